From an optimization exercise on the open Yosys and OpenROAD flow, aimed at small area; shortcuts taken in it are not production practice.
RTL that was checked went through simulation tests only; none was proved equivalent to the original.
Runs are listed by start time; runs that overlapped did not see each other's results, and the first one shown may already differ from the original design.
Some runs may be left out. An edit can pass the tests and still lose a function that they never use.
Only the layout flow was run in runs 2, 3, 6 to 8, 14, 17, 18, 21, 22, 26, 28, 30 and 32; the RTL was not checked for function there.
No activity file was given, so power comes from the tool's default toggle rates.

===== design/flow/run.sh =====
#!/bin/bash
# synth_recipe.tcl (not shown) runs the flow's synth.tcl, then flattens the netlist and writes it again
# the make line also repeats each setting of config.mk as NAME=value (left out here)
make -C /OpenROAD-flow-scripts/flow DESIGN_CONFIG=/design/flow/config.mk WORK_HOME=/design/flow/orfs CLKGATE_MAP_FILE= SYNTH_SCRIPT=/design/flow/synth_recipe.tcl finish

===== design/flow/config.mk =====
export PLATFORM = sky130hd
export DESIGN_NAME = MBF
export DESIGN_NICKNAME = MBF
export VERILOG_FILES = /design/flow/design.v
export SDC_FILE = /design/flow/constraint.sdc
export NUM_CORES = 4
export LEC_CHECK = 0
export CAP_MARGIN = 20
export CORE_MARGIN = 2
export CORE_UTILIZATION = 40
export SLEW_MARGIN = 20

===== design/flow/constraint.sdc =====
create_clock -name core_clock -period 7.0 [get_ports {CLK}]
set_input_delay 1.4000 -clock core_clock [delete_from_list [all_inputs] [get_ports {CLK}]]
set_output_delay 1.4000 -clock core_clock [all_outputs]
set_load 0.01 [all_outputs]

===== design/flow/design.v =====
`timescale 1ns/10ps
module MBF(CLK, RESET, IN_VALID, IN_DATA, X_DATA, Y_DATA, OUT_VALID);
input   CLK;
input   RESET;
input   IN_VALID;
input       [12:0]  IN_DATA;
output  reg [12:0]  X_DATA;
output  reg [12:0]  Y_DATA;
output  reg         OUT_VALID;
reg [5:0] data_cnt;
reg [12:0] s[0:10];
reg [12:0] in_data;
reg [33:0] y_h[0:11];
reg [33:0] y_l[0:11];
wire [17:0] H0, H1, H2, H3, H4, H5, H6, H7, H8, H9, H10, H11;
wire [17:0] L0, L1, L2, L3, L4, L5, L6, L7, L8, L9, L10, L11;
assign H0 = 18'd110592;
assign H1 = 18'd77824;
assign H2 = 18'd20480;
assign H3 = 18'd36864;
assign H4 = 18'd86016;
assign H5 = 18'd69632;
assign H6 = 18'd65536;
assign H7 = 18'd77824;
assign H8 = 18'd45056;
assign H9 = 18'd49152;
assign H10 = 18'd65536;
assign H11 = 18'd126976;
assign L0 = 18'd57344;
assign L1 = 18'd16384;
assign L2 = 18'd12288;
assign L3 = 18'd4096;
assign L4 = 18'd65536;
assign L5 = 18'd57344;
assign L6 = 18'd114688;
assign L7 = 18'd65536;
assign L8 = 18'd126976;
assign L9 = 18'd114688;
assign L10 = 18'd126976;
assign L11 = 18'd69632;
always@(posedge RESET or posedge CLK)
begin
    if (RESET) begin
        in_data <= 13'b0;
        s[0] <= 13'b0;
		s[1] <= 13'b0;
		s[2] <= 13'b0;
		s[3] <= 13'b0;
		s[4] <= 13'b0;
		s[5] <= 13'b0;	
		s[6] <= 13'b0;
		s[7] <= 13'b0;
		s[8] <= 13'b0;
		s[9] <= 13'b0;
		s[10] <= 13'b0;
 		y_h[0] <= 34'b0;
		y_h[1] <= 34'b0;
		y_h[2] <= 34'b0;
		y_h[3] <= 34'b0;
		y_h[4] <= 34'b0;
		y_h[5] <= 34'b0;	
		y_h[6] <= 34'b0;
		y_h[7] <= 34'b0;
		y_h[8] <= 34'b0;
		y_h[9] <= 34'b0;
		y_h[10] <= 34'b0;
		y_h[11] <= 34'b0;
		y_l[0] <= 34'b0;
		y_l[1] <= 34'b0;
		y_l[2] <= 34'b0;
		y_l[3] <= 34'b0;
		y_l[4] <= 34'b0;
		y_l[5] <= 34'b0;	
		y_l[6] <= 34'b0;
		y_l[7] <= 34'b0;
		y_l[8] <= 34'b0;
		y_l[9] <= 34'b0;
		y_l[10] <= 34'b0;
		y_l[11] <= 34'b0;
    end else begin
        in_data <= (IN_VALID) ? IN_DATA : 13'b0;
		s[0] <= in_data;
		s[1] <= s[0];
		s[2] <= s[1];
		s[3] <= s[2];
		s[4] <= s[3];
		s[5] <= s[4];
		s[6] <= s[5];
		s[7] <= s[6];
		s[8] <= s[7];
		s[9] <= s[8];
		s[10] <= s[9];
		y_h[0] <= H0 * in_data;
		y_h[1] <= H1 * s[0];
        y_h[2] <= H2 * s[1];
        y_h[3] <= H3 * s[2];
        y_h[4] <= H4 * s[3];
        y_h[5] <= H5 * s[4];
        y_h[6] <= H6 * s[5];
        y_h[7] <= H7 * s[6];
        y_h[8] <= H8 * s[7];
        y_h[9] <= H9 * s[8];
        y_h[10] <= H10 * s[9];
        y_h[11] <= H11 * s[10];
		y_l[0] <= L0 * in_data;
		y_l[1] <= L1 * s[0];
        y_l[2] <= L2 * s[1];
        y_l[3] <= L3 * s[2];
        y_l[4] <= L4 * s[3];
        y_l[5] <= L5 * s[4];
        y_l[6] <= L6 * s[5];
        y_l[7] <= L7 * s[6];
        y_l[8] <= L8 * s[7];
        y_l[9] <= L9 * s[8];
        y_l[10] <= L10 * s[9];
        y_l[11] <= L11 * s[10];
    end
end
reg [12:0] fk_x;
reg [12:0] fk_y;
always @ (posedge RESET or posedge CLK)
begin
	if (RESET) begin
		X_DATA <= 13'b0;
		Y_DATA <= 13'b0;
		fk_x <= 13'b0;
		fk_y <= 13'b0;
		OUT_VALID <= 1'b0;
	end else begin
		fk_y <= (((y_h[0] + y_h[1] + y_h[2] + y_h[3] + y_h[4] + y_h[5] + y_h[6] + y_h[7] + y_h[8] + y_h[9] + y_h[10] + y_h[11]) >> 20) & 14'd1) ? 
				(((y_h[0] + y_h[1] + y_h[2] + y_h[3] + y_h[4] + y_h[5] + y_h[6] + y_h[7] + y_h[8] + y_h[9] + y_h[10] + y_h[11]) >> 20) + 1'b1) >> 1 :
				((y_h[0] + y_h[1] + y_h[2] + y_h[3] + y_h[4] + y_h[5] + y_h[6] + y_h[7] + y_h[8] + y_h[9] + y_h[10] + y_h[11]) >> 21);
		fk_x <= (((y_l[0] + y_l[1] + y_l[2] + y_l[3] + y_l[4] + y_l[5] + y_l[6] + y_l[7] + y_l[8] + y_l[9] + y_l[10] + y_l[11]) >> 20) & 14'd1) ? 
				(((y_l[0] + y_l[1] + y_l[2] + y_l[3] + y_l[4] + y_l[5] + y_l[6] + y_l[7] + y_l[8] + y_l[9] + y_l[10] + y_l[11]) >> 20) + 1'b1) >> 1 :
				((y_l[0] + y_l[1] + y_l[2] + y_l[3] + y_l[4] + y_l[5] + y_l[6] + y_l[7] + y_l[8] + y_l[9] + y_l[10] + y_l[11]) >> 21);
		X_DATA <= fk_x;
		Y_DATA <= fk_y;
		OUT_VALID <= (fk_x) ? 1'b1 : 1'b0;
	end
end
endmodule

==> impl_metrics.ini, run 1 <==
[timing]
drv_slew = 0
final.period_utilization_pct = 94.6
setup_viol = 0
finalHoldViolations = 0
fin_tns_setup_ps = 0
tightestPinTransition_ps = 993
rsz0062_at_grt = false
finalClockSkew_ps = 12.8
max_freq_mhz = 151
fin_crit_ps = 6620
layout_setup_ws_ps = 380
slew_headroom_pct = 33.8

[die]
dieHeight_microns = 312
die_x_microns = 312
initial_core_util_pct = 40.5
dieArea_sq_um = 97300
io_pins = 43
coreArea_sq_um = 93600
row_count = 112

[global_routing]
grt_max_degree = 156
grt_pass1_vias = 23600
grt_usage_pct = 18.3
antenna_found_initial = 0
grt_pass1_wl_microns = 137000
grt-ovfl-total = 0

[setup_path]
cp_num_cells = 21
path_cells = fa_1, inv_1, fa_1, inv_1, fa_1, fa_1, fa_1, ha_1, a2111o_1, a21oi_4, nor2_4, a21oi_1, xnor2_1, ha_1, nand3_1, nand4b_1, nor4_4, nand3b_1, nor4b_2, a211oi_2, xnor2_1
crit_top_cell = fa_1
path_class = flop to flop
crit_buf_inv = 2
arrival_ps = 7120
ff2ff_path_depth = 21
cp_top_family = adder cells
worst_setup_path_start_kind = flop
max_stage_delay_ps = 570
rrSetupSlack_ps = 380
crit_fanout = 6
worstPathRequired_ps = 7500
cp-end-kind = flop
slowest_stage = fa_1

[clocking]
clock-sinks = 488
path_clk_slew_ps = 60
clockRootBuffer = clkbuf_16
cts_made_buffers = 55
cts_htree_levels = 2
cts.path.max_buffers = 3
clk_latency_ps = 620
cts_tree = built
cts_setup_buffers = 0

[place]
dp_hpwl_microns = 68100
port_buffers = 42
gp_congestion = 0.833
dp_slack_ps = 319

[finish]
fin_util_pct = 45.0
layout-drive-gt1-share_pct = 4.66
syn_to_final_growth_pct = 11.1
final_nets = 4410
final_cell_mix = inv_1, fa_1, dfrtp_1
antenna_cells = 0
final_common_cell = inv_1

[run_status]
status = no timing/DRC/antenna violations

[detailed_routing]
wl_microns = 83600
wire_per_inst_microns = 17.7
drtAntennaViolNets = 0
drt_pass1_iterations = 5
via_per_inst = 4.59
dr_total_vias = 21600
drc = 0
drt_iter0_drc = 1146

[logic_synthesis]
synth_cell_type_count = 75
avgSynthCellArea_sq_um = 11.6
yosys_register_bits = 488
synth_area_sq_um = 37900
synthCells = 3281
ys_seq_area_share_pct = 32.2
synth_warnings = 4
synth_edf_count = 0
synthArstFlopShare_pct = 100
ys.flop_type = dfrtp_1

[run]
drv_cap = 0

[min_path]
holdCritPathClass = flop to flop
whs_path_depth = 0
[worst register-to-register path: stages, from the launching register on]
cell	delay [ps]
dfrtp_1	470
fa_1	570
inv_1	50
fa_1	500
inv_1	50
fa_1	460
fa_1	520
fa_1	490
ha_1	320
a2111o_1	450
a21oi_4	310
nor2_4	110
a21oi_1	220
xnor2_1	140
ha_1	210
nand3_1	140
nand4b_1	430
nor4_4	330
nand3b_1	210
nor4b_2	320
a211oi_2	80
xnor2_1	140
[path summary, 6_finish.rpt]
path / start / endpoint
hold / removal: fk_y[5]$_DFF_PP0_ / Y_DATA[5]$_DFF_PP0_
setup / recovery: s[6][1]$_DFF_PP0_ / fk_y[11]$_DFF_PP0_
setup reg to reg: s[6][1]$_DFF_PP0_ / fk_y[11]$_DFF_PP0_
min in group asynchronous: RESET / y_h[0][15]$_DFF_PP0_
hold reg to reg: fk_y[5]$_DFF_PP0_ / Y_DATA[5]$_DFF_PP0_
max in group asynchronous: RESET / s[5][11]$_DFF_PP0_
[layer usage]
layer	track usage, %	part of all wire (%)	up-vias	routed length [microns]
li1	-	-	10500	-
met1	26.0	47	10800	39100
met2	29.5	47	283	39200
met3	2.22	2.9	109	2410
met4	5.95	3.4	0	2880
met5	0	0	-	0
[state kept, by name, summed over array words and instances (netlist names)]
name,flops
OUT_VALID,1
X_DATA,13
Y_DATA,13
fk_x,13
fk_y,13
in_data,13
s,137
y_h,157
y_l,128
[logic make-up after synthesis]
family	count (synthesis)	synth area share, %
flops	488	32.2
compound gates	404	6.78
mux	1	0.0297
buf+inv	799	7.93
xor+xnor	245	5.68
simple gates	364	4.85
fa+ha+maj	980	42.5
[final cells by class]
type / count / area, sq um
fillers: 8714 / 51500
multi-input cells: 1994 / 22700
flip-flops and latches: 488 / 12200
inverters: 794 / 2980
clock buffers: 77 / 1610
well taps: 1254 / 1570
repair buffers: 82 / 758
clock inverters: 22 / 270
[through the flow]
step           instance area (sq um)  hold WS [ps]  instances
6_report                       42100           345       4711
5_1_grt                        42100           353       4711
4_1_cts                        42100           347       4711
3_5_place_dp                   40200           338       4612
3_3_place_gp                   40200           334       4612
2_1_floorplan                  37900           331       3281
[synthesized netlist by cell type, types with 7 or more instances]
cell / count / share of area [%]
and2_1: 18 / 0.30
or3_1: 7 / 0.12
nor3_1: 31 / 0.41
a21boi_0: 15 / 0.30
xor2_1: 56 / 1.3
nand2b_1: 20 / 0.33
nand3_1: 17 / 0.22
fa_1: 515 / 27
ha_1: 464 / 15
inv_1: 794 / 7.9
dfrtp_1: 488 / 32
o21bai_1: 48 / 0.95
a21oi_1: 134 / 1.8
xnor2_1: 188 / 4.3
o21a_1: 16 / 0.32
nand2_1: 73 / 0.72
nor4_1: 8 / 0.13
nor2_1: 119 / 1.2
and3_1: 7 / 0.12
o21ai_0: 91 / 1.2
nor2b_1: 32 / 0.53
o41ai_1: 11 / 0.25
a21o_1: 44 / 0.87
[what timing repair did]
action	CTS	global route
resized for setup	0	2
hold buffers	0	0
setup endpoints to repair	0	2
hold endpoints to repair	0	0
Power of run 1 is not shown: default switching activity piles up to over one toggle a cycle in this logic, so the estimate is an artifact.
==> inputs of run 2 (changes only) <==
==> design/flow/design.v (replaced) <==
module MBF(CLK, RESET, IN_VALID, IN_DATA, X_DATA, Y_DATA, OUT_VALID);
  input CLK;
  input RESET;
  input IN_VALID;
  input [12:0] IN_DATA;
  output reg [12:0] X_DATA;
  output reg [12:0] Y_DATA;
  output OUT_VALID;
  reg [12:0] r0;
  reg [12:0] r1;
  reg [12:0] r2;
  reg [12:0] r3;
  reg [12:0] r4;
  reg [12:0] r5;
  reg [12:0] r6;
  reg [12:0] r7;
  reg [12:0] r8;
  reg [12:0] r9;
  reg [12:0] r10;
  reg [12:0] r11;
  reg [12:0] r12;
  reg [12:0] r13;
  always @(posedge CLK or posedge RESET) begin
    if (RESET) begin
      r0 <= 13'd0;
      r1 <= 13'd0;
      r2 <= 13'd0;
      r3 <= 13'd0;
      r4 <= 13'd0;
      r5 <= 13'd0;
      r6 <= 13'd0;
      r7 <= 13'd0;
      r8 <= 13'd0;
      r9 <= 13'd0;
      r10 <= 13'd0;
      r11 <= 13'd0;
      r12 <= 13'd0;
      r13 <= 13'd0;
      X_DATA <= 13'd0;
      Y_DATA <= 13'd0;
    end else begin
      r0 <= IN_VALID ? IN_DATA : 13'd0;
      r1 <= r0;
      r2 <= r1;
      r3 <= r2;
      r4 <= r3;
      r5 <= r4;
      r6 <= r5;
      r7 <= r6;
      r8 <= r7;
      r9 <= r8;
      r10 <= r9;
      r11 <= r10;
      r12 <= r11;
      r13 <= r12;
      X_DATA <= {1'b0, sx[20:9]};
      Y_DATA <= {1'b0, sy[20:9]};
    end
  end
  wire s1, c2;
  MBF_ha us1 (.a(r2[0]), .b(r13[0]), .s(s1), .co(c2));
  wire s3, c4;
  MBF_fa us3 (.a(r2[1]), .b(r13[1]), .c(c2), .s(s3), .co(c4));
  wire s5, c6;
  MBF_fa us5 (.a(r2[2]), .b(r13[2]), .c(c4), .s(s5), .co(c6));
  wire s7, c8;
  MBF_fa us7 (.a(r2[3]), .b(r13[3]), .c(c6), .s(s7), .co(c8));
  wire s9, c10;
  MBF_fa us9 (.a(r2[4]), .b(r13[4]), .c(c8), .s(s9), .co(c10));
  wire s11, c12;
  MBF_fa us11 (.a(r2[5]), .b(r13[5]), .c(c10), .s(s11), .co(c12));
  wire s13, c14;
  MBF_fa us13 (.a(r2[6]), .b(r13[6]), .c(c12), .s(s13), .co(c14));
  wire s15, c16;
  MBF_fa us15 (.a(r2[7]), .b(r13[7]), .c(c14), .s(s15), .co(c16));
  wire s17, c18;
  MBF_fa us17 (.a(r2[8]), .b(r13[8]), .c(c16), .s(s17), .co(c18));
  wire s19, c20;
  MBF_fa us19 (.a(r2[9]), .b(r13[9]), .c(c18), .s(s19), .co(c20));
  wire s21, c22;
  MBF_fa us21 (.a(r2[10]), .b(r13[10]), .c(c20), .s(s21), .co(c22));
  wire s23, c24;
  MBF_fa us23 (.a(r2[11]), .b(r13[11]), .c(c22), .s(s23), .co(c24));
  wire s25, c26;
  MBF_fa us25 (.a(r2[12]), .b(r13[12]), .c(c24), .s(s25), .co(c26));
  wire s27, c28;
  MBF_ha us27 (.a(r8[0]), .b(r11[0]), .s(s27), .co(c28));
  wire s29, c30;
  MBF_fa us29 (.a(r8[1]), .b(r11[1]), .c(c28), .s(s29), .co(c30));
  wire s31, c32;
  MBF_fa us31 (.a(r8[2]), .b(r11[2]), .c(c30), .s(s31), .co(c32));
  wire s33, c34;
  MBF_fa us33 (.a(r8[3]), .b(r11[3]), .c(c32), .s(s33), .co(c34));
  wire s35, c36;
  MBF_fa us35 (.a(r8[4]), .b(r11[4]), .c(c34), .s(s35), .co(c36));
  wire s37, c38;
  MBF_fa us37 (.a(r8[5]), .b(r11[5]), .c(c36), .s(s37), .co(c38));
  wire s39, c40;
  MBF_fa us39 (.a(r8[6]), .b(r11[6]), .c(c38), .s(s39), .co(c40));
  wire s41, c42;
  MBF_fa us41 (.a(r8[7]), .b(r11[7]), .c(c40), .s(s41), .co(c42));
  wire s43, c44;
  MBF_fa us43 (.a(r8[8]), .b(r11[8]), .c(c42), .s(s43), .co(c44));
  wire s45, c46;
  MBF_fa us45 (.a(r8[9]), .b(r11[9]), .c(c44), .s(s45), .co(c46));
  wire s47, c48;
  MBF_fa us47 (.a(r8[10]), .b(r11[10]), .c(c46), .s(s47), .co(c48));
  wire s49, c50;
  MBF_fa us49 (.a(r8[11]), .b(r11[11]), .c(c48), .s(s49), .co(c50));
  wire s51, c52;
  MBF_fa us51 (.a(r8[12]), .b(r11[12]), .c(c50), .s(s51), .co(c52));
  wire s53, c54;
  MBF_ha us53 (.a(r12[0]), .b(r10[0]), .s(s53), .co(c54));
  wire s55, c56;
  MBF_fa us55 (.a(r12[1]), .b(r10[1]), .c(c54), .s(s55), .co(c56));
  wire s57, c58;
  MBF_fa us57 (.a(r12[2]), .b(r10[2]), .c(c56), .s(s57), .co(c58));
  wire s59, c60;
  MBF_fa us59 (.a(r12[3]), .b(r10[3]), .c(c58), .s(s59), .co(c60));
  wire s61, c62;
  MBF_fa us61 (.a(r12[4]), .b(r10[4]), .c(c60), .s(s61), .co(c62));
  wire s63, c64;
  MBF_fa us63 (.a(r12[5]), .b(r10[5]), .c(c62), .s(s63), .co(c64));
  wire s65, c66;
  MBF_fa us65 (.a(r12[6]), .b(r10[6]), .c(c64), .s(s65), .co(c66));
  wire s67, c68;
  MBF_fa us67 (.a(r12[7]), .b(r10[7]), .c(c66), .s(s67), .co(c68));
  wire s69, c70;
  MBF_fa us69 (.a(r12[8]), .b(r10[8]), .c(c68), .s(s69), .co(c70));
  wire s71, c72;
  MBF_fa us71 (.a(r12[9]), .b(r10[9]), .c(c70), .s(s71), .co(c72));
  wire s73, c74;
  MBF_fa us73 (.a(r12[10]), .b(r10[10]), .c(c72), .s(s73), .co(c74));
  wire s75, c76;
  MBF_fa us75 (.a(r12[11]), .b(r10[11]), .c(c74), .s(s75), .co(c76));
  wire s77, c78;
  MBF_fa us77 (.a(r12[12]), .b(r10[12]), .c(c76), .s(s77), .co(c78));
  wire s79, c80;
  MBF_ha us79 (.a(r6[0]), .b(r7[0]), .s(s79), .co(c80));
  wire s81, c82;
  MBF_fa us81 (.a(r6[1]), .b(r7[1]), .c(c80), .s(s81), .co(c82));
  wire s83, c84;
  MBF_fa us83 (.a(r6[2]), .b(r7[2]), .c(c82), .s(s83), .co(c84));
  wire s85, c86;
  MBF_fa us85 (.a(r6[3]), .b(r7[3]), .c(c84), .s(s85), .co(c86));
  wire s87, c88;
  MBF_fa us87 (.a(r6[4]), .b(r7[4]), .c(c86), .s(s87), .co(c88));
  wire s89, c90;
  MBF_fa us89 (.a(r6[5]), .b(r7[5]), .c(c88), .s(s89), .co(c90));
  wire s91, c92;
  MBF_fa us91 (.a(r6[6]), .b(r7[6]), .c(c90), .s(s91), .co(c92));
  wire s93, c94;
  MBF_fa us93 (.a(r6[7]), .b(r7[7]), .c(c92), .s(s93), .co(c94));
  wire s95, c96;
  MBF_fa us95 (.a(r6[8]), .b(r7[8]), .c(c94), .s(s95), .co(c96));
  wire s97, c98;
  MBF_fa us97 (.a(r6[9]), .b(r7[9]), .c(c96), .s(s97), .co(c98));
  wire s99, c100;
  MBF_fa us99 (.a(r6[10]), .b(r7[10]), .c(c98), .s(s99), .co(c100));
  wire s101, c102;
  MBF_fa us101 (.a(r6[11]), .b(r7[11]), .c(c100), .s(s101), .co(c102));
  wire s103, c104;
  MBF_fa us103 (.a(r6[12]), .b(r7[12]), .c(c102), .s(s103), .co(c104));
  wire s105, c106;
  MBF_ha us105 (.a(r3[0]), .b(r9[0]), .s(s105), .co(c106));
  wire s107, c108;
  MBF_fa us107 (.a(r3[1]), .b(r9[1]), .c(c106), .s(s107), .co(c108));
  wire s109, c110;
  MBF_fa us109 (.a(r3[2]), .b(r9[2]), .c(c108), .s(s109), .co(c110));
  wire s111, c112;
  MBF_fa us111 (.a(r3[3]), .b(r9[3]), .c(c110), .s(s111), .co(c112));
  wire s113, c114;
  MBF_fa us113 (.a(r3[4]), .b(r9[4]), .c(c112), .s(s113), .co(c114));
  wire s115, c116;
  MBF_fa us115 (.a(r3[5]), .b(r9[5]), .c(c114), .s(s115), .co(c116));
  wire s117, c118;
  MBF_fa us117 (.a(r3[6]), .b(r9[6]), .c(c116), .s(s117), .co(c118));
  wire s119, c120;
  MBF_fa us119 (.a(r3[7]), .b(r9[7]), .c(c118), .s(s119), .co(c120));
  wire s121, c122;
  MBF_fa us121 (.a(r3[8]), .b(r9[8]), .c(c120), .s(s121), .co(c122));
  wire s123, c124;
  MBF_fa us123 (.a(r3[9]), .b(r9[9]), .c(c122), .s(s123), .co(c124));
  wire s125, c126;
  MBF_fa us125 (.a(r3[10]), .b(r9[10]), .c(c124), .s(s125), .co(c126));
  wire s127, c128;
  MBF_fa us127 (.a(r3[11]), .b(r9[11]), .c(c126), .s(s127), .co(c128));
  wire s129, c130;
  MBF_fa us129 (.a(r3[12]), .b(r9[12]), .c(c128), .s(s129), .co(c130));
  wire i131 = ~r10[0];
  wire i132 = ~r10[1];
  wire i133 = ~r10[2];
  wire i134 = ~r10[3];
  wire i135 = ~r10[4];
  wire i136 = ~r10[5];
  wire i137 = ~r10[6];
  wire i138 = ~r10[7];
  wire i139 = ~r10[8];
  wire i140 = ~r10[9];
  wire i141 = ~r10[10];
  wire i142 = ~r10[11];
  wire i143 = ~r10[12];
  wire i144 = ~r4[0];
  wire s145, c146;
  MBF_ha us145 (.a(i131), .b(i144), .s(s145), .co(c146));
  wire s147, c148;
  MBF_fa us147 (.a(r4[1]), .b(r4[0]), .c(i132), .s(s147), .co(c148));
  wire s149, c150;
  MBF_ha us149 (.a(c146), .b(s147), .s(s149), .co(c150));
  wire s151, c152;
  MBF_fa us151 (.a(r4[2]), .b(i133), .c(c148), .s(s151), .co(c152));
  wire s153, c154;
  MBF_ha us153 (.a(c150), .b(s151), .s(s153), .co(c154));
  wire s155, c156;
  MBF_fa us155 (.a(r4[3]), .b(i134), .c(c152), .s(s155), .co(c156));
  wire s157, c158;
  MBF_ha us157 (.a(c154), .b(s155), .s(s157), .co(c158));
  wire s159, c160;
  MBF_fa us159 (.a(r4[4]), .b(i135), .c(c156), .s(s159), .co(c160));
  wire s161, c162;
  MBF_ha us161 (.a(c158), .b(s159), .s(s161), .co(c162));
  wire s163, c164;
  MBF_fa us163 (.a(r4[5]), .b(i136), .c(c160), .s(s163), .co(c164));
  wire s165, c166;
  MBF_ha us165 (.a(c162), .b(s163), .s(s165), .co(c166));
  wire s167, c168;
  MBF_fa us167 (.a(r4[6]), .b(i137), .c(c164), .s(s167), .co(c168));
  wire s169, c170;
  MBF_ha us169 (.a(c166), .b(s167), .s(s169), .co(c170));
  wire s171, c172;
  MBF_fa us171 (.a(r4[7]), .b(i138), .c(c168), .s(s171), .co(c172));
  wire s173, c174;
  MBF_ha us173 (.a(c170), .b(s171), .s(s173), .co(c174));
  wire s175, c176;
  MBF_fa us175 (.a(r4[8]), .b(i139), .c(c172), .s(s175), .co(c176));
  wire s177, c178;
  MBF_ha us177 (.a(c174), .b(s175), .s(s177), .co(c178));
  wire s179, c180;
  MBF_fa us179 (.a(r4[9]), .b(i140), .c(c176), .s(s179), .co(c180));
  wire s181, c182;
  MBF_ha us181 (.a(c178), .b(s179), .s(s181), .co(c182));
  wire s183, c184;
  MBF_fa us183 (.a(r4[10]), .b(i141), .c(c180), .s(s183), .co(c184));
  wire s185, c186;
  MBF_ha us185 (.a(c182), .b(s183), .s(s185), .co(c186));
  wire s187, c188;
  MBF_fa us187 (.a(r4[11]), .b(i142), .c(c184), .s(s187), .co(c188));
  wire s189, c190;
  MBF_ha us189 (.a(c186), .b(s187), .s(s189), .co(c190));
  wire s191, c192;
  MBF_fa us191 (.a(r4[12]), .b(i143), .c(c188), .s(s191), .co(c192));
  wire s193, c194;
  MBF_ha us193 (.a(c190), .b(s191), .s(s193), .co(c194));
  wire i195 = ~c192;
  wire s196, c197;
  MBF_ha us196 (.a(i195), .b(c194), .s(s196), .co(c197));
  wire s198, c199;
  MBF_ha us198 (.a(s27), .b(s53), .s(s198), .co(c199));
  wire s200, c201;
  MBF_fa us200 (.a(c199), .b(s29), .c(s55), .s(s200), .co(c201));
  wire s202, c203;
  MBF_fa us202 (.a(c201), .b(s31), .c(s57), .s(s202), .co(c203));
  wire s204, c205;
  MBF_fa us204 (.a(s33), .b(s59), .c(c203), .s(s204), .co(c205));
  wire s206, c207;
  MBF_fa us206 (.a(s35), .b(s61), .c(c205), .s(s206), .co(c207));
  wire s208, c209;
  MBF_fa us208 (.a(s37), .b(s63), .c(c207), .s(s208), .co(c209));
  wire s210, c211;
  MBF_fa us210 (.a(s39), .b(s65), .c(c209), .s(s210), .co(c211));
  wire s212, c213;
  MBF_fa us212 (.a(s41), .b(s67), .c(c211), .s(s212), .co(c213));
  wire s214, c215;
  MBF_fa us214 (.a(s43), .b(s69), .c(c213), .s(s214), .co(c215));
  wire s216, c217;
  MBF_fa us216 (.a(s45), .b(s71), .c(c215), .s(s216), .co(c217));
  wire s218, c219;
  MBF_fa us218 (.a(s47), .b(s73), .c(c217), .s(s218), .co(c219));
  wire s220, c221;
  MBF_fa us220 (.a(s49), .b(s75), .c(c219), .s(s220), .co(c221));
  wire s222, c223;
  MBF_fa us222 (.a(s51), .b(s77), .c(c221), .s(s222), .co(c223));
  wire s224, c225;
  MBF_fa us224 (.a(c52), .b(c78), .c(c223), .s(s224), .co(c225));
  wire i226 = ~s196;
  wire s227, c228;
  MBF_ha us227 (.a(s105), .b(s153), .s(s227), .co(c228));
  wire s229, c230;
  MBF_fa us229 (.a(s107), .b(c228), .c(s157), .s(s229), .co(c230));
  wire s231, c232;
  MBF_fa us231 (.a(s109), .b(s161), .c(c230), .s(s231), .co(c232));
  wire s233, c234;
  MBF_fa us233 (.a(s111), .b(s165), .c(c232), .s(s233), .co(c234));
  wire s235, c236;
  MBF_fa us235 (.a(s113), .b(s169), .c(c234), .s(s235), .co(c236));
  wire s237, c238;
  MBF_fa us237 (.a(s115), .b(s173), .c(c236), .s(s237), .co(c238));
  wire s239, c240;
  MBF_fa us239 (.a(s117), .b(s177), .c(c238), .s(s239), .co(c240));
  wire s241, c242;
  MBF_fa us241 (.a(s119), .b(s181), .c(c240), .s(s241), .co(c242));
  wire s243, c244;
  MBF_fa us243 (.a(s121), .b(s185), .c(c242), .s(s243), .co(c244));
  wire s245, c246;
  MBF_fa us245 (.a(s123), .b(s189), .c(c244), .s(s245), .co(c246));
  wire s247, c248;
  MBF_fa us247 (.a(s125), .b(s193), .c(c246), .s(s247), .co(c248));
  wire i249 = ~s127;
  wire s250, c251;
  MBF_fa us250 (.a(i249), .b(i226), .c(c248), .s(s250), .co(c251));
  wire i252 = ~s127;
  wire s253, c254;
  MBF_fa us253 (.a(i252), .b(s129), .c(c251), .s(s253), .co(c254));
  wire i255 = ~s127;
  wire s256, c257;
  MBF_fa us256 (.a(i255), .b(c130), .c(c254), .s(s256), .co(c257));
  wire i258 = ~s127;
  wire s259, c260;
  MBF_ha us259 (.a(i258), .b(c257), .s(s259), .co(c260));
  wire i261 = ~s127;
  wire s262, c263;
  MBF_ha us262 (.a(i261), .b(c260), .s(s262), .co(c263));
  wire s264, c265;
  MBF_ha us264 (.a(r5[4]), .b(s79), .s(s264), .co(c265));
  wire s266, c267;
  MBF_fa us266 (.a(r5[5]), .b(c265), .c(s81), .s(s266), .co(c267));
  wire s268, c269;
  MBF_fa us268 (.a(r5[6]), .b(c267), .c(s83), .s(s268), .co(c269));
  wire s270, c271;
  MBF_fa us270 (.a(r5[7]), .b(s85), .c(c269), .s(s270), .co(c271));
  wire s272, c273;
  MBF_fa us272 (.a(r5[8]), .b(s87), .c(c271), .s(s272), .co(c273));
  wire s274, c275;
  MBF_fa us274 (.a(r5[9]), .b(s89), .c(c273), .s(s274), .co(c275));
  wire s276, c277;
  MBF_fa us276 (.a(r5[10]), .b(s91), .c(c275), .s(s276), .co(c277));
  wire s278, c279;
  MBF_fa us278 (.a(r5[11]), .b(s93), .c(c277), .s(s278), .co(c279));
  wire s280, c281;
  MBF_fa us280 (.a(r5[12]), .b(s95), .c(c279), .s(s280), .co(c281));
  wire s282, c283;
  MBF_ha us282 (.a(s97), .b(c281), .s(s282), .co(c283));
  wire s284, c285;
  MBF_ha us284 (.a(c283), .b(s99), .s(s284), .co(c285));
  wire s286, c287;
  MBF_ha us286 (.a(c285), .b(s101), .s(s286), .co(c287));
  wire s288, c289;
  MBF_ha us288 (.a(c287), .b(s103), .s(s288), .co(c289));
  wire s290, c291;
  MBF_ha us290 (.a(c104), .b(c289), .s(s290), .co(c291));
  wire i292 = ~s1;
  wire i293 = ~s3;
  wire i294 = ~s5;
  wire i295 = ~s7;
  wire i296 = ~s9;
  wire i297 = ~s11;
  wire i298 = ~s13;
  wire i299 = ~s15;
  wire i300 = ~s17;
  wire i301 = ~s19;
  wire i302 = ~s21;
  wire i303 = ~s23;
  wire i304 = ~s25;
  wire i305 = ~c26;
  wire i306 = ~r2[3];
  wire s307, c308;
  MBF_ha us307 (.a(i306), .b(i292), .s(s307), .co(c308));
  wire s309, c310;
  MBF_fa us309 (.a(r2[4]), .b(r2[3]), .c(c308), .s(s309), .co(c310));
  wire s311, c312;
  MBF_ha us311 (.a(i293), .b(s309), .s(s311), .co(c312));
  wire s313, c314;
  MBF_fa us313 (.a(r2[5]), .b(c310), .c(i294), .s(s313), .co(c314));
  wire s315, c316;
  MBF_ha us315 (.a(c312), .b(s313), .s(s315), .co(c316));
  wire s317, c318;
  MBF_fa us317 (.a(r2[6]), .b(i295), .c(c314), .s(s317), .co(c318));
  wire s319, c320;
  MBF_ha us319 (.a(c316), .b(s317), .s(s319), .co(c320));
  wire s321, c322;
  MBF_fa us321 (.a(r2[7]), .b(i296), .c(c318), .s(s321), .co(c322));
  wire s323, c324;
  MBF_ha us323 (.a(c320), .b(s321), .s(s323), .co(c324));
  wire s325, c326;
  MBF_fa us325 (.a(r2[8]), .b(i297), .c(c322), .s(s325), .co(c326));
  wire s327, c328;
  MBF_ha us327 (.a(c324), .b(s325), .s(s327), .co(c328));
  wire s329, c330;
  MBF_fa us329 (.a(r2[9]), .b(i298), .c(c326), .s(s329), .co(c330));
  wire s331, c332;
  MBF_ha us331 (.a(c328), .b(s329), .s(s331), .co(c332));
  wire s333, c334;
  MBF_fa us333 (.a(r2[10]), .b(i299), .c(c330), .s(s333), .co(c334));
  wire s335, c336;
  MBF_ha us335 (.a(c332), .b(s333), .s(s335), .co(c336));
  wire s337, c338;
  MBF_fa us337 (.a(r2[11]), .b(i300), .c(c334), .s(s337), .co(c338));
  wire s339, c340;
  MBF_ha us339 (.a(c336), .b(s337), .s(s339), .co(c340));
  wire s341, c342;
  MBF_fa us341 (.a(r2[12]), .b(i301), .c(c338), .s(s341), .co(c342));
  wire s343, c344;
  MBF_ha us343 (.a(c340), .b(s341), .s(s343), .co(c344));
  wire s345, c346;
  MBF_fa us345 (.a(i302), .b(c342), .c(c344), .s(s345), .co(c346));
  wire s347, c348;
  MBF_ha us347 (.a(i303), .b(c346), .s(s347), .co(c348));
  wire s349, c350;
  MBF_ha us349 (.a(i304), .b(c348), .s(s349), .co(c350));
  wire s351, c352;
  MBF_ha us351 (.a(i305), .b(c350), .s(s351), .co(c352));
  wire i353 = ~c352;
  wire i354 = ~r11[0];
  wire i355 = ~r11[1];
  wire i356 = ~r11[2];
  wire i357 = ~r11[3];
  wire i358 = ~r11[4];
  wire i359 = ~r11[5];
  wire i360 = ~r11[6];
  wire i361 = ~r11[7];
  wire i362 = ~r11[8];
  wire i363 = ~r11[9];
  wire i364 = ~r11[10];
  wire i365 = ~r11[11];
  wire i366 = ~r11[12];
  wire i367 = ~s1;
  wire i368 = ~s3;
  wire i369 = ~s5;
  wire i370 = ~s7;
  wire i371 = ~s9;
  wire i372 = ~s11;
  wire i373 = ~s13;
  wire i374 = ~s15;
  wire i375 = ~s17;
  wire i376 = ~s19;
  wire i377 = ~s21;
  wire i378 = ~s23;
  wire i379 = ~s25;
  wire i380 = ~c26;
  wire i381 = ~s105;
  wire i382 = ~s107;
  wire i383 = ~s109;
  wire i384 = ~s111;
  wire i385 = ~s113;
  wire i386 = ~s115;
  wire i387 = ~s117;
  wire i388 = ~s119;
  wire i389 = ~s121;
  wire i390 = ~s123;
  wire i391 = ~s125;
  wire i392 = ~s127;
  wire i393 = ~s129;
  wire i394 = ~c130;
  wire i395 = ~s262;
  wire i396 = ~s262;
  wire i397 = ~r2[0];
  wire i398 = ~r2[1];
  wire i399 = ~r2[2];
  wire i400 = ~s307;
  wire i401 = ~s311;
  wire i402 = ~s315;
  wire i403 = ~s319;
  wire i404 = ~s323;
  wire i405 = ~s327;
  wire i406 = ~s331;
  wire i407 = ~s335;
  wire i408 = ~s339;
  wire i409 = ~s343;
  wire i410 = ~s345;
  wire i411 = ~s347;
  wire i412 = ~s349;
  wire i413 = ~s351;
  wire s414, c415;
  MBF_fa us414 (.a(r5[0]), .b(s79), .c(i367), .s(s414), .co(c415));
  wire s416, c417;
  MBF_fa us416 (.a(i381), .b(s145), .c(s414), .s(s416), .co(c417));
  wire i418 = ~r5[1];
  wire s419, c420;
  MBF_fa us419 (.a(i418), .b(s81), .c(i368), .s(s419), .co(c420));
  wire s421, c422;
  MBF_fa us421 (.a(i382), .b(c415), .c(s149), .s(s421), .co(c422));
  wire s423, c424;
  MBF_fa us423 (.a(c417), .b(s419), .c(s421), .s(s423), .co(c424));
  wire s425, c426;
  MBF_fa us425 (.a(r6[0]), .b(r5[2]), .c(r5[1]), .s(s425), .co(c426));
  wire s427, c428;
  MBF_fa us427 (.a(i354), .b(i397), .c(s145), .s(s427), .co(c428));
  wire s429, c430;
  MBF_fa us429 (.a(s425), .b(s427), .c(s83), .s(s429), .co(c430));
  wire s431, c432;
  MBF_fa us431 (.a(c420), .b(i369), .c(i383), .s(s431), .co(c432));
  wire s433, c434;
  MBF_fa us433 (.a(c422), .b(s227), .c(s429), .s(s433), .co(c434));
  wire s435, c436;
  MBF_fa us435 (.a(s431), .b(c424), .c(s433), .s(s435), .co(c436));
  wire i437 = ~r5[0];
  wire s438, c439;
  MBF_fa us438 (.a(r6[1]), .b(r5[3]), .c(i355), .s(s438), .co(c439));
  wire s440, c441;
  MBF_fa us440 (.a(i398), .b(i437), .c(c426), .s(s440), .co(c441));
  wire s442, c443;
  MBF_fa us442 (.a(s438), .b(c428), .c(s149), .s(s442), .co(c443));
  wire s444, c445;
  MBF_fa us444 (.a(s440), .b(s442), .c(s85), .s(s444), .co(c445));
  wire s446, c447;
  MBF_fa us446 (.a(c430), .b(i370), .c(i384), .s(s446), .co(c447));
  wire s448, c449;
  MBF_fa us448 (.a(c432), .b(c434), .c(s444), .s(s448), .co(c449));
  wire s450, c451;
  MBF_fa us450 (.a(s446), .b(s229), .c(c436), .s(s450), .co(c451));
  wire s452, c453;
  MBF_ha us452 (.a(s448), .b(s450), .s(s452), .co(c453));
  wire s454, c455;
  MBF_fa us454 (.a(r5[1]), .b(r6[2]), .c(r5[0]), .s(s454), .co(c455));
  wire s456, c457;
  MBF_fa us456 (.a(i356), .b(i399), .c(s454), .s(s456), .co(c457));
  wire s458, c459;
  MBF_fa us458 (.a(c439), .b(s198), .c(s264), .s(s458), .co(c459));
  wire s460, c461;
  MBF_fa us460 (.a(c441), .b(s456), .c(s458), .s(s460), .co(c461));
  wire s462, c463;
  MBF_fa us462 (.a(c443), .b(s460), .c(s227), .s(s462), .co(c463));
  wire s464, c465;
  MBF_fa us464 (.a(s87), .b(c445), .c(s462), .s(s464), .co(c465));
  wire s466, c467;
  MBF_fa us466 (.a(i371), .b(i385), .c(c447), .s(s466), .co(c467));
  wire s468, c469;
  MBF_fa us468 (.a(c449), .b(s464), .c(s466), .s(s468), .co(c469));
  wire s470, c471;
  MBF_fa us470 (.a(s231), .b(c451), .c(s468), .s(s470), .co(c471));
  wire s472, c473;
  MBF_ha us472 (.a(c453), .b(s470), .s(s472), .co(c473));
  wire s474, c475;
  MBF_fa us474 (.a(r5[2]), .b(r6[3]), .c(i357), .s(s474), .co(c475));
  wire s476, c477;
  MBF_fa us476 (.a(c455), .b(s474), .c(i400), .s(s476), .co(c477));
  wire s478, c479;
  MBF_fa us478 (.a(c457), .b(c459), .c(s200), .s(s478), .co(c479));
  wire s480, c481;
  MBF_fa us480 (.a(s266), .b(s476), .c(c461), .s(s480), .co(c481));
  wire s482, c483;
  MBF_fa us482 (.a(s478), .b(s480), .c(c463), .s(s482), .co(c483));
  wire s484, c485;
  MBF_fa us484 (.a(s229), .b(s89), .c(c465), .s(s484), .co(c485));
  wire s486, c487;
  MBF_fa us486 (.a(s482), .b(i372), .c(i386), .s(s486), .co(c487));
  wire s488, c489;
  MBF_fa us488 (.a(c467), .b(s484), .c(c469), .s(s488), .co(c489));
  wire s490, c491;
  MBF_fa us490 (.a(s486), .b(s233), .c(c471), .s(s490), .co(c491));
  wire s492, c493;
  MBF_fa us492 (.a(s488), .b(c473), .c(s490), .s(s492), .co(c493));
  wire s494, c495;
  MBF_fa us494 (.a(r5[3]), .b(r6[4]), .c(i358), .s(s494), .co(c495));
  wire s496, c497;
  MBF_fa us496 (.a(c475), .b(s494), .c(c477), .s(s496), .co(c497));
  wire s498, c499;
  MBF_fa us498 (.a(i401), .b(s202), .c(s268), .s(s498), .co(c499));
  wire s500, c501;
  MBF_fa us500 (.a(c479), .b(s496), .c(c481), .s(s500), .co(c501));
  wire s502, c503;
  MBF_fa us502 (.a(s498), .b(s500), .c(c483), .s(s502), .co(c503));
  wire s504, c505;
  MBF_fa us504 (.a(s231), .b(s91), .c(c485), .s(s504), .co(c505));
  wire s506, c507;
  MBF_fa us506 (.a(s502), .b(i373), .c(i387), .s(s506), .co(c507));
  wire s508, c509;
  MBF_fa us508 (.a(c487), .b(s504), .c(c489), .s(s508), .co(c509));
  wire s510, c511;
  MBF_fa us510 (.a(s506), .b(s235), .c(c491), .s(s510), .co(c511));
  wire s512, c513;
  MBF_fa us512 (.a(s508), .b(c493), .c(s510), .s(s512), .co(c513));
  wire s514, c515;
  MBF_fa us514 (.a(r5[4]), .b(r6[5]), .c(i359), .s(s514), .co(c515));
  wire s516, c517;
  MBF_fa us516 (.a(c495), .b(s514), .c(c497), .s(s516), .co(c517));
  wire s518, c519;
  MBF_fa us518 (.a(c499), .b(s204), .c(s270), .s(s518), .co(c519));
  wire s520, c521;
  MBF_fa us520 (.a(i402), .b(s516), .c(c501), .s(s520), .co(c521));
  wire s522, c523;
  MBF_fa us522 (.a(s518), .b(s520), .c(c503), .s(s522), .co(c523));
  wire s524, c525;
  MBF_fa us524 (.a(s233), .b(s93), .c(c505), .s(s524), .co(c525));
  wire s526, c527;
  MBF_fa us526 (.a(s522), .b(i374), .c(i388), .s(s526), .co(c527));
  wire s528, c529;
  MBF_fa us528 (.a(c507), .b(s524), .c(c509), .s(s528), .co(c529));
  wire s530, c531;
  MBF_fa us530 (.a(s526), .b(s237), .c(s528), .s(s530), .co(c531));
  wire s532, c533;
  MBF_fa us532 (.a(c511), .b(s530), .c(c513), .s(s532), .co(c533));
  wire i534 = ~r5[5];
  wire s535, c536;
  MBF_fa us535 (.a(r6[6]), .b(i360), .c(i534), .s(s535), .co(c536));
  wire s537, c538;
  MBF_fa us537 (.a(c515), .b(s535), .c(c517), .s(s537), .co(c538));
  wire s539, c540;
  MBF_fa us539 (.a(s206), .b(s272), .c(c519), .s(s539), .co(c540));
  wire s541, c542;
  MBF_fa us541 (.a(s537), .b(i403), .c(c521), .s(s541), .co(c542));
  wire s543, c544;
  MBF_fa us543 (.a(s539), .b(s541), .c(c523), .s(s543), .co(c544));
  wire s545, c546;
  MBF_fa us545 (.a(s235), .b(s95), .c(c525), .s(s545), .co(c546));
  wire s547, c548;
  MBF_fa us547 (.a(s543), .b(i375), .c(i389), .s(s547), .co(c548));
  wire s549, c550;
  MBF_fa us549 (.a(c527), .b(s545), .c(c529), .s(s549), .co(c550));
  wire s551, c552;
  MBF_fa us551 (.a(s547), .b(s239), .c(c531), .s(s551), .co(c552));
  wire s553, c554;
  MBF_fa us553 (.a(s549), .b(s551), .c(c533), .s(s553), .co(c554));
  wire s555, c556;
  MBF_fa us555 (.a(r5[6]), .b(r6[7]), .c(r5[5]), .s(s555), .co(c556));
  wire s557, c558;
  MBF_fa us557 (.a(i361), .b(s555), .c(c536), .s(s557), .co(c558));
  wire s559, c560;
  MBF_fa us559 (.a(s557), .b(c538), .c(s208), .s(s559), .co(c560));
  wire s561, c562;
  MBF_fa us561 (.a(s274), .b(c540), .c(i404), .s(s561), .co(c562));
  wire s563, c564;
  MBF_fa us563 (.a(c542), .b(s559), .c(s561), .s(s563), .co(c564));
  wire s565, c566;
  MBF_fa us565 (.a(c544), .b(s563), .c(s237), .s(s565), .co(c566));
  wire s567, c568;
  MBF_fa us567 (.a(s97), .b(c546), .c(i376), .s(s567), .co(c568));
  wire s569, c570;
  MBF_fa us569 (.a(i390), .b(c548), .c(s565), .s(s569), .co(c570));
  wire s571, c572;
  MBF_fa us571 (.a(s567), .b(c550), .c(s241), .s(s571), .co(c572));
  wire s573, c574;
  MBF_fa us573 (.a(s569), .b(c552), .c(s571), .s(s573), .co(c574));
  wire s575, c576;
  MBF_ha us575 (.a(c554), .b(s573), .s(s575), .co(c576));
  wire s577, c578;
  MBF_fa us577 (.a(r5[7]), .b(r6[8]), .c(i362), .s(s577), .co(c578));
  wire s579, c580;
  MBF_fa us579 (.a(c556), .b(s577), .c(c558), .s(s579), .co(c580));
  wire s581, c582;
  MBF_fa us581 (.a(s579), .b(s210), .c(s276), .s(s581), .co(c582));
  wire s583, c584;
  MBF_fa us583 (.a(c560), .b(i405), .c(c562), .s(s583), .co(c584));
  wire s585, c586;
  MBF_fa us585 (.a(s581), .b(c564), .c(s583), .s(s585), .co(c586));
  wire s587, c588;
  MBF_fa us587 (.a(s585), .b(s239), .c(c566), .s(s587), .co(c588));
  wire s589, c590;
  MBF_fa us589 (.a(s99), .b(i377), .c(i391), .s(s589), .co(c590));
  wire s591, c592;
  MBF_fa us591 (.a(c568), .b(c570), .c(s587), .s(s591), .co(c592));
  wire s593, c594;
  MBF_fa us593 (.a(s589), .b(s243), .c(c572), .s(s593), .co(c594));
  wire s595, c596;
  MBF_fa us595 (.a(s591), .b(c574), .c(s593), .s(s595), .co(c596));
  wire s597, c598;
  MBF_ha us597 (.a(c576), .b(s595), .s(s597), .co(c598));
  wire s599, c600;
  MBF_fa us599 (.a(r5[8]), .b(r6[9]), .c(i363), .s(s599), .co(c600));
  wire s601, c602;
  MBF_fa us601 (.a(c578), .b(s599), .c(c580), .s(s601), .co(c602));
  wire s603, c604;
  MBF_fa us603 (.a(s601), .b(s212), .c(s278), .s(s603), .co(c604));
  wire s605, c606;
  MBF_fa us605 (.a(c582), .b(i406), .c(c584), .s(s605), .co(c606));
  wire s607, c608;
  MBF_fa us607 (.a(s603), .b(c586), .c(s605), .s(s607), .co(c608));
  wire s609, c610;
  MBF_fa us609 (.a(s607), .b(s241), .c(c588), .s(s609), .co(c610));
  wire s611, c612;
  MBF_fa us611 (.a(s101), .b(i378), .c(i392), .s(s611), .co(c612));
  wire s613, c614;
  MBF_fa us613 (.a(c590), .b(c592), .c(s609), .s(s613), .co(c614));
  wire s615, c616;
  MBF_fa us615 (.a(s611), .b(s245), .c(c594), .s(s615), .co(c616));
  wire s617, c618;
  MBF_fa us617 (.a(s613), .b(c596), .c(s615), .s(s617), .co(c618));
  wire s619, c620;
  MBF_ha us619 (.a(c598), .b(s617), .s(s619), .co(c620));
  wire s621, c622;
  MBF_fa us621 (.a(r5[9]), .b(r6[10]), .c(i364), .s(s621), .co(c622));
  wire s623, c624;
  MBF_fa us623 (.a(c600), .b(s621), .c(c602), .s(s623), .co(c624));
  wire s625, c626;
  MBF_fa us625 (.a(s623), .b(s214), .c(s280), .s(s625), .co(c626));
  wire s627, c628;
  MBF_fa us627 (.a(c604), .b(i407), .c(c606), .s(s627), .co(c628));
  wire s629, c630;
  MBF_fa us629 (.a(s625), .b(c608), .c(s627), .s(s629), .co(c630));
  wire s631, c632;
  MBF_fa us631 (.a(s629), .b(s243), .c(c610), .s(s631), .co(c632));
  wire s633, c634;
  MBF_fa us633 (.a(s103), .b(i379), .c(i393), .s(s633), .co(c634));
  wire s635, c636;
  MBF_fa us635 (.a(c612), .b(c614), .c(s631), .s(s635), .co(c636));
  wire s637, c638;
  MBF_fa us637 (.a(s633), .b(s247), .c(c616), .s(s637), .co(c638));
  wire s639, c640;
  MBF_fa us639 (.a(s635), .b(c618), .c(s637), .s(s639), .co(c640));
  wire s641, c642;
  MBF_ha us641 (.a(c620), .b(s639), .s(s641), .co(c642));
  wire s643, c644;
  MBF_fa us643 (.a(r5[10]), .b(r6[11]), .c(i365), .s(s643), .co(c644));
  wire s645, c646;
  MBF_fa us645 (.a(c622), .b(s643), .c(c624), .s(s645), .co(c646));
  wire s647, c648;
  MBF_fa us647 (.a(s645), .b(s282), .c(s216), .s(s647), .co(c648));
  wire s649, c650;
  MBF_fa us649 (.a(c626), .b(i408), .c(c628), .s(s649), .co(c650));
  wire s651, c652;
  MBF_fa us651 (.a(s647), .b(c630), .c(s649), .s(s651), .co(c652));
  wire s653, c654;
  MBF_fa us653 (.a(c104), .b(i380), .c(i394), .s(s653), .co(c654));
  wire s655, c656;
  MBF_fa us655 (.a(s651), .b(s245), .c(c632), .s(s655), .co(c656));
  wire s657, c658;
  MBF_fa us657 (.a(c634), .b(s653), .c(c636), .s(s657), .co(c658));
  wire s659, c660;
  MBF_fa us659 (.a(s655), .b(s250), .c(c638), .s(s659), .co(c660));
  wire s661, c662;
  MBF_fa us661 (.a(s657), .b(c640), .c(s659), .s(s661), .co(c662));
  wire s663, c664;
  MBF_ha us663 (.a(c642), .b(s661), .s(s663), .co(c664));
  wire s665, c666;
  MBF_fa us665 (.a(r5[11]), .b(r6[12]), .c(i366), .s(s665), .co(c666));
  wire s667, c668;
  MBF_fa us667 (.a(c644), .b(s665), .c(c646), .s(s667), .co(c668));
  wire s669, c670;
  MBF_fa us669 (.a(s667), .b(s284), .c(s218), .s(s669), .co(c670));
  wire s671, c672;
  MBF_fa us671 (.a(c648), .b(i409), .c(c650), .s(s671), .co(c672));
  wire s673, c674;
  MBF_fa us673 (.a(s669), .b(c652), .c(s671), .s(s673), .co(c674));
  wire s675, c676;
  MBF_fa us675 (.a(c654), .b(s673), .c(s247), .s(s675), .co(c676));
  wire s677, c678;
  MBF_fa us677 (.a(c656), .b(c658), .c(s675), .s(s677), .co(c678));
  wire s679, c680;
  MBF_fa us679 (.a(s253), .b(c660), .c(s677), .s(s679), .co(c680));
  wire s681, c682;
  MBF_fa us681 (.a(c662), .b(s679), .c(c664), .s(s681), .co(c682));
  wire s683, c684;
  MBF_fa us683 (.a(r5[12]), .b(c666), .c(c668), .s(s683), .co(c684));
  wire s685, c686;
  MBF_fa us685 (.a(s683), .b(s286), .c(s220), .s(s685), .co(c686));
  wire s687, c688;
  MBF_fa us687 (.a(c670), .b(i410), .c(c672), .s(s687), .co(c688));
  wire s689, c690;
  MBF_fa us689 (.a(s685), .b(c674), .c(s687), .s(s689), .co(c690));
  wire s691, c692;
  MBF_fa us691 (.a(s689), .b(s250), .c(c676), .s(s691), .co(c692));
  wire s693, c694;
  MBF_fa us693 (.a(c678), .b(s691), .c(s256), .s(s693), .co(c694));
  wire s695, c696;
  MBF_fa us695 (.a(c680), .b(s693), .c(c682), .s(s695), .co(c696));
  wire i697 = ~c684;
  wire s698, c699;
  MBF_fa us698 (.a(i697), .b(s288), .c(i411), .s(s698), .co(c699));
  wire s700, c701;
  MBF_fa us700 (.a(s222), .b(c686), .c(c688), .s(s700), .co(c701));
  wire s702, c703;
  MBF_fa us702 (.a(s698), .b(c690), .c(s700), .s(s702), .co(c703));
  wire s704, c705;
  MBF_fa us704 (.a(s702), .b(s253), .c(c692), .s(s704), .co(c705));
  wire s706, c707;
  MBF_fa us706 (.a(s704), .b(s259), .c(c694), .s(s706), .co(c707));
  wire s708, c709;
  MBF_ha us708 (.a(s706), .b(c696), .s(s708), .co(c709));
  wire s710, c711;
  MBF_fa us710 (.a(c684), .b(s290), .c(i412), .s(s710), .co(c711));
  wire s712, c713;
  MBF_fa us712 (.a(c699), .b(s224), .c(c701), .s(s712), .co(c713));
  wire s714, c715;
  MBF_fa us714 (.a(s710), .b(c703), .c(s712), .s(s714), .co(c715));
  wire s716, c717;
  MBF_fa us716 (.a(s714), .b(s256), .c(c705), .s(s716), .co(c717));
  wire s718, c719;
  MBF_fa us718 (.a(s716), .b(i395), .c(c707), .s(s718), .co(c719));
  wire s720, c721;
  MBF_ha us720 (.a(s718), .b(c709), .s(s720), .co(c721));
  wire i722 = ~c291;
  wire s723, c724;
  MBF_fa us723 (.a(i722), .b(i413), .c(c225), .s(s723), .co(c724));
  wire s725, c726;
  MBF_fa us725 (.a(c711), .b(s723), .c(c713), .s(s725), .co(c726));
  wire s727, c728;
  MBF_fa us727 (.a(c715), .b(s725), .c(s259), .s(s727), .co(c728));
  wire s729, c730;
  MBF_fa us729 (.a(c717), .b(s727), .c(c719), .s(s729), .co(c730));
  wire s731, c732;
  MBF_ha us731 (.a(c721), .b(s729), .s(s731), .co(c732));
  wire i733 = ~c291;
  wire s734, c735;
  MBF_fa us734 (.a(i733), .b(i353), .c(c724), .s(s734), .co(c735));
  wire s736, c737;
  MBF_fa us736 (.a(s734), .b(c726), .c(i396), .s(s736), .co(c737));
  wire s738, c739;
  MBF_fa us738 (.a(c728), .b(s736), .c(c730), .s(s738), .co(c739));
  wire s740, c741;
  MBF_ha us740 (.a(c732), .b(s738), .s(s740), .co(c741));
  wire s742, c743;
  MBF_fa us742 (.a(c291), .b(c735), .c(c737), .s(s742), .co(c743));
  wire s744, c745;
  MBF_fa us744 (.a(s742), .b(c739), .c(c741), .s(s744), .co(c745));
  wire i746 = ~r4[0];
  wire i747 = ~r4[1];
  wire i748 = ~r4[2];
  wire i749 = ~r4[3];
  wire i750 = ~r4[4];
  wire i751 = ~r4[5];
  wire i752 = ~r4[6];
  wire i753 = ~r4[7];
  wire i754 = ~r4[8];
  wire i755 = ~r4[9];
  wire i756 = ~r4[10];
  wire i757 = ~r4[11];
  wire i758 = ~r4[12];
  wire i759 = ~r7[0];
  wire i760 = ~r7[1];
  wire i761 = ~r7[2];
  wire i762 = ~r7[3];
  wire i763 = ~r7[4];
  wire i764 = ~r7[5];
  wire i765 = ~r7[6];
  wire i766 = ~r7[7];
  wire i767 = ~r7[8];
  wire i768 = ~r7[9];
  wire i769 = ~r7[10];
  wire i770 = ~r7[11];
  wire i771 = ~r7[12];
  wire i772 = ~s27;
  wire i773 = ~s29;
  wire i774 = ~s31;
  wire i775 = ~s33;
  wire i776 = ~s35;
  wire i777 = ~s37;
  wire i778 = ~s39;
  wire i779 = ~s41;
  wire i780 = ~s43;
  wire i781 = ~s45;
  wire i782 = ~s47;
  wire i783 = ~s49;
  wire i784 = ~s51;
  wire i785 = ~c52;
  wire i786 = ~s53;
  wire i787 = ~s55;
  wire i788 = ~s57;
  wire i789 = ~s59;
  wire i790 = ~s61;
  wire i791 = ~s63;
  wire i792 = ~s65;
  wire i793 = ~s67;
  wire i794 = ~s69;
  wire i795 = ~s71;
  wire i796 = ~s73;
  wire i797 = ~s75;
  wire i798 = ~s77;
  wire i799 = ~c78;
  wire i800 = ~r2[0];
  wire i801 = ~r2[1];
  wire i802 = ~r2[2];
  wire i803 = ~s307;
  wire i804 = ~s311;
  wire i805 = ~s315;
  wire i806 = ~s319;
  wire i807 = ~s323;
  wire i808 = ~s327;
  wire i809 = ~s331;
  wire i810 = ~s335;
  wire i811 = ~s339;
  wire i812 = ~s343;
  wire i813 = ~s345;
  wire i814 = ~s347;
  wire i815 = ~s349;
  wire i816 = ~s351;
  wire s817, c818;
  MBF_fa us817 (.a(r13[0]), .b(r5[0]), .c(i746), .s(s817), .co(c818));
  wire s819, c820;
  MBF_ha us819 (.a(i786), .b(s817), .s(s819), .co(c820));
  wire i821 = ~r13[1];
  wire s822, c823;
  MBF_fa us822 (.a(r5[1]), .b(i747), .c(i759), .s(s822), .co(c823));
  wire s824, c825;
  MBF_fa us824 (.a(i800), .b(i821), .c(c818), .s(s824), .co(c825));
  wire s826, c827;
  MBF_fa us826 (.a(s822), .b(i787), .c(c820), .s(s826), .co(c827));
  wire s828, c829;
  MBF_ha us828 (.a(s824), .b(s826), .s(s828), .co(c829));
  wire s830, c831;
  MBF_fa us830 (.a(r3[0]), .b(r4[0]), .c(r13[2]), .s(s830), .co(c831));
  wire s832, c833;
  MBF_fa us832 (.a(r5[2]), .b(r13[1]), .c(i748), .s(s832), .co(c833));
  wire s834, c835;
  MBF_fa us834 (.a(i760), .b(i801), .c(i772), .s(s834), .co(c835));
  wire s836, c837;
  MBF_fa us836 (.a(s830), .b(c823), .c(s832), .s(s836), .co(c837));
  wire s838, c839;
  MBF_fa us838 (.a(s834), .b(c825), .c(s836), .s(s838), .co(c839));
  wire s840, c841;
  MBF_fa us840 (.a(c827), .b(i788), .c(c829), .s(s840), .co(c841));
  wire s842, c843;
  MBF_ha us842 (.a(s838), .b(s840), .s(s842), .co(c843));
  wire i844 = ~r3[1];
  wire s845, c846;
  MBF_fa us845 (.a(r4[1]), .b(r13[3]), .c(r5[3]), .s(s845), .co(c846));
  wire s847, c848;
  MBF_fa us847 (.a(i749), .b(i761), .c(i802), .s(s847), .co(c848));
  wire s849, c850;
  MBF_fa us849 (.a(i844), .b(c831), .c(s845), .s(s849), .co(c850));
  wire s851, c852;
  MBF_fa us851 (.a(c833), .b(s847), .c(i773), .s(s851), .co(c852));
  wire s853, c854;
  MBF_fa us853 (.a(c835), .b(s849), .c(c837), .s(s853), .co(c854));
  wire s855, c856;
  MBF_fa us855 (.a(s851), .b(c839), .c(s853), .s(s855), .co(c856));
  wire s857, c858;
  MBF_fa us857 (.a(i789), .b(c841), .c(s855), .s(s857), .co(c858));
  wire s859, c860;
  MBF_ha us859 (.a(c843), .b(s857), .s(s859), .co(c860));
  wire s861, c862;
  MBF_fa us861 (.a(r3[2]), .b(r4[2]), .c(r9[0]), .s(s861), .co(c862));
  wire s863, c864;
  MBF_fa us863 (.a(r13[4]), .b(r3[1]), .c(i750), .s(s863), .co(c864));
  wire s865, c866;
  MBF_fa us865 (.a(i762), .b(c846), .c(s861), .s(s865), .co(c866));
  wire s867, c868;
  MBF_fa us867 (.a(c848), .b(s264), .c(s863), .s(s867), .co(c868));
  wire s869, c870;
  MBF_fa us869 (.a(i803), .b(c850), .c(s865), .s(s869), .co(c870));
  wire s871, c872;
  MBF_fa us871 (.a(s867), .b(c852), .c(i774), .s(s871), .co(c872));
  wire s873, c874;
  MBF_fa us873 (.a(c854), .b(s869), .c(s871), .s(s873), .co(c874));
  wire s875, c876;
  MBF_fa us875 (.a(c856), .b(i790), .c(s873), .s(s875), .co(c876));
  wire s877, c878;
  MBF_fa us877 (.a(c858), .b(c860), .c(s875), .s(s877), .co(c878));
  wire s879, c880;
  MBF_fa us879 (.a(r3[3]), .b(r4[3]), .c(r9[1]), .s(s879), .co(c880));
  wire s881, c882;
  MBF_fa us881 (.a(r13[5]), .b(i751), .c(i763), .s(s881), .co(c882));
  wire s883, c884;
  MBF_fa us883 (.a(c862), .b(s879), .c(c864), .s(s883), .co(c884));
  wire s885, c886;
  MBF_fa us885 (.a(s198), .b(s881), .c(c866), .s(s885), .co(c886));
  wire s887, c888;
  MBF_fa us887 (.a(c868), .b(s883), .c(s266), .s(s887), .co(c888));
  wire s889, c890;
  MBF_fa us889 (.a(c870), .b(s885), .c(i804), .s(s889), .co(c890));
  wire s891, c892;
  MBF_fa us891 (.a(i775), .b(c872), .c(s887), .s(s891), .co(c892));
  wire s893, c894;
  MBF_fa us893 (.a(s889), .b(c874), .c(s891), .s(s893), .co(c894));
  wire s895, c896;
  MBF_fa us895 (.a(i791), .b(c876), .c(s893), .s(s895), .co(c896));
  wire s897, c898;
  MBF_ha us897 (.a(c878), .b(s895), .s(s897), .co(c898));
  wire s899, c900;
  MBF_fa us899 (.a(r3[4]), .b(r4[4]), .c(r9[2]), .s(s899), .co(c900));
  wire s901, c902;
  MBF_fa us901 (.a(r13[6]), .b(i752), .c(i764), .s(s901), .co(c902));
  wire s903, c904;
  MBF_fa us903 (.a(c880), .b(s899), .c(c882), .s(s903), .co(c904));
  wire s905, c906;
  MBF_fa us905 (.a(s901), .b(c884), .c(s903), .s(s905), .co(c906));
  wire s907, c908;
  MBF_fa us907 (.a(s200), .b(c886), .c(s905), .s(s907), .co(c908));
  wire s909, c910;
  MBF_fa us909 (.a(s268), .b(c888), .c(c890), .s(s909), .co(c910));
  wire s911, c912;
  MBF_fa us911 (.a(s907), .b(i805), .c(i776), .s(s911), .co(c912));
  wire s913, c914;
  MBF_fa us913 (.a(c892), .b(s909), .c(s911), .s(s913), .co(c914));
  wire s915, c916;
  MBF_fa us915 (.a(c894), .b(i792), .c(s913), .s(s915), .co(c916));
  wire s917, c918;
  MBF_fa us917 (.a(c896), .b(c898), .c(s915), .s(s917), .co(c918));
  wire s919, c920;
  MBF_fa us919 (.a(r3[5]), .b(r4[5]), .c(r9[3]), .s(s919), .co(c920));
  wire s921, c922;
  MBF_fa us921 (.a(r13[7]), .b(i753), .c(i765), .s(s921), .co(c922));
  wire s923, c924;
  MBF_fa us923 (.a(c900), .b(s919), .c(c902), .s(s923), .co(c924));
  wire s925, c926;
  MBF_fa us925 (.a(s921), .b(c904), .c(s923), .s(s925), .co(c926));
  wire s927, c928;
  MBF_fa us927 (.a(c906), .b(s925), .c(s202), .s(s927), .co(c928));
  wire s929, c930;
  MBF_fa us929 (.a(c908), .b(s270), .c(s927), .s(s929), .co(c930));
  wire s931, c932;
  MBF_fa us931 (.a(c910), .b(i806), .c(i777), .s(s931), .co(c932));
  wire s933, c934;
  MBF_fa us933 (.a(c912), .b(s929), .c(c914), .s(s933), .co(c934));
  wire s935, c936;
  MBF_fa us935 (.a(s931), .b(i793), .c(c916), .s(s935), .co(c936));
  wire s937, c938;
  MBF_fa us937 (.a(s933), .b(s935), .c(c918), .s(s937), .co(c938));
  wire i939 = ~r3[6];
  wire s940, c941;
  MBF_fa us940 (.a(r4[6]), .b(r9[4]), .c(r13[8]), .s(s940), .co(c941));
  wire s942, c943;
  MBF_fa us942 (.a(i754), .b(i766), .c(i939), .s(s942), .co(c943));
  wire s944, c945;
  MBF_fa us944 (.a(c920), .b(s940), .c(c922), .s(s944), .co(c945));
  wire s946, c947;
  MBF_fa us946 (.a(s942), .b(c924), .c(s944), .s(s946), .co(c947));
  wire s948, c949;
  MBF_fa us948 (.a(c926), .b(s946), .c(c928), .s(s948), .co(c949));
  wire s950, c951;
  MBF_fa us950 (.a(s204), .b(s272), .c(c930), .s(s950), .co(c951));
  wire s952, c953;
  MBF_fa us952 (.a(s948), .b(i807), .c(i778), .s(s952), .co(c953));
  wire s954, c955;
  MBF_fa us954 (.a(c932), .b(s950), .c(c934), .s(s954), .co(c955));
  wire s956, c957;
  MBF_fa us956 (.a(s952), .b(i794), .c(c936), .s(s956), .co(c957));
  wire s958, c959;
  MBF_fa us958 (.a(s954), .b(s956), .c(c938), .s(s958), .co(c959));
  wire s960, c961;
  MBF_fa us960 (.a(r3[7]), .b(r4[7]), .c(r9[5]), .s(s960), .co(c961));
  wire s962, c963;
  MBF_fa us962 (.a(r13[9]), .b(r3[6]), .c(i755), .s(s962), .co(c963));
  wire s964, c965;
  MBF_fa us964 (.a(i767), .b(c941), .c(s960), .s(s964), .co(c965));
  wire s966, c967;
  MBF_fa us966 (.a(c943), .b(s962), .c(c945), .s(s966), .co(c967));
  wire s968, c969;
  MBF_fa us968 (.a(s964), .b(s966), .c(c947), .s(s968), .co(c969));
  wire s970, c971;
  MBF_fa us970 (.a(s968), .b(c949), .c(s206), .s(s970), .co(c971));
  wire s972, c973;
  MBF_fa us972 (.a(s274), .b(c951), .c(s970), .s(s972), .co(c973));
  wire s974, c975;
  MBF_fa us974 (.a(i808), .b(i779), .c(c953), .s(s974), .co(c975));
  wire s976, c977;
  MBF_fa us976 (.a(s972), .b(c955), .c(s974), .s(s976), .co(c977));
  wire s978, c979;
  MBF_fa us978 (.a(i795), .b(s976), .c(c957), .s(s978), .co(c979));
  wire s980, c981;
  MBF_ha us980 (.a(s978), .b(c959), .s(s980), .co(c981));
  wire s982, c983;
  MBF_fa us982 (.a(r3[8]), .b(r4[8]), .c(r9[6]), .s(s982), .co(c983));
  wire s984, c985;
  MBF_fa us984 (.a(r13[10]), .b(i756), .c(i768), .s(s984), .co(c985));
  wire s986, c987;
  MBF_fa us986 (.a(c961), .b(s982), .c(c963), .s(s986), .co(c987));
  wire s988, c989;
  MBF_fa us988 (.a(s984), .b(c965), .c(s986), .s(s988), .co(c989));
  wire s990, c991;
  MBF_fa us990 (.a(c967), .b(s988), .c(c969), .s(s990), .co(c991));
  wire s992, c993;
  MBF_fa us992 (.a(s990), .b(s208), .c(c971), .s(s992), .co(c993));
  wire s994, c995;
  MBF_fa us994 (.a(s276), .b(c973), .c(s992), .s(s994), .co(c995));
  wire s996, c997;
  MBF_fa us996 (.a(i809), .b(i780), .c(c975), .s(s996), .co(c997));
  wire s998, c999;
  MBF_fa us998 (.a(s994), .b(c977), .c(s996), .s(s998), .co(c999));
  wire s1000, c1001;
  MBF_fa us1000 (.a(i796), .b(s998), .c(c979), .s(s1000), .co(c1001));
  wire s1002, c1003;
  MBF_ha us1002 (.a(c981), .b(s1000), .s(s1002), .co(c1003));
  wire s1004, c1005;
  MBF_fa us1004 (.a(r3[9]), .b(r4[9]), .c(r9[7]), .s(s1004), .co(c1005));
  wire s1006, c1007;
  MBF_fa us1006 (.a(r13[11]), .b(i757), .c(i769), .s(s1006), .co(c1007));
  wire s1008, c1009;
  MBF_fa us1008 (.a(c983), .b(s1004), .c(c985), .s(s1008), .co(c1009));
  wire s1010, c1011;
  MBF_fa us1010 (.a(s1006), .b(c987), .c(s1008), .s(s1010), .co(c1011));
  wire s1012, c1013;
  MBF_fa us1012 (.a(c989), .b(s1010), .c(c991), .s(s1012), .co(c1013));
  wire s1014, c1015;
  MBF_fa us1014 (.a(s1012), .b(s210), .c(c993), .s(s1014), .co(c1015));
  wire s1016, c1017;
  MBF_fa us1016 (.a(s278), .b(c995), .c(s1014), .s(s1016), .co(c1017));
  wire s1018, c1019;
  MBF_fa us1018 (.a(i810), .b(i781), .c(c997), .s(s1018), .co(c1019));
  wire s1020, c1021;
  MBF_fa us1020 (.a(s1016), .b(c999), .c(s1018), .s(s1020), .co(c1021));
  wire s1022, c1023;
  MBF_fa us1022 (.a(i797), .b(s1020), .c(c1001), .s(s1022), .co(c1023));
  wire s1024, c1025;
  MBF_ha us1024 (.a(c1003), .b(s1022), .s(s1024), .co(c1025));
  wire s1026, c1027;
  MBF_fa us1026 (.a(r3[10]), .b(r4[10]), .c(r9[8]), .s(s1026), .co(c1027));
  wire s1028, c1029;
  MBF_fa us1028 (.a(r13[12]), .b(i758), .c(i770), .s(s1028), .co(c1029));
  wire s1030, c1031;
  MBF_fa us1030 (.a(c1005), .b(s1026), .c(c1007), .s(s1030), .co(c1031));
  wire s1032, c1033;
  MBF_fa us1032 (.a(s1028), .b(c1009), .c(s1030), .s(s1032), .co(c1033));
  wire s1034, c1035;
  MBF_fa us1034 (.a(c1011), .b(s1032), .c(c1013), .s(s1034), .co(c1035));
  wire s1036, c1037;
  MBF_fa us1036 (.a(s1034), .b(s212), .c(c1015), .s(s1036), .co(c1037));
  wire s1038, c1039;
  MBF_fa us1038 (.a(s280), .b(s1036), .c(c1017), .s(s1038), .co(c1039));
  wire s1040, c1041;
  MBF_fa us1040 (.a(i811), .b(i782), .c(c1019), .s(s1040), .co(c1041));
  wire s1042, c1043;
  MBF_fa us1042 (.a(s1038), .b(c1021), .c(s1040), .s(s1042), .co(c1043));
  wire s1044, c1045;
  MBF_fa us1044 (.a(i798), .b(s1042), .c(c1023), .s(s1044), .co(c1045));
  wire s1046, c1047;
  MBF_ha us1046 (.a(c1025), .b(s1044), .s(s1046), .co(c1047));
  wire i1048 = ~r3[11];
  wire s1049, c1050;
  MBF_fa us1049 (.a(r4[11]), .b(r9[9]), .c(i771), .s(s1049), .co(c1050));
  wire s1051, c1052;
  MBF_fa us1051 (.a(i1048), .b(c1027), .c(c1029), .s(s1051), .co(c1052));
  wire s1053, c1054;
  MBF_fa us1053 (.a(s1049), .b(c1031), .c(s1051), .s(s1053), .co(c1054));
  wire s1055, c1056;
  MBF_fa us1055 (.a(c1033), .b(s1053), .c(c1035), .s(s1055), .co(c1056));
  wire s1057, c1058;
  MBF_fa us1057 (.a(s1055), .b(s214), .c(c1037), .s(s1057), .co(c1058));
  wire s1059, c1060;
  MBF_fa us1059 (.a(s282), .b(s1057), .c(c1039), .s(s1059), .co(c1060));
  wire s1061, c1062;
  MBF_fa us1061 (.a(i812), .b(i783), .c(c1041), .s(s1061), .co(c1062));
  wire s1063, c1064;
  MBF_fa us1063 (.a(s1059), .b(i799), .c(c1043), .s(s1063), .co(c1064));
  wire s1065, c1066;
  MBF_fa us1065 (.a(s1061), .b(s1063), .c(c1045), .s(s1065), .co(c1066));
  wire s1067, c1068;
  MBF_ha us1067 (.a(c1047), .b(s1065), .s(s1067), .co(c1068));
  wire i1069 = ~r3[12];
  wire s1070, c1071;
  MBF_fa us1070 (.a(r4[12]), .b(r9[10]), .c(r3[11]), .s(s1070), .co(c1071));
  wire s1072, c1073;
  MBF_fa us1072 (.a(i1069), .b(s1070), .c(c1050), .s(s1072), .co(c1073));
  wire s1074, c1075;
  MBF_fa us1074 (.a(c1052), .b(s1072), .c(c1054), .s(s1074), .co(c1075));
  wire s1076, c1077;
  MBF_fa us1076 (.a(s1074), .b(c1056), .c(s216), .s(s1076), .co(c1077));
  wire s1078, c1079;
  MBF_fa us1078 (.a(c1058), .b(s284), .c(s1076), .s(s1078), .co(c1079));
  wire s1080, c1081;
  MBF_fa us1080 (.a(c1060), .b(i813), .c(i784), .s(s1080), .co(c1081));
  wire s1082, c1083;
  MBF_fa us1082 (.a(c1062), .b(s1078), .c(s1080), .s(s1082), .co(c1083));
  wire s1084, c1085;
  MBF_fa us1084 (.a(c1064), .b(s1082), .c(c1066), .s(s1084), .co(c1085));
  wire s1086, c1087;
  MBF_ha us1086 (.a(c1068), .b(s1084), .s(s1086), .co(c1087));
  wire s1088, c1089;
  MBF_fa us1088 (.a(r9[11]), .b(r3[12]), .c(c1071), .s(s1088), .co(c1089));
  wire s1090, c1091;
  MBF_fa us1090 (.a(s1088), .b(c1073), .c(c1075), .s(s1090), .co(c1091));
  wire s1092, c1093;
  MBF_fa us1092 (.a(s1090), .b(s218), .c(c1077), .s(s1092), .co(c1093));
  wire s1094, c1095;
  MBF_fa us1094 (.a(s286), .b(i785), .c(c1079), .s(s1094), .co(c1095));
  wire s1096, c1097;
  MBF_fa us1096 (.a(s1092), .b(i814), .c(c1081), .s(s1096), .co(c1097));
  wire s1098, c1099;
  MBF_fa us1098 (.a(s1094), .b(c1083), .c(s1096), .s(s1098), .co(c1099));
  wire s1100, c1101;
  MBF_fa us1100 (.a(s1098), .b(c1085), .c(c1087), .s(s1100), .co(c1101));
  wire s1102, c1103;
  MBF_fa us1102 (.a(r9[12]), .b(c1089), .c(c1091), .s(s1102), .co(c1103));
  wire s1104, c1105;
  MBF_fa us1104 (.a(s1102), .b(s220), .c(c1093), .s(s1104), .co(c1105));
  wire s1106, c1107;
  MBF_fa us1106 (.a(s288), .b(i815), .c(c1095), .s(s1106), .co(c1107));
  wire s1108, c1109;
  MBF_fa us1108 (.a(s1104), .b(c1097), .c(s1106), .s(s1108), .co(c1109));
  wire s1110, c1111;
  MBF_fa us1110 (.a(c1099), .b(s1108), .c(c1101), .s(s1110), .co(c1111));
  wire i1112 = ~c1103;
  wire s1113, c1114;
  MBF_fa us1113 (.a(i1112), .b(s290), .c(s222), .s(s1113), .co(c1114));
  wire s1115, c1116;
  MBF_fa us1115 (.a(c1105), .b(i816), .c(c1107), .s(s1115), .co(c1116));
  wire s1117, c1118;
  MBF_fa us1117 (.a(s1113), .b(c1109), .c(s1115), .s(s1117), .co(c1118));
  wire s1119, c1120;
  MBF_ha us1119 (.a(s1117), .b(c1111), .s(s1119), .co(c1120));
  wire s1121, c1122;
  MBF_fa us1121 (.a(c1103), .b(c291), .c(i353), .s(s1121), .co(c1122));
  wire s1123, c1124;
  MBF_fa us1123 (.a(s224), .b(c1114), .c(s1121), .s(s1123), .co(c1124));
  wire s1125, c1126;
  MBF_fa us1125 (.a(c1116), .b(s1123), .c(c1118), .s(s1125), .co(c1126));
  wire s1127, c1128;
  MBF_ha us1127 (.a(s1125), .b(c1120), .s(s1127), .co(c1128));
  wire i1129 = ~c225;
  wire s1130, c1131;
  MBF_fa us1130 (.a(i1129), .b(c1122), .c(c1124), .s(s1130), .co(c1131));
  wire s1132, c1133;
  MBF_fa us1132 (.a(s1130), .b(c1126), .c(c1128), .s(s1132), .co(c1133));
  wire i1134 = ~c225;
  wire s1135, c1136;
  MBF_fa us1135 (.a(i1134), .b(c1131), .c(c1133), .s(s1135), .co(c1136));
  wire [20:0] sy = {s744, s740, s731, s720, s708, s695, s681, s663, s641, s619, s597, s575, s553, s532, s512, s492, s472, s452, s435, s423, s416};
  wire [20:0] sx = {s1135, s1132, s1127, s1119, s1110, s1100, s1086, s1067, s1046, s1024, s1002, s980, s958, s937, s917, s897, s877, s859, s842, s828, s819};
  assign OUT_VALID = |X_DATA;
endmodule
module MBF_fa(input a, input b, input c, output s, output co);
  assign {co, s} = a + b + c;
endmodule
module MBF_ha(input a, input b, output s, output co);
  assign {co, s} = a + b;
endmodule
--- a/design/flow/config.mk
+++ b/design/flow/config.mk
@@ -10,2 +10,3 @@
 export CORE_UTILIZATION = 40
 export SLEW_MARGIN = 20
+export SYNTH_HIERARCHICAL = 1
==> impl_metrics.ini, run 2 <==
[timing]
drv_slew = 0
finalClockSkew_ps = 48.1
finalHoldViolations = 0
max_freq_mhz = 103
finalHoldWorstSlack_ps = 345
tightestPinTransition_ps = 854
slew_headroom_pct = 43.1
setup_viol = 16
fin_crit_ps = 9670
final.period_utilization_pct = 138
rsz0062_at_grt = true
layout_setup_ws_ps = -2670

[logic_synthesis]
synth_edf_count = 0
yosys_register_bits = 206
synth.most_common_cell = fa_1
ys_seq_area_share_pct = 34.7
yosys-top-cells-count = fa_1, dfrtp_1, inv_1, ha_1, and2_1
synth_warnings = 7
synth_area_leaders = fa_1, dfrtp_1, ha_1, inv_1, and2_1
yosys.area.top_type = fa_1
synthArstFlopShare_pct = 100
ys.flop_type = dfrtp_1
synthCells = 847
synth_cell_type_count = 10
synth_top_cell_area_share_pct = 55.3
synth_area_sq_um = 14900
avgSynthCellArea_sq_um = 17.6

[finish]
final_area_sq_um = 19300
final_common_cell = buf_4
layout-drive-gt1-share_pct = 42.1
antenna_cells = 0
final_nets = 1651
final_cell_mix = buf_4, fa_1, dfrtp_1
syn_to_final_growth_pct = 29.5
fin_cells = 1645

[detailed_routing]
wl_microns = 35200
dr_total_vias = 7465
drt_pass1_iterations = 4
drt_iter0_drc = 378
via_per_inst = 4.54
drc = 0
wire_per_inst_microns = 21.4
drtAntennaViolNets = 0

[die]
initial_core_util_pct = 40.6
dieHeight_microns = 197
row_count = 70
io_pins = 43
coreArea_sq_um = 36600
dieArea_sq_um = 38700
die_x_microns = 197

[min_path]
holdCritPathClass = flop to flop

[place]
port_buffers = 40
dp_hpwl_microns = 31000
dp_slack_ps = -2960
dpl_cell_area_sq_um = 18000
gp_congestion = 0.856
dp_cells = 1586

[global_routing]
grtUsageMet3_pct = 2.70
grt_pass1_vias = 9031
grt-ovfl-total = 0
antenna_found_initial = 0
grt_max_degree = 140
grtUsageMet1_pct = 31.9
grt_pass1_wl_microns = 54200
grt-busiest-layer = met1
use_met2_pct = 28.2
grt_usage_pct = 19.6

[setup_path]
worstPathRequired_ps = 7430
path_class = flop to flop
path_cells = ha_4, fa_2, fa_2, fa_2, fa_2, fa_2, fa_2, fa_2, fa_2, fa_2, fa_2, fa_2, fa_2, fa_2, fa_2, fa_2, fa_2, fa_2, fa_2, fa_2, fa_1, ha_4, fa_1
cp-end-kind = flop
cp_top_family = adder cells
slowest_stage = fa_2
crit_buf_inv = 0
worst_setup_path_start_kind = flop
crit_fanout = 2
crit_top_cell = fa_2
max_stage_delay_ps = 610
arrival_ps = 10100
rrSetupSlack_ps = -2670

[clocking]
cts_htree_levels = 1
clk_latency_ps = 560
clock-sinks = 206
cts_tree = built
path_clk_slew_ps = 60
cts.path.max_buffers = 3
clockRootBuffer = clkbuf_16
cts_made_buffers = 25

[run]
drv_cap = 0

[run_status]
status = complete, but fails checks
failed_checks = negative setup slack
-- run 2: cell type report --
cell class              count  area [sq um]
fillers                  3009         17400
multi-input cells         496          9820
flip-flops and latches    206          5160
repair buffers            286          2300
clock buffers              37           741
well taps                 468           586
inverters                 143           544
clock inverters             9           113
-- run 2: path summary, 6_finish.rpt --
check                                       endpoint  cells after the start              from
worst max register to register  Y_DATA[11]$_DFF_PP0_                     23   r8[0]$_DFF_PP0_
worst max-delay path            Y_DATA[11]$_DFF_PP0_                     23   r8[0]$_DFF_PP0_
max in group asynchronous           r13[8]$_DFF_PP0_                      4             RESET
worst min register to register      r1[12]$_DFF_PP0_                      0  r0[12]$_DFF_PP0_
min in group asynchronous        Y_DATA[5]$_DFF_PP0_                      3             RESET
worst min-delay path                r1[12]$_DFF_PP0_                      0  r0[12]$_DFF_PP0_
-- run 2: kinds of logic after synthesis --
family	synth area share, %
buf+inv	3.74
simple gates	0.707
fa+ha+maj	60.9
flops	34.7
other cells	0.0252
-- run 2: layer usage --
layer	vias to the layer above	part of all wire [%]
met2	144	44
li1	3116	-
met1	4171	48
met4	0	1.6
met3	34	6.0
met5	-	0
-- run 2: per-stage QoR --
step | utilization, % | TNS, ps
after floorplan | - | -19490
after CTS | 52.3 | -22730
after global routing | 52.6 | -24710
after global placement | 49.2 | -26730
after detailed placement | 49.2 | -27160
final | 52.6 | -22030
-- run 2: Yosys stat by module (local to each module, per instance) --
module  cells inside  area, sq um
MBF              370         5820
MBF_fa             1         20.0
MBF_ha             1         12.5
-- run 2: repair_timing --
action / 4_1_cts / 5_1_grt
hold endpoints to repair: 0 / 0
buffers inserted: 9 / 4
hold buffers: 0 / 0
gates resized for setup: 67 / 19
pin swaps: 37 / 16
endpoints found under the setup margin: 18 / 18
Power of run 2 is left out for the same reason.
==> inputs of run 3 (changes only) <==
==> design/flow/design.v (replaced) <==
module MBF(CLK, RESET, IN_VALID, IN_DATA, X_DATA, Y_DATA, OUT_VALID);
  input CLK;
  input RESET;
  input IN_VALID;
  input [12:0] IN_DATA;
  output [12:0] X_DATA;
  output [12:0] Y_DATA;
  output OUT_VALID;
  reg [12:0] r0;
  reg [12:0] r1;
  reg [12:0] r2;
  reg [12:0] r3;
  reg [12:0] r4;
  reg [12:0] r5;
  reg [12:0] r6;
  reg [12:0] r7;
  reg [12:0] r8;
  reg [12:0] r9;
  reg [12:0] r10;
  reg [12:0] r11;
  reg [12:0] r12;
  reg [12:0] r13;
  reg [12:0] r14;
  wire [11:0] sy, sx;
  always @(posedge CLK or posedge RESET) begin
    if (RESET) begin
      r0 <= 13'd0;
      r1 <= 13'd0;
      r2 <= 13'd0;
      r3 <= 13'd0;
      r4 <= 13'd0;
      r5 <= 13'd0;
      r6 <= 13'd0;
      r7 <= 13'd0;
      r8 <= 13'd0;
      r9 <= 13'd0;
      r10 <= 13'd0;
      r11 <= 13'd0;
      r12 <= 13'd0;
      r13 <= 13'd0;
      r14 <= 13'd0;
    end else begin
      r0 <= IN_VALID ? IN_DATA : 13'd0;
      r1 <= r0;
      r2 <= r1;
      r3 <= r2;
      r4 <= r3;
      r5 <= r4;
      r6 <= r5;
      r7 <= r6;
      r8 <= r7;
      r9 <= r8;
      r10 <= r9;
      r11 <= r10;
      r12 <= r11;
      r13 <= r12;
      r14 <= r13;
    end
  end
  reg q328;
  reg q331;
  reg q334;
  reg q339;
  reg q342;
  reg q343;
  reg q346;
  reg q347;
  reg q353;
  reg q354;
  reg q357;
  reg q358;
  reg q359;
  reg q367;
  reg q381;
  reg q386;
  reg q389;
  reg q390;
  reg q405;
  reg q414;
  reg q417;
  reg q425;
  reg q428;
  reg q429;
  reg q432;
  reg q433;
  reg q434;
  reg q460;
  reg q467;
  reg q472;
  reg q482;
  reg q485;
  reg q514;
  reg q525;
  reg q535;
  reg q538;
  reg q571;
  reg q574;
  reg q587;
  reg q619;
  reg q657;
  reg q660;
  reg q663;
  reg q664;
  reg q667;
  reg q668;
  reg q669;
  reg q673;
  reg q674;
  reg q675;
  reg q681;
  reg q692;
  reg q698;
  reg q701;
  reg q702;
  reg q712;
  reg q715;
  reg q720;
  reg q721;
  reg q724;
  reg q725;
  reg q739;
  reg q740;
  reg q746;
  reg q749;
  reg q764;
  reg q963;
  reg q977;
  reg q983;
  reg q986;
  reg q987;
  reg q1001;
  reg q1023;
  reg q1046;
  reg q1072;
  reg q1097;
  reg q1119;
  reg q1120;
  reg q1133;
  reg q1138;
  reg q1141;
  reg q1142;
  always @(posedge CLK) begin
    if (RESET) begin
      q328 <= 1'b0;
      q331 <= 1'b0;
      q334 <= 1'b0;
      q339 <= 1'b0;
      q342 <= 1'b0;
      q343 <= 1'b0;
      q346 <= 1'b0;
      q347 <= 1'b1;
      q353 <= 1'b0;
      q354 <= 1'b0;
      q357 <= 1'b0;
      q358 <= 1'b0;
      q359 <= 1'b0;
      q367 <= 1'b0;
      q381 <= 1'b0;
      q386 <= 1'b0;
      q389 <= 1'b1;
      q390 <= 1'b0;
      q405 <= 1'b0;
      q414 <= 1'b0;
      q417 <= 1'b0;
      q425 <= 1'b0;
      q428 <= 1'b0;
      q429 <= 1'b0;
      q432 <= 1'b0;
      q433 <= 1'b0;
      q434 <= 1'b1;
      q460 <= 1'b0;
      q467 <= 1'b0;
      q472 <= 1'b0;
      q482 <= 1'b0;
      q485 <= 1'b0;
      q514 <= 1'b0;
      q525 <= 1'b0;
      q535 <= 1'b0;
      q538 <= 1'b0;
      q571 <= 1'b0;
      q574 <= 1'b0;
      q587 <= 1'b0;
      q619 <= 1'b0;
      q657 <= 1'b0;
      q660 <= 1'b0;
      q663 <= 1'b0;
      q664 <= 1'b0;
      q667 <= 1'b0;
      q668 <= 1'b0;
      q669 <= 1'b0;
      q673 <= 1'b1;
      q674 <= 1'b0;
      q675 <= 1'b0;
      q681 <= 1'b0;
      q692 <= 1'b1;
      q698 <= 1'b1;
      q701 <= 1'b0;
      q702 <= 1'b0;
      q712 <= 1'b0;
      q715 <= 1'b0;
      q720 <= 1'b1;
      q721 <= 1'b0;
      q724 <= 1'b0;
      q725 <= 1'b1;
      q739 <= 1'b0;
      q740 <= 1'b0;
      q746 <= 1'b0;
      q749 <= 1'b0;
      q764 <= 1'b0;
      q963 <= 1'b0;
      q977 <= 1'b1;
      q983 <= 1'b0;
      q986 <= 1'b1;
      q987 <= 1'b0;
      q1001 <= 1'b0;
      q1023 <= 1'b0;
      q1046 <= 1'b0;
      q1072 <= 1'b0;
      q1097 <= 1'b0;
      q1119 <= 1'b0;
      q1120 <= 1'b0;
      q1133 <= 1'b0;
      q1138 <= 1'b0;
      q1141 <= 1'b1;
      q1142 <= 1'b0;
    end else begin
      q328 <= c280;
      q331 <= c282;
      q334 <= c284;
      q339 <= s337;
      q342 <= s340;
      q343 <= c290;
      q346 <= c293;
      q347 <= c295;
      q353 <= s235;
      q354 <= c297;
      q357 <= s248;
      q358 <= s139;
      q359 <= c299;
      q367 <= s365;
      q381 <= s379;
      q386 <= s384;
      q389 <= s387;
      q390 <= c388;
      q405 <= s403;
      q414 <= s412;
      q417 <= s415;
      q425 <= s283;
      q428 <= s296;
      q429 <= s185;
      q432 <= s137;
      q433 <= c364;
      q434 <= c366;
      q460 <= s458;
      q467 <= c413;
      q472 <= s470;
      q482 <= s233;
      q485 <= s183;
      q514 <= s512;
      q525 <= s523;
      q535 <= s281;
      q538 <= s231;
      q571 <= s569;
      q574 <= c524;
      q587 <= s279;
      q619 <= s617;
      q657 <= s655;
      q660 <= s658;
      q663 <= s661;
      q664 <= c625;
      q667 <= c520;
      q668 <= s465;
      q669 <= c628;
      q673 <= s583;
      q674 <= s463;
      q675 <= c630;
      q681 <= s679;
      q692 <= s690;
      q698 <= s696;
      q701 <= s699;
      q702 <= c700;
      q712 <= s710;
      q715 <= s713;
      q720 <= s627;
      q721 <= s517;
      q724 <= s461;
      q725 <= c680;
      q739 <= c711;
      q740 <= c714;
      q746 <= c518;
      q749 <= s515;
      q764 <= c516;
      q963 <= s289;
      q977 <= s975;
      q983 <= s981;
      q986 <= s984;
      q987 <= c985;
      q1001 <= s999;
      q1023 <= s1021;
      q1046 <= s1044;
      q1072 <= s1070;
      q1097 <= s1095;
      q1119 <= s1117;
      q1120 <= s624;
      q1133 <= s1131;
      q1138 <= s1136;
      q1141 <= s1139;
      q1142 <= c1140;
    end
  end
  wire s1, c2;
  MBF_ha us1 (.a(r1[0]), .b(r12[0]), .s(s1), .co(c2));
  wire s3, c4;
  MBF_ha us3 (.a(r5[0]), .b(r6[0]), .s(s3), .co(c4));
  wire s5, c6;
  MBF_ha us5 (.a(r2[0]), .b(r8[0]), .s(s5), .co(c6));
  wire s7, c8;
  MBF_hn us7 (.a(r9[0]), .b(r3[0]), .s(s7), .co(c8));
  wire s9, c10;
  MBF_fa us9 (.a(r4[0]), .b(s7), .c(s3), .s(s9), .co(c10));
  wire i11 = ~s9;
  wire s12, c13;
  MBF_fa us12 (.a(s1), .b(s5), .c(i11), .s(s12), .co(c13));
  wire s14, c15;
  MBF_fa us14 (.a(r1[1]), .b(r12[1]), .c(c2), .s(s14), .co(c15));
  wire s16, c17;
  MBF_fa us16 (.a(r5[1]), .b(r6[1]), .c(c4), .s(s16), .co(c17));
  wire s18, c19;
  MBF_fa us18 (.a(r2[1]), .b(r8[1]), .c(c6), .s(s18), .co(c19));
  wire s20, c21;
  MBF_fa us20 (.a(r3[1]), .b(r3[0]), .c(c8), .s(s20), .co(c21));
  wire i22 = ~s20;
  wire s23, c24;
  MBF_hn us23 (.a(r9[1]), .b(i22), .s(s23), .co(c24));
  wire s25, c26;
  MBF_fa us25 (.a(c10), .b(s16), .c(s23), .s(s25), .co(c26));
  wire s27, c28;
  MBF_fa us27 (.a(r4[1]), .b(s14), .c(s18), .s(s27), .co(c28));
  wire i29 = ~s25;
  wire s30, c31;
  MBF_fa us30 (.a(s27), .b(c13), .c(i29), .s(s30), .co(c31));
  wire s32, c33;
  MBF_fa us32 (.a(r1[2]), .b(r12[2]), .c(c15), .s(s32), .co(c33));
  wire s34, c35;
  MBF_fa us34 (.a(r5[2]), .b(r6[2]), .c(c17), .s(s34), .co(c35));
  wire s36, c37;
  MBF_fa us36 (.a(r2[2]), .b(r8[2]), .c(c19), .s(s36), .co(c37));
  wire i38 = ~r9[2];
  wire s39, c40;
  MBF_fa us39 (.a(r3[2]), .b(i38), .c(c21), .s(s39), .co(c40));
  wire s41, c42;
  MBF_ha us41 (.a(c24), .b(s39), .s(s41), .co(c42));
  wire s43, c44;
  MBF_ha us43 (.a(s5), .b(s41), .s(s43), .co(c44));
  wire s45, c46;
  MBF_fa us45 (.a(r5[0]), .b(r4[2]), .c(r4[1]), .s(s45), .co(c46));
  wire i47 = ~s7;
  wire s48, c49;
  MBF_fa us48 (.a(r10[0]), .b(r1[0]), .c(i47), .s(s48), .co(c49));
  wire s50, c51;
  MBF_fa us50 (.a(s45), .b(s34), .c(c26), .s(s50), .co(c51));
  wire s52, c53;
  MBF_fa us52 (.a(s48), .b(c28), .c(s32), .s(s52), .co(c53));
  wire i54 = ~s43;
  wire s55, c56;
  MBF_fa us55 (.a(s36), .b(i54), .c(s52), .s(s55), .co(c56));
  wire i57 = ~s50;
  wire s58, c59;
  MBF_fa us58 (.a(i57), .b(c31), .c(s55), .s(s58), .co(c59));
  wire s60, c61;
  MBF_fa us60 (.a(r1[3]), .b(r12[3]), .c(c33), .s(s60), .co(c61));
  wire s62, c63;
  MBF_fa us62 (.a(r5[3]), .b(r6[3]), .c(c35), .s(s62), .co(c63));
  wire s64, c65;
  MBF_fa us64 (.a(r2[3]), .b(r8[3]), .c(c37), .s(s64), .co(c65));
  wire i66 = ~r9[3];
  wire s67, c68;
  MBF_fa us67 (.a(r3[3]), .b(i66), .c(c40), .s(s67), .co(c68));
  wire s69, c70;
  MBF_ha us69 (.a(c42), .b(s67), .s(s69), .co(c70));
  wire s71, c72;
  MBF_fa us71 (.a(s18), .b(c44), .c(s69), .s(s71), .co(c72));
  wire s73, c74;
  MBF_fa us73 (.a(r10[1]), .b(r1[1]), .c(r4[0]), .s(s73), .co(c74));
  wire s75, c76;
  MBF_fa us75 (.a(r5[1]), .b(r4[3]), .c(c46), .s(s75), .co(c76));
  wire i77 = ~s75;
  wire s78, c79;
  MBF_fa us78 (.a(s73), .b(c49), .c(i77), .s(s78), .co(c79));
  wire s80, c81;
  MBF_fa us80 (.a(s23), .b(s62), .c(c51), .s(s80), .co(c81));
  wire s82, c83;
  MBF_fa us82 (.a(s78), .b(s60), .c(s64), .s(s82), .co(c83));
  wire s84, c85;
  MBF_fa us84 (.a(c53), .b(s82), .c(c56), .s(s84), .co(c85));
  wire i86 = ~c59;
  wire s87, c88;
  MBF_fa us87 (.a(s71), .b(s80), .c(i86), .s(s87), .co(c88));
  wire i89 = ~s87;
  wire s90, c91;
  MBF_hn us90 (.a(s84), .b(i89), .s(s90), .co(c91));
  wire s92, c93;
  MBF_fa us92 (.a(r1[4]), .b(r12[4]), .c(c61), .s(s92), .co(c93));
  wire s94, c95;
  MBF_fa us94 (.a(r5[4]), .b(r6[4]), .c(c63), .s(s94), .co(c95));
  wire s96, c97;
  MBF_fa us96 (.a(r2[4]), .b(r8[4]), .c(c65), .s(s96), .co(c97));
  wire s98, c99;
  MBF_ha us98 (.a(r7[0]), .b(r10[0]), .s(s98), .co(c99));
  wire s100, c101;
  MBF_ha us100 (.a(r11[0]), .b(r9[0]), .s(s100), .co(c101));
  wire s102, c103;
  MBF_ha us102 (.a(s98), .b(s100), .s(s102), .co(c103));
  wire i104 = ~r9[4];
  wire s105, c106;
  MBF_fa us105 (.a(r3[4]), .b(i104), .c(c68), .s(s105), .co(c106));
  wire s107, c108;
  MBF_ha us107 (.a(c70), .b(s105), .s(s107), .co(c108));
  wire s109, c110;
  MBF_fa us109 (.a(s36), .b(s107), .c(c72), .s(s109), .co(c110));
  wire s111, c112;
  MBF_ha us111 (.a(r4[4]), .b(s3), .s(s111), .co(c112));
  wire s113, c114;
  MBF_fa us113 (.a(r4[1]), .b(r5[2]), .c(r4[0]), .s(s113), .co(c114));
  wire s115, c116;
  MBF_fa us115 (.a(r10[2]), .b(r1[2]), .c(c74), .s(s115), .co(c116));
  wire s117, c118;
  MBF_fa us117 (.a(s113), .b(s102), .c(s111), .s(s117), .co(c118));
  wire i119 = ~s115;
  wire s120, c121;
  MBF_fa us120 (.a(c76), .b(i119), .c(s117), .s(s120), .co(c121));
  wire i122 = ~c79;
  wire s123, c124;
  MBF_fa us123 (.a(i122), .b(s120), .c(s43), .s(s123), .co(c124));
  wire s125, c126;
  MBF_fa us125 (.a(s94), .b(s123), .c(c81), .s(s125), .co(c126));
  wire s127, c128;
  MBF_fa us127 (.a(s92), .b(s96), .c(c83), .s(s127), .co(c128));
  wire i129 = ~s109;
  wire s130, c131;
  MBF_fa us130 (.a(s127), .b(c85), .c(i129), .s(s130), .co(c131));
  wire s132, c133;
  MBF_fa us132 (.a(s125), .b(c88), .c(c91), .s(s132), .co(c133));
  wire i134 = ~s132;
  wire s135, c136;
  MBF_hn us135 (.a(s130), .b(i134), .s(s135), .co(c136));
  wire s137, c138;
  MBF_fa us137 (.a(r1[5]), .b(r12[5]), .c(c93), .s(s137), .co(c138));
  wire s139, c140;
  MBF_fa us139 (.a(r5[5]), .b(r6[5]), .c(c95), .s(s139), .co(c140));
  wire s141, c142;
  MBF_fa us141 (.a(r2[5]), .b(r8[5]), .c(c97), .s(s141), .co(c142));
  wire s143, c144;
  MBF_fa us143 (.a(r7[1]), .b(r10[1]), .c(c99), .s(s143), .co(c144));
  wire s145, c146;
  MBF_fa us145 (.a(r11[1]), .b(r9[1]), .c(c101), .s(s145), .co(c146));
  wire s147, c148;
  MBF_fa us147 (.a(c103), .b(s143), .c(s145), .s(s147), .co(c148));
  wire i149 = ~r9[5];
  wire s150, c151;
  MBF_fa us150 (.a(r3[5]), .b(i149), .c(c106), .s(s150), .co(c151));
  wire s152, c153;
  MBF_ha us152 (.a(c108), .b(s150), .s(s152), .co(c153));
  wire s154, c155;
  MBF_fa us154 (.a(s64), .b(c110), .c(s152), .s(s154), .co(c155));
  wire s156, c157;
  MBF_fa us156 (.a(r4[5]), .b(c112), .c(s16), .s(s156), .co(c157));
  wire s158, c159;
  MBF_hn us158 (.a(r1[3]), .b(s1), .s(s158), .co(c159));
  wire i160 = ~r10[3];
  wire s161, c162;
  MBF_fa us161 (.a(r4[2]), .b(r5[3]), .c(i160), .s(s161), .co(c162));
  wire i163 = ~s158;
  wire s164, c165;
  MBF_fa us164 (.a(c114), .b(i163), .c(s161), .s(s164), .co(c165));
  wire s166, c167;
  MBF_fa us166 (.a(c118), .b(s164), .c(s147), .s(s166), .co(c167));
  wire s168, c169;
  MBF_fa us168 (.a(s156), .b(c121), .c(s166), .s(s168), .co(c169));
  wire s170, c171;
  MBF_fa us170 (.a(c124), .b(s71), .c(s168), .s(s170), .co(c171));
  wire s172, c173;
  MBF_fa us172 (.a(c116), .b(s137), .c(s141), .s(s172), .co(c173));
  wire s174, c175;
  MBF_fa us174 (.a(s139), .b(c126), .c(s170), .s(s174), .co(c175));
  wire s176, c177;
  MBF_fa us176 (.a(c128), .b(s172), .c(c131), .s(s176), .co(c177));
  wire s178, c179;
  MBF_fa us178 (.a(s154), .b(s174), .c(c133), .s(s178), .co(c179));
  wire i180 = ~s176;
  wire s181, c182;
  MBF_fa us181 (.a(i180), .b(c136), .c(s178), .s(s181), .co(c182));
  wire s183, c184;
  MBF_fa us183 (.a(r1[6]), .b(r12[6]), .c(c138), .s(s183), .co(c184));
  wire s185, c186;
  MBF_fa us185 (.a(r5[6]), .b(r6[6]), .c(c140), .s(s185), .co(c186));
  wire s187, c188;
  MBF_fa us187 (.a(r2[6]), .b(r8[6]), .c(c142), .s(s187), .co(c188));
  wire s189, c190;
  MBF_fa us189 (.a(r7[2]), .b(r10[2]), .c(c144), .s(s189), .co(c190));
  wire s191, c192;
  MBF_fa us191 (.a(r11[2]), .b(r9[2]), .c(c146), .s(s191), .co(c192));
  wire s193, c194;
  MBF_fa us193 (.a(c148), .b(s189), .c(s191), .s(s193), .co(c194));
  wire i195 = ~r9[6];
  wire s196, c197;
  MBF_fa us196 (.a(r3[6]), .b(i195), .c(c151), .s(s196), .co(c197));
  wire s198, c199;
  MBF_ha us198 (.a(c153), .b(s196), .s(s198), .co(c199));
  wire s200, c201;
  MBF_fa us200 (.a(s96), .b(s198), .c(c155), .s(s200), .co(c201));
  wire s202, c203;
  MBF_fa us202 (.a(r4[6]), .b(c157), .c(s34), .s(s202), .co(c203));
  wire s204, c205;
  MBF_fa us204 (.a(r1[4]), .b(r1[3]), .c(c159), .s(s204), .co(c205));
  wire i206 = ~s204;
  wire s207, c208;
  MBF_hn us207 (.a(s14), .b(i206), .s(s207), .co(c208));
  wire i209 = ~r10[4];
  wire s210, c211;
  MBF_fa us210 (.a(r4[3]), .b(r5[4]), .c(i209), .s(s210), .co(c211));
  wire s212, c213;
  MBF_fa us212 (.a(c162), .b(s210), .c(c165), .s(s212), .co(c213));
  wire s214, c215;
  MBF_fa us214 (.a(s212), .b(s193), .c(s202), .s(s214), .co(c215));
  wire s216, c217;
  MBF_fa us216 (.a(c167), .b(c169), .c(s214), .s(s216), .co(c217));
  wire s218, c219;
  MBF_fa us218 (.a(s109), .b(c171), .c(s216), .s(s218), .co(c219));
  wire s220, c221;
  MBF_fa us220 (.a(s207), .b(s183), .c(s187), .s(s220), .co(c221));
  wire s222, c223;
  MBF_fa us222 (.a(s185), .b(c175), .c(s218), .s(s222), .co(c223));
  wire s224, c225;
  MBF_fa us224 (.a(c173), .b(s220), .c(c177), .s(s224), .co(c225));
  wire s226, c227;
  MBF_fa us226 (.a(s200), .b(s222), .c(c179), .s(s226), .co(c227));
  wire i228 = ~s224;
  wire s229, c230;
  MBF_fa us229 (.a(i228), .b(c182), .c(s226), .s(s229), .co(c230));
  wire s231, c232;
  MBF_fa us231 (.a(r1[7]), .b(r12[7]), .c(c184), .s(s231), .co(c232));
  wire s233, c234;
  MBF_fa us233 (.a(r5[7]), .b(r6[7]), .c(c186), .s(s233), .co(c234));
  wire s235, c236;
  MBF_fa us235 (.a(r2[7]), .b(r8[7]), .c(c188), .s(s235), .co(c236));
  wire s237, c238;
  MBF_fa us237 (.a(r7[3]), .b(r10[3]), .c(c190), .s(s237), .co(c238));
  wire s239, c240;
  MBF_fa us239 (.a(r11[3]), .b(r9[3]), .c(c192), .s(s239), .co(c240));
  wire s241, c242;
  MBF_fa us241 (.a(s237), .b(s239), .c(c194), .s(s241), .co(c242));
  wire i243 = ~r9[7];
  wire s244, c245;
  MBF_fa us244 (.a(r3[7]), .b(i243), .c(c197), .s(s244), .co(c245));
  wire s246, c247;
  MBF_ha us246 (.a(c199), .b(s244), .s(s246), .co(c247));
  wire s248, c249;
  MBF_fa us248 (.a(s141), .b(s246), .c(c201), .s(s248), .co(c249));
  wire s250, c251;
  MBF_fa us250 (.a(r4[7]), .b(s62), .c(c203), .s(s250), .co(c251));
  wire s252, c253;
  MBF_fa us252 (.a(r1[5]), .b(c205), .c(c208), .s(s252), .co(c253));
  wire i254 = ~s252;
  wire s255, c256;
  MBF_hn us255 (.a(s32), .b(i254), .s(s255), .co(c256));
  wire i257 = ~r10[5];
  wire s258, c259;
  MBF_fa us258 (.a(r4[4]), .b(r5[5]), .c(i257), .s(s258), .co(c259));
  wire s260, c261;
  MBF_fa us260 (.a(c211), .b(s258), .c(c213), .s(s260), .co(c261));
  wire s262, c263;
  MBF_fa us262 (.a(s260), .b(c215), .c(s241), .s(s262), .co(c263));
  wire s264, c265;
  MBF_fa us264 (.a(s250), .b(c217), .c(s262), .s(s264), .co(c265));
  wire s266, c267;
  MBF_fa us266 (.a(s154), .b(c219), .c(s264), .s(s266), .co(c267));
  wire s268, c269;
  MBF_fa us268 (.a(s255), .b(s231), .c(s235), .s(s268), .co(c269));
  wire s270, c271;
  MBF_fa us270 (.a(s233), .b(c223), .c(s266), .s(s270), .co(c271));
  wire s272, c273;
  MBF_fa us272 (.a(c221), .b(s268), .c(c225), .s(s272), .co(c273));
  wire s274, c275;
  MBF_fa us274 (.a(s248), .b(s270), .c(c227), .s(s274), .co(c275));
  wire i276 = ~s272;
  wire s277, c278;
  MBF_fa us277 (.a(i276), .b(c230), .c(s274), .s(s277), .co(c278));
  wire s279, c280;
  MBF_fa us279 (.a(r1[8]), .b(r12[8]), .c(c232), .s(s279), .co(c280));
  wire s281, c282;
  MBF_fa us281 (.a(r5[8]), .b(r6[8]), .c(c234), .s(s281), .co(c282));
  wire s283, c284;
  MBF_fa us283 (.a(r2[8]), .b(r8[8]), .c(c236), .s(s283), .co(c284));
  wire s285, c286;
  MBF_fa us285 (.a(r7[4]), .b(r10[4]), .c(c238), .s(s285), .co(c286));
  wire s287, c288;
  MBF_fa us287 (.a(r11[4]), .b(r9[4]), .c(c240), .s(s287), .co(c288));
  wire s289, c290;
  MBF_fa us289 (.a(s285), .b(s287), .c(c242), .s(s289), .co(c290));
  wire i291 = ~r9[8];
  wire s292, c293;
  MBF_fa us292 (.a(r3[8]), .b(i291), .c(c245), .s(s292), .co(c293));
  wire s294, c295;
  MBF_ha us294 (.a(c247), .b(s292), .s(s294), .co(c295));
  wire s296, c297;
  MBF_fa us296 (.a(s187), .b(s294), .c(c249), .s(s296), .co(c297));
  wire s298, c299;
  MBF_fa us298 (.a(r4[8]), .b(s94), .c(c251), .s(s298), .co(c299));
  wire i300 = ~s60;
  wire s301, c302;
  MBF_fa us301 (.a(r1[6]), .b(i300), .c(c253), .s(s301), .co(c302));
  wire s303, c304;
  MBF_ha us303 (.a(c256), .b(s301), .s(s303), .co(c304));
  wire i305 = ~r5[6];
  wire s306, c307;
  MBF_fa us306 (.a(i305), .b(r10[6]), .c(r4[5]), .s(s306), .co(c307));
  wire i308 = ~s306;
  wire s309, c310;
  MBF_fa us309 (.a(c259), .b(i308), .c(c261), .s(s309), .co(c310));
  wire s311, c312;
  MBF_fa us311 (.a(s309), .b(s289), .c(s298), .s(s311), .co(c312));
  wire s313, c314;
  MBF_fa us313 (.a(c263), .b(c265), .c(s311), .s(s313), .co(c314));
  wire s315, c316;
  MBF_fa us315 (.a(s200), .b(c267), .c(s313), .s(s315), .co(c316));
  wire s317, c318;
  MBF_fa us317 (.a(s303), .b(s279), .c(s283), .s(s317), .co(c318));
  wire s319, c320;
  MBF_fa us319 (.a(s281), .b(c271), .c(s315), .s(s319), .co(c320));
  wire s321, c322;
  MBF_fa us321 (.a(c269), .b(s317), .c(c273), .s(s321), .co(c322));
  wire s323, c324;
  MBF_fa us323 (.a(s296), .b(s319), .c(c275), .s(s323), .co(c324));
  wire i325 = ~s321;
  wire s326, c327;
  MBF_fa us326 (.a(i325), .b(c278), .c(s323), .s(s326), .co(c327));
  wire s329, c330;
  MBF_fa us329 (.a(r2[9]), .b(r13[9]), .c(q328), .s(s329), .co(c330));
  wire s332, c333;
  MBF_fa us332 (.a(r6[9]), .b(r7[9]), .c(q331), .s(s332), .co(c333));
  wire s335, c336;
  MBF_fa us335 (.a(r3[9]), .b(r9[9]), .c(q334), .s(s335), .co(c336));
  wire s337, c338;
  MBF_fa us337 (.a(r7[5]), .b(r10[5]), .c(c286), .s(s337), .co(c338));
  wire s340, c341;
  MBF_fa us340 (.a(r11[5]), .b(r9[5]), .c(c288), .s(s340), .co(c341));
  wire s344, c345;
  MBF_fa us344 (.a(q339), .b(q342), .c(q343), .s(s344), .co(c345));
  wire s348, c349;
  MBF_fa us348 (.a(r4[9]), .b(q346), .c(q347), .s(s348), .co(c349));
  wire i350 = ~s348;
  wire s351, c352;
  MBF_hn us351 (.a(r10[9]), .b(i350), .s(s351), .co(c352));
  wire s355, c356;
  MBF_fa us355 (.a(q353), .b(q354), .c(s351), .s(s355), .co(c356));
  wire s360, c361;
  MBF_fa us360 (.a(r5[9]), .b(q358), .c(q359), .s(s360), .co(c361));
  wire i362 = ~s92;
  wire s363, c364;
  MBF_fa us363 (.a(r1[7]), .b(i362), .c(c302), .s(s363), .co(c364));
  wire s365, c366;
  MBF_ha us365 (.a(c304), .b(s363), .s(s365), .co(c366));
  wire i368 = ~c307;
  wire s369, c370;
  MBF_fa us369 (.a(r4[5]), .b(i368), .c(c310), .s(s369), .co(c370));
  wire s371, c372;
  MBF_fa us371 (.a(s369), .b(c312), .c(c314), .s(s371), .co(c372));
  wire i373 = ~c318;
  wire s374, c375;
  MBF_fa us374 (.a(c316), .b(s371), .c(i373), .s(s374), .co(c375));
  wire i376 = ~c322;
  wire s377, c378;
  MBF_fa us377 (.a(c320), .b(s374), .c(i376), .s(s377), .co(c378));
  wire s379, c380;
  MBF_fa us379 (.a(s377), .b(c324), .c(c327), .s(s379), .co(c380));
  wire s382, c383;
  MBF_fa us382 (.a(c370), .b(c372), .c(c375), .s(s382), .co(c383));
  wire s384, c385;
  MBF_fa us384 (.a(s382), .b(c378), .c(c380), .s(s384), .co(c385));
  wire s387, c388;
  MBF_ha us387 (.a(c383), .b(c385), .s(s387), .co(c388));
  wire s391, c392;
  MBF_fa us391 (.a(r5[6]), .b(r6[7]), .c(q357), .s(s391), .co(c392));
  wire i393 = ~q381;
  wire s394, c395;
  MBF_fa us394 (.a(r11[7]), .b(q367), .c(i393), .s(s394), .co(c395));
  wire s396, c397;
  MBF_fa us396 (.a(s332), .b(s344), .c(s360), .s(s396), .co(c397));
  wire s398, c399;
  MBF_fa us398 (.a(s329), .b(s335), .c(s394), .s(s398), .co(c399));
  wire s400, c401;
  MBF_fa us400 (.a(s391), .b(s396), .c(s355), .s(s400), .co(c401));
  wire i402 = ~s400;
  wire s403, c404;
  MBF_hn us403 (.a(s398), .b(i402), .s(s403), .co(c404));
  wire s406, c407;
  MBF_fa us406 (.a(r2[10]), .b(r13[10]), .c(c330), .s(s406), .co(c407));
  wire s408, c409;
  MBF_fa us408 (.a(r6[10]), .b(r7[10]), .c(c333), .s(s408), .co(c409));
  wire s410, c411;
  MBF_fa us410 (.a(r3[10]), .b(r9[10]), .c(c336), .s(s410), .co(c411));
  wire s412, c413;
  MBF_fa us412 (.a(r7[6]), .b(r10[6]), .c(c338), .s(s412), .co(c413));
  wire s415, c416;
  MBF_fa us415 (.a(r11[6]), .b(r9[6]), .c(c341), .s(s415), .co(c416));
  wire s418, c419;
  MBF_fa us418 (.a(q414), .b(q417), .c(c345), .s(s418), .co(c419));
  wire i420 = ~r10[10];
  wire s421, c422;
  MBF_fa us421 (.a(r4[10]), .b(i420), .c(c349), .s(s421), .co(c422));
  wire s423, c424;
  MBF_ha us423 (.a(c352), .b(s421), .s(s423), .co(c424));
  wire s426, c427;
  MBF_fa us426 (.a(q425), .b(s423), .c(c356), .s(s426), .co(c427));
  wire s430, c431;
  MBF_fa us430 (.a(r5[10]), .b(q429), .c(c361), .s(s430), .co(c431));
  wire s435, c436;
  MBF_fa us435 (.a(r2[8]), .b(q433), .c(q434), .s(s435), .co(c436));
  wire i437 = ~s435;
  wire s438, c439;
  MBF_hn us438 (.a(q432), .b(i437), .s(s438), .co(c439));
  wire s440, c441;
  MBF_fa us440 (.a(r5[7]), .b(r6[8]), .c(q428), .s(s440), .co(c441));
  wire s442, c443;
  MBF_fa us442 (.a(q386), .b(c392), .c(s440), .s(s442), .co(c443));
  wire s444, c445;
  MBF_fa us444 (.a(r11[8]), .b(c395), .c(s438), .s(s444), .co(c445));
  wire s446, c447;
  MBF_fa us446 (.a(s408), .b(s418), .c(s430), .s(s446), .co(c447));
  wire s448, c449;
  MBF_fa us448 (.a(s406), .b(s410), .c(c399), .s(s448), .co(c449));
  wire s450, c451;
  MBF_fa us450 (.a(c397), .b(s442), .c(s446), .s(s450), .co(c451));
  wire s452, c453;
  MBF_fa us452 (.a(s426), .b(c401), .c(s450), .s(s452), .co(c453));
  wire i454 = ~c404;
  wire s455, c456;
  MBF_fa us455 (.a(s444), .b(s448), .c(i454), .s(s455), .co(c456));
  wire i457 = ~s455;
  wire s458, c459;
  MBF_ha us458 (.a(s452), .b(i457), .s(s458), .co(c459));
  wire s461, c462;
  MBF_fa us461 (.a(r2[11]), .b(r13[11]), .c(c407), .s(s461), .co(c462));
  wire s463, c464;
  MBF_fa us463 (.a(r6[11]), .b(r7[11]), .c(c409), .s(s463), .co(c464));
  wire s465, c466;
  MBF_fa us465 (.a(r3[11]), .b(r9[11]), .c(c411), .s(s465), .co(c466));
  wire s468, c469;
  MBF_fa us468 (.a(r8[7]), .b(r11[7]), .c(q467), .s(s468), .co(c469));
  wire s470, c471;
  MBF_fa us470 (.a(r11[7]), .b(r9[7]), .c(c416), .s(s470), .co(c471));
  wire s473, c474;
  MBF_fa us473 (.a(q472), .b(s468), .c(c419), .s(s473), .co(c474));
  wire i475 = ~r10[11];
  wire s476, c477;
  MBF_fa us476 (.a(r4[11]), .b(i475), .c(c422), .s(s476), .co(c477));
  wire s478, c479;
  MBF_ha us478 (.a(c424), .b(s476), .s(s478), .co(c479));
  wire s480, c481;
  MBF_fa us480 (.a(s335), .b(s478), .c(c427), .s(s480), .co(c481));
  wire s483, c484;
  MBF_fa us483 (.a(r5[11]), .b(q482), .c(c431), .s(s483), .co(c484));
  wire i486 = ~q485;
  wire s487, c488;
  MBF_fa us487 (.a(r2[9]), .b(i486), .c(c436), .s(s487), .co(c488));
  wire s489, c490;
  MBF_ha us489 (.a(c439), .b(s487), .s(s489), .co(c490));
  wire s491, c492;
  MBF_fa us491 (.a(r5[8]), .b(r6[9]), .c(q389), .s(s491), .co(c492));
  wire i493 = ~r11[9];
  wire s494, c495;
  MBF_fa us494 (.a(i493), .b(c441), .c(s491), .s(s494), .co(c495));
  wire s496, c497;
  MBF_fa us496 (.a(c443), .b(s494), .c(s463), .s(s496), .co(c497));
  wire s498, c499;
  MBF_fa us498 (.a(s489), .b(c445), .c(s461), .s(s498), .co(c499));
  wire s500, c501;
  MBF_fa us500 (.a(s473), .b(s483), .c(c447), .s(s500), .co(c501));
  wire i502 = ~s355;
  wire s503, c504;
  MBF_fa us503 (.a(s465), .b(i502), .c(c449), .s(s503), .co(c504));
  wire s505, c506;
  MBF_fa us505 (.a(s496), .b(s500), .c(c451), .s(s505), .co(c506));
  wire s507, c508;
  MBF_fa us507 (.a(s480), .b(c453), .c(s505), .s(s507), .co(c508));
  wire s509, c510;
  MBF_fa us509 (.a(s498), .b(s503), .c(c456), .s(s509), .co(c510));
  wire i511 = ~s509;
  wire s512, c513;
  MBF_fa us512 (.a(s507), .b(c459), .c(i511), .s(s512), .co(c513));
  wire s515, c516;
  MBF_fa us515 (.a(r2[12]), .b(r13[12]), .c(c462), .s(s515), .co(c516));
  wire s517, c518;
  MBF_fa us517 (.a(r6[12]), .b(r7[12]), .c(c464), .s(s517), .co(c518));
  wire s519, c520;
  MBF_fa us519 (.a(r3[12]), .b(r9[12]), .c(c466), .s(s519), .co(c520));
  wire s521, c522;
  MBF_fa us521 (.a(r8[8]), .b(r11[8]), .c(c469), .s(s521), .co(c522));
  wire s523, c524;
  MBF_fa us523 (.a(r11[8]), .b(r9[8]), .c(c471), .s(s523), .co(c524));
  wire s526, c527;
  MBF_fa us526 (.a(q525), .b(s521), .c(c474), .s(s526), .co(c527));
  wire i528 = ~r10[12];
  wire s529, c530;
  MBF_fa us529 (.a(r4[12]), .b(i528), .c(c477), .s(s529), .co(c530));
  wire s531, c532;
  MBF_ha us531 (.a(c479), .b(s529), .s(s531), .co(c532));
  wire s533, c534;
  MBF_fa us533 (.a(s410), .b(s531), .c(c481), .s(s533), .co(c534));
  wire s536, c537;
  MBF_fa us536 (.a(r5[12]), .b(q535), .c(c484), .s(s536), .co(c537));
  wire i539 = ~q538;
  wire s540, c541;
  MBF_fa us540 (.a(r2[10]), .b(i539), .c(c488), .s(s540), .co(c541));
  wire s542, c543;
  MBF_ha us542 (.a(c490), .b(s540), .s(s542), .co(c543));
  wire s544, c545;
  MBF_fa us544 (.a(r5[9]), .b(r6[10]), .c(q390), .s(s544), .co(c545));
  wire i546 = ~r11[10];
  wire s547, c548;
  MBF_fa us547 (.a(i546), .b(c492), .c(s544), .s(s547), .co(c548));
  wire s549, c550;
  MBF_fa us549 (.a(c495), .b(s547), .c(s517), .s(s549), .co(c550));
  wire s551, c552;
  MBF_fa us551 (.a(s542), .b(s515), .c(s519), .s(s551), .co(c552));
  wire s553, c554;
  MBF_fa us553 (.a(s526), .b(s536), .c(c497), .s(s553), .co(c554));
  wire i555 = ~c499;
  wire s556, c557;
  MBF_fa us556 (.a(i555), .b(c501), .c(s426), .s(s556), .co(c557));
  wire s558, c559;
  MBF_fa us558 (.a(s549), .b(s553), .c(c506), .s(s558), .co(c559));
  wire i560 = ~s556;
  wire s561, c562;
  MBF_fa us561 (.a(c504), .b(s551), .c(i560), .s(s561), .co(c562));
  wire s563, c564;
  MBF_fa us563 (.a(s533), .b(c508), .c(s558), .s(s563), .co(c564));
  wire i565 = ~s563;
  wire s566, c567;
  MBF_fa us566 (.a(s561), .b(c510), .c(i565), .s(s566), .co(c567));
  wire i568 = ~s566;
  wire s569, c570;
  MBF_ha us569 (.a(c513), .b(i568), .s(s569), .co(c570));
  wire s572, c573;
  MBF_fa us572 (.a(r8[9]), .b(r11[9]), .c(c522), .s(s572), .co(c573));
  wire s575, c576;
  MBF_fa us575 (.a(r12[9]), .b(r10[9]), .c(q574), .s(s575), .co(c576));
  wire s577, c578;
  MBF_fa us577 (.a(s575), .b(s572), .c(c527), .s(s577), .co(c578));
  wire i579 = ~c532;
  wire s580, c581;
  MBF_hn us580 (.a(c530), .b(i579), .s(s580), .co(c581));
  wire i582 = ~c534;
  wire s583, c584;
  MBF_fa us583 (.a(s465), .b(s580), .c(i582), .s(s583), .co(c584));
  wire s585, c586;
  MBF_ha us585 (.a(s332), .b(c537), .s(s585), .co(c586));
  wire i588 = ~q587;
  wire s589, c590;
  MBF_fa us589 (.a(r2[11]), .b(i588), .c(c541), .s(s589), .co(c590));
  wire s591, c592;
  MBF_ha us591 (.a(c543), .b(s589), .s(s591), .co(c592));
  wire i593 = ~r11[11];
  wire s594, c595;
  MBF_fa us594 (.a(r5[10]), .b(r6[11]), .c(i593), .s(s594), .co(c595));
  wire s596, c597;
  MBF_fa us596 (.a(c545), .b(s594), .c(c548), .s(s596), .co(c597));
  wire s598, c599;
  MBF_fa us598 (.a(s596), .b(c518), .c(s585), .s(s598), .co(c599));
  wire s600, c601;
  MBF_fa us600 (.a(c516), .b(c520), .c(s591), .s(s600), .co(c601));
  wire s602, c603;
  MBF_fa us602 (.a(s577), .b(c550), .c(c554), .s(s602), .co(c603));
  wire s604, c605;
  MBF_fa us604 (.a(s480), .b(c557), .c(s598), .s(s604), .co(c605));
  wire s606, c607;
  MBF_fa us606 (.a(s602), .b(c559), .c(s604), .s(s606), .co(c607));
  wire s608, c609;
  MBF_fa us608 (.a(c552), .b(s600), .c(c562), .s(s608), .co(c609));
  wire i610 = ~c564;
  wire s611, c612;
  MBF_fa us611 (.a(s583), .b(i610), .c(s608), .s(s611), .co(c612));
  wire i613 = ~s606;
  wire s614, c615;
  MBF_fa us614 (.a(i613), .b(c567), .c(s611), .s(s614), .co(c615));
  wire i616 = ~s614;
  wire s617, c618;
  MBF_ha us617 (.a(c570), .b(i616), .s(s617), .co(c618));
  wire s620, c621;
  MBF_fa us620 (.a(r8[10]), .b(r11[10]), .c(c573), .s(s620), .co(c621));
  wire s622, c623;
  MBF_fa us622 (.a(r12[10]), .b(r10[10]), .c(c576), .s(s622), .co(c623));
  wire s624, c625;
  MBF_fa us624 (.a(s622), .b(s620), .c(c578), .s(s624), .co(c625));
  wire i626 = ~s519;
  wire s627, c628;
  MBF_fa us627 (.a(s465), .b(i626), .c(c584), .s(s627), .co(c628));
  wire s629, c630;
  MBF_ha us629 (.a(s408), .b(c586), .s(s629), .co(c630));
  wire i631 = ~s329;
  wire s632, c633;
  MBF_fa us632 (.a(r2[12]), .b(i631), .c(c590), .s(s632), .co(c633));
  wire s634, c635;
  MBF_ha us634 (.a(c592), .b(s632), .s(s634), .co(c635));
  wire i636 = ~r11[12];
  wire s637, c638;
  MBF_fa us637 (.a(r5[11]), .b(r6[12]), .c(i636), .s(s637), .co(c638));
  wire s639, c640;
  MBF_fa us639 (.a(c595), .b(s637), .c(c597), .s(s639), .co(c640));
  wire s641, c642;
  MBF_fa us641 (.a(s639), .b(s629), .c(c599), .s(s641), .co(c642));
  wire s643, c644;
  MBF_fa us643 (.a(s624), .b(c603), .c(s533), .s(s643), .co(c644));
  wire s645, c646;
  MBF_fa us645 (.a(c605), .b(s641), .c(s643), .s(s645), .co(c646));
  wire s647, c648;
  MBF_fa us647 (.a(s634), .b(c601), .c(c609), .s(s647), .co(c648));
  wire s649, c650;
  MBF_fa us649 (.a(s627), .b(c612), .c(s647), .s(s649), .co(c650));
  wire i651 = ~c615;
  wire s652, c653;
  MBF_fa us652 (.a(c607), .b(s645), .c(i651), .s(s652), .co(c653));
  wire i654 = ~s649;
  wire s655, c656;
  MBF_fa us655 (.a(i654), .b(c618), .c(s652), .s(s655), .co(c656));
  wire s658, c659;
  MBF_fa us658 (.a(r8[11]), .b(r11[11]), .c(c621), .s(s658), .co(c659));
  wire s661, c662;
  MBF_fa us661 (.a(r12[11]), .b(r10[11]), .c(c623), .s(s661), .co(c662));
  wire s665, c666;
  MBF_fa us665 (.a(q660), .b(q663), .c(q664), .s(s665), .co(c666));
  wire i670 = ~q668;
  wire s671, c672;
  MBF_fa us671 (.a(i670), .b(q669), .c(q667), .s(s671), .co(c672));
  wire s676, c677;
  MBF_ha us676 (.a(q674), .b(q675), .s(s676), .co(c677));
  wire i678 = ~s406;
  wire s679, c680;
  MBF_fa us679 (.a(i678), .b(c633), .c(c635), .s(s679), .co(c680));
  wire s682, c683;
  MBF_fa us682 (.a(c638), .b(c640), .c(c642), .s(s682), .co(c683));
  wire s684, c685;
  MBF_fa us684 (.a(c644), .b(s682), .c(c646), .s(s684), .co(c685));
  wire i686 = ~s684;
  wire s687, c688;
  MBF_fa us687 (.a(c648), .b(i686), .c(c650), .s(s687), .co(c688));
  wire i689 = ~s687;
  wire s690, c691;
  MBF_fa us690 (.a(i689), .b(c653), .c(c656), .s(s690), .co(c691));
  wire i693 = ~c688;
  wire s694, c695;
  MBF_fa us694 (.a(c683), .b(c685), .c(i693), .s(s694), .co(c695));
  wire s696, c697;
  MBF_ha us696 (.a(s694), .b(c691), .s(s696), .co(c697));
  wire s699, c700;
  MBF_ha us699 (.a(c695), .b(c697), .s(s699), .co(c700));
  wire s703, c704;
  MBF_fa us703 (.a(r6[12]), .b(q692), .c(s676), .s(s703), .co(c704));
  wire s705, c706;
  MBF_fa us705 (.a(q673), .b(q681), .c(s671), .s(s705), .co(c706));
  wire i707 = ~s705;
  wire s708, c709;
  MBF_fa us708 (.a(s665), .b(s703), .c(i707), .s(s708), .co(c709));
  wire s710, c711;
  MBF_fa us710 (.a(r8[12]), .b(r11[12]), .c(c659), .s(s710), .co(c711));
  wire s713, c714;
  MBF_fa us713 (.a(r12[12]), .b(r10[12]), .c(c662), .s(s713), .co(c714));
  wire s716, c717;
  MBF_fa us716 (.a(q712), .b(q715), .c(c666), .s(s716), .co(c717));
  wire s718, c719;
  MBF_hn us718 (.a(q667), .b(c672), .s(s718), .co(c719));
  wire s722, c723;
  MBF_ha us722 (.a(q721), .b(c677), .s(s722), .co(c723));
  wire i726 = ~q725;
  wire s727, c728;
  MBF_hn us727 (.a(q724), .b(i726), .s(s727), .co(c728));
  wire s729, c730;
  MBF_fa us729 (.a(q698), .b(q720), .c(s722), .s(s729), .co(c730));
  wire s731, c732;
  MBF_fa us731 (.a(c704), .b(s718), .c(s716), .s(s731), .co(c732));
  wire i733 = ~s729;
  wire s734, c735;
  MBF_fa us734 (.a(s727), .b(c706), .c(i733), .s(s734), .co(c735));
  wire i736 = ~s734;
  wire s737, c738;
  MBF_fa us737 (.a(s731), .b(c709), .c(i736), .s(s737), .co(c738));
  wire s741, c742;
  MBF_fa us741 (.a(q739), .b(q740), .c(c717), .s(s741), .co(c742));
  wire i743 = ~c719;
  wire s744, c745;
  MBF_hn us744 (.a(q667), .b(i743), .s(s744), .co(c745));
  wire s747, c748;
  MBF_ha us747 (.a(q746), .b(c723), .s(s747), .co(c748));
  wire i750 = ~c728;
  wire s751, c752;
  MBF_hn us751 (.a(q749), .b(i750), .s(s751), .co(c752));
  wire s753, c754;
  MBF_fa us753 (.a(q720), .b(s751), .c(s671), .s(s753), .co(c754));
  wire s755, c756;
  MBF_fa us755 (.a(q701), .b(s747), .c(c730), .s(s755), .co(c756));
  wire s757, c758;
  MBF_fa us757 (.a(s741), .b(c732), .c(s755), .s(s757), .co(c758));
  wire s759, c760;
  MBF_fa us759 (.a(s744), .b(s753), .c(c735), .s(s759), .co(c760));
  wire i761 = ~s759;
  wire s762, c763;
  MBF_fa us762 (.a(s757), .b(i761), .c(c738), .s(s762), .co(c763));
  wire i765 = ~c752;
  wire s766, c767;
  MBF_hn us766 (.a(q764), .b(i765), .s(s766), .co(c767));
  wire s768, c769;
  MBF_fa us768 (.a(q702), .b(s766), .c(c754), .s(s768), .co(c769));
  wire s770, c771;
  MBF_fa us770 (.a(c748), .b(s718), .c(c742), .s(s770), .co(c771));
  wire s772, c773;
  MBF_fa us772 (.a(c756), .b(s770), .c(c758), .s(s772), .co(c773));
  wire i774 = ~s772;
  wire s775, c776;
  MBF_fa us775 (.a(s768), .b(c760), .c(i774), .s(s775), .co(c776));
  wire i777 = ~s775;
  wire s778, c779;
  MBF_ha us778 (.a(c763), .b(i777), .s(s778), .co(c779));
  wire s780, c781;
  MBF_fa us780 (.a(q702), .b(c767), .c(s744), .s(s780), .co(c781));
  wire i782 = ~c771;
  wire s783, c784;
  MBF_fa us783 (.a(c769), .b(s780), .c(i782), .s(s783), .co(c784));
  wire i785 = ~c773;
  wire s786, c787;
  MBF_fa us786 (.a(s783), .b(i785), .c(c776), .s(s786), .co(c787));
  wire i788 = ~s786;
  wire s789, c790;
  MBF_ha us789 (.a(c779), .b(i788), .s(s789), .co(c790));
  wire i791 = ~q702;
  wire s792, c793;
  MBF_fa us792 (.a(i791), .b(c781), .c(c784), .s(s792), .co(c793));
  wire i794 = ~c790;
  wire s795, c796;
  MBF_fa us795 (.a(s792), .b(c787), .c(i794), .s(s795), .co(c796));
  wire i797 = ~s795;
  wire i798 = ~r3[0];
  wire s799, c800;
  MBF_fa us799 (.a(i798), .b(r12[0]), .c(r4[0]), .s(s799), .co(c800));
  wire i801 = ~s799;
  wire s802, c803;
  MBF_hn us802 (.a(s100), .b(i801), .s(s802), .co(c803));
  wire s804, c805;
  MBF_fa us804 (.a(r12[1]), .b(r4[1]), .c(r3[1]), .s(s804), .co(c805));
  wire s806, c807;
  MBF_fa us806 (.a(r6[0]), .b(r1[0]), .c(s145), .s(s806), .co(c807));
  wire s808, c809;
  MBF_fa us808 (.a(c800), .b(s804), .c(c803), .s(s808), .co(c809));
  wire i810 = ~s808;
  wire s811, c812;
  MBF_hn us811 (.a(s806), .b(i810), .s(s811), .co(c812));
  wire s813, c814;
  MBF_fa us813 (.a(r2[0]), .b(r3[0]), .c(r12[2]), .s(s813), .co(c814));
  wire s815, c816;
  MBF_fa us815 (.a(r3[2]), .b(r6[1]), .c(r1[1]), .s(s815), .co(c816));
  wire s817, c818;
  MBF_fa us817 (.a(r4[2]), .b(c805), .c(s813), .s(s817), .co(c818));
  wire s819, c820;
  MBF_fa us819 (.a(r3[1]), .b(s98), .c(s815), .s(s819), .co(c820));
  wire s821, c822;
  MBF_fa us821 (.a(s819), .b(c807), .c(s191), .s(s821), .co(c822));
  wire s823, c824;
  MBF_fa us823 (.a(s817), .b(c809), .c(c812), .s(s823), .co(c824));
  wire i825 = ~s823;
  wire s826, c827;
  MBF_hn us826 (.a(s821), .b(i825), .s(s826), .co(c827));
  wire s828, c829;
  MBF_fa us828 (.a(r3[1]), .b(r12[3]), .c(r4[3]), .s(s828), .co(c829));
  wire s830, c831;
  MBF_fa us830 (.a(r3[3]), .b(r6[2]), .c(r1[2]), .s(s830), .co(c831));
  wire s832, c833;
  MBF_fa us832 (.a(r2[1]), .b(c816), .c(s830), .s(s832), .co(c833));
  wire s834, c835;
  MBF_fa us834 (.a(c814), .b(s828), .c(c818), .s(s834), .co(c835));
  wire s836, c837;
  MBF_fa us836 (.a(s143), .b(c820), .c(s832), .s(s836), .co(c837));
  wire s838, c839;
  MBF_fa us838 (.a(s239), .b(c822), .c(s836), .s(s838), .co(c839));
  wire s840, c841;
  MBF_fa us840 (.a(s834), .b(c824), .c(c827), .s(s840), .co(c841));
  wire i842 = ~s840;
  wire s843, c844;
  MBF_hn us843 (.a(s838), .b(i842), .s(s843), .co(c844));
  wire s845, c846;
  MBF_fa us845 (.a(r2[2]), .b(r3[2]), .c(r8[0]), .s(s845), .co(c846));
  wire i847 = ~r12[4];
  wire s848, c849;
  MBF_fa us848 (.a(r3[4]), .b(r6[3]), .c(i847), .s(s848), .co(c849));
  wire s850, c851;
  MBF_fa us850 (.a(r2[1]), .b(c829), .c(s845), .s(s850), .co(c851));
  wire s852, c853;
  MBF_fa us852 (.a(c831), .b(s158), .c(s848), .s(s852), .co(c853));
  wire s854, c855;
  MBF_fa us854 (.a(s111), .b(s850), .c(c835), .s(s854), .co(c855));
  wire s856, c857;
  MBF_fa us856 (.a(c833), .b(s852), .c(s189), .s(s856), .co(c857));
  wire s858, c859;
  MBF_fa us858 (.a(c837), .b(s856), .c(s287), .s(s858), .co(c859));
  wire i860 = ~s854;
  wire s861, c862;
  MBF_fa us861 (.a(i860), .b(c839), .c(s858), .s(s861), .co(c862));
  wire i863 = ~s861;
  wire s864, c865;
  MBF_fa us864 (.a(c841), .b(i863), .c(c844), .s(s864), .co(c865));
  wire s866, c867;
  MBF_fa us866 (.a(r2[3]), .b(r3[3]), .c(r8[1]), .s(s866), .co(c867));
  wire i868 = ~r12[5];
  wire s869, c870;
  MBF_fa us869 (.a(r3[5]), .b(r6[4]), .c(i868), .s(s869), .co(c870));
  wire s871, c872;
  MBF_fa us871 (.a(c846), .b(s866), .c(s102), .s(s871), .co(c872));
  wire s873, c874;
  MBF_fa us873 (.a(c849), .b(s869), .c(c853), .s(s873), .co(c874));
  wire s875, c876;
  MBF_fa us875 (.a(c851), .b(s871), .c(s156), .s(s875), .co(c876));
  wire s877, c878;
  MBF_fa us877 (.a(s207), .b(s873), .c(s237), .s(s877), .co(c878));
  wire i879 = ~c857;
  wire s880, c881;
  MBF_fa us880 (.a(i879), .b(c855), .c(s875), .s(s880), .co(c881));
  wire s882, c883;
  MBF_fa us882 (.a(s877), .b(s340), .c(c859), .s(s882), .co(c883));
  wire i884 = ~s880;
  wire s885, c886;
  MBF_fa us885 (.a(i884), .b(c862), .c(s882), .s(s885), .co(c886));
  wire i887 = ~c865;
  wire s888, c889;
  MBF_hn us888 (.a(s885), .b(i887), .s(s888), .co(c889));
  wire s890, c891;
  MBF_fa us890 (.a(r2[4]), .b(r3[4]), .c(r8[2]), .s(s890), .co(c891));
  wire i892 = ~r12[6];
  wire s893, c894;
  MBF_fa us893 (.a(r3[6]), .b(r6[5]), .c(i892), .s(s893), .co(c894));
  wire i895 = ~c870;
  wire s896, c897;
  MBF_fa us896 (.a(c867), .b(i895), .c(s890), .s(s896), .co(c897));
  wire s898, c899;
  MBF_fa us898 (.a(c872), .b(s896), .c(s147), .s(s898), .co(c899));
  wire s900, c901;
  MBF_fa us900 (.a(s202), .b(c876), .c(s898), .s(s900), .co(c901));
  wire s902, c903;
  MBF_fa us902 (.a(s893), .b(c874), .c(s285), .s(s902), .co(c903));
  wire s904, c905;
  MBF_fa us904 (.a(c878), .b(s255), .c(s902), .s(s904), .co(c905));
  wire s906, c907;
  MBF_fa us906 (.a(s415), .b(c883), .c(s904), .s(s906), .co(c907));
  wire i908 = ~c886;
  wire s909, c910;
  MBF_fa us909 (.a(c881), .b(s900), .c(i908), .s(s909), .co(c910));
  wire i911 = ~s906;
  wire s912, c913;
  MBF_fa us912 (.a(i911), .b(c889), .c(s909), .s(s912), .co(c913));
  wire s914, c915;
  MBF_fa us914 (.a(r2[5]), .b(r3[5]), .c(r8[3]), .s(s914), .co(c915));
  wire i916 = ~r12[7];
  wire s917, c918;
  MBF_fa us917 (.a(r3[7]), .b(r6[6]), .c(i916), .s(s917), .co(c918));
  wire i919 = ~c894;
  wire s920, c921;
  MBF_fa us920 (.a(c891), .b(i919), .c(s914), .s(s920), .co(c921));
  wire i922 = ~s917;
  wire s923, c924;
  MBF_fa us923 (.a(i922), .b(c897), .c(s920), .s(s923), .co(c924));
  wire s925, c926;
  MBF_fa us925 (.a(s923), .b(s193), .c(c899), .s(s925), .co(c926));
  wire s927, c928;
  MBF_fa us927 (.a(s250), .b(c901), .c(s925), .s(s927), .co(c928));
  wire s929, c930;
  MBF_fa us929 (.a(s337), .b(c903), .c(s303), .s(s929), .co(c930));
  wire s931, c932;
  MBF_fa us931 (.a(c905), .b(s929), .c(s470), .s(s931), .co(c932));
  wire i933 = ~s927;
  wire s934, c935;
  MBF_fa us934 (.a(i933), .b(c907), .c(s931), .s(s934), .co(c935));
  wire i936 = ~s934;
  wire s937, c938;
  MBF_fa us937 (.a(c910), .b(i936), .c(c913), .s(s937), .co(c938));
  wire s939, c940;
  MBF_fa us939 (.a(r3[6]), .b(r8[4]), .c(r12[8]), .s(s939), .co(c940));
  wire s941, c942;
  MBF_fa us941 (.a(r3[8]), .b(r6[7]), .c(r2[6]), .s(s941), .co(c942));
  wire i943 = ~c918;
  wire s944, c945;
  MBF_fa us944 (.a(c915), .b(i943), .c(s939), .s(s944), .co(c945));
  wire i946 = ~s941;
  wire s947, c948;
  MBF_fa us947 (.a(i946), .b(c921), .c(s944), .s(s947), .co(c948));
  wire s949, c950;
  MBF_fa us949 (.a(c924), .b(s947), .c(c926), .s(s949), .co(c950));
  wire s951, c952;
  MBF_fa us951 (.a(s241), .b(s298), .c(c928), .s(s951), .co(c952));
  wire s953, c954;
  MBF_fa us953 (.a(s412), .b(s365), .c(c930), .s(s953), .co(c954));
  wire s955, c956;
  MBF_fa us955 (.a(s953), .b(s523), .c(c932), .s(s955), .co(c956));
  wire i957 = ~c935;
  wire s958, c959;
  MBF_fa us958 (.a(s949), .b(s951), .c(i957), .s(s958), .co(c959));
  wire i960 = ~s955;
  wire s961, c962;
  MBF_fa us961 (.a(i960), .b(c938), .c(s958), .s(s961), .co(c962));
  wire i964 = ~c942;
  wire s965, c966;
  MBF_fa us965 (.a(r2[6]), .b(c940), .c(i964), .s(s965), .co(c966));
  wire s967, c968;
  MBF_fa us967 (.a(c945), .b(s965), .c(c948), .s(s967), .co(c968));
  wire s969, c970;
  MBF_fa us969 (.a(s967), .b(c950), .c(c952), .s(s969), .co(c970));
  wire i971 = ~s969;
  wire s972, c973;
  MBF_fa us972 (.a(c954), .b(i971), .c(c956), .s(s972), .co(c973));
  wire i974 = ~s972;
  wire s975, c976;
  MBF_fa us975 (.a(i974), .b(c959), .c(c962), .s(s975), .co(c976));
  wire s978, c979;
  MBF_fa us978 (.a(c966), .b(c968), .c(c970), .s(s978), .co(c979));
  wire i980 = ~c973;
  wire s981, c982;
  MBF_fa us981 (.a(s978), .b(i980), .c(c976), .s(s981), .co(c982));
  wire s984, c985;
  MBF_ha us984 (.a(c979), .b(c982), .s(s984), .co(c985));
  wire s988, c989;
  MBF_fa us988 (.a(r3[7]), .b(r4[7]), .c(r9[5]), .s(s988), .co(c989));
  wire s990, c991;
  MBF_fa us990 (.a(r13[9]), .b(q963), .c(q977), .s(s990), .co(c991));
  wire s992, c993;
  MBF_fa us992 (.a(r4[9]), .b(r7[8]), .c(s468), .s(s992), .co(c993));
  wire s994, c995;
  MBF_fa us994 (.a(s360), .b(s988), .c(s990), .s(s994), .co(c995));
  wire s996, c997;
  MBF_fa us996 (.a(s575), .b(s438), .c(s992), .s(s996), .co(c997));
  wire i998 = ~s996;
  wire s999, c1000;
  MBF_ha us999 (.a(s994), .b(i998), .s(s999), .co(c1000));
  wire s1002, c1003;
  MBF_fa us1002 (.a(r3[8]), .b(r4[8]), .c(r9[6]), .s(s1002), .co(c1003));
  wire i1004 = ~r13[10];
  wire s1005, c1006;
  MBF_fa us1005 (.a(r4[10]), .b(r7[9]), .c(i1004), .s(s1005), .co(c1006));
  wire s1007, c1008;
  MBF_fa us1007 (.a(q983), .b(c989), .c(c991), .s(s1007), .co(c1008));
  wire i1009 = ~s1005;
  wire s1010, c1011;
  MBF_fa us1010 (.a(s344), .b(s1002), .c(i1009), .s(s1010), .co(c1011));
  wire s1012, c1013;
  MBF_fa us1012 (.a(s430), .b(c995), .c(s1007), .s(s1012), .co(c1013));
  wire s1014, c1015;
  MBF_fa us1014 (.a(s521), .b(s622), .c(c993), .s(s1014), .co(c1015));
  wire s1016, c1017;
  MBF_fa us1016 (.a(s489), .b(c997), .c(s1014), .s(s1016), .co(c1017));
  wire s1018, c1019;
  MBF_fa us1018 (.a(s1010), .b(s1012), .c(c1000), .s(s1018), .co(c1019));
  wire i1020 = ~s1018;
  wire s1021, c1022;
  MBF_hn us1021 (.a(s1016), .b(i1020), .s(s1021), .co(c1022));
  wire s1024, c1025;
  MBF_fa us1024 (.a(r3[9]), .b(r4[9]), .c(r9[7]), .s(s1024), .co(c1025));
  wire i1026 = ~r13[11];
  wire s1027, c1028;
  MBF_fa us1027 (.a(r4[11]), .b(r7[10]), .c(i1026), .s(s1027), .co(c1028));
  wire s1029, c1030;
  MBF_fa us1029 (.a(q986), .b(c1003), .c(s1024), .s(s1029), .co(c1030));
  wire s1031, c1032;
  MBF_fa us1031 (.a(c1008), .b(s418), .c(s1029), .s(s1031), .co(c1032));
  wire s1033, c1034;
  MBF_fa us1033 (.a(c1011), .b(s483), .c(c1013), .s(s1033), .co(c1034));
  wire s1035, c1036;
  MBF_fa us1035 (.a(c1006), .b(s1027), .c(s572), .s(s1035), .co(c1036));
  wire s1037, c1038;
  MBF_fa us1037 (.a(s661), .b(c1015), .c(s542), .s(s1037), .co(c1038));
  wire s1039, c1040;
  MBF_fa us1039 (.a(s1035), .b(c1017), .c(s1037), .s(s1039), .co(c1040));
  wire s1041, c1042;
  MBF_fa us1041 (.a(s1031), .b(s1033), .c(c1019), .s(s1041), .co(c1042));
  wire i1043 = ~s1039;
  wire s1044, c1045;
  MBF_fa us1044 (.a(c1022), .b(i1043), .c(s1041), .s(s1044), .co(c1045));
  wire s1047, c1048;
  MBF_fa us1047 (.a(r3[10]), .b(r4[10]), .c(r9[8]), .s(s1047), .co(c1048));
  wire i1049 = ~r13[12];
  wire s1050, c1051;
  MBF_fa us1050 (.a(r4[12]), .b(r7[11]), .c(i1049), .s(s1050), .co(c1051));
  wire s1052, c1053;
  MBF_fa us1052 (.a(q987), .b(c1025), .c(s1047), .s(s1052), .co(c1053));
  wire i1054 = ~c1030;
  wire s1055, c1056;
  MBF_fa us1055 (.a(c1028), .b(s1050), .c(i1054), .s(s1055), .co(c1056));
  wire s1057, c1058;
  MBF_fa us1057 (.a(s1052), .b(s473), .c(c1032), .s(s1057), .co(c1058));
  wire s1059, c1060;
  MBF_fa us1059 (.a(s1055), .b(s620), .c(s713), .s(s1059), .co(c1060));
  wire s1061, c1062;
  MBF_fa us1061 (.a(s536), .b(c1034), .c(s1057), .s(s1061), .co(c1062));
  wire s1063, c1064;
  MBF_fa us1063 (.a(c1036), .b(s591), .c(c1038), .s(s1063), .co(c1064));
  wire s1065, c1066;
  MBF_fa us1065 (.a(s1059), .b(c1040), .c(s1063), .s(s1065), .co(c1066));
  wire s1067, c1068;
  MBF_fa us1067 (.a(s1061), .b(c1042), .c(c1045), .s(s1067), .co(c1068));
  wire i1069 = ~s1067;
  wire s1070, c1071;
  MBF_hn us1070 (.a(s1065), .b(i1069), .s(s1070), .co(c1071));
  wire i1073 = ~r7[12];
  wire s1074, c1075;
  MBF_fa us1074 (.a(r4[11]), .b(i1073), .c(r9[9]), .s(s1074), .co(c1075));
  wire i1076 = ~c1048;
  wire s1077, c1078;
  MBF_fa us1077 (.a(r3[11]), .b(i1076), .c(c1051), .s(s1077), .co(c1078));
  wire i1079 = ~s1077;
  wire s1080, c1081;
  MBF_fa us1080 (.a(s1074), .b(c1053), .c(i1079), .s(s1080), .co(c1081));
  wire s1082, c1083;
  MBF_fa us1082 (.a(s1080), .b(s526), .c(c1058), .s(s1082), .co(c1083));
  wire s1084, c1085;
  MBF_fa us1084 (.a(c1056), .b(c714), .c(s658), .s(s1084), .co(c1085));
  wire s1086, c1087;
  MBF_fa us1086 (.a(s585), .b(c1062), .c(s1082), .s(s1086), .co(c1087));
  wire s1088, c1089;
  MBF_fa us1088 (.a(c1060), .b(s634), .c(c1064), .s(s1088), .co(c1089));
  wire s1090, c1091;
  MBF_fa us1090 (.a(s1084), .b(c1066), .c(s1088), .s(s1090), .co(c1091));
  wire i1092 = ~s1090;
  wire s1093, c1094;
  MBF_fa us1093 (.a(s1086), .b(i1092), .c(c1068), .s(s1093), .co(c1094));
  wire s1095, c1096;
  MBF_ha us1095 (.a(c1071), .b(s1093), .s(s1095), .co(c1096));
  wire s1098, c1099;
  MBF_fa us1098 (.a(r4[12]), .b(r9[10]), .c(r3[11]), .s(s1098), .co(c1099));
  wire i1100 = ~r3[12];
  wire s1101, c1102;
  MBF_fa us1101 (.a(i1100), .b(c1075), .c(s1098), .s(s1101), .co(c1102));
  wire i1103 = ~c1078;
  wire s1104, c1105;
  MBF_fa us1104 (.a(i1103), .b(s1101), .c(c1081), .s(s1104), .co(c1105));
  wire s1106, c1107;
  MBF_fa us1106 (.a(s1104), .b(s629), .c(s577), .s(s1106), .co(c1107));
  wire s1108, c1109;
  MBF_fa us1108 (.a(c1083), .b(s1106), .c(c1087), .s(s1108), .co(c1109));
  wire s1110, c1111;
  MBF_fa us1110 (.a(s710), .b(c1085), .c(c1089), .s(s1110), .co(c1111));
  wire s1112, c1113;
  MBF_fa us1112 (.a(s679), .b(c1091), .c(s1110), .s(s1112), .co(c1113));
  wire i1114 = ~s1112;
  wire s1115, c1116;
  MBF_fa us1115 (.a(s1108), .b(i1114), .c(c1094), .s(s1115), .co(c1116));
  wire s1117, c1118;
  MBF_ha us1117 (.a(c1096), .b(s1115), .s(s1117), .co(c1118));
  wire s1121, c1122;
  MBF_fa us1121 (.a(r3[12]), .b(c1099), .c(c1102), .s(s1121), .co(c1122));
  wire s1123, c1124;
  MBF_fa us1123 (.a(s1121), .b(c1105), .c(c1107), .s(s1123), .co(c1124));
  wire i1125 = ~c1111;
  wire s1126, c1127;
  MBF_fa us1126 (.a(s1123), .b(c1109), .c(i1125), .s(s1126), .co(c1127));
  wire i1128 = ~c1113;
  wire s1129, c1130;
  MBF_fa us1129 (.a(i1128), .b(s1126), .c(c1116), .s(s1129), .co(c1130));
  wire s1131, c1132;
  MBF_ha us1131 (.a(c1118), .b(s1129), .s(s1131), .co(c1132));
  wire s1134, c1135;
  MBF_fa us1134 (.a(c1122), .b(c1124), .c(c1127), .s(s1134), .co(c1135));
  wire s1136, c1137;
  MBF_fa us1136 (.a(s1134), .b(c1130), .c(c1132), .s(s1136), .co(c1137));
  wire s1139, c1140;
  MBF_ha us1139 (.a(c1135), .b(c1137), .s(s1139), .co(c1140));
  wire s1143, c1144;
  MBF_fa us1143 (.a(r10[11]), .b(q1120), .c(q1133), .s(s1143), .co(c1144));
  wire i1145 = ~s676;
  wire s1146, c1147;
  MBF_fa us1146 (.a(q739), .b(i1145), .c(s727), .s(s1146), .co(c1147));
  wire i1148 = ~s1146;
  wire s1149, c1150;
  MBF_ha us1149 (.a(s1143), .b(i1148), .s(s1149), .co(c1150));
  wire s1151, c1152;
  MBF_fa us1151 (.a(r10[12]), .b(q1138), .c(c1144), .s(s1151), .co(c1152));
  wire i1153 = ~s751;
  wire s1154, c1155;
  MBF_fa us1154 (.a(s722), .b(s665), .c(i1153), .s(s1154), .co(c1155));
  wire s1156, c1157;
  MBF_fa us1156 (.a(s1151), .b(s1154), .c(c1150), .s(s1156), .co(c1157));
  wire i1158 = ~s1156;
  wire s1159, c1160;
  MBF_hn us1159 (.a(c1147), .b(i1158), .s(s1159), .co(c1160));
  wire s1161, c1162;
  MBF_fa us1161 (.a(s747), .b(c1152), .c(s716), .s(s1161), .co(c1162));
  wire i1163 = ~c1155;
  wire s1164, c1165;
  MBF_fa us1164 (.a(q1141), .b(s766), .c(i1163), .s(s1164), .co(c1165));
  wire i1166 = ~s1164;
  wire s1167, c1168;
  MBF_fa us1167 (.a(s1161), .b(c1157), .c(i1166), .s(s1167), .co(c1168));
  wire s1169, c1170;
  MBF_ha us1169 (.a(c1160), .b(s1167), .s(s1169), .co(c1170));
  wire s1171, c1172;
  MBF_fa us1171 (.a(q1141), .b(q1142), .c(c748), .s(s1171), .co(c1172));
  wire s1173, c1174;
  MBF_fa us1173 (.a(s1171), .b(s741), .c(c1162), .s(s1173), .co(c1174));
  wire i1175 = ~s1173;
  wire s1176, c1177;
  MBF_fa us1176 (.a(c767), .b(c1165), .c(i1175), .s(s1176), .co(c1177));
  wire i1178 = ~s1176;
  wire s1179, c1180;
  MBF_fa us1179 (.a(c1168), .b(c1170), .c(i1178), .s(s1179), .co(c1180));
  wire i1181 = ~c1172;
  wire s1182, c1183;
  MBF_fa us1182 (.a(i1181), .b(c742), .c(c1174), .s(s1182), .co(c1183));
  wire i1184 = ~c1177;
  wire s1185, c1186;
  MBF_fa us1185 (.a(s1182), .b(i1184), .c(c1180), .s(s1185), .co(c1186));
  wire i1187 = ~c1172;
  wire s1188, c1189;
  MBF_fa us1188 (.a(i1187), .b(c1183), .c(c1186), .s(s1188), .co(c1189));
  assign sy = {i797, s789, s778, s762, s737, s708, q657, q619, q571, q514, q460, q405};
  assign sx = {s1188, s1185, s1179, s1169, s1159, s1149, q1119, q1097, q1072, q1046, q1023, q1001};
  assign X_DATA = {1'b0, sx};
  assign Y_DATA = {1'b0, sy};
  assign OUT_VALID = |sx;
endmodule
module MBF_fa(input a, input b, input c, output s, output co);
  assign {co, s} = a + b + c;
endmodule
module MBF_ha(input a, input b, output s, output co);
  assign {co, s} = a + b;
endmodule
module MBF_hn(input a, input b, output s, output co);
  assign s = a ^ b;
  assign co = ~(a | b);
endmodule
==> impl_metrics.ini, run 3 <==
[place]
dp_slack_ps = -253
port_buffers = 40
dp_hpwl_microns = 30900
dp_cells = 1654
gp_congestion = 0.850

[setup_path]
ff2ff_path_depth = 21
worstPathRequired_ps = 7470
path_cells = ha_2, fa_1, fa_2, fa_1, fa_1, fa_2, inv_2, fa_1, inv_1, inv_1, ha_2, fa_2, fa_2, fa_2, fa_2, fa_2, fa_2, fa_2, fa_2, ha_4, or2_1
slowest_stage = fa_1
cp-end-kind = flop
arrival_ps = 7510
max_stage_delay_ps = 550
crit_fanout = 2
worst_setup_path_start_kind = flop
crit_top_cell = fa_2
path_class = flop to flop

[logic_synthesis]
avgSynthCellArea_sq_um = 15.6
yosys_register_bits = 255
synth_top_cell_area_share_pct = 49.4
synthArstFlopShare_pct = 67.8
synth_area_sq_um = 16700
ys_seq_area_share_pct = 35.8
yosys.area.top_type = fa_1
yosys-top-cells-count = fa_1, inv_1, dfrtp_1, dfxtp_1, nor2b_1
synthCells = 1066
ys.flop_type = dfrtp_1
synth_cell_type_count = 15
synth.most_common_cell = fa_1
synth_edf_count = 0
synth_warnings = 7
synth_area_leaders = fa_1, dfrtp_1, dfxtp_1, ha_1, inv_1

[detailed_routing]
drtAntennaViolNets = 0
dr_total_vias = 7715
wire_per_inst_microns = 20.8
drt_iter0_drc = 348
via_per_inst = 4.51
drc = 0
wl_microns = 35500
drt_pass1_iterations = 5

[finish]
fillerInstances = 3556
fin_cells = 1709
syn_to_final_growth_pct = 14.2
final_nets = 1652
final_common_cell = fa_1
fin_util_pct = 46.4
multi_input_area_sq_um = 9840
regArea_sq_um = 5970
antenna_cells = 0
final_cell_mix = fa_1, inv_1, dfrtp_1
layout-drive-gt1-share_pct = 11.9

[clocking]
cts_tree = built
clockRootBuffer = clkbuf_16
clk_latency_ps = 580
cts_made_buffers = 29
cts_hold_buf = 0
cts.path.max_buffers = 3
path_clk_slew_ps = 60
clock-sinks = 255
cts_htree_levels = 1

[timing]
tightestPinTransition_ps = 887
layout_setup_ws_ps = -38.9
setup_viol = 1
fin_crit_ps = 7040
rsz0062_at_grt = true
slew_headroom_pct = 40.9
finalHoldViolations = 0
fin_tns_setup_ps = -38.9
final.period_utilization_pct = 101
drv_slew = 0
max_freq_mhz = 142
finalClockSkew_ps = 31.8

[global_routing]
grt_pass1_vias = 9533
grt_max_degree = 112
antenna_found_initial = 3
grt_pass1_wl_microns = 57900
grt-ovfl-total = 0
grt_usage_pct = 18.2

[die]
die_x_microns = 208
initial_core_util_pct = 40.6
row_count = 74
io_pins = 43
coreArea_sq_um = 41000
dieArea_sq_um = 43300
dieHeight_microns = 208

[min_path]
whs_path_depth = 0
holdCritPathClass = flop to flop

[run_status]
failed_checks = negative setup slack
status = complete, but fails checks

[run]
drv_cap = 0
-- run 3: cell types whose count changed after synthesis, moves of 6 or more --
cell | before | now
buf_4 | 2 | 26
dfrtp_1 | 206 | 173
dfxtp_1 | 0 | 82
buf_2 | 0 | 6
inv_1 | 143 | 195
nor2b_1 | 0 | 71
or2_1 | 0 | 11
-- run 3: path summary, 6_finish.rpt --
kind | start | to | slack [ps]
max | r1[0]$_DFF_PP0_ | q389$_SDFF_PP1_ | -40
min | r1[12]$_DFF_PP0_ | r2[12]$_DFF_PP0_ | 350
max reg2reg | r1[0]$_DFF_PP0_ | q389$_SDFF_PP1_ | -40
min reg2reg | r1[12]$_DFF_PP0_ | r2[12]$_DFF_PP0_ | 350
max in group asynchronous | RESET | r3[8]$_DFF_PP0_ | 4760
min in group asynchronous | RESET | r6[11]$_DFF_PP0_ | 910
-- run 3: kinds of logic after synthesis --
group / after synthesis / share of synthesized area (%)
flops: 255 / 35.8
other cells: 1 / 0.0225
fa+ha+maj: 480 / 54.5
simple gates: 99 / 3.71
buf+inv: 231 / 5.92
-- run 3: cell type report --
cell class                 count  share of cell area, %
multi-input combinational    581                   51.6
sequential                   255                   31.4
timing repair buffer          94                   4.20
clock buffer                  35                   4.19
inverter                     195                   3.88
tap                          532                   3.50
clock inverter                17                   1.22
-- run 3: Yosys stat by module, one instance, submodules excluded --
module,flip-flops and latches,cells
MBF_fa,0,1
MBF_ha,0,1
MBF,255,538
MBF_hn,0,3
-- run 3: what timing repair did --
item,CTS,global route
setup buffers,1,2
pin swaps,5,2
endpoints found under the setup margin,3,7
gates cloned,0,0
gates resized for setup,13,11
-- run 3: routing by layer --
metal | share of wire (%) | GRT usage (%)
met1 | 45 | 26.9
met2 | 48 | 29.1
met3 | 5.7 | 2.78
met4 | 1.5 | 3.42
met5 | 0 | 0
-- run 3: critical path: cells and delay by family (launching register included) --
kind | cells | cell delay, ps
buf+inv | 3 | 160
simple gates | 1 | 190
fa+ha+maj | 17 | 6210
flops | 1 | 390
-- run 3: stage by stage --
stage	instance area, sq um	hold slack [ps]
CTS	19000	349
finish	19000	346
floorplan	16700	331
global placement	17900	332
detailed placement	17900	335
global route	19000	352
Power of run 3 is left out for the same reason.
==> run 4: too many edits to list; what changed since run 3 <==
design/flow/design.v: 1433 -> 1493 lines; modules unchanged: 3
  MBF: edited, 1423 -> 1483 lines, shown in part
==> module MBF, changes in run 4, first 71 of 2577 lines <==
@@ -58,1364 +58,1424 @@
     end
   end
-  reg q328;
-  reg q331;
-  reg q334;
-  reg q339;
-  reg q342;
-  reg q343;
-  reg q346;
-  reg q347;
-  reg q353;
-  reg q354;
-  reg q357;
-  reg q358;
-  reg q359;
-  reg q367;
-  reg q381;
-  reg q386;
-  reg q389;
-  reg q390;
-  reg q405;
-  reg q414;
-  reg q417;
-  reg q425;
-  reg q428;
-  reg q429;
-  reg q432;
-  reg q433;
-  reg q434;
-  reg q460;
-  reg q467;
-  reg q472;
-  reg q482;
-  reg q485;
-  reg q514;
-  reg q525;
-  reg q535;
-  reg q538;
-  reg q571;
-  reg q574;
-  reg q587;
-  reg q619;
-  reg q657;
-  reg q660;
+  reg q362;
+  reg q379;
+  reg q387;
+  reg q391;
+  reg q392;
+  reg q422;
+  reg q466;
+  reg q517;
+  reg q573;
+  reg q620;
   reg q663;
-  reg q664;
-  reg q667;
-  reg q668;
-  reg q669;
-  reg q673;
-  reg q674;
-  reg q675;
-  reg q681;
-  reg q692;
-  reg q698;
+  reg q689;
   reg q701;
-  reg q702;
-  reg q712;
-  reg q715;
==> impl_metrics.ini, run 4 <==
[run_status]
status = no timing/DRC/antenna violations

[logic_synthesis]
yosys.area.top_type = fa_1
synth_top_cell_area_share_pct = 64.6
synthCells = 1019
synth_warnings = 7
ys_seq_area_share_pct = 28.4
yosys_register_bits = 212
yosys-top-cells-count = fa_1, dfrtp_1, inv_1, dfxtp_1, buf_4
synth_edf_count = 0
avgSynthCellArea_sq_um = 17.8
synth.most_common_cell = fa_1
synth_cell_type_count = 15
synth_area_sq_um = 18100
ys.flop_type = dfrtp_1
synthArstFlopShare_pct = 85.4
synth_area_leaders = fa_1, dfrtp_1, dfxtp_1, inv_1, ha_1

[timing]
final.period_utilization_pct = 97.0
rsz0062_at_grt = false
fin_crit_ps = 6790
finalClockSkew_ps = 27.3
max_freq_mhz = 147
finalHoldViolations = 0
setup_viol = 0
drv_slew = 0
fin_tns_setup_ps = 0
slew_headroom_pct = 33.3
tightestPinTransition_ps = 1000

[setup_path]
cp_top_family = adder cells
path_class = flop to output pin
crit_fanout = 5
path_cells = buf_4, fa_1, fa_1, fa_1, fa_1, fa_1, ha_1, fa_1, fa_1, nor4_1, nand3_1, clkdlybuf4s50_1
crit_top_cell = fa_1
max_stage_delay_ps = 530
slowest_stage = fa_1
crit_buf_inv = 2
worst_setup_path_start_kind = flop
arrival_ps = 5390
worstPathRequired_ps = 5600
cp-end-kind = output pin

[global_routing]
grt-ovfl-total = 0
grt_max_degree = 135
grt_pass1_vias = 10500
antenna_found_initial = 0
grt_pass1_wl_microns = 67300
grt_usage_pct = 20.0

[finish]
syn_to_final_growth_pct = 12.1
final_nets = 1714
final_cell_mix = fa_1, dfrtp_1, inv_1
fillerInstances = 3872
antenna_cells = 0
layout-drive-gt1-share_pct = 7.56
final_common_cell = fa_1

[detailed_routing]
via_per_inst = 4.71
drc = 0
drt_pass1_iterations = 4
drtAntennaViolNets = 0
dr_total_vias = 8025
wire_per_inst_microns = 24.3
wl_microns = 41400
drt_iter0_drc = 415

[die]
initial_core_util_pct = 40.7
io_pins = 43
die_x_microns = 217
dieHeight_microns = 217
row_count = 77
coreArea_sq_um = 44500
dieArea_sq_um = 47000

[clocking]
path_clk_slew_ps = 60
cts_tree = built
clock-sinks = 212
cts_hold_buf = 0
cts_made_buffers = 27
clk_latency_ps = 560
cts.path.max_buffers = 3
cts_htree_levels = 1
clockRootBuffer = clkbuf_16

[run]
drv_cap = 0

[min_path]
holdCritPathClass = flop to flop

[place]
port_buffers = 40
dp_hpwl_microns = 35600
gp_congestion = 0.861
## run 4: changes by cell type after synthesis
cell	change
buf_2	-4
buf_6	-1
clkbuf_1	-2
clkbuf_2	+1
dfrtp_1	+8
dfxtp_1	-51
fa_1	+174
ha_1	-46
inv_1	-75
nor2b_1	-49
or2_1	-2
## run 4: per-stage QoR
| stage | cells | utilization (%) | instance area [sq um] | worst slack, ps | hold WS, ps |
|---|---|---|---|---|---|
| final | 1703 | 45.7 | 20300 | 210 | 347 |
| after global routing | 1703 | 45.7 | 20300 | 3.92 | 350 |
| after CTS | 1703 | 45.6 | 20300 | 143 | 348 |
| after detailed placement | 1653 | 43.3 | 19300 | 167 | 335 |
| after global placement | 1653 | 43.3 | 19300 | 283 | 333 |
| after floorplan | 1020 | - | 18100 | 577 | 331 |
## run 4: worst paths after layout
check | start | to | slack [ps] | cells after the start
max | r3[11]$_DFF_PP0_ | OUT_VALID | 210 | 12
min | r0[3]$_DFF_PP0_ | r1[3]$_DFF_PP0_ | 350 | 0
max reg2reg | r2[0]$_DFF_PP0_ | q391$_SDFF_PP1_ | 350 | 24
min reg2reg | r0[3]$_DFF_PP0_ | r1[3]$_DFF_PP0_ | 350 | 0
max in group asynchronous | RESET | r6[11]$_DFF_PP0_ | 4140 | 4
min in group asynchronous | RESET | r12[7]$_DFF_PP0_ | 1660 | 3
## run 4: layer usage
layer  GRT usage, %  share of wire (%)  up-vias
met4           3.93                1.8        0
met3           3.47                4.1       49
met5              0                  0        -
li1               -                  -     3114
met1           28.5                 44     4709
met2           32.7                 50      153
## run 4: Yosys stat by module, one instance, submodules excluded
module,flip-flops and latches,cells
MBF,212,391
MBF_fa,0,1
MBF_ha,0,1
MBF_hn,0,3
## run 4: logic make-up (layout without fill, tap and decap cells)
logic type / Yosys count / after routing / share of synthesized area (%)
adders and majority gates: 608 / 608 / 66.2
other: 1 / 2 / 0.0207
buffers and inverters: 150 / 241 / 3.71
and+or+nand+nor: 48 / 48 / 1.65
DFF: 212 / 212 / 28.4
## run 4: what timing repair did
item,CTS,global route
buffers inserted,0,0
resized for setup,0,2
endpoints found under the hold margin,0,0
endpoints found under the setup margin,0,1
## run 4: final cells by class
| class | instances | area (sq um) | area share (%) |
|---|---|---|---|
| tap | 592 | 741 | 3.65 |
| multi-input combinational | 658 | 12300 | 60.6 |
| sequential | 212 | 5150 | 25.4 |
| clock buffer | 28 | 689 | 3.39 |
| inverter | 120 | 458 | 2.25 |
| timing repair buffer | 71 | 633 | 3.12 |
| clock inverter | 22 | 342 | 1.68 |
## run 4: worst reg2reg max path, delay by kind of cell, from the launching register on
family / cells / cell delay [ps]
buffers and inverters: 7 / 350
adder cells (fa/ha/maj): 16 / 5500
AND/OR/NAND/NOR: 1 / 210
flip-flops: 1 / 480
Power of run 4 is not shown: the default activity estimate is doubtful for this run.
==> inputs of run 5 (changes only) <==
--- a/design/flow/config.mk
+++ b/design/flow/config.mk
@@ -8,5 +8,7 @@
 export CAP_MARGIN = 20
 export CORE_MARGIN = 2
-export CORE_UTILIZATION = 40
+export CORE_UTILIZATION = 60
+export CTS_BUF_LIST = sky130_fd_sc_hd__clkbuf_2 sky130_fd_sc_hd__clkbuf_4
+export CTS_CLUSTER_SIZE = 20
 export SLEW_MARGIN = 20
 export SYNTH_HIERARCHICAL = 1
==> impl_metrics.ini, run 5 <==
[logic_synthesis]
avgSynthCellArea_sq_um = 17.8
synthArstFlopShare_pct = 85.4
yosys.area.top_type = fa_1
synth_area_sq_um = 18100
ys.flop_type = dfrtp_1
synth.most_common_cell = fa_1
yosys_register_bits = 212
synth_warnings = 7
yosys-top-cells-count = fa_1, dfrtp_1, inv_1, dfxtp_1, buf_4
synth_top_cell_area_share_pct = 64.6
synth_edf_count = 0
synthCells = 1019
ys_seq_area_share_pct = 28.4
synth_cell_type_count = 15
synth_area_leaders = fa_1, dfrtp_1, dfxtp_1, inv_1, ha_1

[timing]
rsz0062_at_grt = false
setup_viol = 0
final.period_utilization_pct = 97.6
slew_headroom_pct = 51.3
fin_tns_setup_ps = 0
drv_slew = 0
finalClockSkew_ps = 70.6
max_freq_mhz = 146
tightestPinTransition_ps = 731
finalHoldViolations = 0
fin_crit_ps = 6840

[clocking]
clock-sinks = 212
cts_htree_levels = 2
cts.path.max_buffers = 3
path_clk_slew_ps = 70
cts_made_buffers = 58
clockRootBuffer = clkbuf_4
cts_tree = built
clk_latency_ps = 760

[detailed_routing]
drt_iter0_drc = 667
wl_microns = 43200
drc = 0
drt_pass1_iterations = 4
wire_per_inst_microns = 27.4
dr_total_vias = 8585
via_per_inst = 5.44
drtAntennaViolNets = 0

[global_routing]
grt_usage_pct = 31.5
grt_pass1_wl_microns = 67300
antenna_found_initial = 1
grt-ovfl-total = 0
grt_pass1_vias = 10700
grt_max_degree = 94

[die]
row_count = 63
coreArea_sq_um = 29700
dieHeight_microns = 178
initial_core_util_pct = 61.0
io_pins = 43
die_x_microns = 178
dieArea_sq_um = 31600

[finish]
final_nets = 1764
final_cell_mix = fa_1, dfrtp_1, inv_1
regArea_sq_um = 5160
fin_util_pct = 67.3
layout-drive-gt1-share_pct = 13.4
fillerInstances = 2060
multi_input_area_sq_um = 12300
syn_to_final_growth_pct = 10.3
final_common_cell = fa_1

[setup_path]
worst_setup_path_start_kind = flop
arrival_ps = 5440
crit_fanout = 5
path_class = flop to output pin
cp-end-kind = output pin
worstPathRequired_ps = 5600

[place]
dp_hpwl_microns = 37000
port_buffers = 40
gp_congestion = 0.891

[run]
drv_cap = 0

[run_status]
status = no timing/DRC/antenna violations

[min_path]
holdCritPathClass = flop to flop
run 5: stage by stage:
step                      cell area (sq um)  std cells  hold slack (ps)  setup WS [ps]
after CTS                             19900       1571              343          0.661
after floorplan                       18100       1020              331            577
after global placement                19100       1464              333            389
after detailed placement              19100       1464              336            273
after global routing                  20000       1579              356          0.469
final                                 20000       1579              341            165
run 5: final timing paths:
kind                                  startpoint               end  slack (ps)  cells past startpoint
worst max-delay path            r3[10]$_DFF_PP0_        Y_DATA[11]         160                     11
worst min-delay path            r1[12]$_DFF_PP0_  r2[12]$_DFF_PP0_         340                      0
worst max register to register   r1[1]$_DFF_PP0_   q391$_SDFF_PP1_         330                     18
worst min register to register  r1[12]$_DFF_PP0_  r2[12]$_DFF_PP0_         340                      0
max in group asynchronous                  RESET   r3[1]$_DFF_PP0_        4510                      4
min in group asynchronous                  RESET  r9[12]$_DFF_PP0_        1320                      3
run 5: what timing repair did:
action	in CTS	in global routing
buffers inserted	0	6
gates resized for setup	8	5
endpoints found under the setup margin	2	2
hold buffers	0	0
run 5: final cells by class:
type	count	area share (%)
diodes	2	0.0250
clock buffers	93	3.49
clock inverters	14	0.426
inverters	120	2.29
multi-input cells	658	61.6
flip-flops and latches	212	25.8
well taps	390	2.44
repair buffers	90	3.91
run 5: logic make-up after synthesis:
family	synth area share (%)
flip-flops	28.4
buffers and inverters	3.71
other	0.0207
adder cells (fa/ha/maj)	66.2
AND/OR/NAND/NOR	1.65
run 5: modules after synthesis, one instance, submodules excluded:
module  flops+latches  cell area (sq um)  cells inside
MBF_ha              0               12.5             1
MBF_fa              0               20.0             1
MBF               212               6050           391
MBF_hn              0               20.0             3
run 5: layer usage:
layer	up-vias	wire length, microns	GRT usage (%)
met5	-	0	0
met4	0	830	7.58
met3	59	5260	13.6
met2	430	18300	41.9
met1	4842	18800	48.7
li1	3254	-	-
run 5: worst max-delay path, cell delays in order, from the launching register on:
cell and delay [ps]:
dfrtp_2 450, buf_6 150, inv_1 50, fa_1 390
fa_1 450, fa_1 530, fa_1 430, fa_1 440
fa_1 390, fa_1 390, fa_1 490, clkdlybuf4s50_1 530
Power of run 5 is not shown: the default activity estimate is doubtful for this run.
==> inputs of run 6 (changes only) <==
==> design/flow/design.v (replaced) <==
module MBF(CLK, RESET, IN_VALID, IN_DATA, X_DATA, Y_DATA, OUT_VALID);
  input CLK;
  input RESET;
  input IN_VALID;
  input [12:0] IN_DATA;
  output [12:0] X_DATA;
  output [12:0] Y_DATA;
  output OUT_VALID;
  reg [12:0] r0;
  reg [12:0] r1;
  reg [12:0] r2;
  reg [12:0] r3;
  reg [12:0] r4;
  reg [12:0] r5;
  reg [12:0] r6;
  reg [12:0] r7;
  reg [12:0] r8;
  reg [12:0] r9;
  reg [12:0] r10;
  reg [12:0] r11;
  reg [12:0] r12;
  reg [12:0] r13;
  reg [12:0] r14;
  wire [11:0] sy, sx;
  wire en = IN_VALID & ~RESET;
  always @(posedge CLK) begin
    r0 <= ~(IN_DATA & {13{en}});   
    r1 <= ~(r0 | {13{RESET}});
    r2 <= ~(r1 & {13{~RESET}});   
    r3 <= ~(r2 | {13{RESET}});
    r4 <= ~(r3 & {13{~RESET}});   
    r5 <= ~(r4 | {13{RESET}});
    r6 <= ~(r5 & {13{~RESET}});   
    r7 <= ~(r6 | {13{RESET}});
    r8 <= ~(r7 & {13{~RESET}});   
    r9 <= ~(r8 | {13{RESET}});
    r10 <= ~(r9 & {13{~RESET}});   
    r11 <= ~(r10 | {13{RESET}});
    r12 <= ~(r11 & {13{~RESET}});   
    r13 <= ~(r12 | {13{RESET}});
    r14 <= ~(r13 & {13{~RESET}});   
  end
  reg q280;
  reg q284;
  reg q285;
  reg q286;
  reg q290;
  reg q293;
  reg q297;
  reg q298;
  reg q301;
  reg q305;
  reg q329;
  reg q340;
  reg q346;
  reg q350;
  reg q351;
  reg q374;
  reg q375;
  reg q379;
  reg q382;
  reg q386;
  reg q391;
  reg q424;
  reg q430;
  reg q433;
  reg q434;
  reg q476;
  reg q482;
  reg q485;
  reg q530;
  reg q536;
  reg q537;
  reg q585;
  reg q628;
  reg q670;
  reg q671;
  reg q672;
  reg q673;
  reg q676;
  reg q680;
  reg q681;
  reg q685;
  reg q686;
  reg q706;
  reg q714;
  reg q717;
  reg q718;
  reg q728;
  reg q729;
  reg q732;
  reg q736;
  reg q740;
  reg q752;
  reg q753;
  reg q754;
  reg q769;
  reg q934;
  reg q950;
  reg q959;
  reg q963;
  reg q964;
  reg q1008;
  reg q1035;
  reg q1063;
  reg q1091;
  reg q1116;
  reg q1136;
  reg q1137;
  reg q1148;
  reg q1153;
  reg q1156;
  reg q1157;
  always @(posedge CLK) begin
    if (RESET) begin
      q280 <= 1'b1;
      q284 <= 1'b1;
      q285 <= 1'b1;
      q286 <= 1'b0;
      q290 <= 1'b0;
      q293 <= 1'b0;
      q297 <= 1'b0;
      q298 <= 1'b0;
      q301 <= 1'b0;
      q305 <= 1'b0;
      q329 <= 1'b0;
      q340 <= 1'b1;
      q346 <= 1'b1;
      q350 <= 1'b0;
      q351 <= 1'b0;
      q374 <= 1'b1;
      q375 <= 1'b1;
      q379 <= 1'b0;
      q382 <= 1'b0;
      q386 <= 1'b0;
      q391 <= 1'b0;
      q424 <= 1'b0;
      q430 <= 1'b0;
      q433 <= 1'b0;
      q434 <= 1'b0;
      q476 <= 1'b0;
      q482 <= 1'b0;
      q485 <= 1'b0;
      q530 <= 1'b0;
      q536 <= 1'b0;
      q537 <= 1'b0;
      q585 <= 1'b0;
      q628 <= 1'b0;
      q670 <= 1'b0;
      q671 <= 1'b0;
      q672 <= 1'b0;
      q673 <= 1'b0;
      q676 <= 1'b1;
      q680 <= 1'b0;
      q681 <= 1'b0;
      q685 <= 1'b0;
      q686 <= 1'b0;
      q706 <= 1'b1;
      q714 <= 1'b0;
      q717 <= 1'b1;
      q718 <= 1'b0;
      q728 <= 1'b0;
      q729 <= 1'b0;
      q732 <= 1'b1;
      q736 <= 1'b0;
      q740 <= 1'b0;
      q752 <= 1'b0;
      q753 <= 1'b1;
      q754 <= 1'b0;
      q769 <= 1'b0;
      q934 <= 1'b0;
      q950 <= 1'b1;
      q959 <= 1'b0;
      q963 <= 1'b1;
      q964 <= 1'b0;
      q1008 <= 1'b0;
      q1035 <= 1'b0;
      q1063 <= 1'b0;
      q1091 <= 1'b0;
      q1116 <= 1'b0;
      q1136 <= 1'b0;
      q1137 <= 1'b0;
      q1148 <= 1'b1;
      q1153 <= 1'b1;
      q1156 <= 1'b0;
      q1157 <= 1'b0;
    end else begin
      q280 <= c231;
      q284 <= s181;
      q285 <= s89;
      q286 <= c234;
      q290 <= s59;
      q293 <= s291;
      q297 <= s295;
      q298 <= c241;
      q301 <= c243;
      q305 <= s193;
      q329 <= s327;
      q340 <= s338;
      q346 <= s344;
      q350 <= s348;
      q351 <= c349;
      q374 <= s230;
      q375 <= s134;
      q379 <= s92;
      q382 <= s380;
      q386 <= s384;
      q391 <= s242;
      q424 <= s422;
      q430 <= s137;
      q433 <= s431;
      q434 <= c385;
      q476 <= s474;
      q482 <= s184;
      q485 <= s483;
      q530 <= s528;
      q536 <= s233;
      q537 <= c484;
      q585 <= s583;
      q628 <= s626;
      q670 <= s668;
      q671 <= c532;
      q672 <= s477;
      q673 <= s428;
      q676 <= s674;
      q680 <= s678;
      q681 <= c636;
      q685 <= c639;
      q686 <= s594;
      q706 <= s704;
      q714 <= s712;
      q717 <= s715;
      q718 <= c716;
      q728 <= s531;
      q729 <= s480;
      q732 <= s730;
      q736 <= s734;
      q740 <= s638;
      q752 <= s534;
      q753 <= c731;
      q754 <= c735;
      q769 <= c535;
      q934 <= s240;
      q950 <= s948;
      q959 <= s957;
      q963 <= s961;
      q964 <= c962;
      q1008 <= s1006;
      q1035 <= s1033;
      q1063 <= s1061;
      q1091 <= s1089;
      q1116 <= s1114;
      q1136 <= s1134;
      q1137 <= s635;
      q1148 <= s1146;
      q1153 <= s1151;
      q1156 <= s1154;
      q1157 <= c1155;
    end
  end
  wire s1, c2;
  MBF_hn us1 (.a(r2[0]), .b(r8[0]), .s(s1), .co(c2));
  wire i3 = ~r12[0];
  wire s4, c5;
  MBF_ha us4 (.a(r1[0]), .b(i3), .s(s4), .co(c5));
  wire s6, c7;
  MBF_fa us6 (.a(r5[0]), .b(r3[0]), .c(r4[0]), .s(s6), .co(c7));
  wire s8, c9;
  MBF_fa us8 (.a(r6[0]), .b(r9[0]), .c(s1), .s(s8), .co(c9));
  wire i10 = ~s6;
  wire s11, c12;
  MBF_fa us11 (.a(s4), .b(i10), .c(s8), .s(s11), .co(c12));
  wire i13 = ~c2;
  wire s14, c15;
  MBF_fa us14 (.a(r2[1]), .b(r8[1]), .c(i13), .s(s14), .co(c15));
  wire i16 = ~r12[1];
  wire s17, c18;
  MBF_fa us17 (.a(r1[1]), .b(i16), .c(c5), .s(s17), .co(c18));
  wire s19, c20;
  MBF_fa us19 (.a(r5[1]), .b(r3[1]), .c(r4[1]), .s(s19), .co(c20));
  wire s21, c22;
  MBF_fa us21 (.a(r6[1]), .b(r9[1]), .c(r4[0]), .s(s21), .co(c22));
  wire s23, c24;
  MBF_fa us23 (.a(c7), .b(s19), .c(s14), .s(s23), .co(c24));
  wire s25, c26;
  MBF_fa us25 (.a(s21), .b(c9), .c(s17), .s(s25), .co(c26));
  wire i27 = ~s23;
  wire s28, c29;
  MBF_fa us28 (.a(c12), .b(i27), .c(s25), .s(s28), .co(c29));
  wire s30, c31;
  MBF_fa us30 (.a(r2[2]), .b(r8[2]), .c(c15), .s(s30), .co(c31));
  wire i32 = ~r12[2];
  wire s33, c34;
  MBF_fa us33 (.a(r1[2]), .b(i32), .c(c18), .s(s33), .co(c34));
  wire s35, c36;
  MBF_ha us35 (.a(r3[2]), .b(r5[0]), .s(s35), .co(c36));
  wire s37, c38;
  MBF_fa us37 (.a(r5[2]), .b(r10[0]), .c(r3[0]), .s(s37), .co(c38));
  wire s39, c40;
  MBF_fa us39 (.a(r4[2]), .b(r6[2]), .c(r9[2]), .s(s39), .co(c40));
  wire s41, c42;
  MBF_fa us41 (.a(r1[0]), .b(s1), .c(s35), .s(s41), .co(c42));
  wire s43, c44;
  MBF_fa us43 (.a(r9[0]), .b(r4[1]), .c(c22), .s(s43), .co(c44));
  wire s45, c46;
  MBF_fa us45 (.a(c20), .b(s37), .c(s41), .s(s45), .co(c46));
  wire s47, c48;
  MBF_fa us47 (.a(s30), .b(c24), .c(s45), .s(s47), .co(c48));
  wire s49, c50;
  MBF_fa us49 (.a(s39), .b(s43), .c(c26), .s(s49), .co(c50));
  wire s51, c52;
  MBF_fa us51 (.a(s33), .b(s49), .c(c29), .s(s51), .co(c52));
  wire i53 = ~s51;
  wire s54, c55;
  MBF_ha us54 (.a(s47), .b(i53), .s(s54), .co(c55));
  wire s56, c57;
  MBF_fa us56 (.a(r2[3]), .b(r8[3]), .c(c31), .s(s56), .co(c57));
  wire i58 = ~r12[3];
  wire s59, c60;
  MBF_fa us59 (.a(r1[3]), .b(i58), .c(c34), .s(s59), .co(c60));
  wire s61, c62;
  MBF_fa us61 (.a(r3[3]), .b(r5[1]), .c(c36), .s(s61), .co(c62));
  wire s63, c64;
  MBF_fa us63 (.a(r5[3]), .b(r10[1]), .c(r3[1]), .s(s63), .co(c64));
  wire s65, c66;
  MBF_fa us65 (.a(r4[3]), .b(r4[0]), .c(r6[3]), .s(s65), .co(c66));
  wire s67, c68;
  MBF_fa us67 (.a(r9[3]), .b(r9[1]), .c(r1[0]), .s(s67), .co(c68));
  wire s69, c70;
  MBF_fa us69 (.a(r1[1]), .b(c38), .c(s63), .s(s69), .co(c70));
  wire s71, c72;
  MBF_fa us71 (.a(c40), .b(s65), .c(s67), .s(s71), .co(c72));
  wire i73 = ~s14;
  wire s74, c75;
  MBF_fa us74 (.a(c42), .b(s61), .c(i73), .s(s74), .co(c75));
  wire i76 = ~s69;
  wire s77, c78;
  MBF_fa us77 (.a(c44), .b(i76), .c(s71), .s(s77), .co(c78));
  wire s79, c80;
  MBF_fa us79 (.a(c46), .b(s74), .c(s56), .s(s79), .co(c80));
  wire s81, c82;
  MBF_fa us81 (.a(s59), .b(c50), .c(s77), .s(s81), .co(c82));
  wire i83 = ~c52;
  wire s84, c85;
  MBF_fa us84 (.a(c48), .b(s79), .c(i83), .s(s84), .co(c85));
  wire i86 = ~s81;
  wire s87, c88;
  MBF_fa us87 (.a(i86), .b(c55), .c(s84), .s(s87), .co(c88));
  wire s89, c90;
  MBF_fa us89 (.a(r2[4]), .b(r8[4]), .c(c57), .s(s89), .co(c90));
  wire i91 = ~r12[4];
  wire s92, c93;
  MBF_fa us92 (.a(r1[4]), .b(i91), .c(c60), .s(s92), .co(c93));
  wire s94, c95;
  MBF_ha us94 (.a(r11[0]), .b(r9[0]), .s(s94), .co(c95));
  wire i96 = ~r10[0];
  wire s97, c98;
  MBF_ha us97 (.a(r7[0]), .b(i96), .s(s97), .co(c98));
  wire s99, c100;
  MBF_ha us99 (.a(s94), .b(s97), .s(s99), .co(c100));
  wire s101, c102;
  MBF_fa us101 (.a(r3[4]), .b(r5[2]), .c(c62), .s(s101), .co(c102));
  wire s103, c104;
  MBF_fa us103 (.a(r1[2]), .b(r4[4]), .c(r4[1]), .s(s103), .co(c104));
  wire s105, c106;
  MBF_fa us105 (.a(r5[4]), .b(r10[2]), .c(s1), .s(s105), .co(c106));
  wire s107, c108;
  MBF_fa us107 (.a(r6[4]), .b(r6[0]), .c(r9[4]), .s(s107), .co(c108));
  wire s109, c110;
  MBF_fa us109 (.a(r9[2]), .b(r1[1]), .c(c66), .s(s109), .co(c110));
  wire s111, c112;
  MBF_fa us111 (.a(s35), .b(c64), .c(s99), .s(s111), .co(c112));
  wire s113, c114;
  MBF_fa us113 (.a(c68), .b(s103), .c(s107), .s(s113), .co(c114));
  wire s115, c116;
  MBF_fa us115 (.a(s105), .b(c70), .c(s101), .s(s115), .co(c116));
  wire s117, c118;
  MBF_fa us117 (.a(c72), .b(s109), .c(s113), .s(s117), .co(c118));
  wire i119 = ~s30;
  wire s120, c121;
  MBF_fa us120 (.a(i119), .b(s111), .c(c75), .s(s120), .co(c121));
  wire s122, c123;
  MBF_fa us122 (.a(s115), .b(s120), .c(s89), .s(s122), .co(c123));
  wire s124, c125;
  MBF_fa us124 (.a(c78), .b(s117), .c(s92), .s(s124), .co(c125));
  wire s126, c127;
  MBF_fa us126 (.a(c80), .b(s122), .c(c85), .s(s126), .co(c127));
  wire i128 = ~c88;
  wire s129, c130;
  MBF_fa us129 (.a(c82), .b(s124), .c(i128), .s(s129), .co(c130));
  wire i131 = ~s129;
  wire s132, c133;
  MBF_ha us132 (.a(s126), .b(i131), .s(s132), .co(c133));
  wire s134, c135;
  MBF_fa us134 (.a(r2[5]), .b(r8[5]), .c(c90), .s(s134), .co(c135));
  wire i136 = ~r12[5];
  wire s137, c138;
  MBF_fa us137 (.a(r1[5]), .b(i136), .c(c93), .s(s137), .co(c138));
  wire s139, c140;
  MBF_fa us139 (.a(r11[1]), .b(r9[1]), .c(c95), .s(s139), .co(c140));
  wire i141 = ~r10[1];
  wire s142, c143;
  MBF_fa us142 (.a(r7[1]), .b(i141), .c(c98), .s(s142), .co(c143));
  wire s144, c145;
  MBF_fa us144 (.a(c100), .b(s139), .c(s142), .s(s144), .co(c145));
  wire s146, c147;
  MBF_fa us146 (.a(r3[5]), .b(r5[3]), .c(c102), .s(s146), .co(c147));
  wire s148, c149;
  MBF_fa us148 (.a(r1[3]), .b(r4[5]), .c(r4[2]), .s(s148), .co(c149));
  wire s150, c151;
  MBF_fa us150 (.a(r6[5]), .b(r6[1]), .c(r9[5]), .s(s150), .co(c151));
  wire i152 = ~r9[3];
  wire s153, c154;
  MBF_fa us153 (.a(r5[5]), .b(i152), .c(r10[3]), .s(s153), .co(c154));
  wire s155, c156;
  MBF_fa us155 (.a(s4), .b(s153), .c(c106), .s(s155), .co(c156));
  wire s157, c158;
  MBF_fa us157 (.a(c104), .b(c108), .c(s148), .s(s157), .co(c158));
  wire s159, c160;
  MBF_fa us159 (.a(s150), .b(s14), .c(c110), .s(s159), .co(c160));
  wire s161, c162;
  MBF_fa us161 (.a(s61), .b(c112), .c(s155), .s(s161), .co(c162));
  wire s163, c164;
  MBF_fa us163 (.a(c114), .b(s157), .c(s159), .s(s163), .co(c164));
  wire s165, c166;
  MBF_fa us165 (.a(s144), .b(s146), .c(c116), .s(s165), .co(c166));
  wire s167, c168;
  MBF_fa us167 (.a(c118), .b(s56), .c(s163), .s(s167), .co(c168));
  wire s169, c170;
  MBF_fa us169 (.a(c121), .b(s161), .c(s165), .s(s169), .co(c170));
  wire s171, c172;
  MBF_fa us171 (.a(c123), .b(s134), .c(s169), .s(s171), .co(c172));
  wire s173, c174;
  MBF_fa us173 (.a(s167), .b(s137), .c(c125), .s(s173), .co(c174));
  wire i175 = ~s173;
  wire s176, c177;
  MBF_fa us176 (.a(i175), .b(c127), .c(s171), .s(s176), .co(c177));
  wire i178 = ~c130;
  wire s179, c180;
  MBF_fa us179 (.a(i178), .b(s176), .c(c133), .s(s179), .co(c180));
  wire s181, c182;
  MBF_fa us181 (.a(r2[6]), .b(r8[6]), .c(c135), .s(s181), .co(c182));
  wire i183 = ~r12[6];
  wire s184, c185;
  MBF_fa us184 (.a(r1[6]), .b(i183), .c(c138), .s(s184), .co(c185));
  wire s186, c187;
  MBF_fa us186 (.a(r11[2]), .b(r9[2]), .c(c140), .s(s186), .co(c187));
  wire i188 = ~r10[2];
  wire s189, c190;
  MBF_fa us189 (.a(r7[2]), .b(i188), .c(c143), .s(s189), .co(c190));
  wire s191, c192;
  MBF_fa us191 (.a(s186), .b(c145), .c(s189), .s(s191), .co(c192));
  wire s193, c194;
  MBF_fa us193 (.a(r3[6]), .b(r5[4]), .c(c147), .s(s193), .co(c194));
  wire s195, c196;
  MBF_fa us195 (.a(r1[4]), .b(r4[6]), .c(r4[3]), .s(s195), .co(c196));
  wire s197, c198;
  MBF_fa us197 (.a(r6[6]), .b(r6[2]), .c(r9[6]), .s(s197), .co(c198));
  wire i199 = ~r9[4];
  wire s200, c201;
  MBF_fa us200 (.a(r5[6]), .b(i199), .c(r10[4]), .s(s200), .co(c201));
  wire s202, c203;
  MBF_fa us202 (.a(c149), .b(c151), .c(s195), .s(s202), .co(c203));
  wire s204, c205;
  MBF_fa us204 (.a(c154), .b(s200), .c(s17), .s(s204), .co(c205));
  wire s206, c207;
  MBF_fa us206 (.a(s197), .b(c158), .c(s202), .s(s206), .co(c207));
  wire s208, c209;
  MBF_fa us208 (.a(c156), .b(s101), .c(s204), .s(s208), .co(c209));
  wire s210, c211;
  MBF_fa us210 (.a(s30), .b(c160), .c(s206), .s(s210), .co(c211));
  wire s212, c213;
  MBF_fa us212 (.a(c162), .b(s191), .c(s208), .s(s212), .co(c213));
  wire s214, c215;
  MBF_fa us214 (.a(c164), .b(s89), .c(s210), .s(s214), .co(c215));
  wire s216, c217;
  MBF_fa us216 (.a(s193), .b(c166), .c(s212), .s(s216), .co(c217));
  wire s218, c219;
  MBF_fa us218 (.a(c168), .b(s214), .c(s184), .s(s218), .co(c219));
  wire s220, c221;
  MBF_fa us220 (.a(c170), .b(s181), .c(s216), .s(s220), .co(c221));
  wire s222, c223;
  MBF_fa us222 (.a(c172), .b(s220), .c(c177), .s(s222), .co(c223));
  wire i224 = ~s222;
  wire s225, c226;
  MBF_fa us225 (.a(c174), .b(s218), .c(i224), .s(s225), .co(c226));
  wire i227 = ~s225;
  wire s228, c229;
  MBF_ha us228 (.a(c180), .b(i227), .s(s228), .co(c229));
  wire s230, c231;
  MBF_fa us230 (.a(r2[7]), .b(r8[7]), .c(c182), .s(s230), .co(c231));
  wire i232 = ~r12[7];
  wire s233, c234;
  MBF_fa us233 (.a(r1[7]), .b(i232), .c(c185), .s(s233), .co(c234));
  wire s235, c236;
  MBF_fa us235 (.a(r11[3]), .b(r9[3]), .c(c187), .s(s235), .co(c236));
  wire i237 = ~r10[3];
  wire s238, c239;
  MBF_fa us238 (.a(r7[3]), .b(i237), .c(c190), .s(s238), .co(c239));
  wire s240, c241;
  MBF_fa us240 (.a(s235), .b(s238), .c(c192), .s(s240), .co(c241));
  wire s242, c243;
  MBF_fa us242 (.a(r3[7]), .b(r5[5]), .c(c194), .s(s242), .co(c243));
  wire s244, c245;
  MBF_fa us244 (.a(r1[5]), .b(r4[7]), .c(r4[4]), .s(s244), .co(c245));
  wire s246, c247;
  MBF_fa us246 (.a(r6[7]), .b(r6[3]), .c(r9[7]), .s(s246), .co(c247));
  wire i248 = ~r9[5];
  wire s249, c250;
  MBF_fa us249 (.a(r5[7]), .b(i248), .c(r10[5]), .s(s249), .co(c250));
  wire s251, c252;
  MBF_fa us251 (.a(c196), .b(c198), .c(s244), .s(s251), .co(c252));
  wire i253 = ~s246;
  wire s254, c255;
  MBF_fa us254 (.a(c201), .b(i253), .c(s249), .s(s254), .co(c255));
  wire s256, c257;
  MBF_fa us256 (.a(s254), .b(c205), .c(s33), .s(s256), .co(c257));
  wire s258, c259;
  MBF_fa us258 (.a(c203), .b(s251), .c(c207), .s(s258), .co(c259));
  wire s260, c261;
  MBF_fa us260 (.a(s146), .b(c209), .c(s256), .s(s260), .co(c261));
  wire s262, c263;
  MBF_fa us262 (.a(s56), .b(c211), .c(s258), .s(s262), .co(c263));
  wire s264, c265;
  MBF_fa us264 (.a(s240), .b(c213), .c(s260), .s(s264), .co(c265));
  wire s266, c267;
  MBF_fa us266 (.a(s134), .b(c215), .c(s262), .s(s266), .co(c267));
  wire s268, c269;
  MBF_fa us268 (.a(s242), .b(c217), .c(s264), .s(s268), .co(c269));
  wire s270, c271;
  MBF_fa us270 (.a(s230), .b(c221), .c(s268), .s(s270), .co(c271));
  wire s272, c273;
  MBF_fa us272 (.a(s266), .b(s233), .c(c219), .s(s272), .co(c273));
  wire i274 = ~s272;
  wire s275, c276;
  MBF_fa us275 (.a(i274), .b(s270), .c(c223), .s(s275), .co(c276));
  wire i277 = ~c226;
  wire s278, c279;
  MBF_fa us278 (.a(s275), .b(i277), .c(c229), .s(s278), .co(c279));
  wire i281 = ~q280;
  wire s282, c283;
  MBF_fa us282 (.a(r3[8]), .b(r9[8]), .c(i281), .s(s282), .co(c283));
  wire i287 = ~r2[8];
  wire s288, c289;
  MBF_fa us288 (.a(i287), .b(r13[8]), .c(q286), .s(s288), .co(c289));
  wire s291, c292;
  MBF_fa us291 (.a(r11[4]), .b(r9[4]), .c(c236), .s(s291), .co(c292));
  wire i294 = ~r10[4];
  wire s295, c296;
  MBF_fa us295 (.a(r7[4]), .b(i294), .c(c239), .s(s295), .co(c296));
  wire s299, c300;
  MBF_fa us299 (.a(q293), .b(q297), .c(q298), .s(s299), .co(c300));
  wire i302 = ~q301;
  wire s303, c304;
  MBF_fa us303 (.a(r4[8]), .b(r6[6]), .c(i302), .s(s303), .co(c304));
  wire i306 = ~c250;
  wire s307, c308;
  MBF_fa us307 (.a(c245), .b(c247), .c(i306), .s(s307), .co(c308));
  wire i309 = ~c255;
  wire s310, c311;
  MBF_fa us310 (.a(c252), .b(i309), .c(s307), .s(s310), .co(c311));
  wire i312 = ~c257;
  wire s313, c314;
  MBF_fa us313 (.a(s310), .b(i312), .c(c259), .s(s313), .co(c314));
  wire i315 = ~c261;
  wire s316, c317;
  MBF_fa us316 (.a(i315), .b(c263), .c(s313), .s(s316), .co(c317));
  wire i318 = ~c265;
  wire s319, c320;
  MBF_fa us319 (.a(i318), .b(c267), .c(s316), .s(s319), .co(c320));
  wire i321 = ~c269;
  wire s322, c323;
  MBF_fa us322 (.a(i321), .b(s319), .c(c273), .s(s322), .co(c323));
  wire i324 = ~s322;
  wire s325, c326;
  MBF_fa us325 (.a(c271), .b(i324), .c(c276), .s(s325), .co(c326));
  wire s327, c328;
  MBF_ha us327 (.a(s325), .b(c279), .s(s327), .co(c328));
  wire s330, c331;
  MBF_fa us330 (.a(c308), .b(c311), .c(c314), .s(s330), .co(c331));
  wire s332, c333;
  MBF_fa us332 (.a(c317), .b(s330), .c(c320), .s(s332), .co(c333));
  wire i334 = ~c326;
  wire s335, c336;
  MBF_fa us335 (.a(s332), .b(c323), .c(i334), .s(s335), .co(c336));
  wire i337 = ~c328;
  wire s338, c339;
  MBF_hn us338 (.a(s335), .b(i337), .s(s338), .co(c339));
  wire s341, c342;
  MBF_fa us341 (.a(c331), .b(c333), .c(c336), .s(s341), .co(c342));
  wire i343 = ~c339;
  wire s344, c345;
  MBF_hn us344 (.a(s341), .b(i343), .s(s344), .co(c345));
  wire i347 = ~c345;
  wire s348, c349;
  MBF_hn us348 (.a(c342), .b(i347), .s(s348), .co(c349));
  wire s352, c353;
  MBF_fa us352 (.a(r5[8]), .b(r5[5]), .c(r7[8]), .s(s352), .co(c353));
  wire s354, c355;
  MBF_fa us354 (.a(r7[4]), .b(r10[8]), .c(r10[6]), .s(s354), .co(c355));
  wire s356, c357;
  MBF_fa us356 (.a(r6[8]), .b(r11[6]), .c(q284), .s(s356), .co(c357));
  wire s358, c359;
  MBF_fa us358 (.a(q290), .b(q305), .c(q329), .s(s358), .co(c359));
  wire s360, c361;
  MBF_fa us360 (.a(s299), .b(s352), .c(s354), .s(s360), .co(c361));
  wire s362, c363;
  MBF_fa us362 (.a(q285), .b(r2[6]), .c(s356), .s(s362), .co(c363));
  wire s364, c365;
  MBF_fa us364 (.a(s282), .b(s288), .c(s303), .s(s364), .co(c365));
  wire i366 = ~s362;
  wire s367, c368;
  MBF_fa us367 (.a(s358), .b(s360), .c(i366), .s(s367), .co(c368));
  wire i369 = ~s367;
  wire s370, c371;
  MBF_hn us370 (.a(s364), .b(i369), .s(s370), .co(c371));
  wire s372, c373;
  MBF_fa us372 (.a(r3[9]), .b(r9[9]), .c(c283), .s(s372), .co(c373));
  wire i376 = ~r2[9];
  wire s377, c378;
  MBF_fa us377 (.a(i376), .b(r13[9]), .c(c289), .s(s377), .co(c378));
  wire s380, c381;
  MBF_fa us380 (.a(r11[5]), .b(r9[5]), .c(c292), .s(s380), .co(c381));
  wire i383 = ~r10[5];
  wire s384, c385;
  MBF_fa us384 (.a(r7[5]), .b(i383), .c(c296), .s(s384), .co(c385));
  wire s387, c388;
  MBF_fa us387 (.a(q382), .b(q386), .c(c300), .s(s387), .co(c388));
  wire s389, c390;
  MBF_fa us389 (.a(r4[9]), .b(r6[7]), .c(c304), .s(s389), .co(c390));
  wire s392, c393;
  MBF_fa us392 (.a(r2[7]), .b(r5[9]), .c(r5[6]), .s(s392), .co(c393));
  wire s394, c395;
  MBF_fa us394 (.a(r7[9]), .b(r7[5]), .c(r10[9]), .s(s394), .co(c395));
  wire s396, c397;
  MBF_fa us396 (.a(r10[7]), .b(q379), .c(q391), .s(s396), .co(c397));
  wire s398, c399;
  MBF_fa us398 (.a(r6[9]), .b(r11[7]), .c(q374), .s(s398), .co(c399));
  wire i400 = ~q375;
  wire s401, c402;
  MBF_fa us401 (.a(i400), .b(r2[6]), .c(q340), .s(s401), .co(c402));
  wire s403, c404;
  MBF_fa us403 (.a(c353), .b(c355), .c(c359), .s(s403), .co(c404));
  wire s405, c406;
  MBF_fa us405 (.a(s392), .b(s394), .c(s396), .s(s405), .co(c406));
  wire i407 = ~s401;
  wire s408, c409;
  MBF_fa us408 (.a(c357), .b(s398), .c(i407), .s(s408), .co(c409));
  wire s410, c411;
  MBF_fa us410 (.a(s387), .b(c361), .c(s403), .s(s410), .co(c411));
  wire s412, c413;
  MBF_fa us412 (.a(c363), .b(c365), .c(s372), .s(s412), .co(c413));
  wire s414, c415;
  MBF_fa us414 (.a(s377), .b(s389), .c(s408), .s(s414), .co(c415));
  wire s416, c417;
  MBF_fa us416 (.a(s405), .b(s410), .c(c368), .s(s416), .co(c417));
  wire i418 = ~c371;
  wire s419, c420;
  MBF_fa us419 (.a(s412), .b(s414), .c(i418), .s(s419), .co(c420));
  wire i421 = ~s419;
  wire s422, c423;
  MBF_ha us422 (.a(s416), .b(i421), .s(s422), .co(c423));
  wire s425, c426;
  MBF_fa us425 (.a(r3[10]), .b(r9[10]), .c(c373), .s(s425), .co(c426));
  wire i427 = ~r2[10];
  wire s428, c429;
  MBF_fa us428 (.a(i427), .b(r13[10]), .c(c378), .s(s428), .co(c429));
  wire s431, c432;
  MBF_fa us431 (.a(r11[6]), .b(r9[6]), .c(c381), .s(s431), .co(c432));
  wire i435 = ~r8[6];
  wire s436, c437;
  MBF_fa us436 (.a(i435), .b(r11[6]), .c(q434), .s(s436), .co(c437));
  wire s438, c439;
  MBF_fa us438 (.a(q433), .b(s436), .c(c388), .s(s438), .co(c439));
  wire s440, c441;
  MBF_fa us440 (.a(r4[10]), .b(r6[8]), .c(c390), .s(s440), .co(c441));
  wire s442, c443;
  MBF_fa us442 (.a(r2[8]), .b(r5[10]), .c(r5[7]), .s(s442), .co(c443));
  wire s444, c445;
  MBF_fa us444 (.a(r7[10]), .b(r7[6]), .c(r10[10]), .s(s444), .co(c445));
  wire s446, c447;
  MBF_fa us446 (.a(r10[8]), .b(q430), .c(q346), .s(s446), .co(c447));
  wire s448, c449;
  MBF_fa us448 (.a(r6[10]), .b(r11[8]), .c(q284), .s(s448), .co(c449));
  wire s450, c451;
  MBF_fa us450 (.a(c393), .b(c395), .c(c397), .s(s450), .co(c451));
  wire s452, c453;
  MBF_fa us452 (.a(c402), .b(s442), .c(s444), .s(s452), .co(c453));
  wire s454, c455;
  MBF_fa us454 (.a(s446), .b(s282), .c(c404), .s(s454), .co(c455));
  wire s456, c457;
  MBF_fa us456 (.a(c399), .b(s448), .c(s303), .s(s456), .co(c457));
  wire s458, c459;
  MBF_fa us458 (.a(c406), .b(s450), .c(s452), .s(s458), .co(c459));
  wire s460, c461;
  MBF_fa us460 (.a(s438), .b(c411), .c(s454), .s(s460), .co(c461));
  wire s462, c463;
  MBF_fa us462 (.a(c409), .b(s456), .c(s425), .s(s462), .co(c463));
  wire s464, c465;
  MBF_fa us464 (.a(s428), .b(s440), .c(c413), .s(s464), .co(c465));
  wire s466, c467;
  MBF_fa us466 (.a(s458), .b(s460), .c(c417), .s(s466), .co(c467));
  wire s468, c469;
  MBF_fa us468 (.a(c415), .b(s462), .c(s464), .s(s468), .co(c469));
  wire i470 = ~s466;
  wire s471, c472;
  MBF_fa us471 (.a(c420), .b(i470), .c(s468), .s(s471), .co(c472));
  wire i473 = ~s471;
  wire s474, c475;
  MBF_ha us474 (.a(c423), .b(i473), .s(s474), .co(c475));
  wire s477, c478;
  MBF_fa us477 (.a(r3[11]), .b(r9[11]), .c(c426), .s(s477), .co(c478));
  wire i479 = ~r2[11];
  wire s480, c481;
  MBF_fa us480 (.a(i479), .b(r13[11]), .c(c429), .s(s480), .co(c481));
  wire s483, c484;
  MBF_fa us483 (.a(r11[7]), .b(r9[7]), .c(c432), .s(s483), .co(c484));
  wire i486 = ~r8[7];
  wire s487, c488;
  MBF_fa us487 (.a(i486), .b(r11[7]), .c(c437), .s(s487), .co(c488));
  wire s489, c490;
  MBF_fa us489 (.a(q485), .b(s487), .c(c439), .s(s489), .co(c490));
  wire s491, c492;
  MBF_fa us491 (.a(r4[11]), .b(r6[9]), .c(c441), .s(s491), .co(c492));
  wire s493, c494;
  MBF_fa us493 (.a(r2[9]), .b(r5[11]), .c(r5[8]), .s(s493), .co(c494));
  wire s495, c496;
  MBF_fa us495 (.a(r7[11]), .b(r7[7]), .c(r10[11]), .s(s495), .co(c496));
  wire s497, c498;
  MBF_fa us497 (.a(r10[9]), .b(q482), .c(q350), .s(s497), .co(c498));
  wire s499, c500;
  MBF_fa us499 (.a(r6[11]), .b(r11[9]), .c(q374), .s(s499), .co(c500));
  wire s501, c502;
  MBF_fa us501 (.a(c443), .b(c445), .c(c447), .s(s501), .co(c502));
  wire s503, c504;
  MBF_fa us503 (.a(s493), .b(s495), .c(s497), .s(s503), .co(c504));
  wire s505, c506;
  MBF_fa us505 (.a(c451), .b(c453), .c(s501), .s(s505), .co(c506));
  wire s507, c508;
  MBF_fa us507 (.a(c449), .b(s499), .c(c457), .s(s507), .co(c508));
  wire s509, c510;
  MBF_fa us509 (.a(s372), .b(s503), .c(c455), .s(s509), .co(c510));
  wire s511, c512;
  MBF_fa us511 (.a(c459), .b(s505), .c(s489), .s(s511), .co(c512));
  wire s513, c514;
  MBF_fa us513 (.a(s389), .b(s507), .c(s477), .s(s513), .co(c514));
  wire s515, c516;
  MBF_fa us515 (.a(s480), .b(s491), .c(c463), .s(s515), .co(c516));
  wire i517 = ~c465;
  wire s518, c519;
  MBF_fa us518 (.a(c461), .b(s509), .c(i517), .s(s518), .co(c519));
  wire s520, c521;
  MBF_fa us520 (.a(s511), .b(c467), .c(s518), .s(s520), .co(c521));
  wire s522, c523;
  MBF_fa us522 (.a(c469), .b(s513), .c(s515), .s(s522), .co(c523));
  wire i524 = ~s520;
  wire s525, c526;
  MBF_fa us525 (.a(s522), .b(c472), .c(i524), .s(s525), .co(c526));
  wire i527 = ~s525;
  wire s528, c529;
  MBF_ha us528 (.a(c475), .b(i527), .s(s528), .co(c529));
  wire s531, c532;
  MBF_fa us531 (.a(r3[12]), .b(r9[12]), .c(c478), .s(s531), .co(c532));
  wire i533 = ~r2[12];
  wire s534, c535;
  MBF_fa us534 (.a(i533), .b(r13[12]), .c(c481), .s(s534), .co(c535));
  wire i538 = ~q537;
  wire s539, c540;
  MBF_fa us539 (.a(r12[8]), .b(r10[8]), .c(i538), .s(s539), .co(c540));
  wire i541 = ~r8[8];
  wire s542, c543;
  MBF_fa us542 (.a(i541), .b(r11[8]), .c(c488), .s(s542), .co(c543));
  wire i544 = ~s539;
  wire s545, c546;
  MBF_fa us545 (.a(i544), .b(s542), .c(c490), .s(s545), .co(c546));
  wire s547, c548;
  MBF_fa us547 (.a(r4[12]), .b(r6[10]), .c(c492), .s(s547), .co(c548));
  wire s549, c550;
  MBF_fa us549 (.a(r2[10]), .b(r5[12]), .c(r5[9]), .s(s549), .co(c550));
  wire s551, c552;
  MBF_fa us551 (.a(r7[12]), .b(r7[8]), .c(r10[12]), .s(s551), .co(c552));
  wire s553, c554;
  MBF_fa us553 (.a(r10[10]), .b(q536), .c(q351), .s(s553), .co(c554));
  wire s555, c556;
  MBF_fa us555 (.a(c494), .b(c496), .c(c498), .s(s555), .co(c556));
  wire s557, c558;
  MBF_fa us557 (.a(r6[12]), .b(r11[10]), .c(c500), .s(s557), .co(c558));
  wire s559, c560;
  MBF_fa us559 (.a(s549), .b(s551), .c(s553), .s(s559), .co(c560));
  wire s561, c562;
  MBF_fa us561 (.a(s282), .b(c502), .c(c504), .s(s561), .co(c562));
  wire s563, c564;
  MBF_fa us563 (.a(s555), .b(s559), .c(c506), .s(s563), .co(c564));
  wire s565, c566;
  MBF_fa us565 (.a(s425), .b(s561), .c(c510), .s(s565), .co(c566));
  wire s567, c568;
  MBF_fa us567 (.a(s557), .b(c508), .c(s440), .s(s567), .co(c568));
  wire s569, c570;
  MBF_fa us569 (.a(s563), .b(s545), .c(c512), .s(s569), .co(c570));
  wire s571, c572;
  MBF_fa us571 (.a(s567), .b(s531), .c(s534), .s(s571), .co(c572));
  wire s573, c574;
  MBF_fa us573 (.a(s547), .b(c514), .c(c516), .s(s573), .co(c574));
  wire s575, c576;
  MBF_fa us575 (.a(s565), .b(c519), .c(s569), .s(s575), .co(c576));
  wire s577, c578;
  MBF_fa us577 (.a(c523), .b(s571), .c(s573), .s(s577), .co(c578));
  wire i579 = ~s577;
  wire s580, c581;
  MBF_fa us580 (.a(c521), .b(s575), .c(i579), .s(s580), .co(c581));
  wire i582 = ~c526;
  wire s583, c584;
  MBF_fa us583 (.a(i582), .b(c529), .c(s580), .s(s583), .co(c584));
  wire s586, c587;
  MBF_fa us586 (.a(r12[9]), .b(r10[9]), .c(c540), .s(s586), .co(c587));
  wire i588 = ~r8[9];
  wire s589, c590;
  MBF_fa us589 (.a(i588), .b(r11[9]), .c(c543), .s(s589), .co(c590));
  wire i591 = ~s586;
  wire s592, c593;
  MBF_fa us592 (.a(i591), .b(s589), .c(c546), .s(s592), .co(c593));
  wire s594, c595;
  MBF_hn us594 (.a(r6[11]), .b(c548), .s(s594), .co(c595));
  wire s596, c597;
  MBF_fa us596 (.a(r5[10]), .b(r7[9]), .c(r10[11]), .s(s596), .co(c597));
  wire s598, c599;
  MBF_fa us598 (.a(c550), .b(c552), .c(c554), .s(s598), .co(c599));
  wire s600, c601;
  MBF_fa us600 (.a(s596), .b(s288), .c(c556), .s(s600), .co(c601));
  wire s602, c603;
  MBF_fa us602 (.a(r11[11]), .b(r2[11]), .c(c558), .s(s602), .co(c603));
  wire s604, c605;
  MBF_fa us604 (.a(c560), .b(s598), .c(s372), .s(s604), .co(c605));
  wire s606, c607;
  MBF_fa us606 (.a(c562), .b(s600), .c(s604), .s(s606), .co(c607));
  wire s608, c609;
  MBF_fa us608 (.a(c564), .b(s477), .c(c566), .s(s608), .co(c609));
  wire s610, c611;
  MBF_fa us610 (.a(s602), .b(s491), .c(c568), .s(s610), .co(c611));
  wire s612, c613;
  MBF_fa us612 (.a(c532), .b(c535), .c(s610), .s(s612), .co(c613));
  wire s614, c615;
  MBF_fa us614 (.a(s606), .b(s594), .c(s592), .s(s614), .co(c615));
  wire s616, c617;
  MBF_fa us616 (.a(c572), .b(c574), .c(s612), .s(s616), .co(c617));
  wire s618, c619;
  MBF_fa us618 (.a(c570), .b(s608), .c(c576), .s(s618), .co(c619));
  wire i620 = ~s614;
  wire s621, c622;
  MBF_fa us621 (.a(i620), .b(c578), .c(s616), .s(s621), .co(c622));
  wire i623 = ~s621;
  wire s624, c625;
  MBF_fa us624 (.a(s618), .b(c581), .c(i623), .s(s624), .co(c625));
  wire s626, c627;
  MBF_ha us626 (.a(c584), .b(s624), .s(s626), .co(c627));
  wire s629, c630;
  MBF_fa us629 (.a(r12[10]), .b(r10[10]), .c(c587), .s(s629), .co(c630));
  wire i631 = ~r8[10];
  wire s632, c633;
  MBF_fa us632 (.a(i631), .b(r11[10]), .c(c590), .s(s632), .co(c633));
  wire i634 = ~s629;
  wire s635, c636;
  MBF_fa us635 (.a(i634), .b(s632), .c(c593), .s(s635), .co(c636));
  wire i637 = ~c595;
  wire s638, c639;
  MBF_hn us638 (.a(r6[12]), .b(i637), .s(s638), .co(c639));
  wire s640, c641;
  MBF_fa us640 (.a(r5[11]), .b(r7[10]), .c(r10[12]), .s(s640), .co(c641));
  wire i642 = ~r2[11];
  wire s643, c644;
  MBF_fa us643 (.a(r11[12]), .b(i642), .c(r2[12]), .s(s643), .co(c644));
  wire s645, c646;
  MBF_fa us645 (.a(c597), .b(s640), .c(c599), .s(s645), .co(c646));
  wire s647, c648;
  MBF_fa us647 (.a(s377), .b(c601), .c(s645), .s(s647), .co(c648));
  wire i649 = ~s425;
  wire s650, c651;
  MBF_fa us650 (.a(s643), .b(c603), .c(i649), .s(s650), .co(c651));
  wire s652, c653;
  MBF_fa us652 (.a(c605), .b(s647), .c(c607), .s(s652), .co(c653));
  wire s654, c655;
  MBF_fa us654 (.a(s531), .b(c609), .c(s652), .s(s654), .co(c655));
  wire s656, c657;
  MBF_fa us656 (.a(s650), .b(s547), .c(c611), .s(s656), .co(c657));
  wire s658, c659;
  MBF_fa us658 (.a(s638), .b(s635), .c(c615), .s(s658), .co(c659));
  wire s660, c661;
  MBF_fa us660 (.a(c613), .b(s656), .c(c617), .s(s660), .co(c661));
  wire s662, c663;
  MBF_fa us662 (.a(s654), .b(c619), .c(s658), .s(s662), .co(c663));
  wire i664 = ~s662;
  wire s665, c666;
  MBF_fa us665 (.a(c622), .b(s660), .c(i664), .s(s665), .co(c666));
  wire i667 = ~s665;
  wire s668, c669;
  MBF_fa us668 (.a(c625), .b(i667), .c(c627), .s(s668), .co(c669));
  wire s674, c675;
  MBF_fa us674 (.a(r12[11]), .b(r10[11]), .c(c630), .s(s674), .co(c675));
  wire i677 = ~r8[11];
  wire s678, c679;
  MBF_fa us678 (.a(i677), .b(r11[11]), .c(c633), .s(s678), .co(c679));
  wire i682 = ~q676;
  wire s683, c684;
  MBF_fa us683 (.a(i682), .b(q680), .c(q681), .s(s683), .co(c684));
  wire i687 = ~c644;
  wire s688, c689;
  MBF_fa us688 (.a(r2[12]), .b(c641), .c(i687), .s(s688), .co(c689));
  wire s690, c691;
  MBF_fa us690 (.a(s688), .b(c646), .c(c648), .s(s690), .co(c691));
  wire i692 = ~c651;
  wire s693, c694;
  MBF_fa us693 (.a(i692), .b(s690), .c(c653), .s(s693), .co(c694));
  wire i695 = ~c657;
  wire s696, c697;
  MBF_fa us696 (.a(i695), .b(c655), .c(s693), .s(s696), .co(c697));
  wire s698, c699;
  MBF_fa us698 (.a(c659), .b(s696), .c(c663), .s(s698), .co(c699));
  wire i700 = ~s698;
  wire s701, c702;
  MBF_fa us701 (.a(c661), .b(i700), .c(c666), .s(s701), .co(c702));
  wire i703 = ~c669;
  wire s704, c705;
  MBF_hn us704 (.a(s701), .b(i703), .s(s704), .co(c705));
  wire s707, c708;
  MBF_fa us707 (.a(c689), .b(c691), .c(c694), .s(s707), .co(c708));
  wire s709, c710;
  MBF_fa us709 (.a(c697), .b(s707), .c(c699), .s(s709), .co(c710));
  wire i711 = ~c702;
  wire s712, c713;
  MBF_fa us712 (.a(s709), .b(i711), .c(c705), .s(s712), .co(c713));
  wire s715, c716;
  MBF_fa us715 (.a(c708), .b(c710), .c(c713), .s(s715), .co(c716));
  wire s719, c720;
  MBF_fa us719 (.a(q671), .b(q672), .c(q673), .s(s719), .co(c720));
  wire s721, c722;
  MBF_fa us721 (.a(q685), .b(q686), .c(q706), .s(s721), .co(c722));
  wire s723, c724;
  MBF_fa us723 (.a(r6[12]), .b(s719), .c(s721), .s(s723), .co(c724));
  wire i725 = ~r8[11];
  wire s726, c727;
  MBF_fa us726 (.a(i725), .b(s683), .c(s723), .s(s726), .co(c727));
  wire s730, c731;
  MBF_fa us730 (.a(r12[12]), .b(r10[12]), .c(c675), .s(s730), .co(c731));
  wire i733 = ~r8[12];
  wire s734, c735;
  MBF_fa us734 (.a(i733), .b(r11[12]), .c(c679), .s(s734), .co(c735));
  wire i737 = ~q732;
  wire s738, c739;
  MBF_fa us738 (.a(i737), .b(q736), .c(c684), .s(s738), .co(c739));
  wire s741, c742;
  MBF_fa us741 (.a(q728), .b(q729), .c(q740), .s(s741), .co(c742));
  wire i743 = ~r6[12];
  wire s744, c745;
  MBF_fa us744 (.a(i743), .b(q714), .c(r8[12]), .s(s744), .co(c745));
  wire s746, c747;
  MBF_fa us746 (.a(c720), .b(c722), .c(s741), .s(s746), .co(c747));
  wire s748, c749;
  MBF_fa us748 (.a(s744), .b(c724), .c(s738), .s(s748), .co(c749));
  wire s750, c751;
  MBF_fa us750 (.a(s746), .b(c727), .c(s748), .s(s750), .co(c751));
  wire i755 = ~q753;
  wire s756, c757;
  MBF_fa us756 (.a(i755), .b(q754), .c(c739), .s(s756), .co(c757));
  wire s758, c759;
  MBF_fa us758 (.a(q671), .b(q752), .c(q685), .s(s758), .co(c759));
  wire s760, c761;
  MBF_fa us760 (.a(q717), .b(c742), .c(c745), .s(s760), .co(c761));
  wire s762, c763;
  MBF_fa us762 (.a(s758), .b(c747), .c(s760), .s(s762), .co(c763));
  wire s764, c765;
  MBF_fa us764 (.a(s756), .b(c749), .c(s762), .s(s764), .co(c765));
  wire i766 = ~r8[12];
  wire s767, c768;
  MBF_fa us767 (.a(i766), .b(c751), .c(s764), .s(s767), .co(c768));
  wire i770 = ~q769;
  wire s771, c772;
  MBF_fa us771 (.a(q718), .b(i770), .c(c759), .s(s771), .co(c772));
  wire s773, c774;
  MBF_fa us773 (.a(c761), .b(s771), .c(c757), .s(s773), .co(c774));
  wire s775, c776;
  MBF_fa us775 (.a(c763), .b(s773), .c(c765), .s(s775), .co(c776));
  wire s777, c778;
  MBF_ha us777 (.a(c768), .b(s775), .s(s777), .co(c778));
  wire i779 = ~q769;
  wire s780, c781;
  MBF_fa us780 (.a(i779), .b(c772), .c(c774), .s(s780), .co(c781));
  wire s782, c783;
  MBF_fa us782 (.a(s780), .b(c776), .c(c778), .s(s782), .co(c783));
  wire i784 = ~q769;
  wire s785, c786;
  MBF_fa us785 (.a(i784), .b(c781), .c(c783), .s(s785), .co(c786));
  wire s787, c788;
  MBF_fa us787 (.a(r3[0]), .b(r4[0]), .c(r12[0]), .s(s787), .co(c788));
  wire s789, c790;
  MBF_hn us789 (.a(s94), .b(s787), .s(s789), .co(c790));
  wire s791, c792;
  MBF_fa us791 (.a(r3[1]), .b(r4[1]), .c(r12[1]), .s(s791), .co(c792));
  wire s793, c794;
  MBF_fa us793 (.a(r6[0]), .b(r1[0]), .c(c790), .s(s793), .co(c794));
  wire s795, c796;
  MBF_fa us795 (.a(c788), .b(s791), .c(s139), .s(s795), .co(c796));
  wire i797 = ~s795;
  wire s798, c799;
  MBF_ha us798 (.a(s793), .b(i797), .s(s798), .co(c799));
  wire s800, c801;
  MBF_fa us800 (.a(r1[1]), .b(r2[0]), .c(r3[2]), .s(s800), .co(c801));
  wire s802, c803;
  MBF_fa us802 (.a(r4[2]), .b(r12[2]), .c(r1[0]), .s(s802), .co(c803));
  wire s804, c805;
  MBF_fa us804 (.a(s97), .b(c792), .c(s800), .s(s804), .co(c805));
  wire i806 = ~s802;
  wire s807, c808;
  MBF_fa us807 (.a(r6[1]), .b(r3[0]), .c(i806), .s(s807), .co(c808));
  wire s809, c810;
  MBF_fa us809 (.a(s804), .b(c796), .c(s186), .s(s809), .co(c810));
  wire s811, c812;
  MBF_fa us811 (.a(c794), .b(s807), .c(c799), .s(s811), .co(c812));
  wire i813 = ~s811;
  wire s814, c815;
  MBF_hn us814 (.a(s809), .b(i813), .s(s814), .co(c815));
  wire s816, c817;
  MBF_fa us816 (.a(r2[1]), .b(r3[3]), .c(r4[3]), .s(s816), .co(c817));
  wire s818, c819;
  MBF_fa us818 (.a(r6[2]), .b(r3[1]), .c(r1[2]), .s(s818), .co(c819));
  wire s820, c821;
  MBF_fa us820 (.a(r12[3]), .b(c801), .c(c803), .s(s820), .co(c821));
  wire s822, c823;
  MBF_fa us822 (.a(s816), .b(s142), .c(c805), .s(s822), .co(c823));
  wire i824 = ~s820;
  wire s825, c826;
  MBF_fa us825 (.a(s818), .b(i824), .c(c808), .s(s825), .co(c826));
  wire s827, c828;
  MBF_fa us827 (.a(s822), .b(s235), .c(c810), .s(s827), .co(c828));
  wire s829, c830;
  MBF_fa us829 (.a(s825), .b(c812), .c(c815), .s(s829), .co(c830));
  wire i831 = ~s829;
  wire s832, c833;
  MBF_hn us832 (.a(s827), .b(i831), .s(s832), .co(c833));
  wire s834, c835;
  MBF_fa us834 (.a(r1[3]), .b(r2[2]), .c(r3[4]), .s(s834), .co(c835));
  wire s836, c837;
  MBF_fa us836 (.a(r4[4]), .b(r6[0]), .c(r8[0]), .s(s836), .co(c837));
  wire i838 = ~r6[3];
  wire s839, c840;
  MBF_fa us839 (.a(i838), .b(r12[4]), .c(r1[2]), .s(s839), .co(c840));
  wire s841, c842;
  MBF_fa us841 (.a(s35), .b(s4), .c(c819), .s(s841), .co(c842));
  wire s843, c844;
  MBF_fa us843 (.a(c817), .b(s834), .c(s836), .s(s843), .co(c844));
  wire s845, c846;
  MBF_fa us845 (.a(s839), .b(c821), .c(s843), .s(s845), .co(c846));
  wire s847, c848;
  MBF_fa us847 (.a(s189), .b(c823), .c(s845), .s(s847), .co(c848));
  wire s849, c850;
  MBF_fa us849 (.a(s291), .b(c828), .c(s847), .s(s849), .co(c850));
  wire s851, c852;
  MBF_fa us851 (.a(s841), .b(c826), .c(c830), .s(s851), .co(c852));
  wire i853 = ~s849;
  wire s854, c855;
  MBF_fa us854 (.a(i853), .b(c833), .c(s851), .s(s854), .co(c855));
  wire s856, c857;
  MBF_fa us856 (.a(r1[4]), .b(r2[3]), .c(r3[5]), .s(s856), .co(c857));
  wire s858, c859;
  MBF_fa us858 (.a(r4[5]), .b(r6[1]), .c(r8[1]), .s(s858), .co(c859));
  wire s860, c861;
  MBF_fa us860 (.a(r12[5]), .b(c835), .c(c837), .s(s860), .co(c861));
  wire s862, c863;
  MBF_fa us862 (.a(r6[4]), .b(s99), .c(s61), .s(s862), .co(c863));
  wire s864, c865;
  MBF_fa us864 (.a(c840), .b(s856), .c(s858), .s(s864), .co(c865));
  wire s866, c867;
  MBF_fa us866 (.a(c844), .b(s860), .c(s864), .s(s866), .co(c867));
  wire s868, c869;
  MBF_fa us868 (.a(c842), .b(s17), .c(s862), .s(s868), .co(c869));
  wire s870, c871;
  MBF_fa us870 (.a(c846), .b(s866), .c(s238), .s(s870), .co(c871));
  wire s872, c873;
  MBF_fa us872 (.a(c848), .b(s870), .c(s380), .s(s872), .co(c873));
  wire i874 = ~s868;
  wire s875, c876;
  MBF_fa us875 (.a(i874), .b(c850), .c(s872), .s(s875), .co(c876));
  wire i877 = ~s875;
  wire s878, c879;
  MBF_fa us878 (.a(c852), .b(i877), .c(c855), .s(s878), .co(c879));
  wire s880, c881;
  MBF_fa us880 (.a(r1[5]), .b(r2[4]), .c(r3[6]), .s(s880), .co(c881));
  wire s882, c883;
  MBF_fa us882 (.a(r4[6]), .b(r6[2]), .c(r8[2]), .s(s882), .co(c883));
  wire s884, c885;
  MBF_fa us884 (.a(r12[6]), .b(c857), .c(c859), .s(s884), .co(c885));
  wire s886, c887;
  MBF_fa us886 (.a(s880), .b(s882), .c(c861), .s(s886), .co(c887));
  wire s888, c889;
  MBF_fa us888 (.a(r6[5]), .b(c863), .c(s101), .s(s888), .co(c889));
  wire s890, c891;
  MBF_fa us890 (.a(c865), .b(s884), .c(s886), .s(s890), .co(c891));
  wire s892, c893;
  MBF_fa us892 (.a(s33), .b(s144), .c(c869), .s(s892), .co(c893));
  wire s894, c895;
  MBF_fa us894 (.a(c867), .b(s890), .c(s295), .s(s894), .co(c895));
  wire i896 = ~c871;
  wire s897, c898;
  MBF_fa us897 (.a(s888), .b(i896), .c(s892), .s(s897), .co(c898));
  wire s899, c900;
  MBF_fa us899 (.a(s894), .b(s431), .c(c873), .s(s899), .co(c900));
  wire i901 = ~s897;
  wire s902, c903;
  MBF_fa us902 (.a(i901), .b(c876), .c(s899), .s(s902), .co(c903));
  wire i904 = ~c879;
  wire s905, c906;
  MBF_hn us905 (.a(s902), .b(i904), .s(s905), .co(c906));
  wire s907, c908;
  MBF_fa us907 (.a(r1[6]), .b(r2[5]), .c(r3[7]), .s(s907), .co(c908));
  wire s909, c910;
  MBF_fa us909 (.a(r4[7]), .b(r6[3]), .c(r8[3]), .s(s909), .co(c910));
  wire s911, c912;
  MBF_fa us911 (.a(r12[7]), .b(c881), .c(c883), .s(s911), .co(c912));
  wire s913, c914;
  MBF_fa us913 (.a(s907), .b(s909), .c(c885), .s(s913), .co(c914));
  wire s915, c916;
  MBF_fa us915 (.a(s911), .b(c887), .c(s913), .s(s915), .co(c916));
  wire s917, c918;
  MBF_fa us917 (.a(r6[6]), .b(s146), .c(c889), .s(s917), .co(c918));
  wire i919 = ~c891;
  wire s920, c921;
  MBF_fa us920 (.a(s59), .b(i919), .c(s191), .s(s920), .co(c921));
  wire s922, c923;
  MBF_fa us922 (.a(c893), .b(s917), .c(s920), .s(s922), .co(c923));
  wire s924, c925;
  MBF_fa us924 (.a(s915), .b(s384), .c(c895), .s(s924), .co(c925));
  wire s926, c927;
  MBF_fa us926 (.a(s924), .b(s483), .c(c900), .s(s926), .co(c927));
  wire i928 = ~c903;
  wire s929, c930;
  MBF_fa us929 (.a(c898), .b(s922), .c(i928), .s(s929), .co(c930));
  wire i931 = ~s926;
  wire s932, c933;
  MBF_fa us932 (.a(i931), .b(c906), .c(s929), .s(s932), .co(c933));
  wire s935, c936;
  MBF_fa us935 (.a(c908), .b(c910), .c(c912), .s(s935), .co(c936));
  wire s937, c938;
  MBF_fa us937 (.a(c914), .b(s935), .c(c916), .s(s937), .co(c938));
  wire i939 = ~s937;
  wire s940, c941;
  MBF_fa us940 (.a(c918), .b(c921), .c(i939), .s(s940), .co(c941));
  wire i942 = ~c925;
  wire s943, c944;
  MBF_fa us943 (.a(c923), .b(i942), .c(s940), .s(s943), .co(c944));
  wire i945 = ~c927;
  wire s946, c947;
  MBF_fa us946 (.a(s943), .b(i945), .c(c930), .s(s946), .co(c947));
  wire s948, c949;
  MBF_ha us948 (.a(c933), .b(s946), .s(s948), .co(c949));
  wire i951 = ~c941;
  wire s952, c953;
  MBF_fa us952 (.a(c936), .b(c938), .c(i951), .s(s952), .co(c953));
  wire i954 = ~s952;
  wire s955, c956;
  MBF_fa us955 (.a(c944), .b(i954), .c(c947), .s(s955), .co(c956));
  wire s957, c958;
  MBF_ha us957 (.a(c949), .b(s955), .s(s957), .co(c958));
  wire i960 = ~c953;
  wire s961, c962;
  MBF_fa us961 (.a(i960), .b(c956), .c(c958), .s(s961), .co(c962));
  wire s965, c966;
  MBF_fa us965 (.a(r3[6]), .b(r4[8]), .c(r5[8]), .s(s965), .co(c966));
  wire s967, c968;
  MBF_fa us967 (.a(r7[4]), .b(r9[4]), .c(r13[8]), .s(s967), .co(c968));
  wire s969, c970;
  MBF_fa us969 (.a(q379), .b(q934), .c(q305), .s(s969), .co(c970));
  wire i971 = ~q950;
  wire s972, c973;
  MBF_fa us972 (.a(r7[7]), .b(i971), .c(r2[7]), .s(s972), .co(c973));
  wire s974, c975;
  MBF_fa us974 (.a(s965), .b(s967), .c(s969), .s(s974), .co(c975));
  wire i976 = ~s539;
  wire s977, c978;
  MBF_fa us977 (.a(i976), .b(s436), .c(s972), .s(s977), .co(c978));
  wire i979 = ~s977;
  wire s980, c981;
  MBF_ha us980 (.a(s974), .b(i979), .s(s980), .co(c981));
  wire s982, c983;
  MBF_fa us982 (.a(r2[8]), .b(r3[7]), .c(r4[9]), .s(s982), .co(c983));
  wire s984, c985;
  MBF_fa us984 (.a(r5[9]), .b(r7[5]), .c(r9[5]), .s(s984), .co(c985));
  wire s986, c987;
  MBF_fa us986 (.a(r13[9]), .b(q430), .c(q391), .s(s986), .co(c987));
  wire i988 = ~r7[8];
  wire s989, c990;
  MBF_fa us989 (.a(i988), .b(r2[7]), .c(q959), .s(s989), .co(c990));
  wire s991, c992;
  MBF_fa us991 (.a(c966), .b(c968), .c(c970), .s(s991), .co(c992));
  wire s993, c994;
  MBF_fa us993 (.a(s299), .b(s982), .c(s984), .s(s993), .co(c994));
  wire i995 = ~c973;
  wire s996, c997;
  MBF_fa us996 (.a(i995), .b(s986), .c(s989), .s(s996), .co(c997));
  wire s998, c999;
  MBF_fa us998 (.a(c975), .b(s991), .c(s586), .s(s998), .co(c999));
  wire i1000 = ~s993;
  wire s1001, c1002;
  MBF_fa us1001 (.a(s487), .b(i1000), .c(c978), .s(s1001), .co(c1002));
  wire s1003, c1004;
  MBF_fa us1003 (.a(s996), .b(c981), .c(s998), .s(s1003), .co(c1004));
  wire i1005 = ~s1003;
  wire s1006, c1007;
  MBF_hn us1006 (.a(s1001), .b(i1005), .s(s1006), .co(c1007));
  wire s1009, c1010;
  MBF_fa us1009 (.a(r2[9]), .b(r3[8]), .c(r4[10]), .s(s1009), .co(c1010));
  wire s1011, c1012;
  MBF_fa us1011 (.a(r5[10]), .b(r7[6]), .c(r9[6]), .s(s1011), .co(c1012));
  wire s1013, c1014;
  MBF_fa us1013 (.a(r13[10]), .b(q482), .c(q963), .s(s1013), .co(c1014));
  wire s1015, c1016;
  MBF_fa us1015 (.a(c983), .b(c985), .c(c987), .s(s1015), .co(c1016));
  wire s1017, c1018;
  MBF_fa us1017 (.a(c990), .b(s1009), .c(s1011), .s(s1017), .co(c1018));
  wire i1019 = ~s1013;
  wire s1020, c1021;
  MBF_fa us1020 (.a(r7[9]), .b(i1019), .c(s303), .s(s1020), .co(c1021));
  wire s1022, c1023;
  MBF_fa us1022 (.a(c992), .b(s387), .c(c994), .s(s1022), .co(c1023));
  wire s1024, c1025;
  MBF_fa us1024 (.a(s1015), .b(c997), .c(s1017), .s(s1024), .co(c1025));
  wire s1026, c1027;
  MBF_fa us1026 (.a(s629), .b(c999), .c(s1022), .s(s1026), .co(c1027));
  wire s1028, c1029;
  MBF_fa us1028 (.a(s1020), .b(s542), .c(c1002), .s(s1028), .co(c1029));
  wire s1030, c1031;
  MBF_fa us1030 (.a(s1024), .b(c1004), .c(s1026), .s(s1030), .co(c1031));
  wire i1032 = ~s1028;
  wire s1033, c1034;
  MBF_fa us1033 (.a(i1032), .b(c1007), .c(s1030), .s(s1033), .co(c1034));
  wire s1036, c1037;
  MBF_fa us1036 (.a(r2[10]), .b(r3[9]), .c(r4[11]), .s(s1036), .co(c1037));
  wire s1038, c1039;
  MBF_fa us1038 (.a(r5[11]), .b(r7[7]), .c(r9[7]), .s(s1038), .co(c1039));
  wire s1040, c1041;
  MBF_fa us1040 (.a(r13[11]), .b(q536), .c(q964), .s(s1040), .co(c1041));
  wire s1042, c1043;
  MBF_fa us1042 (.a(c1010), .b(c1012), .c(c1014), .s(s1042), .co(c1043));
  wire s1044, c1045;
  MBF_fa us1044 (.a(s1036), .b(s1038), .c(s1040), .s(s1044), .co(c1045));
  wire s1046, c1047;
  MBF_fa us1046 (.a(c1016), .b(c1018), .c(s1042), .s(s1046), .co(c1047));
  wire s1048, c1049;
  MBF_fa us1048 (.a(r7[10]), .b(c1021), .c(s389), .s(s1048), .co(c1049));
  wire s1050, c1051;
  MBF_fa us1050 (.a(s1044), .b(s438), .c(c1023), .s(s1050), .co(c1051));
  wire s1052, c1053;
  MBF_fa us1052 (.a(c1025), .b(s1046), .c(s674), .s(s1052), .co(c1053));
  wire s1054, c1055;
  MBF_fa us1054 (.a(s1048), .b(s589), .c(c1029), .s(s1054), .co(c1055));
  wire s1056, c1057;
  MBF_fa us1056 (.a(s1050), .b(c1027), .c(s1052), .s(s1056), .co(c1057));
  wire s1058, c1059;
  MBF_fa us1058 (.a(c1031), .b(s1056), .c(c1034), .s(s1058), .co(c1059));
  wire i1060 = ~s1058;
  wire s1061, c1062;
  MBF_hn us1061 (.a(s1054), .b(i1060), .s(s1061), .co(c1062));
  wire s1064, c1065;
  MBF_fa us1064 (.a(r2[11]), .b(r3[10]), .c(r4[12]), .s(s1064), .co(c1065));
  wire s1066, c1067;
  MBF_fa us1066 (.a(r5[12]), .b(r7[8]), .c(r9[8]), .s(s1066), .co(c1067));
  wire s1068, c1069;
  MBF_fa us1068 (.a(r13[12]), .b(c1037), .c(c1039), .s(s1068), .co(c1069));
  wire s1070, c1071;
  MBF_fa us1070 (.a(c1041), .b(s1064), .c(s1066), .s(s1070), .co(c1071));
  wire s1072, c1073;
  MBF_fa us1072 (.a(s288), .b(c1043), .c(c1045), .s(s1072), .co(c1073));
  wire s1074, c1075;
  MBF_fa us1074 (.a(s1068), .b(s1070), .c(c1047), .s(s1074), .co(c1075));
  wire s1076, c1077;
  MBF_fa us1076 (.a(r7[11]), .b(s440), .c(c1049), .s(s1076), .co(c1077));
  wire s1078, c1079;
  MBF_fa us1078 (.a(s1072), .b(s489), .c(c1051), .s(s1078), .co(c1079));
  wire s1080, c1081;
  MBF_fa us1080 (.a(s1074), .b(s730), .c(c1053), .s(s1080), .co(c1081));
  wire s1082, c1083;
  MBF_fa us1082 (.a(s1076), .b(s632), .c(c1055), .s(s1082), .co(c1083));
  wire s1084, c1085;
  MBF_fa us1084 (.a(s1078), .b(c1057), .c(s1080), .s(s1084), .co(c1085));
  wire i1086 = ~s1082;
  wire s1087, c1088;
  MBF_fa us1087 (.a(i1086), .b(s1084), .c(c1059), .s(s1087), .co(c1088));
  wire s1089, c1090;
  MBF_ha us1089 (.a(c1062), .b(s1087), .s(s1089), .co(c1090));
  wire s1092, c1093;
  MBF_fa us1092 (.a(r3[11]), .b(r7[9]), .c(r9[9]), .s(s1092), .co(c1093));
  wire s1094, c1095;
  MBF_fa us1094 (.a(c1065), .b(c1067), .c(s1092), .s(s1094), .co(c1095));
  wire s1096, c1097;
  MBF_fa us1096 (.a(c1069), .b(c1071), .c(s377), .s(s1096), .co(c1097));
  wire i1098 = ~s1094;
  wire s1099, c1100;
  MBF_fa us1099 (.a(r7[12]), .b(r2[12]), .c(i1098), .s(s1099), .co(c1100));
  wire s1101, c1102;
  MBF_fa us1101 (.a(c1073), .b(s1096), .c(c1075), .s(s1101), .co(c1102));
  wire s1103, c1104;
  MBF_fa us1103 (.a(s1099), .b(s491), .c(c1077), .s(s1103), .co(c1104));
  wire s1105, c1106;
  MBF_fa us1105 (.a(c731), .b(s545), .c(c1079), .s(s1105), .co(c1106));
  wire s1107, c1108;
  MBF_fa us1107 (.a(s1101), .b(c1081), .c(s1105), .s(s1107), .co(c1108));
  wire s1109, c1110;
  MBF_fa us1109 (.a(s1103), .b(s678), .c(c1083), .s(s1109), .co(c1110));
  wire i1111 = ~s1109;
  wire s1112, c1113;
  MBF_fa us1112 (.a(c1085), .b(s1107), .c(i1111), .s(s1112), .co(c1113));
  wire s1114, c1115;
  MBF_fa us1114 (.a(c1088), .b(s1112), .c(c1090), .s(s1114), .co(c1115));
  wire s1117, c1118;
  MBF_fa us1117 (.a(r3[12]), .b(r7[10]), .c(r9[10]), .s(s1117), .co(c1118));
  wire s1119, c1120;
  MBF_fa us1119 (.a(r2[12]), .b(c1093), .c(s1117), .s(s1119), .co(c1120));
  wire s1121, c1122;
  MBF_fa us1121 (.a(c1095), .b(s1119), .c(s428), .s(s1121), .co(c1122));
  wire s1123, c1124;
  MBF_fa us1123 (.a(c1097), .b(s1121), .c(c1102), .s(s1123), .co(c1124));
  wire s1125, c1126;
  MBF_fa us1125 (.a(c1100), .b(s547), .c(c1104), .s(s1125), .co(c1126));
  wire s1127, c1128;
  MBF_fa us1127 (.a(s592), .b(c1106), .c(s1123), .s(s1127), .co(c1128));
  wire s1129, c1130;
  MBF_fa us1129 (.a(s1125), .b(s734), .c(c1110), .s(s1129), .co(c1130));
  wire s1131, c1132;
  MBF_fa us1131 (.a(c1108), .b(s1127), .c(c1113), .s(s1131), .co(c1132));
  wire i1133 = ~s1129;
  wire s1134, c1135;
  MBF_fa us1134 (.a(i1133), .b(s1131), .c(c1115), .s(s1134), .co(c1135));
  wire s1138, c1139;
  MBF_fa us1138 (.a(c1118), .b(c1120), .c(c1122), .s(s1138), .co(c1139));
  wire i1140 = ~c1126;
  wire s1141, c1142;
  MBF_fa us1141 (.a(s1138), .b(c1124), .c(i1140), .s(s1141), .co(c1142));
  wire i1143 = ~c1130;
  wire s1144, c1145;
  MBF_fa us1144 (.a(c1128), .b(s1141), .c(i1143), .s(s1144), .co(c1145));
  wire s1146, c1147;
  MBF_fa us1146 (.a(c1132), .b(s1144), .c(c1135), .s(s1146), .co(c1147));
  wire s1149, c1150;
  MBF_fa us1149 (.a(c1139), .b(c1142), .c(c1145), .s(s1149), .co(c1150));
  wire s1151, c1152;
  MBF_ha us1151 (.a(s1149), .b(c1147), .s(s1151), .co(c1152));
  wire s1154, c1155;
  MBF_ha us1154 (.a(c1150), .b(c1152), .s(s1154), .co(c1155));
  wire s1158, c1159;
  MBF_fa us1158 (.a(q729), .b(q1137), .c(q686), .s(s1158), .co(c1159));
  wire s1160, c1161;
  MBF_fa us1160 (.a(r8[11]), .b(r10[11]), .c(q754), .s(s1160), .co(c1161));
  wire i1162 = ~s1160;
  wire s1163, c1164;
  MBF_fa us1163 (.a(q1148), .b(s1158), .c(i1162), .s(s1163), .co(c1164));
  wire s1165, c1166;
  MBF_fa us1165 (.a(q752), .b(q740), .c(q1153), .s(s1165), .co(c1166));
  wire s1167, c1168;
  MBF_fa us1167 (.a(c1159), .b(s1165), .c(s683), .s(s1167), .co(c1168));
  wire s1169, c1170;
  MBF_fa us1169 (.a(r8[12]), .b(r10[12]), .c(c1161), .s(s1169), .co(c1170));
  wire i1171 = ~s1169;
  wire s1172, c1173;
  MBF_fa us1172 (.a(i1171), .b(c1164), .c(s1167), .s(s1172), .co(c1173));
  wire i1174 = ~q769;
  wire s1175, c1176;
  MBF_fa us1175 (.a(q685), .b(q1156), .c(i1174), .s(s1175), .co(c1176));
  wire s1177, c1178;
  MBF_fa us1177 (.a(c1166), .b(s1175), .c(c1168), .s(s1177), .co(c1178));
  wire s1179, c1180;
  MBF_fa us1179 (.a(s738), .b(c1173), .c(s1177), .s(s1179), .co(c1180));
  wire i1181 = ~s1179;
  wire s1182, c1183;
  MBF_hn us1182 (.a(c1170), .b(i1181), .s(s1182), .co(c1183));
  wire i1184 = ~q769;
  wire s1185, c1186;
  MBF_fa us1185 (.a(q1157), .b(i1184), .c(c1176), .s(s1185), .co(c1186));
  wire s1187, c1188;
  MBF_fa us1187 (.a(s1185), .b(c1178), .c(s756), .s(s1187), .co(c1188));
  wire s1189, c1190;
  MBF_fa us1189 (.a(c1180), .b(s1187), .c(c1183), .s(s1189), .co(c1190));
  wire i1191 = ~q769;
  wire s1192, c1193;
  MBF_fa us1192 (.a(i1191), .b(c1186), .c(c757), .s(s1192), .co(c1193));
  wire s1194, c1195;
  MBF_fa us1194 (.a(c1188), .b(s1192), .c(c1190), .s(s1194), .co(c1195));
  wire i1196 = ~q769;
  wire s1197, c1198;
  MBF_fa us1197 (.a(i1196), .b(c1193), .c(c1195), .s(s1197), .co(c1198));
  assign sy = {s785, s782, s777, s767, s750, s726, q670, q628, q585, q530, q476, q424};
  assign sx = {s1197, s1194, s1189, s1182, s1172, s1163, q1136, q1116, q1091, q1063, q1035, q1008};
  assign X_DATA = {1'b0, sx};
  assign Y_DATA = {1'b0, sy};
  assign OUT_VALID = |sx;
endmodule
module MBF_fa(input a, input b, input c, output s, output co);
  assign {co, s} = a + b + c;
endmodule
module MBF_ha(input a, input b, output s, output co);
  assign {co, s} = a + b;
endmodule
module MBF_hn(input a, input b, output s, output co);
  assign s = a ^ b;
  assign co = ~(a | b);
endmodule
==> design/flow/config.mk (replaced) <==
export PLATFORM = sky130hd
export DESIGN_NAME = MBF
export DESIGN_NICKNAME = MBF
export VERILOG_FILES = /design/flow/design.v
export SDC_FILE = /design/flow/constraint.sdc
export NUM_CORES = 4
export LEC_CHECK = 0
export CAP_MARGIN = 20
export CORE_MARGIN = 2
export CORE_UTILIZATION = 40
export CTS_BUF_LIST = sky130_fd_sc_hd__clkbuf_4
export CTS_CLUSTER_SIZE = 12
export SLEW_MARGIN = 20
export SYNTH_HIERARCHICAL = 1
==> impl_metrics.ini, run 6 <==
[clocking]
clock-sinks = 245
cts.path.max_buffers = 3
cts_hold_buf = 0
path_clk_slew_ps = 70
cts_tree = built
cts_htree_levels = 3
clockRootBuffer = clkbuf_4
clk_latency_ps = 760
cts_made_buffers = 72

[timing]
finalHoldWorstSlack_ps = 324
final.period_utilization_pct = 97.0
setup_viol = 0
max_freq_mhz = 147
finalHoldViolations = 0
fin_crit_ps = 6790
finalClockSkew_ps = 65.9
tightestPinTransition_ps = 958
rsz0062_at_grt = true
drv_slew = 0
slew_headroom_pct = 36.1
fin_tns_setup_ps = 0

[setup_path]
ff2ff_path_depth = 25
path_class = flop to flop
crit_top_cell = fa_1
rrSetupSlack_ps = 210
max_stage_delay_ps = 620
worst_setup_path_start_kind = flop
r2r_end = q350$_SDFF_PP0_
worstPathRequired_ps = 7560
arrival_ps = 7340
r2r-start = r5[0]$_DFF_P_
worstSetupEndpoint = q350$_SDFF_PP0_
startpoint = r5[0]$_DFF_P_
cp-end-kind = flop
slowest_stage = fa_2
crit_fanout = 3

[place]
dp_cells = 1772
gp_congestion = 0.879
dp_hpwl_microns = 33800
dpl_cell_area_sq_um = 17800
port_buffers = 40

[finish]
fillerInstances = 3706
final_cell_mix = fa_1, dfxtp_1, inv_1
fin_util_pct = 44.9
final_common_cell = fa_1
final_nets = 1816
syn_to_final_growth_pct = 11.5
regArea_sq_um = 4910
multi_input_area_sq_um = 10900
layout-drive-gt1-share_pct = 13.2
fin_cells = 1903
final_area_sq_um = 18800

[logic_synthesis]
synth_area_sq_um = 16800
ys.flop_type = dfxtp_1
synth_cell_type_count = 17
synth_warnings = 7
avgSynthCellArea_sq_um = 14.0
yosys-top-cells-count = fa_1, dfxtp_1, inv_1, nor2_1, nand2b_1
yosys.area.top_type = fa_1
synth_edf_count = 0
synth_top_cell_area_share_pct = 54.3
synthCells = 1204
ys_seq_area_share_pct = 29.2
synthArstFlopShare_pct = 0
synth.most_common_cell = fa_1
synth_area_leaders = fa_1, dfxtp_1, inv_1, nand2b_1, ha_1
yosys_register_bits = 245

[min_path]
holdCritPathClass = flop to flop

[pwr]
p_leak_nw = 8.42
ir_drop_uv = 141
power.density_nw_per_um2 = 250

[global_routing]
grt_pass1_vias = 10600
grt-ovfl-total = 0
grt_usage_pct = 19.9
antenna_found_initial = 2
grt_pass1_wl_microns = 62800
grt_max_degree = 133

[detailed_routing]
wire_per_inst_microns = 20.7
drt_iter0_drc = 493
dr_total_vias = 8666
drtAntennaViolNets = 0
drt_pass1_iterations = 4
drc = 0
wl_microns = 39400
via_per_inst = 4.55

[die]
row_count = 75
die_x_microns = 209
dieHeight_microns = 209
coreArea_sq_um = 41800
dieArea_sq_um = 43700
initial_core_util_pct = 40.3
io_pins = 43

[run]
drv_cap = 0

[run_status]
status = no timing/DRC/antenna violations
[run 6: changes by cell type after synthesis, moves of 12 or more]
cell	previous run	this run
and2_1	13	0
buf_6	1	13
clkbuf_1	0	13
dfrtp_1	181	0
dfxtp_1	31	245
fa_1	585	456
ha_1	23	36
inv_1	120	163
nand2_1	0	13
nand2b_1	0	78
nor2_1	0	83
nor2b_1	22	56
or2_2	0	14
[run 6: critical path: cells and delay by family (launching register included)]
kind	cells	cell delay, ps
adders and majority gates	16	5750
buffers and inverters	8	370
DFF	1	360
and+or+nand+nor	1	120
[run 6: per-layer routing]
metal  track usage (%)  wire, microns  vias to the layer above
met5                 0              0                        -
met4              5.42            671                        0
met3              4.60           2310                       54
met2              31.2          18500                      233
met1              28.0          17900                     4653
li1                  -              -                     3726
[run 6: how the worst min path moves through the flow]
stage / cells past startpoint / from / endpoint / slack [ps]
floorplan: 1 / r1[10]$_DFF_P_ / r2[10]$_DFF_P_ / 360
global placement: 1 / r1[10]$_DFF_P_ / r2[10]$_DFF_P_ / 360
detailed placement: 1 / r1[11]$_DFF_P_ / r2[11]$_DFF_P_ / 360
CTS: 1 / r0[9]$_DFF_P_ / r1[9]$_DFF_P_ / 300
global route: 1 / r0[9]$_DFF_P_ / r1[9]$_DFF_P_ / 350
finish: 1 / r0[9]$_DFF_P_ / r1[9]$_DFF_P_ / 320
[run 6: Yosys stat by module (local to each module, per instance)]
module,area [sq um],flip-flops and latches
MBF_ha,12.5,0
MBF,7130,245
MBF_hn,20.0,0
MBF_fa,20.0,0
[run 6: cell type report]
cell class | instances | area share [%]
multi-input cells | 744 | 58.3
flip-flops and latches | 245 | 26.2
clock buffers | 103 | 4.12
repair buffers | 82 | 3.84
well taps | 539 | 3.60
inverters | 163 | 3.26
clock inverters | 24 | 0.707
diodes | 3 | 0.0400
[run 6: logic make-up after synthesis]
family	Yosys count	synth area share, %
flops	245	29.2
other cells	1	0.0223
fa+ha+maj	492	57.0
simple gates	250	7.86
buf+inv	216	5.99
[run 6: report_power, final]
| part | leakage, nW | total, mW | switching [mW] | internal, mW |
|---|---|---|---|---|
| Clock | 0.543 | 1.36 | 0.645 | 0.717 |
| Sequential | 1.99 | 1.51 | 0.0390 | 1.47 |
| Combinational | 5.89 | 1.81 | 0.906 | 0.902 |
| Total | 8.42 | 4.68 | 1.59 | 3.09 |
[run 6: through the flow]
step | power, mW | setup WS (ps)
finish | 4.68 | 212
global route | 5.09 | -38.5
CTS | 4.79 | 31.4
detailed placement | 3.38 | 147
global placement | 3.39 | 125
floorplan | 2.80 | 409
[run 6: timing repair]
| item | CTS | global route |
|---|---|---|
| endpoints found under the setup margin | 1 | 5 |
| hold endpoints to repair | 0 | 0 |
| resized for setup | 1 | 8 |
| pin swaps | 0 | 1 |
| buffers inserted | 0 | 1 |
==> inputs of run 7 (changes only) <==
--- a/design/flow/config.mk
+++ b/design/flow/config.mk
@@ -9,6 +9,4 @@
 export CORE_MARGIN = 2
 export CORE_UTILIZATION = 40
-export CTS_BUF_LIST = sky130_fd_sc_hd__clkbuf_4
-export CTS_CLUSTER_SIZE = 12
 export SLEW_MARGIN = 20
 export SYNTH_HIERARCHICAL = 1
==> impl_metrics.ini, run 7 <==
[global_routing]
grt_max_degree = 133
antenna_found_initial = 0
grt_pass1_vias = 10200
grt_pass1_wl_microns = 62000
grt-ovfl-total = 0
grt_usage_pct = 19.5

[finish]
regArea_sq_um = 4910
multi_input_area_sq_um = 10900
antenna_cells = 0
final_area_sq_um = 18900
layout-drive-gt1-share_pct = 9.24
final_common_cell = fa_1
final_nets = 1773
fillerInstances = 3666
final_cell_mix = fa_1, dfxtp_1, inv_1
syn_to_final_growth_pct = 12.3
fin_util_pct = 45.2

[die]
initial_core_util_pct = 40.3
dieHeight_microns = 209
coreArea_sq_um = 41800
row_count = 75
io_pins = 43
dieArea_sq_um = 43700
die_x_microns = 209

[logic_synthesis]
yosys_register_bits = 245
synth.most_common_cell = fa_1
synth_area_sq_um = 16800
synth_area_leaders = fa_1, dfxtp_1, inv_1, nand2b_1, ha_1
yosys-top-cells-count = fa_1, dfxtp_1, inv_1, nor2_1, nand2b_1
ys.flop_type = dfxtp_1
synthArstFlopShare_pct = 0
synthCells = 1204
synth_top_cell_area_share_pct = 54.3
avgSynthCellArea_sq_um = 14.0
synth_edf_count = 0
synth_warnings = 7
synth_cell_type_count = 17
yosys.area.top_type = fa_1
ys_seq_area_share_pct = 29.2

[setup_path]
crit_top_cell = fa_1
cp-end-kind = output pin
path_class = flop to output pin
path_cells = buf_4, fa_1, fa_1, inv_1, fa_1, fa_1, inv_1, inv_1, ha_1, fa_1, fa_1, fa_1, nor4_2, nand3_1, clkdlybuf4s50_1
crit_fanout = 4
arrival_ps = 5350
worst_setup_path_start_kind = flop
max_stage_delay_ps = 520
slowest_stage = fa_1
worstPathRequired_ps = 5600

[clocking]
cts_hold_buf = 0
clock-sinks = 245
clk_latency_ps = 580
cts_htree_levels = 1
clockRootBuffer = clkbuf_16
cts_tree = built
cts.path.max_buffers = 3
cts_made_buffers = 29
path_clk_slew_ps = 60

[detailed_routing]
wl_microns = 39000
via_per_inst = 4.57
drtAntennaViolNets = 0
dr_total_vias = 8344
drt_pass1_iterations = 4
drt_iter0_drc = 450
drc = 0
wire_per_inst_microns = 21.3

[timing]
drv_slew = 0
finalClockSkew_ps = 11.8
finalHoldViolations = 0
max_freq_mhz = 148
final.period_utilization_pct = 96.4
fin_crit_ps = 6750
tightestPinTransition_ps = 975
setup_viol = 0
slew_headroom_pct = 35.0
rsz0062_at_grt = true

[run_status]
status = no timing/DRC/antenna violations

[run]
drv_cap = 0

[pwr]
p_leak_nw = 8.36
ir_drop_uv = 195
finalPower_mw = 4.94
power.density_nw_per_um2 = 262

[place]
dp_hpwl_microns = 33800
gp_congestion = 0.879
port_buffers = 40
dpl_cell_area_sq_um = 17800

[min_path]
holdCritPathClass = flop to flop
## run 7: per-module statistics from Yosys, one instance, submodules excluded
| module | cells | area, sq um | copies in the design |
|---|---|---|---|
| MBF | 682 | 7130 | 1 |
| MBF_hn | 3 | 20.0 | 15 |
| MBF_fa | 1 | 20.0 | 456 |
| MBF_ha | 1 | 12.5 | 21 |
## run 7: per-stage QoR
| stage | setup slack, ps | setup TNS (ps) | cells | hold WS (ps) |
|---|---|---|---|---|
| finish | 251 | 0 | 1827 | 373 |
| global route | -0.314 | -0.314 | 1827 | 386 |
| detailed placement | 147 | 0 | 1772 | 363 |
| floorplan | 409 | 0 | 1205 | 356 |
| CTS | 112 | 0 | 1826 | 374 |
| global placement | 125 | 0 | 1772 | 360 |
## run 7: path summary, 6_finish.rpt
path	start	end	slack (ps)	depth (start not counted)
worst max-delay path	r10[11]$_DFF_P_	OUT_VALID	250	15
worst min-delay path	r0[10]$_DFF_P_	r1[10]$_DFF_P_	370	1
worst max register to register	r13[8]$_DFF_P_	q717$_SDFF_PP1_	250	18
worst min register to register	r0[10]$_DFF_P_	r1[10]$_DFF_P_	370	1
## run 7: repair_timing
item	in CTS	in global routing
setup endpoints to repair	0	5
buffers inserted	0	1
gates resized for setup	0	11
hold endpoints to repair	0	0
## run 7: worst max-delay path, delay by kind of cell, from the launching register on
kind | cells | cell delay (ps)
fa+ha+maj | 8 | 3270
buf+inv | 5 | 850
flops | 1 | 360
simple gates | 2 | 300
## run 7: cells by family after synthesis
logic type	share of synthesized area, %
buf+inv	5.99
fa+ha+maj	57.0
flops	29.2
simple gates	7.86
other cells	0.0223
## run 7: layer usage
| metal | wire length (microns) | GRT usage (%) | share of wire (%) | vias to the layer above |
|---|---|---|---|---|
| met3 | 2330 | 3.52 | 6.0 | 45 |
| met4 | 714 | 4.33 | 1.8 | 0 |
| met1 | 17700 | 27.9 | 45 | 4518 |
| met5 | 0 | 0 | 0 | - |
| met2 | 18200 | 31.3 | 47 | 195 |
| li1 | - | - | - | 3586 |
## run 7: layout make-up
cell class              count  area share (%)
flip-flops and latches    245            26.0
well taps                 539            3.57
repair buffers             82            3.80
inverters                 163            3.24
clock buffers              37            4.27
multi-input cells         744            57.9
clock inverters            17            1.22
## run 7: power breakdown
part | internal, mW | leakage [nW] | switching (mW)
clock | 0.972 | 0.495 | 0.645
combinational | 0.904 | 5.88 | 0.910
sequential | 1.47 | 1.99 | 0.0397
==> inputs of run 8 (changes only) <==
--- a/design/flow/config.mk
+++ b/design/flow/config.mk
@@ -6,7 +6,10 @@
 export NUM_CORES = 4
 export LEC_CHECK = 0
+export ABC_AREA = 1
 export CAP_MARGIN = 20
 export CORE_MARGIN = 2
 export CORE_UTILIZATION = 40
+export CTS_BUF_LIST = sky130_fd_sc_hd__clkbuf_4
+export CTS_CLUSTER_SIZE = 12
 export SLEW_MARGIN = 20
 export SYNTH_HIERARCHICAL = 1
==> impl_metrics.ini, run 8 <==
[run_status]
status = no timing/DRC/antenna violations

[logic_synthesis]
yosys.area.top_type = fa_1
synth_cell_type_count = 15
yosys-top-cells-count = fa_1, dfxtp_1, inv_1, nor2_1, nand2_1
synth_area_leaders = fa_1, dfxtp_1, inv_1, nor2_1, ha_1
synthCells = 1267
ys.flop_type = dfxtp_1
synth_edf_count = 0
synthArstFlopShare_pct = 0
synth_top_cell_area_share_pct = 54.7
synth.most_common_cell = fa_1
synth_area_sq_um = 16700
yosys_register_bits = 245
synth_warnings = 7
ys_seq_area_share_pct = 29.4
avgSynthCellArea_sq_um = 13.2

[min_path]
holdCritPathClass = flop to flop

[finish]
layout-drive-gt1-share_pct = 10.8
syn_to_final_growth_pct = 11.0
final_common_cell = fa_1
multi_input_area_sq_um = 10600
regArea_sq_um = 4910
final_nets = 1879
final_cell_mix = fa_1, dfxtp_1, inv_1
fin_cells = 1944
fillerInstances = 3751

[setup_path]
max_stage_delay_ps = 540
crit_buf_inv = 3
worst_setup_path_start_kind = flop
arrival_ps = 7320
path_class = flop to flop
path_cells = fa_2, fa_1, fa_1, fa_1, fa_1, fa_1, fa_1, fa_1, inv_1, fa_1, ha_1, fa_1, inv_1, inv_1, ha_1, fa_1, fa_1, or2_1
crit_top_cell = fa_1
crit_fanout = 3
worstPathRequired_ps = 7610
slowest_stage = fa_2
cp_top_family = adder cells
cp-end-kind = flop

[die]
coreArea_sq_um = 41000
initial_core_util_pct = 40.7
row_count = 74
dieArea_sq_um = 43300
io_pins = 43
dieHeight_microns = 208
die_x_microns = 208

[clocking]
clockRootBuffer = clkbuf_4
cts_made_buffers = 69
cts.path.max_buffers = 3
clk_latency_ps = 740
cts_setup_buffers = 0
cts_htree_levels = 3
cts_tree = built
clock-sinks = 245
cts_hold_buf = 0
path_clk_slew_ps = 70

[timing]
finalClockSkew_ps = 66.7
final.period_utilization_pct = 95.8
finalHoldViolations = 0
slew_headroom_pct = 30.6
max_freq_mhz = 149
tightestPinTransition_ps = 1040
fin_crit_ps = 6710
drv_slew = 0
layout_setup_ws_ps = 293
setup_viol = 0
fin_tns_setup_ps = 0
rsz0062_at_grt = false

[global_routing]
grt-ovfl-total = 0
grt_pass1_wl_microns = 63500
grt_max_degree = 94
grt_usage_pct = 20.1
grt_pass1_vias = 10800
antenna_found_initial = 1

[detailed_routing]
wire_per_inst_microns = 20.3
drtAntennaViolNets = 0
wl_microns = 39500
dr_total_vias = 8903
drt_iter0_drc = 401
via_per_inst = 4.58
drt_pass1_iterations = 9
drc = 0

[run]
drv_cap = 0

[place]
dp_cells = 1832
dp_slack_ps = 207
dp_hpwl_microns = 34100
gp_congestion = 0.943
port_buffers = 40

[pwr]
p_leak_nw = 8.42
power.density_nw_per_um2 = 246
ir_drop_uv = 141
## run 8: changes by cell type after synthesis, sizes merged, moves of 3 or more
cell / change
nand2b: -78
clkbuf: -13
nor2b: -56
nor4: -3
inv: +57
nor2: +63
buf: +12
nand2: +81
## run 8: per-stage QoR
step / utilization [%] / power (mW) / hold WS (ps) / area (sq um)
3_3_place_gp: 43.2 / 3.38 / 355 / 17700
3_5_place_dp: 43.2 / 3.41 / 357 / 17700
5_1_grt: 45.2 / 5.02 / 371 / 18500
2_1_floorplan: - / 2.85 / 351 / 16700
6_report: 45.2 / 4.56 / 357 / 18500
4_1_cts: 45.1 / 4.67 / 362 / 18500
## run 8: repair_timing
action | CTS | global route
gates cloned | 0 | 0
endpoints found under the setup margin | 1 | 2
hold endpoints to repair | 0 | 0
gates resized for setup | 1 | 4
## run 8: layer usage
| layer | part of all wire [%] | global-route usage, % |
|---|---|---|
| met1 | 44 | 27.5 |
| met4 | 1.8 | 5.90 |
| met3 | 6.9 | 5.07 |
| met2 | 47 | 31.9 |
| met5 | 0 | 0 |
## run 8: kinds of logic (layout without fill, tap and decap cells)
| logic type | after synthesis | after routing | share of synthesized area [%] |
|---|---|---|---|
| and+or+nand+nor | 257 | 257 | 6.08 |
| adders and majority gates | 492 | 492 | 57.4 |
| other | 1 | 3 | 0.0225 |
| DFF | 245 | 245 | 29.4 |
| buffers and inverters | 272 | 415 | 7.06 |
## run 8: final timing paths
check                 startpoint         endpoint  slack [ps]  depth (start not counted)
setup reg to reg  r13[8]$_DFF_P_  q717$_SDFF_PP1_         290                         18
hold / removal     r0[5]$_DFF_P_    r1[5]$_DFF_P_         360                          1
setup / recovery  r13[8]$_DFF_P_  q717$_SDFF_PP1_         290                         18
hold reg to reg    r0[5]$_DFF_P_    r1[5]$_DFF_P_         360                          1
## run 8: power by group
part | switching [mW] | internal (mW)
Clock | 0.608 | 0.631
Sequential | 0.0359 | 1.47
Combinational | 0.958 | 0.854
## run 8: per-module statistics from Yosys, one instance, submodules excluded
module | cell area, sq um | flip-flops and latches
MBF | 6990 | 245
MBF_ha | 12.5 | 0
MBF_fa | 20.0 | 0
MBF_hn | 20.0 | 0
## run 8: cell type report
type,instances,area share [%]
Clock buffer,90,3.65
Clock inverter,21,0.594
Sequential cell,245,26.5
Multi-Input combinational cell,751,57.3
Inverter,220,4.46
Timing Repair Buffer,84,3.92
Antenna cell,1,0.0135
Tap cell,532,3.59
## run 8: worst register-to-register path, delay by kind of cell (launching register included)
| kind | cells | cell delay (ps) |
|---|---|---|
| adder cells (fa/ha/maj) | 14 | 5790 |
| buffers and inverters | 3 | 150 |
| flip-flops | 1 | 420 |
| AND/OR/NAND/NOR | 1 | 210 |
==> run 9: too many edits to list; what changed since run 8 <==
design/flow/design.v: 1403 -> 1641 lines; modules unchanged: 3
  MBF: edited, 1393 -> 1622 lines, not shown
  MBF_xor2: new, 3 lines
  MBF_nand2: new, 3 lines
  MBF_nor2: new, 3 lines
==> module MBF_xor2 as of run 9 <==
module MBF_xor2(input a, input b, output y);
  assign y = a ^ b;
endmodule
==> module MBF_nand2 as of run 9 <==
module MBF_nand2(input a, input b, output y);
  assign y = ~(a & b);
endmodule
==> module MBF_nor2 as of run 9 <==
module MBF_nor2(input a, input b, output y);
  assign y = ~(a | b);
endmodule
--- a/design/flow/config.mk
+++ b/design/flow/config.mk
@@ -6,5 +6,4 @@
 export NUM_CORES = 4
 export LEC_CHECK = 0
-export ABC_AREA = 1
 export CAP_MARGIN = 20
 export CORE_MARGIN = 2
==> impl_metrics.ini, run 9 <==
[finish]
syn_to_final_growth_pct = 11.9
final_area_sq_um = 18100
fillerInstances = 3643
final_nets = 1787
final_common_cell = fa_1
final_cell_mix = fa_1, dfxtp_1, inv_1
layout-drive-gt1-share_pct = 9.98

[global_routing]
use_met2_pct = 30.9
grt_max_degree = 78
grtUsageMet3_pct = 4.97
grt-busiest-layer = met2
grt_pass1_vias = 9800
grt-ovfl-total = 0
grtUsageMet1_pct = 27.4
antenna_found_initial = 1
grt_pass1_wl_microns = 59600
grt_usage_pct = 19.9

[logic_synthesis]
synth_cell_type_count = 13
ys_seq_area_share_pct = 30.2
yosys-top-cells-count = fa_1, dfxtp_1, inv_1, nand2_1, nor2_1
ys.flop_type = dfxtp_1
synth.most_common_cell = fa_1
synth_top_cell_area_share_pct = 56.3
yosys_register_bits = 245
synth_edf_count = 0
synthCells = 1191
synthArstFlopShare_pct = 0
synth_warnings = 7
synth_area_leaders = fa_1, dfxtp_1, inv_1, nand2_1, nor2_1
synth_area_sq_um = 16200
yosys.area.top_type = fa_1
avgSynthCellArea_sq_um = 13.6

[clocking]
cts.path.max_buffers = 3
cts_made_buffers = 72
cts_setup_buffers = 0
cts_tree = built
cts_htree_levels = 3
clk_latency_ps = 730
path_clk_slew_ps = 60
clock-sinks = 245
clockRootBuffer = clkbuf_4

[timing]
setup_viol = 0
drv_slew = 0
final.period_utilization_pct = 94.7
rsz0062_at_grt = false
finalClockSkew_ps = 45.9
fin_tns_setup_ps = 0
tightestPinTransition_ps = 862
fin_crit_ps = 6630
max_freq_mhz = 151
finalHoldViolations = 0
slew_headroom_pct = 42.5

[die]
dieHeight_microns = 205
io_pins = 43
coreArea_sq_um = 39900
initial_core_util_pct = 40.6
dieArea_sq_um = 42200
row_count = 73
die_x_microns = 205

[place]
dpl_cell_area_sq_um = 17200
dp_hpwl_microns = 32800
port_buffers = 40
gp_congestion = 0.901

[pwr]
intPower_mw = 3.16
pwr-share-seq_pct = 30.8
power.density_nw_per_um2 = 272
p_leak_nw = 7.59
p_comb_share_pct = 41.4
finalPower_mw = 4.94
sw_frac_of_total_pct = 36.0
clkPwrFrac_pct = 27.7
ir_drop_uv = 159
power.switching_mw = 1.78

[setup_path]
cp-end-kind = output pin
arrival_ps = 5230
crit_fanout = 6
worstPathRequired_ps = 5600
worst_setup_path_start_kind = flop
path_class = flop to output pin

[min_path]
holdCritPathClass = flop to flop

[run]
drv_cap = 0

[detailed_routing]
wire_per_inst_microns = 20.4
via_per_inst = 4.63
wl_microns = 38400
dr_total_vias = 8703
drt_iter0_drc = 563
drc = 0
drtAntennaViolNets = 0
drt_pass1_iterations = 5

[run_status]
status = no timing/DRC/antenna violations
## run 9: final timing paths
path	cells after the start	slack, ps	end	start
worst max-delay path	12	370	Y_DATA[11]	r6[12]$_DFF_P_
worst min-delay path	1	360	r2[9]$_DFF_P_	r1[9]$_DFF_P_
worst max register to register	16	420	q717$_DFF_P_	r3[8]$_DFF_P_
worst min register to register	1	360	r2[9]$_DFF_P_	r1[9]$_DFF_P_
## run 9: critical path: stages (launching register included)
cell,delay (ps)
dfxtp_1,620
fa_1,520
fa_1,360
inv_1,70
fa_1,450
fa_1,390
fa_1,440
ha_1,230
fa_1,360
inv_1,70
fa_1,400
inv_1,60
clkdlybuf4s50_1,530
## run 9: cells by family after synthesis
kind of cell / Yosys count / synth area share [%]
flops: 245 / 30.2
fa+ha+maj: 475 / 57.8
buf+inv: 191 / 5.02
other cells: 1 / 0.0231
xor+xnor: 12 / 0.648
simple gates: 267 / 6.29
## run 9: Yosys stat by module, one instance, submodules excluded
module | cell area [sq um] | cells
MBF | 5760 | 442
MBF_fa | 20.0 | 1
MBF_ha | 12.5 | 1
MBF_nand2 | 3.75 | 1
MBF_nor2 | 3.75 | 1
MBF_xor2 | 8.76 | 1
## run 9: cell type report
type                       count  area, sq um  area share, %
sequential                   245         4910           27.1
tap                          525          657           3.62
timing repair buffer          56          520           2.87
inverter                     165          622           3.43
clock buffer                  97          728           4.01
multi-input combinational    756        10500           57.9
clock inverter                34          196           1.08
antenna                        1         2.50         0.0138
## run 9: metal layers
metal  vias up  share of wire (%)
met2       263                 48
li1       3699                  -
met4         0                2.5
met3        55                6.8
met5         -                  0
met1      4686                 43
## run 9: what timing repair did
| item | CTS | global route |
|---|---|---|
| setup endpoints to repair | 1 | 1 |
| hold buffers | 0 | 0 |
| resized for setup | 2 | 5 |
| pin swaps | 0 | 1 |
## run 9: through the flow
step / hold WS, ps / util, % / setup slack, ps / cells
3_5_place_dp: 357 / 43.1 / 388 / 1747
3_3_place_gp: 353 / 43.1 / 397 / 1747
4_1_cts: 364 / 45.4 / 26.8 / 1878
6_report: 360 / 45.5 / 371 / 1879
5_1_grt: 357 / 45.5 / 163 / 1879
2_1_floorplan: 352 / - / 712 / 1192
## run 9: power by group through the flow
stage	clock (mW)	combinational [mW]	sequential (mW)
6_report	1.37	2.05	1.52
5_1_grt	1.51	2.38	1.53
4_1_cts	1.44	2.11	1.53
3_5_place_dp	0	2.10	1.56
3_3_place_gp	0	2.09	1.56
2_1_floorplan	0	1.51	1.54
==> inputs of run 10 (changes only) <==
--- a/design/flow/config.mk
+++ b/design/flow/config.mk
@@ -6,9 +6,9 @@
 export NUM_CORES = 4
 export LEC_CHECK = 0
-export CAP_MARGIN = 20
+export CAP_MARGIN = 0
 export CORE_MARGIN = 2
 export CORE_UTILIZATION = 40
 export CTS_BUF_LIST = sky130_fd_sc_hd__clkbuf_4
 export CTS_CLUSTER_SIZE = 12
-export SLEW_MARGIN = 20
+export SLEW_MARGIN = 0
 export SYNTH_HIERARCHICAL = 1
==> impl_metrics.ini, run 10 <==
[run_status]
status = no timing/DRC/antenna violations

[logic_synthesis]
ys.flop_type = dfxtp_1
synth.most_common_cell = fa_1
synthCells = 1191
yosys_register_bits = 245
synth_edf_count = 0
synth_top_cell_area_share_pct = 56.3
yosys.area.top_type = fa_1
yosys-top-cells-count = fa_1, dfxtp_1, inv_1, nand2_1, nor2_1
ys_seq_area_share_pct = 30.2
synth_cell_type_count = 13
synthArstFlopShare_pct = 0
synth_area_leaders = fa_1, dfxtp_1, inv_1, nand2_1, nor2_1
synth_warnings = 7
synth_area_sq_um = 16200
avgSynthCellArea_sq_um = 13.6

[min_path]
min_from = r1[9]$_DFF_P_
whs_path_depth = 1
min_delay_worst_endpoint = r2[9]$_DFF_P_
holdCritPathClass = flop to flop

[setup_path]
slowest_stage = dfxtp_1
max_stage_delay_ps = 620
path_class = flop to output pin
worstPathRequired_ps = 5600
rrSetupSlack_ps = 420
path_cells = fa_1, fa_1, inv_1, fa_1, fa_1, fa_1, ha_1, fa_1, inv_1, fa_1, inv_1, clkdlybuf4s50_1
crit_fanout = 6
cp-end-kind = output pin
r2r-start = r3[8]$_DFF_P_
arrival_ps = 5220
worst_setup_path_start_kind = flop
r2r_end = q717$_DFF_P_
crit_top_cell = fa_1
ff2ff_path_depth = 16

[clocking]
clk_latency_ps = 730
cts_htree_levels = 3
cts_setup_buffers = 0
cts_made_buffers = 72
path_clk_slew_ps = 60
cts_tree = built
cts_hold_buf = 0
clock-sinks = 245
cts.path.max_buffers = 3
clockRootBuffer = clkbuf_4

[die]
die_x_microns = 205
row_count = 73
coreArea_sq_um = 39900
dieHeight_microns = 205
dieArea_sq_um = 42200
io_pins = 43
initial_core_util_pct = 40.6

[timing]
drv_slew = 0
layout_setup_ws_ps = 375
slew_headroom_pct = 34.3
final.period_utilization_pct = 94.6
max_freq_mhz = 151
setup_viol = 0
finalHoldViolations = 0
finalClockSkew_ps = 43.9
fin_tns_setup_ps = 0
fin_crit_ps = 6620
tightestPinTransition_ps = 983
rsz0062_at_grt = false

[global_routing]
antenna_found_initial = 1
grt-ovfl-total = 0
grt_pass1_wl_microns = 59600
grt_usage_pct = 19.9
grt_max_degree = 78
grt_pass1_vias = 9800

[detailed_routing]
wl_microns = 38400
drtAntennaViolNets = 0
drt_iter0_drc = 539
dr_total_vias = 8682
wire_per_inst_microns = 20.4
drt_pass1_iterations = 5
via_per_inst = 4.62
drc = 0

[pwr]
power.density_nw_per_um2 = 272
ir_drop_uv = 159
p_leak_nw = 7.59

[finish]
fin_util_pct = 45.4
final_cell_mix = fa_1, dfxtp_1, inv_1
final_nets = 1787
syn_to_final_growth_pct = 11.9
layout-drive-gt1-share_pct = 9.90
final_common_cell = fa_1

[place]
dp_slack_ps = 388
port_buffers = 40
dp_hpwl_microns = 32800
gp_congestion = 0.901

[run]
drv_cap = 0
-- run 10: cells by family (layout without fill, tap and decap cells) --
group	after synthesis	in the layout	share of synthesized area, %
adders and majority gates	475	475	57.8
and+or+nand+nor	267	267	6.29
DFF	245	245	30.2
buffers and inverters	191	352	5.02
xor gates and xnor gates	12	12	0.648
other	1	3	0.0231
-- run 10: how the worst max path moves through the flow --
stage	from	endpoint	slack, ps
floorplan	r3[8]$_DFF_P_	q717$_DFF_P_	710
global placement	r3[8]$_DFF_P_	q717$_DFF_P_	400
detailed placement	r3[8]$_DFF_P_	q717$_DFF_P_	390
CTS	r10[11]$_DFF_P_	OUT_VALID	30
global route	r6[12]$_DFF_P_	Y_DATA[11]	160
finish	r6[12]$_DFF_P_	Y_DATA[11]	380
-- run 10: final cells by class --
class / instances / area, sq um
Tap cell: 525 / 657
Clock inverter: 34 / 196
Multi-Input combinational cell: 756 / 10500
Inverter: 165 / 622
Sequential cell: 245 / 4910
Timing Repair Buffer: 56 / 520
Clock buffer: 97 / 728
Fill cell: 3644 / 21800
Antenna cell: 1 / 2.50
-- run 10: what timing repair did --
action                                  in CTS  in global routing
endpoints found under the setup margin       1                  1
resized for setup                            2                  5
pin swaps                                    0                  1
gates cloned                                 0                  0
-- run 10: critical path: cells and delay by family (launching register included) --
family | cells | cell delay (ps)
adder cells (fa/ha/maj) | 8 | 3150
buffers and inverters | 4 | 730
flip-flops | 1 | 620
-- run 10: metrics by stage --
stage / power [mW] / hold slack [ps] / cells / cell area, sq um
after floorplan: 3.04 / 352 / 1192 / 16200
after global placement: 3.64 / 353 / 1747 / 17200
after detailed placement: 3.66 / 357 / 1747 / 17200
after CTS: 5.07 / 364 / 1878 / 18100
after global routing: 5.42 / 357 / 1879 / 18100
final: 4.94 / 360 / 1879 / 18100
-- run 10: power by group --
part / leakage, nW / switching, mW / internal [mW]
logic: 5.05 / 1.09 / 0.954
clock network: 0.546 / 0.644 / 0.726
registers: 1.99 / 0.0423 / 1.48
total: 7.59 / 1.78 / 3.16
-- run 10: routing by layer --
metal / vias up / global-route usage, % / share of wire, %
li1: 3701 / - / -
met1: 4655 / 27.4 / 43
met2: 269 / 30.9 / 48
met3: 57 / 4.97 / 6.8
met4: 0 / 6.71 / 2.5
met5: - / 0 / 0
-- run 10: per-module statistics from Yosys (local to each module, per instance) --
module | flops+latches | area [sq um]
MBF | 245 | 5760
MBF_fa | 0 | 20.0
MBF_ha | 0 | 12.5
MBF_nand2 | 0 | 3.75
MBF_nor2 | 0 | 3.75
MBF_xor2 | 0 | 8.76
==> inputs of run 11 (changes only) <==
==> design/flow/config.mk (replaced) <==
export PLATFORM = sky130hd
export DESIGN_NAME = MBF
export DESIGN_NICKNAME = MBF
export VERILOG_FILES = /design/flow/design.v
export SDC_FILE = /design/flow/constraint.sdc
export NUM_CORES = 4
export LEC_CHECK = 0
export CAP_MARGIN = 20
export CORE_MARGIN = 2
export CORE_UTILIZATION = 40
export CTS_BUF_LIST = sky130_fd_sc_hd__clkbuf_8
export CTS_CLUSTER_DIAMETER = 60
export CTS_CLUSTER_SIZE = 24
export SLEW_MARGIN = 20
export SYNTH_HIERARCHICAL = 1
==> impl_metrics.ini, run 11 <==
[die]
dieHeight_microns = 205
die_x_microns = 205
initial_core_util_pct = 40.6
dieArea_sq_um = 42200
coreArea_sq_um = 39900
io_pins = 43
row_count = 73

[logic_synthesis]
ys_seq_area_share_pct = 30.2
yosys_register_bits = 245
synth_area_sq_um = 16200
synth_area_leaders = fa_1, dfxtp_1, inv_1, nand2_1, nor2_1
yosys-top-cells-count = fa_1, dfxtp_1, inv_1, nand2_1, nor2_1
synthCells = 1191
synth_cell_type_count = 13
ys.flop_type = dfxtp_1
synth.most_common_cell = fa_1
synth_edf_count = 0
synth_top_cell_area_share_pct = 56.3
synth_warnings = 7
yosys.area.top_type = fa_1
avgSynthCellArea_sq_um = 13.6
synthArstFlopShare_pct = 0

[global_routing]
grt_usage_pct = 19.3
grt-ovfl-total = 0
grt_pass1_wl_microns = 58300
antenna_found_initial = 0
grt_max_degree = 78
grt_pass1_vias = 9294

[detailed_routing]
wire_per_inst_microns = 21.1
via_per_inst = 4.68
wl_microns = 37900
drt_iter0_drc = 519
dr_total_vias = 8393
drc = 0
drtAntennaViolNets = 0
drt_pass1_iterations = 4

[finish]
fin_util_pct = 44.6
final_common_cell = fa_1
syn_to_final_growth_pct = 9.72
layout-drive-gt1-share_pct = 5.28
final_cell_mix = fa_1, dfxtp_1, inv_1
fillerInstances = 3620
final_nets = 1741
antenna_cells = 0

[pwr]
finalPower_mw = 4.62
intPower_mw = 2.85
ir_drop_uv = 157
p_comb_share_pct = 44.5
power.density_nw_per_um2 = 260
power.switching_mw = 1.77
p_leak_nw = 7.35
sw_frac_of_total_pct = 38.3
pwr-share-seq_pct = 33.0
clkPwrFrac_pct = 22.5

[timing]
finalHoldWorstSlack_ps = 374
finalHoldViolations = 0
rsz0062_at_grt = false
max_freq_mhz = 148
finalClockSkew_ps = 24.1
fin_tns_setup_ps = 0
setup_viol = 0
drv_slew = 0
tightestPinTransition_ps = 873
final.period_utilization_pct = 96.8
fin_crit_ps = 6780
slew_headroom_pct = 41.8

[setup_path]
arrival_ps = 5380
cp-end-kind = output pin
crit_fanout = 5
path_class = flop to output pin
worstPathRequired_ps = 5600
worst_setup_path_start_kind = flop

[place]
port_buffers = 40
gp_congestion = 0.901
dp_hpwl_microns = 32800

[run]
drv_cap = 0

[run_status]
status = no timing/DRC/antenna violations

[clocking]
clock-sinks = 245
cts_tree = built
clk_latency_ps = 620
clockRootBuffer = clkbuf_8
cts.path.max_buffers = 3
path_clk_slew_ps = 100
cts_hold_buf = 0
cts_htree_levels = 1
cts_made_buffers = 26

[min_path]
holdCritPathClass = flop to flop
==> run 11: path summary, 6_finish.rpt <==
| check | start | endpoint | slack (ps) | cells after the start |
|---|---|---|---|---|
| max reg2reg | r3[8]$_DFF_P_ | q717$_DFF_P_ | 380 | 16 |
| min | r1[9]$_DFF_P_ | r2[9]$_DFF_P_ | 370 | 1 |
| min reg2reg | r1[9]$_DFF_P_ | r2[9]$_DFF_P_ | 370 | 1 |
| max | r10[12]$_DFF_P_ | OUT_VALID | 220 | 14 |
==> run 11: cells by family after synthesis <==
logic type               Yosys count  synth area share [%]
adder cells (fa/ha/maj)          475                  57.8
flip-flops                       245                  30.2
buffers and inverters            191                  5.02
AND/OR/NAND/NOR                  267                  6.29
XOR/XNOR                          12                 0.648
other                              1                0.0231
==> run 11: layer usage <==
layer	GRT usage, %	wire length (microns)	up-vias
met1	27.9	17100	4606
met3	3.88	2030	45
met2	30.2	18000	195
li1	-	-	3547
met4	4.47	780	0
met5	0	0	-
==> run 11: cell type report <==
cell class / count / area, sq um / share of cell area, %
Clock buffer: 27 / 372 / 2.09
Clock inverter: 21 / 210 / 1.18
Inverter: 165 / 622 / 3.50
Multi-Input combinational cell: 756 / 10500 / 59.0
Sequential cell: 245 / 4910 / 27.6
Tap cell: 525 / 657 / 3.69
Timing Repair Buffer: 56 / 518 / 2.91
==> run 11: modules after synthesis, one instance, submodules excluded <==
module	cells inside	area, sq um
MBF_nand2	1	3.75
MBF_xor2	1	8.76
MBF_ha	1	12.5
MBF_fa	1	20.0
MBF	442	5760
MBF_nor2	1	3.75
==> run 11: power by group through the flow <==
stage               clock network (mW)  logic [mW]  registers (mW)
floorplan                            0        1.51            1.54
global placement                     0        2.09            1.56
detailed placement                   0        2.10            1.56
CTS                               1.08        2.11            1.53
global route                      1.13        2.37            1.53
finish                            1.04        2.06            1.52
==> run 11: worst max-delay path: stages, from the launching register on <==
cell             delay (ps)
dfxtp_2                 460
fa_1                    470
fa_1                    390
fa_1                    550
inv_1                    70
fa_1                    470
inv_1                    50
nor2_1                  130
fa_1                    190
inv_1                    80
fa_1                    400
fa_2                    610
nand4bb_1               110
or3_1                   310
clkdlybuf4s50_1         480
==> run 11: through the flow <==
step / setup slack [ps] / cell area, sq um / cells
after floorplan: 712 / 16200 / 1192
after global placement: 397 / 17200 / 1747
after detailed placement: 388 / 17200 / 1747
after CTS: 8.00 / 17800 / 1795
after global routing: 12.1 / 17800 / 1795
final: 222 / 17800 / 1795
==> run 11: what timing repair did <==
action / CTS / global route
gates resized for setup: 0 / 4
setup buffers: 0 / 0
endpoints found under the setup margin: 0 / 1
==> inputs of run 12 (changes only) <==
--- a/design/flow/config.mk
+++ b/design/flow/config.mk
@@ -10,6 +10,6 @@
 export CORE_UTILIZATION = 40
 export CTS_BUF_LIST = sky130_fd_sc_hd__clkbuf_8
-export CTS_CLUSTER_DIAMETER = 60
-export CTS_CLUSTER_SIZE = 24
+export CTS_CLUSTER_DIAMETER = 45
+export CTS_CLUSTER_SIZE = 30
 export SLEW_MARGIN = 20
 export SYNTH_HIERARCHICAL = 1
==> impl_metrics.ini, run 12 <==
[clocking]
cts_hold_buf = 0
path_clk_slew_ps = 90
cts_htree_levels = 2
clock-sinks = 245
clk_latency_ps = 620
cts_made_buffers = 37
cts.path.max_buffers = 3
cts_setup_buffers = 0
ctsResizeCount = 0
clockRootBuffer = clkbuf_8
cts_tree = built

[global_routing]
grt_pass1_vias = 9445
use_met2_pct = 30.3
grt_pass1_wl_microns = 58600
grtUsageMet1_pct = 27.3
grt-busiest-layer = met2
grtUsageMet3_pct = 4.69
antenna_found_initial = 0
grt-ovfl-total = 0
grt_max_degree = 78
grt_usage_pct = 19.5

[logic_synthesis]
synthArstFlopShare_pct = 0
ys_seq_area_share_pct = 30.2
ys.flop_type = dfxtp_1
avgSynthCellArea_sq_um = 13.6
synth_warnings = 7
synth_cell_type_count = 13
synth_top_cell_area_share_pct = 56.3
synth_area_leaders = fa_1, dfxtp_1, inv_1, nand2_1, nor2_1
synthCells = 1191
synth_area_sq_um = 16200
synth_edf_count = 0
yosys_register_bits = 245
yosys.area.top_type = fa_1
yosys-top-cells-count = fa_1, dfxtp_1, inv_1, nand2_1, nor2_1
synth.most_common_cell = fa_1

[setup_path]
cp-end-kind = output pin
arrival_ps = 5390
worst_setup_path_start_kind = flop
path_class = flop to output pin
crit_fanout = 5
worstPathRequired_ps = 5600

[timing]
slew_headroom_pct = 42.6
final.period_utilization_pct = 97.0
drv_slew = 0
finalClockSkew_ps = 59.4
finalHoldViolations = 0
setup_viol = 0
fin_crit_ps = 6790
tightestPinTransition_ps = 862
rsz0062_at_grt = false
fin_tns_setup_ps = 0
max_freq_mhz = 147

[die]
initial_core_util_pct = 40.6
row_count = 73
dieArea_sq_um = 42200
io_pins = 43
die_x_microns = 205
coreArea_sq_um = 39900
dieHeight_microns = 205

[detailed_routing]
drt_iter0_drc = 500
drc = 0
drt_pass1_iterations = 5
wl_microns = 37900
dr_total_vias = 8403
via_per_inst = 4.63
wire_per_inst_microns = 20.9
drtAntennaViolNets = 0

[run_status]
status = no timing/DRC/antenna violations

[pwr]
power.density_nw_per_um2 = 271
ir_drop_uv = 158
p_leak_nw = 7.47
finalPower_mw = 4.89

[min_path]
holdCritPathClass = flop to flop

[place]
gp_congestion = 0.901
dpl_cell_area_sq_um = 17200
port_buffers = 40
dp_hpwl_microns = 32800

[finish]
final_area_sq_um = 18000
final_nets = 1752
antenna_cells = 0
layout-drive-gt1-share_pct = 6.75
syn_to_final_growth_pct = 11.3
fin_util_pct = 45.2
final_cell_mix = fa_1, dfxtp_1, inv_1
fillerInstances = 3606
final_common_cell = fa_1

[run]
drv_cap = 0
## run 12: cell counts after synthesis
No cell type changed its count.
## run 12: per-module statistics from Yosys (local to each module, per instance)
| module | cell area, sq um | times used | flip-flops and latches |
|---|---|---|---|
| MBF_ha | 12.5 | 19 | 0 |
| MBF_fa | 20.0 | 456 | 0 |
| MBF | 5760 | 1 | 245 |
| MBF_nor2 | 3.75 | 125 | 0 |
| MBF_nand2 | 3.75 | 137 | 0 |
| MBF_xor2 | 8.76 | 12 | 0 |
## run 12: routing by layer
layer / vias up / wire (microns)
met5: - / 0
met4: 0 / 950
met3: 58 / 2500
met2: 225 / 18100
met1: 4542 / 16400
li1: 3578 / -
## run 12: worst paths after layout
path | startpoint | to | slack (ps) | cells after the start
worst max-delay path | r10[12]$_DFF_P_ | OUT_VALID | 210 | 14
worst min-delay path | r1[9]$_DFF_P_ | r2[9]$_DFF_P_ | 350 | 1
worst max register to register | r3[8]$_DFF_P_ | q717$_DFF_P_ | 410 | 16
worst min register to register | r1[9]$_DFF_P_ | r2[9]$_DFF_P_ | 350 | 1
## run 12: worst max-delay path: stages (launching register included)
cell and delay [ps]:
dfxtp_2 460, fa_1 470, fa_1 390, fa_1 550
inv_1 70, fa_1 470, inv_1 50, nor2_1 130
fa_1 190, inv_1 80, fa_1 390, fa_1 610
nand4bb_1 120, or3_1 310, clkdlybuf4s50_1 480
## run 12: power breakdown
part           switching (mW)  total, mW  internal (mW)
logic                    1.09       2.04          0.953
registers              0.0422       1.52           1.48
clock network           0.682       1.32          0.640
## run 12: cells by family after synthesis
logic type | share of synthesized area (%)
xor+xnor | 0.648
other cells | 0.0231
fa+ha+maj | 57.8
simple gates | 6.29
flops | 30.2
buf+inv | 5.02
## run 12: area by class of cell
class | count | area, sq um | area share (%)
multi-input combinational | 756 | 10500 | 58.2
sequential | 245 | 4910 | 27.2
tap | 525 | 657 | 3.64
inverter | 165 | 622 | 3.45
clock buffer | 42 | 578 | 3.20
timing repair buffer | 56 | 518 | 2.87
clock inverter | 25 | 259 | 1.44
## run 12: per-stage QoR
step / setup slack, ps / hold WS, ps / std cells
after floorplan: 712 / 352 / 1192
after global placement: 397 / 353 / 1747
after detailed placement: 388 / 357 / 1747
after CTS: 16.7 / 362 / 1814
after global routing: 19.1 / 368 / 1814
final: 211 / 353 / 1814
==> inputs of run 13 (changes only) <==
--- a/design/flow/config.mk
+++ b/design/flow/config.mk
@@ -9,7 +9,7 @@
 export CORE_MARGIN = 2
 export CORE_UTILIZATION = 40
-export CTS_BUF_LIST = sky130_fd_sc_hd__clkbuf_8
-export CTS_CLUSTER_DIAMETER = 45
-export CTS_CLUSTER_SIZE = 30
+export CTS_BUF_LIST = sky130_fd_sc_hd__clkbuf_16
+export CTS_CLUSTER_DIAMETER = 80
+export CTS_CLUSTER_SIZE = 40
 export SLEW_MARGIN = 20
 export SYNTH_HIERARCHICAL = 1
==> impl_metrics.ini, run 13 <==
[detailed_routing]
wire_per_inst_microns = 21.2
drt_pass1_iterations = 5
drc = 0
drt_iter0_drc = 557
wl_microns = 37800
dr_total_vias = 8298
via_per_inst = 4.66
drtAntennaViolNets = 0

[place]
dp_slack_ps = 388
gp_congestion = 0.901
dp_hpwl_microns = 32800
dp_cells = 1747
port_buffers = 40
dpl_cell_area_sq_um = 17200

[setup_path]
arrival_ps = 5410
cp-end-kind = output pin
path_cells = fa_1, fa_1, fa_1, inv_1, fa_1, inv_1, nor2_1, fa_1, inv_1, fa_1, fa_1, nand4bb_1, or3_1, clkdlybuf4s50_1
path_class = flop to output pin
worst_setup_path_start_kind = flop
crit_top_cell = fa_1
slowest_stage = fa_1
crit_buf_inv = 4
worstPathRequired_ps = 5600
crit_fanout = 5
max_stage_delay_ps = 610
cp_top_family = adder cells

[run]
drv_cap = 0

[logic_synthesis]
synth-simple-area-share_pct = 6.29
synth_mux_area_share_pct = 0
synth.most_common_cell = fa_1
synth_top_family_by_area = adder cells
yosys_register_bits = 245
synthCells = 1191
ys.flop_type = dfxtp_1
ys_seq_area_share_pct = 30.2
yosys-top-cells-count = fa_1, dfxtp_1, inv_1, nand2_1, nor2_1
synth_area_sq_um = 16200
synthArstFlopShare_pct = 0
yosys.area_share.adder_pct = 57.8
synth_compound_area_share_pct = 0
yosys.area.top_type = fa_1
synth_xor_area_share_pct = 0.648
synth_cell_type_count = 13
avgSynthCellArea_sq_um = 13.6
synth_top_cell_area_share_pct = 56.3
synth_area_leaders = fa_1, dfxtp_1, inv_1, nand2_1, nor2_1
synth_edf_count = 0
synth_warnings = 7

[timing]
finalClockSkew_ps = 25.1
drv_slew = 0
setup_viol = 0
layout_setup_ws_ps = 192
tightestPinTransition_ps = 861
max_freq_mhz = 147
rsz0062_at_grt = false
final.period_utilization_pct = 97.3
slew_headroom_pct = 42.6
finalHoldWorstSlack_ps = 348
fin_tns_setup_ps = 0
finalHoldViolations = 0
fin_crit_ps = 6810

[clocking]
cts_tree = built
clockRootBuffer = clkbuf_16
clock-sinks = 245
cts_setup_buffers = 0
clk_latency_ps = 550
path_clk_slew_ps = 100
cts_htree_levels = 1
cts_made_buffers = 19
cts.path.max_buffers = 3
cts_hold_buf = 0

[global_routing]
grt_pass1_vias = 9280
grt_usage_pct = 19.2
grt_pass1_wl_microns = 58100
grt_max_degree = 78
grt-ovfl-total = 0
antenna_found_initial = 0

[finish]
fin_cells = 1781
fin_util_pct = 45.0
layout-drive-gt1-share_pct = 4.30
fillerInstances = 3595
syn_to_final_growth_pct = 10.8
final_nets = 1734
final_common_cell = fa_1
final_area_sq_um = 18000
antenna_cells = 0
final_cell_mix = fa_1, dfxtp_1, inv_1

[pwr]
p_leak_nw = 7.40
finalPower_mw = 4.84
ir_drop_uv = 162
power.density_nw_per_um2 = 269

[die]
coreArea_sq_um = 39900
row_count = 73
dieHeight_microns = 205
die_x_microns = 205
initial_core_util_pct = 40.6
io_pins = 43
dieArea_sq_um = 42200

[min_path]
holdCritPathClass = flop to flop

[run_status]
status = no timing/DRC/antenna violations
run 13: area by class of cell:
type,count,area [sq um],area share (%)
Clock buffer,19,475,2.65
Clock inverter,15,287,1.59
Inverter,165,622,3.46
Multi-Input combinational cell,756,10500,58.5
Sequential cell,245,4910,27.3
Tap cell,525,657,3.66
Timing Repair Buffer,56,518,2.88
run 13: per-module statistics from Yosys (local to each module, per instance):
module	times used	area [sq um]	cells inside
MBF	1	5760	442
MBF_fa	456	20.0	1
MBF_ha	19	12.5	1
MBF_nand2	137	3.75	1
MBF_nor2	125	3.75	1
MBF_xor2	12	8.76	1
run 13: per-layer routing:
metal	up-vias	global-route usage, %	routed length [microns]
li1	3528	-	-
met1	4486	27.7	16500
met2	233	30.4	18100
met3	51	3.75	2220
met4	0	4.24	895
met5	-	0	0
run 13: report_power, final:
| part | switching (mW) | internal, mW | total (mW) | leakage [nW] |
|---|---|---|---|---|
| registers | 0.0427 | 1.48 | 1.52 | 1.99 |
| logic | 1.10 | 0.956 | 2.06 | 5.06 |
| clock network | 0.679 | 0.577 | 1.26 | 0.354 |
| total | 1.82 | 3.01 | 4.84 | 7.40 |
run 13: cell families after synthesis:
family,Yosys count
buffers and inverters,191
adders and majority gates,475
DFF,245
xor gates and xnor gates,12
and+or+nand+nor,267
other,1
run 13: final timing paths:
check                 startpoint       endpoint  slack [ps]  cells after the start
setup reg to reg   r3[8]$_DFF_P_   q717$_DFF_P_         400                     16
setup / recovery  r8[12]$_DFF_P_      OUT_VALID         190                     14
hold / removal     r1[9]$_DFF_P_  r2[9]$_DFF_P_         350                      1
hold reg to reg    r1[9]$_DFF_P_  r2[9]$_DFF_P_         350                      1
run 13: timing repair:
action,in CTS,in global routing
setup endpoints to repair,0,1
hold endpoints to repair,0,0
gates resized for setup,0,1
--- run 14: outline of the changes from run 13 ---
design/flow/design.v: 1641 -> 1609 lines; modules unchanged: 6
  MBF: edited, 1622 -> 1590 lines, shown in part
==> module MBF, changes in run 14, first 14 of 2519 lines <==
@@ -234,1387 +234,1355 @@
     r13[12] <= r13_d[12];
   end
-  reg q280;
-  wire q280_d; MBF_nor2 uq280_d (.a(c231), .b(RESET), .y(q280_d));
-  reg q283;
-  wire q283_d; MBF_nor2 uq283_d (.a(s181), .b(RESET), .y(q283_d));
-  reg q284;
-  wire q284_d; MBF_nor2 uq284_d (.a(s89), .b(RESET), .y(q284_d));
-  reg q285;
-  wire q285_d; MBF_nand2 uq285_d (.a(c234), .b(rst_n), .y(q285_d));
-  reg q289;
-  wire q289_d; MBF_nand2 uq289_d (.a(s59), .b(rst_n), .y(q289_d));
-  reg q292;
--- a/design/flow/config.mk
+++ b/design/flow/config.mk
@@ -9,7 +9,7 @@
 export CORE_MARGIN = 2
 export CORE_UTILIZATION = 40
-export CTS_BUF_LIST = sky130_fd_sc_hd__clkbuf_16
-export CTS_CLUSTER_DIAMETER = 80
-export CTS_CLUSTER_SIZE = 40
+export CTS_BUF_LIST = sky130_fd_sc_hd__clkbuf_8
+export CTS_CLUSTER_DIAMETER = 60
+export CTS_CLUSTER_SIZE = 24
 export SLEW_MARGIN = 20
 export SYNTH_HIERARCHICAL = 1
==> impl_metrics.ini, run 14 <==
[run_status]
status = no timing/DRC/antenna violations

[setup_path]
rrSetupSlack_ps = 390
crit_top_cell = fa_1
cp-end-kind = output pin
cp_top_family = adder cells
worstSetupEndpoint = OUT_VALID
path_cells = fa_1, fa_2, fa_1, inv_1, fa_1, inv_1, fa_1, fa_1, fa_1, or4_1, or3_1, clkdlybuf4s50_1
worst_setup_path_start_kind = flop
arrival_ps = 5340
ff2ff_path_depth = 21
path_class = flop to output pin
r2r-start = r13[8]$_DFF_P_
worstPathRequired_ps = 5600
startpoint = q707$_DFF_P_
crit_buf_inv = 3
slowest_stage = fa_1
crit_fanout = 2
max_stage_delay_ps = 520
r2r_end = q758$_DFF_P_
cp_num_cells = 12

[finish]
fin_cells = 1767
antenna_cells = 0
final_cell_mix = fa_1, dfxtp_1, inv_1
final_common_cell = fa_1
fin_util_pct = 44.8
final_nets = 1701
syn_to_final_growth_pct = 10.4
layout-drive-gt1-share_pct = 5.36

[clocking]
path_clk_slew_ps = 120
cts_made_buffers = 25
cts_htree_levels = 1
clockRootBuffer = clkbuf_8
clk_latency_ps = 600
cts.path.max_buffers = 3
cts_hold_buf = 0
cts_tree = built
clock-sinks = 241

[timing]
slew_headroom_pct = 35.3
final.period_utilization_pct = 96.2
max_freq_mhz = 148
finalHoldViolations = 0
drv_slew = 0
rsz0062_at_grt = false
tightestPinTransition_ps = 971
finalClockSkew_ps = 27.1
fin_tns_setup_ps = 0
layout_setup_ws_ps = 265
fin_crit_ps = 6740
setup_viol = 0

[logic_synthesis]
yosys-top-cells-count = fa_1, dfxtp_1, inv_1, nand2_1, nor2_1
synthArstFlopShare_pct = 0
synth_top_cell_area_share_pct = 54.7
synth_cell_type_count = 14
avgSynthCellArea_sq_um = 13.4
synth_warnings = 7
yosys_register_bits = 241
synth_edf_count = 0
synth_area_sq_um = 15700
synth.most_common_cell = fa_1
ys_seq_area_share_pct = 30.7
synthCells = 1174
yosys.area.top_type = fa_1
ys.flop_type = dfxtp_1
synth_area_leaders = fa_1, dfxtp_1, inv_1, nand2_1, nor2_1

[detailed_routing]
via_per_inst = 4.56
wire_per_inst_microns = 19.9
drt_iter0_drc = 463
wl_microns = 35200
dr_total_vias = 8062
drtAntennaViolNets = 0
drt_pass1_iterations = 5
drc = 0

[die]
die_x_microns = 202
dieArea_sq_um = 40900
initial_core_util_pct = 40.6
io_pins = 43
coreArea_sq_um = 38700
row_count = 72
dieHeight_microns = 202

[place]
port_buffers = 40
dp_cells = 1721
gp_congestion = 0.905
dp_slack_ps = 386
dp_hpwl_microns = 30600

[global_routing]
antenna_found_initial = 0
grt_usage_pct = 18.3
grt_pass1_wl_microns = 55300
grt_max_degree = 92
grt-ovfl-total = 0
grt_pass1_vias = 9249

[pwr]
power.density_nw_per_um2 = 274
ir_drop_uv = 182
p_leak_nw = 7.10

[run]
drv_cap = 0

[min_path]
holdCritPathClass = flop to flop
run 14: through the flow:
| stage | hold WS, ps | instance area [sq um] | power (mW) |
|---|---|---|---|
| 6_report | 365 | 17400 | 4.76 |
| 5_1_grt | 386 | 17400 | 5.22 |
| 4_1_cts | 367 | 17300 | 4.87 |
| 3_5_place_dp | 355 | 16700 | 3.74 |
| 3_3_place_gp | 353 | 16700 | 3.74 |
| 2_1_floorplan | 352 | 15700 | 3.14 |
run 14: layer usage:
metal	vias up	wire length [microns]	global-route usage, %
li1	3494	-	-
met1	4385	16000	26.3
met2	145	17000	29.4
met3	38	1630	3.39
met4	0	604	3.49
met5	-	0	0
run 14: modules after synthesis, one instance, submodules excluded:
module	times used	flops+latches
MBF	1	241
MBF_nand2	136	0
MBF_xor2	16	0
MBF_ha	25	0
MBF_nor2	127	0
MBF_fa	430	0
run 14: worst min-delay path by stage:
| stage | startpoint | end | slack (ps) | depth (start not counted) |
|---|---|---|---|---|
| 2_1_floorplan | r1[10]$_DFF_P_ | r2[10]$_DFF_P_ | 350 | 1 |
| 3_3_place_gp | r1[10]$_DFF_P_ | r2[10]$_DFF_P_ | 350 | 1 |
| 3_5_place_dp | r1[10]$_DFF_P_ | r2[10]$_DFF_P_ | 360 | 1 |
| 4_1_cts | r1[9]$_DFF_P_ | r2[9]$_DFF_P_ | 370 | 1 |
| 5_1_grt | r1[9]$_DFF_P_ | r2[9]$_DFF_P_ | 390 | 1 |
| 6_report | r1[9]$_DFF_P_ | r2[9]$_DFF_P_ | 360 | 1 |
run 14: kinds of logic after synthesis:
| group | count (synthesis) | synth area share [%] |
|---|---|---|
| xor gates and xnor gates | 16 | 0.891 |
| adders and majority gates | 455 | 56.7 |
| buffers and inverters | 193 | 5.22 |
| DFF | 241 | 30.7 |
| other | 1 | 0.0238 |
| and+or+nand+nor | 268 | 6.50 |
run 14: what timing repair did:
item | in CTS | in global routing
resized for setup | 0 | 4
setup endpoints to repair | 0 | 2
buffers inserted | 0 | 0
run 14: worst reg2reg max path: cells and delay by family (launching register included):
kind | cells | cell delay [ps]
simple gates | 3 | 360
flops | 1 | 400
buf+inv | 5 | 310
fa+ha+maj | 13 | 5480
run 14: layout make-up:
type | instances | area, sq um
well taps | 518 | 648
multi-input cells | 741 | 10100
flip-flops and latches | 241 | 4830
inverters | 167 | 629
repair buffers | 54 | 503
clock buffers | 25 | 344
clock inverters | 21 | 308
fillers | 3576 | 21400
run 14: where the power goes:
part	total, mW	switching, mW	internal [mW]
combinational	2.16	1.14	1.02
clock	1.10	0.653	0.451
sequential	1.50	0.0420	1.46
total	4.76	1.83	2.93
--- run 15: outline of the changes from run 14 ---
design/flow/design.v: 1609 -> 1568 lines; modules unchanged: 6
  MBF: edited, 1590 -> 1549 lines, not shown
==> impl_metrics.ini, run 15 <==
[logic_synthesis]
synth_warnings = 7
synth_top_cell_area_share_pct = 56.5
synth_edf_count = 0
avgSynthCellArea_sq_um = 13.5
synthArstFlopShare_pct = 0
ys.flop_type = dfxtp_1
synth.most_common_cell = fa_1
synth_area_leaders = fa_1, dfxtp_1, inv_1, nand2_1, nor2_1
synth_area_sq_um = 15500
synth_cell_type_count = 13
synthCells = 1147
ys_seq_area_share_pct = 29.5
yosys_register_bits = 229
yosys.area.top_type = fa_1
yosys-top-cells-count = fa_1, dfxtp_1, inv_1, nand2_1, nor2_1

[finish]
antenna_cells = 0
fin_util_pct = 44.9
final_cell_mix = fa_1, dfxtp_1, inv_1
final_nets = 1700
layout-drive-gt1-share_pct = 7.57
syn_to_final_growth_pct = 11.3
final_common_cell = fa_1
fin_cells = 1759

[pwr]
finalPower_mw = 4.20
p_leak_nw = 7.22
sw_frac_of_total_pct = 37.4
power.density_nw_per_um2 = 243
power.switching_mw = 1.57
clkPwrFrac_pct = 25.2
ir_drop_uv = 169
p_comb_share_pct = 40.1
pwr-share-seq_pct = 34.7
intPower_mw = 2.63

[global_routing]
grt-ovfl-total = 0
grt_max_degree = 89
grt_usage_pct = 18.9
grt_pass1_wl_microns = 56400
antenna_found_initial = 1
grt_pass1_vias = 9393

[die]
dieArea_sq_um = 40400
row_count = 72
die_x_microns = 201
initial_core_util_pct = 40.3
dieHeight_microns = 201
coreArea_sq_um = 38500
io_pins = 43

[setup_path]
arrival_ps = 7290
r2r_end = q1030$_DFF_P_
r2r-start = r12[0]$_DFF_P_
slowest_stage = fa_2
cp-end-kind = flop
worst_setup_path_start_kind = flop
crit_buf_inv = 3
ff2ff_path_depth = 19
path_class = flop to flop
crit_top_cell = fa_1
cp_top_family = adder cells
crit_fanout = 3
worstPathRequired_ps = 7470
max_stage_delay_ps = 620
rrSetupSlack_ps = 180
cp_num_cells = 19
path_cells = inv_1, ha_1, fa_1, fa_1, fa_1, fa_2, fa_1, fa_1, fa_1, inv_1, fa_1, fa_1, inv_1, fa_1, fa_1, ha_1, fa_1, ha_1, nor2_1

[detailed_routing]
wire_per_inst_microns = 20.4
drtAntennaViolNets = 0
wl_microns = 35900
drt_pass1_iterations = 4
dr_total_vias = 7890
via_per_inst = 4.49
drc = 0
drt_iter0_drc = 442

[min_path]
whs_path_depth = 1
min_from = r0[7]$_DFF_P_
min_delay_worst_endpoint = r1[7]$_DFF_P_
holdCritPathClass = flop to flop

[timing]
drv_slew = 0
finalClockSkew_ps = 26.8
fin_tns_setup_ps = 0
max_freq_mhz = 147
layout_setup_ws_ps = 178
slew_headroom_pct = 32.1
finalHoldViolations = 0
fin_crit_ps = 6820
setup_viol = 0
final.period_utilization_pct = 97.5
tightestPinTransition_ps = 1020

[clocking]
cts.path.max_buffers = 3
path_clk_slew_ps = 110
clk_latency_ps = 610
cts_htree_levels = 1
cts_made_buffers = 25
clockRootBuffer = clkbuf_8
cts_hold_buf = 0
cts_tree = built
clock-sinks = 229

[place]
port_buffers = 40
dp_cells = 1713
dp_hpwl_microns = 30800
dp_slack_ps = -1.42
gp_congestion = 0.877

[run]
drv_cap = 0

[run_status]
status = no timing/DRC/antenna violations
run 15: changes by cell type after synthesis, sizes merged, moves of 7 or more:
| cell | change |
|---|---|
| nand2 | -7 |
| fa | +8 |
| nor2 | -14 |
| inv | +8 |
| xor2 | -8 |
| dfxtp | -12 |
run 15: metal layers:
layer / vias up / global-route usage [%] / part of all wire, %
li1: 3441 / - / -
met1: 4233 / 25.9 / 42
met2: 157 / 31.2 / 49
met3: 57 / 3.56 / 5.8
met4: 2 / 4.97 / 2.4
met5: - / 0 / 0.036
run 15: power groups by stage:
stage,registers (mW),logic [mW],clock network [mW]
2_1_floorplan,1.47,1.28,0
6_report,1.45,1.68,1.06
5_1_grt,1.46,1.96,1.14
3_5_place_dp,1.49,1.73,0
4_1_cts,1.46,1.73,1.09
3_3_place_gp,1.49,1.70,0
run 15: area by class of cell:
| class | count | area, sq um |
|---|---|---|
| Clock buffer | 27 | 372 |
| Clock inverter | 18 | 246 |
| Fill cell | 3519 | 21200 |
| Inverter | 175 | 658 |
| Multi-Input combinational cell | 718 | 10100 |
| Sequential cell | 229 | 4590 |
| Tap cell | 518 | 648 |
| Timing Repair Buffer | 74 | 653 |
run 15: worst max-delay path by stage:
stage              startpoint       endpoint  slack, ps
2_1_floorplan   r3[8]$_DFF_P_  q1183$_DFF_P_        340
3_3_place_gp    r9[0]$_DFF_P_  q1030$_DFF_P_        130
3_5_place_dp    r9[0]$_DFF_P_  q1030$_DFF_P_         -1
4_1_cts         r7[6]$_DFF_P_  q1183$_DFF_P_         50
5_1_grt        r10[0]$_DFF_P_   q488$_DFF_P_         -8
6_report       r12[0]$_DFF_P_  q1030$_DFF_P_        180
run 15: through the flow:
stage	hold WS, ps	area (sq um)
3_5_place_dp	359	16600
3_3_place_gp	356	16600
6_report	355	17300
4_1_cts	363	17200
5_1_grt	381	17300
2_1_floorplan	352	15500
run 15: cell families (layout without fill, tap and decap cells):
group                      count (synthesis)  in the layout  synth area share, %
other                                      1              2               0.0242
xor gates and xnor gates                   8              8                0.451
DFF                                      229            229                 29.5
buffers and inverters                    201            294                 5.49
adders and majority gates                461            461                 58.3
and+or+nand+nor                          247            247                 6.15
run 15: timing repair:
item / in CTS / in global routing
pin swaps: 0 / 3
setup buffers: 0 / 1
gates resized for setup: 1 / 12
endpoints found under the setup margin: 1 / 7
run 15: per-module statistics from Yosys, one instance, submodules excluded:
module     cells  area, sq um  flops+latches
MBF          436         5490            229
MBF_fa         1         20.0              0
MBF_ha         1         12.5              0
MBF_xor2       1         8.76              0
MBF_nand2      1         3.75              0
MBF_nor2       1         3.75              0
==> inputs of run 16 (changes only) <==
--- a/design/flow/config.mk
+++ b/design/flow/config.mk
@@ -8,8 +8,8 @@
 export CAP_MARGIN = 20
 export CORE_MARGIN = 2
-export CORE_UTILIZATION = 40
+export CORE_UTILIZATION = 55
 export CTS_BUF_LIST = sky130_fd_sc_hd__clkbuf_8
-export CTS_CLUSTER_DIAMETER = 60
-export CTS_CLUSTER_SIZE = 24
+export CTS_CLUSTER_DIAMETER = 50
+export CTS_CLUSTER_SIZE = 20
 export SLEW_MARGIN = 20
 export SYNTH_HIERARCHICAL = 1
==> impl_metrics.ini, run 16 <==
[run_status]
status = no timing/DRC/antenna violations

[run]
drv_cap = 0

[setup_path]
worst_setup_path_start_kind = flop
max_stage_delay_ps = 560
arrival_ps = 7280
slowest_stage = fa_1
crit_top_cell = fa_1
cp-end-kind = flop
path_cells = ha_1, fa_1, fa_1, fa_1, fa_1, fa_1, fa_1, fa_1, fa_1, fa_1, fa_1, inv_1, fa_1, fa_1, ha_1, fa_1, ha_1, nor2_1
crit_fanout = 4
cp_top_family = adder cells
worstPathRequired_ps = 7450
path_class = flop to flop
crit_buf_inv = 1

[die]
die_x_microns = 172
initial_core_util_pct = 55.9
dieHeight_microns = 172
dieArea_sq_um = 29600
coreArea_sq_um = 27800
io_pins = 43
row_count = 61

[pwr]
intPower_mw = 2.69
power.density_nw_per_um2 = 248
p_comb_share_pct = 40.4
power.switching_mw = 1.55
p_leak_nw = 7.24
pwr-share-seq_pct = 34.1
ir_drop_uv = 143
clkPwrFrac_pct = 25.6
sw_frac_of_total_pct = 36.5

[timing]
setup_viol = 0
max_freq_mhz = 147
rsz0062_at_grt = false
slew_headroom_pct = 33.7
tightestPinTransition_ps = 995
drv_slew = 0
finalHoldViolations = 0
fin_tns_setup_ps = 0
final.period_utilization_pct = 97.5
fin_crit_ps = 6830
finalClockSkew_ps = 24.5

[global_routing]
use_met2_pct = 39.9
grt_usage_pct = 26.3
grt-busiest-layer = met1
grt-ovfl-total = 0
grt_max_degree = 88
grt_pass1_wl_microns = 54700
grtUsageMet1_pct = 40.3
antenna_found_initial = 0
grt_pass1_vias = 8987
grtUsageMet3_pct = 5.79

[logic_synthesis]
synthCells = 1147
synth_xor_area_share_pct = 0.451
synthArstFlopShare_pct = 0
synth_top_family_by_area = adder cells
synth_area_sq_um = 15500
avgSynthCellArea_sq_um = 13.5
ys.flop_type = dfxtp_1
synth.most_common_cell = fa_1
synth_top_cell_area_share_pct = 56.5
synth_warnings = 7
yosys.area.top_type = fa_1
yosys.area_share.adder_pct = 58.3
ys_seq_area_share_pct = 29.5
synth_area_leaders = fa_1, dfxtp_1, inv_1, nand2_1, nor2_1
synth_edf_count = 0
synth-simple-area-share_pct = 6.15
yosys-top-cells-count = fa_1, dfxtp_1, inv_1, nand2_1, nor2_1
synth_mux_area_share_pct = 0
synth_compound_area_share_pct = 0
synth_cell_type_count = 13
yosys_register_bits = 229

[finish]
fillerInstances = 2276
regArea_sq_um = 4590
multi_input_area_sq_um = 10100
fin_util_pct = 61.7
syn_to_final_growth_pct = 10.4
layout-drive-gt1-share_pct = 8.43
final_nets = 1701
final_common_cell = fa_1
antenna_cells = 0
final_cell_mix = fa_1, dfxtp_1, inv_1

[detailed_routing]
wl_microns = 35600
dr_total_vias = 7998
wire_per_inst_microns = 21.9
drt_iter0_drc = 572
drtAntennaViolNets = 0
drc = 0
drt_pass1_iterations = 5
via_per_inst = 4.92

[clocking]
path_clk_slew_ps = 100
clock-sinks = 229
cts_htree_levels = 1
clk_latency_ps = 590
clockRootBuffer = clkbuf_8
cts.path.max_buffers = 3
cts_tree = built
cts_made_buffers = 28

[place]
gp_congestion = 0.924
dp_hpwl_microns = 30500
port_buffers = 40

[min_path]
holdCritPathClass = flop to flop
run 16: cell counts after synthesis:
Identical to the previous run, type by type.
run 16: layout make-up:
type / instances / share of cell area, %
Clock buffer: 30 / 2.41
Clock inverter: 22 / 1.42
Inverter: 175 / 3.84
Multi-Input combinational cell: 718 / 59.0
Sequential cell: 229 / 26.8
Tap cell: 378 / 2.76
Timing Repair Buffer: 72 / 3.72
run 16: cells by family (layout without fill, tap and decap cells):
family,count (synthesis),count (layout)
buffers and inverters,201,299
other,1,2
flip-flops,229,229
XOR/XNOR,8,8
AND/OR/NAND/NOR,247,247
adder cells (fa/ha/maj),461,461
run 16: per-module statistics from Yosys (local to each module, per instance):
module,area [sq um],times used,flops+latches
MBF,5490,1,229
MBF_fa,20.0,438,0
MBF_ha,12.5,23,0
MBF_nand2,3.75,129,0
MBF_nor2,3.75,113,0
MBF_xor2,8.76,8,0
run 16: repair_timing:
action / CTS / global route
setup endpoints to repair: 0 / 5
setup buffers: 0 / 0
hold buffers: 0 / 0
endpoints found under the hold margin: 0 / 0
resized for setup: 0 / 18
run 16: final timing paths:
path	startpoint	endpoint	slack, ps	cells past startpoint
min	r1[10]$_DFF_P_	r2[10]$_DFF_P_	360	1
max	r9[0]$_DFF_P_	q1030$_DFF_P_	170	18
min reg2reg	r1[10]$_DFF_P_	r2[10]$_DFF_P_	360	1
max reg2reg	r9[0]$_DFF_P_	q1030$_DFF_P_	170	18
run 16: through the flow:
step	hold slack (ps)	worst slack, ps	cells	area, sq um	power, mW
global route	389	0.655	1624	17100	4.60
global placement	353	109	1572	16400	3.19
finish	365	174	1624	17100	4.24
floorplan	352	341	1148	15500	2.75
detailed placement	359	24.9	1572	16400	3.21
CTS	371	21.6	1624	17100	4.30
run 16: metal layers:
metal | routed length, microns | part of all wire (%)
met1 | 16400 | 46
met3 | 2750 | 7.7
met5 | 0 | 0
met2 | 16100 | 45
met4 | 416 | 1.2
run 16: worst reg2reg max path: cells and delay by family, from the launching register on:
family / cells / cell delay (ps)
buffers and inverters: 1 / 50
DFF: 1 / 370
adders and majority gates: 16 / 6240
and+or+nand+nor: 1 / 30
run 16: power groups by stage:
stage	registers [mW]	logic (mW)	clock network, mW
after floorplan	1.47	1.28	0
after global placement	1.48	1.71	0
after detailed placement	1.48	1.73	0
after CTS	1.45	1.74	1.12
after global routing	1.45	1.98	1.17
final	1.44	1.71	1.09
--- run 17: outline of the changes from run 16 ---
design/flow/design.v: 1568 -> 1569 lines; modules unchanged: 6
  MBF: edited, 1549 -> 1544 lines, not shown
  MBF_maj3: new, 3 lines
  MBF_and2: new, 3 lines
==> module MBF_maj3 as of run 17 <==
module MBF_maj3(input a, input b, input c, output y);
  assign y = (a & b) | (c & (a | b));
endmodule
==> module MBF_and2 as of run 17 <==
module MBF_and2(input a, input b, output y);
  assign y = a & b;
endmodule
--- a/design/flow/config.mk
+++ b/design/flow/config.mk
@@ -8,5 +8,5 @@
 export CAP_MARGIN = 20
 export CORE_MARGIN = 2
-export CORE_UTILIZATION = 55
+export CORE_UTILIZATION = 50
 export CTS_BUF_LIST = sky130_fd_sc_hd__clkbuf_8
 export CTS_CLUSTER_DIAMETER = 50
==> impl_metrics.ini, run 17 <==
[setup_path]
worst_setup_path_start_kind = flop
r2r_end = q479$_DFF_P_
startpoint = r10[0]$_DFF_P_
ff2ff_path_depth = 19
worstSetupEndpoint = q479$_DFF_P_
r2r-start = r10[0]$_DFF_P_
arrival_ps = 7250
path_class = flop to flop
rrSetupSlack_ps = 210
crit_fanout = 3
worstPathRequired_ps = 7460
cp-end-kind = flop

[run_status]
status = no timing/DRC/antenna violations

[run]
drv_cap = 0

[logic_synthesis]
synth_top_cell_area_share_pct = 55.5
synth_edf_count = 0
synth_warnings = 7
synth.most_common_cell = fa_1
synthCells = 1147
yosys-top-cells-count = fa_1, dfxtp_1, inv_1, nand2_1, nor2_1
yosys_register_bits = 229
ys_seq_area_share_pct = 29.7
ys.flop_type = dfxtp_1
synth_area_leaders = fa_1, dfxtp_1, inv_1, nand2_1, nor2_1
yosys.area.top_type = fa_1
synth_cell_type_count = 15
synthArstFlopShare_pct = 0
avgSynthCellArea_sq_um = 13.4
synth_area_sq_um = 15400

[die]
initial_core_util_pct = 50.5
die_x_microns = 180
row_count = 64
io_pins = 43
dieHeight_microns = 180
dieArea_sq_um = 32200
coreArea_sq_um = 30500

[timing]
finalHoldViolations = 0
max_freq_mhz = 147
final.period_utilization_pct = 97.1
rsz0062_at_grt = false
finalClockSkew_ps = 20.2
setup_viol = 0
drv_slew = 0
tightestPinTransition_ps = 748
fin_tns_setup_ps = 0
slew_headroom_pct = 50.0
finalHoldWorstSlack_ps = 363
fin_crit_ps = 6790

[finish]
syn_to_final_growth_pct = 10.9
antenna_cells = 0
final_common_cell = fa_1
final_cell_mix = fa_1, dfxtp_1, inv_1
layout-drive-gt1-share_pct = 8.78
fillerInstances = 2528
final_nets = 1695

[pwr]
power.density_nw_per_um2 = 251
ir_drop_uv = 165
p_leak_nw = 7.23

[clocking]
cts.path.max_buffers = 3
path_clk_slew_ps = 100
cts_hold_buf = 0
cts_tree = built
cts_setup_buffers = 0
clockRootBuffer = clkbuf_8
cts_htree_levels = 1
cts_made_buffers = 29
clock-sinks = 229
ctsResizeCount = 0
clk_latency_ps = 610

[place]
dp_hpwl_microns = 30900
port_buffers = 40
gp_congestion = 0.891

[detailed_routing]
via_per_inst = 4.84
dr_total_vias = 7974
wl_microns = 36000
drt_pass1_iterations = 5
drc = 0
wire_per_inst_microns = 21.8
drt_iter0_drc = 534
drtAntennaViolNets = 0

[min_path]
whs_path_depth = 1
holdCritPathClass = flop to flop

[global_routing]
grt_max_degree = 55
grt_usage_pct = 23.6
antenna_found_initial = 1
grt_pass1_wl_microns = 55800
grt_pass1_vias = 9137
grt-ovfl-total = 0
==> run 17: how the worst min path moves through the flow <==
stage	startpoint	end	slack [ps]
global placement	r1[12]$_DFF_P_	r2[12]$_DFF_P_	360
finish	r0[9]$_DFF_P_	r1[9]$_DFF_P_	360
CTS	r0[9]$_DFF_P_	r1[9]$_DFF_P_	360
floorplan	r1[10]$_DFF_P_	r2[10]$_DFF_P_	350
global route	r0[1]$_DFF_P_	r1[1]$_DFF_P_	380
detailed placement	r1[11]$_DFF_P_	r2[11]$_DFF_P_	360
==> run 17: power breakdown <==
| part | total (mW) | switching [mW] | internal [mW] |
|---|---|---|---|
| Combinational | 1.73 | 0.913 | 0.819 |
| Sequential | 1.45 | 0.0470 | 1.40 |
| Clock | 1.11 | 0.637 | 0.473 |
| Total | 4.29 | 1.60 | 2.70 |
==> run 17: per-module statistics from Yosys, one instance, submodules excluded <==
module     copies in the design  cell area [sq um]  cells
MBF_nor2                    113               3.75      1
MBF_fa                      427               20.0      1
MBF_nand2                   129               3.75      1
MBF_maj3                     11               11.3      1
MBF_ha                       21               12.5      1
MBF_and2                      2               6.26      1
MBF_xor2                      8               8.76      1
MBF                           1               5490    436
==> run 17: cells by family after synthesis <==
| group | count (synthesis) | synth area share (%) |
|---|---|---|
| XOR/XNOR | 8 | 0.455 |
| adder cells (fa/ha/maj) | 459 | 58.0 |
| buffers and inverters | 201 | 5.53 |
| flip-flops | 229 | 29.7 |
| other | 1 | 0.0243 |
| AND/OR/NAND/NOR | 249 | 6.28 |
==> run 17: layout make-up <==
type / instances / area (sq um) / share of cell area (%)
clock buffer: 31 / 427 / 2.50
timing repair buffer: 78 / 683 / 4.00
tap: 396 / 495 / 2.90
clock inverter: 22 / 246 / 1.44
inverter: 175 / 658 / 3.85
sequential: 229 / 4590 / 26.8
multi-input combinational: 718 / 9990 / 58.5
==> run 17: metrics by stage <==
stage | util [%] | power [mW] | std cells | setup slack, ps | instance area, sq um
2_1_floorplan | - | 2.75 | 1148 | 341 | 15400
3_3_place_gp | 53.8 | 3.21 | 1596 | 195 | 16400
3_5_place_dp | 53.8 | 3.24 | 1596 | 159 | 16400
4_1_cts | 56.0 | 4.36 | 1649 | 138 | 17100
5_1_grt | 56.0 | 4.67 | 1649 | 6.48 | 17100
6_report | 56.0 | 4.29 | 1649 | 206 | 17100
==> run 17: critical path: stages, from the launching register on <==
cell	delay [ps]
dfxtp_1	420
inv_1	70
ha_1	190
fa_1	490
fa_1	440
fa_1	420
fa_1	540
fa_1	430
fa_1	510
fa_1	420
fa_1	420
fa_1	520
inv_1	60
fa_1	570
nor2_1	60
fa_1	380
ha_1	210
ha_1	180
ha_1	270
nand2_1	50
==> run 17: metal layers <==
metal  part of all wire (%)  vias up  track usage, %
met3                    6.8       53            5.47
met4                    2.0        2            5.24
li1                       -     3486               -
met1                     45     4231            35.0
met5                  0.036        -               0
met2                     46      202            36.1
==> inputs of run 18 (changes only) <==
==> design/flow/flow/run.sh (new file) <==
#!/bin/bash
# The standard layout, with the port buffers that global placement inserts made from the
# smallest buffer cell. The make output goes to flow_make.log; ORFS keeps each step's own
# log under orfs/logs/.
set -euo pipefail
export BUFFER_PORTS_ARGS="-buffer_cell sky130_fd_sc_hd__buf_1"
bash standard.sh finish > flow_make.log 2>&1
==> design/flow/standard.sh (new file) <==
#!/bin/bash
# synth_recipe.tcl (not shown) runs the flow's synth.tcl, then flattens the netlist and writes it again
# the make line also repeats each setting of config.mk as NAME=value (left out here)
make -C /OpenROAD-flow-scripts/flow DESIGN_CONFIG=/design/flow/config.mk WORK_HOME=/design/flow/orfs CLKGATE_MAP_FILE= SYNTH_SCRIPT=/design/flow/synth_recipe.tcl "${@:-finish}"
removed: design/flow/run.sh
==> impl_metrics.ini, run 18 <==
[clocking]
cts_htree_levels = 1
cts.path.max_buffers = 3
path_clk_slew_ps = 100
clockRootBuffer = clkbuf_8
cts_tree = built
clock-sinks = 229
clk_latency_ps = 610
cts_hold_buf = 0
cts_made_buffers = 28

[logic_synthesis]
synth_warnings = 7
synth_area_leaders = fa_1, dfxtp_1, inv_1, nand2_1, nor2_1
synth_cell_type_count = 15
synth.most_common_cell = fa_1
synth_mux_area_share_pct = 0
ys_seq_area_share_pct = 29.7
synth_compound_area_share_pct = 0
synth_area_sq_um = 15400
synth-simple-area-share_pct = 6.28
synth_edf_count = 0
synth_top_family_by_area = adder cells
synth_top_cell_area_share_pct = 55.5
yosys.area_share.adder_pct = 58.0
yosys-top-cells-count = fa_1, dfxtp_1, inv_1, nand2_1, nor2_1
synthArstFlopShare_pct = 0
yosys_register_bits = 229
avgSynthCellArea_sq_um = 13.4
yosys.area.top_type = fa_1
ys.flop_type = dfxtp_1
synth_xor_area_share_pct = 0.455
synthCells = 1147

[setup_path]
crit_fanout = 2
cp-end-kind = flop
worst_setup_path_start_kind = flop
arrival_ps = 7330
path_class = flop to flop
worstPathRequired_ps = 7480

[timing]
slew_headroom_pct = 40.7
drv_slew = 0
fin_tns_setup_ps = 0
finalClockSkew_ps = 28.9
finalHoldViolations = 0
max_freq_mhz = 146
setup_viol = 0
tightestPinTransition_ps = 889
rsz0062_at_grt = false
final.period_utilization_pct = 97.8
fin_crit_ps = 6850

[global_routing]
grt_pass1_vias = 9210
grt_max_degree = 76
antenna_found_initial = 0
grt_usage_pct = 23.6
grt-ovfl-total = 0
grt_pass1_wl_microns = 56000

[detailed_routing]
drc = 0
wire_per_inst_microns = 21.8
drt_iter0_drc = 549
wl_microns = 35900
drtAntennaViolNets = 0
drt_pass1_iterations = 5
dr_total_vias = 8023
via_per_inst = 4.87

[finish]
antenna_cells = 0
fillerInstances = 2554
final_common_cell = fa_1
layout-drive-gt1-share_pct = 9.28
syn_to_final_growth_pct = 9.33
final_cell_mix = fa_1, dfxtp_1, inv_1
final_nets = 1693

[place]
dp_hpwl_microns = 30800
gp_congestion = 0.882
port_buffers = 40

[min_path]
holdCritPathClass = flop to flop

[run]
drv_cap = 0

[die]
die_x_microns = 180
dieArea_sq_um = 32200
row_count = 64
initial_core_util_pct = 50.5
coreArea_sq_um = 30500
dieHeight_microns = 180
io_pins = 43

[pwr]
power.density_nw_per_um2 = 254
p_leak_nw = 7.11
ir_drop_uv = 160
finalPower_mw = 4.28

[run_status]
status = no timing/DRC/antenna violations
==> run 18: cell counts after synthesis <==
Identical to the previous run, type by type.
==> run 18: cell families after synthesis <==
logic type                 after synthesis
buffers and inverters                  201
other                                    1
and+or+nand+nor                        249
xor gates and xnor gates                 8
DFF                                    229
adders and majority gates              459
==> run 18: per-stage QoR <==
stage	std cells	utilization (%)	hold slack (ps)	setup WS, ps	area, sq um
2_1_floorplan	1148	-	352	341	15400
3_3_place_gp	1594	52.9	356	180	16100
3_5_place_dp	1594	52.9	358	100	16100
4_1_cts	1645	55.1	372	48.3	16800
5_1_grt	1646	55.2	385	4.02	16800
6_report	1646	55.2	374	153	16800
==> run 18: cell type report <==
| cell class | instances | area, sq um | area share, % |
|---|---|---|---|
| multi-input cells | 718 | 10000 | 59.3 |
| flip-flops and latches | 229 | 4590 | 27.3 |
| inverters | 175 | 658 | 3.91 |
| well taps | 396 | 495 | 2.94 |
| repair buffers | 77 | 432 | 2.56 |
| clock buffers | 31 | 427 | 2.53 |
| clock inverters | 20 | 246 | 1.46 |
==> run 18: worst paths after layout <==
kind | slack, ps | endpoint | cells past startpoint | from
setup / recovery | 150 | q823$_DFF_P_ | 18 | r3[8]$_DFF_P_
hold / removal | 370 | r1[6]$_DFF_P_ | 1 | r0[6]$_DFF_P_
hold reg to reg | 370 | r1[6]$_DFF_P_ | 1 | r0[6]$_DFF_P_
setup reg to reg | 150 | q823$_DFF_P_ | 18 | r3[8]$_DFF_P_
==> run 18: per-module statistics from Yosys (local to each module, per instance) <==
module	copies in the design	flops+latches	cell area, sq um
MBF_nand2	129	0	3.75
MBF_xor2	8	0	8.76
MBF	1	229	5490
MBF_ha	21	0	12.5
MBF_nor2	113	0	3.75
MBF_fa	427	0	20.0
MBF_maj3	11	0	11.3
MBF_and2	2	0	6.26
==> run 18: layer usage <==
layer  vias to the layer above  global-route usage (%)  part of all wire [%]
met5                         -                       0                     0
met2                       212                    35.8                    46
met1                      4278                    34.8                    45
met4                         0                    5.20                   2.1
li1                       3484                       -                     -
met3                        49                    6.16                   7.3
==> run 18: worst max-delay path, stage by stage, from the launching register on <==
cell and delay (ps):
dfxtp_1 340, fa_1 440, fa_1 460, fa_1 530, inv_1 70, fa_1 420, fa_2 360, fa_2 360
fa_1 400, fa_1 400, fa_1 400, fa_1 510, buf_4 160, fa_1 390, fa_1 530, nor2_1 60
fa_1 380, fa_1 480, nand2_1 50
==> run 18: power breakdown <==
group	switching [mW]	total, mW	internal [mW]
Clock	0.619	1.12	0.499
Sequential	0.0492	1.45	1.40
Combinational	0.940	1.71	0.769
Total	1.61	4.28	2.67
==> run 18: timing repair <==
item,CTS,global route
gates resized for setup,0,14
buffers inserted,0,1
setup endpoints to repair,0,4
--- run 19: outline of the changes from run 18 ---
design/flow/design.v: 1569 -> 1559 lines; modules unchanged: 8
  MBF: edited, 1544 -> 1531 lines, not shown
  MBF_or2: new, 3 lines
==> module MBF_or2 as of run 19 <==
module MBF_or2(input a, input b, output y);
  assign y = a | b;
endmodule
==> impl_metrics.ini, run 19 <==
[setup_path]
ff2ff_path_depth = 17
path_cells = fa_1, fa_2, inv_1, fa_2, fa_1, fa_1, fa_1, fa_1, fa_1, fa_1, fa_1, nor2_1, fa_1, ha_1, fa_1, fa_1, nand2_1
path_class = flop to flop
crit_top_cell = fa_1
arrival_ps = 7240
r2r-start = r7[6]$_DFF_P_
startpoint = r7[6]$_DFF_P_
crit_fanout = 3
worstPathRequired_ps = 7450
slowest_stage = fa_1
worst_setup_path_start_kind = flop
max_stage_delay_ps = 630
r2r_end = q816$_DFF_P_
rrSetupSlack_ps = 210
cp-end-kind = flop

[finish]
final_common_cell = fa_1
multi_input_area_sq_um = 9990
final_nets = 1678
fillerInstances = 2568
final_cell_mix = fa_1, dfxtp_1, inv_1
layout-drive-gt1-share_pct = 9.14
syn_to_final_growth_pct = 9.52
regArea_sq_um = 4590
antenna_cells = 0

[global_routing]
grt_pass1_vias = 9194
antenna_found_initial = 0
grt_pass1_wl_microns = 56300
grt_max_degree = 70
grt-ovfl-total = 0
grt_usage_pct = 25.0

[logic_synthesis]
ys_seq_area_share_pct = 29.9
ys.flop_type = dfxtp_1
synthArstFlopShare_pct = 0
synth_edf_count = 0
synth_warnings = 7
synthCells = 1135
yosys.area.top_type = fa_1
yosys_register_bits = 229
synth_area_sq_um = 15300
synth_area_leaders = fa_1, dfxtp_1, inv_1, nand2_1, nor2_1
synth_top_cell_area_share_pct = 55.7
synth_cell_type_count = 16
avgSynthCellArea_sq_um = 13.5
yosys-top-cells-count = fa_1, dfxtp_1, inv_1, nand2_1, nor2_1
synth.most_common_cell = fa_1

[detailed_routing]
dr_total_vias = 8029
via_per_inst = 4.92
drt_iter0_drc = 498
drc = 0
drt_pass1_iterations = 4
wire_per_inst_microns = 22.8
wl_microns = 37200
drtAntennaViolNets = 0

[die]
dieArea_sq_um = 32100
initial_core_util_pct = 50.4
io_pins = 43
row_count = 64
dieHeight_microns = 179
die_x_microns = 179
coreArea_sq_um = 30400

[timing]
finalHoldViolations = 0
final.period_utilization_pct = 97.0
rsz0062_at_grt = false
drv_slew = 0
fin_tns_setup_ps = 0
setup_viol = 0
finalHoldWorstSlack_ps = 385
finalClockSkew_ps = 38.4
slew_headroom_pct = 45.1
max_freq_mhz = 147
fin_crit_ps = 6790
tightestPinTransition_ps = 824

[clocking]
clk_latency_ps = 600
cts_tree = built
path_clk_slew_ps = 110
cts.path.max_buffers = 3
cts_made_buffers = 25
clockRootBuffer = clkbuf_8
clock-sinks = 229
cts_setup_buffers = 0
cts_htree_levels = 1

[min_path]
min_from = r0[1]$_DFF_P_
min_delay_worst_endpoint = r1[1]$_DFF_P_
whs_path_depth = 1
holdCritPathClass = flop to flop

[pwr]
ir_drop_uv = 162
finalPower_mw = 4.11
p_leak_nw = 7.26
power.density_nw_per_um2 = 245

[place]
port_buffers = 40
dp_hpwl_microns = 31900
gp_congestion = 0.898

[run_status]
status = no timing/DRC/antenna violations

[run]
drv_cap = 0
run 19: what timing repair did:
item                                    in CTS  in global routing
resized for setup                            0                 14
endpoints found under the setup margin       0                  5
hold buffers                                 0                  0
run 19: through the flow:
| step | area [sq um] | setup WS (ps) | cells | utilization (%) |
|---|---|---|---|---|
| after floorplan | 15400 | 391 | 1136 | - |
| after global placement | 16100 | 152 | 1587 | 53.0 |
| after detailed placement | 16100 | 130 | 1587 | 53.0 |
| after CTS | 16800 | 108 | 1632 | 55.1 |
| after global routing | 16800 | 7.19 | 1632 | 55.2 |
| final | 16800 | 208 | 1632 | 55.2 |
run 19: area by class of cell:
class | count | share of cell area, %
multi-input cells | 718 | 59.4
flip-flops and latches | 229 | 27.3
well taps | 396 | 2.95
inverters | 163 | 3.65
clock inverters | 20 | 1.90
repair buffers | 81 | 2.75
clock buffers | 25 | 2.05
run 19: per-module statistics from Yosys (local to each module, per instance):
module / area, sq um / cells / copies in the design
MBF_ha: 12.5 / 1 / 17
MBF_nand2: 3.75 / 1 / 131
MBF: 5440 / 424 / 1
MBF_and2: 6.26 / 1 / 2
MBF_maj3: 11.3 / 1 / 11
MBF_xor2: 8.76 / 1 / 10
MBF_nor2: 3.75 / 1 / 110
MBF_fa: 20.0 / 1 / 427
MBF_or2: 6.26 / 1 / 3
run 19: metal layers:
metal  vias up  track usage (%)  part of all wire (%)  routed length [microns]
met3        52             7.12                   8.0                     2980
met5         -                0                     0                        0
met2       223             35.8                    43                    15900
li1       3458                -                     -                        -
met4         0             6.01                   2.3                      846
met1      4296             37.9                    47                    17400
run 19: cells by family (layout without fill, tap and decap cells):
| kind of cell | after synthesis | count (layout) | share of synthesized area (%) |
|---|---|---|---|
| other cells | 1 | 2 | 0.0244 |
| flops | 229 | 229 | 29.9 |
| fa+ha+maj | 455 | 455 | 57.9 |
| simple gates | 251 | 251 | 6.40 |
| xor+xnor | 10 | 10 | 0.571 |
| buf+inv | 189 | 289 | 5.26 |
run 19: worst max path at each step:
stage / endpoint / slack, ps / depth (start not counted)
floorplan: q816$_DFF_P_ / 390 / 17
global placement: q816$_DFF_P_ / 150 / 17
detailed placement: q816$_DFF_P_ / 130 / 17
CTS: q816$_DFF_P_ / 110 / 17
global route: q816$_DFF_P_ / 7 / 17
finish: q816$_DFF_P_ / 210 / 17
run 19: report_power, final:
| part | switching [mW] | internal (mW) | total [mW] |
|---|---|---|---|
| clock | 0.588 | 0.536 | 1.12 |
| sequential | 0.0504 | 1.40 | 1.45 |
| combinational | 0.833 | 0.704 | 1.54 |
run 19: critical path, delay by kind of cell (launching register included):
family        cells  cell delay [ps]
fa+ha+maj        14             6060
buf+inv           1               60
simple gates      2              130
flops             1              380
==> inputs of run 20 (changes only) <==
==> design/flow/flow/run.sh (replaced) <==
#!/bin/bash
# The standard layout, with the port buffers that global placement inserts made from the
# smallest buffer cell, and clock tree synthesis without dummy loads. The make output goes to
# flow_make.log; ORFS keeps each step's own log under orfs/logs/.
set -euo pipefail
export BUFFER_PORTS_ARGS="-buffer_cell sky130_fd_sc_hd__buf_1"
export CTS_ARGS="-sink_clustering_enable -repair_clock_nets -dont_use_dummy_load -buf_list sky130_fd_sc_hd__clkbuf_8 -sink_clustering_size 20 -sink_clustering_max_diameter 50"
bash standard.sh finish > flow_make.log 2>&1
--- a/design/flow/config.mk
+++ b/design/flow/config.mk
@@ -12,4 +12,5 @@
 export CTS_CLUSTER_DIAMETER = 50
 export CTS_CLUSTER_SIZE = 20
+export GPL_TIMING_DRIVEN = 0
 export SLEW_MARGIN = 20
 export SYNTH_HIERARCHICAL = 1
==> impl_metrics.ini, run 20 <==
[global_routing]
grt_pass1_wl_microns = 53200
antenna_found_initial = 0
grt_max_degree = 72
grt_usage_pct = 23.4
grt-ovfl-total = 0
grt_pass1_vias = 8960

[finish]
final_common_cell = fa_1
final_area_sq_um = 16600
final_nets = 1671
fillerInstances = 2586
layout-drive-gt1-share_pct = 9.18
final_cell_mix = fa_1, dfxtp_1, inv_1
antenna_cells = 0
syn_to_final_growth_pct = 7.95
fin_cells = 1605

[setup_path]
path_class = flop to flop
rrSetupSlack_ps = 190
max_stage_delay_ps = 700
worstPathRequired_ps = 7460
crit_fanout = 4
worst_setup_path_start_kind = flop
crit_top_cell = fa_1
slowest_stage = fa_2
arrival_ps = 7270
cp-end-kind = flop
path_cells = ha_1, fa_1, fa_1, fa_1, fa_1, fa_1, fa_2, fa_1, fa_1, fa_1, fa_1, ha_1, fa_1, ha_2, inv_1, nor2_1, inv_1, xor2_1, nand2_1

[detailed_routing]
dr_total_vias = 7921
drt_pass1_iterations = 4
via_per_inst = 4.94
wl_microns = 34600
drtAntennaViolNets = 0
drc = 0
wire_per_inst_microns = 21.6
drt_iter0_drc = 439

[timing]
tightestPinTransition_ps = 730
layout_setup_ws_ps = 186
slew_headroom_pct = 51.2
final.period_utilization_pct = 97.3
finalClockSkew_ps = 88.4
drv_slew = 0
finalHoldViolations = 0
fin_crit_ps = 6810
fin_tns_setup_ps = 0
setup_viol = 0
rsz0062_at_grt = false
max_freq_mhz = 147

[die]
dieHeight_microns = 179
io_pins = 43
die_x_microns = 179
row_count = 64
dieArea_sq_um = 32100
initial_core_util_pct = 50.4
coreArea_sq_um = 30400

[clocking]
cts.path.max_buffers = 3
cts_hold_buf = 0
path_clk_slew_ps = 100
clk_latency_ps = 590
cts_tree = built
clock-sinks = 229
cts_htree_levels = 1
cts_made_buffers = 25
clockRootBuffer = clkbuf_8

[logic_synthesis]
synthCells = 1135
synth_area_leaders = fa_1, dfxtp_1, inv_1, nand2_1, nor2_1
synth_edf_count = 0
synth_cell_type_count = 16
ys_seq_area_share_pct = 29.9
ys.flop_type = dfxtp_1
yosys-top-cells-count = fa_1, dfxtp_1, inv_1, nand2_1, nor2_1
synth_top_cell_area_share_pct = 55.7
synthArstFlopShare_pct = 0
synth_warnings = 7
yosys_register_bits = 229
avgSynthCellArea_sq_um = 13.5
synth.most_common_cell = fa_1
synth_area_sq_um = 15300
yosys.area.top_type = fa_1

[place]
dpl_cell_area_sq_um = 16100
dp_cells = 1576
dp_hpwl_microns = 30000
gp_congestion = 0.888
port_buffers = 40
dp_slack_ps = -218

[pwr]
clkPwrFrac_pct = 19.7
intPower_mw = 2.49
sw_frac_of_total_pct = 34.7
ir_drop_uv = 167
power.switching_mw = 1.32
p_leak_nw = 7.11
pwr-share-seq_pct = 38.1
power.density_nw_per_um2 = 230
p_comb_share_pct = 42.2

[run]
drv_cap = 0

[run_status]
status = no timing/DRC/antenna violations

[min_path]
holdCritPathClass = flop to flop
## run 20: changes by cell type in the layout (fill, tap and decap cells not counted), sizes merged
cell      before  now
buf           80   74
bufinv         4    0
clkbuf        26   25
clkinv         6    0
clkinvlp       3    0
inv          170  163
## run 20: path summary, 6_finish.rpt
| kind | startpoint | endpoint | cells after the start |
|---|---|---|---|
| hold reg to reg | r11[7]$_DFF_P_ | r12[7]$_DFF_P_ | 1 |
| setup reg to reg | r9[0]$_DFF_P_ | q478$_DFF_P_ | 19 |
| hold / removal | r11[7]$_DFF_P_ | r12[7]$_DFF_P_ | 1 |
| setup / recovery | r9[0]$_DFF_P_ | q478$_DFF_P_ | 19 |
## run 20: layout make-up
type / instances / area, sq um / area share, %
Timing Repair Buffer: 48 / 284 / 1.71
Inverter: 163 / 617 / 3.72
Sequential cell: 229 / 4610 / 27.8
Clock buffer: 25 / 344 / 2.08
Multi-Input combinational cell: 718 / 10000 / 60.5
Buffer: 26 / 195 / 1.18
Tap cell: 396 / 495 / 2.99
## run 20: repair_timing
action | 4_1_cts | 5_1_grt
endpoints found under the setup margin | 3 | 7
buffers inserted | 1 | 3
resized for setup | 11 | 31
pin swaps | 0 | 7
## run 20: per-module statistics from Yosys (local to each module, per instance)
module / times used / flops+latches
MBF: 1 / 229
MBF_fa: 427 / 0
MBF_ha: 17 / 0
MBF_maj3: 11 / 0
MBF_xor2: 10 / 0
MBF_and2: 2 / 0
MBF_or2: 3 / 0
MBF_nand2: 131 / 0
MBF_nor2: 110 / 0
## run 20: layer usage
layer	up-vias	wire length, microns	GRT usage (%)
li1	3419	-	-
met1	4255	16000	35.6
met2	204	15300	34.5
met3	43	2750	6.28
met4	0	591	4.17
met5	-	0	0
## run 20: logic make-up (layout without fill, tap and decap cells)
kind of cell,after synthesis,in the layout,share of synthesized area (%)
XOR/XNOR,10,10,0.571
adder cells (fa/ha/maj),455,455,57.9
buffers and inverters,189,262,5.26
flip-flops,229,229,29.9
other,1,2,0.0244
AND/OR/NAND/NOR,251,251,6.40
## run 20: worst max-delay path, delay by kind of cell (launching register included)
kind                       cells  cell delay [ps]
buffers and inverters          2              180
adders and majority gates     14             5940
and+or+nand+nor                2              110
xor gates and xnor gates       1              130
DFF                            1              360
## run 20: power by group through the flow
stage | logic (mW) | registers, mW | clock network (mW)
after floorplan | 1.20 | 1.46 | 0
after global placement | 1.61 | 1.48 | 0
after detailed placement | 1.62 | 1.48 | 0
after CTS | 1.64 | 1.45 | 0.781
after global routing | 1.86 | 1.46 | 0.826
final | 1.61 | 1.45 | 0.752
## run 20: per-stage QoR
stage,hold slack [ps],power [mW],util (%)
final,364,3.81,54.5
after global routing,375,4.15,54.5
after CTS,360,3.87,54.2
after detailed placement,359,3.10,52.9
after global placement,358,3.09,52.6
after floorplan,352,2.66,-
## Run 21: large edit since run 20, in outline
design/flow/design.v: 1559 -> 1549 lines; modules unchanged: 9
  MBF: edited, 1531 -> 1521 lines, shown in part
==> module MBF, changes in run 21, first 18 of 2314 lines <==
@@ -230,176 +230,173 @@
     r13[12] <= r13_d[12];
   end
+  reg q390;
+  wire q390_d; MBF_nand2 uq390_d (.a(s388), .b(rst_n), .y(q390_d));
+  reg q391;
+  wire q391_d; MBF_nor2 uq391_d (.a(q390), .b(RESET), .y(q391_d));
+  reg q392;
+  wire q392_d; MBF_nand2 uq392_d (.a(c337), .b(rst_n), .y(q392_d));
+  reg q396;
+  wire q396_d; MBF_nand2 uq396_d (.a(c339), .b(rst_n), .y(q396_d));
+  reg q399;
+  wire q399_d; MBF_nand2 uq399_d (.a(s287), .b(rst_n), .y(q399_d));
+  reg q400;
+  wire q400_d; MBF_nand2 uq400_d (.a(c342), .b(rst_n), .y(q400_d));
   reg q406;
   wire q406_d; MBF_nand2 uq406_d (.a(s404), .b(rst_n), .y(q406_d));
-  reg q407;
--- a/design/flow/config.mk
+++ b/design/flow/config.mk
@@ -12,5 +12,4 @@
 export CTS_CLUSTER_DIAMETER = 50
 export CTS_CLUSTER_SIZE = 20
-export GPL_TIMING_DRIVEN = 0
 export SLEW_MARGIN = 20
 export SYNTH_HIERARCHICAL = 1
==> impl_metrics.ini, run 21 <==
[pwr]
power.density_nw_per_um2 = 237
clkPwrFrac_pct = 21.1
p_leak_nw = 7.23
sw_frac_of_total_pct = 35.7
p_comb_share_pct = 42.3
intPower_mw = 2.54
pwr-share-seq_pct = 36.6
ir_drop_uv = 121
power.switching_mw = 1.41

[finish]
syn_to_final_growth_pct = 8.80
layout-drive-gt1-share_pct = 10.1
fin_cells = 1629
final_common_cell = fa_1
final_nets = 1694
final_cell_mix = fa_1, dfxtp_1, inv_1
antenna_cells = 0

[detailed_routing]
via_per_inst = 4.89
wl_microns = 35600
drt_iter0_drc = 452
drtAntennaViolNets = 0
dr_total_vias = 7958
wire_per_inst_microns = 21.8
drt_pass1_iterations = 5
drc = 0

[global_routing]
grt-ovfl-total = 0
grtUsageMet3_pct = 4.90
antenna_found_initial = 0
grt-busiest-layer = met2
grt_max_degree = 66
grt_pass1_wl_microns = 56600
grt_pass1_vias = 9473
grt_usage_pct = 24.8
use_met2_pct = 38.6
grtUsageMet1_pct = 36.7

[clocking]
clock-sinks = 228
cts_tree = built
clockRootBuffer = clkbuf_8
cts_made_buffers = 30
cts_hold_buf = 0
path_clk_slew_ps = 100
clk_latency_ps = 610
cts_htree_levels = 1
cts.path.max_buffers = 3

[die]
die_x_microns = 179
io_pins = 43
coreArea_sq_um = 30300
row_count = 64
dieHeight_microns = 179
initial_core_util_pct = 50.5
dieArea_sq_um = 32100

[place]
dp_hpwl_microns = 30600
port_buffers = 40
dp_cells = 1597
gp_congestion = 0.930

[timing]
finalHoldWorstSlack_ps = 315
slew_headroom_pct = 40.7
rsz0062_at_grt = false
tightestPinTransition_ps = 889
finalHoldViolations = 0
fin_crit_ps = 6820
max_freq_mhz = 147
final.period_utilization_pct = 97.4
finalClockSkew_ps = 52.0
setup_viol = 0
drv_slew = 0

[logic_synthesis]
synth.most_common_cell = fa_1
synth_warnings = 7
yosys.area.top_type = fa_1
yosys_register_bits = 228
avgSynthCellArea_sq_um = 13.5
synthCells = 1132
synthArstFlopShare_pct = 0
ys_seq_area_share_pct = 29.8
synth_area_sq_um = 15300
synth_area_leaders = fa_1, dfxtp_1, inv_1, nand2_1, nor2_1
ys.flop_type = dfxtp_1
synth_cell_type_count = 16
synth_edf_count = 0
yosys-top-cells-count = fa_1, dfxtp_1, inv_1, nand2_1, nor2_1
synth_top_cell_area_share_pct = 56.0

[setup_path]
worstPathRequired_ps = 7410
crit_fanout = 2
cp-end-kind = flop
startpoint = r9[8]$_DFF_P_
worst_setup_path_start_kind = flop
ff2ff_path_depth = 18
arrival_ps = 7230
path_class = flop to flop
r2r-start = r9[8]$_DFF_P_

[run_status]
status = no timing/DRC/antenna violations

[min_path]
min_from = r1[10]$_DFF_P_
holdCritPathClass = flop to flop
whs_path_depth = 1

[run]
drv_cap = 0
run 21: cell count changes after synthesis, sizes merged:
cell,change
nor4b,+1
nor2,-3
dfxtp,-1
and4b,-1
maj3,-1
nand2,+3
ha,-3
fa,+2
run 21: worst paths after layout:
check                        end  slack [ps]
hold / removal    r2[10]$_DFF_P_         310
setup / recovery    q790$_DFF_P_         180
setup reg to reg    q790$_DFF_P_         180
hold reg to reg   r2[10]$_DFF_P_         310
run 21: cell families after synthesis:
logic type	Yosys count	share of synthesized area, %
xor gates and xnor gates	10	0.571
other	1	0.0245
DFF	228	29.8
buffers and inverters	189	5.27
and+or+nand+nor	251	6.44
adders and majority gates	453	57.9
run 21: timing repair:
item | 4_1_cts | 5_1_grt
endpoints found under the hold margin | 0 | 0
endpoints found under the setup margin | 1 | 4
pin swaps | 3 | 5
buffers inserted | 1 | 1
gates resized for setup | 4 | 21
run 21: per-stage QoR:
stage                     setup TNS [ps]  total power [mW]  setup WS, ps  area [sq um]  utilization, %
after global routing                   0              4.32         0.130         16700            54.9
after detailed placement           -67.1              3.13         -67.1         16200            53.3
after floorplan                        0              2.72          90.6         15300               -
after CTS                              0              3.98          7.00         16600            54.8
final                                  0              3.95           182         16700            54.9
after global placement                 0              3.11          50.0         16200            53.3
run 21: worst max-delay path, stage by stage, from the launching register on:
cell	delay, ps
dfxtp_1	330
inv_1	60
fa_1	410
fa_2	360
fa_1	490
fa_2	600
fa_1	460
fa_2	530
inv_1	50
fa_2	340
fa_2	380
fa_2	380
fa_2	370
fa_1	410
fa_1	390
ha_1	210
fa_2	340
fa_1	480
nand2_1	50
run 21: Yosys stat by module (local to each module, per instance):
module     copies in the design  area, sq um  flops+latches  cells inside
MBF                           1         5430            228           423
MBF_and2                      2         6.26              0             1
MBF_fa                      429         20.0              0             1
MBF_ha                       14         12.5              0             1
MBF_maj3                     10         11.3              0             1
MBF_nand2                   134         3.75              0             1
MBF_nor2                    107         3.75              0             1
MBF_or2                       3         6.26              0             1
MBF_xor2                     10         8.76              0             1
run 21: cell type report:
class	instances	area, sq um
Timing Repair Buffer	96	574
Fill cell	2567	13700
Tap cell	396	495
Sequential cell	228	4570
Clock buffer	30	413
Inverter	163	613
Multi-Input combinational cell	716	10000
run 21: layer usage:
layer / share of wire, % / vias up
met4: 2.0 / 0
met5: 0 / -
met3: 6.7 / 48
met1: 45 / 4267
met2: 46 / 200
li1: - / 3443
run 21: power by group through the flow:
stage / Sequential (mW) / Combinational, mW / Clock [mW]
after floorplan: 1.46 / 1.26 / 0
after global placement: 1.48 / 1.63 / 0
after detailed placement: 1.48 / 1.66 / 0
after CTS: 1.45 / 1.67 / 0.861
after global routing: 1.45 / 1.95 / 0.917
final: 1.45 / 1.67 / 0.832
==> inputs of run 22 (changes only) <==
--- a/design/flow/config.mk
+++ b/design/flow/config.mk
@@ -8,5 +8,5 @@
 export CAP_MARGIN = 20
 export CORE_MARGIN = 2
-export CORE_UTILIZATION = 50
+export CORE_UTILIZATION = 65
 export CTS_BUF_LIST = sky130_fd_sc_hd__clkbuf_8
 export CTS_CLUSTER_DIAMETER = 50
==> impl_metrics.ini, run 22 <==
[detailed_routing]
drc = 0
drtAntennaViolNets = 0
via_per_inst = 5.19
wire_per_inst_microns = 22.7
wl_microns = 35000
dr_total_vias = 8008
drt_pass1_iterations = 4
drt_iter0_drc = 535

[setup_path]
arrival_ps = 7190
worst_setup_path_start_kind = flop
r2r-start = r9[8]$_DFF_P_
max_stage_delay_ps = 540
path_class = flop to flop
crit_fanout = 2
startpoint = r9[8]$_DFF_P_
cp-end-kind = flop
worstPathRequired_ps = 7400
slowest_stage = fa_1
path_cells = inv_1, fa_2, fa_2, fa_1, fa_2, fa_1, fa_2, inv_1, fa_2, fa_2, fa_2, fa_2, fa_2, fa_1, ha_1, fa_1, fa_1, nand2_1
crit_top_cell = fa_2

[logic_synthesis]
ys.flop_type = dfxtp_1
synth_edf_count = 0
synth_area_leaders = fa_1, dfxtp_1, inv_1, nand2_1, nor2_1
yosys_register_bits = 228
synth_area_sq_um = 15300
avgSynthCellArea_sq_um = 13.5
yosys-top-cells-count = fa_1, dfxtp_1, inv_1, nand2_1, nor2_1
synth_warnings = 7
synthArstFlopShare_pct = 0
synth_top_cell_area_share_pct = 56.0
ys_seq_area_share_pct = 29.8
synth_cell_type_count = 16
yosys.area.top_type = fa_1
synthCells = 1132
synth.most_common_cell = fa_1

[timing]
finalClockSkew_ps = 116
slew_headroom_pct = 32.9
finalHoldViolations = 0
setup_viol = 0
tightestPinTransition_ps = 1010
final.period_utilization_pct = 97.0
fin_crit_ps = 6790
drv_slew = 0
max_freq_mhz = 147
fin_tns_setup_ps = 0
rsz0062_at_grt = false

[global_routing]
antenna_found_initial = 0
grt_max_degree = 92
grt_usage_pct = 31.4
grt_pass1_vias = 9325
grt_pass1_wl_microns = 54600
grt-ovfl-total = 0

[clocking]
cts.path.max_buffers = 3
cts_made_buffers = 24
clock-sinks = 228
cts_hold_buf = 0
clockRootBuffer = clkbuf_8
clk_latency_ps = 620
path_clk_slew_ps = 110
cts_tree = built
cts_htree_levels = 1

[pwr]
p_comb_share_pct = 43.5
clkPwrFrac_pct = 19.0
sw_frac_of_total_pct = 35.9
power.switching_mw = 1.38
intPower_mw = 2.46
p_leak_nw = 7.17
pwr-share-seq_pct = 37.5
power.density_nw_per_um2 = 233
ir_drop_uv = 215

[finish]
final_nets = 1684
antenna_cells = 0
syn_to_final_growth_pct = 7.56
final_common_cell = fa_1
final_area_sq_um = 16500
layout-drive-gt1-share_pct = 9.98
fin_util_pct = 70.7
final_cell_mix = fa_1, dfxtp_1, inv_1
fin_cells = 1542

[die]
io_pins = 43
row_count = 56
dieArea_sq_um = 24800
initial_core_util_pct = 65.7
die_x_microns = 158
coreArea_sq_um = 23300
dieHeight_microns = 158

[place]
gp_congestion = 0.917
dp_cells = 1513
dp_hpwl_microns = 30600
dpl_cell_area_sq_um = 16000
port_buffers = 40

[min_path]
holdCritPathClass = flop to flop
min_from = r9[10]$_DFF_P_

[run]
drv_cap = 0

[run_status]
status = no timing/DRC/antenna violations
[run 22: cell counts after synthesis]
No cell type changed its count.
[run 22: repair_timing]
action                     4_1_cts  5_1_grt
setup endpoints to repair        2        3
pin swaps                        2       11
gates resized for setup          5       28
buffers inserted                 0        5
[run 22: critical path: cells and delay by family, from the launching register on]
kind	cells	cell delay, ps
flip-flops	1	350
buffers and inverters	2	110
AND/OR/NAND/NOR	1	50
adder cells (fa/ha/maj)	15	6050
[run 22: per-stage QoR]
stage | hold slack, ps | total power, mW | setup WS [ps]
final | 366 | 3.84 | 210
after global routing | 388 | 4.20 | 16.7
after CTS | 374 | 3.85 | 45.6
after detailed placement | 356 | 3.13 | 43.4
after global placement | 354 | 3.11 | 93.7
after floorplan | 352 | 2.72 | 90.6
[run 22: area by class of cell]
| class | instances | area (sq um) |
|---|---|---|
| Inverter | 163 | 613 |
| Multi-Input combinational cell | 716 | 10000 |
| Fill cell | 1739 | 6850 |
| Timing Repair Buffer | 92 | 544 |
| Tap cell | 319 | 399 |
| Clock buffer | 24 | 330 |
| Sequential cell | 228 | 4570 |
[run 22: power by group through the flow]
stage / combinational (mW) / sequential, mW / clock (mW)
2_1_floorplan: 1.26 / 1.46 / 0
4_1_cts: 1.67 / 1.44 / 0.745
3_3_place_gp: 1.64 / 1.47 / 0
6_report: 1.67 / 1.44 / 0.729
3_5_place_dp: 1.65 / 1.47 / 0
5_1_grt: 1.96 / 1.45 / 0.794
[run 22: final timing paths]
| kind | end | slack [ps] | cells after the start |
|---|---|---|---|
| setup reg to reg | q790$_DFF_P_ | 210 | 18 |
| hold reg to reg | r10[10]$_DFF_P_ | 370 | 1 |
| hold / removal | r10[10]$_DFF_P_ | 370 | 1 |
| setup / recovery | q790$_DFF_P_ | 210 | 18 |
[run 22: per-module statistics from Yosys (local to each module, per instance)]
| module | flip-flops and latches | copies in the design | cells inside | cell area [sq um] |
|---|---|---|---|---|
| MBF_maj3 | 0 | 10 | 1 | 11.3 |
| MBF_fa | 0 | 429 | 1 | 20.0 |
| MBF_ha | 0 | 14 | 1 | 12.5 |
| MBF | 228 | 1 | 423 | 5430 |
| MBF_nor2 | 0 | 107 | 1 | 3.75 |
| MBF_or2 | 0 | 3 | 1 | 6.26 |
| MBF_xor2 | 0 | 10 | 1 | 8.76 |
| MBF_nand2 | 0 | 134 | 1 | 3.75 |
| MBF_and2 | 0 | 2 | 1 | 6.26 |
[run 22: kinds of logic after synthesis]
family / after synthesis / share of synthesized area [%]
XOR/XNOR: 10 / 0.571
flip-flops: 228 / 29.8
buffers and inverters: 189 / 5.27
AND/OR/NAND/NOR: 251 / 6.44
adder cells (fa/ha/maj): 453 / 57.9
other: 1 / 0.0245
[run 22: layer usage]
| metal | routed length (microns) | GRT usage, % | up-vias |
|---|---|---|---|
| li1 | - | - | 3433 |
| met3 | 2760 | 7.85 | 61 |
| met4 | 875 | 7.36 | 0 |
| met5 | 0 | 0 | - |
| met1 | 15800 | 47.9 | 4225 |
| met2 | 15600 | 46.7 | 289 |
==> inputs of run 23 (changes only) <==
==> design/flow/design.v: back to that of run 19 <==
--- a/design/flow/config.mk
+++ b/design/flow/config.mk
@@ -8,5 +8,5 @@
 export CAP_MARGIN = 20
 export CORE_MARGIN = 2
-export CORE_UTILIZATION = 65
+export CORE_UTILIZATION = 50
 export CTS_BUF_LIST = sky130_fd_sc_hd__clkbuf_8
 export CTS_CLUSTER_DIAMETER = 50
==> impl_metrics.ini, run 23 <==
[setup_path]
path_class = flop to flop
ff2ff_path_depth = 17
r2r_end = q816$_DFF_P_
rrSetupSlack_ps = 220
worst_setup_path_start_kind = flop
worstPathRequired_ps = 7410
crit_fanout = 3
cp-end-kind = flop
arrival_ps = 7190
r2r-start = r7[6]$_DFF_P_

[finish]
syn_to_final_growth_pct = 7.52
antenna_cells = 0
final_nets = 1678
final_area_sq_um = 16500
fin_util_pct = 54.2
final_cell_mix = fa_1, dfxtp_1, inv_1
layout-drive-gt1-share_pct = 8.14
final_common_cell = fa_1
fin_cells = 1612

[detailed_routing]
met3_length_microns = 3240
top_layer_used = met4
drc = 0
drt_iter0_drc = 509
wl_met2_microns = 15800
drtAntennaViolNets = 0
wl_microns = 36900
via_per_inst = 5.00
dr_total_vias = 8065
wire_per_inst_microns = 22.9
drt_pass1_iterations = 4
wl_met1_microns = 17100

[run]
drv_cap = 0

[timing]
setup_viol = 0
fin_crit_ps = 6780
final.period_utilization_pct = 96.9
slew_headroom_pct = 45.1
drv_slew = 0
finalClockSkew_ps = 88.3
finalHoldViolations = 0
max_freq_mhz = 147
tightestPinTransition_ps = 824

[logic_synthesis]
yosys-top-cells-count = fa_1, dfxtp_1, inv_1, nand2_1, nor2_1
synth_edf_count = 0
synthCells = 1135
yosys.area.top_type = fa_1
synth_compound_area_share_pct = 0
yosys.area_share.adder_pct = 57.9
synth_top_family_by_area = adder cells
ys_seq_area_share_pct = 29.9
synth_top_cell_area_share_pct = 55.7
synth_xor_area_share_pct = 0.571
synth-simple-area-share_pct = 6.40
avgSynthCellArea_sq_um = 13.5
synthArstFlopShare_pct = 0
synth_warnings = 7
synth_cell_type_count = 16
yosys_register_bits = 229
synth_mux_area_share_pct = 0
synth.most_common_cell = fa_1
synth_area_leaders = fa_1, dfxtp_1, inv_1, nand2_1, nor2_1
synth_area_sq_um = 15300
ys.flop_type = dfxtp_1

[clocking]
cts_hold_buf = 0
cts_htree_levels = 1
path_clk_slew_ps = 110
cts_made_buffers = 25
cts_setup_buffers = 0
cts.path.max_buffers = 3
ctsResizeCount = 0
clockRootBuffer = clkbuf_8
clock-sinks = 229
clk_latency_ps = 600
cts_tree = built

[place]
dpl_cell_area_sq_um = 16100
gp_congestion = 0.898
dp_hpwl_microns = 31900
port_buffers = 40
dp_cells = 1587

[pwr]
clkPwrFrac_pct = 20.0
intPower_mw = 2.42
power.density_nw_per_um2 = 226
ir_drop_uv = 143
p_comb_share_pct = 41.1
sw_frac_of_total_pct = 35.2
pwr-share-seq_pct = 38.8
power.switching_mw = 1.32
p_leak_nw = 7.12

[die]
initial_core_util_pct = 50.4
row_count = 64
coreArea_sq_um = 30400
dieArea_sq_um = 32100
dieHeight_microns = 179
die_x_microns = 179
io_pins = 43

[global_routing]
grt_usage_pct = 24.9
grt_max_degree = 70
antenna_found_initial = 0
grt-ovfl-total = 0
grt_pass1_vias = 9099
grt_pass1_wl_microns = 56000

[min_path]
holdCritPathClass = flop to flop
min_from = r0[1]$_DFF_P_
min_delay_worst_endpoint = r1[1]$_DFF_P_
whs_path_depth = 1

[run_status]
status = no timing/DRC/antenna violations
## run 23: changes by cell type in the layout (fill, tap and decap cells not counted), sizes merged, moves of 2 or more
| cell | delta |
|---|---|
| nand2 | -3 |
| nor2 | +3 |
| buf | -11 |
| ha | +3 |
| fa | -2 |
## run 23: cells by family after synthesis
logic type / after synthesis
xor gates and xnor gates: 10
adders and majority gates: 455
buffers and inverters: 189
DFF: 229
other: 1
and+or+nand+nor: 251
## run 23: through the flow
stage                     hold slack, ps  TNS, ps  power, mW  worst slack [ps]
after global routing                 398    -9.29       4.06             -9.29
final                                376        0       3.74               219
after global placement               357        0       3.00               152
after detailed placement             357        0       3.03               130
after CTS                            385        0       3.78              81.7
after floorplan                      352        0       2.66               391
## run 23: power groups by stage
stage,logic [mW],registers [mW],clock network [mW]
after floorplan,1.20,1.46,0
after global placement,1.52,1.48,0
after detailed placement,1.55,1.48,0
after CTS,1.56,1.45,0.771
after global routing,1.78,1.46,0.813
final,1.54,1.45,0.749
## run 23: modules after synthesis (local to each module, per instance)
module,area (sq um),flip-flops and latches
MBF,5440,229
MBF_and2,6.26,0
MBF_fa,20.0,0
MBF_ha,12.5,0
MBF_maj3,11.3,0
MBF_nand2,3.75,0
MBF_nor2,3.75,0
MBF_or2,6.26,0
MBF_xor2,8.76,0
## run 23: cell type report
cell class	instances	area (sq um)
Clock buffer	25	344
Fill cell	2600	13900
Inverter	163	613
Multi-Input combinational cell	718	10000
Sequential cell	229	4590
Tap cell	396	495
Timing Repair Buffer	81	462
## run 23: worst max-delay path by stage
stage / startpoint / endpoint / slack (ps)
final: r7[6]$_DFF_P_ / q816$_DFF_P_ / 220
after global routing: r3[2]$_DFF_P_ / q478$_DFF_P_ / -9
after global placement: r2[10]$_DFF_P_ / q816$_DFF_P_ / 150
after floorplan: r3[8]$_DFF_P_ / q816$_DFF_P_ / 390
after CTS: r2[10]$_DFF_P_ / q816$_DFF_P_ / 80
after detailed placement: r2[10]$_DFF_P_ / q816$_DFF_P_ / 130
## run 23: worst max-delay path, cell delays in order (launching register included)
cell,delay [ps]
dfxtp_4,380
fa_1,430
fa_2,530
inv_1,60
fa_2,390
fa_1,390
fa_2,610
fa_1,440
fa_1,400
fa_1,420
fa_1,400
fa_1,550
nor2_1,70
fa_1,370
ha_1,200
fa_1,380
fa_1,500
nand2_1,60
## run 23: layer usage
metal	up-vias	global-route usage (%)
li1	3431	-
met3	48	6.87
met2	253	35.6
met1	4333	38.1
met4	0	5.68
met5	-	0
==> inputs of run 24 (changes only) <==
--- a/design/flow/flow/run.sh
+++ b/design/flow/flow/run.sh
@@ -5,4 +5,4 @@
 set -euo pipefail
 export BUFFER_PORTS_ARGS="-buffer_cell sky130_fd_sc_hd__buf_1"
-export CTS_ARGS="-sink_clustering_enable -repair_clock_nets -dont_use_dummy_load -buf_list sky130_fd_sc_hd__clkbuf_8 -sink_clustering_size 20 -sink_clustering_max_diameter 50"
+export CTS_ARGS="-sink_clustering_enable -repair_clock_nets -dont_use_dummy_load -buf_list sky130_fd_sc_hd__clkbuf_16 -sink_clustering_size 30 -sink_clustering_max_diameter 60"
 bash standard.sh finish > flow_make.log 2>&1
==> impl_metrics.ini, run 24 <==
[finish]
regArea_sq_um = 4590
antenna_cells = 0
fin_cells = 1608
syn_to_final_growth_pct = 8.60
final_common_cell = fa_1
final_cell_mix = fa_1, dfxtp_1, inv_1
final_nets = 1674
multi_input_area_sq_um = 9980
fillerInstances = 2565
layout-drive-gt1-share_pct = 7.34

[global_routing]
antenna_found_initial = 0
grt_pass1_wl_microns = 56000
grt-ovfl-total = 0
grt_usage_pct = 24.9
grt_pass1_vias = 9117
grt_max_degree = 70

[setup_path]
ff2ff_path_depth = 17
r2r_end = q816$_DFF_P_
worstPathRequired_ps = 7350
path_class = flop to flop
slowest_stage = fa_1
crit_top_cell = fa_1
cp-end-kind = flop
worst_setup_path_start_kind = flop
arrival_ps = 7130
path_cells = fa_1, fa_2, inv_1, fa_2, fa_1, fa_1, fa_1, fa_1, fa_1, fa_1, fa_1, nor2_1, fa_1, ha_1, fa_1, fa_1, nand2_1
r2r-start = r7[6]$_DFF_P_
rrSetupSlack_ps = 220
crit_fanout = 3
max_stage_delay_ps = 630

[logic_synthesis]
synthCells = 1135
yosys.area.top_type = fa_1
yosys_register_bits = 229
yosys.area_share.adder_pct = 57.9
synth_compound_area_share_pct = 0
yosys-top-cells-count = fa_1, dfxtp_1, inv_1, nand2_1, nor2_1
ys_seq_area_share_pct = 29.9
synth_cell_type_count = 16
synth_warnings = 7
synth_top_cell_area_share_pct = 55.7
ys.flop_type = dfxtp_1
synth_mux_area_share_pct = 0
synth-simple-area-share_pct = 6.40
synth_top_family_by_area = adder cells
synth_edf_count = 0
synth.most_common_cell = fa_1
synth_area_sq_um = 15300
synthArstFlopShare_pct = 0
synth_area_leaders = fa_1, dfxtp_1, inv_1, nand2_1, nor2_1
avgSynthCellArea_sq_um = 13.5
synth_xor_area_share_pct = 0.571

[min_path]
whs_path_depth = 1
holdCritPathClass = flop to flop
min_from = r1[12]$_DFF_P_
min_delay_worst_endpoint = r2[12]$_DFF_P_

[detailed_routing]
wire_per_inst_microns = 23.0
via_per_inst = 5.01
wl_microns = 36900
dr_total_vias = 8049
drt_pass1_iterations = 5
drc = 0
drt_iter0_drc = 467
drtAntennaViolNets = 0

[clocking]
clock-sinks = 229
cts_hold_buf = 0
cts_setup_buffers = 0
cts_htree_levels = 1
path_clk_slew_ps = 70
cts.path.max_buffers = 3
clockRootBuffer = clkbuf_16
cts_made_buffers = 21
clk_latency_ps = 520
cts_tree = built

[pwr]
p_leak_nw = 7.21
ir_drop_uv = 166
power.density_nw_per_um2 = 238
finalPower_mw = 3.96

[run]
drv_cap = 0

[timing]
final.period_utilization_pct = 96.9
finalClockSkew_ps = 48.9
fin_tns_setup_ps = 0
max_freq_mhz = 147
fin_crit_ps = 6780
drv_slew = 0
rsz0062_at_grt = false
slew_headroom_pct = 45.3
setup_viol = 0
tightestPinTransition_ps = 821
finalHoldViolations = 0

[die]
initial_core_util_pct = 50.4
io_pins = 43
dieArea_sq_um = 32100
dieHeight_microns = 179
coreArea_sq_um = 30400
row_count = 64
die_x_microns = 179

[run_status]
status = no timing/DRC/antenna violations

[place]
dp_hpwl_microns = 31900
port_buffers = 40
gp_congestion = 0.898
dp_cells = 1587
-- run 24: cell counts after synthesis --
Identical to the previous run, type by type.
-- run 24: worst max path at each step --
| stage | start | cells past startpoint | endpoint | slack, ps |
|---|---|---|---|---|
| floorplan | r3[8]$_DFF_P_ | 17 | q816$_DFF_P_ | 390 |
| global placement | r2[10]$_DFF_P_ | 17 | q816$_DFF_P_ | 150 |
| detailed placement | r2[10]$_DFF_P_ | 17 | q816$_DFF_P_ | 130 |
| CTS | r2[10]$_DFF_P_ | 17 | q816$_DFF_P_ | 110 |
| global route | r3[2]$_DFF_P_ | 20 | q478$_DFF_P_ | 4 |
| finish | r7[6]$_DFF_P_ | 17 | q816$_DFF_P_ | 220 |
-- run 24: cells by family after synthesis --
group | count (synthesis)
xor gates and xnor gates | 10
DFF | 229
other | 1
and+or+nand+nor | 251
adders and majority gates | 455
buffers and inverters | 189
-- run 24: per-layer routing --
layer	GRT usage (%)	vias up	routed length, microns
met5	0	-	0
met4	4.23	0	530
met3	7.25	35	3300
met2	35.8	263	15900
met1	38.2	4331	17200
li1	-	3420	-
-- run 24: where the power goes --
part	internal (mW)	switching (mW)
sequential	1.40	0.0500
combinational	0.701	0.828
clock	0.526	0.455
total	2.63	1.33
-- run 24: repair_timing --
item,in CTS,in global routing
endpoints found under the setup margin,0,5
resized for setup,0,13
hold endpoints to repair,0,0
-- run 24: final cells by class --
| type | instances | share of cell area (%) |
|---|---|---|
| inverter | 163 | 3.68 |
| multi-input combinational | 718 | 59.9 |
| clock buffer | 21 | 3.15 |
| tap | 396 | 2.97 |
| timing repair buffer | 81 | 2.77 |
| sequential | 229 | 27.5 |
-- run 24: stage by stage --
step,hold WS [ps],area (sq um),setup slack (ps),util (%)
finish,374,16700,219,54.8
global route,398,16700,4.20,54.8
CTS,379,16600,114,54.7
detailed placement,357,16100,130,53.0
global placement,357,16100,152,53.0
floorplan,352,15400,391,-
-- run 24: modules after synthesis, one instance, submodules excluded --
module | cell area, sq um | flops+latches
MBF_maj3 | 11.3 | 0
MBF | 5440 | 229
MBF_or2 | 6.26 | 0
MBF_ha | 12.5 | 0
MBF_and2 | 6.26 | 0
MBF_xor2 | 8.76 | 0
MBF_nor2 | 3.75 | 0
MBF_fa | 20.0 | 0
MBF_nand2 | 3.75 | 0
-- run 24: worst max-delay path: cells and delay by family, from the launching register on --
| kind | cells | cell delay (ps) |
|---|---|---|
| flops | 1 | 360 |
| buf+inv | 1 | 60 |
| fa+ha+maj | 14 | 6080 |
| simple gates | 2 | 130 |
==> inputs of run 25 (changes only) <==
--- a/design/flow/flow/run.sh
+++ b/design/flow/flow/run.sh
@@ -5,4 +5,4 @@
 set -euo pipefail
 export BUFFER_PORTS_ARGS="-buffer_cell sky130_fd_sc_hd__buf_1"
-export CTS_ARGS="-sink_clustering_enable -repair_clock_nets -dont_use_dummy_load -buf_list sky130_fd_sc_hd__clkbuf_16 -sink_clustering_size 30 -sink_clustering_max_diameter 60"
+export CTS_ARGS="-sink_clustering_enable -repair_clock_nets -dont_use_dummy_load -buf_list sky130_fd_sc_hd__clkbuf_8 -sink_clustering_size 28 -sink_clustering_max_diameter 60"
 bash standard.sh finish > flow_make.log 2>&1
==> impl_metrics.ini, run 25 <==
[logic_synthesis]
synthCells = 1135
ys_seq_area_share_pct = 29.9
yosys_register_bits = 229
yosys-top-cells-count = fa_1, dfxtp_1, inv_1, nand2_1, nor2_1
synth_cell_type_count = 16
yosys.area.top_type = fa_1
synth_warnings = 7
avgSynthCellArea_sq_um = 13.5
synth_area_leaders = fa_1, dfxtp_1, inv_1, nand2_1, nor2_1
synth_top_cell_area_share_pct = 55.7
synth_area_sq_um = 15300
synthArstFlopShare_pct = 0
synth_edf_count = 0
synth.most_common_cell = fa_1
ys.flop_type = dfxtp_1

[clocking]
cts_made_buffers = 21
cts_hold_buf = 0
clk_latency_ps = 560
cts_setup_buffers = 0
clockRootBuffer = clkbuf_8
cts_tree = built
path_clk_slew_ps = 100
clock-sinks = 229
cts.path.max_buffers = 3
cts_htree_levels = 1

[die]
row_count = 64
coreArea_sq_um = 30400
dieArea_sq_um = 32100
dieHeight_microns = 179
io_pins = 43
initial_core_util_pct = 50.4
die_x_microns = 179

[finish]
layout-drive-gt1-share_pct = 7.34
syn_to_final_growth_pct = 7.06
final_area_sq_um = 16400
final_cell_mix = fa_1, dfxtp_1, inv_1
final_common_cell = fa_1
final_nets = 1674
antenna_cells = 0

[detailed_routing]
wl_microns = 36900
wire_per_inst_microns = 22.9
via_per_inst = 4.99
drc = 0
drt_iter0_drc = 517
dr_total_vias = 8027
drt_pass1_iterations = 4
drtAntennaViolNets = 0

[global_routing]
grt_usage_pct = 24.8
grt_pass1_vias = 9101
grt_pass1_wl_microns = 55900
antenna_found_initial = 0
grt-ovfl-total = 0
grt_max_degree = 70

[timing]
max_freq_mhz = 148
slew_headroom_pct = 44.3
drv_slew = 0
fin_tns_setup_ps = 0
tightestPinTransition_ps = 836
rsz0062_at_grt = false
finalHoldViolations = 0
fin_crit_ps = 6760
final.period_utilization_pct = 96.6
setup_viol = 0
finalClockSkew_ps = 62.7

[setup_path]
ff2ff_path_depth = 17
crit_fanout = 3
worst_setup_path_start_kind = flop
cp-end-kind = flop
worstPathRequired_ps = 7390
arrival_ps = 7150
path_class = flop to flop
rrSetupSlack_ps = 240

[pwr]
ir_drop_uv = 132
power.density_nw_per_um2 = 223
p_leak_nw = 7.09
finalPower_mw = 3.67

[min_path]
holdCritPathClass = flop to flop
whs_path_depth = 1

[place]
dpl_cell_area_sq_um = 16100
gp_congestion = 0.898
dp_hpwl_microns = 31900
port_buffers = 40

[run_status]
status = no timing/DRC/antenna violations

[run]
drv_cap = 0
## run 25: cell types whose count changed in the layout (fill, tap and decap cells not counted)
cell / previous run / this run
clkbuf_16: 21 / 0
clkbuf_8: 0 / 21
## run 25: area by class of cell
class                           instances  area, sq um
Multi-Input combinational cell        718         9980
Fill cell                            2598        14000
Sequential cell                       229         4590
Inverter                              163          613
Timing Repair Buffer                   81          462
Tap cell                              396          495
Clock buffer                           21          289
## run 25: final timing paths
check	endpoint	start
worst max-delay path	q816$_DFF_P_	r7[6]$_DFF_P_
worst min-delay path	r1[9]$_DFF_P_	r0[9]$_DFF_P_
worst max register to register	q816$_DFF_P_	r7[6]$_DFF_P_
worst min register to register	r1[9]$_DFF_P_	r0[9]$_DFF_P_
## run 25: metrics by stage
stage	std cells	worst slack [ps]	utilization [%]	hold WS, ps
global route	1608	5.73	54.0	390
finish	1608	237	54.0	364
global placement	1587	152	53.0	357
detailed placement	1587	130	53.0	357
CTS	1608	111	53.9	370
floorplan	1136	391	-	352
## run 25: metal layers
| layer | track usage (%) | vias to the layer above | part of all wire, % |
|---|---|---|---|
| met5 | 0 | - | 0 |
| met4 | 5.11 | 0 | 1.9 |
| met3 | 7.06 | 47 | 8.4 |
| met2 | 35.4 | 241 | 43 |
| met1 | 38.2 | 4321 | 47 |
| li1 | - | 3418 | - |
## run 25: worst max-delay path: stages (launching register included)
cell,delay [ps]
dfxtp_2,360
fa_1,430
fa_2,530
inv_1,60
fa_2,380
fa_1,390
fa_1,620
fa_1,470
fa_1,400
fa_1,420
fa_1,400
fa_1,550
nor2_1,70
fa_1,370
ha_1,200
fa_1,380
fa_1,490
nand2_1,60
## run 25: where the power goes
part	leakage, nW	internal [mW]	switching, mW
Sequential	1.86	1.40	0.0500
Combinational	5.08	0.701	0.828
Clock	0.151	0.268	0.420
## run 25: cell families (layout without fill, tap and decap cells)
group	after synthesis	after routing	share of synthesized area, %
adder cells (fa/ha/maj)	455	455	57.9
AND/OR/NAND/NOR	251	251	6.40
flip-flops	229	229	29.9
buffers and inverters	189	265	5.26
XOR/XNOR	10	10	0.571
other	1	2	0.0244
## run 25: modules after synthesis (local to each module, per instance), a selection
module     area, sq um  cells inside  flops+latches
MBF_nor2          3.75             1              0
MBF_ha            12.5             1              0
MBF_or2           6.26             1              0
MBF_nand2         3.75             1              0
MBF_maj3          11.3             1              0
MBF_and2          6.26             1              0
## run 25: repair_timing
item | 4_1_cts | 5_1_grt
resized for setup | 0 | 13
setup endpoints to repair | 0 | 5
endpoints found under the hold margin | 0 | 0
--- run 26: outline of the changes from run 25 ---
design/flow/design.v: 1559 -> 1589 lines; modules unchanged: 9
  MBF: edited, 1531 -> 1561 lines, not shown
==> impl_metrics.ini, run 26 <==
[run_status]
status = no timing/DRC/antenna violations

[timing]
rsz0062_at_grt = false
finalHoldWorstSlack_ps = 336
setup_viol = 0
tightestPinTransition_ps = 679
slew_headroom_pct = 54.7
fin_tns_setup_ps = 0
finalClockSkew_ps = 82.9
layout_setup_ws_ps = 320
max_freq_mhz = 150
finalHoldViolations = 0
drv_slew = 0
fin_crit_ps = 6680
final.period_utilization_pct = 95.4

[finish]
final_nets = 1660
fin_cells = 1612
layout-drive-gt1-share_pct = 4.11
antenna_cells = 0
final_cell_mix = fa_1, dfxtp_1, inv_1
fillerInstances = 2608
fin_util_pct = 53.4
multi_input_area_sq_um = 9690
final_area_sq_um = 16300
syn_to_final_growth_pct = 5.71
regArea_sq_um = 4910
final_common_cell = fa_1

[clocking]
clock-sinks = 245
clk_latency_ps = 580
cts_tree = built
cts_setup_buffers = 0
clockRootBuffer = clkbuf_8
cts_htree_levels = 1
cts.path.max_buffers = 3
path_clk_slew_ps = 100
cts_made_buffers = 24

[setup_path]
path_class = flop to flop
worstPathRequired_ps = 7480
arrival_ps = 7160
worst_setup_path_start_kind = flop
slowest_stage = fa_1
crit_fanout = 3
crit_top_cell = fa_1
path_cells = fa_1, fa_1, fa_1, fa_1, fa_1, fa_1, fa_1, fa_1, fa_1, fa_1, inv_1, fa_1, ha_1, fa_1, inv_1, fa_1, nor2_1
worstSetupEndpoint = q765$_DFF_P_
r2r_end = q765$_DFF_P_
rrSetupSlack_ps = 320
ff2ff_path_depth = 17
max_stage_delay_ps = 570
r2r-start = r2[8]$_DFF_P_
cp-end-kind = flop
startpoint = r2[8]$_DFF_P_

[die]
die_x_microns = 180
row_count = 64
dieArea_sq_um = 32200
initial_core_util_pct = 50.5
dieHeight_microns = 180
coreArea_sq_um = 30500
io_pins = 43

[logic_synthesis]
yosys-top-cells-count = fa_1, dfxtp_1, inv_1, nand2_1, nor2_1
synth_warnings = 7
synth_top_cell_area_share_pct = 51.2
synth_edf_count = 0
ys_seq_area_share_pct = 31.8
avgSynthCellArea_sq_um = 13.2
synth_area_leaders = fa_1, dfxtp_1, inv_1, nand2_1, nor2_1
yosys.area.top_type = fa_1
synth_area_sq_um = 15400
synthCells = 1167
ys.flop_type = dfxtp_1
synth_cell_type_count = 17
synth.most_common_cell = fa_1
synthArstFlopShare_pct = 0
yosys_register_bits = 245

[global_routing]
grt_usage_pct = 23.0
grt_pass1_vias = 9049
antenna_found_initial = 0
grt_max_degree = 93
grt_pass1_wl_microns = 54600
grt-ovfl-total = 0

[min_path]
min_from = r2[6]$_DFF_P_
holdCritPathClass = flop to flop

[detailed_routing]
drt_iter0_drc = 564
wire_per_inst_microns = 21.6
dr_total_vias = 7897
drtAntennaViolNets = 0
drt_pass1_iterations = 5
drc = 0
via_per_inst = 4.90
wl_microns = 34800

[pwr]
ir_drop_uv = 235
finalPower_mw = 5.00
p_leak_nw = 6.92
power.density_nw_per_um2 = 307

[place]
dp_slack_ps = 240
dpl_cell_area_sq_um = 16000
dp_hpwl_microns = 29600
dp_cells = 1588
port_buffers = 40
gp_congestion = 0.885

[run]
drv_cap = 0
run 26: cell count changes after synthesis, sizes merged, moves of 2 or more:
| cell | before | now |
|---|---|---|
| and4b | 2 | 0 |
| xor2 | 10 | 17 |
| nor2 | 110 | 116 |
| inv | 163 | 167 |
| or2 | 3 | 13 |
| dfxtp | 229 | 245 |
| nand2 | 131 | 125 |
| fa | 427 | 394 |
| and2 | 2 | 16 |
| ha | 17 | 32 |
run 26: Yosys stat by module (local to each module, per instance), a selection:
| module | flip-flops and latches | times used | area, sq um |
|---|---|---|---|
| MBF | 245 | 1 | 5780 |
| MBF_maj3 | 0 | 10 | 11.3 |
| MBF_nor2 | 0 | 116 | 3.75 |
| MBF_xor2 | 0 | 17 | 8.76 |
| MBF_fa | 0 | 394 | 20.0 |
| MBF_and2 | 0 | 16 | 6.26 |
| MBF_nand2 | 0 | 125 | 3.75 |
run 26: worst max-delay path, delay by kind of cell (launching register included):
kind | cells | cell delay (ps)
DFF | 1 | 370
adders and majority gates | 14 | 6030
and+or+nand+nor | 1 | 90
buffers and inverters | 2 | 120
run 26: timing repair:
item | CTS | global route
setup endpoints to repair | 0 | 3
gates resized for setup | 0 | 2
hold buffers | 0 | 0
run 26: logic make-up (layout without fill, tap and decap cells):
family / Yosys count / in the layout / synth area share, %
fa+ha+maj: 436 / 436 / 54.5
simple gates: 275 / 275 / 7.34
other cells: 1 / 2 / 0.0243
buf+inv: 193 / 241 / 5.33
xor+xnor: 17 / 17 / 0.966
flops: 245 / 245 / 31.8
run 26: area by class of cell:
class,count,area share (%)
clock buffer,24,2.03
inverter,167,3.86
multi-input combinational,730,59.5
sequential,245,30.1
tap,396,3.04
timing repair buffer,50,1.48
run 26: worst min path at each step:
stage | end | slack (ps) | cells past startpoint
2_1_floorplan | r1[0]$_DFF_P_ | 360 | 1
3_3_place_gp | r1[8]$_DFF_P_ | 360 | 1
3_5_place_dp | r1[11]$_DFF_P_ | 370 | 1
4_1_cts | r3[6]$_DFF_P_ | 340 | 1
5_1_grt | r3[6]$_DFF_P_ | 360 | 1
6_report | r3[6]$_DFF_P_ | 340 | 1
run 26: where the power goes:
| group | switching [mW] | total (mW) | leakage, nW | internal, mW |
|---|---|---|---|---|
| registers | 0.0437 | 1.54 | 1.99 | 1.49 |
| logic | 1.50 | 2.71 | 4.76 | 1.21 |
| clock network | 0.452 | 0.757 | 0.173 | 0.304 |
run 26: per-layer routing:
metal  wire length [microns]  global-route usage (%)  up-vias
met5                       0                       0        -
met1                   15900                    35.4     4149
met2                   15500                    33.9      239
met4                     711                    5.04        0
met3                    2610                    4.68       43
li1                        -                       -     3466
==> inputs of run 27 (changes only) <==
==> design/flow/design.v: back to that of run 19 <==
==> design/flow/flow/run.sh (replaced) <==
#!/bin/bash
# The standard layout, with the port buffers that global placement inserts made from the
# smallest buffer cell, resizer changes from timing-driven placement not kept, and clock
# tree synthesis without dummy loads. The make output goes to
# flow_make.log; ORFS keeps each step's own log under orfs/logs/.
set -euo pipefail
export BUFFER_PORTS_ARGS="-buffer_cell sky130_fd_sc_hd__buf_1"
export GPL_KEEP_OVERFLOW=0
export CTS_ARGS="-sink_clustering_enable -repair_clock_nets -dont_use_dummy_load -buf_list sky130_fd_sc_hd__clkbuf_8 -sink_clustering_size 24 -sink_clustering_max_diameter 60"
bash standard.sh finish > flow_make.log 2>&1
==> impl_metrics.ini, run 27 <==
[run_status]
status = no timing/DRC/antenna violations

[timing]
finalHoldWorstSlack_ps = 375
slew_headroom_pct = 51.6
setup_viol = 0
final.period_utilization_pct = 97.0
tightestPinTransition_ps = 725
drv_slew = 0
max_freq_mhz = 147
finalClockSkew_ps = 71.8
rsz0062_at_grt = false
fin_tns_setup_ps = 0
fin_crit_ps = 6790
finalHoldViolations = 0

[logic_synthesis]
ys_seq_area_share_pct = 29.9
yosys.area.top_type = fa_1
ys.flop_type = dfxtp_1
synth_area_leaders = fa_1, dfxtp_1, inv_1, nand2_1, nor2_1
synthArstFlopShare_pct = 0
synth_cell_type_count = 16
yosys-top-cells-count = fa_1, dfxtp_1, inv_1, nand2_1, nor2_1
synth_edf_count = 0
yosys_register_bits = 229
avgSynthCellArea_sq_um = 13.5
synthCells = 1135
synth.most_common_cell = fa_1
synth_area_sq_um = 15300
synth_warnings = 7
synth_top_cell_area_share_pct = 55.7

[place]
dp_hpwl_microns = 31400
dpl_cell_area_sq_um = 15900
gp_congestion = 0.916
port_buffers = 40

[finish]
fin_util_pct = 53.5
final_area_sq_um = 16300
final_nets = 1642
fillerInstances = 2605
antenna_cells = 0
multi_input_area_sq_um = 9980
layout-drive-gt1-share_pct = 4.75
syn_to_final_growth_pct = 5.99
final_common_cell = fa_1
regArea_sq_um = 4590
final_cell_mix = fa_1, dfxtp_1, inv_1

[detailed_routing]
wl_met1_microns = 16800
drc = 0
top_layer_used = met4
dr_total_vias = 7807
via_per_inst = 4.95
wl_met2_microns = 15900
drt_pass1_iterations = 5
wire_per_inst_microns = 22.9
met3_length_microns = 2910
wl_microns = 36100
drtAntennaViolNets = 0
drt_iter0_drc = 523

[setup_path]
r2r-start = r11[8]$_DFF_P_
path_cells = inv_1, fa_1, fa_1, fa_1, fa_1, fa_1, fa_1, inv_1, fa_1, fa_1, inv_1, fa_1, nor2_1, fa_1, ha_1, fa_1, fa_1, nand2_1
ff2ff_path_depth = 18
crit_fanout = 4
worstPathRequired_ps = 7440
r2r_end = q816$_DFF_P_
crit_buf_inv = 3
cp-end-kind = flop
rrSetupSlack_ps = 210
path_class = flop to flop
crit_top_cell = fa_1
cp_top_family = adder cells
max_stage_delay_ps = 600
arrival_ps = 7230
worst_setup_path_start_kind = flop
slowest_stage = fa_1

[die]
die_x_microns = 179
dieHeight_microns = 179
io_pins = 43
coreArea_sq_um = 30400
dieArea_sq_um = 32100
row_count = 64
initial_core_util_pct = 50.4

[global_routing]
grt_pass1_vias = 8875
grt_max_degree = 82
antenna_found_initial = 0
grt_usage_pct = 24.2
grt_pass1_wl_microns = 54700
grt-ovfl-total = 0

[clocking]
cts.path.max_buffers = 3
cts_tree = built
cts_htree_levels = 1
cts_made_buffers = 23
cts_hold_buf = 0
clockRootBuffer = clkbuf_8
clock-sinks = 229
clk_latency_ps = 590
path_clk_slew_ps = 120

[pwr]
power.density_nw_per_um2 = 228
p_leak_nw = 6.97
ir_drop_uv = 157

[min_path]
whs_path_depth = 1
holdCritPathClass = flop to flop
min_delay_worst_endpoint = r1[0]$_DFF_P_
min_from = r0[0]$_DFF_P_

[run]
drv_cap = 0
[run 27: cell types whose count changed in the layout (fill, tap and decap cells not counted), moves of 7 or more]
cell / delta
or2_1: -10
dfxtp_1: -20
fa_1: +27
and2_1: -14
xor2_1: -7
ha_1: -15
[run 27: through the flow]
step / setup slack (ps) / cells / power, mW
2_1_floorplan: 391 / 1136 / 2.66
3_3_place_gp: -3900 / 1546 / 3.02
3_5_place_dp: 10.7 / 1550 / 3.04
4_1_cts: 67.0 / 1573 / 3.77
5_1_grt: 4.19 / 1576 / 4.03
6_report: 211 / 1576 / 3.71
[run 27: timing repair]
item	CTS	global route
buffers inserted	0	3
pin swaps	0	1
endpoints found under the setup margin	2	2
resized for setup	1	12
[run 27: worst max path at each step]
| stage | startpoint | end | slack (ps) | cells past startpoint |
|---|---|---|---|---|
| finish | r11[8]$_DFF_P_ | q816$_DFF_P_ | 210 | 18 |
| global route | q421$_DFF_P_ | q816$_DFF_P_ | 4 | 17 |
| CTS | r11[8]$_DFF_P_ | q816$_DFF_P_ | 70 | 18 |
| detailed placement | r3[8]$_DFF_P_ | q816$_DFF_P_ | 10 | 17 |
| global placement | RESET | r2[10]$_DFF_P_ | -3900 | 3 |
| floorplan | r3[8]$_DFF_P_ | q816$_DFF_P_ | 390 | 17 |
[run 27: kinds of logic (layout without fill, tap and decap cells)]
family                     count (synthesis)  count (layout)  synth area share, %
other                                      1               2               0.0244
xor gates and xnor gates                  10              10                0.571
buffers and inverters                    189             233                 5.26
adders and majority gates                455             455                 57.9
DFF                                      229             229                 29.9
and+or+nand+nor                          251             251                 6.40
[run 27: cell type report]
type | instances | area share (%)
Clock buffer | 23 | 1.95
Inverter | 163 | 3.79
Multi-Input combinational cell | 718 | 61.3
Sequential cell | 229 | 28.2
Tap cell | 396 | 3.05
Timing Repair Buffer | 47 | 1.65
[run 27: Yosys stat by module (local to each module, per instance), excerpt]
module / flip-flops and latches / area [sq um] / times used / cells
MBF_maj3: 0 / 11.3 / 11 / 1
MBF_nand2: 0 / 3.75 / 131 / 1
MBF_and2: 0 / 6.26 / 2 / 1
MBF_xor2: 0 / 8.76 / 10 / 1
MBF_or2: 0 / 6.26 / 3 / 1
MBF_nor2: 0 / 3.75 / 110 / 1
MBF: 229 / 5440 / 1 / 424
[run 27: per-layer routing]
| metal | global-route usage (%) | up-vias |
|---|---|---|
| met3 | 7.19 | 37 |
| li1 | - | 3355 |
| met1 | 36.9 | 4196 |
| met2 | 35.2 | 219 |
| met4 | 4.07 | 0 |
| met5 | 0 | - |
[run 27: worst register-to-register path, cell delays in order (launching register included)]
cell and delay (ps):
dfxtp_2 440, inv_1 80, fa_1 410, fa_1 600, fa_1 480, fa_1 430
fa_1 400, fa_1 550, inv_1 70, fa_1 480, fa_1 550, inv_1 50
fa_1 510, nor2_1 70, fa_1 370, ha_1 200, fa_1 380, fa_1 490
nand2_1 60
[run 27: report_power, final]
part,switching (mW),internal (mW)
sequential,0.0494,1.40
combinational,0.833,0.707
clock,0.433,0.291
==> inputs of run 28 (changes only) <==
==> design/flow/design.v: back to that of run 26 <==
--- a/design/flow/flow/run.sh
+++ b/design/flow/flow/run.sh
@@ -7,4 +7,4 @@
 export BUFFER_PORTS_ARGS="-buffer_cell sky130_fd_sc_hd__buf_1"
 export GPL_KEEP_OVERFLOW=0
-export CTS_ARGS="-sink_clustering_enable -repair_clock_nets -dont_use_dummy_load -buf_list sky130_fd_sc_hd__clkbuf_8 -sink_clustering_size 24 -sink_clustering_max_diameter 60"
+export CTS_ARGS="-sink_clustering_enable -repair_clock_nets -dont_use_dummy_load -buf_list sky130_fd_sc_hd__clkbuf_8 -sink_clustering_size 28 -sink_clustering_max_diameter 60"
 bash standard.sh finish > flow_make.log 2>&1
==> impl_metrics.ini, run 28 <==
[timing]
setup_viol = 0
fin_crit_ps = 6710
max_freq_mhz = 149
tightestPinTransition_ps = 765
slew_headroom_pct = 48.8
rsz0062_at_grt = false
final.period_utilization_pct = 95.9
drv_slew = 0
finalHoldWorstSlack_ps = 306
finalClockSkew_ps = 72.2
layout_setup_ws_ps = 285
finalHoldViolations = 0

[finish]
final_nets = 1653
syn_to_final_growth_pct = 5.63
final_common_cell = fa_1
antenna_cells = 0
layout-drive-gt1-share_pct = 3.56
fillerInstances = 2660
final_cell_mix = fa_1, dfxtp_1, inv_1
final_area_sq_um = 16300

[pwr]
finalPower_mw = 5.01
power.density_nw_per_um2 = 308
p_leak_nw = 6.90
ir_drop_uv = 222

[die]
coreArea_sq_um = 30500
initial_core_util_pct = 50.5
die_x_microns = 180
row_count = 64
io_pins = 43
dieHeight_microns = 180
dieArea_sq_um = 32200

[logic_synthesis]
synth_area_leaders = fa_1, dfxtp_1, inv_1, nand2_1, nor2_1
yosys_register_bits = 245
synth_area_sq_um = 15400
yosys-top-cells-count = fa_1, dfxtp_1, inv_1, nand2_1, nor2_1
synthArstFlopShare_pct = 0
synth_edf_count = 0
synth-simple-area-share_pct = 7.34
yosys.area_share.adder_pct = 54.5
synth.most_common_cell = fa_1
synth_top_cell_area_share_pct = 51.2
synth_warnings = 7
ys.flop_type = dfxtp_1
synth_top_family_by_area = adder cells
synth_compound_area_share_pct = 0
synthCells = 1167
synth_xor_area_share_pct = 0.966
avgSynthCellArea_sq_um = 13.2
synth_mux_area_share_pct = 0
ys_seq_area_share_pct = 31.8
synth_cell_type_count = 17
yosys.area.top_type = fa_1

[global_routing]
grt_max_degree = 81
grt_pass1_vias = 9060
grtUsageMet1_pct = 33.5
use_met2_pct = 33.9
grt-ovfl-total = 0
grt_usage_pct = 22.4
antenna_found_initial = 0
grt_pass1_wl_microns = 53700
grt-busiest-layer = met2
grtUsageMet3_pct = 5.35

[clocking]
cts_tree = built
clk_latency_ps = 590
path_clk_slew_ps = 110
cts_hold_buf = 0
clock-sinks = 245
cts_made_buffers = 23
clockRootBuffer = clkbuf_8
cts.path.max_buffers = 3
cts_htree_levels = 1

[detailed_routing]
drtAntennaViolNets = 0
wl_microns = 34200
via_per_inst = 4.88
dr_total_vias = 7839
wire_per_inst_microns = 21.3
drc = 0
drt_pass1_iterations = 5
drt_iter0_drc = 493

[run_status]
status = no timing/DRC/antenna violations

[place]
dp_slack_ps = 292
dpl_cell_area_sq_um = 16000
port_buffers = 40
gp_congestion = 0.892
dp_hpwl_microns = 29700

[setup_path]
rrSetupSlack_ps = 290
cp-end-kind = flop
crit_fanout = 3
worst_setup_path_start_kind = flop
worstPathRequired_ps = 7480
path_class = flop to flop
arrival_ps = 7200

[min_path]
holdCritPathClass = flop to flop

[run]
drv_cap = 0
-- run 28: area by class of cell --
class                      instances  area [sq um]  area share (%)
tap                              396           495            3.04
multi-input combinational        730          9690            59.5
clock buffer                      23           317            1.94
inverter                         167           632            3.88
timing repair buffer              44           239            1.47
sequential                       245          4910            30.1
-- run 28: worst paths after layout --
check	startpoint	to	cells past startpoint
min reg2reg	r0[7]$_DFF_P_	r1[7]$_DFF_P_	1
max reg2reg	r5[9]$_DFF_P_	q765$_DFF_P_	16
max	r5[9]$_DFF_P_	q765$_DFF_P_	16
min	r0[7]$_DFF_P_	r1[7]$_DFF_P_	1
-- run 28: modules after synthesis, one instance, submodules excluded --
module | cells inside | area (sq um)
MBF_fa | 1 | 20.0
MBF_or2 | 1 | 6.26
MBF_nor2 | 1 | 3.75
MBF_maj3 | 1 | 11.3
MBF_ha | 1 | 12.5
MBF | 444 | 5780
MBF_and2 | 1 | 6.26
MBF_nand2 | 1 | 3.75
MBF_xor2 | 1 | 8.76
-- run 28: worst max-delay path, stage by stage (launching register included) --
cell and delay, ps:
dfxtp_1 590, fa_1 480, fa_1 500, fa_1 430
fa_1 590, fa_1 480, fa_1 480, fa_1 510
fa_1 400, fa_1 510, inv_1 50, fa_1 450
ha_1 200, fa_1 360, inv_1 80, fa_1 400
nor2_1 90
-- run 28: repair_timing --
action                                  in CTS  in global routing
setup buffers                                0                  0
endpoints found under the setup margin       0                  1
gates resized for setup                      0                  1
hold endpoints to repair                     0                  0
-- run 28: metal layers --
layer	share of wire [%]	vias up
li1	-	3452
met1	46	4157
met2	45	190
met3	6.7	40
met4	1.9	0
met5	0	-
-- run 28: through the flow --
| step | std cells | TNS (ps) | util (%) |
|---|---|---|---|
| after floorplan | 1168 | 0 | - |
| after global placement | 1578 | -528360 | 52.0 |
| after detailed placement | 1582 | 0 | 52.3 |
| after global routing | 1605 | 0 | 53.4 |
| after CTS | 1605 | 0 | 53.4 |
| final | 1605 | 0 | 53.4 |
-- run 28: cells by family after synthesis --
group | after synthesis
and+or+nand+nor | 275
DFF | 245
xor gates and xnor gates | 17
buffers and inverters | 193
adders and majority gates | 436
other | 1
-- run 28: power by group --
group	switching, mW	internal [mW]
combinational	1.51	1.22
clock	0.446	0.292
sequential	0.0436	1.49
==> inputs of run 29 (changes only) <==
==> design/flow/design.v: back to that of run 19 <==
==> impl_metrics.ini, run 29 <==
[clocking]
cts_htree_levels = 1
cts.path.max_buffers = 3
clk_latency_ps = 590
path_clk_slew_ps = 120
clock-sinks = 229
clockRootBuffer = clkbuf_8
cts_hold_buf = 0
cts_made_buffers = 23
cts_tree = built

[logic_synthesis]
yosys-top-cells-count = fa_1, dfxtp_1, inv_1, nand2_1, nor2_1
ys_seq_area_share_pct = 29.9
synth.most_common_cell = fa_1
synthCells = 1135
synth_area_leaders = fa_1, dfxtp_1, inv_1, nand2_1, nor2_1
yosys.area.top_type = fa_1
avgSynthCellArea_sq_um = 13.5
synthArstFlopShare_pct = 0
synth_edf_count = 0
yosys_register_bits = 229
synth_area_sq_um = 15300
synth_top_cell_area_share_pct = 55.7
ys.flop_type = dfxtp_1
synth_cell_type_count = 16
synth_warnings = 7

[min_path]
holdCritPathClass = flop to flop
whs_path_depth = 1

[timing]
rsz0062_at_grt = false
tightestPinTransition_ps = 725
max_freq_mhz = 147
drv_slew = 0
slew_headroom_pct = 51.6
layout_setup_ws_ps = 211
fin_crit_ps = 6790
final.period_utilization_pct = 97.0
setup_viol = 0
finalHoldViolations = 0
finalClockSkew_ps = 71.8

[detailed_routing]
dr_total_vias = 7807
wire_per_inst_microns = 22.9
drt_pass1_iterations = 5
drc = 0
wl_microns = 36100
via_per_inst = 4.95
drtAntennaViolNets = 0
drt_iter0_drc = 523

[setup_path]
crit_top_cell = fa_1
slowest_stage = fa_1
worst_setup_path_start_kind = flop
rrSetupSlack_ps = 210
crit_fanout = 4
path_class = flop to flop
ff2ff_path_depth = 18
worstPathRequired_ps = 7440
arrival_ps = 7230
path_cells = inv_1, fa_1, fa_1, fa_1, fa_1, fa_1, fa_1, inv_1, fa_1, fa_1, inv_1, fa_1, nor2_1, fa_1, ha_1, fa_1, fa_1, nand2_1
cp-end-kind = flop
max_stage_delay_ps = 600

[run]
drv_cap = 0

[place]
dp_hpwl_microns = 31400
gp_congestion = 0.916
dp_slack_ps = 10.7
port_buffers = 40
dpl_cell_area_sq_um = 15900

[global_routing]
grt_max_degree = 82
grt_pass1_wl_microns = 54700
antenna_found_initial = 0
grt_usage_pct = 24.2
grt-ovfl-total = 0
grt_pass1_vias = 8875

[pwr]
ir_drop_uv = 157
p_leak_nw = 6.97
power.density_nw_per_um2 = 228

[finish]
final_nets = 1642
antenna_cells = 0
final_area_sq_um = 16300
multi_input_area_sq_um = 9980
fillerInstances = 2605
regArea_sq_um = 4590
syn_to_final_growth_pct = 5.99
layout-drive-gt1-share_pct = 4.75
final_cell_mix = fa_1, dfxtp_1, inv_1
final_common_cell = fa_1

[die]
row_count = 64
die_x_microns = 179
initial_core_util_pct = 50.4
coreArea_sq_um = 30400
dieArea_sq_um = 32100
dieHeight_microns = 179
io_pins = 43

[run_status]
status = no timing/DRC/antenna violations
run 29: worst paths after layout:
| kind | startpoint | endpoint |
|---|---|---|
| max | r11[8]$_DFF_P_ | q816$_DFF_P_ |
| min | r0[0]$_DFF_P_ | r1[0]$_DFF_P_ |
| max reg2reg | r11[8]$_DFF_P_ | q816$_DFF_P_ |
| min reg2reg | r0[0]$_DFF_P_ | r1[0]$_DFF_P_ |
run 29: layout make-up:
type	count	share of cell area, %
Multi-Input combinational cell	718	61.3
Inverter	163	3.79
Clock buffer	23	1.95
Tap cell	396	3.05
Sequential cell	229	28.2
Timing Repair Buffer	47	1.65
run 29: Yosys stat by module, one instance, submodules excluded:
module,flops+latches,cells,area [sq um]
MBF_fa,0,1,20.0
MBF_or2,0,1,6.26
MBF_and2,0,1,6.26
MBF_xor2,0,1,8.76
MBF,229,424,5440
MBF_nor2,0,1,3.75
MBF_ha,0,1,12.5
MBF_maj3,0,1,11.3
MBF_nand2,0,1,3.75
run 29: what timing repair did:
action | in CTS | in global routing
gates resized for setup | 1 | 12
cloned | 0 | 0
setup endpoints to repair | 2 | 2
pin swaps | 0 | 1
setup buffers | 0 | 3
run 29: cells by family after synthesis:
| logic type | Yosys count | synth area share, % |
|---|---|---|
| adder cells (fa/ha/maj) | 455 | 57.9 |
| AND/OR/NAND/NOR | 251 | 6.40 |
| flip-flops | 229 | 29.9 |
| buffers and inverters | 189 | 5.26 |
| XOR/XNOR | 10 | 0.571 |
| other | 1 | 0.0244 |
run 29: metrics by stage:
| stage | TNS [ps] | std cells | hold slack, ps | util, % | power, mW |
|---|---|---|---|---|---|
| global route | 0 | 1576 | 385 | 53.5 | 4.03 |
| CTS | 0 | 1573 | 374 | 53.3 | 3.77 |
| global placement | -429410 | 1546 | 360 | 51.9 | 3.02 |
| floorplan | 0 | 1136 | 352 | - | 2.66 |
| finish | 0 | 1576 | 375 | 53.5 | 3.71 |
| detailed placement | 0 | 1550 | 356 | 52.3 | 3.04 |
run 29: critical path, delay by kind of cell, from the launching register on:
kind                       cells  cell delay (ps)
buffers and inverters          3              200
and+or+nand+nor                2              130
adders and majority gates     13             5850
DFF                            1              440
run 29: routing by layer:
layer,GRT usage (%),routed length [microns],vias up
met3,7.19,2910,37
li1,-,-,3355
met5,0,0,-
met2,35.2,15900,219
met4,4.07,495,0
met1,36.9,16800,4196
run 29: report_power, final:
group	switching (mW)	internal, mW
logic	0.833	0.707
registers	0.0494	1.40
clock network	0.433	0.291
total	1.31	2.40
==> run 30: too many edits to list; what changed since run 29 <==
design/flow/design.v: 1559 -> 1547 lines; modules unchanged: 9
  MBF: edited, 1531 -> 1519 lines, shown in part
==> module MBF, changes in run 30, first 12 of 2334 lines <==
@@ -230,176 +230,173 @@
     r13[12] <= r13_d[12];
   end
-  reg q406;
-  wire q406_d; MBF_nand2 uq406_d (.a(s404), .b(rst_n), .y(q406_d));
+  reg q388;
+  wire q388_d; MBF_nand2 uq388_d (.a(s386), .b(rst_n), .y(q388_d));
+  reg q389;
+  wire q389_d; MBF_nor2 uq389_d (.a(q388), .b(RESET), .y(q389_d));
+  reg q390;
+  wire q390_d; MBF_nand2 uq390_d (.a(c335), .b(rst_n), .y(q390_d));
+  reg q394;
--- a/design/flow/flow/run.sh
+++ b/design/flow/flow/run.sh
@@ -7,4 +7,4 @@
 export BUFFER_PORTS_ARGS="-buffer_cell sky130_fd_sc_hd__buf_1"
 export GPL_KEEP_OVERFLOW=0
-export CTS_ARGS="-sink_clustering_enable -repair_clock_nets -dont_use_dummy_load -buf_list sky130_fd_sc_hd__clkbuf_8 -sink_clustering_size 28 -sink_clustering_max_diameter 60"
+export CTS_ARGS="-sink_clustering_enable -repair_clock_nets -dont_use_dummy_load -buf_list sky130_fd_sc_hd__clkbuf_8 -sink_clustering_size 16 -sink_clustering_max_diameter 40"
 bash standard.sh finish > flow_make.log 2>&1
==> impl_metrics.ini, run 30 <==
[run_status]
status = no timing/DRC/antenna violations

[pwr]
ir_drop_uv = 148
finalPower_mw = 4.19
clkPwrFrac_pct = 23.4
intPower_mw = 2.72
p_comb_share_pct = 41.9
power.density_nw_per_um2 = 254
sw_frac_of_total_pct = 35.2
p_leak_nw = 7.02
pwr-share-seq_pct = 34.7
power.switching_mw = 1.48

[logic_synthesis]
yosys_register_bits = 228
yosys.area.top_type = fa_1
synth_cell_type_count = 16
synthArstFlopShare_pct = 0
synth_edf_count = 0
synth-simple-area-share_pct = 6.45
synth_warnings = 7
ys_seq_area_share_pct = 29.8
synth_xor_area_share_pct = 0.629
yosys-top-cells-count = fa_1, dfxtp_1, inv_1, nand2_1, nor2_1
synthCells = 1130
synth_top_cell_area_share_pct = 56.1
synth.most_common_cell = fa_1
yosys.area_share.adder_pct = 57.9
avgSynthCellArea_sq_um = 13.6
synth_compound_area_share_pct = 0
synth_mux_area_share_pct = 0
synth_area_sq_um = 15300
synth_area_leaders = fa_1, dfxtp_1, inv_1, nand2_1, nor2_1
ys.flop_type = dfxtp_1
synth_top_family_by_area = adder cells

[detailed_routing]
dr_total_vias = 7818
drtAntennaViolNets = 0
drt_pass1_iterations = 4
drc = 0
wire_per_inst_microns = 21.7
wl_microns = 34500
drt_iter0_drc = 433
via_per_inst = 4.92

[setup_path]
cp-end-kind = flop
cp_top_family = adder cells
ff2ff_path_depth = 18
crit_top_cell = fa_2
crit_fanout = 4
worst_setup_path_start_kind = flop
worstPathRequired_ps = 7430
max_stage_delay_ps = 540
r2r-start = r9[8]$_DFF_P_
slowest_stage = fa_1
arrival_ps = 7220
path_cells = inv_1, fa_2, fa_2, fa_1, fa_2, fa_1, fa_2, inv_1, fa_1, fa_2, fa_2, fa_2, fa_1, fa_1, ha_1, fa_2, fa_1, nand2_1
r2r_end = q787$_DFF_P_
rrSetupSlack_ps = 200
crit_buf_inv = 2
path_class = flop to flop

[finish]
final_nets = 1653
final_common_cell = fa_1
antenna_cells = 0
final_cell_mix = fa_1, dfxtp_1, inv_1
syn_to_final_growth_pct = 7.92
fin_cells = 1589
layout-drive-gt1-share_pct = 8.30

[clocking]
cts_htree_levels = 2
cts.path.max_buffers = 3
clock-sinks = 228
cts_tree = built
path_clk_slew_ps = 80
clockRootBuffer = clkbuf_8
cts_made_buffers = 40
clk_latency_ps = 590
cts_hold_buf = 0

[die]
coreArea_sq_um = 30300
die_x_microns = 179
dieHeight_microns = 179
row_count = 64
dieArea_sq_um = 32000
io_pins = 43
initial_core_util_pct = 50.5

[timing]
fin_crit_ps = 6800
finalHoldViolations = 0
max_freq_mhz = 147
drv_slew = 0
final.period_utilization_pct = 97.1
setup_viol = 0
rsz0062_at_grt = false
tightestPinTransition_ps = 678
fin_tns_setup_ps = 0
slew_headroom_pct = 54.6
finalClockSkew_ps = 86.1

[global_routing]
grt_max_degree = 74
grt_pass1_wl_microns = 54800
grt_usage_pct = 24.3
grt-ovfl-total = 0
antenna_found_initial = 0
grt_pass1_vias = 9226

[place]
port_buffers = 40
dp_hpwl_microns = 29300
dp_cells = 1545
gp_congestion = 0.917

[run]
drv_cap = 0

[min_path]
whs_path_depth = 1
holdCritPathClass = flop to flop
min_from = r1[12]$_DFF_P_
min_delay_worst_endpoint = r2[12]$_DFF_P_
run 30: stage by stage:
| stage | worst slack (ps) | utilization [%] | instance area (sq um) | hold slack (ps) |
|---|---|---|---|---|
| after floorplan | 76.9 | - | 15300 | 352 |
| after global placement | -3450 | 52.0 | 15800 | 357 |
| after detailed placement | -183 | 52.3 | 15900 | 357 |
| after CTS | 32.7 | 54.1 | 16400 | 351 |
| after global routing | 2.73 | 54.5 | 16500 | 366 |
| final | 205 | 54.5 | 16500 | 351 |
run 30: power groups by stage:
| stage | sequential [mW] | combinational [mW] | clock [mW] |
|---|---|---|---|
| floorplan | 1.46 | 1.36 | 0 |
| global placement | 1.48 | 1.74 | 0 |
| detailed placement | 1.48 | 1.76 | 0 |
| CTS | 1.46 | 1.78 | 1.02 |
| global route | 1.46 | 2.08 | 1.08 |
| finish | 1.45 | 1.76 | 0.983 |
run 30: worst max path at each step:
stage,startpoint,end,slack (ps),depth (start not counted)
3_3_place_gp,RESET,r10[8]$_DFF_P_,-3450,3
3_5_place_dp,r9[8]$_DFF_P_,q787$_DFF_P_,-180,18
4_1_cts,r9[8]$_DFF_P_,q787$_DFF_P_,30,18
5_1_grt,r9[8]$_DFF_P_,q787$_DFF_P_,3,18
6_report,r9[8]$_DFF_P_,q787$_DFF_P_,200,18
2_1_floorplan,r9[8]$_DFF_P_,q787$_DFF_P_,80,18
run 30: metal layers:
layer,routed length (microns),up-vias,GRT usage [%]
li1,-,3368,-
met1,15900,4213,35.4
met2,15800,174,37.0
met3,1910,63,5.17
met4,939,0,7.11
met5,0,-,0
run 30: area by class of cell:
cell class	instances	area (sq um)
Tap cell	396	495
Sequential cell	228	4580
Fill cell	2542	13800
Multi-Input combinational cell	716	10000
Timing Repair Buffer	48	269
Inverter	161	609
Clock buffer	40	551
run 30: Yosys stat by module (local to each module, per instance):
| module | cell area (sq um) | copies in the design | cells inside |
|---|---|---|---|
| MBF | 5420 | 1 | 421 |
| MBF_fa | 20.0 | 429 | 1 |
| MBF_ha | 12.5 | 13 | 1 |
| MBF_maj3 | 11.3 | 10 | 1 |
| MBF_xor2 | 8.76 | 11 | 1 |
| MBF_and2 | 6.26 | 2 | 1 |
| MBF_or2 | 6.26 | 3 | 1 |
| MBF_nand2 | 3.75 | 134 | 1 |
| MBF_nor2 | 3.75 | 107 | 1 |
run 30: timing repair:
item / in CTS / in global routing
setup endpoints to repair: 1 / 6
cloned: 0 / 0
setup buffers: 0 / 4
resized for setup: 8 / 30
pin swaps: 1 / 7
run 30: worst register-to-register path, cell delays in order (launching register included):
cell and delay (ps):
dfxtp_4 380, inv_1 60, fa_2 350, fa_2 350
fa_1 540, fa_2 500, fa_1 520, fa_2 530
inv_1 50, fa_1 380, fa_2 370, fa_2 370
fa_2 360, fa_1 420, fa_1 380, ha_1 210
fa_2 340, fa_1 480, nand2_1 50
run 30: cell families (layout without fill, tap and decap cells):
group	after synthesis	count (layout)
adders and majority gates	452	452
and+or+nand+nor	251	251
DFF	228	228
buffers and inverters	187	249
xor gates and xnor gates	11	11
other	1	2
==> run 31: too many edits to list; what changed since run 30 <==
design/flow/design.v: 1547 -> 1589 lines; modules unchanged: 9
  MBF: edited, 1519 -> 1561 lines, not shown
==> impl_metrics.ini, run 31 <==
[detailed_routing]
dr_total_vias = 7831
drc = 0
drt_iter0_drc = 450
via_per_inst = 4.85
wl_microns = 34200
drt_pass1_iterations = 5
drtAntennaViolNets = 0
wire_per_inst_microns = 21.2

[timing]
finalClockSkew_ps = 81.8
finalHoldViolations = 0
slew_headroom_pct = 48.8
max_freq_mhz = 148
fin_crit_ps = 6770
final.period_utilization_pct = 96.7
setup_viol = 0
tightestPinTransition_ps = 764
layout_setup_ws_ps = 229
rsz0062_at_grt = false
drv_slew = 0

[setup_path]
crit_top_cell = fa_1
max_stage_delay_ps = 600
worst_setup_path_start_kind = flop
path_class = flop to flop
crit_fanout = 3
path_cells = fa_1, fa_1, fa_1, fa_1, fa_1, fa_1, fa_1, fa_1, fa_1, fa_1, inv_1, fa_1, ha_1, fa_1, inv_1, fa_1, nor2_1
cp-end-kind = flop
rrSetupSlack_ps = 230
slowest_stage = fa_1
ff2ff_path_depth = 17
r2r-start = r2[8]$_DFF_P_
worstPathRequired_ps = 7430
arrival_ps = 7200
r2r_end = q765$_DFF_P_

[finish]
antenna_cells = 0
fillerInstances = 2585
fin_cells = 1616
final_cell_mix = fa_1, dfxtp_1, inv_1
final_nets = 1662
syn_to_final_growth_pct = 6.67
layout-drive-gt1-share_pct = 4.43
final_common_cell = fa_1

[logic_synthesis]
yosys.area.top_type = fa_1
yosys_register_bits = 245
synth_warnings = 7
synth_cell_type_count = 17
synth_top_cell_area_share_pct = 51.2
yosys-top-cells-count = fa_1, dfxtp_1, inv_1, nand2_1, nor2_1
synth_area_sq_um = 15400
ys.flop_type = dfxtp_1
avgSynthCellArea_sq_um = 13.2
synth.most_common_cell = fa_1
synthArstFlopShare_pct = 0
synth_area_leaders = fa_1, dfxtp_1, inv_1, nand2_1, nor2_1
synth_edf_count = 0
ys_seq_area_share_pct = 31.8
synthCells = 1167

[clocking]
clockRootBuffer = clkbuf_8
path_clk_slew_ps = 70
cts_made_buffers = 34
cts.path.max_buffers = 3
cts_htree_levels = 2
clock-sinks = 245
cts_hold_buf = 0
cts_setup_buffers = 0
clk_latency_ps = 550
cts_tree = built

[die]
initial_core_util_pct = 50.6
die_x_microns = 180
dieHeight_microns = 180
io_pins = 43
row_count = 64
coreArea_sq_um = 30400
dieArea_sq_um = 32200

[min_path]
holdCritPathClass = flop to flop
whs_path_depth = 1
min_delay_worst_endpoint = r1[4]$_DFF_P_
min_from = r0[4]$_DFF_P_

[global_routing]
grt_max_degree = 90
grt_pass1_vias = 8976
grtUsageMet1_pct = 34.6
grt-ovfl-total = 0
use_met2_pct = 33.5
grt-busiest-layer = met1
grtUsageMet3_pct = 5.35
grt_usage_pct = 22.7
grt_pass1_wl_microns = 54300
antenna_found_initial = 0

[run]
drv_cap = 0

[place]
gp_congestion = 0.891
dp_hpwl_microns = 29500
dp_slack_ps = 219
dp_cells = 1582
port_buffers = 40

[pwr]
ir_drop_uv = 222
power.density_nw_per_um2 = 314
p_leak_nw = 6.98
finalPower_mw = 5.16

[run_status]
status = no timing/DRC/antenna violations
[run 31: changes by cell type in the layout (fill, tap and decap cells not counted), moves of 8 or more]
| cell | change |
|---|---|
| and2_1 | +14 |
| dfxtp_1 | +27 |
| dfxtp_2 | -8 |
| fa_1 | -10 |
| fa_2 | -25 |
| ha_1 | +17 |
| nand2_1 | -9 |
| nor2_1 | +9 |
| or2_1 | +10 |
| xor2_1 | +8 |
[run 31: per-module statistics from Yosys, one instance, submodules excluded]
| module | flops+latches | cells inside |
|---|---|---|
| MBF | 245 | 444 |
| MBF_fa | 0 | 1 |
| MBF_ha | 0 | 1 |
| MBF_maj3 | 0 | 1 |
| MBF_xor2 | 0 | 1 |
| MBF_and2 | 0 | 1 |
| MBF_or2 | 0 | 1 |
| MBF_nand2 | 0 | 1 |
| MBF_nor2 | 0 | 1 |
[run 31: timing repair]
action,in CTS,in global routing
hold endpoints to repair,0,0
gates resized for setup,0,1
setup endpoints to repair,0,3
[run 31: kinds of logic (layout without fill, tap and decap cells)]
| logic type | count (synthesis) | count (layout) | synth area share, % |
|---|---|---|---|
| xor+xnor | 19 | 19 | 1.08 |
| fa+ha+maj | 434 | 434 | 54.4 |
| buf+inv | 193 | 245 | 5.34 |
| flops | 245 | 245 | 31.8 |
| other cells | 1 | 2 | 0.0243 |
| simple gates | 275 | 275 | 7.34 |
[run 31: layer usage]
layer  share of wire (%)  wire length [microns]
met5                   0                      0
met4                 2.1                    713
met3                 7.2                   2480
met2                  44                  15100
met1                  46                  15900
[run 31: cell type report]
class	instances	area [sq um]	area share [%]
Clock buffer	34	468	2.85
Sequential cell	245	4910	29.9
Timing Repair Buffer	44	246	1.50
Multi-Input combinational cell	730	9680	58.9
Tap cell	396	495	3.02
Inverter	167	632	3.85
[run 31: report_power, final]
part / switching (mW) / total (mW) / internal [mW] / leakage (nW)
logic: 1.49 / 2.70 / 1.21 / 4.74
registers: 0.0450 / 1.54 / 1.50 / 1.99
clock network: 0.484 / 0.914 / 0.430 / 0.244
total: 2.02 / 5.16 / 3.14 / 6.98
[run 31: worst max-delay path by stage]
| stage | endpoint | from |
|---|---|---|
| floorplan | q1103$_DFF_P_ | r5[8]$_DFF_P_ |
| global placement | r2[0]$_DFF_P_ | RESET |
| detailed placement | q765$_DFF_P_ | r11[6]$_DFF_P_ |
| CTS | q765$_DFF_P_ | r11[6]$_DFF_P_ |
| global route | q765$_DFF_P_ | r7[8]$_DFF_P_ |
| finish | q765$_DFF_P_ | r2[8]$_DFF_P_ |
[run 31: critical path: cells and delay by family (launching register included)]
family / cells / cell delay [ps]
adders and majority gates: 14 / 6050
DFF: 1 / 370
buffers and inverters: 2 / 130
and+or+nand+nor: 1 / 100
[run 31: metrics by stage]
step	utilization, %	hold WS (ps)	instance area (sq um)	TNS (ps)
2_1_floorplan	-	363	15400	0
6_report	54.0	367	16400	0
3_3_place_gp	52.1	364	15900	-500600
4_1_cts	54.0	366	16400	0
3_5_place_dp	52.5	365	16000	0
5_1_grt	54.0	389	16400	0
==> inputs of run 32 (changes only) <==
==> design/flow/design.v: back to that of run 30 <==
--- a/design/flow/flow/run.sh
+++ b/design/flow/flow/run.sh
@@ -7,4 +7,4 @@
 export BUFFER_PORTS_ARGS="-buffer_cell sky130_fd_sc_hd__buf_1"
 export GPL_KEEP_OVERFLOW=0
-export CTS_ARGS="-sink_clustering_enable -repair_clock_nets -dont_use_dummy_load -buf_list sky130_fd_sc_hd__clkbuf_8 -sink_clustering_size 16 -sink_clustering_max_diameter 40"
+export CTS_ARGS="-sink_clustering_enable -repair_clock_nets -dont_use_dummy_load -buf_list sky130_fd_sc_hd__clkbuf_8 -sink_clustering_size 24 -sink_clustering_max_diameter 50"
 bash standard.sh finish > flow_make.log 2>&1
==> impl_metrics.ini, run 32 <==
[setup_path]
crit_fanout = 4
r2r-start = r9[0]$_DFF_P_
worstPathRequired_ps = 7460
worstSetupEndpoint = q458$_DFF_P_
crit_buf_inv = 3
rrSetupSlack_ps = 210
worst_setup_path_start_kind = flop
cp-end-kind = flop
path_cells = ha_1, fa_1, fa_1, fa_2, fa_2, buf_4, fa_1, fa_2, fa_1, fa_1, fa_1, fa_1, ha_1, fa_1, ha_1, inv_1, nor2_1, inv_1, xor2_1, nand2_1
r2r_end = q458$_DFF_P_
slowest_stage = fa_2
path_class = flop to flop
startpoint = r9[0]$_DFF_P_
max_stage_delay_ps = 620
arrival_ps = 7260
cp_top_family = adder cells
cp_num_cells = 20
ff2ff_path_depth = 20
crit_top_cell = fa_1

[timing]
tightestPinTransition_ps = 711
setup_viol = 0
layout_setup_ws_ps = 206
drv_slew = 0
fin_crit_ps = 6790
finalHoldViolations = 0
rsz0062_at_grt = false
finalClockSkew_ps = 72.3
max_freq_mhz = 147
slew_headroom_pct = 52.4
final.period_utilization_pct = 97.1

[logic_synthesis]
yosys-top-cells-count = fa_1, dfxtp_1, inv_1, nand2_1, nor2_1
synth_area_sq_um = 15300
synth_edf_count = 0
synth_area_leaders = fa_1, dfxtp_1, inv_1, nand2_1, nor2_1
synth_top_cell_area_share_pct = 56.1
synthArstFlopShare_pct = 0
avgSynthCellArea_sq_um = 13.6
ys.flop_type = dfxtp_1
yosys_register_bits = 228
synth_cell_type_count = 16
synth.most_common_cell = fa_1
yosys.area.top_type = fa_1
synth_warnings = 7
ys_seq_area_share_pct = 29.8
synthCells = 1130

[global_routing]
grt_pass1_wl_microns = 54300
use_met2_pct = 36.8
grt_max_degree = 74
grt-busiest-layer = met2
grtUsageMet3_pct = 4.20
antenna_found_initial = 0
grt_pass1_vias = 9077
grt-ovfl-total = 0
grt_usage_pct = 23.9
grtUsageMet1_pct = 35.4

[finish]
layout-drive-gt1-share_pct = 8.04
antenna_cells = 0
final_common_cell = fa_1
fillerInstances = 2549
final_cell_mix = fa_1, dfxtp_1, inv_1
syn_to_final_growth_pct = 6.96
multi_input_area_sq_um = 10000
regArea_sq_um = 4590
fin_cells = 1578
final_nets = 1642

[clocking]
path_clk_slew_ps = 90
cts_htree_levels = 1
cts_tree = built
cts.path.max_buffers = 3
clk_latency_ps = 600
cts_made_buffers = 28
clock-sinks = 228
clockRootBuffer = clkbuf_8

[place]
dp_slack_ps = -183
dp_cells = 1545
gp_congestion = 0.917
port_buffers = 40
dp_hpwl_microns = 29300

[die]
row_count = 64
dieArea_sq_um = 32000
coreArea_sq_um = 30300
die_x_microns = 179
dieHeight_microns = 179
io_pins = 43
initial_core_util_pct = 50.5

[pwr]
p_leak_nw = 6.94
finalPower_mw = 3.99
ir_drop_uv = 141
power.density_nw_per_um2 = 244

[detailed_routing]
wl_microns = 34200
wire_per_inst_microns = 21.7
drt_pass1_iterations = 4
drtAntennaViolNets = 0
dr_total_vias = 7721
drc = 0
via_per_inst = 4.89
drt_iter0_drc = 473

[min_path]
holdCritPathClass = flop to flop

[run_status]
status = no timing/DRC/antenna violations

[run]
drv_cap = 0
==> run 32: metrics by stage <==
| stage | TNS, ps | util [%] | hold WS (ps) | area (sq um) |
|---|---|---|---|---|
| 2_1_floorplan | 0 | - | 352 | 15300 |
| 6_report | 0 | 54.0 | 362 | 16400 |
| 3_5_place_dp | -183 | 52.3 | 357 | 15900 |
| 4_1_cts | 0 | 53.6 | 372 | 16300 |
| 3_3_place_gp | -409630 | 52.0 | 357 | 15800 |
| 5_1_grt | 0 | 54.0 | 383 | 16400 |
==> run 32: area by class of cell <==
| cell class | count | area share [%] |
|---|---|---|
| Multi-Input combinational cell | 716 | 61.2 |
| Sequential cell | 228 | 28.0 |
| Inverter | 161 | 3.72 |
| Tap cell | 396 | 3.02 |
| Clock buffer | 28 | 2.35 |
| Timing Repair Buffer | 49 | 1.69 |
==> run 32: cell families after synthesis <==
group,after synthesis,synth area share [%]
XOR/XNOR,11,0.629
adder cells (fa/ha/maj),452,57.9
buffers and inverters,187,5.22
flip-flops,228,29.8
other,1,0.0245
AND/OR/NAND/NOR,251,6.45
==> run 32: what timing repair did <==
item                                    4_1_cts  5_1_grt
endpoints found under the setup margin        1        6
pin swaps                                     1        7
hold buffers                                  0        0
buffers inserted                              0        5
resized for setup                             8       37
==> run 32: routing by layer <==
| metal | wire [microns] | part of all wire (%) |
|---|---|---|
| met1 | 15700 | 46 |
| met2 | 15600 | 46 |
| met3 | 1960 | 5.7 |
| met4 | 959 | 2.8 |
| met5 | 0 | 0 |
==> run 32: modules after synthesis (local to each module, per instance), excerpt <==
module	copies in the design	flops+latches	cells	area [sq um]
MBF	1	228	421	5420
MBF_fa	429	0	1	20.0
MBF_ha	13	0	1	12.5
MBF_maj3	10	0	1	11.3
MBF_xor2	11	0	1	8.76
MBF_and2	2	0	1	6.26
MBF_nor2	107	0	1	3.75
==> run 32: report_power, final <==
group          leakage (nW)  internal [mW]  switching (mW)  total, mW
Combinational          4.88          0.812           0.938       1.75
Clock                 0.201          0.351           0.441      0.791
Sequential             1.86           1.40          0.0509       1.45
Total                  6.94           2.56            1.43       3.99
==> run 32: worst min path at each step <==
| stage | endpoint | startpoint | slack [ps] | cells after the start |
|---|---|---|---|---|
| 5_1_grt | r1[0]$_DFF_P_ | r0[0]$_DFF_P_ | 380 | 1 |
| 4_1_cts | r1[12]$_DFF_P_ | r0[12]$_DFF_P_ | 370 | 1 |
| 6_report | r1[12]$_DFF_P_ | r0[12]$_DFF_P_ | 360 | 1 |
| 2_1_floorplan | r2[10]$_DFF_P_ | r1[10]$_DFF_P_ | 350 | 1 |
| 3_3_place_gp | r2[12]$_DFF_P_ | r1[12]$_DFF_P_ | 360 | 1 |
| 3_5_place_dp | r2[12]$_DFF_P_ | r1[12]$_DFF_P_ | 360 | 1 |
==> inputs of run 33 (changes only) <==
==> design/flow/design.v: back to that of run 31 <==
==> impl_metrics.ini, run 33 <==
[logic_synthesis]
synthCells = 1167
synth_top_cell_area_share_pct = 51.2
synthArstFlopShare_pct = 0
synth_warnings = 7
synth_cell_type_count = 17
synth_edf_count = 0
yosys_register_bits = 245
synth_area_sq_um = 15400
ys.flop_type = dfxtp_1
synth.most_common_cell = fa_1
yosys.area.top_type = fa_1
ys_seq_area_share_pct = 31.8
synth_area_leaders = fa_1, dfxtp_1, inv_1, nand2_1, nor2_1
yosys-top-cells-count = fa_1, dfxtp_1, inv_1, nand2_1, nor2_1
avgSynthCellArea_sq_um = 13.2

[die]
dieArea_sq_um = 32200
coreArea_sq_um = 30400
dieHeight_microns = 180
io_pins = 43
row_count = 64
initial_core_util_pct = 50.6
die_x_microns = 180

[setup_path]
worstPathRequired_ps = 7490
path_cells = fa_1, fa_1, fa_1, fa_1, fa_1, fa_1, fa_1, fa_1, fa_1, fa_1, inv_1, fa_1, ha_1, fa_1, inv_1, fa_1, nor2_1
crit_top_cell = fa_1
crit_fanout = 3
arrival_ps = 7200
max_stage_delay_ps = 600
rrSetupSlack_ps = 300
worst_setup_path_start_kind = flop
cp_top_family = adder cells
crit_buf_inv = 2
slowest_stage = fa_1
path_class = flop to flop
cp-end-kind = flop

[min_path]
holdCritPathClass = flop to flop

[finish]
final_nets = 1655
regArea_sq_um = 4910
fin_cells = 1609
multi_input_area_sq_um = 9680
syn_to_final_growth_pct = 6.04
final_common_cell = fa_1
fillerInstances = 2600
final_cell_mix = fa_1, dfxtp_1, inv_1
layout-drive-gt1-share_pct = 3.87
antenna_cells = 0

[clocking]
cts_htree_levels = 1
cts.path.max_buffers = 3
cts_tree = built
path_clk_slew_ps = 90
cts_made_buffers = 27
clock-sinks = 245
clockRootBuffer = clkbuf_8
clk_latency_ps = 600

[pwr]
p_leak_nw = 6.93
power.density_nw_per_um2 = 309
ir_drop_uv = 196
finalPower_mw = 5.04

[detailed_routing]
via_per_inst = 4.81
dr_total_vias = 7738
drc = 0
drtAntennaViolNets = 0
drt_pass1_iterations = 5
wire_per_inst_microns = 21.2
wl_microns = 34100
drt_iter0_drc = 485

[timing]
drv_slew = 0
setup_viol = 0
fin_crit_ps = 6700
final.period_utilization_pct = 95.8
slew_headroom_pct = 49.6
finalClockSkew_ps = 80.7
max_freq_mhz = 149
tightestPinTransition_ps = 753
layout_setup_ws_ps = 295
rsz0062_at_grt = false
finalHoldViolations = 0

[run_status]
status = no timing/DRC/antenna violations

[run]
drv_cap = 0

[global_routing]
grt_usage_pct = 22.5
grt_pass1_vias = 8938
grt-ovfl-total = 0
grt_max_degree = 90
antenna_found_initial = 0
grt_pass1_wl_microns = 54000

[place]
dp_hpwl_microns = 29500
dp_cells = 1582
gp_congestion = 0.891
dp_slack_ps = 219
port_buffers = 40
==> run 33: what timing repair did <==
action / 4_1_cts / 5_1_grt
setup endpoints to repair: 0 / 3
gates resized for setup: 0 / 1
buffers inserted: 0 / 0
hold buffers: 0 / 0
==> run 33: kinds of logic after synthesis <==
| logic type | Yosys count | share of synthesized area (%) |
|---|---|---|
| xor gates and xnor gates | 19 | 1.08 |
| other | 1 | 0.0243 |
| buffers and inverters | 193 | 5.34 |
| adders and majority gates | 434 | 54.4 |
| and+or+nand+nor | 275 | 7.34 |
| DFF | 245 | 31.8 |
==> run 33: layer usage <==
layer / GRT usage [%] / vias to the layer above / part of all wire [%]
li1: - / 3462 / -
met1: 34.3 / 4038 / 47
met2: 33.8 / 201 / 45
met3: 4.92 / 37 / 6.9
met4: 4.39 / 0 / 1.8
met5: 0 / - / 0
==> run 33: where the power goes <==
| group | switching, mW | internal [mW] |
|---|---|---|
| logic | 1.49 | 1.21 |
| registers | 0.0451 | 1.49 |
| clock network | 0.465 | 0.340 |
| total | 2.00 | 3.04 |
==> run 33: worst paths after layout <==
| check | start | to | cells past startpoint |
|---|---|---|---|
| worst max-delay path | r2[8]$_DFF_P_ | q765$_DFF_P_ | 17 |
| worst min-delay path | r2[6]$_DFF_P_ | r3[6]$_DFF_P_ | 1 |
| worst max register to register | r2[8]$_DFF_P_ | q765$_DFF_P_ | 17 |
| worst min register to register | r2[6]$_DFF_P_ | r3[6]$_DFF_P_ | 1 |
==> run 33: worst register-to-register path: stages (launching register included) <==
cell     delay, ps
dfxtp_1        370
fa_1           470
fa_1           410
fa_1           400
fa_1           600
fa_1           470
fa_1           400
fa_1           450
fa_1           460
fa_1           480
fa_1           490
inv_1           60
fa_1           460
ha_1           210
fa_1           350
inv_1           70
fa_1           400
nor2_1         100
==> run 33: metrics by stage <==
| step | TNS, ps | hold WS (ps) | cell area (sq um) | utilization (%) |
|---|---|---|---|---|
| floorplan | 0 | 363 | 15400 | - |
| global placement | -500600 | 364 | 15900 | 52.1 |
| detailed placement | 0 | 365 | 16000 | 52.5 |
| CTS | 0 | 362 | 16300 | 53.7 |
| global route | 0 | 376 | 16300 | 53.7 |
| finish | 0 | 361 | 16300 | 53.7 |
==> run 33: final cells by class <==
cell class	count	area share, %
clock buffers	27	2.27
well taps	396	3.03
inverters	167	3.87
multi-input cells	730	59.3
flip-flops and latches	245	30.0
repair buffers	44	1.51
==> run 33: modules after synthesis, one instance, submodules excluded <==
module	times used	area, sq um
MBF_and2	16	6.26
MBF	1	5780
MBF_fa	394	20.0
MBF_xor2	19	8.76
MBF_maj3	10	11.3
MBF_ha	30	12.5
MBF_nand2	125	3.75
MBF_nor2	116	3.75
MBF_or2	13	6.26

==> separate check: timing with driven ports <==
In the flow no input, the clock included, has a driving cell. The finished layouts below were timed again as built, in two steps. Step 1: set_driving_cell puts a clkbuf_16 on CLK and a buf_2 on each other input, an assumption about the parent block. Step 2 adds t to the input delays and takes it off the output delays; t is the mean of the earliest and latest rising clock arrival at the registers after step 1. Input paths then give back, and output paths get back, about the clock's delay inside the block. Three values: ideal, step 1, step 2; two values: the first two.
run | shift t [ns] | setup WS [ns] | worst setup path at the end | slew at the worst register clock pin (ns) | pins driven straight from the clock port
run 1 | 0.675 | 0.380 / 0.380 / 0.380 | register to register | 0.07 / 0.07 | 1
run 2 | 0.598 | -2.669 / -2.669 / -2.669 | register to register | 0.07 / 0.07 | 1
run 3 | 0.617 | -0.039 / -0.039 / -0.039 | register to register | 0.07 / 0.07 | 1
run 4 | 0.602 | 0.210 / 0.157 / 0.348 | register to register | 0.07 / 0.07 | 1
run 5 | 0.772 | 0.165 / 0.120 / 0.327 | register to register | 0.08 / 0.08 | 1
run 6 | 0.768 | 0.212 / 0.212 / 0.212 | register to register | 0.07 / 0.07 | 1
run 7 | 0.623 | 0.251 / 0.200 / 0.254 | register to register | 0.07 / 0.07 | 1
run 8 | 0.754 | 0.293 / 0.258 / 0.293 | register to register | 0.07 / 0.07 | 1
run 9 | 0.761 | 0.371 / 0.320 / 0.421 | register to register | 0.08 / 0.08 | 1
run 10 | 0.758 | 0.375 / 0.325 / 0.417 | register to register | 0.08 / 0.08 | 1
run 11 | 0.663 | 0.222 / 0.168 / 0.375 | register to register | 0.11 / 0.11 | 1
run 12 | 0.639 | 0.211 / 0.160 / 0.411 | register to register | 0.09 / 0.09 | 1
run 13 | 0.590 | 0.192 / 0.138 / 0.399 | register to register | 0.10 / 0.10 | 1
run 14 | 0.643 | 0.265 / 0.214 / 0.390 | register to register | 0.12 / 0.12 | 1
run 15 | 0.641 | 0.178 / 0.178 / 0.178 | register to register | 0.12 / 0.12 | 1
run 16 | 0.627 | 0.174 / 0.174 / 0.174 | register to register | 0.10 / 0.10 | 1
run 17 | 0.647 | 0.206 / 0.206 / 0.206 | register to register | 0.10 / 0.10 | 1
run 18 | 0.647 | 0.153 / 0.153 / 0.153 | register to register | 0.11 / 0.11 | 1
run 19 | 0.633 | 0.208 / 0.208 / 0.208 | register to register | 0.11 / 0.11 | 1
run 20 | 0.598 | 0.186 / 0.186 / 0.186 | register to register | 0.11 / 0.11 | 1
run 21 | 0.631 | 0.182 / 0.182 / 0.182 | register to register | 0.10 / 0.10 | 1
run 22 | 0.604 | 0.210 / 0.210 / 0.210 | register to register | 0.11 / 0.11 | 1
run 23 | 0.607 | 0.219 / 0.219 / 0.219 | register to register | 0.11 / 0.11 | 1
run 24 | 0.545 | 0.219 / 0.219 / 0.219 | register to register | 0.08 / 0.08 | 1
run 25 | 0.574 | 0.237 / 0.237 / 0.237 | register to register | 0.11 / 0.11 | 1
run 26 | 0.591 | 0.320 / 0.320 / 0.320 | register to register | 0.11 / 0.11 | 1
run 27 | 0.607 | 0.211 / 0.211 / 0.211 | register to register | 0.12 / 0.12 | 1
run 28 | 0.599 | 0.285 / 0.285 / 0.285 | register to register | 0.12 / 0.12 | 1
run 29 | 0.607 | 0.211 / 0.211 / 0.211 | register to register | 0.12 / 0.12 | 1
run 30 | 0.601 | 0.205 / 0.205 / 0.205 | register to register | 0.09 / 0.09 | 1
run 31 | 0.559 | 0.229 / 0.229 / 0.229 | register to register | 0.09 / 0.09 | 1
run 32 | 0.607 | 0.206 / 0.206 / 0.206 | register to register | 0.11 / 0.11 | 1
run 33 | 0.615 | 0.295 / 0.295 / 0.295 | register to register | 0.10 / 0.10 | 1
